Source: an optimization exercise on an open RTL-to-GDS flow (aim: small area and a short achievable clock period). Production flows keep margins and buffers that such runs may drop. Where RTL was checked, it was by simulation tests only, not by an equivalence proof against the original. Runs are listed by start time; runs that overlapped did not see each other's results, and the first one shown may already differ from the original design. The series may have gaps, and a smaller design here may also do less where the tests do not look. The RTL of runs 1 to 7, 13 to 16, 20 to 23, 26 and 27 was laid out without a check of its function.

### flow/design.v
module convolution (
    input clk,
    input rst,
    input signed [15:0] x_in,
    output reg signed [31:0] y_out,
    output reg signed [31:0] y_out_t
);
    parameter FILTER_LENGTH = 39;
    reg [16*FILTER_LENGTH-1:0] x_buffer;
    reg signed [31:0] accumulator;
    integer i;
    localparam [16*FILTER_LENGTH-1:0] H_LUT = {
        16'h01B, 16'h023, 16'h033, 16'h04C, 16'h072, 16'h0A4,
        16'h0E5, 16'h135, 16'h191, 16'h1FA, 16'h26B, 16'h2E1,
        16'h359, 16'h3CD, 16'h439, 16'h499, 16'h4E9, 16'h524,
        16'h549, 16'h555, 16'h549, 16'h524, 16'h4E9, 16'h499,
        16'h439, 16'h3CD, 16'h359, 16'h2E1, 16'h26B, 16'h1FA,
        16'h191, 16'h135, 16'h0E5, 16'h0A4, 16'h072, 16'h04C,
        16'h033, 16'h023, 16'h01B
    };
    always @(*) begin
        accumulator = 0;
        for (i = 0; i < FILTER_LENGTH; i = i + 1) begin
            accumulator = accumulator + ($signed(x_buffer[16*i +: 16]) * $signed(H_LUT[16*i +: 16]));
        end
    end
    always @(posedge clk, posedge rst) begin
        if (rst == 1) begin
            y_out <= 0;
            y_out_t <= 0;
            x_buffer <= 0;
        end else begin
            if (x_in != 16'hFFFF) begin
                x_buffer <= {x_buffer[16*(FILTER_LENGTH-1)-1:0], x_in};
                y_out_t <= $signed(x_buffer[15:0]);
            end else begin
                x_buffer <= {x_buffer[16*(FILTER_LENGTH-1)-1:0], 16'h0000};
            end
            y_out <= accumulator;
        end
    end
endmodule
### flow/run.sh
#!/bin/bash
# synth_recipe.tcl (not shown) runs the flow's synth.tcl, then flattens the netlist and writes it again
# the make line also repeats each setting of config.mk as NAME=value (left out here)
make -C /OpenROAD-flow-scripts/flow DESIGN_CONFIG=/design/flow/config.mk WORK_HOME=/design/flow/orfs CLKGATE_MAP_FILE= SYNTH_SCRIPT=/design/flow/synth_recipe.tcl finish
### flow/config.mk
export PLATFORM = sky130hd
export DESIGN_NAME = convolution
export DESIGN_NICKNAME = convolution
export VERILOG_FILES = /design/flow/design.v
export SDC_FILE = /design/flow/constraint.sdc
export NUM_CORES = 4
export LEC_CHECK = 0
export CAP_MARGIN = 20
export CORE_MARGIN = 2
export CORE_UTILIZATION = 40
export SLEW_MARGIN = 20
### flow/constraint.sdc
create_clock -name core_clock -period 15.0 [get_ports {clk}]
set_input_delay 3.0000 -clock core_clock [delete_from_list [all_inputs] [get_ports {clk}]]
set_output_delay 3.0000 -clock core_clock [all_outputs]
set_load 0.01 [all_outputs]
==> results.ini, run 1 <==
[run_status]
status=finished clean

[timing]
relSlewSlack_pct=18.8
min_period_ps=14160
finalHoldViolations=0
finClkSkew_ps=56.0
fin_tns_setup_ps=0
slew_violations=0
tightest_slew_ps=1210
rsz0062_at_grt=false
timing.fmax_ghz=0.0706
setup_viol=0
post-route-period-util_pct=94.4

[clocking]
cts_tree=done
cts-resized-gates=0
clk_pin_slew_ps=60
clk_path_buf_depth=3
cts_sinks=672
numCtsBuffers=94
cts-hold-fix-buffers=0
post_cts_buffers=0
htreeDepth=3
root_buffer=clkbuf_16
clk_latency_ps=780

[floorplan]
dieArea_um2=353000
start_util_pct=40.2
die_width_um=594
rows=216
die_h_um=594
coreArea_um2=346000
ios=82

[synthesis]
async_flop_share_pct=100
synth_warnings=1
syn_avg_cell_area_um2=11.2
syn_nets=18200
seq_area_frac_synth_pct=12.1
syn_inst=12400
ys_top_cells_by_area=fa_1, ha_1, inv_1
syn_area_um2=139000
yosysUniqueCellTypes=72
synth_top_area_cell=fa_1
netlist.area_leader.share_pct=47.0
synth_edf_count=0
ys_ff_latch=672
ys.flop_type=dfrtp_1

[global_routing]
grt_max_degree=128
grt_pass1_vias=91100
overflow=0
grt_usage_pct=23.7
grt_pass1_wl_mm=607
antenna_found_initial=28

[min_path]
hold_class=flip-flop to flip-flop

[worst_setup_path]
arrival_ps=14820
cpMostUsedCell=fa_1
slowest_delay_ps=700
path_max_fanout=8
critPathLaunchType=flip-flop
critical_path_class=flip-flop to flip-flop
required_ps=15660
crit_path_end_kind=flip-flop
slowest_stage=o311ai_0

[drt]
antenna_left=0
drc_errors=0
wl_mm=400
viasPerCell=4.73
num_vias=81700
firstDrtPassIters=7
avgRoutedWirePerCell_um=23.1
detail_route.iter0.violations=4972

[final_layout]
final_common_cell=inv_1
layout_common_cells=inv_1, fa_1, ha_1, dfrtp_1, xnor2_1
final_nets=18400
drive_above_1_share_pct=2.08
area_growth_pct=7.23

[job]
drv_cap=0

[placement]
portBuffers=81
dp.final_hpwl_mm=360
gp_congestion=0.957

## per-layer routing
| metal | share of wire [%] | vias up | GRT usage, % |
|---|---|---|---|
| li1 | - | 36400 | - |
| met1 | 44 | 43200 | 32.8 |
| met2 | 47 | 1665 | 38.4 |
| met3 | 5.2 | 446 | 3.39 |
| met4 | 4.1 | 14 | 7.69 |
| met5 | 0.024 | - | 0 |
## synthesized netlist by cell type, types with 7 or more instances
cell	instances
inv_1	4679
fa_1	3273
ha_1	2458
dfrtp_1	672
xnor2_1	212
a21oi_1	144
nor2_1	133
nand2_1	102
xor2_1	101
o21ai_0	99
a21o_1	60
nand3_1	46
nor2b_1	45
nor3_1	45
o21a_1	33
or2_2	31
nand2b_1	24
o21bai_1	23
a211oi_1	20
and3_1	18
buf_4	16
mux2_2	16
a31oi_1	15
nand4_1	11
o21ai_1	11
mux2i_1	10
or3_1	10
clkbuf_1	8
o31ai_1	8
a211o_1	7
and2_1	7
o211ai_1	7
## final cells by class
type,instances,area [um2]
Sequential cell,672,16800
Clock inverter,60,795
Inverter,4679,17600
Multi-Input combinational cell,7056,105000
Clock buffer,114,2600
Antenna cell,11,27.5
Tap cell,4578,5730
Timing Repair Buffer,111,1060
Fill cell,32900,197000
## stage by stage
stage / utilization, % / hold WS [ps] / instances / setup slack [ps] / area (um2)
final: 43.2 / 440 / 17300 / 839 / 150000
after global routing: 43.1 / 457 / 17300 / 24.8 / 149000
after CTS: 43.1 / 439 / 17300 / 999 / 149000
after detailed placement: 42.2 / 426 / 17100 / 1030 / 146000
after global placement: 42.2 / 421 / 17100 / 1010 / 146000
after floorplan: - / 384 / 12400 / 2160 / 139000
## kinds of logic after synthesis
| logic type | count (synthesis) | share of synthesized area [%] |
|---|---|---|
| fa+ha+maj | 5731 | 69.0 |
| buf+inv | 4704 | 12.7 |
| flops | 672 | 12.1 |
| compound gates | 495 | 2.30 |
| simple gates | 490 | 1.71 |
| xor+xnor | 314 | 1.98 |
| mux | 26 | 0.201 |
## worst paths after layout
path	startpoint	to	slack (ps)	depth (start not counted)
worst max register to register	x_buffer[147]	y_out[30]	840	45
worst min-delay path	x_buffer[551]	x_buffer[567]	440	0
min in group asynchronous	rst	x_buffer[617]	2680	2
max in group asynchronous	rst	x_buffer[318]	9390	5
worst min register to register	x_buffer[551]	x_buffer[567]	440	0
worst max-delay path	x_buffer[147]	y_out[30]	840	45
## sequential cells by signal, summed over array words and instances (netlist names)
name and cells:
x_buffer 624, y_out 32, y_out_t 16
## worst max-delay path, delay by kind of cell, from the launching register on
kind                     cells  cell delay, ps
adder cells (fa/ha/maj)     19            9230
buffers and inverters       10             520
AO/OA/AOI/OAI                7            2080
flip-flops                   1             520
AND/OR/NAND/NOR              7            1250
XOR/XNOR                     2             450
Power of run 1 is not shown: default switching activity piles up to over one toggle a cycle in this logic, so the estimate is an artifact.
## Run 2: large edit since run 1, in outline
flow/design.v: 42 -> 2851 lines; modules unchanged: 0
  convolution: edited, 42 -> 2847 lines, shown in part
  fa: new, 4 lines
==> module convolution, changes in run 2, first 54 of 2882 lines <==
@@ -2,41 +2,2846 @@
     input clk,
     input rst,
     input signed [15:0] x_in,
-    output reg signed [31:0] y_out,
-    output reg signed [31:0] y_out_t
+    output signed [31:0] y_out,
+    output signed [31:0] y_out_t
 );
-    parameter FILTER_LENGTH = 39;
-    reg [16*FILTER_LENGTH-1:0] x_buffer;
-    reg signed [31:0] accumulator;
-    integer i;
-    localparam [16*FILTER_LENGTH-1:0] H_LUT = {
-        16'h01B, 16'h023, 16'h033, 16'h04C, 16'h072, 16'h0A4,
-        16'h0E5, 16'h135, 16'h191, 16'h1FA, 16'h26B, 16'h2E1,
-        16'h359, 16'h3CD, 16'h439, 16'h499, 16'h4E9, 16'h524,
-        16'h549, 16'h555, 16'h549, 16'h524, 16'h4E9, 16'h499,
-        16'h439, 16'h3CD, 16'h359, 16'h2E1, 16'h26B, 16'h1FA,
-        16'h191, 16'h135, 16'h0E5, 16'h0A4, 16'h072, 16'h04C,
-        16'h033, 16'h023, 16'h01B
-    };
-    always @(*) begin
-        accumulator = 0;
-        for (i = 0; i < FILTER_LENGTH; i = i + 1) begin
-            accumulator = accumulator + ($signed(x_buffer[16*i +: 16]) * $signed(H_LUT[16*i +: 16]));
-        end
-    end
-    always @(posedge clk, posedge rst) begin
-        if (rst == 1) begin
-            y_out <= 0;
-            y_out_t <= 0;
-            x_buffer <= 0;
-        end else begin
-            if (x_in != 16'hFFFF) begin
-                x_buffer <= {x_buffer[16*(FILTER_LENGTH-1)-1:0], x_in};
-                y_out_t <= $signed(x_buffer[15:0]);
-            end else begin
-                x_buffer <= {x_buffer[16*(FILTER_LENGTH-1)-1:0], 16'h0000};
-            end
-            y_out <= accumulator;
-        end
+  reg [15:0] s0;
+  reg [15:0] s1;
+  reg [15:0] s2;
+  reg [15:0] s3;
+  reg [15:0] s4;
+  reg [15:0] s5;
+  reg [15:0] s6;
+  reg [15:0] s7;
+  reg [15:0] s8;
+  reg [15:0] s9;
+  reg [15:0] s10;
+  reg [15:0] s11;
==> module fa as of run 2 <==
module fa (input a, input b, input c, output s, output co);
  assign s = a ^ b ^ c;
  assign co = (a & b) | (a & c) | (b & c);
endmodule
--- a/flow/config.mk
+++ b/flow/config.mk
@@ -9,3 +9,4 @@
 export CORE_MARGIN = 2
 export CORE_UTILIZATION = 40
 export SLEW_MARGIN = 20
+export SYNTH_HIERARCHICAL = 1
==> run 2 against run 1 <==
Core utilization rose by 2.0 points; worst setup slack gained 8700 ps; non-clock buffer count is 22 lower; still clean; final area fell by 64%; first-iteration DRC count fell by 73%; synthesized area shrank 65%; flip-flop and latch count increased by 151; synthesized cell count shrank 78%; hold slack got worse by 98 ps; critical path depth down 40.
==> results.ini, run 2 <==
[placement]
portBuffers=81  ; unchanged
dp_slack_ps=8340  ; +7310 ps
place_area_um2=51200  ; -65%
dp.final_hpwl_mm=86.3  ; -76%
gp_congestion=0.867  ; -9.5%

[min_path]
min-delay-start=s6[8]
hold_class=flip-flop to flip-flop
hold_end=s7[8]
holdPathStages=0  ; unchanged

[timing]
post-route-period-util_pct=36.5  ; -58 points
relSlewSlack_pct=33.5  ; +15 points
setup_viol=0  ; unchanged
tightest_slew_ps=997  ; -212 ps
timing.fmax_ghz=0.183  ; +160%
finClkSkew_ps=22.3  ; -33.7 ps
finalHoldViolations=0  ; unchanged
whs_ps=341  ; -98.1 ps
rsz0062_at_grt=false
slew_violations=0  ; unchanged
fin_tns_setup_ps=0  ; unchanged
min_period_ps=5470  ; -8690 ps
fin_ws_ps=9530  ; +8690 ps

[final_layout]
final_common_cell=fa_1
final_nets=4150  ; -77%
layout_common_cells=fa_1, dfrtp_1, inv_1, ha_1, clkbuf_16
largestRegisters=vc: 31 flops, vs: 31 flops, y: 31 flops
nFillCells=10300  ; -69%
final_area_um2=54200  ; -64%
antenna-diode-count=0  ; -11
area_growth_pct=11.9
drive_above_1_share_pct=6.44  ; +4.4 points

[clocking]
cts-resized-gates=0  ; unchanged
post_cts_buffers=0  ; unchanged
root_buffer=clkbuf_16
numCtsBuffers=88  ; -6.4%
clk_pin_slew_ps=60  ; about the same
cts-hold-fix-buffers=0  ; unchanged
clk_latency_ps=660  ; -120 ps
clk_path_buf_depth=3  ; unchanged
cts_tree=done
cts_sinks=823  ; +22%
htreeDepth=3  ; unchanged

[worst_setup_path]
slowest_stage=buf_4
path_max_fanout=180  ; +172
critical_path_class=input port to async pin
r2r_start=s0[14]
worstPathCellList=clkdlybuf4s50_1 -> clkinvlp_4 -> buf_6 -> buf_12 -> buf_4
slowest_delay_ps=800  ; +100 ps
cp_num_buf_inv=5  ; -5
regToRegSetupSlack_ps=9560  ; +8720 ps
reg2reg_to=y[29]
rr_worst_depth=14  ; -69%
arrival_ps=6150  ; -8670 ps
required_ps=15680  ; +20 ps
crit_family=buffers and inverters
critPathLaunchType=input port
crit_path_end_kind=async pin

[global_routing]
grt_max_degree=185  ; +45%
antenna_found_initial=1  ; -96%
overflow=0  ; unchanged
grt_pass1_vias=27300  ; -70%
grt_usage_pct=18.1  ; -5.6 points
grt_pass1_wl_mm=169  ; -72%

[drt]
antenna_left=0  ; unchanged
num_vias=21700  ; -73%
firstDrtPassIters=5  ; -2
wl_mm=104  ; -74%
detail_route.iter0.violations=1356  ; -73%
avgRoutedWirePerCell_um=22.9  ; -1.2%
drc_errors=0  ; unchanged
viasPerCell=4.78  ; +1.0%

[floorplan]
die_width_um=352  ; -41%
dieArea_um2=124000  ; -65%
start_util_pct=40.4  ; +0.12 points
rows=127  ; -41%
coreArea_um2=120000  ; -65%
die_h_um=352  ; -41%
ios=82  ; unchanged

[synthesis]
yosysUniqueCellTypes=58  ; -19%
netlist.area_leader.share_pct=47.1  ; +0.15 points
synthTopCellsByCount=fa_1, dfrtp_1, inv_1
syn_inst=2720  ; -78%
syn_avg_cell_area_um2=17.8  ; +59%
synth_edf_count=0  ; unchanged
syn_nets=4007  ; -78%
ys.flop_type=dfrtp_1
synth_warnings=7  ; +6
seq_area_frac_synth_pct=42.5  ; +30 points
synth.most_common_cell=fa_1
ys_ff_latch=823  ; +22%
synth_top_area_cell=fa_1
syn_area_um2=48500  ; -65%
async_flop_share_pct=100  ; unchanged
ys_top_cells_by_area=fa_1, dfrtp_1, ha_1

[job]
drv_cap=0  ; unchanged

[run_status]
status=finished clean

run 2: changes by cell type after synthesis, moves of 101 or more:
| cell | before | now |
|---|---|---|
| inv_1 | 4679 | 207 |
| ha_1 | 2458 | 127 |
| fa_1 | 3273 | 1142 |
| xnor2_1 | 212 | 39 |
| dfrtp_1 | 672 | 800 |
| nor2_1 | 133 | 22 |
| a21oi_1 | 144 | 43 |
run 2: Yosys stat by module, one instance, submodules excluded:
module / area [um2] / flops+latches / copies in the design / cells inside
convolution: 25700 / 823 / 1 / 1580
fa: 20.0 / 0 / 1140 / 1
run 2: stage by stage:
stage	utilization [%]	std cells
5_1_grt	45.2	4547
6_report	45.2	4547
3_5_place_dp	42.6	4385
3_3_place_gp	42.6	4385
4_1_cts	45.2	4547
2_1_floorplan	-	2720
run 2: worst max-delay path by stage:
| stage | to | startpoint | depth (start not counted) |
|---|---|---|---|
| after floorplan | s0[0] | rst | 1 |
| after global placement | s8[4] | rst | 5 |
| after detailed placement | s11[4] | rst | 5 |
| after CTS | s11[4] | rst | 5 |
| after global routing | s15[4] | rst | 5 |
| final | s10[4] | rst | 5 |
run 2: final cells by class:
type,count,area [um2],area share (%)
inverters,207,781,1.44
flip-flops and latches,823,20600,38.0
repair buffers,89,912,1.68
well taps,1612,2020,3.72
clock inverters,35,440,0.812
clock buffers,127,2570,4.74
multi-input cells,1654,26900,49.6
run 2: worst register-to-register path: cells and delay by family, from the launching register on:
family | cells | cell delay, ps
and+or+nand+nor | 3 | 860
DFF | 1 | 630
buffers and inverters | 1 | 210
adders and majority gates | 6 | 2740
AOI/OAI and AO/OA | 4 | 900
run 2: routing by layer:
metal	GRT usage [%]	vias up	wire (um)
li1	-	8838	-
met1	25.3	12400	43900
met2	30.1	402	53800
met3	2.97	135	3860
met4	4.33	0	2430
met5	0	-	0
run 2: kinds of logic (layout without fill, tap and decap cells):
kind of cell    Yosys count  in the layout  synth area share (%)
compound gates          181            181                  2.47
xor+xnor                 55             55                 0.993
fa+ha+maj              1269           1269                  50.4
buf+inv                 243            458                  2.02
flops                   823            823                  42.5
mux                       2              2                0.0413
simple gates            147            147                  1.53
Power of run 2 is left out for the same reason.
==> run 3: too many edits to list; what changed since run 2 <==
flow/design.v: 2851 -> 2328 lines; modules unchanged: 1
  convolution: edited, 2847 -> 2324 lines, shown in part
==> module convolution as of run 3, first 89 of 2324 lines <==
module convolution (
    input clk,
    input rst,
    input signed [15:0] x_in,
    output signed [31:0] y_out,
    output signed [31:0] y_out_t
);
  reg [15:0] s0;
  reg [15:0] s1;
  reg [15:0] s2;
  reg [15:0] s3;
  reg [15:0] s4;
  reg [15:0] s5;
  reg [15:0] s6;
  reg [15:0] s7;
  reg [15:0] s8;
  reg [15:0] s9;
  reg [15:0] s10;
  reg [15:0] s11;
  reg [15:0] s12;
  reg [15:0] s13;
  reg [15:0] s14;
  reg [15:0] s15;
  reg [15:0] s16;
  reg [15:0] s17;
  reg [15:0] s18;
  reg [15:0] s19;
  reg [15:0] s20;
  reg [15:0] s21;
  reg [15:0] s22;
  reg [15:0] s23;
  reg [15:0] s24;
  reg [15:0] s25;
  reg [15:0] s26;
  reg [15:0] s27;
  reg [15:0] s28;
  reg [15:0] s29;
  reg [15:0] s30;
  reg [15:0] s31;
  reg [15:0] s32;
  reg [15:0] s33;
  reg [15:0] s34;
  reg [15:0] s35;
  reg [15:0] s36;
  reg [15:0] s37;
  reg [15:0] s38;
  reg [15:0] s39;
  reg [15:0] yt;
  reg [30:0] y;
  reg [30:0] vs, vc, us, uc;
  wire valid = ~&x_in;
  assign y_out = {y[30], y};
  assign y_out_t = {{16{yt[15]}}, yt};
  wire n0 = ~s0[0];
  wire n1 = ~s0[1];
  wire n2 = ~s0[2];
  wire n3 = ~s0[0];
  wire n4 = ~s0[3];
  wire n5 = ~s0[1];
  wire n6 = ~s0[4];
  wire n7 = ~s0[2];
  wire n8 = ~s0[5];
  wire n9 = ~s0[3];
  wire n10 = ~s0[6];
  wire n11 = ~s0[4];
  wire n12 = ~s0[7];
  wire n13 = ~s0[5];
  wire n14 = ~s0[8];
  wire n15 = ~s0[6];
  wire n16 = ~s0[9];
  wire n17 = ~s0[7];
  wire n18 = ~s0[10];
  wire n19 = ~s0[8];
  wire n20 = ~s0[11];
  wire n21 = ~s0[9];
  wire n22 = ~s0[12];
  wire n23 = ~s0[10];
  wire n24 = ~s0[13];
  wire n25 = ~s0[11];
  wire n26 = ~s0[14];
  wire n27 = ~s0[12];
  wire n28 = ~s0[13];
  wire n29 = ~s0[14];
  wire n30 = ~s0[15];
  wire n31 = ~(us[0] ^ uc[0]);
  wire n32 = us[0] | uc[0];
  wire n33, n34;
  fa un33 (vs[0], vc[0], n0, n33, n34);
  wire n35, n36;
==> run 3 against run 2 <==
Still clean; sequential share of layout area grew 3.7 points; synthesized area fell by 11%; global-route usage grew 2.4 points.
==> results.ini, run 3 <==
[drt]
viasPerCell=4.80  ; +0.52%
antenna_left=0  ; unchanged
wl_mm=106  ; +1.5%
avgRoutedWirePerCell_um=26.3  ; +15%
num_vias=19300  ; -11%
detail_route.iter0.violations=1349  ; -0.52%
firstDrtPassIters=5  ; unchanged
drc_errors=0  ; unchanged

[synthesis]
netlist.area_leader.share_pct=47.1  ; -0.084 points
ys.flop_type=dfrtp_1
yosysUniqueCellTypes=50  ; -14%
syn_inst=2392  ; -12%
synth.most_common_cell=fa_1
ys_ff_latch=811  ; -1.5%
syn_avg_cell_area_um2=18.0  ; +1.1%
async_flop_share_pct=100  ; unchanged
syn_area_um2=43100  ; -11%
synth_warnings=7  ; unchanged
synth_edf_count=0  ; unchanged
syn_nets=3463  ; -14%
synth_top_area_cell=dfrtp_1
ys_top_cells_by_area=dfrtp_1, fa_1, ha_1
seq_area_frac_synth_pct=47.1  ; +4.5 points
synthTopCellsByCount=fa_1, dfrtp_1, inv_1

[final_layout]
final_nets=3612  ; -13%
area_growth_pct=12.8
layout_common_cells=fa_1, dfrtp_1, inv_1, ha_1, clkbuf_16
final_common_cell=fa_1
final_area_um2=48600  ; -10%
final_cells=4010  ; -12%
antenna-diode-count=0  ; unchanged
drive_above_1_share_pct=6.25  ; -0.19 points
nFillCells=9124  ; -12%

[global_routing]
overflow=0  ; unchanged
grt_usage_pct=20.6  ; +2.4 points
grt_pass1_wl_mm=162  ; -4.1%
grt_pass1_vias=23600  ; -14%
grt_util_met3_pct=3.13  ; +0.15 points
grt_max_degree=181  ; -2.2%
use_met2_pct=34.3  ; +4.2 points
grt_most_used_layer=met2
grt.met1_usage_pct=28.2  ; +3.0 points
antenna_found_initial=2  ; +1

[clocking]
clk_latency_ps=670  ; about the same
post_cts_buffers=0  ; unchanged
numCtsBuffers=84  ; -4.5%
cts_sinks=811  ; -1.5%
root_buffer=clkbuf_16
clk_path_buf_depth=3  ; unchanged
cts_tree=done
cts-hold-fix-buffers=0  ; unchanged
clk_pin_slew_ps=60  ; about the same
htreeDepth=3  ; unchanged
cts-resized-gates=0  ; unchanged

[timing]
finClkSkew_ps=31.3  ; +9.06 ps
timing.fmax_ghz=0.193  ; +5.6%
post-route-period-util_pct=34.5  ; -1.9 points
slew_violations=0  ; unchanged
whs_ps=343  ; +1.83 ps
min_period_ps=5180  ; -290 ps
tightest_slew_ps=940  ; -57.4 ps
relSlewSlack_pct=37.3  ; +3.8 points
setup_viol=0  ; unchanged
rsz0062_at_grt=false
fin_tns_setup_ps=0  ; unchanged
finalHoldViolations=0  ; unchanged

[floorplan]
coreArea_um2=107000  ; -11%
rows=120  ; -5.5%
ios=82  ; unchanged
die_h_um=332  ; -5.6%
start_util_pct=40.3  ; -0.084 points
die_width_um=332  ; -5.6%
dieArea_um2=110000  ; -11%

[worst_setup_path]
arrival_ps=5710  ; -440 ps
required_ps=15530  ; -150 ps
rr_worst_depth=13  ; -1
r2r_start=s0[14]
reg2reg_to=y[30]
cp-endpoint=y[30]
crit_path_end_kind=flip-flop
critical_path_class=flip-flop to flip-flop
startpoint=s0[14]
regToRegSetupSlack_ps=9820  ; +260 ps
critPathLaunchType=flip-flop
path_max_fanout=8  ; -96%

[placement]
portBuffers=81  ; unchanged
place_area_um2=45600  ; -11%
placed_cells=3856  ; -12%
dp.final_hpwl_mm=87.4  ; +1.2%
gp_congestion=0.928  ; +7.0%

[job]
drv_cap=0  ; unchanged

[run_status]
status=finished clean

[min_path]
hold_class=flip-flop to flip-flop
holdPathStages=0  ; unchanged

[run 3: cell types whose count changed in the layout (fill, tap and decap cells not counted), moves of 8 or more]
cell	before	now
a21o_1	26	10
nand3_1	16	8
fa_1	1142	933
xnor2_1	39	27
o21ai_0	46	32
a21oi_1	43	32
dfstp_2	23	0
xor2_1	16	6
a211oi_1	12	1
inv_1	206	239
dfrtp_1	800	811
[run 3: area by class of cell]
cell class	instances	area (um2)	share of cell area, %
Multi-Input combinational cell	1311	21800	44.7
Tap cell	1403	1760	3.61
Clock buffer	119	2470	5.08
Inverter	240	905	1.86
Sequential cell	811	20300	41.7
Clock inverter	33	487	1.00
Timing Repair Buffer	93	962	1.98
[run 3: cell families after synthesis]
group                      synth area share [%]
adders and majority gates                  46.8
muxes                                    0.0464
buffers and inverters                      2.50
and+or+nand+nor                            1.36
AOI/OAI and AO/OA                          1.56
xor gates and xnor gates                  0.670
DFF                                        47.1
[run 3: metrics by stage]
stage / utilization [%] / worst slack (ps)
6_report: 45.4 / 9820
5_1_grt: 45.4 / 9430
4_1_cts: 45.4 / 9570
3_5_place_dp: 42.6 / 8880
3_3_place_gp: 42.6 / 8950
2_1_floorplan: - / 865
[run 3: worst max-delay path, cell delays in order, from the launching register on]
cell and delay [ps]:
dfrtp_1 750, inv_1 250, fa_1 440, fa_1 400, fa_1 420, fa_1 580
fa_1 440, ha_1 400, a21oi_1 270, o21ai_0 190, a221oi_1 390, o41a_4 280
o32ai_2 100, xnor2_1 140
[run 3: routing by layer]
layer	wire, um	vias to the layer above	part of all wire [%]
met3	3680	153	3.5
met2	54700	363	52
met4	3100	0	2.9
li1	-	7666	-
met5	0	-	0
met1	44100	11100	42
[run 3: worst min-delay path by stage]
| stage | from | to |
|---|---|---|
| CTS | s33[5] | s34[5] |
| detailed placement | s14[3] | s15[3] |
| floorplan | s14[0] | s15[0] |
| finish | s20[11] | s21[11] |
| global route | s33[5] | s34[5] |
| global placement | s14[5] | s15[5] |
[run 3: Yosys stat by module, one instance, submodules excluded]
module / area [um2] / flip-flops and latches / cells inside
convolution: 24500 / 811 / 1460
fa: 20.0 / 0 / 1
Power of run 3 is left out for the same reason.
==> run 4, diff against run 3 <==
==> flow/flow/run.sh (new file) <==
#!/bin/bash
# Standard ORFS layout, with repair_timing asked to keep a larger setup margin
# than the clock period needs, so that it works on the paths that set the
# achieved period.  Constraints (constraint.sdc) are unchanged.
set -euo pipefail
export SETUP_SLACK_MARGIN=10.5
bash standard.sh finish > standard_finish.log 2>&1
==> flow/standard.sh (new file) <==
#!/bin/bash
# synth_recipe.tcl (not shown) runs the flow's synth.tcl, then flattens the netlist and writes it again
# the make line also repeats each setting of config.mk as NAME=value (left out here)
make -C /OpenROAD-flow-scripts/flow DESIGN_CONFIG=/design/flow/config.mk WORK_HOME=/design/flow/orfs CLKGATE_MAP_FILE= SYNTH_SCRIPT=/design/flow/synth_recipe.tcl "${@:-finish}"
removed: flow/run.sh
==> run 4 against run 3 <==
Still clean; synthesized area did not move; clock-buffer cell count rose by 11; hold slack got worse by 6.8 ps; register-to-register slack improved by 520 ps.
==> results.ini, run 4 <==
[run_status]
status=finished clean

[synthesis]
ys_ff_latch=811  ; unchanged
seq_area_frac_synth_pct=47.1  ; unchanged
synth_edf_count=0  ; unchanged
synth_top_area_cell=dfrtp_1
yosysUniqueCellTypes=50  ; unchanged
syn_area_um2=43100  ; unchanged
ys_top_cells_by_area=dfrtp_1, fa_1, ha_1
ys.flop_type=dfrtp_1
synthTopCellsByCount=fa_1, dfrtp_1, inv_1
syn_inst=2392  ; unchanged
async_flop_share_pct=100  ; unchanged
syn_avg_cell_area_um2=18.0  ; unchanged
netlist.area_leader.share_pct=47.1  ; unchanged
syn_nets=3463  ; unchanged
synth_warnings=7  ; unchanged
synth.most_common_cell=fa_1

[placement]
gp_congestion=0.898  ; -3.2%
placed_cells=3854  ; -0.052%
dp.final_hpwl_mm=86.8  ; -0.65%
place_area_um2=45600  ; about the same
portBuffers=81  ; unchanged

[final_layout]
area_growth_pct=18.2
final_nets=3743  ; +3.6%
final_cells=4139  ; +3.2%
final_common_cell=fa_1
layout_common_cells=fa_1, dfrtp_1, inv_1, fa_2, buf_4
drive_above_1_share_pct=24.9  ; +19 points
final_area_um2=51000  ; +4.8%
fin_util_pct=47.6  ; +2.2 points
antenna-diode-count=0  ; unchanged
nFillCells=8926  ; -2.2%

[floorplan]
rows=120  ; unchanged
start_util_pct=40.3  ; unchanged
dieArea_um2=110000  ; unchanged
die_width_um=332  ; unchanged
ios=82  ; unchanged
die_h_um=332  ; unchanged
coreArea_um2=107000  ; unchanged

[drt]
wl_mm=110  ; +4.2%
detail_route.iter0.violations=1209  ; -10%
avgRoutedWirePerCell_um=26.6  ; +0.92%
viasPerCell=4.83  ; +0.56%
num_vias=20000  ; +3.8%
antenna_left=0  ; unchanged
firstDrtPassIters=6  ; +1
drc_errors=0  ; unchanged

[job]
drv_cap=0  ; unchanged

[global_routing]
grt_pass1_vias=24300  ; +2.8%
grt_usage_pct=21.1  ; +0.55 points
antenna_found_initial=2  ; unchanged
grt_pass1_wl_mm=166  ; +2.0%
overflow=0  ; unchanged
grt_max_degree=101  ; -44%

[clocking]
clk_pin_slew_ps=60  ; about the same
cts_tree=done
cts-hold-fix-buffers=0  ; unchanged
root_buffer=clkbuf_16
numCtsBuffers=85  ; +1.2%
cts_sinks=811  ; unchanged
clk_path_buf_depth=3  ; unchanged
htreeDepth=3  ; unchanged
clk_latency_ps=650  ; -20 ps

[worst_setup_path]
path_max_fanout=4  ; -4
critical_path_class=flip-flop to flip-flop
required_ps=15580  ; +50 ps
crit_path_end_kind=flip-flop
rr_worst_depth=9  ; -4
critPathLaunchType=flip-flop
arrival_ps=5250  ; -460 ps

[timing]
finClkSkew_ps=21.6  ; -9.70 ps
post-route-period-util_pct=31.1  ; -3.4 points
min_period_ps=4670  ; -515 ps
fin_tns_setup_ps=0  ; unchanged
rsz0062_at_grt=true
finalHoldViolations=0  ; unchanged
tightest_slew_ps=888  ; -51.8 ps
timing.fmax_ghz=0.214  ; +11%
relSlewSlack_pct=40.8  ; +3.5 points
setup_viol=0  ; unchanged
slew_violations=0  ; unchanged

[min_path]
holdPathStages=0  ; unchanged
hold_class=flip-flop to flip-flop

[run 4: cell counts after synthesis]
No cell type changed its count.
[run 4: per-stage QoR]
| stage | hold slack (ps) | setup slack [ps] |
|---|---|---|
| 2_1_floorplan | 331 | 865 |
| 3_3_place_gp | 331 | 9160 |
| 3_5_place_dp | 335 | 9040 |
| 4_1_cts | 342 | 10310 |
| 5_1_grt | 352 | 10280 |
| 6_report | 336 | 10330 |
[run 4: cells by family after synthesis]
kind of cell               Yosys count  synth area share, %
DFF                                811                 47.1
muxes                                2               0.0464
buffers and inverters              270                 2.50
xor gates and xnor gates            33                0.670
AOI/OAI and AO/OA                  102                 1.56
adders and majority gates         1053                 46.8
and+or+nand+nor                    121                 1.36
[run 4: modules after synthesis, one instance, submodules excluded]
module / times used / area, um2
fa: 932 / 20.0
convolution: 1 / 24500
[run 4: layer usage]
layer  routed length, um  global-route usage [%]  part of all wire [%]
met3                5370                    4.13                   4.9
met1               44700                    28.4                    41
met4                4410                    7.45                   4.0
met5                   0                       0                     0
met2               55600                    34.6                    51
[run 4: final cells by class]
class	instances	area [um2]	area share [%]
Multi-Input combinational cell	1311	22900	44.8
Sequential cell	811	20400	40.1
Clock buffer	130	2570	5.04
Timing Repair Buffer	222	2150	4.22
Tap cell	1403	1760	3.44
Inverter	240	923	1.81
Clock inverter	21	282	0.552
Timing Repair inverter	1	5.00	0.00982
[run 4: worst max-delay path, cell delays in order (launching register included)]
cell     delay (ps)
dfrtp_4         530
fa_2            370
fa_1            460
fa_1            540
ha_4            220
fa_1            550
fa_1            430
fa_1            510
fa_1            450
fa_2            550
[run 4: what timing repair did]
action                     CTS  global route
buffers inserted            92            37
setup endpoints to repair  676           340
cloned                       5             0
pin swaps                   80            90
gates resized for setup    417           163
[run 4: path summary, 6_finish.rpt]
check	to	start	slack [ps]
worst max-delay path	uc[18]	s0[15]	10330
worst min-delay path	s32[9]	s31[9]	340
worst max register to register	uc[18]	s0[15]	10330
worst min register to register	s32[9]	s31[9]	340
max in group asynchronous	s0[5]	rst	10680
min in group asynchronous	yt[3]	rst	2890
Power of run 4 is left out for the same reason.
==> run 5, diff against run 4 <==
==> flow/flow/run.sh (replaced) <==
#!/bin/bash
# Standard ORFS layout, with repair_timing asked to keep a larger setup margin
# than the clock period needs, so that it works on the paths that set the
# achieved period.  Constraints (constraint.sdc) are unchanged.
set -euo pipefail
export SETUP_SLACK_MARGIN=11.0
bash standard.sh finish > standard_finish.log 2>&1
==> run 5 against run 4 <==
Critical path depth is 1 higher; first-iteration DRC count grew 8.4%; final cell count grew 1.8%; critical endpoint unchanged; highest routed layer unchanged.
==> results.ini, run 5 <==
[drt]
wl_mm=113  ; +2.4%
num_vias=20400  ; +2.0%
antenna_left=0  ; unchanged
firstDrtPassIters=5  ; -1
detail_route.iter0.violations=1311  ; +8.4%
viasPerCell=4.84  ; +0.18%
drc_errors=0  ; unchanged
avgRoutedWirePerCell_um=26.7  ; +0.62%

[global_routing]
grt_pass1_wl_mm=171  ; +3.3%
grt_max_degree=96  ; -5.0%
overflow=0  ; unchanged
antenna_found_initial=0  ; -2
grt_usage_pct=21.6  ; +0.47 points
grt_pass1_vias=25000  ; +2.8%

[timing]
slew_violations=0  ; unchanged
finalHoldViolations=0  ; unchanged
finClkSkew_ps=34.4  ; +12.8 ps
relSlewSlack_pct=54.3  ; +13 points
fin_ws_ps=10310  ; -24.8 ps
timing.fmax_ghz=0.213  ; -0.53%
rsz0062_at_grt=true
whs_ps=332  ; -4.12 ps
fin_tns_setup_ps=0  ; unchanged
min_period_ps=4690  ; +24.8 ps
setup_viol=0  ; unchanged
post-route-period-util_pct=31.3  ; +0.17 points
tightest_slew_ps=686  ; -202 ps

[worst_setup_path]
critPathLaunchType=flip-flop
arrival_ps=5270  ; +20 ps
required_ps=15580  ; about the same
critical_path_class=flip-flop to flip-flop
crit_path_end_kind=flip-flop
path_max_fanout=4  ; unchanged

[floorplan]
dieArea_um2=110000  ; unchanged
rows=120  ; unchanged
die_h_um=332  ; unchanged
die_width_um=332  ; unchanged
start_util_pct=40.3  ; unchanged
ios=82  ; unchanged
coreArea_um2=107000  ; unchanged

[placement]
dp.final_hpwl_mm=87.4  ; +0.67%
gp_congestion=0.900  ; +0.19%
dp_slack_ps=9070  ; +30.6 ps
portBuffers=81  ; unchanged

[synthesis]
synthAdderAreaFrac_pct=46.8  ; unchanged
netlist.area_leader.share_pct=47.1  ; unchanged
yosysUniqueCellTypes=50  ; unchanged
seq_area_frac_synth_pct=47.1  ; unchanged
synthTopCellsByCount=fa_1, dfrtp_1, inv_1
synth_top_family_by_area=adder cells
synth-simple-area-share_pct=1.36  ; unchanged
synth.most_common_cell=fa_1
synthXorXnorAreaFrac_pct=0.670  ; unchanged
syn_area_um2=43100  ; unchanged
async_flop_share_pct=100  ; unchanged
syn_inst=2392  ; unchanged
synth_warnings=7  ; unchanged
synth_compound_area_share_pct=1.56  ; unchanged
synth_edf_count=0  ; unchanged
synth_top_area_cell=dfrtp_1
synthMuxAreaShare_pct=0.0464  ; unchanged
syn_nets=3463  ; unchanged
ys_top_cells_by_area=dfrtp_1, fa_1, ha_1
ys_ff_latch=811  ; unchanged
ys.flop_type=dfrtp_1
syn_avg_cell_area_um2=18.0  ; unchanged

[job]
drv_cap=0  ; unchanged

[clocking]
clk_latency_ps=670  ; +20 ps
clk_path_buf_depth=3  ; unchanged
cts_tree=done
htreeDepth=3  ; unchanged
numCtsBuffers=85  ; unchanged
cts_sinks=811  ; unchanged
clk_pin_slew_ps=60  ; about the same
root_buffer=clkbuf_16

[final_layout]
drive_above_1_share_pct=35.4  ; +10 points
nFillCells=8737  ; -2.1%
layout_common_cells=dfrtp_1, fa_1, fa_2, inv_1, buf_4
area_growth_pct=21.8
final_nets=3812  ; +1.8%
final_common_cell=dfrtp_1
antenna-diode-count=0  ; unchanged

[run_status]
status=finished clean

[min_path]
hold_class=flip-flop to flip-flop

[run 5: cell types whose count changed in the layout (fill, tap and decap cells not counted), moves of 13 or more]
cell             previous run  this run
buf_6                      29        82
fa_2                      202       320
dlygate4sd2_1              47         8
inv_1                     227       213
fa_1                      731       613
buf_4                     110       131
inv_2                       7        20
clkdlybuf4s50_1            17         1
buf_2                       0        29
dfrtp_1                   718       702
[run 5: repair_timing]
item,in CTS,in global routing
pin swaps,146,135
buffers inserted,145,43
gates cloned,6,6
hold buffers,0,0
endpoints found under the setup margin,929,665
gates resized for setup,824,218
[run 5: final timing paths]
| path | slack [ps] | from | depth (start not counted) | endpoint |
|---|---|---|---|---|
| min in group asynchronous | 2890 | rst | 2 | y[9] |
| worst min register to register | 330 | s31[12] | 0 | s32[12] |
| worst min-delay path | 330 | s31[12] | 0 | s32[12] |
| worst max register to register | 10310 | s0[15] | 10 | uc[18] |
| worst max-delay path | 10310 | s0[15] | 10 | uc[18] |
| max in group asynchronous | 11080 | rst | 6 | s9[4] |
[run 5: worst max-delay path, cell delays in order, from the launching register on]
cell	delay, ps
dfrtp_4	530
buf_4	160
fa_1	520
fa_2	460
fa_1	590
ha_4	230
fa_2	360
fa_2	360
fa_1	490
fa_1	390
fa_2	530
[run 5: layout make-up]
cell class                 count  area (um2)  share of cell area (%)
sequential                   811       20500                    39.0
multi-input combinational   1311       23400                    44.6
timing repair buffer         291        2910                    5.54
inverter                     240         927                    1.76
tap                         1403        1760                    3.34
timing repair inverter         1        5.00                 0.00952
clock inverter                35         531                    1.01
clock buffer                 121        2520                    4.81
[run 5: metrics by stage]
stage	utilization [%]	cell area (um2)	instances
6_report	49.1	52500	4213
5_1_grt	49.1	52500	4213
4_1_cts	48.0	51400	4164
3_5_place_dp	42.6	45600	3857
3_3_place_gp	42.6	45600	3857
2_1_floorplan	-	43200	2392
[run 5: per-module statistics from Yosys, one instance, submodules excluded]
module,cell area [um2],cells
fa,20.0,1
convolution,24500,1460
[run 5: logic make-up (layout without fill, tap and decap cells)]
family          Yosys count  in the layout
compound gates          102            102
xor+xnor                 33             33
fa+ha+maj              1053           1053
buf+inv                 270            688
flops                   811            811
mux                       2              2
simple gates            121            121
[run 5: metal layers]
| layer | up-vias | part of all wire [%] | GRT usage [%] |
|---|---|---|---|
| met4 | 0 | 4.4 | 8.00 |
| li1 | 8073 | - | - |
| met2 | 476 | 51 | 35.5 |
| met3 | 199 | 3.8 | 2.74 |
| met1 | 11600 | 41 | 29.7 |
| met5 | - | 0 | 0 |
Power of run 5 is left out for the same reason.
==> run 6, diff against run 5 <==
==> flow/flow/run.sh (replaced) <==
#!/bin/bash
# Standard ORFS layout, with repair_timing asked to keep a larger setup margin
# than the clock period needs, so that it works on the paths that set the
# achieved period.  Constraints (constraint.sdc) are unchanged.
set -euo pipefail
export SETUP_SLACK_MARGIN=11.5
bash standard.sh finish > standard_finish.log 2>&1
==> run 6 against run 5 <==
Fmax about the same; clock skew decreased by 1.4 ps; via count increased by 0.77%; critical path depth unchanged; largest cell class unchanged; hold slack got worse by 5.2 ps; global-route usage increased by 0.40 points.
==> results.ini, run 6 <==
[run_status]
status=finished clean

[synthesis]
ys_top_cells_by_area=dfrtp_1, fa_1, ha_1
syn_nets=3463  ; unchanged
synthAdderAreaFrac_pct=46.8  ; unchanged
async_flop_share_pct=100  ; unchanged
syn_area_um2=43100  ; unchanged
synthMuxAreaShare_pct=0.0464  ; unchanged
ys_ff_latch=811  ; unchanged
yosysUniqueCellTypes=50  ; unchanged
syn_avg_cell_area_um2=18.0  ; unchanged
synth_warnings=7  ; unchanged
syn_inst=2392  ; unchanged
synth_compound_area_share_pct=1.56  ; unchanged
synth_edf_count=0  ; unchanged
synth.most_common_cell=fa_1
ys.flop_type=dfrtp_1
synth-simple-area-share_pct=1.36  ; unchanged
synth_top_area_cell=dfrtp_1
synthXorXnorAreaFrac_pct=0.670  ; unchanged
synthTopCellsByCount=fa_1, dfrtp_1, inv_1
netlist.area_leader.share_pct=47.1  ; unchanged
synth_top_family_by_area=adder cells
seq_area_frac_synth_pct=47.1  ; unchanged

[final_layout]
final_nets=3850  ; +1.0%
area_growth_pct=23.9
nFillCells=8648  ; -1.0%
final_common_cell=dfrtp_1
layout_common_cells=dfrtp_1, fa_1, fa_2, inv_1, buf_4
drive_above_1_share_pct=39.1  ; +3.7 points
antenna-diode-count=0  ; unchanged

[clocking]
clk_path_buf_depth=3  ; unchanged
cts_sinks=811  ; unchanged
clk_pin_slew_ps=70  ; about the same
root_buffer=clkbuf_16
clk_latency_ps=670  ; about the same
cts-hold-fix-buffers=0  ; unchanged
cts_tree=done
numCtsBuffers=85  ; unchanged
htreeDepth=3  ; unchanged

[timing]
relSlewSlack_pct=59.3  ; +5.0 points
timing.fmax_ghz=0.213  ; about the same
fin_tns_setup_ps=0  ; unchanged
rsz0062_at_grt=true
finClkSkew_ps=33.0  ; -1.39 ps
finalHoldViolations=0  ; unchanged
setup_viol=0  ; unchanged
tightest_slew_ps=602  ; -83.5 ps
slew_violations=0  ; unchanged
post-route-period-util_pct=31.3  ; about the same
min_period_ps=4690  ; -0.700 ps

[placement]
gp_congestion=0.900  ; unchanged
dp.final_hpwl_mm=87.4  ; unchanged
portBuffers=81  ; unchanged

[floorplan]
dieArea_um2=110000  ; unchanged
die_width_um=332  ; unchanged
die_h_um=332  ; unchanged
start_util_pct=40.3  ; unchanged
ios=82  ; unchanged
coreArea_um2=107000  ; unchanged
rows=120  ; unchanged

[global_routing]
grt_pass1_wl_mm=173  ; +0.95%
grt_usage_pct=22.0  ; +0.40 points
overflow=0  ; unchanged
antenna_found_initial=0  ; unchanged
grt_max_degree=87  ; -9.4%
grt_pass1_vias=25100  ; +0.41%

[min_path]
hold_class=flip-flop to flip-flop
min-delay-start=s31[12]

[worst_setup_path]
critical_path_class=flip-flop to flip-flop
arrival_ps=5280  ; about the same
critPathLaunchType=flip-flop
slowest_stage=fa_1
r2r_start=s0[15]
slowest_delay_ps=590  ; about the same
crit_family=adder cells
path_max_fanout=4  ; unchanged
cp_num_buf_inv=1  ; unchanged
crit_path_end_kind=flip-flop
required_ps=15590  ; about the same
startpoint=s0[15]
worstPathCellList=buf_4 -> fa_1 -> fa_2 -> fa_1 -> ha_4 -> fa_2 -> fa_2 -> fa_1 -> fa_1 -> fa_2

[job]
drv_cap=0  ; unchanged

[drt]
drc_errors=0  ; unchanged
num_vias=20500  ; +0.77%
avgRoutedWirePerCell_um=26.9  ; +0.79%
antenna_left=0  ; unchanged
firstDrtPassIters=5  ; unchanged
viasPerCell=4.83  ; -0.13%
detail_route.iter0.violations=1228  ; -6.3%
wl_mm=115  ; +1.7%

run 6: layout make-up:
type,instances,area (um2),share of cell area (%)
Timing Repair Buffer,329,3470,6.50
Sequential cell,811,20500,38.3
Multi-Input combinational cell,1311,23700,44.4
Inverter,240,931,1.74
Clock inverter,35,531,0.993
Timing Repair inverter,1,5.00,0.00937
Tap cell,1403,1760,3.29
Clock buffer,121,2520,4.73
run 6: layer usage:
layer	vias to the layer above	share of wire, %	global-route usage, %
li1	8148	-	-
met1	11600	40	29.3
met2	546	51	35.8
met3	199	4.8	4.26
met4	0	4.1	8.87
met5	-	0	0
run 6: cell families (layout without fill, tap and decap cells):
logic type | Yosys count | after routing
multiplexers | 2 | 2
adder cells (fa/ha/maj) | 1053 | 1053
AO/OA/AOI/OAI | 102 | 102
XOR/XNOR | 33 | 33
AND/OR/NAND/NOR | 121 | 121
flip-flops | 811 | 811
buffers and inverters | 270 | 726
run 6: per-module statistics from Yosys (local to each module, per instance):
| module | cells | copies in the design |
|---|---|---|
| convolution | 1460 | 1 |
| fa | 1 | 932 |
run 6: metrics by stage:
stage          util, %  hold WS [ps]  setup slack, ps  area [um2]  cells
2_1_floorplan        -           331              865       43200   2392
3_3_place_gp      42.6           331             9150       45600   3857
3_5_place_dp      42.6           335             9070       45600   3857
4_1_cts           48.7           341            10280       52100   4187
5_1_grt           49.9           347            10220       53400   4251
6_report          49.9           327            10310       53400   4251
run 6: timing repair:
item	in CTS	in global routing
resized for setup	958	239
buffers inserted	158	62
setup endpoints to repair	993	620
pin swaps	181	160
gates cloned	16	2
run 6: worst paths after layout:
check                               end  slack [ps]  cells past startpoint
worst max-delay path             uc[18]       10310                     10
worst min-delay path            s32[12]         330                      0
worst max register to register   uc[18]       10310                     10
worst min register to register  s32[12]         330                      0
max in group asynchronous         vs[7]       11510                      5
min in group asynchronous          y[9]        2630                      2
Power of run 6 is left out for the same reason.
--- run 7: outline of the changes from run 6 ---
flow/design.v: 2328 -> 2583 lines; modules unchanged: 1
  convolution: edited, 2324 -> 2579 lines, shown in part
==> module convolution, changes in run 7, first 84 of 3917 lines <==
@@ -47,10 +47,55 @@
   reg [15:0] s39;
   reg [15:0] yt;
   reg [30:0] y;
-  reg [30:0] vs, vc, us, uc;
+  reg [30:0] vs, vc, rs, rc;
+  reg [3:0] ytsx;    
+  reg zr0_0;
+  reg zr0_1;
+  reg zr1_0;
+  reg zr1_1;
+  reg zr2_0;
+  reg zr2_1;
+  reg zr3_0;
+  reg zr3_1;
+  reg zr4_0;
+  reg zr4_1;
+  reg zr5_0;
+  reg zr5_1;
+  reg zr6_0;
+  reg zr6_1;
+  reg zr7_0;
+  reg zr7_1;
+  reg zr8_0;
+  reg zr8_1;
+  reg zr9_0;
+  reg zr9_1;
+  reg zr10_0;
+  reg zr10_1;
+  reg zr11_0;
+  reg zr11_1;
+  reg zr12_0;
+  reg zr12_1;
+  reg zr13_0;
+  reg zr13_1;
+  reg zr14_0;
+  reg zr14_1;
+  reg zr15_0;
+  reg zr15_1;
+  reg zr16_0;
+  reg zr16_1;
+  reg zr17_0;
+  reg zr17_1;
+  reg zr18_0;
+  reg zr18_1;
+  reg zr19_0;
+  reg zr19_1;
+  reg zr20_0;
+  reg zr20_1;
+  reg zr21_0;
+  reg zr21_1;
   wire valid = ~&x_in;
   assign y_out = {y[30], y};
-  assign y_out_t = {{16{yt[15]}}, yt};
+  assign y_out_t = {{4{ytsx[0]}}, {4{ytsx[1]}}, {4{ytsx[2]}}, {4{ytsx[3]}}, yt};
   wire n0 = ~s0[0];
   wire n1 = ~s0[1];
   wire n2 = ~s0[2];
@@ -82,2148 +127,2268 @@
   wire n28 = ~s0[13];
   wire n29 = ~s0[14];
   wire n30 = ~s0[15];
-  wire n31 = ~(us[0] ^ uc[0]);
-  wire n32 = us[0] | uc[0];
-  wire n33, n34;
-  fa un33 (vs[0], vc[0], n0, n33, n34);
+  wire n31 = ~(rs[0] ^ rc[0]);
+  wire n32 = rs[0] | rc[0];
+  wire n33 = y[0] ^ n0;
+  wire n34 = y[0] & n0;
   wire n35, n36;
-  fa un35 (us[1], uc[1], vs[1], n35, n36);
+  fa un35 (rs[1], rc[1], y[1], n35, n36);
   wire n37, n38;
-  fa un37 (vc[1], n1, n32, n37, n38);
-  wire n39 = n35 ^ n34;
-  wire n40 = n35 & n34;
-  wire n41 = ~(us[2] ^ uc[2]);
-  wire n42 = us[2] | uc[2];
+  fa un37 (n1, n32, n34, n37, n38);
+  wire n39 = ~(rs[2] ^ rc[2]);
+  wire n40 = rs[2] | rc[2];
+  wire n41, n42;
+  fa un41 (y[2], n2, n3, n41, n42);
==> flow/flow/run.sh (replaced) <==
#!/bin/bash
# Standard ORFS layout, with repair_timing asked to keep a larger setup margin
# than the clock period needs, so that it works on the paths that set the
# achieved period.  Constraints (constraint.sdc) are unchanged.
set -euo pipefail
export SETUP_SLACK_MARGIN=11.0
bash standard.sh finish > standard_finish.log 2>&1
==> run 7 against run 6 <==
First-iteration DRC count down 23%; via count decreased by 2.9%; register-to-register slack better by 480 ps; non-clock buffer count down 81; hold slack gained 14 ps; routed wire length is 13% lower; clock-buffer cell count grew 3; clock skew down 15 ps; synthesized cell count is 3.1% higher; still clean on timing, DRC and antenna; core utilization decreased by 2.2 points; fmax grew 4.8%; largest cell class unchanged; critical path depth shrank 8.
==> results.ini, run 7 <==
[synthesis]
seq_area_frac_synth_pct=47.7  ; +0.68 points
ys.flop_type=dfrtp_1
syn_avg_cell_area_um2=18.2  ; +0.90%
syn_inst=2467  ; +3.1%
syn_nets=3572  ; +3.1%
synthTopCellsByCount=fa_1, dfrtp_1, inv_1
ys_top_cells_by_area=dfrtp_1, fa_1, ha_1
syn_area_um2=44900  ; +4.1%
ys_ff_latch=855  ; +5.4%
synth_warnings=7  ; unchanged
async_flop_share_pct=100  ; unchanged
netlist.area_leader.share_pct=46.4  ; -0.66 points
synth_top_area_cell=dfrtp_1
synth_edf_count=0  ; unchanged
yosysUniqueCellTypes=42  ; -16%
synth.most_common_cell=fa_1

[drt]
firstDrtPassIters=4  ; -1
drc_errors=0  ; unchanged
detail_route.iter0.violations=949  ; -23%
avgRoutedWirePerCell_um=23.0  ; -15%
num_vias=19900  ; -2.9%
viasPerCell=4.60  ; -4.8%
wl_mm=99.8  ; -13%
antenna_left=0  ; unchanged

[final_layout]
antenna-diode-count=0  ; unchanged
area_growth_pct=18.1
layout_common_cells=dfrtp_1, fa_1, inv_1, fa_2, ha_1
nFillCells=9254  ; +7.0%
fin_util_pct=47.8  ; -2.2 points
drive_above_1_share_pct=23.4  ; -16 points
final_nets=3879  ; +0.75%
final_common_cell=dfrtp_1

[worst_setup_path]
worstPathCellList=buf_12 -> buf_2
slowest_stage=dfrtp_4
arrival_ps=1470  ; -3810 ps
crit_path_end_kind=output pin
critical_path_class=flip-flop to output pin
slowest_delay_ps=540  ; -50 ps
path_max_fanout=9  ; +5
required_ps=12000  ; -3590 ps
critPathLaunchType=flip-flop

[timing]
post-route-period-util_pct=29.8  ; -1.4 points
fin_tns_setup_ps=0  ; unchanged
finalHoldViolations=0  ; unchanged
relSlewSlack_pct=54.7  ; -4.6 points
min_period_ps=4470  ; -215 ps
timing.fmax_ghz=0.223  ; +4.8%
slew_violations=0  ; unchanged
setup_viol=0  ; unchanged
finClkSkew_ps=18.1  ; -14.9 ps
tightest_slew_ps=676  ; +73.4 ps
rsz0062_at_grt=true

[floorplan]
rows=122  ; +1.7%
die_width_um=339  ; +2.0%
ios=82  ; unchanged
die_h_um=339  ; +2.0%
dieArea_um2=115000  ; +4.0%
start_util_pct=40.4  ; +0.15 points
coreArea_um2=111000  ; +3.7%

[global_routing]
overflow=0  ; unchanged
grt_max_degree=84  ; -3.4%
grt_pass1_wl_mm=159  ; -8.0%
grt_usage_pct=18.8  ; -3.2 points
antenna_found_initial=0  ; unchanged
grt_pass1_vias=24900  ; -0.61%

[run_status]
status=finished clean

[clocking]
clk_pin_slew_ps=60  ; about the same
htreeDepth=3  ; unchanged
cts_sinks=855  ; +5.4%
root_buffer=clkbuf_16
clk_path_buf_depth=3  ; unchanged
clk_latency_ps=630  ; -40 ps
numCtsBuffers=86  ; +1.2%
cts_tree=done

[placement]
dp.final_hpwl_mm=76.8  ; -12%
gp_congestion=0.840  ; -6.6%
portBuffers=81  ; unchanged

[min_path]
hold_class=flip-flop to flip-flop

[job]
drv_cap=0  ; unchanged

run 7: changes by cell type after synthesis, sizes merged, moves of 5 or more:
cell,delta
a31oi,-6
inv,+19
fa,+32
nand2,-8
dfstp,+23
nor3,-6
dfrtp,+21
nor2,-8
xor2,+5
run 7: layer usage:
layer,global-route usage (%),share of wire (%)
met1,25.0,40
met2,31.7,53
met3,2.85,3.2
met4,6.39,3.6
met5,0,0
run 7: cell families (layout without fill, tap and decap cells):
family                   Yosys count  count (layout)  synth area share [%]
adder cells (fa/ha/maj)         1087            1087                  46.5
XOR/XNOR                          34              34                 0.664
buffers and inverters            289             666                  2.56
flip-flops                       855             855                  47.7
AND/OR/NAND/NOR                   98              98                  1.09
AO/OA/AOI/OAI                    104             104                  1.49
run 7: cell type report:
type / count / area [um2] / area share [%]
Sequential cell: 855 / 21500 / 40.5
Tap cell: 1488 / 1860 / 3.51
Multi-Input combinational cell: 1323 / 23100 / 43.6
Timing Repair inverter: 1 / 5.00 / 0.00944
Timing Repair Buffer: 248 / 2530 / 4.77
Clock inverter: 34 / 500 / 0.944
Clock buffer: 124 / 2540 / 4.79
Inverter: 259 / 993 / 1.87
run 7: timing repair:
| action | in CTS | in global routing |
|---|---|---|
| hold endpoints to repair | 0 | 0 |
| pin swaps | 70 | 89 |
| hold buffers | 0 | 0 |
| resized for setup | 530 | 136 |
| cloned | 7 | 2 |
| buffers inserted | 99 | 35 |
| setup endpoints to repair | 994 | 374 |
run 7: worst paths after layout:
kind                              from     endpoint  slack, ps  depth (start not counted)
worst max register to register   s0[6]        rc[7]      10790                         10
worst max-delay path            yt[15]  y_out_t[21]      10530                          2
max in group asynchronous          rst      s22[11]      11040                          5
worst min-delay path            s24[9]       s25[9]        340                          0
min in group asynchronous          rst         y[7]       2870                          2
worst min register to register  s24[9]       s25[9]        340                          0
run 7: critical path, delay by kind of cell, from the launching register on:
kind	cells	cell delay, ps
flip-flops	1	540
buffers and inverters	2	300
run 7: metrics by stage:
step / hold WS [ps] / instances / setup slack (ps) / area [um2]
after detailed placement: 335 / 4031 / 7950 / 47600
after global placement: 331 / 4031 / 8110 / 47600
after CTS: 343 / 4295 / 10430 / 52300
after floorplan: 331 / 2467 / 269 / 44900
after global routing: 350 / 4332 / 10480 / 53000
final: 341 / 4332 / 10530 / 53000
run 7: per-module statistics from Yosys, one instance, submodules excluded:
module / flops+latches / area [um2] / cells inside
convolution: 855 / 25600 / 1503
fa: 0 / 20.0 / 1
Power of run 7 is left out for the same reason.
==> run 8, diff against run 7 <==
--- a/flow/design.v
+++ b/flow/design.v
@@ -44,7 +44,6 @@
   reg [15:0] s36;
   reg [15:0] s37;
   reg [15:0] s38;
-  reg [15:0] s39;
   reg [15:0] yt;
   reg [30:0] y;
   reg [30:0] vs, vc, rs, rc;
@@ -93,6 +92,48 @@
   reg zr20_1;
   reg zr21_0;
   reg zr21_1;
+  reg zv0_0;
+  reg zv0_1;
+  reg zv1_0;
+  reg zv1_1;
+  reg zv2_0;
+  reg zv2_1;
+  reg zv3_0;
+  reg zv3_1;
+  reg zv4_0;
+  reg zv4_1;
+  reg zv5_0;
+  reg zv5_1;
+  reg zv6_0;
+  reg zv6_1;
+  reg zv7_0;
+  reg zv7_1;
+  reg zv8_0;
+  reg zv8_1;
+  reg zv9_0;
+  reg zv9_1;
+  reg zv10_0;
+  reg zv10_1;
+  reg zv11_0;
+  reg zv11_1;
+  reg zv12_0;
+  reg zv12_1;
+  reg zv13_0;
+  reg zv13_1;
+  reg zv14_0;
+  reg zv14_1;
+  reg zv15_0;
+  reg zv15_1;
+  reg zv16_0;
+  reg zv16_1;
+  reg zv17_0;
+  reg zv17_1;
+  reg zv18_0;
+  reg zv18_1;
+  reg zv19_0;
+  reg zv19_1;
+  reg zv20_0;
+  reg zv20_1;
   wire valid = ~&x_in;
   assign y_out = {y[30], y};
   assign y_out_t = {{4{ytsx[0]}}, {4{ytsx[1]}}, {4{ytsx[2]}}, {4{ytsx[3]}}, yt};
@@ -1614,780 +1655,822 @@
   fa un1514 (n1510, n1505, n1512, n1514, n1515);
   wire n1516 = n1507 ^ n1514;
   wire n1517 = n1507 & n1514;
-  wire n1518 = s8[0] ^ s15[0];
-  wire n1519 = s8[0] & s15[0];
+  wire n1518, n1519;
+  fa un1518 (s14[2], s16[0], s34[0], n1518, n1519);
   wire n1520, n1521;
-  fa un1520 (s8[1], s15[1], s39[1], n1520, n1521);
+  fa un1520 (s14[3], s16[1], s34[1], n1520, n1521);
   wire n1522, n1523;
-  fa un1522 (s8[2], s15[2], s17[0], n1522, n1523);
+  fa un1522 (s38[3], s38[0], n1519, n1522, n1523);
   wire n1524, n1525;
-  fa un1524 (s35[0], s39[2], n1521, n1524, n1525);
+  fa un1524 (s14[4], s16[2], s34[2], n1524, n1525);
   wire n1526, n1527;
-  fa un1526 (s8[3], s9[0], s11[0], n1526, n1527);
-  wire n1528, n1529;
-  fa un1528 (s12[0], s14[0], s15[3], n1528, n1529);
+  fa un1526 (s38[4], s38[1], n1521, n1526, n1527);
+  wire n1528 = n1524 ^ n1523;
+  wire n1529 = n1524 & n1523;
   wire n1530, n1531;
-  fa un1530 (s17[1], s35[1], s39[3], n1530, n1531);
+  fa un1530 (s14[5], s16[3], s34[3], n1530, n1531);
   wire n1532, n1533;
-  fa un1532 (s39[0], n1523, n1526, n1532, n1533);
+  fa un1532 (s38[5], s38[2], n1525, n1532, n1533);
   wire n1534, n1535;
-  fa un1534 (n1528, n1530, n1525, n1534, n1535);
+  fa un1534 (n1530, n1527, n1532, n1534, n1535);
   wire n1536, n1537;
-  fa un1536 (s8[4], s9[1], s11[1], n1536, n1537);
+  fa un1536 (s14[6], s16[4], s34[4], n1536, n1537);
   wire n1538, n1539;
-  fa un1538 (s12[1], s14[1], s15[4], n1538, n1539);
+  fa un1538 (s38[6], s38[3], n1531, n1538, n1539);
   wire n1540, n1541;
-  fa un1540 (s17[2], s35[2], s39[4], n1540, n1541);
+  fa un1540 (n1536, n1533, n1538, n1540, n1541);
   wire n1542, n1543;
-  fa un1542 (s39[1], n1527, n1529, n1542, n1543);
+  fa un1542 (s14[7], s16[5], s34[5], n1542, n1543);
   wire n1544, n1545;
-  fa un1544 (n1531, n1536, n1538, n1544, n1545);
+  fa un1544 (s38[7], s38[4], n1537, n1544, n1545);
   wire n1546, n1547;
-  fa un1546 (n1540, n1533, n1542, n1546, n1547);
-  wire n1548 = n1544 ^ n1535;
-  wire n1549 = n1544 & n1535;
+  fa un1546 (n1542, n1539, n1544, n1546, n1547);
+  wire n1548, n1549;
+  fa un1548 (s14[8], s16[6], s34[6], n1548, n1549);
   wire n1550, n1551;
-  fa un1550 (s8[5], s9[2], s11[2], n1550, n1551);
+  fa un1550 (s38[8], s38[5], n1543, n1550, n1551);
   wire n1552, n1553;
-  fa un1552 (s12[2], s14[2], s15[5], n1552, n1553);
+  fa un1552 (n1548, n1545, n1550, n1552, n1553);
   wire n1554, n1555;
-  fa un1554 (s17[3], s35[3], s39[5], n1554, n1555);
+  fa un1554 (s14[9], s16[7], s34[7], n1554, n1555);
   wire n1556, n1557;
-  fa un1556 (s39[2], n1537, n1539, n1556, n1557);
+  fa un1556 (s38[9], s38[6], n1549, n1556, n1557);
   wire n1558, n1559;
-  fa un1558 (n1541, n1550, n1552, n1558, n1559);
+  fa un1558 (n1554, n1551, n1556, n1558, n1559);
   wire n1560, n1561;
-  fa un1560 (n1554, n1543, n1545, n1560, n1561);
+  fa un1560 (s14[10], s16[8], s34[8], n1560, n1561);
   wire n1562, n1563;
-  fa un1562 (n1556, n1558, n1547, n1562, n1563);
-  wire n1564 = n1560 ^ n1549;
-  wire n1565 = n1560 & n1549;
+  fa un1562 (s38[10], s38[7], n1555, n1562, n1563);
+  wire n1564, n1565;
+  fa un1564 (n1560, n1557, n1562, n1564, n1565);
   wire n1566, n1567;
-  fa un1566 (s8[6], s9[3], s11[3], n1566, n1567);
+  fa un1566 (s14[11], s16[9], s34[9], n1566, n1567);
   wire n1568, n1569;
-  fa un1568 (s12[3], s14[3], s15[6], n1568, n1569);
+  fa un1568 (s38[11], s38[8], n1561, n1568, n1569);
   wire n1570, n1571;
-  fa un1570 (s17[4], s35[4], s39[6], n1570, n1571);
+  fa un1570 (n1566, n1563, n1568, n1570, n1571);
   wire n1572, n1573;
-  fa un1572 (s39[3], n1551, n1553, n1572, n1573);
+  fa un1572 (s14[12], s16[10], s34[10], n1572, n1573);
   wire n1574, n1575;
-  fa un1574 (n1555, n1566, n1568, n1574, n1575);
+  fa un1574 (s38[12], s38[9], n1567, n1574, n1575);
   wire n1576, n1577;
-  fa un1576 (n1570, n1557, n1559, n1576, n1577);
+  fa un1576 (n1572, n1569, n1574, n1576, n1577);
   wire n1578, n1579;
-  fa un1578 (n1572, n1574, n1561, n1578, n1579);
+  fa un1578 (s14[13], s16[11], s34[11], n1578, n1579);
   wire n1580, n1581;
-  fa un1580 (n1576, n1565, n1563, n1580, n1581);
+  fa un1580 (s38[13], s38[10], n1573, n1580, n1581);
   wire n1582, n1583;
-  fa un1582 (s8[7], s9[4], s11[4], n1582, n1583);
+  fa un1582 (n1578, n1575, n1580, n1582, n1583);
   wire n1584, n1585;
-  fa un1584 (s12[4], s14[4], s15[7], n1584, n1585);
+  fa un1584 (s14[14], s16[12], s34[12], n1584, n1585);
   wire n1586, n1587;
-  fa un1586 (s17[5], s35[5], s39[7], n1586, n1587);
+  fa un1586 (s38[14], s38[11], n1579, n1586, n1587);
   wire n1588, n1589;
-  fa un1588 (s39[4], n1567, n1569, n1588, n1589);
+  fa un1588 (n1584, n1581, n1586, n1588, n1589);
   wire n1590, n1591;
-  fa un1590 (n1571, n1582, n1584, n1590, n1591);
+  fa un1590 (s16[13], s21[15], s26[15], n1590, n1591);
   wire n1592, n1593;
-  fa un1592 (n1586, n1573, n1575, n1592, n1593);
+  fa un1592 (s34[13], s38[12], n1585, n1592, n1593);
   wire n1594, n1595;
-  fa un1594 (n1588, n1590, n1577, n1594, n1595);
+  fa un1594 (n1590, n1587, n1592, n1594, n1595);
   wire n1596, n1597;
-  fa un1596 (n1592, n1579, n1594, n1596, n1597);
+  fa un1596 (s16[14], s34[14], s38[13], n1596, n1597);
   wire n1598, n1599;
-  fa un1598 (s8[8], s9[5], s11[5], n1598, n1599);
+  fa un1598 (n1591, n1596, n1593, n1598, n1599);
   wire n1600, n1601;
-  fa un1600 (s12[5], s14[5], s15[8], n1600, n1601);
+  fa un1600 (s19[15], s21[15], s24[15], n1600, n1601);
   wire n1602, n1603;
-  fa un1602 (s17[6], s35[6], s39[8], n1602, n1603);
+  fa un1602 (s38[14], n1597, n1600, n1602, n1603);
   wire n1604, n1605;
-  fa un1604 (s39[5], n1583, n1585, n1604, n1605);
-  wire n1606, n1607;
-  fa un1606 (n1587, n1598, n1600, n1606, n1607);
-  wire n1608, n1609;
-  fa un1608 (n1602, n1589, n1591, n1608, n1609);
-  wire n1610, n1611;
-  fa un1610 (n1604, n1606, n1593, n1610, n1611);
-  wire n1612, n1613;
-  fa un1612 (n1608, n1595, n1610, n1612, n1613);
-  wire n1614, n1615;
-  fa un1614 (s8[9], s9[6], s11[6], n1614, n1615);
-  wire n1616, n1617;
-  fa un1616 (s12[6], s14[6], s15[9], n1616, n1617);
-  wire n1618, n1619;
-  fa un1618 (s17[7], s35[7], s39[9], n1618, n1619);
-  wire n1620, n1621;
-  fa un1620 (s39[6], n1599, n1601, n1620, n1621);
-  wire n1622, n1623;
-  fa un1622 (n1603, n1614, n1616, n1622, n1623);
-  wire n1624, n1625;
-  fa un1624 (n1618, n1605, n1607, n1624, n1625);
-  wire n1626, n1627;
-  fa un1626 (n1620, n1622, n1609, n1626, n1627);
-  wire n1628, n1629;
-  fa un1628 (n1624, n1611, n1626, n1628, n1629);
-  wire n1630, n1631;
-  fa un1630 (s8[10], s9[7], s11[7], n1630, n1631);
-  wire n1632, n1633;
-  fa un1632 (s12[7], s14[7], s15[10], n1632, n1633);
-  wire n1634, n1635;
-  fa un1634 (s17[8], s35[8], s39[10], n1634, n1635);
-  wire n1636, n1637;
-  fa un1636 (s39[7], n1615, n1617, n1636, n1637);
-  wire n1638, n1639;
-  fa un1638 (n1619, n1630, n1632, n1638, n1639);
-  wire n1640, n1641;
-  fa un1640 (n1634, n1621, n1623, n1640, n1641);
-  wire n1642, n1643;
-  fa un1642 (n1636, n1638, n1625, n1642, n1643);
-  wire n1644, n1645;
-  fa un1644 (n1640, n1627, n1642, n1644, n1645);
-  wire n1646, n1647;
-  fa un1646 (s8[11], s9[8], s11[8], n1646, n1647);
+  fa un1604 (s22[15], s25[15], s27[15], n1604, n1605);
+  wire n1606 = n1601 ^ n1604;
+  wire n1607 = n1601 & n1604;
+  wire n1608 = ~s14[0];
+  wire n1609 = ~s38[0];
+  wire n1610 = ~s14[1];
+  wire n1611 = ~s38[1];
+  wire n1612 = ~s38[2];
+  wire n1613 = ~n1518;
+  wire n1614 = ~n1520;
+  wire n1615 = ~n1522;
+  wire n1616 = ~n1526;
+  wire n1617 = ~n1528;
+  wire n1618 = ~n1529;
+  wire n1619 = ~n1534;
+  wire n1620 = ~n1535;
+  wire n1621 = ~n1540;
+  wire n1622 = ~n1541;
+  wire n1623 = ~n1546;
+  wire n1624 = ~n1547;
+  wire n1625 = ~n1552;
+  wire n1626 = ~n1553;
+  wire n1627 = ~n1558;
+  wire n1628 = ~n1559;
+  wire n1629 = ~n1564;
+  wire n1630 = ~n1565;
+  wire n1631 = ~n1570;
+  wire n1632 = ~n1571;
+  wire n1633 = ~n1576;
+  wire n1634 = ~n1577;
+  wire n1635 = ~n1582;
+  wire n1636 = ~n1583;
+  wire n1637 = ~n1588;
+  wire n1638 = ~n1589;
+  wire n1639 = ~n1594;
+  wire n1640 = ~n1598;
+  wire n1641 = ~n1595;
+  wire n1642 = ~n1602;
+  wire n1643 = ~n1599;
+  wire n1644 = ~n1606;
+  wire n1645 = ~n1603;
+  wire n1646 = ~n1605;
+  wire n1647 = ~n1607;
   wire n1648, n1649;
-  fa un1648 (s12[8], s14[8], s15[11], n1648, n1649);
-  wire n1650, n1651;
-  fa un1650 (s17[9], s35[9], s39[11], n1650, n1651);
+  fa un1648 (s21[0], s26[0], n1608, n1648, n1649);
+  wire n1650 = ~(s21[1] ^ s26[1]);
+  wire n1651 = s21[1] | s26[1];
   wire n1652, n1653;
-  fa un1652 (s39[8], n1631, n1633, n1652, n1653);
+  fa un1652 (n1610, n1611, n1650, n1652, n1653);
   wire n1654, n1655;
-  fa un1654 (n1635, n1646, n1648, n1654, n1655);
+  fa un1654 (s19[0], s21[2], s21[0], n1654, n1655);
   wire n1656, n1657;
-  fa un1656 (n1650, n1637, n1639, n1656, n1657);
+  fa un1656 (s24[0], s26[2], n1612, n1656, n1657);
   wire n1658, n1659;
-  fa un1658 (n1652, n1654, n1641, n1658, n1659);
-  wire n1660, n1661;
-  fa un1660 (n1656, n1643, n1658, n1660, n1661);
+  fa un1658 (n1651, n1654, n1613, n1658, n1659);
+  wire n1660 = n1656 ^ n1653;
+  wire n1661 = n1656 & n1653;
   wire n1662, n1663;
-  fa un1662 (s8[12], s9[9], s11[9], n1662, n1663);
+  fa un1662 (s19[1], s21[3], s21[1], n1662, n1663);
   wire n1664, n1665;
-  fa un1664 (s12[9], s14[9], s15[12], n1664, n1665);
+  fa un1664 (s22[0], s24[1], s25[0], n1664, n1665);
   wire n1666, n1667;
-  fa un1666 (s17[10], s35[10], s39[12], n1666, n1667);
+  fa un1666 (s26[3], s27[0], n1655, n1666, n1667);
   wire n1668, n1669;
-  fa un1668 (s39[9], n1647, n1649, n1668, n1669);
+  fa un1668 (n1662, n1664, n1657, n1668, n1669);
   wire n1670, n1671;
-  fa un1670 (n1651, n1662, n1664, n1670, n1671);
+  fa un1670 (n1614, n1661, n1666, n1670, n1671);
   wire n1672, n1673;
-  fa un1672 (n1666, n1653, n1655, n1672, n1673);
+  fa un1672 (n1615, n1659, n1668, n1672, n1673);
   wire n1674, n1675;
-  fa un1674 (n1668, n1670, n1657, n1674, n1675);
+  fa un1674 (s19[2], s21[4], s21[2], n1674, n1675);
   wire n1676, n1677;
-  fa un1676 (n1672, n1659, n1674, n1676, n1677);
+  fa un1676 (s22[1], s24[2], s25[1], n1676, n1677);
   wire n1678, n1679;
-  fa un1678 (s8[13], s9[10], s11[10], n1678, n1679);
+  fa un1678 (s26[4], s27[1], n1663, n1678, n1679);
   wire n1680, n1681;
-  fa un1680 (s12[10], s14[10], s15[13], n1680, n1681);
+  fa un1680 (n1665, n1674, n1676, n1680, n1681);
   wire n1682, n1683;
-  fa un1682 (s17[11], s35[11], s39[13], n1682, n1683);
+  fa un1682 (n1667, n1678, n1669, n1682, n1683);
   wire n1684, n1685;
-  fa un1684 (s39[10], n1663, n1665, n1684, n1685);
+  fa un1684 (n1680, n1616, n1617, n1684, n1685);
   wire n1686, n1687;
-  fa un1686 (n1667, n1678, n1680, n1686, n1687);
+  fa un1686 (n1671, n1682, n1673, n1686, n1687);
   wire n1688, n1689;
-  fa un1688 (n1682, n1669, n1671, n1688, n1689);
+  fa un1688 (s19[3], s21[5], s21[3], n1688, n1689);
   wire n1690, n1691;
-  fa un1690 (n1684, n1686, n1673, n1690, n1691);
+  fa un1690 (s22[2], s24[3], s25[2], n1690, n1691);
   wire n1692, n1693;
-  fa un1692 (n1688, n1675, n1690, n1692, n1693);
+  fa un1692 (s26[5], s27[2], n1675, n1692, n1693);
   wire n1694, n1695;
-  fa un1694 (s8[14], s9[11], s11[11], n1694, n1695);
+  fa un1694 (n1677, n1688, n1690, n1694, n1695);
   wire n1696, n1697;
-  fa un1696 (s12[11], s14[11], s15[14], n1696, n1697);
+  fa un1696 (n1679, n1681, n1692, n1696, n1697);
   wire n1698, n1699;
-  fa un1698 (s17[12], s35[12], s39[14], n1698, n1699);
+  fa un1698 (n1694, n1618, n1683, n1698, n1699);
   wire n1700, n1701;
-  fa un1700 (s39[11], n1679, n1681, n1700, n1701);
-  wire n1702, n1703;
-  fa un1702 (n1683, n1694, n1696, n1702, n1703);
+  fa un1700 (n1696, n1619, n1685, n1700, n1701);
+  wire n1702 = n1698 ^ n1687;
+  wire n1703 = n1698 & n1687;
   wire n1704, n1705;
-  fa un1704 (n1698, n1685, n1687, n1704, n1705);
+  fa un1704 (s19[4], s21[6], s21[4], n1704, n1705);
   wire n1706, n1707;
-  fa un1706 (n1700, n1702, n1689, n1706, n1707);
+  fa un1706 (s22[3], s24[4], s25[3], n1706, n1707);
   wire n1708, n1709;
-  fa un1708 (n1704, n1691, n1706, n1708, n1709);
+  fa un1708 (s26[6], s27[3], n1689, n1708, n1709);
   wire n1710, n1711;
-  fa un1710 (s1[15], s9[12], s11[12], n1710, n1711);
+  fa un1710 (n1691, n1704, n1706, n1710, n1711);
   wire n1712, n1713;
-  fa un1712 (s12[12], s14[12], s17[13], n1712, n1713);
+  fa un1712 (n1693, n1695, n1708, n1712, n1713);
   wire n1714, n1715;
-  fa un1714 (s22[15], s27[15], s35[13], n1714, n1715);
+  fa un1714 (n1710, n1697, n1712, n1714, n1715);
   wire n1716, n1717;
-  fa un1716 (s39[12], n1695, n1697, n1716, n1717);
+  fa un1716 (n1620, n1621, n1699, n1716, n1717);
   wire n1718, n1719;
-  fa un1718 (n1699, n1710, n1712, n1718, n1719);
+  fa un1718 (n1714, n1701, n1703, n1718, n1719);
   wire n1720, n1721;
-  fa un1720 (n1714, n1701, n1703, n1720, n1721);
+  fa un1720 (s19[5], s21[7], s21[5], n1720, n1721);
   wire n1722, n1723;
-  fa un1722 (n1716, n1718, n1705, n1722, n1723);
+  fa un1722 (s22[4], s24[5], s25[4], n1722, n1723);
   wire n1724, n1725;
-  fa un1724 (n1720, n1707, n1722, n1724, n1725);
+  fa un1724 (s26[7], s27[4], n1705, n1724, n1725);
   wire n1726, n1727;
-  fa un1726 (s9[13], s11[13], s12[13], n1726, n1727);
+  fa un1726 (n1707, n1720, n1722, n1726, n1727);
   wire n1728, n1729;
-  fa un1728 (s14[13], s17[14], s35[14], n1728, n1729);
+  fa un1728 (n1709, n1711, n1724, n1728, n1729);
   wire n1730, n1731;
-  fa un1730 (s39[13], n1711, n1713, n1730, n1731);
+  fa un1730 (n1726, n1713, n1728, n1730, n1731);
   wire n1732, n1733;
-  fa un1732 (n1715, n1726, n1728, n1732, n1733);
+  fa un1732 (n1622, n1623, n1715, n1732, n1733);
   wire n1734, n1735;
-  fa un1734 (n1717, n1719, n1730, n1734, n1735);
+  fa un1734 (n1730, n1717, n1732, n1734, n1735);
   wire n1736, n1737;
-  fa un1736 (n1732, n1721, n1734, n1736, n1737);
-  wire n1738 = n1723 ^ n1736;
-  wire n1739 = n1723 & n1736;
+  fa un1736 (s19[6], s21[8], s21[6], n1736, n1737);
+  wire n1738, n1739;
+  fa un1738 (s22[5], s24[6], s25[5], n1738, n1739);
   wire n1740, n1741;
-  fa un1740 (s2[15], s9[14], s11[14], n1740, n1741);
+  fa un1740 (s26[8], s27[5], n1721, n1740, n1741);
   wire n1742, n1743;
-  fa un1742 (s12[14], s14[14], s20[15], n1742, n1743);
+  fa un1742 (n1723, n1736, n1738, n1742, n1743);
   wire n1744, n1745;
-  fa un1744 (s22[15], s25[15], s39[14], n1744, n1745);
+  fa un1744 (n1725, n1727, n1740, n1744, n1745);
   wire n1746, n1747;
-  fa un1746 (n1727, n1729, n1740, n1746, n1747);
+  fa un1746 (n1742, n1729, n1744, n1746, n1747);
   wire n1748, n1749;
-  fa un1748 (n1742, n1744, n1731, n1748, n1749);
+  fa un1748 (n1624, n1625, n1731, n1748, n1749);
   wire n1750, n1751;
-  fa un1750 (n1733, n1746, n1748, n1750, n1751);
+  fa un1750 (n1746, n1733, n1748, n1750, n1751);
   wire n1752, n1753;
-  fa un1752 (n1735, n1750, n1737, n1752, n1753);
+  fa un1752 (s19[7], s21[9], s21[7], n1752, n1753);
   wire n1754, n1755;
-  fa un1754 (s0[15], s23[15], s26[15], n1754, n1755);
+  fa un1754 (s22[6], s24[7], s25[6], n1754, n1755);
   wire n1756, n1757;
-  fa un1756 (s28[15], n1741, n1743, n1756, n1757);
+  fa un1756 (s26[9], s27[6], n1737, n1756, n1757);
   wire n1758, n1759;
-  fa un1758 (n1745, n1754, n1747, n1758, n1759);
+  fa un1758 (n1739, n1752, n1754, n1758, n1759);
   wire n1760, n1761;
-  fa un1760 (n1756, n1749, n1758, n1760, n1761);
-  wire n1762 = n1751 ^ n1760;
-  wire n1763 = n1751 & n1760;
+  fa un1760 (n1741, n1743, n1756, n1760, n1761);
+  wire n1762, n1763;
+  fa un1762 (n1758, n1745, n1760, n1762, n1763);
   wire n1764, n1765;
-  fa un1764 (n1755, n1757, n1759, n1764, n1765);
-  wire n1766 = n1761 ^ n1764;
-  wire n1767 = n1761 & n1764;
-  wire n1768 = ~s39[0];
-  wire n1769 = ~n1518;
-  wire n1770 = ~n1519;
-  wire n1771 = ~n1520;
-  wire n1772 = ~n1522;
-  wire n1773 = ~n1524;
-  wire n1774 = ~n1532;
-  wire n1775 = ~n1534;
-  wire n1776 = ~n1546;
-  wire n1777 = ~n1548;
-  wire n1778 = ~n1564;
-  wire n1779 = ~n1562;
-  wire n1780 = ~n1578;
-  wire n1781 = ~n1580;
-  wire n1782 = ~n1581;
-  wire n1783 = ~n1596;
-  wire n1784 = ~n1597;
-  wire n1785 = ~n1612;
-  wire n1786 = ~n1613;
-  wire n1787 = ~n1628;
-  wire n1788 = ~n1629;
-  wire n1789 = ~n1644;
-  wire n1790 = ~n1645;
-  wire n1791 = ~n1660;
-  wire n1792 = ~n1661;
-  wire n1793 = ~n1676;
-  wire n1794 = ~n1677;
-  wire n1795 = ~n1692;
-  wire n1796 = ~n1693;
-  wire n1797 = ~n1708;
-  wire n1798 = ~n1709;
-  wire n1799 = ~n1724;
-  wire n1800 = ~n1738;
-  wire n1801 = ~n1725;
-  wire n1802 = ~n1739;
-  wire n1803 = ~n1752;
-  wire n1804 = ~n1762;
-  wire n1805 = ~n1753;
-  wire n1806 = ~n1763;
-  wire n1807 = ~n1766;
-  wire n1808 = ~n1765;
-  wire n1809 = ~n1767;
+  fa un1764 (n1626, n1627, n1747, n1764, n1765);
+  wire n1766, n1767;
+  fa un1766 (n1762, n1749, n1764, n1766, n1767);
+  wire n1768, n1769;
+  fa un1768 (s19[8], s21[10], s21[8], n1768, n1769);
+  wire n1770, n1771;
+  fa un1770 (s22[7], s24[8], s25[7], n1770, n1771);
+  wire n1772, n1773;
+  fa un1772 (s26[10], s27[7], n1753, n1772, n1773);
+  wire n1774, n1775;
+  fa un1774 (n1755, n1768, n1770, n1774, n1775);
+  wire n1776, n1777;
+  fa un1776 (n1757, n1759, n1772, n1776, n1777);
+  wire n1778, n1779;
+  fa un1778 (n1774, n1761, n1776, n1778, n1779);
+  wire n1780, n1781;
+  fa un1780 (n1628, n1629, n1763, n1780, n1781);
+  wire n1782, n1783;
+  fa un1782 (n1778, n1765, n1780, n1782, n1783);
+  wire n1784, n1785;
+  fa un1784 (s19[9], s21[11], s21[9], n1784, n1785);
+  wire n1786, n1787;
+  fa un1786 (s22[8], s24[9], s25[8], n1786, n1787);
+  wire n1788, n1789;
+  fa un1788 (s26[11], s27[8], n1769, n1788, n1789);
+  wire n1790, n1791;
+  fa un1790 (n1771, n1784, n1786, n1790, n1791);
+  wire n1792, n1793;
+  fa un1792 (n1773, n1775, n1788, n1792, n1793);
+  wire n1794, n1795;
+  fa un1794 (n1790, n1777, n1792, n1794, n1795);
+  wire n1796, n1797;
+  fa un1796 (n1630, n1631, n1779, n1796, n1797);
+  wire n1798, n1799;
+  fa un1798 (n1794, n1781, n1796, n1798, n1799);
+  wire n1800, n1801;
+  fa un1800 (s19[10], s21[12], s21[10], n1800, n1801);
+  wire n1802, n1803;
+  fa un1802 (s22[9], s24[10], s25[9], n1802, n1803);
+  wire n1804, n1805;
+  fa un1804 (s26[12], s27[9], n1785, n1804, n1805);
+  wire n1806, n1807;
+  fa un1806 (n1787, n1800, n1802, n1806, n1807);
+  wire n1808, n1809;
+  fa un1808 (n1789, n1791, n1804, n1808, n1809);
   wire n1810, n1811;
-  fa un1810 (vs[0], vc[0], s1[0], n1810, n1811);
+  fa un1810 (n1806, n1793, n1808, n1810, n1811);
   wire n1812, n1813;
-  fa un1812 (s22[0], s27[0], n1768, n1812, n1813);
-  wire n1814 = n1769 ^ n1810;
-  wire n1815 = n1769 & n1810;
-  wire n1816 = ~(vs[1] ^ vc[1]);
-  wire n1817 = vs[1] | vc[1];
+  fa un1812 (n1632, n1633, n1795, n1812, n1813);
+  wire n1814, n1815;
+  fa un1814 (n1810, n1797, n1812, n1814, n1815);
+  wire n1816, n1817;
+  fa un1816 (s19[11], s21[13], s21[11], n1816, n1817);
   wire n1818, n1819;
-  fa un1818 (s1[1], s22[1], s27[1], n1818, n1819);
+  fa un1818 (s22[10], s24[11], s25[10], n1818, n1819);
   wire n1820, n1821;
-  fa un1820 (n1816, n1770, n1811, n1820, n1821);
+  fa un1820 (s26[13], s27[10], n1801, n1820, n1821);
   wire n1822, n1823;
-  fa un1822 (n1818, n1813, n1771, n1822, n1823);
-  wire n1824 = n1815 ^ n1820;
-  wire n1825 = n1815 & n1820;
+  fa un1822 (n1803, n1816, n1818, n1822, n1823);
+  wire n1824, n1825;
+  fa un1824 (n1805, n1807, n1820, n1824, n1825);
   wire n1826, n1827;
-  fa un1826 (vs[2], vc[2], s1[2], n1826, n1827);
+  fa un1826 (n1822, n1809, n1824, n1826, n1827);
   wire n1828, n1829;
-  fa un1828 (s2[0], s20[0], s22[2], n1828, n1829);
+  fa un1828 (n1634, n1635, n1811, n1828, n1829);
   wire n1830, n1831;
-  fa un1830 (s22[0], s25[0], s27[2], n1830, n1831);
+  fa un1830 (n1826, n1813, n1828, n1830, n1831);
   wire n1832, n1833;
-  fa un1832 (n1817, n1819, n1826, n1832, n1833);
+  fa un1832 (s19[12], s21[14], s21[12], n1832, n1833);
   wire n1834, n1835;
-  fa un1834 (n1828, n1830, n1772, n1834, n1835);
+  fa un1834 (s22[11], s24[12], s25[11], n1834, n1835);
   wire n1836, n1837;
-  fa un1836 (n1821, n1832, n1773, n1836, n1837);
+  fa un1836 (s26[14], s27[11], n1817, n1836, n1837);
   wire n1838, n1839;
-  fa un1838 (n1823, n1834, n1825, n1838, n1839);
+  fa un1838 (n1819, n1832, n1834, n1838, n1839);
   wire n1840, n1841;
-  fa un1840 (vs[3], vc[3], s0[0], n1840, n1841);
+  fa un1840 (n1821, n1823, n1836, n1840, n1841);
   wire n1842, n1843;
-  fa un1842 (s1[3], s2[1], s20[1], n1842, n1843);
+  fa un1842 (n1838, n1825, n1840, n1842, n1843);
   wire n1844, n1845;
-  fa un1844 (s22[3], s22[1], s23[0], n1844, n1845);
+  fa un1844 (n1636, n1637, n1827, n1844, n1845);
   wire n1846, n1847;
-  fa un1846 (s25[1], s26[0], s27[3], n1846, n1847);
+  fa un1846 (n1842, n1829, n1844, n1846, n1847);
   wire n1848, n1849;
-  fa un1848 (s28[0], n1827, n1829, n1848, n1849);
+  fa un1848 (s14[15], s19[13], s21[13], n1848, n1849);
   wire n1850, n1851;
-  fa un1850 (n1831, n1840, n1842, n1850, n1851);
+  fa un1850 (s22[12], s24[13], s25[12], n1850, n1851);
   wire n1852, n1853;
-  fa un1852 (n1844, n1846, n1833, n1852, n1853);
+  fa un1852 (s27[12], s38[15], n1833, n1852, n1853);
   wire n1854, n1855;
-  fa un1854 (n1848, n1850, n1835, n1854, n1855);
+  fa un1854 (n1835, n1848, n1850, n1854, n1855);
   wire n1856, n1857;
-  fa un1856 (n1774, n1852, n1775, n1856, n1857);
+  fa un1856 (n1837, n1839, n1852, n1856, n1857);
   wire n1858, n1859;
-  fa un1858 (n1837, n1854, n1839, n1858, n1859);
+  fa un1858 (n1854, n1841, n1856, n1858, n1859);
   wire n1860, n1861;
-  fa un1860 (vs[4], vc[4], s0[1], n1860, n1861);
+  fa un1860 (n1638, n1639, n1843, n1860, n1861);
   wire n1862, n1863;
-  fa un1862 (s1[4], s2[2], s20[2], n1862, n1863);
+  fa un1862 (n1858, n1845, n1860, n1862, n1863);
   wire n1864, n1865;
-  fa un1864 (s22[4], s22[2], s23[1], n1864, n1865);
+  fa un1864 (s19[14], s21[14], s22[13], n1864, n1865);
   wire n1866, n1867;
-  fa un1866 (s25[2], s26[1], s27[4], n1866, n1867);
+  fa un1866 (s24[14], s25[13], s27[13], n1866, n1867);
   wire n1868, n1869;
-  fa un1868 (s28[1], n1841, n1843, n1868, n1869);
+  fa un1868 (n1849, n1851, n1864, n1868, n1869);
   wire n1870, n1871;
-  fa un1870 (n1845, n1847, n1860, n1870, n1871);
+  fa un1870 (n1866, n1853, n1855, n1870, n1871);
   wire n1872, n1873;
-  fa un1872 (n1862, n1864, n1866, n1872, n1873);
+  fa un1872 (n1868, n1857, n1870, n1872, n1873);
   wire n1874, n1875;
-  fa un1874 (n1849, n1851, n1868, n1874, n1875);
+  fa un1874 (n1640, n1641, n1859, n1874, n1875);
   wire n1876, n1877;
-  fa un1876 (n1870, n1872, n1853, n1876, n1877);
+  fa un1876 (n1872, n1861, n1874, n1876, n1877);
   wire n1878, n1879;
-  fa un1878 (n1874, n1855, n1776, n1878, n1879);
+  fa un1878 (s16[15], s22[14], s25[14], n1878, n1879);
   wire n1880, n1881;
-  fa un1880 (n1777, n1876, n1857, n1880, n1881);
-  wire n1882 = n1878 ^ n1859;
-  wire n1883 = n1878 & n1859;
+  fa un1880 (s27[14], s34[15], n1865, n1880, n1881);
+  wire n1882, n1883;
+  fa un1882 (n1867, n1878, n1869, n1882, n1883);
   wire n1884, n1885;
-  fa un1884 (vs[5], vc[5], s0[2], n1884, n1885);
+  fa un1884 (n1880, n1642, n1871, n1884, n1885);
   wire n1886, n1887;
-  fa un1886 (s1[5], s2[3], s20[3], n1886, n1887);
+  fa un1886 (n1643, n1882, n1873, n1886, n1887);
   wire n1888, n1889;
-  fa un1888 (s22[5], s22[3], s23[2], n1888, n1889);
+  fa un1888 (n1884, n1875, n1886, n1888, n1889);
   wire n1890, n1891;
-  fa un1890 (s25[3], s26[2], s27[5], n1890, n1891);
+  fa un1890 (s38[15], n1879, n1881, n1890, n1891);
   wire n1892, n1893;
-  fa un1892 (s28[2], n1861, n1863, n1892, n1893);
+  fa un1892 (n1644, n1645, n1890, n1892, n1893);
   wire n1894, n1895;
-  fa un1894 (n1865, n1867, n1884, n1894, n1895);
-  wire n1896, n1897;
-  fa un1896 (n1886, n1888, n1890, n1896, n1897);
+  fa un1894 (n1883, n1885, n1892, n1894, n1895);
+  wire n1896 = n1887 ^ n1894;
+  wire n1897 = n1887 & n1894;
   wire n1898, n1899;
-  fa un1898 (n1869, n1871, n1873, n1898, n1899);
+  fa un1898 (n1646, n1647, n1891, n1898, n1899);
   wire n1900, n1901;
-  fa un1900 (n1892, n1894, n1896, n1900, n1901);
+  fa un1900 (n1893, n1898, n1895, n1900, n1901);
   wire n1902, n1903;
-  fa un1902 (n1875, n1898, n1900, n1902, n1903);
-  wire n1904, n1905;
-  fa un1904 (n1877, n1778, n1779, n1904, n1905);
+  fa un1902 (s8[3], s9[0], s11[0], n1902, n1903);
+  wire n1904 = s12[0] ^ s14[0];
+  wire n1905 = s12[0] & s14[0];
   wire n1906, n1907;
-  fa un1906 (n1879, n1902, n1883, n1906, n1907);
-  wire n1908 = n1881 ^ n1904;
-  wire n1909 = n1881 & n1904;
-  wire n1910, n1911;
-  fa un1910 (vs[6], vc[6], s0[3], n1910, n1911);
+  fa un1906 (s8[4], s9[1], s11[1], n1906, n1907);
+  wire n1908, n1909;
+  fa un1908 (s12[1], s14[1], n1905, n1908, n1909);
+  wire n1910 = n1903 ^ n1906;
+  wire n1911 = n1903 & n1906;
   wire n1912, n1913;
-  fa un1912 (s1[6], s2[4], s20[4], n1912, n1913);
+  fa un1912 (s8[5], s9[2], s11[2], n1912, n1913);
   wire n1914, n1915;
-  fa un1914 (s22[6], s22[4], s23[3], n1914, n1915);
+  fa un1914 (s12[2], s14[2], n1907, n1914, n1915);
   wire n1916, n1917;
-  fa un1916 (s25[4], s26[3], s27[6], n1916, n1917);
+  fa un1916 (n1912, n1909, n1911, n1916, n1917);
   wire n1918, n1919;
-  fa un1918 (s28[3], n1885, n1887, n1918, n1919);
+  fa un1918 (s8[6], s9[3], s11[3], n1918, n1919);
   wire n1920, n1921;
-  fa un1920 (n1889, n1891, n1910, n1920, n1921);
+  fa un1920 (s12[3], s14[3], n1913, n1920, n1921);
   wire n1922, n1923;
-  fa un1922 (n1912, n1914, n1916, n1922, n1923);
+  fa un1922 (n1918, n1915, n1920, n1922, n1923);
   wire n1924, n1925;
-  fa un1924 (n1893, n1895, n1897, n1924, n1925);
+  fa un1924 (s8[7], s9[4], s11[4], n1924, n1925);
   wire n1926, n1927;
-  fa un1926 (n1918, n1920, n1922, n1926, n1927);
+  fa un1926 (s12[4], s14[4], n1919, n1926, n1927);
   wire n1928, n1929;
-  fa un1928 (n1899, n1901, n1924, n1928, n1929);
+  fa un1928 (n1924, n1921, n1926, n1928, n1929);
   wire n1930, n1931;
-  fa un1930 (n1926, n1903, n1928, n1930, n1931);
+  fa un1930 (s8[8], s9[5], s11[5], n1930, n1931);
   wire n1932, n1933;
-  fa un1932 (n1780, n1781, n1905, n1932, n1933);
+  fa un1932 (s12[5], s14[5], n1925, n1932, n1933);
   wire n1934, n1935;
-  fa un1934 (n1930, n1909, n1907, n1934, n1935);
+  fa un1934 (n1930, n1927, n1932, n1934, n1935);
   wire n1936, n1937;
-  fa un1936 (vs[7], vc[7], s0[4], n1936, n1937);
+  fa un1936 (s8[9], s9[6], s11[6], n1936, n1937);
   wire n1938, n1939;
-  fa un1938 (s1[7], s2[5], s20[5], n1938, n1939);
+  fa un1938 (s12[6], s14[6], n1931, n1938, n1939);
   wire n1940, n1941;
-  fa un1940 (s22[7], s22[5], s23[4], n1940, n1941);
+  fa un1940 (n1936, n1933, n1938, n1940, n1941);
   wire n1942, n1943;
-  fa un1942 (s25[5], s26[4], s27[7], n1942, n1943);
+  fa un1942 (s8[10], s9[7], s11[7], n1942, n1943);
   wire n1944, n1945;
-  fa un1944 (s28[4], n1911, n1913, n1944, n1945);
+  fa un1944 (s12[7], s14[7], n1937, n1944, n1945);
   wire n1946, n1947;
-  fa un1946 (n1915, n1917, n1936, n1946, n1947);
+  fa un1946 (n1942, n1939, n1944, n1946, n1947);
   wire n1948, n1949;
-  fa un1948 (n1938, n1940, n1942, n1948, n1949);
+  fa un1948 (s8[11], s9[8], s11[8], n1948, n1949);
   wire n1950, n1951;
-  fa un1950 (n1919, n1921, n1923, n1950, n1951);
+  fa un1950 (s12[8], s14[8], n1943, n1950, n1951);
   wire n1952, n1953;
-  fa un1952 (n1944, n1946, n1948, n1952, n1953);
+  fa un1952 (n1948, n1945, n1950, n1952, n1953);
   wire n1954, n1955;
-  fa un1954 (n1925, n1927, n1950, n1954, n1955);
+  fa un1954 (s8[12], s9[9], s11[9], n1954, n1955);
   wire n1956, n1957;
-  fa un1956 (n1952, n1929, n1954, n1956, n1957);
+  fa un1956 (s12[9], s14[9], n1949, n1956, n1957);
   wire n1958, n1959;
-  fa un1958 (n1782, n1931, n1956, n1958, n1959);
+  fa un1958 (n1954, n1951, n1956, n1958, n1959);
   wire n1960, n1961;
-  fa un1960 (n1783, n1933, n1958, n1960, n1961);
+  fa un1960 (s8[13], s9[10], s11[10], n1960, n1961);
   wire n1962, n1963;
-  fa un1962 (vs[8], vc[8], s0[5], n1962, n1963);
+  fa un1962 (s12[10], s14[10], n1955, n1962, n1963);
   wire n1964, n1965;
-  fa un1964 (s1[8], s2[6], s20[6], n1964, n1965);
+  fa un1964 (n1960, n1957, n1962, n1964, n1965);
   wire n1966, n1967;
-  fa un1966 (s22[8], s22[6], s23[5], n1966, n1967);
+  fa un1966 (s8[14], s9[11], s11[11], n1966, n1967);
   wire n1968, n1969;
-  fa un1968 (s25[6], s26[5], s27[8], n1968, n1969);
+  fa un1968 (s12[11], s14[11], n1961, n1968, n1969);
   wire n1970, n1971;
-  fa un1970 (s28[5], n1937, n1939, n1970, n1971);
+  fa un1970 (n1966, n1963, n1968, n1970, n1971);
   wire n1972, n1973;
-  fa un1972 (n1941, n1943, n1962, n1972, n1973);
+  fa un1972 (s1[15], s9[12], s11[12], n1972, n1973);
   wire n1974, n1975;
-  fa un1974 (n1964, n1966, n1968, n1974, n1975);
+  fa un1974 (s12[12], s14[12], n1967, n1974, n1975);
   wire n1976, n1977;
-  fa un1976 (n1945, n1947, n1949, n1976, n1977);
+  fa un1976 (n1972, n1969, n1974, n1976, n1977);
   wire n1978, n1979;
-  fa un1978 (n1970, n1972, n1974, n1978, n1979);
+  fa un1978 (s9[13], s11[13], s12[13], n1978, n1979);
   wire n1980, n1981;
-  fa un1980 (n1951, n1953, n1976, n1980, n1981);
-  wire n1982, n1983;
-  fa un1982 (n1978, n1955, n1980, n1982, n1983);
+  fa un1980 (s14[13], n1973, n1978, n1980, n1981);
+  wire n1982 = n1975 ^ n1980;
+  wire n1983 = n1975 & n1980;
   wire n1984, n1985;
-  fa un1984 (n1957, n1784, n1982, n1984, n1985);
+  fa un1984 (s2[15], s9[14], s11[14], n1984, n1985);
   wire n1986, n1987;
-  fa un1986 (n1785, n1959, n1984, n1986, n1987);
+  fa un1986 (s12[14], s14[14], n1979, n1986, n1987);
   wire n1988, n1989;
-  fa un1988 (vs[9], vc[9], s0[6], n1988, n1989);
+  fa un1988 (n1984, n1981, n1986, n1988, n1989);
   wire n1990, n1991;
-  fa un1990 (s1[9], s2[7], s20[7], n1990, n1991);
-  wire n1992, n1993;
-  fa un1992 (s22[9], s22[7], s23[6], n1992, n1993);
-  wire n1994, n1995;
-  fa un1994 (s25[7], s26[6], s27[9], n1994, n1995);
-  wire n1996, n1997;
-  fa un1996 (s28[6], n1963, n1965, n1996, n1997);
-  wire n1998, n1999;
-  fa un1998 (n1967, n1969, n1988, n1998, n1999);
-  wire n2000, n2001;
-  fa un2000 (n1990, n1992, n1994, n2000, n2001);
-  wire n2002, n2003;
-  fa un2002 (n1971, n1973, n1975, n2002, n2003);
-  wire n2004, n2005;
-  fa un2004 (n1996, n1998, n2000, n2004, n2005);
-  wire n2006, n2007;
-  fa un2006 (n1977, n1979, n2002, n2006, n2007);
-  wire n2008, n2009;
-  fa un2008 (n2004, n1981, n2006, n2008, n2009);
-  wire n2010, n2011;
-  fa un2010 (n1983, n1786, n2008, n2010, n2011);
-  wire n2012, n2013;
-  fa un2012 (n1787, n1985, n2010, n2012, n2013);
-  wire n2014, n2015;
-  fa un2014 (vs[10], vc[10], s0[7], n2014, n2015);
-  wire n2016, n2017;
-  fa un2016 (s1[10], s2[8], s20[8], n2016, n2017);
-  wire n2018, n2019;
-  fa un2018 (s22[10], s22[8], s23[7], n2018, n2019);
-  wire n2020, n2021;
-  fa un2020 (s25[8], s26[7], s27[10], n2020, n2021);
-  wire n2022, n2023;
-  fa un2022 (s28[7], n1989, n1991, n2022, n2023);
-  wire n2024, n2025;
-  fa un2024 (n1993, n1995, n2014, n2024, n2025);
-  wire n2026, n2027;
-  fa un2026 (n2016, n2018, n2020, n2026, n2027);
-  wire n2028, n2029;
-  fa un2028 (n1997, n1999, n2001, n2028, n2029);
+  fa un1990 (s0[15], n1985, n1987, n1990, n1991);
+  wire n1992 = ~s8[0];
+  wire n1993 = ~s8[1];
+  wire n1994 = ~s8[2];
+  wire n1995 = ~n1904;
+  wire n1996 = ~n1902;
+  wire n1997 = ~n1908;
+  wire n1998 = ~n1910;
+  wire n1999 = ~n1914;
+  wire n2000 = ~n1916;
+  wire n2001 = ~n1917;
+  wire n2002 = ~n1922;
+  wire n2003 = ~n1923;
+  wire n2004 = ~n1928;
+  wire n2005 = ~n1929;
+  wire n2006 = ~n1934;
+  wire n2007 = ~n1935;
+  wire n2008 = ~n1940;
+  wire n2009 = ~n1941;
+  wire n2010 = ~n1946;
+  wire n2011 = ~n1947;
+  wire n2012 = ~n1952;
+  wire n2013 = ~n1953;
+  wire n2014 = ~n1958;
+  wire n2015 = ~n1959;
+  wire n2016 = ~n1964;
+  wire n2017 = ~n1965;
+  wire n2018 = ~n1970;
+  wire n2019 = ~n1971;
+  wire n2020 = ~n1976;
+  wire n2021 = ~n1982;
+  wire n2022 = ~n1977;
+  wire n2023 = ~n1983;
+  wire n2024 = ~n1988;
+  wire n2025 = ~n1990;
+  wire n2026 = ~n1989;
+  wire n2027 = ~n1991;
+  wire n2028 = ~(vs[0] ^ vc[0]);
+  wire n2029 = vs[0] | vc[0];
   wire n2030, n2031;
-  fa un2030 (n2022, n2024, n2026, n2030, n2031);
-  wire n2032, n2033;
-  fa un2032 (n2003, n2005, n2028, n2032, n2033);
+  fa un2030 (s1[0], zv0_0, zv0_1, n2030, n2031);
+  wire n2032 = n1992 ^ n2028;
+  wire n2033 = n1992 & n2028;
   wire n2034, n2035;
-  fa un2034 (n2030, n2007, n2032, n2034, n2035);
+  fa un2034 (vs[1], vc[1], s1[1], n2034, n2035);
   wire n2036, n2037;
-  fa un2036 (n2009, n1788, n2034, n2036, n2037);
+  fa un2036 (zv1_0, zv1_1, n1993, n2036, n2037);
   wire n2038, n2039;
-  fa un2038 (n1789, n2011, n2036, n2038, n2039);
-  wire n2040, n2041;
-  fa un2040 (vs[11], vc[11], s0[8], n2040, n2041);
+  fa un2038 (n2029, n2031, n2033, n2038, n2039);
+  wire n2040 = n2034 ^ n2036;
+  wire n2041 = n2034 & n2036;
   wire n2042, n2043;
-  fa un2042 (s1[11], s2[9], s20[9], n2042, n2043);
+  fa un2042 (vs[2], vc[2], s1[2], n2042, n2043);
   wire n2044, n2045;
-  fa un2044 (s22[11], s22[9], s23[8], n2044, n2045);
+  fa un2044 (s2[0], zv2_0, zv2_1, n2044, n2045);
   wire n2046, n2047;
-  fa un2046 (s25[9], s26[8], s27[11], n2046, n2047);
+  fa un2046 (n1994, n2035, n2042, n2046, n2047);
   wire n2048, n2049;
-  fa un2048 (s28[8], n2015, n2017, n2048, n2049);
-  wire n2050, n2051;
-  fa un2050 (n2019, n2021, n2040, n2050, n2051);
-  wire n2052, n2053;
-  fa un2052 (n2042, n2044, n2046, n2052, n2053);
+  fa un2048 (n2044, n2037, n2041, n2048, n2049);
+  wire n2050 = n2039 ^ n2046;
+  wire n2051 = n2039 & n2046;
+  wire n2052 = ~(vs[3] ^ vc[3]);
+  wire n2053 = vs[3] | vc[3];
   wire n2054, n2055;
-  fa un2054 (n2023, n2025, n2027, n2054, n2055);
+  fa un2054 (s0[0], s1[3], s2[1], n2054, n2055);
   wire n2056, n2057;
-  fa un2056 (n2048, n2050, n2052, n2056, n2057);
+  fa un2056 (zv3_0, zv3_1, n2052, n2056, n2057);
   wire n2058, n2059;
-  fa un2058 (n2029, n2031, n2054, n2058, n2059);
+  fa un2058 (n1995, n2043, n2045, n2058, n2059);
   wire n2060, n2061;
-  fa un2060 (n2056, n2033, n2058, n2060, n2061);
+  fa un2060 (n2054, n1996, n2056, n2060, n2061);
   wire n2062, n2063;
-  fa un2062 (n2035, n1790, n2060, n2062, n2063);
-  wire n2064, n2065;
-  fa un2064 (n1791, n2037, n2062, n2064, n2065);
+  fa un2062 (n2047, n2058, n2051, n2062, n2063);
+  wire n2064 = n2060 ^ n2049;
+  wire n2065 = n2060 & n2049;
   wire n2066, n2067;
-  fa un2066 (vs[12], vc[12], s0[9], n2066, n2067);
+  fa un2066 (vs[4], vc[4], s0[1], n2066, n2067);
   wire n2068, n2069;
-  fa un2068 (s1[12], s2[10], s20[10], n2068, n2069);
+  fa un2068 (s1[4], s2[2], zv4_0, n2068, n2069);
   wire n2070, n2071;
-  fa un2070 (s22[12], s22[10], s23[9], n2070, n2071);
+  fa un2070 (zv4_1, n2053, n2055, n2070, n2071);
   wire n2072, n2073;
-  fa un2072 (s25[10], s26[9], s27[12], n2072, n2073);
+  fa un2072 (n2066, n2068, n2057, n2072, n2073);
   wire n2074, n2075;
-  fa un2074 (s28[9], n2041, n2043, n2074, n2075);
+  fa un2074 (n1997, n2059, n1998, n2074, n2075);
   wire n2076, n2077;
-  fa un2076 (n2045, n2047, n2066, n2076, n2077);
+  fa un2076 (n2070, n2061, n2072, n2076, n2077);
   wire n2078, n2079;
-  fa un2078 (n2068, n2070, n2072, n2078, n2079);
+  fa un2078 (n2074, n2065, n2063, n2078, n2079);
   wire n2080, n2081;
-  fa un2080 (n2049, n2051, n2053, n2080, n2081);
+  fa un2080 (vs[5], vc[5], s0[2], n2080, n2081);
   wire n2082, n2083;
-  fa un2082 (n2074, n2076, n2078, n2082, n2083);
+  fa un2082 (s1[5], s2[3], zv5_0, n2082, n2083);
   wire n2084, n2085;
-  fa un2084 (n2055, n2057, n2080, n2084, n2085);
+  fa un2084 (zv5_1, n2067, n2069, n2084, n2085);
   wire n2086, n2087;
-  fa un2086 (n2082, n2059, n2084, n2086, n2087);
+  fa un2086 (n2080, n2082, n2071, n2086, n2087);
   wire n2088, n2089;
-  fa un2088 (n2061, n1792, n2086, n2088, n2089);
+  fa un2088 (n2084, n1999, n2073, n2088, n2089);
   wire n2090, n2091;
-  fa un2090 (n1793, n2063, n2088, n2090, n2091);
+  fa un2090 (n2000, n2075, n2086, n2090, n2091);
   wire n2092, n2093;
-  fa un2092 (vs[13], vc[13], s0[10], n2092, n2093);
+  fa un2092 (n2077, n2088, n2090, n2092, n2093);
   wire n2094, n2095;
-  fa un2094 (s1[13], s2[11], s20[11], n2094, n2095);
+  fa un2094 (vs[6], vc[6], s0[3], n2094, n2095);
   wire n2096, n2097;
-  fa un2096 (s22[13], s22[11], s23[10], n2096, n2097);
+  fa un2096 (s1[6], s2[4], zv6_0, n2096, n2097);
   wire n2098, n2099;
-  fa un2098 (s25[11], s26[10], s27[13], n2098, n2099);
+  fa un2098 (zv6_1, n2081, n2083, n2098, n2099);
   wire n2100, n2101;
-  fa un2100 (s28[10], n2067, n2069, n2100, n2101);
+  fa un2100 (n2094, n2096, n2085, n2100, n2101);
   wire n2102, n2103;
-  fa un2102 (n2071, n2073, n2092, n2102, n2103);
+  fa un2102 (n2098, n2001, n2087, n2102, n2103);
   wire n2104, n2105;
-  fa un2104 (n2094, n2096, n2098, n2104, n2105);
+  fa un2104 (n2100, n2002, n2089, n2104, n2105);
   wire n2106, n2107;
-  fa un2106 (n2075, n2077, n2079, n2106, n2107);
+  fa un2106 (n2091, n2102, n2104, n2106, n2107);
   wire n2108, n2109;
-  fa un2108 (n2100, n2102, n2104, n2108, n2109);
+  fa un2108 (vs[7], vc[7], s0[4], n2108, n2109);
   wire n2110, n2111;
-  fa un2110 (n2081, n2083, n2106, n2110, n2111);
+  fa un2110 (s1[7], s2[5], zv7_0, n2110, n2111);
   wire n2112, n2113;
-  fa un2112 (n2108, n2085, n2110, n2112, n2113);
+  fa un2112 (zv7_1, n2095, n2097, n2112, n2113);
   wire n2114, n2115;
-  fa un2114 (n2087, n1794, n2112, n2114, n2115);
+  fa un2114 (n2108, n2110, n2099, n2114, n2115);
   wire n2116, n2117;
-  fa un2116 (n1795, n2089, n2114, n2116, n2117);
+  fa un2116 (n2112, n2101, n2114, n2116, n2117);
   wire n2118, n2119;
-  fa un2118 (vs[14], vc[14], s0[11], n2118, n2119);
+  fa un2118 (n2003, n2004, n2103, n2118, n2119);
   wire n2120, n2121;
-  fa un2120 (s1[14], s2[12], s20[12], n2120, n2121);
+  fa un2120 (n2116, n2105, n2118, n2120, n2121);
   wire n2122, n2123;
-  fa un2122 (s22[14], s22[12], s23[11], n2122, n2123);
+  fa un2122 (vs[8], vc[8], s0[5], n2122, n2123);
   wire n2124, n2125;
-  fa un2124 (s25[12], s26[11], s27[14], n2124, n2125);
+  fa un2124 (s1[8], s2[6], zv8_0, n2124, n2125);
   wire n2126, n2127;
-  fa un2126 (s28[11], n2093, n2095, n2126, n2127);
+  fa un2126 (zv8_1, n2109, n2111, n2126, n2127);
   wire n2128, n2129;
-  fa un2128 (n2097, n2099, n2118, n2128, n2129);
+  fa un2128 (n2122, n2124, n2113, n2128, n2129);
   wire n2130, n2131;
-  fa un2130 (n2120, n2122, n2124, n2130, n2131);
+  fa un2130 (n2126, n2115, n2128, n2130, n2131);
   wire n2132, n2133;
-  fa un2132 (n2101, n2103, n2105, n2132, n2133);
+  fa un2132 (n2005, n2006, n2117, n2132, n2133);
   wire n2134, n2135;
-  fa un2134 (n2126, n2128, n2130, n2134, n2135);
+  fa un2134 (n2130, n2119, n2132, n2134, n2135);
   wire n2136, n2137;
-  fa un2136 (n2107, n2109, n2132, n2136, n2137);
+  fa un2136 (vs[9], vc[9], s0[6], n2136, n2137);
   wire n2138, n2139;
-  fa un2138 (n2134, n2111, n2136, n2138, n2139);
+  fa un2138 (s1[9], s2[7], zv9_0, n2138, n2139);
   wire n2140, n2141;
-  fa un2140 (n2113, n1796, n2138, n2140, n2141);
+  fa un2140 (zv9_1, n2123, n2125, n2140, n2141);
   wire n2142, n2143;
-  fa un2142 (n1797, n2115, n2140, n2142, n2143);
+  fa un2142 (n2136, n2138, n2127, n2142, n2143);
   wire n2144, n2145;
-  fa un2144 (vs[15], vc[15], s0[12], n2144, n2145);
+  fa un2144 (n2140, n2129, n2142, n2144, n2145);
   wire n2146, n2147;
-  fa un2146 (s2[13], s8[15], s15[15], n2146, n2147);
+  fa un2146 (n2007, n2008, n2131, n2146, n2147);
   wire n2148, n2149;
-  fa un2148 (s20[13], s22[13], s23[12], n2148, n2149);
+  fa un2148 (n2144, n2133, n2146, n2148, n2149);
   wire n2150, n2151;
-  fa un2150 (s25[13], s26[12], s28[12], n2150, n2151);
+  fa un2150 (vs[10], vc[10], s0[7], n2150, n2151);
   wire n2152, n2153;
-  fa un2152 (s39[15], n2119, n2121, n2152, n2153);
+  fa un2152 (s1[10], s2[8], zv10_0, n2152, n2153);
   wire n2154, n2155;
-  fa un2154 (n2123, n2125, n2144, n2154, n2155);
+  fa un2154 (zv10_1, n2137, n2139, n2154, n2155);
   wire n2156, n2157;
-  fa un2156 (n2146, n2148, n2150, n2156, n2157);
+  fa un2156 (n2150, n2152, n2141, n2156, n2157);
   wire n2158, n2159;
-  fa un2158 (n2127, n2129, n2131, n2158, n2159);
+  fa un2158 (n2154, n2143, n2156, n2158, n2159);
   wire n2160, n2161;
-  fa un2160 (n2152, n2154, n2156, n2160, n2161);
+  fa un2160 (n2009, n2010, n2145, n2160, n2161);
   wire n2162, n2163;
-  fa un2162 (n2133, n2135, n2158, n2162, n2163);
+  fa un2162 (n2158, n2147, n2160, n2162, n2163);
   wire n2164, n2165;
-  fa un2164 (n2160, n2137, n2162, n2164, n2165);
+  fa un2164 (vs[11], vc[11], s0[8], n2164, n2165);
   wire n2166, n2167;
-  fa un2166 (n2139, n1798, n2164, n2166, n2167);
+  fa un2166 (s1[11], s2[9], zv11_0, n2166, n2167);
   wire n2168, n2169;
-  fa un2168 (n1799, n2141, n2166, n2168, n2169);
+  fa un2168 (zv11_1, n2151, n2153, n2168, n2169);
   wire n2170, n2171;
-  fa un2170 (vs[16], vc[16], s0[13], n2170, n2171);
+  fa un2170 (n2164, n2166, n2155, n2170, n2171);
   wire n2172, n2173;
-  fa un2172 (s2[14], s20[14], s22[14], n2172, n2173);
+  fa un2172 (n2168, n2157, n2170, n2172, n2173);
   wire n2174, n2175;
-  fa un2174 (s23[13], s25[14], s26[13], n2174, n2175);
+  fa un2174 (n2011, n2012, n2159, n2174, n2175);
   wire n2176, n2177;
-  fa un2176 (s28[13], n2145, n2147, n2176, n2177);
+  fa un2176 (n2172, n2161, n2174, n2176, n2177);
   wire n2178, n2179;
-  fa un2178 (n2149, n2151, n2170, n2178, n2179);
+  fa un2178 (vs[12], vc[12], s0[9], n2178, n2179);
   wire n2180, n2181;
-  fa un2180 (n2172, n2174, n2153, n2180, n2181);
+  fa un2180 (s1[12], s2[10], zv12_0, n2180, n2181);
   wire n2182, n2183;
-  fa un2182 (n2155, n2157, n2176, n2182, n2183);
+  fa un2182 (zv12_1, n2165, n2167, n2182, n2183);
   wire n2184, n2185;
-  fa un2184 (n2178, n2180, n2159, n2184, n2185);
+  fa un2184 (n2178, n2180, n2169, n2184, n2185);
   wire n2186, n2187;
-  fa un2186 (n2161, n2182, n2163, n2186, n2187);
+  fa un2186 (n2182, n2171, n2184, n2186, n2187);
   wire n2188, n2189;
-  fa un2188 (n2184, n1800, n2165, n2188, n2189);
+  fa un2188 (n2013, n2014, n2173, n2188, n2189);
   wire n2190, n2191;
-  fa un2190 (n2186, n1801, n2167, n2190, n2191);
-  wire n2192 = n2188 ^ n2169;
-  wire n2193 = n2188 & n2169;
+  fa un2190 (n2186, n2175, n2188, n2190, n2191);
+  wire n2192, n2193;
+  fa un2192 (vs[13], vc[13], s0[10], n2192, n2193);
   wire n2194, n2195;
-  fa un2194 (vs[17], vc[17], s0[14], n2194, n2195);
+  fa un2194 (s1[13], s2[11], zv13_0, n2194, n2195);
   wire n2196, n2197;
-  fa un2196 (s17[15], s23[14], s26[14], n2196, n2197);
+  fa un2196 (zv13_1, n2179, n2181, n2196, n2197);
   wire n2198, n2199;
-  fa un2198 (s28[14], s35[15], n2171, n2198, n2199);
+  fa un2198 (n2192, n2194, n2183, n2198, n2199);
   wire n2200, n2201;
-  fa un2200 (n2173, n2175, n2194, n2200, n2201);
+  fa un2200 (n2196, n2185, n2198, n2200, n2201);
   wire n2202, n2203;
-  fa un2202 (n2196, n2177, n2179, n2202, n2203);
+  fa un2202 (n2015, n2016, n2187, n2202, n2203);
   wire n2204, n2205;
-  fa un2204 (n2198, n2200, n2181, n2204, n2205);
+  fa un2204 (n2200, n2189, n2202, n2204, n2205);
   wire n2206, n2207;
-  fa un2206 (n2183, n2202, n2204, n2206, n2207);
+  fa un2206 (vs[14], vc[14], s0[11], n2206, n2207);
   wire n2208, n2209;
-  fa un2208 (n2185, n1802, n2206, n2208, n2209);
+  fa un2208 (s1[14], s2[12], zv14_0, n2208, n2209);
   wire n2210, n2211;
-  fa un2210 (n2187, n1803, n2208, n2210, n2211);
+  fa un2210 (zv14_1, n2193, n2195, n2210, n2211);
   wire n2212, n2213;
-  fa un2212 (n2189, n2210, n2191, n2212, n2213);
+  fa un2212 (n2206, n2208, n2197, n2212, n2213);
   wire n2214, n2215;
-  fa un2214 (vs[18], vc[18], s9[15], n2214, n2215);
+  fa un2214 (n2210, n2199, n2212, n2214, n2215);
   wire n2216, n2217;
-  fa un2216 (s11[15], s12[15], s14[15], n2216, n2217);
+  fa un2216 (n2017, n2018, n2201, n2216, n2217);
   wire n2218, n2219;
-  fa un2218 (s39[15], n2195, n2197, n2218, n2219);
+  fa un2218 (n2214, n2203, n2216, n2218, n2219);
   wire n2220, n2221;
-  fa un2220 (n2214, n2216, n2199, n2220, n2221);
+  fa un2220 (vs[15], vc[15], s0[12], n2220, n2221);
   wire n2222, n2223;
-  fa un2222 (n2201, n2218, n2220, n2222, n2223);
+  fa un2222 (s2[13], s8[15], zv15_0, n2222, n2223);
   wire n2224, n2225;
-  fa un2224 (n2203, n2205, n2222, n2224, n2225);
+  fa un2224 (zv15_1, n2207, n2209, n2224, n2225);
   wire n2226, n2227;
-  fa un2226 (n2207, n1804, n2224, n2226, n2227);
+  fa un2226 (n2220, n2222, n2211, n2226, n2227);
   wire n2228, n2229;
-  fa un2228 (n1805, n2209, n2226, n2228, n2229);
-  wire n2230 = n2211 ^ n2228;
-  wire n2231 = n2211 & n2228;
+  fa un2228 (n2224, n2213, n2226, n2228, n2229);
+  wire n2230, n2231;
+  fa un2230 (n2019, n2020, n2215, n2230, n2231);
   wire n2232, n2233;
-  fa un2232 (vs[19], vc[19], n2215, n2232, n2233);
+  fa un2232 (n2228, n2217, n2230, n2232, n2233);
   wire n2234, n2235;
-  fa un2234 (n2217, n2219, n2232, n2234, n2235);
+  fa un2234 (vs[16], vc[16], s0[13], n2234, n2235);
   wire n2236, n2237;
-  fa un2236 (n2221, n2234, n2223, n2236, n2237);
+  fa un2236 (s2[14], zv16_0, zv16_1, n2236, n2237);
   wire n2238, n2239;
-  fa un2238 (n1806, n1807, n2225, n2238, n2239);
+  fa un2238 (n2221, n2223, n2234, n2238, n2239);
   wire n2240, n2241;
-  fa un2240 (n2236, n2227, n2238, n2240, n2241);
-  wire n2242 = n2229 ^ n2240;
-  wire n2243 = n2229 & n2240;
+  fa un2240 (n2236, n2225, n2238, n2240, n2241);
+  wire n2242, n2243;
+  fa un2242 (n2227, n2021, n2022, n2242, n2243);
   wire n2244, n2245;
-  fa un2244 (vs[20], vc[20], n2233, n2244, n2245);
-  wire n2246, n2247;
-  fa un2246 (n2244, n2235, n1808, n2246, n2247);
+  fa un2244 (n2240, n2229, n2242, n2244, n2245);
+  wire n2246 = n2231 ^ n2244;
+  wire n2247 = n2231 & n2244;
   wire n2248, n2249;
-  fa un2248 (n1809, n2237, n2246, n2248, n2249);
+  fa un2248 (vs[17], vc[17], s0[14], n2248, n2249);
   wire n2250, n2251;
-  fa un2250 (n2239, n2248, n2241, n2250, n2251);
+  fa un2250 (zv17_0, zv17_1, n2235, n2250, n2251);
   wire n2252, n2253;
-  fa un2252 (vs[21], vc[21], n2245, n2252, n2253);
+  fa un2252 (n2237, n2248, n2239, n2252, n2253);
   wire n2254, n2255;
-  fa un2254 (n2252, n2247, n2249, n2254, n2255);
-  wire n2256 = ~(vs[22] ^ vc[22]);
-  wire n2257 = vs[22] | vc[22];
-  wire n2258 = n2256 ^ n2253;
-  wire n2259 = n2256 & n2253;
-  wire n2260 = ~(vs[23] ^ vc[23]);
-  wire n2261 = vs[23] | vc[23];
-  wire n2262 = n2257 ^ n2260;
-  wire n2263 = n2257 & n2260;
-  wire n2264 = ~(vs[24] ^ vc[24]);
-  wire n2265 = vs[24] | vc[24];
-  wire n2266 = n2261 ^ n2264;
-  wire n2267 = n2261 & n2264;
-  wire n2268 = ~(vs[25] ^ vc[25]);
-  wire n2269 = vs[25] | vc[25];
-  wire n2270 = n2265 ^ n2268;
-  wire n2271 = n2265 & n2268;
-  wire n2272 = ~(vs[26] ^ vc[26]);
-  wire n2273 = vs[26] | vc[26];
-  wire n2274 = n2269 ^ n2272;
-  wire n2275 = n2269 & n2272;
-  wire n2276 = ~(vs[27] ^ vc[27]);
-  wire n2277 = vs[27] | vc[27];
-  wire n2278 = n2273 ^ n2276;
-  wire n2279 = n2273 & n2276;
-  wire n2280 = ~(vs[28] ^ vc[28]);
-  wire n2281 = vs[28] | vc[28];
-  wire n2282 = n2277 ^ n2280;
-  wire n2283 = n2277 & n2280;
-  wire n2284 = ~(vs[29] ^ vc[29]);
-  wire n2285 = vs[29] | vc[29];
-  wire n2286 = n2281 ^ n2284;
-  wire n2287 = n2281 & n2284;
-  wire n2288 = ~(vs[30] ^ vc[30]);
-  wire n2289 = vs[30] | vc[30];
-  wire n2290 = n2285 ^ n2288;
-  wire n2291 = n2285 & n2288;
+  fa un2254 (n2250, n2023, n2241, n2254, n2255);
+  wire n2256, n2257;
+  fa un2256 (n2252, n2024, n2243, n2256, n2257);
+  wire n2258, n2259;
+  fa un2258 (n2254, n2245, n2256, n2258, n2259);
+  wire n2260, n2261;
+  fa un2260 (vs[18], vc[18], s9[15], n2260, n2261);
+  wire n2262, n2263;
+  fa un2262 (s11[15], s12[15], s14[15], n2262, n2263);
+  wire n2264, n2265;
+  fa un2264 (zv18_0, zv18_1, n2249, n2264, n2265);
+  wire n2266, n2267;
+  fa un2266 (n2260, n2262, n2251, n2266, n2267);
+  wire n2268, n2269;
+  fa un2268 (n2264, n2266, n2253, n2268, n2269);
+  wire n2270, n2271;
+  fa un2270 (n2025, n2026, n2255, n2270, n2271);
+  wire n2272, n2273;
+  fa un2272 (n2268, n2257, n2270, n2272, n2273);
+  wire n2274 = ~(vs[19] ^ vc[19]);
+  wire n2275 = vs[19] | vc[19];
+  wire n2276, n2277;
+  fa un2276 (zv19_0, zv19_1, n2274, n2276, n2277);
+  wire n2278, n2279;
+  fa un2278 (n2261, n2263, n2276, n2278, n2279);
+  wire n2280, n2281;
+  fa un2280 (n2265, n2278, n2267, n2280, n2281);
+  wire n2282, n2283;
+  fa un2282 (n2027, n2280, n2269, n2282, n2283);
+  wire n2284 = n2271 ^ n2282;
+  wire n2285 = n2271 & n2282;
+  wire n2286, n2287;
+  fa un2286 (vs[20], vc[20], zv20_0, n2286, n2287);
+  wire n2288, n2289;
+  fa un2288 (zv20_1, n2275, n2286, n2288, n2289);
+  wire n2290, n2291;
+  fa un2290 (n2277, n2288, n2279, n2290, n2291);
+  wire n2292, n2293;
+  fa un2292 (n2290, n2281, n2283, n2292, n2293);
+  wire n2294, n2295;
+  fa un2294 (vs[21], vc[21], n2287, n2294, n2295);
+  wire n2296, n2297;
+  fa un2296 (n2289, n2294, n2291, n2296, n2297);
+  wire n2298 = ~(vs[22] ^ vc[22]);
+  wire n2299 = vs[22] | vc[22];
+  wire n2300 = n2298 ^ n2295;
+  wire n2301 = n2298 & n2295;
+  wire n2302 = ~(vs[23] ^ vc[23]);
+  wire n2303 = vs[23] | vc[23];
+  wire n2304 = n2299 ^ n2302;
+  wire n2305 = n2299 & n2302;
+  wire n2306 = ~(vs[24] ^ vc[24]);
+  wire n2307 = vs[24] | vc[24];
+  wire n2308 = n2303 ^ n2306;
+  wire n2309 = n2303 & n2306;
+  wire n2310 = ~(vs[25] ^ vc[25]);
+  wire n2311 = vs[25] | vc[25];
+  wire n2312 = n2307 ^ n2310;
+  wire n2313 = n2307 & n2310;
+  wire n2314 = ~(vs[26] ^ vc[26]);
+  wire n2315 = vs[26] | vc[26];
+  wire n2316 = n2311 ^ n2314;
+  wire n2317 = n2311 & n2314;
+  wire n2318 = ~(vs[27] ^ vc[27]);
+  wire n2319 = vs[27] | vc[27];
+  wire n2320 = n2315 ^ n2318;
+  wire n2321 = n2315 & n2318;
+  wire n2322 = ~(vs[28] ^ vc[28]);
+  wire n2323 = vs[28] | vc[28];
+  wire n2324 = n2319 ^ n2322;
+  wire n2325 = n2319 & n2322;
+  wire n2326 = ~(vs[29] ^ vc[29]);
+  wire n2327 = vs[29] | vc[29];
+  wire n2328 = n2323 ^ n2326;
+  wire n2329 = n2323 & n2326;
+  wire n2330 = ~(vs[30] ^ vc[30]);
+  wire n2331 = vs[30] | vc[30];
+  wire n2332 = n2327 ^ n2330;
+  wire n2333 = n2327 & n2330;
   wire [30:0] y_next = {n240, n234, n228, n222, n216, n210, n204, n203, n197, n191, n180, n172, n171, n156, n146, n136, n128, n120, n112, n104, n96, n88, n80, n72, n64, n56, n50, n44, n38, n35, n31} + {n245, n239, n233, n227, n221, n215, n209, n198, n192, n186, n185, n179, n164, n163, n155, n145, n135, n127, n119, n111, n103, n95, n87, n79, n71, n63, n55, n49, n43, n37, n33};
   always @(posedge clk, posedge rst) begin
     if (rst) begin
@@ -2430,7 +2513,6 @@
       s36 <= 16'd0;
       s37 <= 16'd0;
       s38 <= 16'd0;
-      s39 <= 16'd0;
       yt <= 16'd0;
       ytsx <= 4'd0;
       y <= 31'd0;
@@ -2482,6 +2564,48 @@
       zr20_1 <= 1'b1;
       zr21_0 <= 1'b1;
       zr21_1 <= 1'b0;
+      zv0_0 <= 1'b1;
+      zv0_1 <= 1'b1;
+      zv1_0 <= 1'b0;
+      zv1_1 <= 1'b1;
+      zv2_0 <= 1'b0;
+      zv2_1 <= 1'b1;
+      zv3_0 <= 1'b0;
+      zv3_1 <= 1'b1;
+      zv4_0 <= 1'b0;
+      zv4_1 <= 1'b1;
+      zv5_0 <= 1'b0;
+      zv5_1 <= 1'b1;
+      zv6_0 <= 1'b0;
+      zv6_1 <= 1'b1;
+      zv7_0 <= 1'b0;
+      zv7_1 <= 1'b1;
+      zv8_0 <= 1'b0;
+      zv8_1 <= 1'b1;
+      zv9_0 <= 1'b0;
+      zv9_1 <= 1'b1;
+      zv10_0 <= 1'b0;
+      zv10_1 <= 1'b1;
+      zv11_0 <= 1'b0;
+      zv11_1 <= 1'b1;
+      zv12_0 <= 1'b0;
+      zv12_1 <= 1'b1;
+      zv13_0 <= 1'b0;
+      zv13_1 <= 1'b1;
+      zv14_0 <= 1'b0;
+      zv14_1 <= 1'b1;
+      zv15_0 <= 1'b0;
+      zv15_1 <= 1'b1;
+      zv16_0 <= 1'b0;
+      zv16_1 <= 1'b1;
+      zv17_0 <= 1'b0;
+      zv17_1 <= 1'b1;
+      zv18_0 <= 1'b0;
+      zv18_1 <= 1'b1;
+      zv19_0 <= 1'b0;
+      zv19_1 <= 1'b1;
+      zv20_0 <= 1'b1;
+      zv20_1 <= 1'b0;
     end else begin
       s0 <= valid ? x_in : 16'd0;
       s1 <= s0;
@@ -2522,12 +2646,11 @@
       s36 <= s35;
       s37 <= s36;
       s38 <= s37;
-      s39 <= s38;
       if (valid) yt <= s0;
       if (valid) ytsx <= {4{s0[15]}};
       y <= y_next;
-      vs <= {n2287, n2283, n2279, n2275, n2271, n2267, n2263, n2262, n2258, n2254, n2243, n2231, n2230, n2193, n2190, n2143, n2117, n2091, n2065, n2039, n2013, n1987, n1961, n1935, n1932, n1908, n1882, n1856, n1836, n1822, n1812};
-      vc <= {n2290, n2286, n2282, n2278, n2274, n2270, n2266, n2259, n2255, n2251, n2250, n2242, n2213, n2212, n2192, n2168, n2142, n2116, n2090, n2064, n2038, n2012, n1986, n1960, n1934, n1906, n1880, n1858, n1838, n1824, n1814};
+      vs <= {n2329, n2325, n2321, n2317, n2313, n2309, n2305, n2304, n2300, n2296, n2285, n2284, n2259, n2247, n2233, n2219, n2205, n2191, n2177, n2163, n2149, n2135, n2121, n2107, n2093, n2079, n2076, n2064, n2050, n2040, n2030};
+      vc <= {n2332, n2328, n2324, n2320, n2316, n2312, n2308, n2301, n2297, n2293, n2292, n2273, n2272, n2258, n2246, n2232, n2218, n2204, n2190, n2176, n2162, n2148, n2134, n2120, n2106, n2092, n2078, n2062, n2048, n2038, n2032};
       rs <= {n1509, n1501, n1493, n1485, n1477, n1476, n1468, n1460, n1452, n1433, n1417, n1416, n1381, n1359, n1335, n1307, n1281, n1255, n1229, n1203, n1177, n1151, n1125, n1099, n1073, n1070, n1044, n1020, n998, n980, n962};
       rc <= {n1516, n1508, n1500, n1492, n1484, n1469, n1461, n1453, n1445, n1444, n1432, n1399, n1398, n1380, n1358, n1334, n1306, n1280, n1254, n1228, n1202, n1176, n1150, n1124, n1098, n1072, n1046, n1022, n1000, n978, n964};
       zr0_0 <= n462;
@@ -2574,6 +2697,48 @@
       zr20_1 <= n710;
       zr21_0 <= n709;
       zr21_1 <= n711;
+      zv0_0 <= n1609;
+      zv0_1 <= n1648;
+      zv1_0 <= n1649;
+      zv1_1 <= n1652;
+      zv2_0 <= n1660;
+      zv2_1 <= n1658;
+      zv3_0 <= n1670;
+      zv3_1 <= n1672;
+      zv4_0 <= n1684;
+      zv4_1 <= n1686;
+      zv5_0 <= n1700;
+      zv5_1 <= n1702;
+      zv6_0 <= n1716;
+      zv6_1 <= n1718;
+      zv7_0 <= n1719;
+      zv7_1 <= n1734;
+      zv8_0 <= n1735;
+      zv8_1 <= n1750;
+      zv9_0 <= n1751;
+      zv9_1 <= n1766;
+      zv10_0 <= n1767;
+      zv10_1 <= n1782;
+      zv11_0 <= n1783;
+      zv11_1 <= n1798;
+      zv12_0 <= n1799;
+      zv12_1 <= n1814;
+      zv13_0 <= n1815;
+      zv13_1 <= n1830;
+      zv14_0 <= n1831;
+      zv14_1 <= n1846;
+      zv15_0 <= n1847;
+      zv15_1 <= n1862;
+      zv16_0 <= n1863;
+      zv16_1 <= n1876;
+      zv17_0 <= n1877;
+      zv17_1 <= n1888;
+      zv18_0 <= n1896;
+      zv18_1 <= n1889;
+      zv19_0 <= n1897;
+      zv19_1 <= n1900;
+      zv20_0 <= n1899;
+      zv20_1 <= n1901;
     end
   end
 endmodule
==> run 8 against run 7 <==
Sequential share of layout area increased by 1.3 points; non-clock buffer count fell by 55; via count grew 2.8%; core utilization down 1.3 points; final area is essentially flat; flip-flop and latch count up 26; synthesized area increased by 2.6%; register-to-register slack better by 220 ps; largest cell class unchanged; highest routed layer unchanged.
==> results.ini, run 8 <==
[run_status]
status=finished clean

[timing]
slew_violations=0  ; unchanged
rsz0062_at_grt=true
tightest_slew_ps=711  ; +35.3 ps
relSlewSlack_pct=52.6  ; -2.1 points
timing.fmax_ghz=0.230  ; +2.8%
finalHoldViolations=0  ; unchanged
post-route-period-util_pct=29.0  ; -0.80 points
min_period_ps=4350  ; -120 ps
finClkSkew_ps=24.7  ; +6.58 ps
setup_viol=0  ; unchanged

[synthesis]
syn_area_um2=46000  ; +2.6%
ys_top_cells_by_area=dfrtp_1, fa_1, ha_1
syn_nets=3692  ; +3.4%
async_flop_share_pct=100  ; unchanged
yosysUniqueCellTypes=63  ; +50%
syn_inst=2583  ; +4.7%
seq_area_frac_synth_pct=48.0  ; +0.26 points
synth_top_area_cell=dfrtp_1
netlist.area_leader.share_pct=45.4  ; -0.96 points
synth_edf_count=0  ; unchanged
synth.most_common_cell=fa_1
syn_avg_cell_area_um2=17.8  ; -2.0%
ys.flop_type=dfrtp_1
synthTopCellsByCount=fa_1, dfrtp_1, inv_1
synth_warnings=7  ; unchanged
ys_ff_latch=881  ; +3.0%

[floorplan]
ios=82  ; unchanged
rows=124  ; +1.6%
start_util_pct=40.3  ; -0.12 points
coreArea_um2=114000  ; +2.9%
die_h_um=343  ; +1.3%
dieArea_um2=118000  ; +2.6%
die_width_um=343  ; +1.3%

[drt]
antenna_left=0  ; unchanged
num_vias=20500  ; +2.8%
firstDrtPassIters=4  ; unchanged
drc_errors=0  ; unchanged
wl_mm=98.5  ; -1.3%
avgRoutedWirePerCell_um=22.3  ; -3.4%
detail_route.iter0.violations=1240  ; +31%
viasPerCell=4.63  ; +0.69%

[worst_setup_path]
crit_path_end_kind=output pin
critical_path_class=flip-flop to output pin
arrival_ps=1350  ; -120 ps
required_ps=12000  ; about the same
critPathLaunchType=flip-flop
regToRegSetupSlack_ps=11010  ; +220 ps
path_max_fanout=9  ; unchanged

[global_routing]
grt_pass1_wl_mm=158  ; -0.72%
grt_max_degree=80  ; -4.8%
grt_pass1_vias=25600  ; +2.7%
overflow=0  ; unchanged
antenna_found_initial=0  ; unchanged
grt_usage_pct=18.1  ; -0.65 points

[clocking]
cts_tree=done
root_buffer=clkbuf_16
cts-hold-fix-buffers=0  ; unchanged
numCtsBuffers=90  ; +4.7%
cts_sinks=881  ; +3.0%
htreeDepth=3  ; unchanged
clk_pin_slew_ps=60  ; about the same
clk_path_buf_depth=3  ; unchanged
clk_latency_ps=660  ; +30 ps

[final_layout]
nFillCells=9793  ; +5.8%
drive_above_1_share_pct=16.3  ; -7.1 points
fin_util_pct=46.5  ; -1.3 points
layout_common_cells=fa_1, dfrtp_1, inv_1, ha_1, clkbuf_16
final_area_um2=53100  ; about the same
final_common_cell=fa_1
area_growth_pct=15.2
final_nets=3945  ; +1.7%

[placement]
portBuffers=81  ; unchanged
gp_congestion=0.870  ; +3.5%
dp.final_hpwl_mm=76.7  ; -0.23%
place_area_um2=48700  ; +2.3%

[job]
drv_cap=0  ; unchanged

[min_path]
hold_class=flip-flop to flip-flop

==> run 8: through the flow <==
stage	hold slack [ps]	setup WS [ps]	cells	setup TNS, ps
floorplan	331	-77.0	2583	-64360
global placement	332	8380	4158	0
detailed placement	336	8240	4158	0
CTS	329	10610	4395	0
global route	336	10590	4422	0
finish	334	10650	4423	0
==> run 8: logic make-up (layout without fill, tap and decap cells) <==
kind of cell	Yosys count	count (layout)	synth area share (%)
AOI/OAI and AO/OA	117	117	1.67
xor gates and xnor gates	31	31	0.590
adders and majority gates	1091	1091	45.4
buffers and inverters	335	662	2.91
DFF	881	881	48.0
muxes	1	1	0.0217
other	0	1	0
and+or+nand+nor	127	127	1.42
==> run 8: Yosys stat by module, one instance, submodules excluded <==
| module | cells inside | flops+latches |
|---|---|---|
| fa | 1 | 0 |
| convolution | 1619 | 881 |
==> run 8: timing repair <==
item                       4_1_cts  5_1_grt
pin swaps                        9       26
buffers inserted                63       25
setup endpoints to repair      889      378
gates cloned                     8        2
resized for setup              367       86
==> run 8: cell type report <==
| type | instances | area, um2 | share of cell area (%) |
|---|---|---|---|
| inverters | 302 | 1140 | 2.14 |
| clock buffers | 129 | 2560 | 4.83 |
| repair inverters | 1 | 5.00 | 0.00943 |
| flip-flops and latches | 881 | 22200 | 41.8 |
| multi-input cells | 1367 | 23000 | 43.3 |
| repair buffers | 193 | 1890 | 3.56 |
| diodes | 1 | 2.50 | 0.00472 |
| clock inverters | 37 | 425 | 0.802 |
| well taps | 1512 | 1890 | 3.57 |
==> run 8: worst paths after layout <==
kind | from | end | depth (start not counted)
min in group asynchronous | rst | s6[2] | 2
worst min-delay path | s3[14] | s4[14] | 0
max in group asynchronous | rst | zv16_1 | 5
worst min register to register | s3[14] | s4[14] | 0
worst max register to register | y[15] | y[25] | 12
worst max-delay path | ytsx[0] | y_out_t[30] | 2
==> run 8: layer usage <==
layer	GRT usage, %	wire, um	part of all wire (%)
met5	0	0	0
met4	5.05	2890	2.9
met3	2.86	3090	3.1
met2	30.4	51800	53
met1	24.7	40700	41
==> run 8: worst max-delay path: stages, from the launching register on <==
cell and delay (ps):
dfrtp_2 410, buf_6 140, buf_2 140
Power of run 8 is left out for the same reason.
==> run 9, diff against run 8 <==
--- a/flow/config.mk
+++ b/flow/config.mk
@@ -8,5 +8,7 @@
 export CAP_MARGIN = 20
 export CORE_MARGIN = 2
 export CORE_UTILIZATION = 40
+export CTS_CLUSTER_DIAMETER = 100
+export CTS_CLUSTER_SIZE = 30
 export SLEW_MARGIN = 20
 export SYNTH_HIERARCHICAL = 1
==> run 9 against run 8 <==
Die area unchanged; core utilization down 1.5 points; clock skew up 7.8 ps; worst setup slack better by 31 ps; final area down 3.3%; first-iteration DRC count down 12%; flip-flop and latch count unchanged; synthesized area unchanged; critical path depth unchanged; global-route usage down 0.35 points; non-clock buffer count down 2; synthesized cell count unchanged; critical path type unchanged; critical endpoint unchanged.
==> results.ini, run 9 <==
[synthesis]
seq_area_frac_synth_pct=48.0  ; unchanged
synthTopCellsByCount=fa_1, dfrtp_1, inv_1
yosysUniqueCellTypes=63  ; unchanged
ys_top_cells_by_area=dfrtp_1, fa_1, ha_1
syn_inst=2583  ; unchanged
synth.most_common_cell=fa_1
synth_edf_count=0  ; unchanged
syn_avg_cell_area_um2=17.8  ; unchanged
synth_top_area_cell=dfrtp_1
ys.flop_type=dfrtp_1
syn_nets=3692  ; unchanged
netlist.area_leader.share_pct=45.4  ; unchanged
async_flop_share_pct=100  ; unchanged
synth_warnings=7  ; unchanged
ys_ff_latch=881  ; unchanged
syn_area_um2=46000  ; unchanged

[final_layout]
final_nets=3891  ; -1.4%
area_growth_pct=11.4
layout_common_cells=fa_1, dfrtp_1, inv_1, ha_1, buf_4
fin_util_pct=44.9  ; -1.5 points
final_cells=4318  ; -2.4%
regArea_um2=22200  ; unchanged
final_common_cell=fa_1
nFillCells=9957  ; +1.7%
antenna-diode-count=0  ; -1
drive_above_1_share_pct=13.9  ; -2.4 points
multi_input_area_um2=23000  ; +0.16%

[floorplan]
coreArea_um2=114000  ; unchanged
ios=82  ; unchanged
start_util_pct=40.3  ; unchanged
rows=124  ; unchanged
die_width_um=343  ; unchanged
die_h_um=343  ; unchanged
dieArea_um2=118000  ; unchanged

[worst_setup_path]
crit_path_end_kind=output pin
arrival_ps=1320  ; -30 ps
required_ps=12000  ; about the same
cp_num_buf_inv=2  ; unchanged
path_max_fanout=9  ; unchanged
worstPathCellList=buf_6 -> buf_2
critical_path_class=flip-flop to output pin
slowest_delay_ps=430  ; +20 ps
slowest_stage=dfrtp_2
crit_family=flip-flops
critPathLaunchType=flip-flop

[timing]
fin_ws_ps=10680  ; +30.6 ps
fin_tns_setup_ps=0  ; unchanged
slew_violations=0  ; unchanged
post-route-period-util_pct=28.8  ; -0.20 points
relSlewSlack_pct=52.6  ; about the same
timing.fmax_ghz=0.231  ; +0.71%
rsz0062_at_grt=true
finClkSkew_ps=32.5  ; +7.80 ps
tightest_slew_ps=710  ; -0.765 ps
finalHoldViolations=0  ; unchanged
min_period_ps=4320  ; -30.6 ps
setup_viol=0  ; unchanged

[drt]
wl_mm=96.9  ; -1.5%
antenna_left=0  ; unchanged
viasPerCell=4.66  ; +0.58%
avgRoutedWirePerCell_um=22.5  ; +0.86%
num_vias=20100  ; -1.8%
detail_route.iter0.violations=1093  ; -12%
drc_errors=0  ; unchanged
firstDrtPassIters=4  ; unchanged

[clocking]
root_buffer=clkbuf_16
cts_sinks=881  ; unchanged
cts_tree=done
htreeDepth=2  ; -1
clk_path_buf_depth=3  ; unchanged
clk_pin_slew_ps=110  ; +50 ps
numCtsBuffers=38  ; -58%
clk_latency_ps=630  ; -30 ps

[placement]
placed_cells=4158  ; unchanged
dp_slack_ps=8240  ; unchanged
portBuffers=81  ; unchanged
dp.final_hpwl_mm=76.7  ; unchanged
gp_congestion=0.870  ; unchanged

[global_routing]
grt_max_degree=80  ; unchanged
overflow=0  ; unchanged
grt_usage_pct=17.8  ; -0.35 points
grt_pass1_vias=25000  ; -2.2%
antenna_found_initial=0  ; unchanged
grt_pass1_wl_mm=155  ; -1.6%

[job]
drv_cap=0  ; unchanged

[run_status]
status=finished clean

[min_path]
hold_class=flip-flop to flip-flop

-- run 9: modules after synthesis (local to each module, per instance) --
| module | flops+latches | times used | area [um2] |
|---|---|---|---|
| convolution | 881 | 1 | 26700 |
| fa | 0 | 964 | 20.0 |
-- run 9: final timing paths --
check	to	start	cells past startpoint	slack, ps
min	s30[9]	s29[9]	0	340
min in group asynchronous	s3[2]	rst	2	2850
min reg2reg	s30[9]	s29[9]	0	340
max reg2reg	rc[13]	s0[6]	8	10980
max in group asynchronous	zv18_1	rst	5	11100
max	y_out_t[30]	ytsx[0]	2	10680
-- run 9: cell type report --
class	count	share of cell area, %
inverters	302	2.22
flip-flops and latches	881	43.2
well taps	1512	3.69
repair inverters	1	0.00976
clock inverters	9	0.261
multi-input cells	1367	44.9
repair buffers	191	3.63
clock buffers	55	2.12
-- run 9: metal layers --
layer  vias to the layer above  track usage [%]  part of all wire (%)
met5                         -                0                     0
met4                         0             4.32                   2.6
met3                       103             2.11                   2.7
met2                       265             30.2                    53
met1                     11500             24.7                    42
li1                       8281                -                     -
-- run 9: through the flow --
step / cell area [um2] / hold WS (ps)
after floorplan: 46100 / 331
after global placement: 48700 / 332
after detailed placement: 48700 / 336
after global routing: 51300 / 347
after CTS: 50800 / 347
final: 51300 / 344
-- run 9: what timing repair did --
| action | in CTS | in global routing |
|---|---|---|
| gates cloned | 8 | 2 |
| buffers inserted | 69 | 17 |
| setup endpoints to repair | 901 | 432 |
| gates resized for setup | 389 | 75 |
| pin swaps | 10 | 28 |
| hold buffers | 0 | 0 |
-- run 9: kinds of logic (layout without fill, tap and decap cells) --
family | after synthesis | count (layout) | synth area share (%)
fa+ha+maj | 1091 | 1091 | 45.4
buf+inv | 335 | 558 | 2.91
simple gates | 127 | 127 | 1.42
flops | 881 | 881 | 48.0
compound gates | 117 | 117 | 1.67
mux | 1 | 1 | 0.0217
xor+xnor | 31 | 31 | 0.590
Power of run 9 is left out for the same reason.
==> run 10, diff against run 9 <==
--- a/flow/config.mk
+++ b/flow/config.mk
@@ -7,8 +7,8 @@
 export LEC_CHECK = 0
 export CAP_MARGIN = 20
 export CORE_MARGIN = 2
-export CORE_UTILIZATION = 40
-export CTS_CLUSTER_DIAMETER = 100
-export CTS_CLUSTER_SIZE = 30
+export CORE_UTILIZATION = 60
+export CTS_CLUSTER_DIAMETER = 80
+export CTS_CLUSTER_SIZE = 24
 export SLEW_MARGIN = 20
 export SYNTH_HIERARCHICAL = 1
==> run 10 against run 9 <==
Still clean on timing, DRC and antenna; via count is 0.24% higher; die area is 33% lower; routed wire length is 0.19% lower; core utilization is 23 points higher; critical path type unchanged.
==> results.ini, run 10 <==
[drt]
viasPerCell=5.19  ; +11%
detail_route.iter0.violations=960  ; -12%
antenna_left=0  ; unchanged
wl_mm=96.8  ; -0.19%
avgRoutedWirePerCell_um=24.9  ; +11%
drc_errors=0  ; unchanged
firstDrtPassIters=4  ; unchanged
num_vias=20200  ; +0.24%

[placement]
dp_slack_ps=8320  ; +84.3 ps
dp.final_hpwl_mm=75.8  ; -1.1%
portBuffers=81  ; unchanged
placed_cells=3672  ; -12%
gp_congestion=0.846  ; -2.7%

[final_layout]
layout_common_cells=fa_1, dfrtp_1, inv_1, ha_1, buf_4
area_growth_pct=11.6
antenna-diode-count=0  ; unchanged
final_cells=3887  ; -10%
final_common_cell=fa_1
drive_above_1_share_pct=15.9  ; +2.0 points
fin_util_pct=67.6  ; +23 points
final_nets=3930  ; +1.0%

[worst_setup_path]
crit_path_end_kind=output pin
startpoint=ytsx[0]
r2r_start=y[3]
cp-endpoint=y_out_t[24]
path_max_fanout=9  ; unchanged
cp_num_buf_inv=2  ; unchanged
arrival_ps=1340  ; +20 ps
slowest_delay_ps=440  ; about the same
regToRegSetupSlack_ps=10880  ; -100 ps
reg2reg_to=y[30]
required_ps=12000  ; about the same
rr_worst_depth=12  ; +4
critical_path_class=flip-flop to output pin
worstPathCellList=buf_12 -> buf_2
slowest_stage=dfrtp_2
path_depth=2  ; unchanged
crit_family=flip-flops
critPathLaunchType=flip-flop

[global_routing]
antenna_found_initial=1  ; +1
grt_usage_pct=27.2  ; +9.4 points
grt_pass1_wl_mm=154  ; -0.93%
grt_pass1_vias=24700  ; -1.2%
grt_max_degree=105  ; +31%
overflow=0  ; unchanged

[timing]
relSlewSlack_pct=50.1  ; -2.5 points
setup_viol=0  ; unchanged
post-route-period-util_pct=28.9  ; +0.096 points
timing.fmax_ghz=0.231  ; -0.33%
min_period_ps=4340  ; +14.4 ps
tightest_slew_ps=748  ; +37.8 ps
rsz0062_at_grt=true
finalHoldViolations=0  ; unchanged
fin_ws_ps=10660  ; -14.4 ps
slew_violations=0  ; unchanged
finClkSkew_ps=23.1  ; -9.35 ps
fin_tns_setup_ps=0  ; unchanged

[synthesis]
yosysUniqueCellTypes=63  ; unchanged
synth.most_common_cell=fa_1
netlist.area_leader.share_pct=45.4  ; unchanged
ys_top_cells_by_area=dfrtp_1, fa_1, ha_1
seq_area_frac_synth_pct=48.0  ; unchanged
synth_edf_count=0  ; unchanged
syn_avg_cell_area_um2=17.8  ; unchanged
syn_area_um2=46000  ; unchanged
async_flop_share_pct=100  ; unchanged
syn_inst=2583  ; unchanged
syn_nets=3692  ; unchanged
ys_ff_latch=881  ; unchanged
synth_warnings=7  ; unchanged
synthTopCellsByCount=fa_1, dfrtp_1, inv_1
ys.flop_type=dfrtp_1
synth_top_area_cell=dfrtp_1

[clocking]
htreeDepth=2  ; unchanged
clk_pin_slew_ps=100  ; about the same
clk_latency_ps=630  ; about the same
cts_tree=done
root_buffer=clkbuf_16
numCtsBuffers=47  ; +24%
cts-hold-fix-buffers=0  ; unchanged
clk_path_buf_depth=3  ; unchanged
cts_sinks=881  ; unchanged

[min_path]
hold_class=flip-flop to flip-flop
holdPathStages=0  ; unchanged

[run_status]
status=finished clean

[floorplan]
dieArea_um2=79000  ; -33%
die_width_um=281  ; -18%
coreArea_um2=75900  ; -33%
start_util_pct=60.6  ; +20 points
rows=101  ; -19%
ios=82  ; unchanged
die_h_um=281  ; -18%

[job]
drv_cap=0  ; unchanged

run 10: cell counts after synthesis:
No cell type changed its count.
run 10: worst register-to-register path, delay by kind of cell, from the launching register on:
family / cells / cell delay (ps)
adder cells (fa/ha/maj): 4 / 1670
AO/OA/AOI/OAI: 6 / 1620
flip-flops: 1 / 400
buffers and inverters: 2 / 320
run 10: worst min path at each step:
| stage | start | to | slack, ps |
|---|---|---|---|
| after floorplan | s29[0] | s30[0] | 330 |
| after CTS | s29[0] | s30[0] | 350 |
| final | s29[11] | s30[11] | 350 |
| after detailed placement | s29[0] | s30[0] | 330 |
| after global routing | s35[15] | s36[15] | 360 |
| after global placement | s29[12] | s30[12] | 330 |
run 10: layer usage:
metal / GRT usage [%] / share of wire (%) / up-vias
li1: - / - / 8383
met1: 37.2 / 39 / 11400
met2: 47.5 / 55 / 253
met3: 2.53 / 2.2 / 121
met4: 7.84 / 3.2 / 0
met5: 0 / 0 / -
run 10: modules after synthesis (local to each module, per instance):
module	flip-flops and latches	cell area, um2	copies in the design
fa	0	20.0	964
convolution	881	26700	1
run 10: layout make-up:
class	count	area (um2)
repair buffers	222	2180
well taps	1030	1290
inverters	302	1140
clock buffers	68	1270
multi-input cells	1367	23100
clock inverters	17	225
fillers	5238	24600
flip-flops and latches	881	22200
run 10: cells by family (layout without fill, tap and decap cells):
logic type	Yosys count	count (layout)	share of synthesized area (%)
xor gates and xnor gates	31	31	0.590
and+or+nand+nor	127	127	1.42
buffers and inverters	335	609	2.91
muxes	1	1	0.0217
adders and majority gates	1091	1091	45.4
AOI/OAI and AO/OA	117	117	1.67
DFF	881	881	48.0
run 10: repair_timing:
item                                    CTS  global route
pin swaps                                10            33
endpoints found under the setup margin  815           465
gates resized for setup                 368           107
buffers inserted                         81            38
gates cloned                              9             2
run 10: through the flow:
step | cell area, um2 | hold slack (ps)
final | 51400 | 353
after global placement | 48100 | 332
after global routing | 51400 | 363
after floorplan | 46100 | 331
after CTS | 50600 | 354
after detailed placement | 48100 | 335
Power of run 10 is left out for the same reason.
==> run 11, diff against run 10 <==
==> flow/flow/run.sh (replaced) <==
#!/bin/bash
# Standard ORFS layout, with repair_timing asked to keep a larger setup margin
# than the clock period needs, so that it works on the paths that set the
# achieved period.  Constraints (constraint.sdc) are unchanged.
set -euo pipefail
export SETUP_SLACK_MARGIN=10.8
bash standard.sh finish > standard_finish.log 2>&1
--- a/flow/config.mk
+++ b/flow/config.mk
@@ -7,8 +7,8 @@
 export LEC_CHECK = 0
 export CAP_MARGIN = 20
 export CORE_MARGIN = 2
-export CORE_UTILIZATION = 60
+export CORE_UTILIZATION = 40
 export CTS_CLUSTER_DIAMETER = 80
-export CTS_CLUSTER_SIZE = 24
+export CTS_CLUSTER_SIZE = 28
 export SLEW_MARGIN = 20
 export SYNTH_HIERARCHICAL = 1
==> run 11 against run 10 <==
Still clean on timing, DRC and antenna; worst setup slack improved by 6.5 ps; global-route usage shrank 9.6 points; clock skew is 5.8 ps higher; fmax up 0.15%; sequential share of layout area grew 0.46 points; non-clock buffer count fell by 61; first-iteration DRC count up 15%.
==> results.ini, run 11 <==
[run_status]
status=finished clean

[global_routing]
antenna_found_initial=0  ; -1
overflow=0  ; unchanged
grt_usage_pct=17.6  ; -9.6 points
grt_pass1_vias=24500  ; -0.93%
grt_max_degree=96  ; -8.6%
grt_pass1_wl_mm=153  ; -0.37%

[placement]
portBuffers=81  ; unchanged
place_area_um2=48700  ; +1.3%
gp_congestion=0.891  ; +5.3%
dp_slack_ps=9000  ; +674 ps
dp.final_hpwl_mm=75.9  ; +0.15%
placed_cells=4155  ; +13%

[worst_setup_path]
cp-endpoint=y_out_t[18]
startpoint=ytsx[0]
regToRegSetupSlack_ps=10890  ; about the same
reg2reg_to=y[23]
arrival_ps=1330  ; about the same
rr_worst_depth=10  ; -2
critPathLaunchType=flip-flop
r2r_start=s0[3]
crit_path_end_kind=output pin
required_ps=12000  ; about the same
critical_path_class=flip-flop to output pin
path_max_fanout=9  ; unchanged

[synthesis]
synth_edf_count=0  ; unchanged
async_flop_share_pct=100  ; unchanged
synth_top_area_cell=dfrtp_1
syn_inst=2583  ; unchanged
yosysUniqueCellTypes=63  ; unchanged
synth_warnings=7  ; unchanged
netlist.area_leader.share_pct=45.4  ; unchanged
ys_top_cells_by_area=dfrtp_1, fa_1, ha_1
synth.most_common_cell=fa_1
syn_avg_cell_area_um2=17.8  ; unchanged
syn_area_um2=46000  ; unchanged
seq_area_frac_synth_pct=48.0  ; unchanged
synthTopCellsByCount=fa_1, dfrtp_1, inv_1
ys.flop_type=dfrtp_1
ys_ff_latch=881  ; unchanged
syn_nets=3692  ; unchanged

[timing]
post-route-period-util_pct=28.9  ; -0.043 points
finClkSkew_ps=28.9  ; +5.76 ps
fin_ws_ps=10670  ; +6.50 ps
relSlewSlack_pct=40.5  ; -9.6 points
finalHoldViolations=0  ; unchanged
slew_violations=0  ; unchanged
rsz0062_at_grt=true
tightest_slew_ps=887  ; +139 ps
setup_viol=0  ; unchanged
timing.fmax_ghz=0.231  ; +0.15%
min_period_ps=4330  ; -6.50 ps

[final_layout]
final_cells=4302  ; +11%
area_growth_pct=10.3
final_area_um2=50800  ; -1.1%
drive_above_1_share_pct=10.6  ; -5.2 points
layout_common_cells=fa_1, dfrtp_1, inv_1, ha_1, buf_4
final_nets=3865  ; -1.7%
final_common_cell=fa_1

[drt]
antenna_left=0  ; unchanged
avgRoutedWirePerCell_um=22.1  ; -11%
detail_route.iter0.violations=1104  ; +15%
num_vias=19900  ; -1.1%
firstDrtPassIters=5  ; +1
drc_errors=0  ; unchanged
viasPerCell=4.64  ; -11%
wl_mm=95.1  ; -1.7%

[clocking]
clk_pin_slew_ps=100  ; about the same
clk_latency_ps=630  ; about the same
cts_tree=done
root_buffer=clkbuf_16
htreeDepth=2  ; unchanged
cts_sinks=881  ; unchanged
clk_path_buf_depth=3  ; unchanged
numCtsBuffers=42  ; -11%

[floorplan]
coreArea_um2=114000  ; +50%
ios=82  ; unchanged
die_width_um=343  ; +22%
start_util_pct=40.3  ; -20 points
rows=124  ; +23%
dieArea_um2=118000  ; +49%
die_h_um=343  ; +22%

[job]
drv_cap=0  ; unchanged

[min_path]
hold_class=flip-flop to flip-flop

-- run 11: critical path: stages (launching register included) --
cell and delay (ps):
dfrtp_2 420, buf_6 150, buf_2 140
-- run 11: stage by stage --
stage	setup TNS (ps)	utilization (%)	hold slack, ps
after floorplan	-64360	-	331
after global placement	0	42.6	332
after detailed placement	0	42.6	335
after CTS	0	44.2	355
after global routing	0	44.5	362
final	0	44.5	351
-- run 11: cell families (layout without fill, tap and decap cells) --
family | count (synthesis) | in the layout | synth area share, %
compound gates | 117 | 117 | 1.67
xor+xnor | 31 | 31 | 0.590
fa+ha+maj | 1091 | 1091 | 45.4
buf+inv | 335 | 541 | 2.91
flops | 881 | 881 | 48.0
mux | 1 | 1 | 0.0217
other cells | 0 | 1 | 0
simple gates | 127 | 127 | 1.42
-- run 11: worst min path at each step --
stage / from / cells after the start / to / slack (ps)
final: s29[12] / 0 / s30[12] / 350
after global routing: s35[3] / 0 / s36[3] / 360
after floorplan: s29[0] / 0 / s30[0] / 330
after global placement: s29[12] / 0 / s30[12] / 330
after CTS: s29[12] / 0 / s30[12] / 360
after detailed placement: s29[4] / 0 / s30[4] / 330
-- run 11: area by class of cell --
cell class / instances / area, um2
diodes: 1 / 2.50
fillers: 9995 / 63400
well taps: 1512 / 1890
clock inverters: 13 / 229
multi-input cells: 1367 / 22700
inverters: 302 / 1140
flip-flops and latches: 881 / 22200
repair buffers: 161 / 1440
repair inverters: 1 / 5.00
clock buffers: 64 / 1210
-- run 11: Yosys stat by module, one instance, submodules excluded --
module	cells	times used
convolution	1619	1
fa	1	964
-- run 11: routing by layer --
layer	routed length [um]	GRT usage, %	vias up
met5	0	0	-
met4	1680	3.30	0
met3	2790	2.11	84
met2	50300	29.8	270
met1	40300	24.8	11400
li1	-	-	8236
-- run 11: timing repair --
item	4_1_cts	5_1_grt
cloned	4	0
setup buffers	43	22
setup endpoints to repair	939	77
pin swaps	0	7
gates resized for setup	327	29
hold buffers	0	0
Power of run 11 is left out for the same reason.
==> run 12, diff against run 11 <==
--- a/flow/config.mk
+++ b/flow/config.mk
@@ -7,8 +7,8 @@
 export LEC_CHECK = 0
 export CAP_MARGIN = 20
 export CORE_MARGIN = 2
-export CORE_UTILIZATION = 40
-export CTS_CLUSTER_DIAMETER = 80
-export CTS_CLUSTER_SIZE = 28
+export CORE_UTILIZATION = 55
+export CTS_CLUSTER_DIAMETER = 60
+export CTS_CLUSTER_SIZE = 30
 export SLEW_MARGIN = 20
 export SYNTH_HIERARCHICAL = 1
==> run 12 against run 11 <==
Still clean on timing, DRC and antenna; final cell count decreased by 8.9%; non-clock buffer count decreased by 3; sequential share of layout area decreased by 0.51 points; final area increased by 1.2%; register-to-register slack got worse by 30 ps; worst setup slack improved by 14 ps; flip-flop and latch count unchanged; die area decreased by 27%; clock-buffer cell count increased by 22.
==> results.ini, run 12 <==
[global_routing]
overflow=0  ; unchanged
grt.met1_usage_pct=34.5  ; +9.7 points
grt_usage_pct=25.3  ; +7.7 points
grt_util_met3_pct=2.84  ; +0.74 points
antenna_found_initial=0  ; unchanged
grt_max_degree=94  ; -2.1%
grt_pass1_vias=24800  ; +1.3%
use_met2_pct=43.4  ; +14 points
grt_pass1_wl_mm=157  ; +2.2%
grt_most_used_layer=met2

[synthesis]
synth_warnings=7  ; unchanged
syn_inst=2583  ; unchanged
seq_area_frac_synth_pct=48.0  ; unchanged
ys_top_cells_by_area=dfrtp_1, fa_1, ha_1
synth_edf_count=0  ; unchanged
syn_area_um2=46000  ; unchanged
synthTopCellsByCount=fa_1, dfrtp_1, inv_1
async_flop_share_pct=100  ; unchanged
synth_top_area_cell=dfrtp_1
synth.most_common_cell=fa_1
syn_nets=3692  ; unchanged
ys.flop_type=dfrtp_1
syn_avg_cell_area_um2=17.8  ; unchanged
ys_ff_latch=881  ; unchanged
yosysUniqueCellTypes=63  ; unchanged
netlist.area_leader.share_pct=45.4  ; unchanged

[timing]
finalHoldViolations=0  ; unchanged
fin_ws_ps=10680  ; +13.7 ps
rsz0062_at_grt=true
finClkSkew_ps=40.2  ; +11.3 ps
post-route-period-util_pct=28.8  ; -0.091 points
timing.fmax_ghz=0.232  ; +0.32%
tightest_slew_ps=889  ; +2.30 ps
setup_viol=0  ; unchanged
slew_violations=0  ; unchanged
whs_ps=345  ; -5.19 ps
min_period_ps=4320  ; -13.7 ps
relSlewSlack_pct=40.7  ; +0.17 points

[worst_setup_path]
required_ps=12000  ; about the same
r2r_start=s0[9]
crit_path_end_kind=output pin
path_max_fanout=9  ; unchanged
worstPathCellList=buf_6 -> buf_2
critPathLaunchType=flip-flop
reg2reg_to=y[18]
slowest_stage=dfrtp_2
rr_worst_depth=12  ; +2
slowest_delay_ps=410  ; about the same
critical_path_class=flip-flop to output pin
arrival_ps=1320  ; about the same
regToRegSetupSlack_ps=10860  ; -30 ps

[floorplan]
start_util_pct=55.3  ; +15 points
rows=106  ; -15%
die_h_um=293  ; -15%
ios=82  ; unchanged
dieArea_um2=86000  ; -27%
coreArea_um2=83300  ; -27%
die_width_um=293  ; -15%

[final_layout]
layout_common_cells=fa_1, dfrtp_1, inv_1, ha_1, clkbuf_16
final_common_cell=fa_1
drive_above_1_share_pct=12.9  ; +2.2 points
fin_util_pct=61.7  ; +17 points
antenna-diode-count=0  ; -1
final_nets=3892  ; +0.70%
area_growth_pct=11.6

[placement]
dp_slack_ps=8620  ; -380 ps
portBuffers=81  ; unchanged
dp.final_hpwl_mm=77.7  ; +2.3%
gp_congestion=0.821  ; -7.8%

[min_path]
hold_end=s36[10]
hold_class=flip-flop to flip-flop
holdPathStages=0  ; unchanged
min-delay-start=s35[10]

[drt]
detail_route.iter0.violations=1035  ; -6.3%
viasPerCell=5.12  ; +10%
drc_errors=0  ; unchanged
antenna_left=0  ; unchanged
num_vias=20100  ; +0.71%
firstDrtPassIters=5  ; unchanged
wl_mm=98.4  ; +3.5%
avgRoutedWirePerCell_um=25.1  ; +14%

[clocking]
cts_sinks=881  ; unchanged
root_buffer=clkbuf_16
clk_latency_ps=640  ; about the same
clk_path_buf_depth=3  ; unchanged
cts_tree=done
numCtsBuffers=72  ; +71%
htreeDepth=3  ; +1
clk_pin_slew_ps=70  ; -30 ps

[job]
drv_cap=0  ; unchanged

[run_status]
status=finished clean

==> run 12: how the worst max path moves through the flow <==
| stage | endpoint | cells after the start | slack (ps) | from |
|---|---|---|---|---|
| floorplan | rc[0] | 1 | -80 | rst |
| global placement | s4[9] | 5 | 8690 | rst |
| detailed placement | s8[9] | 5 | 8620 | rst |
| CTS | y_out_t[16] | 2 | 10640 | ytsx[0] |
| global route | y_out_t[20] | 2 | 10630 | ytsx[0] |
| finish | y_out_t[16] | 2 | 10680 | ytsx[0] |
==> run 12: cells by family (layout without fill, tap and decap cells) <==
group | Yosys count | after routing | synth area share (%)
flip-flops | 881 | 881 | 48.0
buffers and inverters | 335 | 593 | 2.91
adder cells (fa/ha/maj) | 1091 | 1091 | 45.4
XOR/XNOR | 31 | 31 | 0.590
AO/OA/AOI/OAI | 117 | 117 | 1.67
AND/OR/NAND/NOR | 127 | 127 | 1.42
multiplexers | 1 | 1 | 0.0217
==> run 12: through the flow <==
step	instance area (um2)	cells	setup TNS, ps
after floorplan	46000	2583	-64360
after global placement	48100	3723	0
after detailed placement	48100	3723	0
after CTS	51100	3902	0
after global routing	51400	3921	0
final	51400	3921	0
==> run 12: area by class of cell <==
class,count,area [um2]
Timing Repair inverter,1,5.00
Multi-Input combinational cell,1367,22800
Clock inverter,46,534
Timing Repair Buffer,158,1480
Clock buffer,86,1980
Inverter,302,1140
Tap cell,1080,1350
Sequential cell,881,22200
Fill cell,6161,31900
==> run 12: modules after synthesis (local to each module, per instance) <==
module / cell area (um2) / copies in the design / flops+latches
fa: 20.0 / 964 / 0
convolution: 26700 / 1 / 881
==> run 12: timing repair <==
action / 4_1_cts / 5_1_grt
setup buffers: 40 / 16
hold buffers: 0 / 0
cloned: 7 / 3
resized for setup: 321 / 25
endpoints found under the setup margin: 853 / 158
pin swaps: 2 / 13
==> run 12: worst max-delay path: cells and delay by family, from the launching register on <==
kind,cells,cell delay (ps)
buf+inv,2,280
flops,1,410
==> run 12: routing by layer <==
metal	vias to the layer above	routed length [um]
met5	-	0
met4	0	3350
met3	131	2290
met2	245	53800
met1	11400	39000
li1	8347	-
Power of run 12 is left out for the same reason.
--- run 13: outline of the changes from run 12 ---
flow/design.v: 2748 -> 2608 lines; modules unchanged: 1
  convolution: edited, 2744 -> 2604 lines, shown in part
==> module convolution, changes in run 13, first 64 of 2710 lines <==
@@ -46,8 +46,9 @@
   reg [15:0] s38;
   reg [15:0] yt;
   reg [30:0] y;
-  reg [30:0] vs, vc, rs, rc;
-  reg [3:0] ytsx;    
+  reg [24:0] v;
+  reg [30:0] rs, rc;
+  reg ytn;    
   reg zr0_0;
   reg zr0_1;
   reg zr1_0;
@@ -134,9 +135,11 @@
   reg zv19_1;
   reg zv20_0;
   reg zv20_1;
+  reg zv21_0;
+  reg zv21_1;
   wire valid = ~&x_in;
   assign y_out = {y[30], y};
-  assign y_out_t = {{4{ytsx[0]}}, {4{ytsx[1]}}, {4{ytsx[2]}}, {4{ytsx[3]}}, yt};
+  assign y_out_t = {{8{~ytn}}, {8{yt[15]}}, yt};
   wire n0 = ~s0[0];
   wire n1 = ~s0[1];
   wire n2 = ~s0[2];
@@ -1095,1382 +1098,1237 @@
   wire n955 = ~n915;
   wire n956 = ~n917;
   wire n957 = ~s0[15];
-  wire n958, n959;
-  fa un958 (rs[0], rc[0], vs[0], n958, n959);
-  wire n960, n961;
-  fa un960 (vc[0], s0[0], s10[0], n960, n961);
-  wire n962, n963;
-  fa un962 (zr0_0, zr0_1, n918, n962, n963);
-  wire n964, n965;
-  fa un964 (n958, n960, n919, n964, n965);
-  wire n966 = ~(rs[1] ^ rc[1]);
-  wire n967 = rs[1] | rc[1];
-  wire n968, n969;
-  fa un968 (vs[1], vc[1], s0[1], n968, n969);
-  wire n970, n971;
-  fa un970 (s5[0], s6[0], s10[1], n970, n971);
-  wire n972, n973;
-  fa un972 (zr1_0, zr1_1, n966, n972, n973);
-  wire n974, n975;
-  fa un974 (n959, n961, n968, n974, n975);
-  wire n976, n977;
-  fa un976 (n970, n963, n920, n976, n977);
-  wire n978, n979;
-  fa un978 (n972, n974, n921, n978, n979);
-  wire n980 = n965 ^ n976;
-  wire n981 = n965 & n976;
-  wire n982, n983;
-  fa un982 (rs[2], rc[2], vs[2], n982, n983);
-  wire n984, n985;
-  fa un984 (vc[2], s0[2], s5[1], n984, n985);
-  wire n986, n987;
-  fa un986 (s6[1], s10[2], s13[0], n986, n987);
-  wire n988, n989;
-  fa un988 (s15[0], zr2_0, zr2_1, n988, n989);
-  wire n990, n991;
-  fa un990 (n967, n969, n971, n990, n991);
-  wire n992, n993;
--- a/flow/config.mk
+++ b/flow/config.mk
@@ -7,8 +7,8 @@
 export LEC_CHECK = 0
 export CAP_MARGIN = 20
 export CORE_MARGIN = 2
-export CORE_UTILIZATION = 55
-export CTS_CLUSTER_DIAMETER = 60
-export CTS_CLUSTER_SIZE = 30
+export CORE_UTILIZATION = 40
+export CTS_CLUSTER_DIAMETER = 80
+export CTS_CLUSTER_SIZE = 28
 export SLEW_MARGIN = 20
 export SYNTH_HIERARCHICAL = 1
==> run 13 against run 12 <==
Clock-buffer cell count down 26; core utilization down 17 points; non-clock buffer count up 27; critical endpoint is now y_out_t[26]; critical path type unchanged; highest routed layer unchanged; synthesized cell count up 1.0%; clock skew down 1.1 ps; hold slack better by 3.1 ps; flip-flop and latch count down 34; critical path depth unchanged; largest cell class unchanged.
==> results.ini, run 13 <==
[drt]
num_vias=20300  ; +1.2%
avgRoutedWirePerCell_um=22.5  ; -10%
detail_route.iter0.violations=1238  ; +20%
firstDrtPassIters=5  ; unchanged
wl_mm=97.2  ; -1.3%
drc_errors=0  ; unchanged
antenna_left=0  ; unchanged
viasPerCell=4.71  ; -8.2%

[clocking]
cts_sinks=847  ; -3.9%
clk_path_buf_depth=3  ; unchanged
cts_tree=done
cts-hold-fix-buffers=0  ; unchanged
clk_pin_slew_ps=100  ; +30 ps
numCtsBuffers=40  ; -44%
clk_latency_ps=640  ; about the same
root_buffer=clkbuf_16
htreeDepth=2  ; -1

[synthesis]
synth-simple-area-share_pct=1.59  ; +0.17 points
synthMuxAreaShare_pct=0.0446  ; +0.023 points
synthXorXnorAreaFrac_pct=1.05  ; +0.46 points
ys_top_cells_by_area=dfrtp_1, fa_1, ha_1
async_flop_share_pct=100  ; unchanged
yosysUniqueCellTypes=64  ; +1.6%
syn_inst=2609  ; +1.0%
synthAdderAreaFrac_pct=44.3  ; -1.1 points
ys.flop_type=dfrtp_1
seq_area_frac_synth_pct=47.3  ; -0.68 points
synth_compound_area_share_pct=2.74  ; +1.1 points
syn_area_um2=44900  ; -2.5%
synth_top_family_by_area=adder cells
synth.most_common_cell=fa_1
synth_top_area_cell=dfrtp_1
ys_ff_latch=847  ; -3.9%
synth_edf_count=0  ; unchanged
syn_avg_cell_area_um2=17.2  ; -3.4%
synth_warnings=7  ; unchanged
syn_nets=3672  ; -0.54%
synthTopCellsByCount=fa_1, dfrtp_1, inv_1
netlist.area_leader.share_pct=44.6  ; -0.86 points

[timing]
fin_tns_setup_ps=0  ; unchanged
rsz0062_at_grt=true
post-route-period-util_pct=29.0  ; +0.20 points
tightest_slew_ps=593  ; -297 ps
relSlewSlack_pct=60.2  ; +20 points
finalHoldViolations=0  ; unchanged
min_period_ps=4350  ; +30.2 ps
finClkSkew_ps=39.1  ; -1.09 ps
setup_viol=0  ; unchanged
timing.fmax_ghz=0.230  ; -0.69%
slew_violations=0  ; unchanged

[global_routing]
grt_pass1_wl_mm=156  ; -0.60%
antenna_found_initial=1  ; +1
overflow=0  ; unchanged
grt_pass1_vias=24500  ; -1.3%
grt_max_degree=89  ; -5.3%
grt_usage_pct=18.1  ; -7.3 points

[final_layout]
final_common_cell=fa_1
antenna-diode-count=0  ; unchanged
drive_above_1_share_pct=13.1  ; +0.21 points
largestRegisters=rc: 31 flops, rs: 31 flops, y: 31 flops
layout_common_cells=fa_1, dfrtp_1, inv_1, ha_1, buf_4
final_nets=3864  ; -0.72%
area_growth_pct=11.6  ; about the same
final_area_um2=50100  ; -2.5%

[floorplan]
die_width_um=339  ; +16%
rows=122  ; +15%
die_h_um=339  ; +16%
ios=82  ; unchanged
start_util_pct=40.5  ; -15 points
dieArea_um2=115000  ; +34%
coreArea_um2=111000  ; +33%

[worst_setup_path]
crit_family=flip-flops
arrival_ps=1350  ; +30 ps
crit_path_end_kind=output pin
slowest_stage=dfstp_2
slowest_delay_ps=550  ; +140 ps
required_ps=12000  ; about the same
critPathLaunchType=flip-flop
cp_num_buf_inv=2  ; unchanged
path_max_fanout=9  ; unchanged
worstPathCellList=inv_4 -> buf_2
critical_path_class=flip-flop to output pin

[min_path]
hold_class=flip-flop to flip-flop

[placement]
place_area_um2=47500  ; -1.3%
gp_congestion=0.846  ; +3.0%
dp.final_hpwl_mm=77.2  ; -0.68%
portBuffers=81  ; unchanged

[run_status]
status=finished clean

[job]
drv_cap=0  ; unchanged

==> run 13: cell count changes in the layout (fill, tap and decap cells not counted), moves of 10 or more <==
cell and change:
fa_2 +15, buf_4 +19, clkbuf_1 +10, a21o_1 +14
a21oi_1 +17, inv_1 -10, clkbuf_16 -35, dfrtp_1 -28
nor2_1 +11, nand2_1 +15, xnor2_1 +19, fa_1 -71
==> run 13: timing repair <==
| action | 4_1_cts | 5_1_grt |
|---|---|---|
| resized for setup | 374 | 72 |
| setup buffers | 53 | 29 |
| pin swaps | 5 | 39 |
| cloned | 4 | 1 |
| setup endpoints to repair | 804 | 345 |
==> run 13: worst register-to-register path, delay by kind of cell, from the launching register on <==
family          cells  cell delay [ps]
compound gates      5              960
xor+xnor            1              150
fa+ha+maj           5             2190
buf+inv             2              320
flops               1              410
==> run 13: final timing paths <==
| check | from | to | slack, ps | depth (start not counted) |
|---|---|---|---|---|
| max | ytn | y_out_t[26] | 10650 | 2 |
| min | s3[11] | s4[11] | 350 | 0 |
| max reg2reg | s0[2] | v[21] | 10840 | 13 |
| min reg2reg | s3[11] | s4[11] | 350 | 0 |
| max in group asynchronous | rst | zr18_1 | 10950 | 5 |
| min in group asynchronous | rst | s0[1] | 2900 | 3 |
==> run 13: cells by family after synthesis <==
family	count (synthesis)
muxes	2
AOI/OAI and AO/OA	185
adders and majority gates	1045
buffers and inverters	329
DFF	847
and+or+nand+nor	147
xor gates and xnor gates	54
==> run 13: per-module statistics from Yosys (local to each module, per instance) <==
module	area, um2	flops+latches	cells inside
convolution	26700	847	1702
fa	20.0	0	1
==> run 13: stage by stage <==
step	hold WS [ps]	instances	utilization (%)	setup slack, ps
floorplan	331	2609	-	400
global placement	331	4160	42.8	8800
detailed placement	335	4160	42.8	8670
CTS	351	4291	44.7	10600
global route	356	4321	45.2	10600
finish	349	4321	45.2	10650
==> run 13: cell type report <==
class / count / area [um2]
inverter: 294 / 1110
clock buffer: 60 / 1150
tap: 1488 / 1860
multi-input combinational: 1433 / 22800
fill: 9589 / 60800
clock inverter: 14 / 160
sequential: 847 / 21300
timing repair buffer: 185 / 1730
==> run 13: metal layers <==
metal  vias up  share of wire (%)  global-route usage (%)
met5         -                  0                       0
met4         0                2.4                    4.20
met3       111                3.3                    2.21
met2       321                 51                    29.4
met1     11400                 44                    26.1
li1       8452                  -                       -
Power of run 13 is left out for the same reason.
==> run 14, diff against run 13 <==
--- a/flow/config.mk
+++ b/flow/config.mk
@@ -7,7 +7,7 @@
 export LEC_CHECK = 0
 export CAP_MARGIN = 20
 export CORE_MARGIN = 2
-export CORE_UTILIZATION = 40
+export CORE_UTILIZATION = 30
 export CTS_CLUSTER_DIAMETER = 80
 export CTS_CLUSTER_SIZE = 28
 export SLEW_MARGIN = 20
==> run 14 against run 13 <==
Final area increased by 1.8%; worst setup slack lost 7.9 ps; synthesized cell count is the same.
==> results.ini, run 14 <==
[synthesis]
synth_top_area_cell=dfrtp_1
synth_warnings=7  ; unchanged
netlist.area_leader.share_pct=44.6  ; unchanged
syn_nets=3672  ; unchanged
yosysUniqueCellTypes=64  ; unchanged
syn_inst=2609  ; unchanged
syn_avg_cell_area_um2=17.2  ; unchanged
ys.flop_type=dfrtp_1
syn_area_um2=44900  ; unchanged
ys_top_cells_by_area=dfrtp_1, fa_1, ha_1
async_flop_share_pct=100  ; unchanged
seq_area_frac_synth_pct=47.3  ; unchanged
ys_ff_latch=847  ; unchanged
synthTopCellsByCount=fa_1, dfrtp_1, inv_1
synth.most_common_cell=fa_1
synth_edf_count=0  ; unchanged

[timing]
post-route-period-util_pct=29.0  ; +0.053 points
setup_viol=0  ; unchanged
relSlewSlack_pct=43.9  ; -16 points
tightest_slew_ps=837  ; +244 ps
rsz0062_at_grt=true
timing.fmax_ghz=0.230  ; -0.18%
min_period_ps=4360  ; +7.90 ps
fin_tns_setup_ps=0  ; unchanged
finalHoldViolations=0  ; unchanged
fin_ws_ps=10640  ; -7.90 ps
finClkSkew_ps=42.1  ; +2.96 ps
slew_violations=0  ; unchanged

[drt]
drt-met1-wl_mm=42.8  ; +1.1%
top_layer_used=met4
wl_met3_mm=2.68  ; -17%
drc_errors=0  ; unchanged
wl_met2_mm=49.7  ; +0.79%
firstDrtPassIters=5  ; unchanged
avgRoutedWirePerCell_um=20.2  ; -10%
num_vias=20300  ; -0.22%
wl_mm=96.8  ; -0.34%
viasPerCell=4.24  ; -9.9%
detail_route.iter0.violations=1302  ; +5.2%
antenna_left=0  ; unchanged

[clocking]
clk_pin_slew_ps=110  ; about the same
numCtsBuffers=41  ; +2.5%
cts_tree=done
clk_latency_ps=650  ; about the same
clk_path_buf_depth=3  ; unchanged
htreeDepth=2  ; unchanged
cts-hold-fix-buffers=0  ; unchanged
cts_sinks=847  ; unchanged
root_buffer=clkbuf_16

[final_layout]
layout_common_cells=fa_1, dfrtp_1, inv_1, ha_1, buf_4
area_growth_pct=13.6
final_common_cell=fa_1
final_area_um2=51000  ; +1.8%
antenna-diode-count=0  ; unchanged
final_nets=3885  ; +0.54%
largestRegisters=rc: 31 flops, rs: 31 flops, y: 31 flops
drive_above_1_share_pct=14.4  ; +1.3 points

[min_path]
hold_end=s36[8]
holdPathStages=0  ; unchanged
min-delay-start=s35[8]
hold_class=flip-flop to flip-flop

[worst_setup_path]
required_ps=12000  ; about the same
critPathLaunchType=flip-flop
path_max_fanout=9  ; unchanged
regToRegSetupSlack_ps=10840  ; about the same
critical_path_class=flip-flop to output pin
reg2reg_to=rc[13]
r2r_start=s0[6]
rr_worst_depth=9  ; -4
arrival_ps=1360  ; about the same
crit_path_end_kind=output pin

[floorplan]
start_util_pct=30.3  ; -10 points
ios=82  ; unchanged
die_width_um=391  ; +15%
coreArea_um2=148000  ; +34%
dieArea_um2=153000  ; +33%
die_h_um=391  ; +15%
rows=141  ; +16%

[job]
drv_cap=0  ; unchanged

[placement]
portBuffers=81  ; unchanged
gp_congestion=0.827  ; -2.3%
place_area_um2=48100  ; +1.2%
dp.final_hpwl_mm=76.1  ; -1.4%
dp_slack_ps=8510  ; -157 ps

[global_routing]
antenna_found_initial=0  ; -1
grt_max_degree=168  ; +89%
grt_pass1_wl_mm=152  ; -2.3%
grt_usage_pct=13.4  ; -4.7 points
overflow=0  ; unchanged
grt_pass1_vias=23700  ; -3.2%

[run_status]
status=finished clean

-- run 14: changes by cell type in the layout (fill, tap and decap cells not counted), sizes merged --
cell	previous run	this run
bufinv	0	1
clkinv	8	6
clkinvlp	2	9
clkbuf	61	58
bufbuf	4	2
buf	163	182
-- run 14: layout make-up --
class,instances,area [um2]
fill,14100,97200
multi-input combinational,1433,22900
sequential,847,21300
tap,1930,2410
timing repair buffer,204,1920
inverter,294,1130
clock buffer,55,1100
clock inverter,19,241
timing repair inverter,1,5.00
-- run 14: critical path, cell delays in order (launching register included) --
cell	delay, ps
dfstp_2	550
inv_4	50
buf_2	130
-- run 14: worst max-delay path by stage --
stage / from / endpoint / slack (ps) / depth (start not counted)
global route: ytn / y_out_t[28] / 10590 / 2
detailed placement: rst / s32[10] / 8510 / 5
global placement: rst / s32[10] / 8560 / 5
finish: ytn / y_out_t[29] / 10640 / 2
floorplan: rst / rc[0] / 400 / 1
CTS: ytn / y_out_t[29] / 10600 / 2
-- run 14: per-layer routing --
layer	track usage, %	up-vias
met5	0	-
met1	18.9	11400
met2	22.4	274
met3	1.48	78
met4	2.50	0
li1	-	8503
-- run 14: cell families (layout without fill, tap and decap cells) --
family	Yosys count	after routing	synth area share, %
multiplexers	2	2	0.0446
flip-flops	847	847	47.3
adder cells (fa/ha/maj)	1045	1045	44.3
AO/OA/AOI/OAI	185	185	2.74
XOR/XNOR	54	54	1.05
buffers and inverters	329	573	2.93
AND/OR/NAND/NOR	147	147	1.59
-- run 14: repair_timing --
action / 4_1_cts / 5_1_grt
endpoints found under the hold margin: 0 / 0
setup endpoints to repair: 842 / 355
resized for setup: 382 / 99
cloned: 4 / 2
setup buffers: 66 / 37
pin swaps: 9 / 31
-- run 14: modules after synthesis (local to each module, per instance) --
module | flops+latches | copies in the design | area [um2] | cells
convolution | 847 | 1 | 26700 | 1702
fa | 0 | 907 | 20.0 | 1
-- run 14: through the flow --
stage | cells | hold WS (ps) | util [%]
after detailed placement | 4600 | 335 | 32.5
after floorplan | 2609 | 331 | -
final | 4783 | 322 | 34.4
after CTS | 4744 | 329 | 33.9
after global placement | 4600 | 332 | 32.5
after global routing | 4783 | 335 | 34.4
Power of run 14 is left out for the same reason.
==> run 15, diff against run 14 <==
==> flow/flow/run.sh (replaced) <==
#!/bin/bash
# Standard ORFS layout, with repair_timing asked to keep a larger setup margin
# than the clock period needs, so that it works on the paths that set the
# achieved period.  Constraints (constraint.sdc) are unchanged.
set -euo pipefail
export SETUP_SLACK_MARGIN=10.6
bash standard.sh finish > standard_finish.log 2>&1
--- a/flow/config.mk
+++ b/flow/config.mk
@@ -7,7 +7,7 @@
 export LEC_CHECK = 0
 export CAP_MARGIN = 20
 export CORE_MARGIN = 2
-export CORE_UTILIZATION = 30
+export CORE_UTILIZATION = 40
 export CTS_CLUSTER_DIAMETER = 80
 export CTS_CLUSTER_SIZE = 28
 export SLEW_MARGIN = 20
==> run 15 against run 14 <==
First-iteration DRC count fell by 0.69%; synthesized cell count stayed put; final cell count shrank 10%; largest cell class unchanged; worst setup slack lost 17 ps; critical endpoint unchanged; clock skew is 13 ps lower; synthesized area is the same; critical path type unchanged; final area is 2.4% lower; non-clock buffer count is 54 lower; clock-buffer cell count up 1; routed wire length hardly changed.
==> results.ini, run 15 <==
[run_status]
status=finished clean

[synthesis]
synth_edf_count=0  ; unchanged
synth.most_common_cell=fa_1
seq_area_frac_synth_pct=47.3  ; unchanged
synthTopCellsByCount=fa_1, dfrtp_1, inv_1
syn_nets=3672  ; unchanged
syn_inst=2609  ; unchanged
netlist.area_leader.share_pct=44.6  ; unchanged
synthMuxAreaShare_pct=0.0446  ; unchanged
syn_avg_cell_area_um2=17.2  ; unchanged
synth_top_family_by_area=adder cells
ys.flop_type=dfrtp_1
synthXorXnorAreaFrac_pct=1.05  ; unchanged
yosysUniqueCellTypes=64  ; unchanged
synth-simple-area-share_pct=1.59  ; unchanged
synth_top_area_cell=dfrtp_1
synthAdderAreaFrac_pct=44.3  ; unchanged
async_flop_share_pct=100  ; unchanged
ys_top_cells_by_area=dfrtp_1, fa_1, ha_1
syn_area_um2=44900  ; unchanged
synth_compound_area_share_pct=2.74  ; unchanged
synth_warnings=7  ; unchanged
ys_ff_latch=847  ; unchanged

[placement]
portBuffers=81  ; unchanged
gp_congestion=0.864  ; +4.5%
place_area_um2=47500  ; -1.2%
placed_cells=4159  ; -9.6%
dp.final_hpwl_mm=77.0  ; +1.2%

[global_routing]
grt_max_degree=92  ; -45%
grt_pass1_vias=24200  ; +2.0%
overflow=0  ; unchanged
antenna_found_initial=0  ; unchanged
grt_usage_pct=18.0  ; +4.7 points
grt_pass1_wl_mm=156  ; +2.2%

[timing]
rsz0062_at_grt=true
finClkSkew_ps=29.0  ; -13.1 ps
timing.fmax_ghz=0.229  ; -0.38%
relSlewSlack_pct=54.2  ; +10 points
slew_violations=0  ; unchanged
post-route-period-util_pct=29.2  ; +0.11 points
min_period_ps=4370  ; +16.6 ps
fin_tns_setup_ps=0  ; unchanged
tightest_slew_ps=687  ; -150 ps
setup_viol=0  ; unchanged
finalHoldViolations=0  ; unchanged

[clocking]
cts_sinks=847  ; unchanged
clk_latency_ps=640  ; about the same
htreeDepth=2  ; unchanged
root_buffer=clkbuf_16
clk_path_buf_depth=3  ; unchanged
clk_pin_slew_ps=110  ; about the same
cts_tree=done
numCtsBuffers=41  ; unchanged

[final_layout]
drive_above_1_share_pct=9.24  ; -5.2 points
final_area_um2=49800  ; -2.4%
largestRegisters=rc: 31 flops, rs: 31 flops, y: 31 flops
final_common_cell=fa_1
final_cells=4291  ; -10%
area_growth_pct=10.9
layout_common_cells=fa_1, dfrtp_1, inv_1, ha_1, nand2_1
final_nets=3832  ; -1.4%

[floorplan]
die_h_um=339  ; -13%
rows=122  ; -13%
die_width_um=339  ; -13%
dieArea_um2=115000  ; -25%
coreArea_um2=111000  ; -25%
start_util_pct=40.5  ; +10 points
ios=82  ; unchanged

[worst_setup_path]
critical_path_class=flip-flop to output pin
slowest_stage=dfstp_2
slowest_delay_ps=570  ; +20 ps
path_max_fanout=9  ; unchanged
critPathLaunchType=flip-flop
required_ps=12000  ; about the same
arrival_ps=1370  ; about the same
worstPathCellList=inv_6 -> buf_6
crit_path_end_kind=output pin

[min_path]
hold_class=flip-flop to flip-flop

[drt]
antenna_left=0  ; unchanged
avgRoutedWirePerCell_um=22.6  ; +12%
num_vias=20100  ; -0.93%
drc_errors=0  ; unchanged
viasPerCell=4.68  ; +10%
firstDrtPassIters=5  ; unchanged
detail_route.iter0.violations=1293  ; -0.69%
wl_mm=96.9  ; about the same

[job]
drv_cap=0  ; unchanged

[run 15: cell counts after synthesis]
Identical to the previous run, type by type.
[run 15: logic make-up (layout without fill, tap and decap cells)]
| logic type | Yosys count | in the layout |
|---|---|---|
| fa+ha+maj | 1045 | 1045 |
| other cells | 0 | 1 |
| flops | 847 | 847 |
| buf+inv | 329 | 522 |
| compound gates | 185 | 185 |
| xor+xnor | 54 | 54 |
| mux | 2 | 2 |
| simple gates | 147 | 147 |
[run 15: Yosys stat by module (local to each module, per instance)]
module	area (um2)	cells
convolution	26700	1702
fa	20.0	1
[run 15: metrics by stage]
| step | util [%] | hold WS, ps | setup WS [ps] |
|---|---|---|---|
| floorplan | - | 331 | 400 |
| global placement | 42.8 | 332 | 8340 |
| detailed placement | 42.8 | 335 | 8170 |
| CTS | 44.6 | 354 | 10580 |
| global route | 44.9 | 357 | 10530 |
| finish | 44.9 | 352 | 10630 |
[run 15: repair_timing]
item	CTS	global route
pin swaps	1	6
endpoints found under the setup margin	793	474
buffers inserted	36	13
gates cloned	4	2
resized for setup	191	40
hold buffers	0	0
[run 15: layer usage]
metal / vias to the layer above / track usage, % / wire length, um
met2: 299 / 29.8 / 50100
met1: 11300 / 26.2 / 42400
met5: - / 0 / 0
li1: 8387 / - / -
met3: 71 / 2.06 / 2830
met4: 0 / 3.42 / 1620
[run 15: path summary, 6_finish.rpt]
| path | start | endpoint | slack, ps | cells past startpoint |
|---|---|---|---|---|
| max in group asynchronous | rst | s26[13] | 10660 | 5 |
| min in group asynchronous | rst | rc[2] | 2960 | 2 |
| worst max register to register | s0[3] | y[29] | 10710 | 14 |
| worst max-delay path | ytn | y_out_t[29] | 10630 | 2 |
| worst min register to register | s12[13] | s13[13] | 350 | 0 |
| worst min-delay path | s12[13] | s13[13] | 350 | 0 |
[run 15: cell type report]
| cell class | instances | area, um2 |
|---|---|---|
| fill | 9592 | 61200 |
| multi-input combinational | 1433 | 22600 |
| sequential | 847 | 21300 |
| tap | 1488 | 1860 |
| timing repair buffer | 150 | 1510 |
| inverter | 294 | 1120 |
| clock buffer | 56 | 1100 |
| clock inverter | 20 | 357 |
| timing repair inverter | 2 | 12.5 |
| antenna | 1 | 2.50 |
[run 15: critical path, delay by kind of cell, from the launching register on]
| family | cells | cell delay [ps] |
|---|---|---|
| buffers and inverters | 2 | 180 |
| DFF | 1 | 570 |
Power of run 15 is left out for the same reason.
==> run 16, diff against run 15 <==
==> flow/run.sh (new file) <==
#!/bin/bash
# synth_recipe.tcl (not shown) runs the flow's synth.tcl, then flattens the netlist and writes it again
# the make line also repeats each setting of config.mk as NAME=value (left out here)
make -C /OpenROAD-flow-scripts/flow DESIGN_CONFIG=/design/flow/config.mk WORK_HOME=/design/flow/orfs CLKGATE_MAP_FILE= SYNTH_SCRIPT=/design/flow/synth_recipe.tcl finish
removed: flow/flow/run.sh
removed: flow/standard.sh
==> run 16 against run 15 <==
Flip-flop and latch count is the same; highest routed layer unchanged; still clean on timing, DRC and antenna; first-iteration DRC count rose by 4.7%; critical path type is now input port to async pin; critical path depth grew 3; synthesized cell count is the same; register-to-register slack got worse by 920 ps; routed wire length shrank 2.4%.
==> results.ini, run 16 <==
[final_layout]
final_common_cell=fa_1
largestRegisters=rc: 31 flops, rs: 31 flops, y: 31 flops
antenna-diode-count=0  ; -1
final_nets=3777  ; -1.4%
area_growth_pct=9.08
layout_common_cells=fa_1, dfrtp_1, inv_1, ha_1, clkdlybuf4s50_1
drive_above_1_share_pct=5.13  ; -4.1 points
nFillCells=9642  ; +0.52%

[global_routing]
overflow=0  ; unchanged
grt_pass1_wl_mm=153  ; -1.5%
antenna_found_initial=0  ; unchanged
grt_usage_pct=17.7  ; -0.30 points
grt_max_degree=183  ; +99%
grt_pass1_vias=23800  ; -1.4%

[clocking]
cts-hold-fix-buffers=0  ; unchanged
cts-resized-gates=0  ; -100%
cts_sinks=847  ; unchanged
htreeDepth=2  ; unchanged
clk_pin_slew_ps=110  ; about the same
root_buffer=clkbuf_16
numCtsBuffers=41  ; unchanged
post_cts_buffers=0  ; -100%
cts_tree=done
clk_path_buf_depth=3  ; unchanged
clk_latency_ps=650  ; about the same

[drt]
antenna_left=0  ; unchanged
detail_route.iter0.violations=1354  ; +4.7%
wl_mm=94.6  ; -2.4%
drc_errors=0  ; unchanged
num_vias=19900  ; -1.1%
firstDrtPassIters=5  ; unchanged
avgRoutedWirePerCell_um=22.3  ; -1.1%
viasPerCell=4.69  ; +0.17%

[timing]
tightest_slew_ps=984  ; +297 ps
relSlewSlack_pct=34.4  ; -20 points
rsz0062_at_grt=false
fin_tns_setup_ps=0  ; unchanged
post-route-period-util_pct=39.7  ; +11 points
finalHoldViolations=0  ; unchanged
min_period_ps=5960  ; +1580 ps
finClkSkew_ps=27.8  ; -1.22 ps
fin_ws_ps=9040  ; -1580 ps
setup_viol=0  ; unchanged
slew_violations=0  ; unchanged
timing.fmax_ghz=0.168  ; -27%

[synthesis]
seq_area_frac_synth_pct=47.3  ; unchanged
ys.flop_type=dfrtp_1
syn_inst=2609  ; unchanged
async_flop_share_pct=100  ; unchanged
synthTopCellsByCount=fa_1, dfrtp_1, inv_1
syn_area_um2=44900  ; unchanged
synth_top_area_cell=dfrtp_1
syn_avg_cell_area_um2=17.2  ; unchanged
netlist.area_leader.share_pct=44.6  ; unchanged
ys_top_cells_by_area=dfrtp_1, fa_1, ha_1
synth.most_common_cell=fa_1
synth_warnings=7  ; unchanged
synth_edf_count=0  ; unchanged
ys_ff_latch=847  ; unchanged
syn_nets=3672  ; unchanged
yosysUniqueCellTypes=64  ; unchanged

[run_status]
status=finished clean

[floorplan]
ios=82  ; unchanged
die_width_um=339  ; unchanged
start_util_pct=40.5  ; unchanged
die_h_um=339  ; unchanged
rows=122  ; unchanged
coreArea_um2=111000  ; unchanged
dieArea_um2=115000  ; unchanged

[placement]
gp_congestion=0.864  ; unchanged
dp_slack_ps=8170  ; unchanged
portBuffers=81  ; unchanged
dp.final_hpwl_mm=77.0  ; unchanged

[worst_setup_path]
path_max_fanout=72  ; +63
crit_path_end_kind=async pin
critical_path_class=input port to async pin
required_ps=15670  ; +3670 ps
arrival_ps=6630  ; +5260 ps
regToRegSetupSlack_ps=9790  ; -920 ps
critPathLaunchType=input port

[min_path]
hold_class=flip-flop to flip-flop

[job]
drv_cap=0  ; unchanged

-- run 16: Yosys stat by module, one instance, submodules excluded --
module,flops+latches,times used,cell area (um2)
fa,0,907,20.0
convolution,847,1,26700
-- run 16: worst paths after layout --
check                             start       to  cells past startpoint
worst max-delay path                rst   s30[6]                      5
worst min-delay path            s12[13]  s13[13]                      0
worst max register to register    s0[2]    v[23]                     11
worst min register to register  s12[13]  s13[13]                      0
max in group core_clock           s0[2]    v[23]                     11
min in group asynchronous           rst    rc[4]                      2
-- run 16: cells by family after synthesis --
group | count (synthesis) | synth area share, %
DFF | 847 | 47.3
and+or+nand+nor | 147 | 1.59
muxes | 2 | 0.0446
buffers and inverters | 329 | 2.93
xor gates and xnor gates | 54 | 1.05
AOI/OAI and AO/OA | 185 | 2.74
adders and majority gates | 1045 | 44.3
-- run 16: cell type report --
type	count	area, um2	area share, %
clock buffers	56	1100	2.25
well taps	1488	1860	3.80
flip-flops and latches	847	21300	43.4
clock inverters	20	357	0.728
multi-input cells	1433	22300	45.6
repair buffers	97	960	1.96
inverters	294	1110	2.26
-- run 16: critical path, cell delays in order --
cell,delay (ps)
clkdlybuf4s50_1,450
clkinvlp_4,660
buf_4,810
buf_4,770
buf_4,820
-- run 16: per-stage QoR --
stage                     instances  instance area [um2]  hold slack (ps)  utilization (%)
final                          4235                49000              351             44.1
after global routing           4235                49000              358             44.1
after CTS                      4235                49000              354             44.1
after detailed placement       4159                47500              335             42.8
after global placement         4159                47500              332             42.8
after floorplan                2609                44900              331                -
-- run 16: layer usage --
metal  track usage (%)  wire, um
met4              3.26      1570
met3              2.02      3160
met5                 0         0
met1              25.8     41100
met2              29.3     48800
Power of run 16 is left out for the same reason.
==> run 17, diff against run 16 <==
--- a/flow/design.v
+++ b/flow/design.v
@@ -48,7 +48,7 @@
   reg [30:0] y;
   reg [24:0] v;
   reg [30:0] rs, rc;
-  reg ytn;    
+  reg ytc1, ytc2;    
   reg zr0_0;
   reg zr0_1;
   reg zr1_0;
@@ -139,7 +139,7 @@
   reg zv21_1;
   wire valid = ~&x_in;
   assign y_out = {y[30], y};
-  assign y_out_t = {{8{~ytn}}, {8{yt[15]}}, yt};
+  assign y_out_t = {{5{ytc2}}, {6{ytc1}}, {5{yt[15]}}, yt};
   wire n0 = ~s0[0];
   wire n1 = ~s0[1];
   wire n2 = ~s0[2];
@@ -2372,7 +2372,8 @@
       s37 <= 16'd0;
       s38 <= 16'd0;
       yt <= 16'd0;
-      ytn <= 1'b1;
+      ytc1 <= 1'b0;
+      ytc2 <= 1'b0;
       y <= 31'd0;
       rs <= 31'd0;
       rc <= 31'd0;
@@ -2506,7 +2507,8 @@
       s37 <= s36;
       s38 <= s37;
       if (valid) yt <= s0;
-      if (valid) ytn <= ~s0[15];
+      ytc1 <= valid ? s0[15] : yt[15];
+      ytc2 <= valid ? s0[15] : ytc1;
       y <= y_next;
       v <= {v[23], n2187, n2184, n2183, n2177, n2166, n2165, n2146, n2134, n2122, n2110, n2098, n2086, n2074, n2062, n2050, n2038, n2026, n2014, n2002, n1999, n1989, n1975, n1967, n1961} + {n2188, n2186, n2185, n2178, n2172, n2171, n2156, n2155, n2145, n2133, n2121, n2109, n2097, n2085, n2073, n2061, n2049, n2037, n2025, n2013, n2001, n1987, n1977, n1969, n1963};
       rs <= {n1440, n1436, n1432, n1428, n1427, n1423, n1416, n1415, n1409, n1403, n1380, n1379, n1348, n1328, n1306, n1280, n1256, n1232, n1208, n1184, n1160, n1136, n1112, n1088, n1064, n1061, n1037, n1015, n995, n977, n965};
==> flow/flow/run.sh (new file) <==
#!/bin/bash
# Standard ORFS layout, with repair_timing asked to keep a larger setup margin
# than the clock period needs, so that it works on the paths that set the
# achieved period.  Constraints (constraint.sdc) are unchanged.
set -euo pipefail
export SETUP_SLACK_MARGIN=11.0
bash standard.sh finish > standard_finish.log 2>&1
==> flow/standard.sh (new file) <==
#!/bin/bash
# synth_recipe.tcl (not shown) runs the flow's synth.tcl, then flattens the netlist and writes it again
# the make line also repeats each setting of config.mk as NAME=value (left out here)
make -C /OpenROAD-flow-scripts/flow DESIGN_CONFIG=/design/flow/config.mk WORK_HOME=/design/flow/orfs CLKGATE_MAP_FILE= SYNTH_SCRIPT=/design/flow/synth_recipe.tcl "${@:-finish}"
removed: flow/run.sh
==> run 17 against run 16 <==
Synthesized area hardly changed; global-route usage is 0.65 points higher; core utilization up 2.3 points; synthesized cell count hardly changed; die area about the same; clock-buffer cell count up 2; hold slack better by 1.4 ps; worst setup slack better by 1600 ps; non-clock buffer count grew 155; critical path depth down 3; routed wire length up 5.1%; final cell count increased by 3.6%; critical endpoint is now y_out_t[17]; highest routed layer unchanged.
==> results.ini, run 17 <==
[job]
drv_cap=0  ; unchanged

[synthesis]
ys_ff_latch=848  ; +0.12%
synth-simple-area-share_pct=1.60  ; +0.0074 points
ys.flop_type=dfrtp_1
synth_top_family_by_area=adder cells
synthXorXnorAreaFrac_pct=1.05  ; about the same
syn_area_um2=44900  ; about the same
synth_edf_count=0  ; unchanged
synth_compound_area_share_pct=2.75  ; +0.0095 points
synthMuxAreaShare_pct=0.0223  ; -0.022 points
yosysUniqueCellTypes=64  ; unchanged
async_flop_share_pct=100  ; unchanged
synthAdderAreaFrac_pct=44.3  ; about the same
seq_area_frac_synth_pct=47.4  ; about the same
ys_top_cells_by_area=dfrtp_1, fa_1, ha_1
syn_avg_cell_area_um2=17.2  ; about the same
syn_nets=3674  ; +0.054%
syn_inst=2611  ; +0.077%
netlist.area_leader.share_pct=44.7  ; +0.085 points
synthTopCellsByCount=fa_1, dfrtp_1, inv_1
synth_top_area_cell=dfrtp_1
synth.most_common_cell=fa_1
synth_warnings=7  ; unchanged

[drt]
antenna_left=0  ; unchanged
avgRoutedWirePerCell_um=22.7  ; +1.5%
firstDrtPassIters=5  ; unchanged
wl_mm=99.5  ; +5.1%
num_vias=20700  ; +4.2%
detail_route.iter0.violations=1062  ; -22%
drc_errors=0  ; unchanged
viasPerCell=4.72  ; +0.53%

[timing]
min_period_ps=4350  ; -1600 ps
whs_ps=352  ; +1.41 ps
relSlewSlack_pct=63.7  ; +29 points
timing.fmax_ghz=0.230  ; +37%
fin_tns_setup_ps=0  ; unchanged
post-route-period-util_pct=29.0  ; -11 points
tightest_slew_ps=544  ; -440 ps
setup_viol=0  ; unchanged
rsz0062_at_grt=true
finClkSkew_ps=40.3  ; +12.5 ps
finalHoldViolations=0  ; unchanged
slew_violations=0  ; unchanged

[global_routing]
grt_pass1_vias=25100  ; +5.3%
antenna_found_initial=1  ; +1
overflow=0  ; unchanged
grt_pass1_wl_mm=159  ; +3.8%
grt_max_degree=92  ; -50%
grt_usage_pct=18.4  ; +0.65 points

[worst_setup_path]
worstPathCellList=buf_6 -> buf_6
regToRegSetupSlack_ps=10780  ; +990 ps
critical_path_class=flip-flop to output pin
crit_family=flip-flops
critPathLaunchType=flip-flop
rr_worst_depth=9  ; -2
r2r_start=s0[1]
slowest_stage=dfrtp_2
required_ps=12000  ; -3670 ps
crit_path_end_kind=output pin
slowest_delay_ps=460  ; -360 ps
arrival_ps=1350  ; -5280 ps
cpMostUsedCell=buf_6
path_max_fanout=5  ; -93%
reg2reg_to=rc[7]
cp_num_buf_inv=2  ; -3
path_depth=2  ; -3

[placement]
dp.final_hpwl_mm=76.6  ; -0.56%
gp_congestion=0.839  ; -2.9%
portBuffers=81  ; unchanged

[final_layout]
final_common_cell=fa_1
final_nets=3932  ; +4.1%
area_growth_pct=14.6
layout_common_cells=fa_1, dfrtp_1, inv_1, buf_4, ha_1
nFillCells=9534  ; -1.1%
multi_input_area_um2=23400  ; +4.8%
drive_above_1_share_pct=19.8  ; +15 points
regArea_um2=21300  ; +0.39%
antenna-diode-count=0  ; unchanged
largestRegisters=rc: 31 flops, rs: 31 flops, y: 31 flops

[floorplan]
rows=122  ; unchanged
coreArea_um2=111000  ; unchanged
start_util_pct=40.5  ; about the same
ios=82  ; unchanged
dieArea_um2=115000  ; about the same
die_h_um=339  ; about the same
die_width_um=339  ; about the same

[min_path]
hold_class=flip-flop to flip-flop
holdPathStages=0  ; unchanged
min-delay-start=s29[10]
hold_end=s30[10]

[clocking]
clk_latency_ps=640  ; about the same
cts-hold-fix-buffers=0  ; unchanged
cts_sinks=848  ; +0.12%
root_buffer=clkbuf_16
cts_tree=done
clk_pin_slew_ps=100  ; about the same
numCtsBuffers=40  ; -2.4%
htreeDepth=2  ; unchanged
clk_path_buf_depth=3  ; unchanged

[run_status]
status=finished clean

-- run 17: changes by cell type in the layout (fill, tap and decap cells not counted), moves of 11 or more --
| cell | previous run | this run |
|---|---|---|
| ha_1 | 136 | 106 |
| buf_4 | 13 | 114 |
| dfrtp_1 | 800 | 783 |
| fa_2 | 0 | 103 |
| fa_1 | 909 | 806 |
| a21oi_2 | 1 | 12 |
| clkdlybuf4s50_1 | 81 | 17 |
| dfrtp_4 | 0 | 14 |
| a21oi_1 | 51 | 35 |
| buf_6 | 1 | 59 |
| ha_4 | 0 | 23 |
| buf_2 | 0 | 39 |
-- run 17: kinds of logic after synthesis --
family	Yosys count
compound gates	186
mux	1
fa+ha+maj	1045
flops	848
buf+inv	329
simple gates	148
xor+xnor	54
-- run 17: worst max path at each step --
| stage | from | slack, ps | to |
|---|---|---|---|
| floorplan | rst | 390 | rc[0] |
| global placement | rst | 8650 | s35[13] |
| detailed placement | rst | 8550 | s36[13] |
| CTS | yt[15] | 10610 | y_out_t[17] |
| global route | yt[15] | 10610 | y_out_t[17] |
| finish | yt[15] | 10650 | y_out_t[17] |
-- run 17: metal layers --
layer	GRT usage (%)	part of all wire, %	vias up
li1	-	-	8568
met1	26.2	43	11700
met2	30.6	52	293
met3	2.18	2.7	116
met4	4.19	2.3	0
met5	0	0	-
-- run 17: area by class of cell --
class | instances | area share, %
multi-input cells | 1434 | 45.5
flip-flops and latches | 848 | 41.4
repair buffers | 252 | 4.76
well taps | 1488 | 3.62
clock buffers | 58 | 2.20
inverters | 293 | 2.19
clock inverters | 15 | 0.352
-- run 17: stage by stage --
| stage | worst slack [ps] | utilization, % | instances | area, um2 |
|---|---|---|---|---|
| floorplan | 385 | - | 2611 | 44900 |
| global placement | 8650 | 42.8 | 4153 | 47500 |
| detailed placement | 8550 | 42.8 | 4153 | 47500 |
| CTS | 10610 | 45.6 | 4332 | 50600 |
| global route | 10610 | 46.4 | 4388 | 51500 |
| finish | 10650 | 46.4 | 4388 | 51500 |
-- run 17: per-module statistics from Yosys, one instance, submodules excluded --
module / flip-flops and latches / cell area [um2] / cells
convolution: 848 / 26800 / 1704
fa: 0 / 20.0 / 1
-- run 17: repair_timing --
| item | CTS | global route |
|---|---|---|
| setup buffers | 99 | 56 |
| pin swaps | 74 | 88 |
| gates cloned | 7 | 0 |
| gates resized for setup | 529 | 106 |
| setup endpoints to repair | 802 | 203 |
Power of run 17 is left out for the same reason.
==> run 18, diff against run 17 <==
==> flow/flow/run.sh (replaced) <==
#!/bin/bash
# Standard ORFS layout, with repair_timing asked to keep a larger setup margin
# than the clock period needs, so that it works on the paths that set the
# achieved period.  Constraints (constraint.sdc) are unchanged.
set -euo pipefail
export SETUP_SLACK_MARGIN=10.8
bash standard.sh finish > standard_finish.log 2>&1
==> run 18 against run 17 <==
Routed wire length is 1.9% lower; critical endpoint is now y_out_t[15]; synthesized cell count stayed put; die area unchanged; final area decreased by 2.1%; final cell count fell by 1.3%; sequential share of layout area up 0.89 points; via count decreased by 1.8%; clock skew fell by 9.7 ps; flip-flop and latch count stayed put; still clean on timing, DRC and antenna.
==> results.ini, run 18 <==
[global_routing]
grt_pass1_wl_mm=156  ; -1.7%
grt_pass1_vias=24700  ; -1.7%
overflow=0  ; unchanged
grt_max_degree=96  ; +4.3%
antenna_found_initial=1  ; unchanged
grt_usage_pct=18.1  ; -0.26 points

[synthesis]
synthMuxAreaShare_pct=0.0223  ; unchanged
synth-simple-area-share_pct=1.60  ; unchanged
ys_ff_latch=848  ; unchanged
netlist.area_leader.share_pct=44.7  ; unchanged
synth_top_area_cell=dfrtp_1
ys.flop_type=dfrtp_1
synth_compound_area_share_pct=2.75  ; unchanged
synth_top_family_by_area=adder cells
syn_area_um2=44900  ; unchanged
ys_top_cells_by_area=dfrtp_1, fa_1, ha_1
async_flop_share_pct=100  ; unchanged
synthAdderAreaFrac_pct=44.3  ; unchanged
synthXorXnorAreaFrac_pct=1.05  ; unchanged
synth_warnings=7  ; unchanged
syn_nets=3674  ; unchanged
synthTopCellsByCount=fa_1, dfrtp_1, inv_1
syn_inst=2611  ; unchanged
yosysUniqueCellTypes=64  ; unchanged
synth.most_common_cell=fa_1
syn_avg_cell_area_um2=17.2  ; unchanged
seq_area_frac_synth_pct=47.4  ; unchanged
synth_edf_count=0  ; unchanged

[timing]
timing.fmax_ghz=0.232  ; +0.88%
fin_tns_setup_ps=0  ; unchanged
setup_viol=0  ; unchanged
finClkSkew_ps=30.6  ; -9.70 ps
post-route-period-util_pct=28.8  ; -0.25 points
relSlewSlack_pct=54.3  ; -9.4 points
rsz0062_at_grt=true
finalHoldViolations=0  ; unchanged
tightest_slew_ps=681  ; +137 ps
slew_violations=0  ; unchanged
min_period_ps=4310  ; -37.9 ps

[final_layout]
area_growth_pct=12.2
final_cells=4331  ; -1.3%
final_common_cell=fa_1
antenna-diode-count=0  ; unchanged
final_nets=3873  ; -1.5%
largestRegisters=rc: 31 flops, rs: 31 flops, y: 31 flops
layout_common_cells=fa_1, dfrtp_1, inv_1, ha_1, buf_4
drive_above_1_share_pct=14.1  ; -5.7 points

[min_path]
hold_class=flip-flop to flip-flop

[clocking]
cts_sinks=848  ; unchanged
clk_pin_slew_ps=110  ; about the same
cts_tree=done
htreeDepth=2  ; unchanged
cts-hold-fix-buffers=0  ; unchanged
numCtsBuffers=42  ; +5.0%
root_buffer=clkbuf_16
clk_path_buf_depth=3  ; unchanged
clk_latency_ps=640  ; about the same

[worst_setup_path]
crit_path_end_kind=output pin
worstPathCellList=buf_6 -> buf_6
critPathLaunchType=flip-flop
critical_path_class=flip-flop to output pin
cpMostUsedCell=buf_6
arrival_ps=1310  ; -40 ps
slowest_stage=dfrtp_2
cp_num_buf_inv=2  ; unchanged
crit_family=flip-flops
path_max_fanout=3  ; -2
required_ps=12000  ; about the same
slowest_delay_ps=440  ; -20 ps

[drt]
drc_errors=0  ; unchanged
avgRoutedWirePerCell_um=22.5  ; -0.65%
viasPerCell=4.69  ; -0.50%
antenna_left=0  ; unchanged
num_vias=20300  ; -1.8%
firstDrtPassIters=6  ; +1
wl_mm=97.5  ; -1.9%
detail_route.iter0.violations=1038  ; -2.3%

[placement]
placed_cells=4156  ; +0.072%
gp_congestion=0.850  ; +1.3%
dp.final_hpwl_mm=77.5  ; +1.1%
portBuffers=81  ; unchanged

[job]
drv_cap=0  ; unchanged

[floorplan]
rows=122  ; unchanged
die_width_um=339  ; unchanged
coreArea_um2=111000  ; unchanged
dieArea_um2=115000  ; unchanged
start_util_pct=40.5  ; unchanged
die_h_um=339  ; unchanged
ios=82  ; unchanged

[run_status]
status=finished clean

-- run 18: changes by cell type in the layout (fill, tap and decap cells not counted), sizes merged --
cell / before / now
inv: 293 / 301
buf: 230 / 171
bufinv: 0 / 1
bufbuf: 5 / 3
clkbuf: 58 / 57
clkinv: 6 / 5
clkinvlp: 9 / 6
-- run 18: modules after synthesis (local to each module, per instance) --
module	flip-flops and latches	area, um2	copies in the design
convolution	848	26800	1
fa	0	20.0	907
-- run 18: worst paths after layout --
path | start | endpoint | slack, ps | cells after the start
min in group asynchronous | rst | yt[0] | 2840 | 3
min reg2reg | s12[4] | s13[4] | 340 | 0
min | s12[4] | s13[4] | 340 | 0
max in group asynchronous | rst | zv17_0 | 11000 | 5
max reg2reg | s0[1] | rc[7] | 10780 | 9
max | yt[15] | y_out_t[15] | 10690 | 2
-- run 18: layout make-up --
cell class,count,area (um2)
Clock buffer,57,1140
Clock inverter,20,274
Fill cell,9618,60600
Inverter,293,1110
Multi-Input combinational cell,1434,22900
Sequential cell,848,21300
Tap cell,1488,1860
Timing Repair Buffer,191,1820
-- run 18: kinds of logic after synthesis --
kind of cell             after synthesis
buffers and inverters                329
XOR/XNOR                              54
AO/OA/AOI/OAI                        186
multiplexers                           1
AND/OR/NAND/NOR                      148
adder cells (fa/ha/maj)             1045
flip-flops                           848
-- run 18: worst reg2reg max path: stages (launching register included) --
cell and delay, ps:
dfrtp_4 510, buf_6 150, buf_6 150, fa_1 520, fa_1 440, fa_2 550
fa_2 450, fa_2 390, fa_2 540, fa_1 410
-- run 18: stage by stage --
stage          hold slack [ps]  area (um2)  util [%]  worst slack (ps)
2_1_floorplan              331       44900         -               385
3_3_place_gp               331       47500      42.8              8680
3_5_place_dp               335       47500      42.8              8540
4_1_cts                    332       49800      44.9             10660
5_1_grt                    351       50400      45.4             10630
6_report                   340       50400      45.4             10690
-- run 18: metal layers --
metal	wire, um	vias to the layer above	track usage, %
li1	-	8469	-
met5	0	-	0
met4	1760	0	3.44
met2	50100	287	30.0
met3	3480	90	2.67
met1	42200	11500	25.9
-- run 18: timing repair --
action | 4_1_cts | 5_1_grt
cloned | 4 | 0
setup buffers | 67 | 26
gates resized for setup | 389 | 82
pin swaps | 7 | 38
endpoints found under the setup margin | 823 | 97
Power of run 18 is left out for the same reason.
==> run 19, diff against run 18 <==
--- a/flow/config.mk
+++ b/flow/config.mk
@@ -8,7 +8,7 @@
 export CAP_MARGIN = 20
 export CORE_MARGIN = 2
 export CORE_UTILIZATION = 40
-export CTS_CLUSTER_DIAMETER = 80
-export CTS_CLUSTER_SIZE = 28
+export CTS_CLUSTER_DIAMETER = 60
+export CTS_CLUSTER_SIZE = 40
 export SLEW_MARGIN = 20
 export SYNTH_HIERARCHICAL = 1
==> run 19 against run 18 <==
First-iteration DRC count grew 10%; global-route usage grew 0.12 points; synthesized cell count is the same; synthesized area is the same; routed wire length grew 0.80%; largest cell class unchanged; final area grew 1.5%; clock skew grew 7.5 ps; register-to-register slack lost 40 ps.
==> results.ini, run 19 <==
[run_status]
status=finished clean

[synthesis]
synth_top_family_by_area=adder cells
synthAdderAreaFrac_pct=44.3  ; unchanged
synthMuxAreaShare_pct=0.0223  ; unchanged
ys.flop_type=dfrtp_1
ys_top_cells_by_area=dfrtp_1, fa_1, ha_1
syn_inst=2611  ; unchanged
ys_ff_latch=848  ; unchanged
synthXorXnorAreaFrac_pct=1.05  ; unchanged
synth-simple-area-share_pct=1.60  ; unchanged
netlist.area_leader.share_pct=44.7  ; unchanged
syn_area_um2=44900  ; unchanged
synth_edf_count=0  ; unchanged
yosysUniqueCellTypes=64  ; unchanged
syn_nets=3674  ; unchanged
synthTopCellsByCount=fa_1, dfrtp_1, inv_1
async_flop_share_pct=100  ; unchanged
syn_avg_cell_area_um2=17.2  ; unchanged
seq_area_frac_synth_pct=47.4  ; unchanged
synth_top_area_cell=dfrtp_1
synth_compound_area_share_pct=2.75  ; unchanged
synth.most_common_cell=fa_1
synth_warnings=7  ; unchanged

[timing]
rsz0062_at_grt=true
tightest_slew_ps=697  ; +15.2 ps
relSlewSlack_pct=53.3  ; -1.0 points
min_period_ps=4310  ; -0.100 ps
setup_viol=0  ; unchanged
fin_tns_setup_ps=0  ; unchanged
finClkSkew_ps=38.1  ; +7.46 ps
timing.fmax_ghz=0.232  ; about the same
post-route-period-util_pct=28.8  ; about the same
finalHoldViolations=0  ; unchanged
slew_violations=0  ; unchanged

[global_routing]
overflow=0  ; unchanged
grt_pass1_wl_mm=157  ; +0.61%
grt_max_degree=96  ; unchanged
antenna_found_initial=1  ; unchanged
grt_usage_pct=18.3  ; +0.12 points
grt_pass1_vias=25000  ; +1.1%

[clocking]
clk_path_buf_depth=3  ; unchanged
cts_sinks=848  ; unchanged
cts-hold-fix-buffers=0  ; unchanged
htreeDepth=2  ; unchanged
numCtsBuffers=54  ; +29%
root_buffer=clkbuf_16
cts_tree=done
clk_latency_ps=670  ; +30 ps
clk_pin_slew_ps=110  ; about the same

[drt]
num_vias=20500  ; +0.68%
firstDrtPassIters=4  ; -2
wl_mm=98.3  ; +0.80%
drc_errors=0  ; unchanged
antenna_left=0  ; unchanged
avgRoutedWirePerCell_um=22.5  ; about the same
detail_route.iter0.violations=1144  ; +10%
viasPerCell=4.69  ; -0.13%

[worst_setup_path]
critPathLaunchType=flip-flop
slowest_delay_ps=430  ; about the same
critical_path_class=flip-flop to output pin
required_ps=12000  ; about the same
arrival_ps=1310  ; about the same
cpMostUsedCell=buf_6
slowest_stage=dfrtp_2
crit_path_end_kind=output pin
path_max_fanout=4  ; +1
worstPathCellList=buf_6 -> buf_6

[final_layout]
antenna-diode-count=0  ; unchanged
nFillCells=9526  ; -0.96%
largestRegisters=rc: 31 flops, rs: 31 flops, y: 31 flops
layout_common_cells=fa_1, dfrtp_1, inv_1, ha_1, buf_4
area_growth_pct=13.9
drive_above_1_share_pct=15.5  ; +1.4 points
final_area_um2=51200  ; +1.5%
final_common_cell=fa_1
fin_util_pct=46.1  ; +0.70 points
final_nets=3896  ; +0.59%

[min_path]
hold_class=flip-flop to flip-flop

[floorplan]
die_h_um=339  ; unchanged
dieArea_um2=115000  ; unchanged
die_width_um=339  ; unchanged
start_util_pct=40.5  ; unchanged
ios=82  ; unchanged
rows=122  ; unchanged
coreArea_um2=111000  ; unchanged

[placement]
portBuffers=81  ; unchanged
place_area_um2=47500  ; unchanged
dp.final_hpwl_mm=77.5  ; unchanged
gp_congestion=0.850  ; unchanged

[job]
drv_cap=0  ; unchanged

==> run 19: critical path: cells and delay by family (launching register included) <==
kind                   cells  cell delay, ps
DFF                        1             430
buffers and inverters      2             250
==> run 19: per-module statistics from Yosys (local to each module, per instance) <==
module | times used | cell area (um2) | flip-flops and latches
convolution | 1 | 26800 | 848
fa | 907 | 20.0 | 0
==> run 19: final cells by class <==
class | count | area (um2) | share of cell area [%]
Clock buffer | 55 | 1380 | 2.69
Clock inverter | 46 | 676 | 1.32
Inverter | 293 | 1110 | 2.17
Multi-Input combinational cell | 1434 | 22900 | 44.8
Sequential cell | 848 | 21300 | 41.7
Tap cell | 1488 | 1860 | 3.64
Timing Repair Buffer | 202 | 1920 | 3.74
==> run 19: metal layers <==
layer | vias to the layer above | GRT usage [%] | part of all wire [%]
met1 | 11500 | 25.7 | 43
met2 | 294 | 30.1 | 51
met5 | - | 0 | 0
li1 | 8542 | - | -
met3 | 113 | 2.86 | 3.5
met4 | 0 | 4.30 | 2.4
==> run 19: path summary, 6_finish.rpt <==
kind	from	endpoint	slack, ps	depth (start not counted)
max	yt[15]	y_out_t[17]	10690	2
min	s35[15]	s36[15]	340	0
max reg2reg	s0[1]	rc[7]	10740	9
min reg2reg	s35[15]	s36[15]	340	0
max in group asynchronous	rst	s25[14]	11030	5
min in group asynchronous	rst	yt[4]	2590	2
==> run 19: stage by stage <==
| stage | setup WS, ps | std cells | hold WS [ps] |
|---|---|---|---|
| CTS | 10650 | 4327 | 349 |
| global route | 10620 | 4366 | 350 |
| floorplan | 385 | 2611 | 331 |
| finish | 10690 | 4366 | 343 |
| detailed placement | 8540 | 4156 | 335 |
| global placement | 8680 | 4156 | 331 |
==> run 19: what timing repair did <==
item	CTS	global route
setup endpoints to repair	823	407
pin swaps	8	39
gates resized for setup	386	88
buffers inserted	65	38
hold endpoints to repair	0	0
gates cloned	5	0
==> run 19: logic make-up after synthesis <==
group                      after synthesis
adders and majority gates             1045
DFF                                    848
buffers and inverters                  329
AOI/OAI and AO/OA                      186
and+or+nand+nor                        148
xor gates and xnor gates                54
muxes                                    1
Power of run 19 is left out for the same reason.
==> run 20: too many edits to list; what changed since run 19 <==
flow/design.v: 2610 -> 2590 lines; modules unchanged: 1
  convolution: edited, 2606 -> 2586 lines, shown in part
==> module convolution, changes in run 20, first 50 of 3396 lines <==
@@ -387,1948 +387,1928 @@
   fa un243 (y[30], n236, n241, n243, n244);
   wire n245 = n238 ^ n243;
   wire n246 = n238 & n243;
-  wire n247, n248;
-  fa un247 (s20[0], s28[0], s30[0], n247, n248);
-  wire n249 = s33[0] ^ s36[0];
-  wire n250 = s33[0] & s36[0];
-  wire n251, n252;
-  fa un251 (s20[1], s26[0], s28[1], n251, n252);
+  wire n247 = s20[0] ^ s33[0];
+  wire n248 = s20[0] & s33[0];
+  wire n249, n250;
+  fa un249 (s20[1], s26[0], s33[1], n249, n250);
+  wire n251 = s36[1] ^ n248;
+  wire n252 = s36[1] & n248;
   wire n253, n254;
-  fa un253 (s30[1], s33[1], s36[1], n253, n254);
+  fa un253 (s20[2], s22[0], s26[1], n253, n254);
   wire n255, n256;
-  fa un255 (n250, n248, n251, n255, n256);
+  fa un255 (s28[0], s33[2], s36[2], n255, n256);
   wire n257, n258;
-  fa un257 (s20[2], s23[0], s26[1], n257, n258);
+  fa un257 (n250, n252, n253, n257, n258);
   wire n259, n260;
-  fa un259 (s28[2], s28[0], s30[2], n259, n260);
+  fa un259 (s20[3], s22[1], s26[2], n259, n260);
   wire n261, n262;
-  fa un261 (s33[2], s36[2], n252, n261, n262);
+  fa un261 (s28[1], s33[3], s36[3], n261, n262);
   wire n263, n264;
-  fa un263 (n254, n257, n259, n263, n264);
-  wire n265 = n256 ^ n261;
-  wire n266 = n256 & n261;
+  fa un263 (n254, n256, n259, n263, n264);
+  wire n265 = n261 ^ n258;
+  wire n266 = n261 & n258;
   wire n267, n268;
-  fa un267 (s20[3], s23[1], s26[2], n267, n268);
+  fa un267 (s20[4], s22[2], s26[3], n267, n268);
   wire n269, n270;
-  fa un269 (s28[3], s28[1], s30[3], n269, n270);
+  fa un269 (s28[2], s33[4], s36[4], n269, n270);
   wire n271, n272;
-  fa un271 (s33[3], s36[3], n258, n271, n272);
+  fa un271 (n260, n262, n267, n271, n272);
   wire n273, n274;
-  fa un273 (n260, n267, n269, n273, n274);
+  fa un273 (n269, n264, n271, n273, n274);
--- a/flow/config.mk
+++ b/flow/config.mk
@@ -8,7 +8,7 @@
 export CAP_MARGIN = 20
 export CORE_MARGIN = 2
 export CORE_UTILIZATION = 40
-export CTS_CLUSTER_DIAMETER = 60
-export CTS_CLUSTER_SIZE = 40
+export CTS_CLUSTER_DIAMETER = 80
+export CTS_CLUSTER_SIZE = 28
 export SLEW_MARGIN = 20
 export SYNTH_HIERARCHICAL = 1
==> run 20 against run 19 <==
Fmax rose by 0.27%; die area is 0.64% lower; still clean on timing, DRC and antenna; critical path type unchanged; critical endpoint is now y_out_t[15]; synthesized cell count is 1.0% lower.
==> results.ini, run 20 <==
[global_routing]
overflow=0  ; unchanged
grt_pass1_wl_mm=152  ; -3.0%
grt_pass1_vias=24400  ; -2.1%
antenna_found_initial=2  ; +1
grt_max_degree=93  ; -3.1%
grt_usage_pct=18.2  ; -0.076 points

[synthesis]
syn_inst=2585  ; -1.0%
synth-simple-area-share_pct=1.64  ; +0.047 points
seq_area_frac_synth_pct=47.6  ; +0.29 points
syn_area_um2=44600  ; -0.64%
syn_nets=3638  ; -0.98%
synth_top_area_cell=dfrtp_1
synth_edf_count=0  ; unchanged
synthTopCellsByCount=fa_1, dfrtp_1, inv_1
ys.flop_type=dfrtp_1
ys_ff_latch=848  ; unchanged
netlist.area_leader.share_pct=45.2  ; +0.57 points
ys_top_cells_by_area=dfrtp_1, fa_1, ha_1
synthXorXnorAreaFrac_pct=1.06  ; +0.0068 points
syn_avg_cell_area_um2=17.3  ; +0.36%
synth_warnings=7  ; unchanged
yosysUniqueCellTypes=62  ; -3.1%
synthAdderAreaFrac_pct=44.0  ; -0.26 points
async_flop_share_pct=100  ; unchanged
synthMuxAreaShare_pct=0.0224  ; +0.00014 points
synth_top_family_by_area=adder cells
synth_compound_area_share_pct=2.80  ; +0.046 points
synth.most_common_cell=fa_1

[final_layout]
largestRegisters=rc: 31 flops, rs: 31 flops, y: 31 flops
area_growth_pct=12.5
layout_common_cells=fa_1, dfrtp_1, inv_1, ha_1, buf_4
drive_above_1_share_pct=15.4  ; -0.091 points
final_common_cell=fa_1
nFillCells=9537  ; +0.12%
final_nets=3850  ; -1.2%
antenna-diode-count=0  ; unchanged
fin_util_pct=45.4  ; -0.72 points

[timing]
slew_violations=0  ; unchanged
tightest_slew_ps=684  ; -12.7 ps
min_period_ps=4300  ; -11.8 ps
rsz0062_at_grt=true
finClkSkew_ps=36.1  ; -1.95 ps
finalHoldViolations=0  ; unchanged
post-route-period-util_pct=28.7  ; -0.079 points
fin_tns_setup_ps=0  ; unchanged
setup_viol=0  ; unchanged
timing.fmax_ghz=0.232  ; +0.27%
relSlewSlack_pct=54.4  ; +1.1 points

[clocking]
numCtsBuffers=42  ; -22%
clk_pin_slew_ps=100  ; about the same
clk_latency_ps=640  ; -30 ps
cts_sinks=848  ; unchanged
htreeDepth=2  ; unchanged
clk_path_buf_depth=3  ; unchanged
root_buffer=clkbuf_16
cts_tree=done
cts-hold-fix-buffers=0  ; unchanged

[floorplan]
dieArea_um2=114000  ; -0.64%
die_h_um=338  ; -0.32%
start_util_pct=40.3  ; -0.15 points
die_width_um=338  ; -0.32%
ios=82  ; unchanged
coreArea_um2=111000  ; -0.27%
rows=122  ; unchanged

[min_path]
holdPathStages=0  ; unchanged
min-delay-start=s3[0]
hold_class=flip-flop to flip-flop
hold_end=s4[0]

[placement]
dp.final_hpwl_mm=77.5  ; about the same
portBuffers=81  ; unchanged
gp_congestion=0.855  ; +0.49%

[drt]
avgRoutedWirePerCell_um=22.5  ; about the same
wl_mm=97.2  ; -1.2%
detail_route.iter0.violations=1272  ; +11%
firstDrtPassIters=5  ; +1
drc_errors=0  ; unchanged
viasPerCell=4.70  ; +0.29%
antenna_left=0  ; unchanged
num_vias=20300  ; -0.81%

[worst_setup_path]
arrival_ps=1300  ; about the same
rr_worst_depth=14  ; +5
critPathLaunchType=flip-flop
required_ps=12000  ; about the same
regToRegSetupSlack_ps=10730  ; about the same
reg2reg_to=v[23]
critical_path_class=flip-flop to output pin
r2r_start=s0[5]
crit_path_end_kind=output pin
path_max_fanout=4  ; unchanged

[job]
drv_cap=0  ; unchanged

[run_status]
status=finished clean

## run 20: cell types whose count changed after synthesis, moves of 5 or more
cell | previous run | this run
o21ai_0 | 42 | 48
dfstp_2 | 46 | 41
o21ai_1 | 8 | 1
ha_1 | 136 | 142
inv_1 | 293 | 275
fa_1 | 909 | 893
dfrtp_1 | 802 | 807
## run 20: through the flow
| step | cell area (um2) | hold WS (ps) | setup slack (ps) | cells |
|---|---|---|---|---|
| 3_3_place_gp | 47200 | 332 | 8790 | 4128 |
| 5_1_grt | 50200 | 361 | 10630 | 4318 |
| 2_1_floorplan | 44600 | 331 | 381 | 2585 |
| 6_report | 50200 | 357 | 10700 | 4318 |
| 3_5_place_dp | 47200 | 335 | 8710 | 4128 |
| 4_1_cts | 49600 | 358 | 10670 | 4287 |
## run 20: layer usage
metal  global-route usage, %  wire length [um]  vias up
met5                       0                 0        -
met3                    2.33              2890       72
met2                    31.0             50900      284
met4                    3.04              1340        0
li1                        -                 -     8450
met1                    25.5             42000    11500
## run 20: Yosys stat by module, one instance, submodules excluded
module | times used | flip-flops and latches
fa | 891 | 0
convolution | 1 | 848
## run 20: kinds of logic (layout without fill, tap and decap cells)
kind of cell,count (synthesis),count (layout)
compound gates,184,184
xor+xnor,54,54
mux,1,1
flops,848,848
simple gates,152,152
buf+inv,311,556
fa+ha+maj,1035,1035
## run 20: worst max-delay path by stage
stage | end | slack, ps | cells past startpoint | start
2_1_floorplan | rc[0] | 380 | 1 | rst
3_3_place_gp | s25[11] | 8790 | 5 | rst
3_5_place_dp | s31[12] | 8710 | 5 | rst
4_1_cts | y_out_t[16] | 10670 | 2 | yt[15]
5_1_grt | v[19] | 10630 | 14 | s0[6]
6_report | y_out_t[15] | 10700 | 2 | yt[15]
## run 20: timing repair
item	CTS	global route
pin swaps	22	40
endpoints found under the setup margin	822	346
endpoints found under the hold margin	0	0
setup buffers	80	29
resized for setup	413	96
gates cloned	2	2
## run 20: area by class of cell
class / count / area [um2] / share of cell area [%]
inverter: 275 / 1050 / 2.09
multi-input combinational: 1426 / 22800 / 45.3
sequential: 848 / 21300 / 42.5
timing repair buffer: 204 / 1830 / 3.64
tap: 1488 / 1860 / 3.71
clock inverter: 17 / 259 / 0.516
clock buffer: 60 / 1150 / 2.29
## run 20: critical path, cell delays in order (launching register included)
cell,delay [ps]
dfrtp_2,430
buf_6,140
buf_6,110
Power of run 20 is left out for the same reason.
==> run 21, diff against run 20 <==
--- a/flow/config.mk
+++ b/flow/config.mk
@@ -5,6 +5,7 @@
 export SDC_FILE = /design/flow/constraint.sdc
 export NUM_CORES = 4
 export LEC_CHECK = 0
+export ABC_AREA = 1
 export CAP_MARGIN = 20
 export CORE_MARGIN = 2
 export CORE_UTILIZATION = 40
==> run 21 against run 20 <==
Still clean on timing, DRC and antenna; via count is 6.7% higher; core utilization is 0.51 points lower; critical path depth stayed put; die area is 1.7% higher; clock-buffer cell count is 1 lower; worst setup slack worse by 19 ps; clock skew is 8.0 ps lower; first-iteration DRC count is 18% higher; global-route usage is 0.49 points higher; synthesized cell count is 14% higher; routed wire length is 4.8% higher; final area is 0.66% higher; critical endpoint is now y_out_t[21].
==> results.ini, run 21 <==
[drt]
avgRoutedWirePerCell_um=21.7  ; -3.7%
antenna_left=0  ; unchanged
num_vias=21700  ; +6.7%
firstDrtPassIters=5  ; unchanged
viasPerCell=4.61  ; -1.9%
drc_errors=0  ; unchanged
wl_mm=102  ; +4.8%
detail_route.iter0.violations=1501  ; +18%

[clocking]
cts-hold-fix-buffers=0  ; unchanged
clk_latency_ps=640  ; about the same
htreeDepth=2  ; unchanged
root_buffer=clkbuf_16
cts_sinks=848  ; unchanged
clk_path_buf_depth=3  ; unchanged
cts_tree=done
clk_pin_slew_ps=110  ; about the same
numCtsBuffers=43  ; +2.4%

[global_routing]
grt_usage_pct=18.7  ; +0.49 points
overflow=0  ; unchanged
grt_pass1_wl_mm=160  ; +5.1%
grt_max_degree=85  ; -8.6%
grt_pass1_vias=25100  ; +2.8%
antenna_found_initial=0  ; -2

[timing]
timing.fmax_ghz=0.231  ; -0.44%
fin_tns_setup_ps=0  ; unchanged
relSlewSlack_pct=36.3  ; -18 points
min_period_ps=4320  ; +19.2 ps
finalHoldViolations=0  ; unchanged
slew_violations=0  ; unchanged
post-route-period-util_pct=28.8  ; +0.13 points
rsz0062_at_grt=true
fin_ws_ps=10680  ; -19.2 ps
setup_viol=0  ; unchanged
tightest_slew_ps=950  ; +267 ps
finClkSkew_ps=28.1  ; -7.96 ps

[floorplan]
die_h_um=341  ; +0.87%
ios=82  ; unchanged
rows=123  ; +0.82%
die_width_um=341  ; +0.87%
dieArea_um2=116000  ; +1.7%
start_util_pct=40.3  ; about the same
coreArea_um2=113000  ; +1.8%

[placement]
gp_congestion=0.898  ; +5.1%
dp_slack_ps=8140  ; -571 ps
dp.final_hpwl_mm=82.2  ; +6.0%
portBuffers=81  ; unchanged

[worst_setup_path]
slowest_delay_ps=440  ; about the same
path_max_fanout=4  ; unchanged
arrival_ps=1320  ; +20 ps
slowest_stage=dfrtp_1
cp_num_buf_inv=2  ; unchanged
required_ps=12000  ; about the same
critical_path_class=flip-flop to output pin
rr_worst_depth=8  ; -6
worstPathCellList=buf_6 -> buf_6
critPathLaunchType=flip-flop
crit_family=flip-flops
crit_path_end_kind=output pin
cpMostUsedCell=buf_6
path_depth=2  ; unchanged

[run_status]
status=finished clean

[synthesis]
async_flop_share_pct=100  ; unchanged
synthTopCellsByCount=fa_1, dfrtp_1, inv_1
netlist.area_leader.share_pct=44.4  ; -0.79 points
synth.most_common_cell=fa_1
ys_ff_latch=848  ; unchanged
ys.flop_type=dfrtp_1
ys_top_cells_by_area=dfrtp_1, fa_1, ha_1
synth_top_area_cell=dfrtp_1
yosysUniqueCellTypes=24  ; -61%
syn_inst=2955  ; +14%
syn_nets=4008  ; +10%
synth_edf_count=0  ; unchanged
syn_avg_cell_area_um2=15.4  ; -11%
seq_area_frac_synth_pct=46.8  ; -0.83 points
syn_area_um2=45400  ; +1.8%
synth_warnings=7  ; unchanged

[final_layout]
final_common_cell=fa_1
nFillCells=10100  ; +5.6%
final_nets=4216  ; +9.5%
area_growth_pct=11.3
antenna-diode-count=0  ; unchanged
layout_common_cells=fa_1, dfrtp_1, inv_1, nand2_1, ha_1
drive_above_1_share_pct=9.88  ; -5.5 points
largestRegisters=rc: 31 flops, rs: 31 flops, y: 31 flops

[job]
drv_cap=0  ; unchanged

[min_path]
holdPathStages=0  ; unchanged
hold_class=flip-flop to flip-flop

[run 21: cell count changes after synthesis, sizes merged, moves of 12 or more]
| cell | previous run | this run |
|---|---|---|
| nand2 | 60 | 355 |
| inv | 275 | 429 |
| nor2 | 28 | 80 |
| nand3 | 4 | 48 |
| xnor2 | 39 | 5 |
| a21o | 28 | 1 |
| o21ai | 49 | 24 |
| nor2b | 22 | 0 |
| xor2 | 15 | 28 |
| a31oi | 12 | 0 |
| clkbuf | 12 | 0 |
[run 21: repair_timing]
action                                 4_1_cts  5_1_grt
resized for setup                          320       56
pin swaps                                    0        3
gates cloned                                 5        4
setup endpoints to repair                  880      528
buffers inserted                            41       42
endpoints found under the hold margin        0        0
[run 21: logic make-up (layout without fill, tap and decap cells)]
| group | Yosys count | in the layout | synth area share [%] |
|---|---|---|---|
| and+or+nand+nor | 516 | 516 | 4.57 |
| buffers and inverters | 451 | 693 | 3.88 |
| AOI/OAI and AO/OA | 72 | 72 | 0.832 |
| DFF | 848 | 848 | 46.8 |
| adders and majority gates | 1035 | 1035 | 43.3 |
| xor gates and xnor gates | 33 | 33 | 0.636 |
[run 21: final timing paths]
kind,startpoint,endpoint,slack [ps]
max reg2reg,s0[5],rc[13],10890
min,s35[5],s36[5],350
max in group asynchronous,rst,s33[14],10830
max,ytc1,y_out_t[21],10680
min reg2reg,s35[5],s36[5],350
min in group asynchronous,rst,s30[0],3060
[run 21: modules after synthesis, one instance, submodules excluded]
module       area (um2)  copies in the design
convolution       27600                     1
fa                 20.0                   891
[run 21: through the flow]
step | utilization, % | instances | hold slack [ps] | instance area (um2)
global route | 44.9 | 4697 | 362 | 50600
detailed placement | 42.7 | 4526 | 335 | 48100
finish | 44.9 | 4697 | 350 | 50600
CTS | 44.3 | 4651 | 350 | 49900
global placement | 42.7 | 4526 | 332 | 48100
floorplan | - | 2955 | 331 | 45400
[run 21: layer usage]
metal / track usage, % / vias up / wire [um]
met2: 29.3 / 296 / 49400
met5: 0 / - / 0
met1: 28.6 / 12000 / 47600
met3: 2.14 / 73 / 3310
li1: - / 9291 / -
met4: 3.27 / 0 / 1450
[run 21: area by class of cell]
cell class	instances	area, um2	area share [%]
clock inverter	20	294	0.581
timing repair inverter	2	10.0	0.0198
clock buffer	59	1180	2.33
multi-input combinational	1656	22500	44.5
inverter	429	1620	3.21
timing repair buffer	183	1780	3.52
sequential	848	21300	42.2
tap	1500	1880	3.71
[run 21: worst reg2reg max path, stage by stage, from the launching register on]
cell and delay, ps:
dfrtp_4 550, buf_4 200, fa_1 510, fa_1 500
fa_1 400, fa_1 460, fa_1 440, fa_1 520
fa_1 410
Power of run 21 is left out for the same reason.
==> run 22, diff against run 21 <==
--- a/flow/config.mk
+++ b/flow/config.mk
@@ -5,11 +5,11 @@
 export SDC_FILE = /design/flow/constraint.sdc
 export NUM_CORES = 4
 export LEC_CHECK = 0
-export ABC_AREA = 1
 export CAP_MARGIN = 20
 export CORE_MARGIN = 2
 export CORE_UTILIZATION = 40
 export CTS_CLUSTER_DIAMETER = 80
 export CTS_CLUSTER_SIZE = 28
+export PLACE_DENSITY = 0.75
 export SLEW_MARGIN = 20
 export SYNTH_HIERARCHICAL = 1
==> run 22 against run 21 <==
Via count decreased by 4.7%; synthesized area decreased by 1.7%; sequential share of layout area is 0.33 points higher; non-clock buffer count grew 28; routed wire length shrank 6.9%; critical endpoint is now y_out_t[18]; largest cell class unchanged; highest routed layer unchanged.
==> results.ini, run 22 <==
[run_status]
status=finished clean

[timing]
slew_violations=0  ; unchanged
finalHoldViolations=0  ; unchanged
timing.fmax_ghz=0.232  ; +0.30%
post-route-period-util_pct=28.7  ; -0.087 points
finClkSkew_ps=30.5  ; +2.36 ps
tightest_slew_ps=893  ; -57.6 ps
fin_ws_ps=10690  ; +13.0 ps
fin_tns_setup_ps=0  ; unchanged
relSlewSlack_pct=40.5  ; +4.2 points
rsz0062_at_grt=true
setup_viol=0  ; unchanged
min_period_ps=4310  ; -13.0 ps

[placement]
dp_slack_ps=8790  ; +650 ps
dp.final_hpwl_mm=73.9  ; -10%
gp_congestion=0.865  ; -3.7%
placed_cells=4130  ; -8.7%
portBuffers=81  ; unchanged

[synthesis]
ys.flop_type=dfrtp_1
syn_area_um2=44600  ; -1.7%
synth_top_area_cell=dfrtp_1
syn_nets=3638  ; -9.2%
seq_area_frac_synth_pct=47.6  ; +0.83 points
syn_inst=2585  ; -13%
synthTopCellsByCount=fa_1, dfrtp_1, inv_1
async_flop_share_pct=100  ; unchanged
synth.most_common_cell=fa_1
ys_ff_latch=848  ; unchanged
ys_top_cells_by_area=dfrtp_1, fa_1, ha_1
yosysUniqueCellTypes=62  ; +160%
synth_warnings=7  ; unchanged
netlist.area_leader.share_pct=45.2  ; +0.79 points
syn_avg_cell_area_um2=17.3  ; +12%
synth_edf_count=0  ; unchanged

[global_routing]
antenna_found_initial=1  ; +1
grt_pass1_wl_mm=148  ; -7.5%
overflow=0  ; unchanged
grt_max_degree=81  ; -4.7%
grt_pass1_vias=24400  ; -3.0%
grt_usage_pct=17.5  ; -1.2 points

[min_path]
hold_end=s24[8]
min-delay-start=s23[8]
hold_class=flip-flop to flip-flop
holdPathStages=0  ; unchanged

[clocking]
htreeDepth=2  ; unchanged
clk_latency_ps=630  ; about the same
cts_tree=done
root_buffer=clkbuf_16
clk_pin_slew_ps=100  ; about the same
numCtsBuffers=39  ; -9.3%
cts-hold-fix-buffers=0  ; unchanged
cts_sinks=848  ; unchanged
clk_path_buf_depth=3  ; unchanged

[worst_setup_path]
required_ps=12000  ; about the same
rr_worst_depth=13  ; +5
regToRegSetupSlack_ps=10730  ; -160 ps
crit_path_end_kind=output pin
critPathLaunchType=flip-flop
critical_path_class=flip-flop to output pin
startpoint=yt[15]
arrival_ps=1310  ; about the same
r2r_start=s0[8]
reg2reg_to=v[23]
path_max_fanout=5  ; +1

[final_layout]
multi_input_area_um2=22800  ; +1.4%
drive_above_1_share_pct=15.4  ; +5.5 points
largestRegisters=rc: 31 flops, rs: 31 flops, y: 31 flops
layout_common_cells=fa_1, dfrtp_1, inv_1, ha_1, buf_4
area_growth_pct=12.4
antenna-diode-count=0  ; unchanged
final_nets=3854  ; -8.6%
final_common_cell=fa_1
final_cells=4318  ; -8.1%
regArea_um2=21300  ; about the same
nFillCells=9217  ; -8.5%

[drt]
drc_errors=0  ; unchanged
firstDrtPassIters=5  ; unchanged
viasPerCell=4.78  ; +3.7%
wl_mm=94.7  ; -6.9%
antenna_left=0  ; unchanged
avgRoutedWirePerCell_um=21.9  ; +1.2%
num_vias=20600  ; -4.7%
detail_route.iter0.violations=1556  ; +3.7%

[floorplan]
start_util_pct=40.3  ; about the same
dieArea_um2=114000  ; -1.7%
die_h_um=338  ; -0.86%
die_width_um=338  ; -0.86%
rows=122  ; -0.81%
coreArea_um2=111000  ; -1.8%
ios=82  ; unchanged

[job]
drv_cap=0  ; unchanged

-- run 22: cell count changes in the layout (fill, tap and decap cells not counted), sizes merged, moves of 22 or more --
cell and change:
nor2b +22, inv -162, xnor2 +34, buf +29
a21o +27, nand2 -295, nand3 -44, nor2 -52
o21ai +25
-- run 22: final cells by class --
type	instances	share of cell area [%]
Multi-Input combinational cell	1426	45.4
Sequential cell	848	42.5
Timing Repair Buffer	211	3.75
Tap cell	1488	3.71
Clock buffer	60	2.21
Inverter	275	2.09
Clock inverter	10	0.294
-- run 22: Yosys stat by module (local to each module, per instance) --
| module | times used | cells | flip-flops and latches |
|---|---|---|---|
| fa | 891 | 1 | 0 |
| convolution | 1 | 1694 | 848 |
-- run 22: timing repair --
| item | CTS | global route |
|---|---|---|
| setup endpoints to repair | 749 | 421 |
| pin swaps | 19 | 45 |
| resized for setup | 403 | 110 |
| cloned | 1 | 4 |
| hold endpoints to repair | 0 | 0 |
| buffers inserted | 82 | 31 |
-- run 22: cell families after synthesis --
logic type      after synthesis  synth area share (%)
fa+ha+maj                  1035                  44.0
flops                       848                  47.6
buf+inv                     311                  2.81
compound gates              184                  2.80
simple gates                152                  1.64
xor+xnor                     54                  1.06
mux                           1                0.0224
-- run 22: worst max-delay path by stage --
stage	endpoint	slack, ps
after global placement	s21[11]	8870
after floorplan	rc[0]	380
after CTS	y_out_t[18]	10640
final	y_out_t[18]	10690
after global routing	v[23]	10570
after detailed placement	s21[11]	8790
-- run 22: metal layers --
layer	vias to the layer above	track usage, %	wire length (um)
li1	8462	-	-
met1	11600	24.0	39100
met2	416	29.3	49000
met3	130	2.76	4090
met4	0	4.37	2530
met5	-	0	0
-- run 22: metrics by stage --
step | utilization, % | hold WS, ps | instance area, um2
after global routing | 45.3 | 354 | 50200
after floorplan | - | 331 | 44600
after global placement | 42.7 | 332 | 47200
final | 45.3 | 345 | 50200
after detailed placement | 42.7 | 335 | 47200
after CTS | 44.6 | 353 | 49400
-- run 22: worst max-delay path, stage by stage (launching register included) --
cell and delay (ps):
dfrtp_2 450, buf_6 130, buf_6 110
Power of run 22 is left out for the same reason.
==> run 23, diff against run 22 <==
--- a/flow/design.v
+++ b/flow/design.v
@@ -2309,7 +2309,216 @@
   fa un2165 (v[22], n2160, n2162, n2165, n2166);
   wire n2167 = ~v[23];
   wire n2168 = ~v[24];
-  wire [30:0] y_next = {n240, n234, n228, n222, n216, n210, n204, n203, n197, n191, n180, n172, n171, n156, n146, n136, n128, n120, n112, n104, n96, n88, n80, n72, n64, n56, n50, n44, n38, n35, n31} + {n245, n239, n233, n227, n221, n215, n209, n198, n192, n186, n185, n179, n164, n163, n155, n145, n135, n127, n119, n111, n103, n95, n87, n79, n71, n63, n55, n49, n43, n37, n33};
+  wire [30:0] y_next_a = {n240, n234, n228, n222, n216, n210, n204, n203, n197, n191, n180, n172, n171, n156, n146, n136, n128, n120, n112, n104, n96, n88, n80, n72, n64, n56, n50, n44, n38, n35, n31}, y_next_b = {n245, n239, n233, n227, n221, n215, n209, n198, n192, n186, n185, n179, n164, n163, n155, n145, n135, n127, n119, n111, n103, n95, n87, n79, n71, n63, n55, n49, n43, n37, n33};
+  wire [30:0] y_next_g = y_next_a & y_next_b, y_next_p = y_next_a ^ y_next_b;
+  wire y_next_G1_1 = y_next_g[1] | (y_next_p[1] & y_next_g[0]);
+  wire y_next_G1_3 = y_next_g[3] | (y_next_p[3] & y_next_g[2]);
+  wire y_next_P1_3 = y_next_p[3] & y_next_p[2];
+  wire y_next_G1_5 = y_next_g[5] | (y_next_p[5] & y_next_g[4]);
+  wire y_next_P1_5 = y_next_p[5] & y_next_p[4];
+  wire y_next_G1_7 = y_next_g[7] | (y_next_p[7] & y_next_g[6]);
+  wire y_next_P1_7 = y_next_p[7] & y_next_p[6];
+  wire y_next_G1_9 = y_next_g[9] | (y_next_p[9] & y_next_g[8]);
+  wire y_next_P1_9 = y_next_p[9] & y_next_p[8];
+  wire y_next_G1_11 = y_next_g[11] | (y_next_p[11] & y_next_g[10]);
+  wire y_next_P1_11 = y_next_p[11] & y_next_p[10];
+  wire y_next_G1_13 = y_next_g[13] | (y_next_p[13] & y_next_g[12]);
+  wire y_next_P1_13 = y_next_p[13] & y_next_p[12];
+  wire y_next_G1_15 = y_next_g[15] | (y_next_p[15] & y_next_g[14]);
+  wire y_next_P1_15 = y_next_p[15] & y_next_p[14];
+  wire y_next_G1_17 = y_next_g[17] | (y_next_p[17] & y_next_g[16]);
+  wire y_next_P1_17 = y_next_p[17] & y_next_p[16];
+  wire y_next_G1_19 = y_next_g[19] | (y_next_p[19] & y_next_g[18]);
+  wire y_next_P1_19 = y_next_p[19] & y_next_p[18];
+  wire y_next_G1_21 = y_next_g[21] | (y_next_p[21] & y_next_g[20]);
+  wire y_next_P1_21 = y_next_p[21] & y_next_p[20];
+  wire y_next_G1_23 = y_next_g[23] | (y_next_p[23] & y_next_g[22]);
+  wire y_next_P1_23 = y_next_p[23] & y_next_p[22];
+  wire y_next_G1_25 = y_next_g[25] | (y_next_p[25] & y_next_g[24]);
+  wire y_next_P1_25 = y_next_p[25] & y_next_p[24];
+  wire y_next_G1_27 = y_next_g[27] | (y_next_p[27] & y_next_g[26]);
+  wire y_next_P1_27 = y_next_p[27] & y_next_p[26];
+  wire y_next_G1_29 = y_next_g[29] | (y_next_p[29] & y_next_g[28]);
+  wire y_next_P1_29 = y_next_p[29] & y_next_p[28];
+  wire y_next_G2_2 = y_next_g[2] | (y_next_p[2] & y_next_G1_1);
+  wire y_next_G2_3 = y_next_G1_3 | (y_next_P1_3 & y_next_G1_1);
+  wire y_next_G2_6 = y_next_g[6] | (y_next_p[6] & y_next_G1_5);
+  wire y_next_P2_6 = y_next_p[6] & y_next_P1_5;
+  wire y_next_G2_7 = y_next_G1_7 | (y_next_P1_7 & y_next_G1_5);
+  wire y_next_P2_7 = y_next_P1_7 & y_next_P1_5;
+  wire y_next_G2_10 = y_next_g[10] | (y_next_p[10] & y_next_G1_9);
+  wire y_next_P2_10 = y_next_p[10] & y_next_P1_9;
+  wire y_next_G2_11 = y_next_G1_11 | (y_next_P1_11 & y_next_G1_9);
+  wire y_next_P2_11 = y_next_P1_11 & y_next_P1_9;
+  wire y_next_G2_14 = y_next_g[14] | (y_next_p[14] & y_next_G1_13);
+  wire y_next_P2_14 = y_next_p[14] & y_next_P1_13;
+  wire y_next_G2_15 = y_next_G1_15 | (y_next_P1_15 & y_next_G1_13);
+  wire y_next_P2_15 = y_next_P1_15 & y_next_P1_13;
+  wire y_next_G2_18 = y_next_g[18] | (y_next_p[18] & y_next_G1_17);
+  wire y_next_P2_18 = y_next_p[18] & y_next_P1_17;
+  wire y_next_G2_19 = y_next_G1_19 | (y_next_P1_19 & y_next_G1_17);
+  wire y_next_P2_19 = y_next_P1_19 & y_next_P1_17;
+  wire y_next_G2_22 = y_next_g[22] | (y_next_p[22] & y_next_G1_21);
+  wire y_next_P2_22 = y_next_p[22] & y_next_P1_21;
+  wire y_next_G2_23 = y_next_G1_23 | (y_next_P1_23 & y_next_G1_21);
+  wire y_next_P2_23 = y_next_P1_23 & y_next_P1_21;
+  wire y_next_G2_26 = y_next_g[26] | (y_next_p[26] & y_next_G1_25);
+  wire y_next_P2_26 = y_next_p[26] & y_next_P1_25;
+  wire y_next_G2_27 = y_next_G1_27 | (y_next_P1_27 & y_next_G1_25);
+  wire y_next_P2_27 = y_next_P1_27 & y_next_P1_25;
+  wire y_next_G2_30 = y_next_g[30] | (y_next_p[30] & y_next_G1_29);
+  wire y_next_P2_30 = y_next_p[30] & y_next_P1_29;
+  wire y_next_G4_4 = y_next_g[4] | (y_next_p[4] & y_next_G2_3);
+  wire y_next_G4_5 = y_next_G1_5 | (y_next_P1_5 & y_next_G2_3);
+  wire y_next_G4_6 = y_next_G2_6 | (y_next_P2_6 & y_next_G2_3);
+  wire y_next_G4_7 = y_next_G2_7 | (y_next_P2_7 & y_next_G2_3);
+  wire y_next_G4_12 = y_next_g[12] | (y_next_p[12] & y_next_G2_11);
+  wire y_next_P4_12 = y_next_p[12] & y_next_P2_11;
+  wire y_next_G4_13 = y_next_G1_13 | (y_next_P1_13 & y_next_G2_11);
+  wire y_next_P4_13 = y_next_P1_13 & y_next_P2_11;
+  wire y_next_G4_14 = y_next_G2_14 | (y_next_P2_14 & y_next_G2_11);
+  wire y_next_P4_14 = y_next_P2_14 & y_next_P2_11;
+  wire y_next_G4_15 = y_next_G2_15 | (y_next_P2_15 & y_next_G2_11);
+  wire y_next_P4_15 = y_next_P2_15 & y_next_P2_11;
+  wire y_next_G4_20 = y_next_g[20] | (y_next_p[20] & y_next_G2_19);
+  wire y_next_P4_20 = y_next_p[20] & y_next_P2_19;
+  wire y_next_G4_21 = y_next_G1_21 | (y_next_P1_21 & y_next_G2_19);
+  wire y_next_P4_21 = y_next_P1_21 & y_next_P2_19;
+  wire y_next_G4_22 = y_next_G2_22 | (y_next_P2_22 & y_next_G2_19);
+  wire y_next_P4_22 = y_next_P2_22 & y_next_P2_19;
+  wire y_next_G4_23 = y_next_G2_23 | (y_next_P2_23 & y_next_G2_19);
+  wire y_next_P4_23 = y_next_P2_23 & y_next_P2_19;
+  wire y_next_G4_28 = y_next_g[28] | (y_next_p[28] & y_next_G2_27);
+  wire y_next_P4_28 = y_next_p[28] & y_next_P2_27;
+  wire y_next_G4_29 = y_next_G1_29 | (y_next_P1_29 & y_next_G2_27);
+  wire y_next_P4_29 = y_next_P1_29 & y_next_P2_27;
+  wire y_next_G4_30 = y_next_G2_30 | (y_next_P2_30 & y_next_G2_27);
+  wire y_next_P4_30 = y_next_P2_30 & y_next_P2_27;
+  wire y_next_G8_8 = y_next_g[8] | (y_next_p[8] & y_next_G4_7);
+  wire y_next_G8_9 = y_next_G1_9 | (y_next_P1_9 & y_next_G4_7);
+  wire y_next_G8_10 = y_next_G2_10 | (y_next_P2_10 & y_next_G4_7);
+  wire y_next_G8_11 = y_next_G2_11 | (y_next_P2_11 & y_next_G4_7);
+  wire y_next_G8_12 = y_next_G4_12 | (y_next_P4_12 & y_next_G4_7);
+  wire y_next_G8_13 = y_next_G4_13 | (y_next_P4_13 & y_next_G4_7);
+  wire y_next_G8_14 = y_next_G4_14 | (y_next_P4_14 & y_next_G4_7);
+  wire y_next_G8_15 = y_next_G4_15 | (y_next_P4_15 & y_next_G4_7);
+  wire y_next_G8_24 = y_next_g[24] | (y_next_p[24] & y_next_G4_23);
+  wire y_next_P8_24 = y_next_p[24] & y_next_P4_23;
+  wire y_next_G8_25 = y_next_G1_25 | (y_next_P1_25 & y_next_G4_23);
+  wire y_next_P8_25 = y_next_P1_25 & y_next_P4_23;
+  wire y_next_G8_26 = y_next_G2_26 | (y_next_P2_26 & y_next_G4_23);
+  wire y_next_P8_26 = y_next_P2_26 & y_next_P4_23;
+  wire y_next_G8_27 = y_next_G2_27 | (y_next_P2_27 & y_next_G4_23);
+  wire y_next_P8_27 = y_next_P2_27 & y_next_P4_23;
+  wire y_next_G8_28 = y_next_G4_28 | (y_next_P4_28 & y_next_G4_23);
+  wire y_next_P8_28 = y_next_P4_28 & y_next_P4_23;
+  wire y_next_G8_29 = y_next_G4_29 | (y_next_P4_29 & y_next_G4_23);
+  wire y_next_P8_29 = y_next_P4_29 & y_next_P4_23;
+  wire y_next_G8_30 = y_next_G4_30 | (y_next_P4_30 & y_next_G4_23);
+  wire y_next_P8_30 = y_next_P4_30 & y_next_P4_23;
+  wire y_next_G16_16 = y_next_g[16] | (y_next_p[16] & y_next_G8_15);
+  wire y_next_G16_17 = y_next_G1_17 | (y_next_P1_17 & y_next_G8_15);
+  wire y_next_G16_18 = y_next_G2_18 | (y_next_P2_18 & y_next_G8_15);
+  wire y_next_G16_19 = y_next_G2_19 | (y_next_P2_19 & y_next_G8_15);
+  wire y_next_G16_20 = y_next_G4_20 | (y_next_P4_20 & y_next_G8_15);
+  wire y_next_G16_21 = y_next_G4_21 | (y_next_P4_21 & y_next_G8_15);
+  wire y_next_G16_22 = y_next_G4_22 | (y_next_P4_22 & y_next_G8_15);
+  wire y_next_G16_23 = y_next_G4_23 | (y_next_P4_23 & y_next_G8_15);
+  wire y_next_G16_24 = y_next_G8_24 | (y_next_P8_24 & y_next_G8_15);
+  wire y_next_G16_25 = y_next_G8_25 | (y_next_P8_25 & y_next_G8_15);
+  wire y_next_G16_26 = y_next_G8_26 | (y_next_P8_26 & y_next_G8_15);
+  wire y_next_G16_27 = y_next_G8_27 | (y_next_P8_27 & y_next_G8_15);
+  wire y_next_G16_28 = y_next_G8_28 | (y_next_P8_28 & y_next_G8_15);
+  wire y_next_G16_29 = y_next_G8_29 | (y_next_P8_29 & y_next_G8_15);
+  wire y_next_G16_30 = y_next_G8_30 | (y_next_P8_30 & y_next_G8_15);
+  wire [30:0] y_next = {y_next_p[30] ^ y_next_G16_29, y_next_p[29] ^ y_next_G16_28, y_next_p[28] ^ y_next_G16_27, y_next_p[27] ^ y_next_G16_26, y_next_p[26] ^ y_next_G16_25, y_next_p[25] ^ y_next_G16_24, y_next_p[24] ^ y_next_G16_23, y_next_p[23] ^ y_next_G16_22, y_next_p[22] ^ y_next_G16_21, y_next_p[21] ^ y_next_G16_20, y_next_p[20] ^ y_next_G16_19, y_next_p[19] ^ y_next_G16_18, y_next_p[18] ^ y_next_G16_17, y_next_p[17] ^ y_next_G16_16, y_next_p[16] ^ y_next_G8_15, y_next_p[15] ^ y_next_G8_14, y_next_p[14] ^ y_next_G8_13, y_next_p[13] ^ y_next_G8_12, y_next_p[12] ^ y_next_G8_11, y_next_p[11] ^ y_next_G8_10, y_next_p[10] ^ y_next_G8_9, y_next_p[9] ^ y_next_G8_8, y_next_p[8] ^ y_next_G4_7, y_next_p[7] ^ y_next_G4_6, y_next_p[6] ^ y_next_G4_5, y_next_p[5] ^ y_next_G4_4, y_next_p[4] ^ y_next_G2_3, y_next_p[3] ^ y_next_G2_2, y_next_p[2] ^ y_next_G1_1, y_next_p[1] ^ y_next_g[0], y_next_p[0]};
+  wire [24:0] v_next_a = {v[23], n2167, n2164, n2163, n2157, n2146, n2145, n2126, n2112, n2098, n2084, n2070, n2056, n2042, n2028, n2014, n2000, n1986, n1972, n1958, n1955, n1943, n1927, n1917, n1911}, v_next_b = {n2168, n2166, n2165, n2158, n2152, n2151, n2136, n2135, n2125, n2111, n2097, n2083, n2069, n2055, n2041, n2027, n2013, n1999, n1985, n1971, n1957, n1941, n1929, n1919, n1913};
+  wire [24:0] v_next_g = v_next_a & v_next_b, v_next_p = v_next_a ^ v_next_b;
+  wire v_next_G1_1 = v_next_g[1] | (v_next_p[1] & v_next_g[0]);
+  wire v_next_G1_3 = v_next_g[3] | (v_next_p[3] & v_next_g[2]);
+  wire v_next_P1_3 = v_next_p[3] & v_next_p[2];
+  wire v_next_G1_5 = v_next_g[5] | (v_next_p[5] & v_next_g[4]);
+  wire v_next_P1_5 = v_next_p[5] & v_next_p[4];
+  wire v_next_G1_7 = v_next_g[7] | (v_next_p[7] & v_next_g[6]);
+  wire v_next_P1_7 = v_next_p[7] & v_next_p[6];
+  wire v_next_G1_9 = v_next_g[9] | (v_next_p[9] & v_next_g[8]);
+  wire v_next_P1_9 = v_next_p[9] & v_next_p[8];
+  wire v_next_G1_11 = v_next_g[11] | (v_next_p[11] & v_next_g[10]);
+  wire v_next_P1_11 = v_next_p[11] & v_next_p[10];
+  wire v_next_G1_13 = v_next_g[13] | (v_next_p[13] & v_next_g[12]);
+  wire v_next_P1_13 = v_next_p[13] & v_next_p[12];
+  wire v_next_G1_15 = v_next_g[15] | (v_next_p[15] & v_next_g[14]);
+  wire v_next_P1_15 = v_next_p[15] & v_next_p[14];
+  wire v_next_G1_17 = v_next_g[17] | (v_next_p[17] & v_next_g[16]);
+  wire v_next_P1_17 = v_next_p[17] & v_next_p[16];
+  wire v_next_G1_19 = v_next_g[19] | (v_next_p[19] & v_next_g[18]);
+  wire v_next_P1_19 = v_next_p[19] & v_next_p[18];
+  wire v_next_G1_21 = v_next_g[21] | (v_next_p[21] & v_next_g[20]);
+  wire v_next_P1_21 = v_next_p[21] & v_next_p[20];
+  wire v_next_G1_23 = v_next_g[23] | (v_next_p[23] & v_next_g[22]);
+  wire v_next_P1_23 = v_next_p[23] & v_next_p[22];
+  wire v_next_G2_2 = v_next_g[2] | (v_next_p[2] & v_next_G1_1);
+  wire v_next_G2_3 = v_next_G1_3 | (v_next_P1_3 & v_next_G1_1);
+  wire v_next_G2_6 = v_next_g[6] | (v_next_p[6] & v_next_G1_5);
+  wire v_next_P2_6 = v_next_p[6] & v_next_P1_5;
+  wire v_next_G2_7 = v_next_G1_7 | (v_next_P1_7 & v_next_G1_5);
+  wire v_next_P2_7 = v_next_P1_7 & v_next_P1_5;
+  wire v_next_G2_10 = v_next_g[10] | (v_next_p[10] & v_next_G1_9);
+  wire v_next_P2_10 = v_next_p[10] & v_next_P1_9;
+  wire v_next_G2_11 = v_next_G1_11 | (v_next_P1_11 & v_next_G1_9);
+  wire v_next_P2_11 = v_next_P1_11 & v_next_P1_9;
+  wire v_next_G2_14 = v_next_g[14] | (v_next_p[14] & v_next_G1_13);
+  wire v_next_P2_14 = v_next_p[14] & v_next_P1_13;
+  wire v_next_G2_15 = v_next_G1_15 | (v_next_P1_15 & v_next_G1_13);
+  wire v_next_P2_15 = v_next_P1_15 & v_next_P1_13;
+  wire v_next_G2_18 = v_next_g[18] | (v_next_p[18] & v_next_G1_17);
+  wire v_next_P2_18 = v_next_p[18] & v_next_P1_17;
+  wire v_next_G2_19 = v_next_G1_19 | (v_next_P1_19 & v_next_G1_17);
+  wire v_next_P2_19 = v_next_P1_19 & v_next_P1_17;
+  wire v_next_G2_22 = v_next_g[22] | (v_next_p[22] & v_next_G1_21);
+  wire v_next_P2_22 = v_next_p[22] & v_next_P1_21;
+  wire v_next_G2_23 = v_next_G1_23 | (v_next_P1_23 & v_next_G1_21);
+  wire v_next_P2_23 = v_next_P1_23 & v_next_P1_21;
+  wire v_next_G4_4 = v_next_g[4] | (v_next_p[4] & v_next_G2_3);
+  wire v_next_G4_5 = v_next_G1_5 | (v_next_P1_5 & v_next_G2_3);
+  wire v_next_G4_6 = v_next_G2_6 | (v_next_P2_6 & v_next_G2_3);
+  wire v_next_G4_7 = v_next_G2_7 | (v_next_P2_7 & v_next_G2_3);
+  wire v_next_G4_12 = v_next_g[12] | (v_next_p[12] & v_next_G2_11);
+  wire v_next_P4_12 = v_next_p[12] & v_next_P2_11;
+  wire v_next_G4_13 = v_next_G1_13 | (v_next_P1_13 & v_next_G2_11);
+  wire v_next_P4_13 = v_next_P1_13 & v_next_P2_11;
+  wire v_next_G4_14 = v_next_G2_14 | (v_next_P2_14 & v_next_G2_11);
+  wire v_next_P4_14 = v_next_P2_14 & v_next_P2_11;
+  wire v_next_G4_15 = v_next_G2_15 | (v_next_P2_15 & v_next_G2_11);
+  wire v_next_P4_15 = v_next_P2_15 & v_next_P2_11;
+  wire v_next_G4_20 = v_next_g[20] | (v_next_p[20] & v_next_G2_19);
+  wire v_next_P4_20 = v_next_p[20] & v_next_P2_19;
+  wire v_next_G4_21 = v_next_G1_21 | (v_next_P1_21 & v_next_G2_19);
+  wire v_next_P4_21 = v_next_P1_21 & v_next_P2_19;
+  wire v_next_G4_22 = v_next_G2_22 | (v_next_P2_22 & v_next_G2_19);
+  wire v_next_P4_22 = v_next_P2_22 & v_next_P2_19;
+  wire v_next_G4_23 = v_next_G2_23 | (v_next_P2_23 & v_next_G2_19);
+  wire v_next_P4_23 = v_next_P2_23 & v_next_P2_19;
+  wire v_next_G8_8 = v_next_g[8] | (v_next_p[8] & v_next_G4_7);
+  wire v_next_G8_9 = v_next_G1_9 | (v_next_P1_9 & v_next_G4_7);
+  wire v_next_G8_10 = v_next_G2_10 | (v_next_P2_10 & v_next_G4_7);
+  wire v_next_G8_11 = v_next_G2_11 | (v_next_P2_11 & v_next_G4_7);
+  wire v_next_G8_12 = v_next_G4_12 | (v_next_P4_12 & v_next_G4_7);
+  wire v_next_G8_13 = v_next_G4_13 | (v_next_P4_13 & v_next_G4_7);
+  wire v_next_G8_14 = v_next_G4_14 | (v_next_P4_14 & v_next_G4_7);
+  wire v_next_G8_15 = v_next_G4_15 | (v_next_P4_15 & v_next_G4_7);
+  wire v_next_G8_24 = v_next_g[24] | (v_next_p[24] & v_next_G4_23);
+  wire v_next_P8_24 = v_next_p[24] & v_next_P4_23;
+  wire v_next_G16_16 = v_next_g[16] | (v_next_p[16] & v_next_G8_15);
+  wire v_next_G16_17 = v_next_G1_17 | (v_next_P1_17 & v_next_G8_15);
+  wire v_next_G16_18 = v_next_G2_18 | (v_next_P2_18 & v_next_G8_15);
+  wire v_next_G16_19 = v_next_G2_19 | (v_next_P2_19 & v_next_G8_15);
+  wire v_next_G16_20 = v_next_G4_20 | (v_next_P4_20 & v_next_G8_15);
+  wire v_next_G16_21 = v_next_G4_21 | (v_next_P4_21 & v_next_G8_15);
+  wire v_next_G16_22 = v_next_G4_22 | (v_next_P4_22 & v_next_G8_15);
+  wire v_next_G16_23 = v_next_G4_23 | (v_next_P4_23 & v_next_G8_15);
+  wire v_next_G16_24 = v_next_G8_24 | (v_next_P8_24 & v_next_G8_15);
+  wire [24:0] v_next = {v_next_p[24] ^ v_next_G16_23, v_next_p[23] ^ v_next_G16_22, v_next_p[22] ^ v_next_G16_21, v_next_p[21] ^ v_next_G16_20, v_next_p[20] ^ v_next_G16_19, v_next_p[19] ^ v_next_G16_18, v_next_p[18] ^ v_next_G16_17, v_next_p[17] ^ v_next_G16_16, v_next_p[16] ^ v_next_G8_15, v_next_p[15] ^ v_next_G8_14, v_next_p[14] ^ v_next_G8_13, v_next_p[13] ^ v_next_G8_12, v_next_p[12] ^ v_next_G8_11, v_next_p[11] ^ v_next_G8_10, v_next_p[10] ^ v_next_G8_9, v_next_p[9] ^ v_next_G8_8, v_next_p[8] ^ v_next_G4_7, v_next_p[7] ^ v_next_G4_6, v_next_p[6] ^ v_next_G4_5, v_next_p[5] ^ v_next_G4_4, v_next_p[4] ^ v_next_G2_3, v_next_p[3] ^ v_next_G2_2, v_next_p[2] ^ v_next_G1_1, v_next_p[1] ^ v_next_g[0], v_next_p[0]};
   always @(posedge clk, posedge rst) begin
     if (rst) begin
       s0 <= 16'd0;
@@ -2490,7 +2699,7 @@
       ytc1 <= valid ? s0[15] : yt[15];
       ytc2 <= valid ? s0[15] : ytc1;
       y <= y_next;
-      v <= {v[23], n2167, n2164, n2163, n2157, n2146, n2145, n2126, n2112, n2098, n2084, n2070, n2056, n2042, n2028, n2014, n2000, n1986, n1972, n1958, n1955, n1943, n1927, n1917, n1911} + {n2168, n2166, n2165, n2158, n2152, n2151, n2136, n2135, n2125, n2111, n2097, n2083, n2069, n2055, n2041, n2027, n2013, n1999, n1985, n1971, n1957, n1941, n1929, n1919, n1913};
+      v <= v_next;
       rs <= {n1452, n1448, n1444, n1440, n1439, n1435, n1431, n1427, n1421, n1415, n1392, n1376, n1375, n1338, n1312, n1311, n1256, n1230, n1204, n1178, n1152, n1126, n1100, n1074, n1071, n1045, n1021, n995, n973, n955, n899};
       rc <= {n1455, n1451, n1447, n1443, n1436, n1432, n1428, n1422, n1416, n1406, n1405, n1391, n1358, n1357, n1337, n1282, n1281, n1255, n1229, n1203, n1177, n1151, n1125, n1099, n1073, n1047, n1019, n997, n975, n957, n945};
       zr0_0 <= n446;
--- a/flow/config.mk
+++ b/flow/config.mk
@@ -10,6 +10,5 @@
 export CORE_UTILIZATION = 40
 export CTS_CLUSTER_DIAMETER = 80
 export CTS_CLUSTER_SIZE = 28
-export PLACE_DENSITY = 0.75
 export SLEW_MARGIN = 20
 export SYNTH_HIERARCHICAL = 1
==> run 23 against run 22 <==
Highest routed layer unchanged; final cell count fell by 4.2%; synthesized cell count fell by 5.8%; routed wire length fell by 1.1%; flip-flop and latch count did not move.
==> results.ini, run 23 <==
[timing]
fin_ws_ps=10570  ; -125 ps
post-route-period-util_pct=29.6  ; +0.83 points
relSlewSlack_pct=44.8  ; +4.3 points
finalHoldViolations=0  ; unchanged
setup_viol=0  ; unchanged
finClkSkew_ps=30.0  ; -0.453 ps
tightest_slew_ps=828  ; -64.7 ps
min_period_ps=4430  ; +125 ps
fin_tns_setup_ps=0  ; unchanged
timing.fmax_ghz=0.226  ; -2.8%
rsz0062_at_grt=true
slew_violations=0  ; unchanged

[synthesis]
ys_top_cells_by_area=dfrtp_1, fa_1, ha_1
synth_top_area_cell=dfrtp_1
seq_area_frac_synth_pct=48.5  ; +0.85 points
synthTopCellsByCount=fa_1, dfrtp_1, inv_1
ys.flop_type=dfrtp_1
netlist.area_leader.share_pct=46.0  ; +0.80 points
syn_area_um2=43900  ; -1.7%
synth.most_common_cell=fa_1
syn_inst=2435  ; -5.8%
ys_ff_latch=848  ; unchanged
synth_edf_count=0  ; unchanged
synth_warnings=7  ; unchanged
syn_avg_cell_area_um2=18.0  ; +4.3%
yosysUniqueCellTypes=50  ; -19%
async_flop_share_pct=100  ; unchanged
syn_nets=3494  ; -4.0%

[worst_setup_path]
critical_path_class=flip-flop to flip-flop
worstPathCellList=buf_12 -> fa_1 -> fa_1 -> fa_1 -> fa_1 -> ha_4 -> o211ai_1 -> o21ai_4 -> buf_6 -> o21ai_4 -> a21oi_2 -> o21a_2 -> o21a_1 -> nor2_2 -> xnor2_2
cpMostUsedCell=fa_1
crit_path_end_kind=flip-flop
slowest_stage=fa_1
cp_num_buf_inv=2  ; unchanged
critPathLaunchType=flip-flop
crit_family=adder cells
path_max_fanout=4  ; -1
slowest_delay_ps=540  ; +90 ps
arrival_ps=4950  ; +3640 ps
required_ps=15510  ; +3510 ps

[placement]
dp_slack_ps=8570  ; -224 ps
portBuffers=81  ; unchanged
gp_congestion=0.825  ; -4.6%
place_area_um2=46400  ; -1.7%
dp.final_hpwl_mm=73.1  ; -1.1%

[drt]
wl_mm=93.7  ; -1.1%
detail_route.iter0.violations=985  ; -37%
viasPerCell=4.62  ; -3.3%
firstDrtPassIters=5  ; unchanged
drc_errors=0  ; unchanged
num_vias=19100  ; -7.3%
antenna_left=0  ; unchanged
avgRoutedWirePerCell_um=22.7  ; +3.3%

[floorplan]
start_util_pct=40.3  ; -0.042 points
die_width_um=335  ; -0.87%
die_h_um=335  ; -0.87%
dieArea_um2=112000  ; -1.7%
ios=82  ; unchanged
coreArea_um2=109000  ; -1.6%
rows=121  ; -0.82%

[global_routing]
antenna_found_initial=0  ; -1
grt_pass1_vias=23800  ; -2.4%
grt_usage_pct=18.0  ; +0.54 points
grt_max_degree=176  ; +120%
overflow=0  ; unchanged
grt_pass1_wl_mm=149  ; +0.64%

[final_layout]
largestRegisters=rc: 31 flops, rs: 31 flops, y: 31 flops
final_area_um2=49800  ; -0.68%
layout_common_cells=fa_1, dfrtp_1, inv_1, buf_4, ha_1
nFillCells=9221  ; +0.043%
final_common_cell=fa_1
antenna-diode-count=0  ; unchanged
area_growth_pct=13.6
drive_above_1_share_pct=18.4  ; +3.0 points
final_nets=3749  ; -2.7%

[clocking]
cts_sinks=848  ; unchanged
clk_latency_ps=630  ; about the same
clk_path_buf_depth=3  ; unchanged
htreeDepth=2  ; unchanged
root_buffer=clkbuf_16
cts_tree=done
numCtsBuffers=41  ; +5.1%
cts-hold-fix-buffers=0  ; unchanged
clk_pin_slew_ps=110  ; about the same

[run_status]
status=finished clean

[min_path]
hold_class=flip-flop to flip-flop

[job]
drv_cap=0  ; unchanged

-- run 23: final timing paths --
path,depth (start not counted),end,from,slack (ps)
worst max register to register,15,v[14],s0[3],10570
worst max-delay path,15,v[14],s0[3],10570
worst min register to register,0,s4[9],s3[9],340
worst min-delay path,0,s4[9],s3[9],340
min in group asynchronous,3,s17[6],rst,2870
max in group asynchronous,5,zv16_0,rst,10970
-- run 23: area by class of cell --
class                           instances  area (um2)  area share, %
Clock inverter                         16         211          0.424
Multi-Input combinational cell       1287       22200           44.5
Clock buffer                           60        1150           2.31
Timing Repair Buffer                  234        2140           4.29
Inverter                              278        1060           2.13
Sequential cell                       848       21300           42.8
Tap cell                             1414        1770           3.55
-- run 23: per-layer routing --
metal / GRT usage (%) / vias to the layer above / part of all wire (%)
met2: 31.1 / 204 / 54
met5: 0 / - / 0
met1: 24.7 / 10900 / 42
li1: - / 7933 / -
met4: 3.60 / 0 / 1.9
met3: 2.25 / 83 / 2.8
-- run 23: timing repair --
action / in CTS / in global routing
gates cloned: 4 / 1
pin swaps: 66 / 64
buffers inserted: 105 / 36
endpoints found under the setup margin: 716 / 158
gates resized for setup: 445 / 77
-- run 23: logic make-up (layout without fill, tap and decap cells) --
kind of cell | count (synthesis) | in the layout | synth area share [%]
xor gates and xnor gates | 45 | 45 | 0.898
adders and majority gates | 1041 | 1041 | 45.1
buffers and inverters | 300 | 588 | 2.71
DFF | 848 | 848 | 48.5
AOI/OAI and AO/OA | 99 | 99 | 1.62
and+or+nand+nor | 102 | 102 | 1.17
-- run 23: per-stage QoR --
stage | std cells | utilization [%] | hold WS (ps)
4_1_cts | 4100 | 45.2 | 343
3_5_place_dp | 3915 | 42.6 | 335
6_report | 4137 | 45.8 | 343
5_1_grt | 4137 | 45.8 | 362
2_1_floorplan | 2435 | - | 331
3_3_place_gp | 3915 | 42.6 | 335
-- run 23: modules after synthesis (local to each module, per instance) --
| module | cell area [um2] | copies in the design | cells | flip-flops and latches |
|---|---|---|---|---|
| fa | 20.0 | 891 | 1 | 0 |
| convolution | 26000 | 1 | 1544 | 848 |
Power of run 23 is left out for the same reason.
==> run 24, diff against run 23 <==
--- a/flow/design.v
+++ b/flow/design.v
@@ -48,7 +48,7 @@
   reg [30:0] y;
   reg [24:0] v;
   reg [30:0] rs, rc;
-  reg ytc1, ytc2;    
+  reg ytc1, ytc2, ytc3;    
   reg zr0_0;
   reg zr0_1;
   reg zr1_0;
@@ -138,8 +138,9 @@
   reg zv21_0;
   reg zv21_1;
   wire valid = ~&x_in;
+  wire [15:0] xg = valid ? x_in : 16'd0;    
   assign y_out = {y[30], y};
-  assign y_out_t = {{5{ytc2}}, {6{ytc1}}, {5{yt[15]}}, yt};
+  assign y_out_t = {{5{ytc3}}, {5{ytc2}}, {4{ytc1}}, {2{yt[15]}}, yt};
   wire n0 = ~s0[0];
   wire n1 = ~s0[1];
   wire n2 = ~s0[2];
@@ -2309,216 +2310,7 @@
   fa un2165 (v[22], n2160, n2162, n2165, n2166);
   wire n2167 = ~v[23];
   wire n2168 = ~v[24];
-  wire [30:0] y_next_a = {n240, n234, n228, n222, n216, n210, n204, n203, n197, n191, n180, n172, n171, n156, n146, n136, n128, n120, n112, n104, n96, n88, n80, n72, n64, n56, n50, n44, n38, n35, n31}, y_next_b = {n245, n239, n233, n227, n221, n215, n209, n198, n192, n186, n185, n179, n164, n163, n155, n145, n135, n127, n119, n111, n103, n95, n87, n79, n71, n63, n55, n49, n43, n37, n33};
-  wire [30:0] y_next_g = y_next_a & y_next_b, y_next_p = y_next_a ^ y_next_b;
-  wire y_next_G1_1 = y_next_g[1] | (y_next_p[1] & y_next_g[0]);
-  wire y_next_G1_3 = y_next_g[3] | (y_next_p[3] & y_next_g[2]);
-  wire y_next_P1_3 = y_next_p[3] & y_next_p[2];
-  wire y_next_G1_5 = y_next_g[5] | (y_next_p[5] & y_next_g[4]);
-  wire y_next_P1_5 = y_next_p[5] & y_next_p[4];
-  wire y_next_G1_7 = y_next_g[7] | (y_next_p[7] & y_next_g[6]);
-  wire y_next_P1_7 = y_next_p[7] & y_next_p[6];
-  wire y_next_G1_9 = y_next_g[9] | (y_next_p[9] & y_next_g[8]);
-  wire y_next_P1_9 = y_next_p[9] & y_next_p[8];
-  wire y_next_G1_11 = y_next_g[11] | (y_next_p[11] & y_next_g[10]);
-  wire y_next_P1_11 = y_next_p[11] & y_next_p[10];
-  wire y_next_G1_13 = y_next_g[13] | (y_next_p[13] & y_next_g[12]);
-  wire y_next_P1_13 = y_next_p[13] & y_next_p[12];
-  wire y_next_G1_15 = y_next_g[15] | (y_next_p[15] & y_next_g[14]);
-  wire y_next_P1_15 = y_next_p[15] & y_next_p[14];
-  wire y_next_G1_17 = y_next_g[17] | (y_next_p[17] & y_next_g[16]);
-  wire y_next_P1_17 = y_next_p[17] & y_next_p[16];
-  wire y_next_G1_19 = y_next_g[19] | (y_next_p[19] & y_next_g[18]);
-  wire y_next_P1_19 = y_next_p[19] & y_next_p[18];
-  wire y_next_G1_21 = y_next_g[21] | (y_next_p[21] & y_next_g[20]);
-  wire y_next_P1_21 = y_next_p[21] & y_next_p[20];
-  wire y_next_G1_23 = y_next_g[23] | (y_next_p[23] & y_next_g[22]);
-  wire y_next_P1_23 = y_next_p[23] & y_next_p[22];
-  wire y_next_G1_25 = y_next_g[25] | (y_next_p[25] & y_next_g[24]);
-  wire y_next_P1_25 = y_next_p[25] & y_next_p[24];
-  wire y_next_G1_27 = y_next_g[27] | (y_next_p[27] & y_next_g[26]);
-  wire y_next_P1_27 = y_next_p[27] & y_next_p[26];
-  wire y_next_G1_29 = y_next_g[29] | (y_next_p[29] & y_next_g[28]);
-  wire y_next_P1_29 = y_next_p[29] & y_next_p[28];
-  wire y_next_G2_2 = y_next_g[2] | (y_next_p[2] & y_next_G1_1);
-  wire y_next_G2_3 = y_next_G1_3 | (y_next_P1_3 & y_next_G1_1);
-  wire y_next_G2_6 = y_next_g[6] | (y_next_p[6] & y_next_G1_5);
-  wire y_next_P2_6 = y_next_p[6] & y_next_P1_5;
-  wire y_next_G2_7 = y_next_G1_7 | (y_next_P1_7 & y_next_G1_5);
-  wire y_next_P2_7 = y_next_P1_7 & y_next_P1_5;
-  wire y_next_G2_10 = y_next_g[10] | (y_next_p[10] & y_next_G1_9);
-  wire y_next_P2_10 = y_next_p[10] & y_next_P1_9;
-  wire y_next_G2_11 = y_next_G1_11 | (y_next_P1_11 & y_next_G1_9);
-  wire y_next_P2_11 = y_next_P1_11 & y_next_P1_9;
-  wire y_next_G2_14 = y_next_g[14] | (y_next_p[14] & y_next_G1_13);
-  wire y_next_P2_14 = y_next_p[14] & y_next_P1_13;
-  wire y_next_G2_15 = y_next_G1_15 | (y_next_P1_15 & y_next_G1_13);
-  wire y_next_P2_15 = y_next_P1_15 & y_next_P1_13;
-  wire y_next_G2_18 = y_next_g[18] | (y_next_p[18] & y_next_G1_17);
-  wire y_next_P2_18 = y_next_p[18] & y_next_P1_17;
-  wire y_next_G2_19 = y_next_G1_19 | (y_next_P1_19 & y_next_G1_17);
-  wire y_next_P2_19 = y_next_P1_19 & y_next_P1_17;
-  wire y_next_G2_22 = y_next_g[22] | (y_next_p[22] & y_next_G1_21);
-  wire y_next_P2_22 = y_next_p[22] & y_next_P1_21;
-  wire y_next_G2_23 = y_next_G1_23 | (y_next_P1_23 & y_next_G1_21);
-  wire y_next_P2_23 = y_next_P1_23 & y_next_P1_21;
-  wire y_next_G2_26 = y_next_g[26] | (y_next_p[26] & y_next_G1_25);
-  wire y_next_P2_26 = y_next_p[26] & y_next_P1_25;
-  wire y_next_G2_27 = y_next_G1_27 | (y_next_P1_27 & y_next_G1_25);
-  wire y_next_P2_27 = y_next_P1_27 & y_next_P1_25;
-  wire y_next_G2_30 = y_next_g[30] | (y_next_p[30] & y_next_G1_29);
-  wire y_next_P2_30 = y_next_p[30] & y_next_P1_29;
-  wire y_next_G4_4 = y_next_g[4] | (y_next_p[4] & y_next_G2_3);
-  wire y_next_G4_5 = y_next_G1_5 | (y_next_P1_5 & y_next_G2_3);
-  wire y_next_G4_6 = y_next_G2_6 | (y_next_P2_6 & y_next_G2_3);
-  wire y_next_G4_7 = y_next_G2_7 | (y_next_P2_7 & y_next_G2_3);
-  wire y_next_G4_12 = y_next_g[12] | (y_next_p[12] & y_next_G2_11);
-  wire y_next_P4_12 = y_next_p[12] & y_next_P2_11;
-  wire y_next_G4_13 = y_next_G1_13 | (y_next_P1_13 & y_next_G2_11);
-  wire y_next_P4_13 = y_next_P1_13 & y_next_P2_11;
-  wire y_next_G4_14 = y_next_G2_14 | (y_next_P2_14 & y_next_G2_11);
-  wire y_next_P4_14 = y_next_P2_14 & y_next_P2_11;
-  wire y_next_G4_15 = y_next_G2_15 | (y_next_P2_15 & y_next_G2_11);
-  wire y_next_P4_15 = y_next_P2_15 & y_next_P2_11;
-  wire y_next_G4_20 = y_next_g[20] | (y_next_p[20] & y_next_G2_19);
-  wire y_next_P4_20 = y_next_p[20] & y_next_P2_19;
-  wire y_next_G4_21 = y_next_G1_21 | (y_next_P1_21 & y_next_G2_19);
-  wire y_next_P4_21 = y_next_P1_21 & y_next_P2_19;
-  wire y_next_G4_22 = y_next_G2_22 | (y_next_P2_22 & y_next_G2_19);
-  wire y_next_P4_22 = y_next_P2_22 & y_next_P2_19;
-  wire y_next_G4_23 = y_next_G2_23 | (y_next_P2_23 & y_next_G2_19);
-  wire y_next_P4_23 = y_next_P2_23 & y_next_P2_19;
-  wire y_next_G4_28 = y_next_g[28] | (y_next_p[28] & y_next_G2_27);
-  wire y_next_P4_28 = y_next_p[28] & y_next_P2_27;
-  wire y_next_G4_29 = y_next_G1_29 | (y_next_P1_29 & y_next_G2_27);
-  wire y_next_P4_29 = y_next_P1_29 & y_next_P2_27;
-  wire y_next_G4_30 = y_next_G2_30 | (y_next_P2_30 & y_next_G2_27);
-  wire y_next_P4_30 = y_next_P2_30 & y_next_P2_27;
-  wire y_next_G8_8 = y_next_g[8] | (y_next_p[8] & y_next_G4_7);
-  wire y_next_G8_9 = y_next_G1_9 | (y_next_P1_9 & y_next_G4_7);
-  wire y_next_G8_10 = y_next_G2_10 | (y_next_P2_10 & y_next_G4_7);
-  wire y_next_G8_11 = y_next_G2_11 | (y_next_P2_11 & y_next_G4_7);
-  wire y_next_G8_12 = y_next_G4_12 | (y_next_P4_12 & y_next_G4_7);
-  wire y_next_G8_13 = y_next_G4_13 | (y_next_P4_13 & y_next_G4_7);
-  wire y_next_G8_14 = y_next_G4_14 | (y_next_P4_14 & y_next_G4_7);
-  wire y_next_G8_15 = y_next_G4_15 | (y_next_P4_15 & y_next_G4_7);
-  wire y_next_G8_24 = y_next_g[24] | (y_next_p[24] & y_next_G4_23);
-  wire y_next_P8_24 = y_next_p[24] & y_next_P4_23;
-  wire y_next_G8_25 = y_next_G1_25 | (y_next_P1_25 & y_next_G4_23);
-  wire y_next_P8_25 = y_next_P1_25 & y_next_P4_23;
-  wire y_next_G8_26 = y_next_G2_26 | (y_next_P2_26 & y_next_G4_23);
-  wire y_next_P8_26 = y_next_P2_26 & y_next_P4_23;
-  wire y_next_G8_27 = y_next_G2_27 | (y_next_P2_27 & y_next_G4_23);
-  wire y_next_P8_27 = y_next_P2_27 & y_next_P4_23;
-  wire y_next_G8_28 = y_next_G4_28 | (y_next_P4_28 & y_next_G4_23);
-  wire y_next_P8_28 = y_next_P4_28 & y_next_P4_23;
-  wire y_next_G8_29 = y_next_G4_29 | (y_next_P4_29 & y_next_G4_23);
-  wire y_next_P8_29 = y_next_P4_29 & y_next_P4_23;
-  wire y_next_G8_30 = y_next_G4_30 | (y_next_P4_30 & y_next_G4_23);
-  wire y_next_P8_30 = y_next_P4_30 & y_next_P4_23;
-  wire y_next_G16_16 = y_next_g[16] | (y_next_p[16] & y_next_G8_15);
-  wire y_next_G16_17 = y_next_G1_17 | (y_next_P1_17 & y_next_G8_15);
-  wire y_next_G16_18 = y_next_G2_18 | (y_next_P2_18 & y_next_G8_15);
-  wire y_next_G16_19 = y_next_G2_19 | (y_next_P2_19 & y_next_G8_15);
-  wire y_next_G16_20 = y_next_G4_20 | (y_next_P4_20 & y_next_G8_15);
-  wire y_next_G16_21 = y_next_G4_21 | (y_next_P4_21 & y_next_G8_15);
-  wire y_next_G16_22 = y_next_G4_22 | (y_next_P4_22 & y_next_G8_15);
-  wire y_next_G16_23 = y_next_G4_23 | (y_next_P4_23 & y_next_G8_15);
-  wire y_next_G16_24 = y_next_G8_24 | (y_next_P8_24 & y_next_G8_15);
-  wire y_next_G16_25 = y_next_G8_25 | (y_next_P8_25 & y_next_G8_15);
-  wire y_next_G16_26 = y_next_G8_26 | (y_next_P8_26 & y_next_G8_15);
-  wire y_next_G16_27 = y_next_G8_27 | (y_next_P8_27 & y_next_G8_15);
-  wire y_next_G16_28 = y_next_G8_28 | (y_next_P8_28 & y_next_G8_15);
-  wire y_next_G16_29 = y_next_G8_29 | (y_next_P8_29 & y_next_G8_15);
-  wire y_next_G16_30 = y_next_G8_30 | (y_next_P8_30 & y_next_G8_15);
-  wire [30:0] y_next = {y_next_p[30] ^ y_next_G16_29, y_next_p[29] ^ y_next_G16_28, y_next_p[28] ^ y_next_G16_27, y_next_p[27] ^ y_next_G16_26, y_next_p[26] ^ y_next_G16_25, y_next_p[25] ^ y_next_G16_24, y_next_p[24] ^ y_next_G16_23, y_next_p[23] ^ y_next_G16_22, y_next_p[22] ^ y_next_G16_21, y_next_p[21] ^ y_next_G16_20, y_next_p[20] ^ y_next_G16_19, y_next_p[19] ^ y_next_G16_18, y_next_p[18] ^ y_next_G16_17, y_next_p[17] ^ y_next_G16_16, y_next_p[16] ^ y_next_G8_15, y_next_p[15] ^ y_next_G8_14, y_next_p[14] ^ y_next_G8_13, y_next_p[13] ^ y_next_G8_12, y_next_p[12] ^ y_next_G8_11, y_next_p[11] ^ y_next_G8_10, y_next_p[10] ^ y_next_G8_9, y_next_p[9] ^ y_next_G8_8, y_next_p[8] ^ y_next_G4_7, y_next_p[7] ^ y_next_G4_6, y_next_p[6] ^ y_next_G4_5, y_next_p[5] ^ y_next_G4_4, y_next_p[4] ^ y_next_G2_3, y_next_p[3] ^ y_next_G2_2, y_next_p[2] ^ y_next_G1_1, y_next_p[1] ^ y_next_g[0], y_next_p[0]};
-  wire [24:0] v_next_a = {v[23], n2167, n2164, n2163, n2157, n2146, n2145, n2126, n2112, n2098, n2084, n2070, n2056, n2042, n2028, n2014, n2000, n1986, n1972, n1958, n1955, n1943, n1927, n1917, n1911}, v_next_b = {n2168, n2166, n2165, n2158, n2152, n2151, n2136, n2135, n2125, n2111, n2097, n2083, n2069, n2055, n2041, n2027, n2013, n1999, n1985, n1971, n1957, n1941, n1929, n1919, n1913};
-  wire [24:0] v_next_g = v_next_a & v_next_b, v_next_p = v_next_a ^ v_next_b;
-  wire v_next_G1_1 = v_next_g[1] | (v_next_p[1] & v_next_g[0]);
-  wire v_next_G1_3 = v_next_g[3] | (v_next_p[3] & v_next_g[2]);
-  wire v_next_P1_3 = v_next_p[3] & v_next_p[2];
-  wire v_next_G1_5 = v_next_g[5] | (v_next_p[5] & v_next_g[4]);
-  wire v_next_P1_5 = v_next_p[5] & v_next_p[4];
-  wire v_next_G1_7 = v_next_g[7] | (v_next_p[7] & v_next_g[6]);
-  wire v_next_P1_7 = v_next_p[7] & v_next_p[6];
-  wire v_next_G1_9 = v_next_g[9] | (v_next_p[9] & v_next_g[8]);
-  wire v_next_P1_9 = v_next_p[9] & v_next_p[8];
-  wire v_next_G1_11 = v_next_g[11] | (v_next_p[11] & v_next_g[10]);
-  wire v_next_P1_11 = v_next_p[11] & v_next_p[10];
-  wire v_next_G1_13 = v_next_g[13] | (v_next_p[13] & v_next_g[12]);
-  wire v_next_P1_13 = v_next_p[13] & v_next_p[12];
-  wire v_next_G1_15 = v_next_g[15] | (v_next_p[15] & v_next_g[14]);
-  wire v_next_P1_15 = v_next_p[15] & v_next_p[14];
-  wire v_next_G1_17 = v_next_g[17] | (v_next_p[17] & v_next_g[16]);
-  wire v_next_P1_17 = v_next_p[17] & v_next_p[16];
-  wire v_next_G1_19 = v_next_g[19] | (v_next_p[19] & v_next_g[18]);
-  wire v_next_P1_19 = v_next_p[19] & v_next_p[18];
-  wire v_next_G1_21 = v_next_g[21] | (v_next_p[21] & v_next_g[20]);
-  wire v_next_P1_21 = v_next_p[21] & v_next_p[20];
-  wire v_next_G1_23 = v_next_g[23] | (v_next_p[23] & v_next_g[22]);
-  wire v_next_P1_23 = v_next_p[23] & v_next_p[22];
-  wire v_next_G2_2 = v_next_g[2] | (v_next_p[2] & v_next_G1_1);
-  wire v_next_G2_3 = v_next_G1_3 | (v_next_P1_3 & v_next_G1_1);
-  wire v_next_G2_6 = v_next_g[6] | (v_next_p[6] & v_next_G1_5);
-  wire v_next_P2_6 = v_next_p[6] & v_next_P1_5;
-  wire v_next_G2_7 = v_next_G1_7 | (v_next_P1_7 & v_next_G1_5);
-  wire v_next_P2_7 = v_next_P1_7 & v_next_P1_5;
-  wire v_next_G2_10 = v_next_g[10] | (v_next_p[10] & v_next_G1_9);
-  wire v_next_P2_10 = v_next_p[10] & v_next_P1_9;
-  wire v_next_G2_11 = v_next_G1_11 | (v_next_P1_11 & v_next_G1_9);
-  wire v_next_P2_11 = v_next_P1_11 & v_next_P1_9;
-  wire v_next_G2_14 = v_next_g[14] | (v_next_p[14] & v_next_G1_13);
-  wire v_next_P2_14 = v_next_p[14] & v_next_P1_13;
-  wire v_next_G2_15 = v_next_G1_15 | (v_next_P1_15 & v_next_G1_13);
-  wire v_next_P2_15 = v_next_P1_15 & v_next_P1_13;
-  wire v_next_G2_18 = v_next_g[18] | (v_next_p[18] & v_next_G1_17);
-  wire v_next_P2_18 = v_next_p[18] & v_next_P1_17;
-  wire v_next_G2_19 = v_next_G1_19 | (v_next_P1_19 & v_next_G1_17);
-  wire v_next_P2_19 = v_next_P1_19 & v_next_P1_17;
-  wire v_next_G2_22 = v_next_g[22] | (v_next_p[22] & v_next_G1_21);
-  wire v_next_P2_22 = v_next_p[22] & v_next_P1_21;
-  wire v_next_G2_23 = v_next_G1_23 | (v_next_P1_23 & v_next_G1_21);
-  wire v_next_P2_23 = v_next_P1_23 & v_next_P1_21;
-  wire v_next_G4_4 = v_next_g[4] | (v_next_p[4] & v_next_G2_3);
-  wire v_next_G4_5 = v_next_G1_5 | (v_next_P1_5 & v_next_G2_3);
-  wire v_next_G4_6 = v_next_G2_6 | (v_next_P2_6 & v_next_G2_3);
-  wire v_next_G4_7 = v_next_G2_7 | (v_next_P2_7 & v_next_G2_3);
-  wire v_next_G4_12 = v_next_g[12] | (v_next_p[12] & v_next_G2_11);
-  wire v_next_P4_12 = v_next_p[12] & v_next_P2_11;
-  wire v_next_G4_13 = v_next_G1_13 | (v_next_P1_13 & v_next_G2_11);
-  wire v_next_P4_13 = v_next_P1_13 & v_next_P2_11;
-  wire v_next_G4_14 = v_next_G2_14 | (v_next_P2_14 & v_next_G2_11);
-  wire v_next_P4_14 = v_next_P2_14 & v_next_P2_11;
-  wire v_next_G4_15 = v_next_G2_15 | (v_next_P2_15 & v_next_G2_11);
-  wire v_next_P4_15 = v_next_P2_15 & v_next_P2_11;
-  wire v_next_G4_20 = v_next_g[20] | (v_next_p[20] & v_next_G2_19);
-  wire v_next_P4_20 = v_next_p[20] & v_next_P2_19;
-  wire v_next_G4_21 = v_next_G1_21 | (v_next_P1_21 & v_next_G2_19);
-  wire v_next_P4_21 = v_next_P1_21 & v_next_P2_19;
-  wire v_next_G4_22 = v_next_G2_22 | (v_next_P2_22 & v_next_G2_19);
-  wire v_next_P4_22 = v_next_P2_22 & v_next_P2_19;
-  wire v_next_G4_23 = v_next_G2_23 | (v_next_P2_23 & v_next_G2_19);
-  wire v_next_P4_23 = v_next_P2_23 & v_next_P2_19;
-  wire v_next_G8_8 = v_next_g[8] | (v_next_p[8] & v_next_G4_7);
-  wire v_next_G8_9 = v_next_G1_9 | (v_next_P1_9 & v_next_G4_7);
-  wire v_next_G8_10 = v_next_G2_10 | (v_next_P2_10 & v_next_G4_7);
-  wire v_next_G8_11 = v_next_G2_11 | (v_next_P2_11 & v_next_G4_7);
-  wire v_next_G8_12 = v_next_G4_12 | (v_next_P4_12 & v_next_G4_7);
-  wire v_next_G8_13 = v_next_G4_13 | (v_next_P4_13 & v_next_G4_7);
-  wire v_next_G8_14 = v_next_G4_14 | (v_next_P4_14 & v_next_G4_7);
-  wire v_next_G8_15 = v_next_G4_15 | (v_next_P4_15 & v_next_G4_7);
-  wire v_next_G8_24 = v_next_g[24] | (v_next_p[24] & v_next_G4_23);
-  wire v_next_P8_24 = v_next_p[24] & v_next_P4_23;
-  wire v_next_G16_16 = v_next_g[16] | (v_next_p[16] & v_next_G8_15);
-  wire v_next_G16_17 = v_next_G1_17 | (v_next_P1_17 & v_next_G8_15);
-  wire v_next_G16_18 = v_next_G2_18 | (v_next_P2_18 & v_next_G8_15);
-  wire v_next_G16_19 = v_next_G2_19 | (v_next_P2_19 & v_next_G8_15);
-  wire v_next_G16_20 = v_next_G4_20 | (v_next_P4_20 & v_next_G8_15);
-  wire v_next_G16_21 = v_next_G4_21 | (v_next_P4_21 & v_next_G8_15);
-  wire v_next_G16_22 = v_next_G4_22 | (v_next_P4_22 & v_next_G8_15);
-  wire v_next_G16_23 = v_next_G4_23 | (v_next_P4_23 & v_next_G8_15);
-  wire v_next_G16_24 = v_next_G8_24 | (v_next_P8_24 & v_next_G8_15);
-  wire [24:0] v_next = {v_next_p[24] ^ v_next_G16_23, v_next_p[23] ^ v_next_G16_22, v_next_p[22] ^ v_next_G16_21, v_next_p[21] ^ v_next_G16_20, v_next_p[20] ^ v_next_G16_19, v_next_p[19] ^ v_next_G16_18, v_next_p[18] ^ v_next_G16_17, v_next_p[17] ^ v_next_G16_16, v_next_p[16] ^ v_next_G8_15, v_next_p[15] ^ v_next_G8_14, v_next_p[14] ^ v_next_G8_13, v_next_p[13] ^ v_next_G8_12, v_next_p[12] ^ v_next_G8_11, v_next_p[11] ^ v_next_G8_10, v_next_p[10] ^ v_next_G8_9, v_next_p[9] ^ v_next_G8_8, v_next_p[8] ^ v_next_G4_7, v_next_p[7] ^ v_next_G4_6, v_next_p[6] ^ v_next_G4_5, v_next_p[5] ^ v_next_G4_4, v_next_p[4] ^ v_next_G2_3, v_next_p[3] ^ v_next_G2_2, v_next_p[2] ^ v_next_G1_1, v_next_p[1] ^ v_next_g[0], v_next_p[0]};
+  wire [30:0] y_next = {n240, n234, n228, n222, n216, n210, n204, n203, n197, n191, n180, n172, n171, n156, n146, n136, n128, n120, n112, n104, n96, n88, n80, n72, n64, n56, n50, n44, n38, n35, n31} + {n245, n239, n233, n227, n221, n215, n209, n198, n192, n186, n185, n179, n164, n163, n155, n145, n135, n127, n119, n111, n103, n95, n87, n79, n71, n63, n55, n49, n43, n37, n33};
   always @(posedge clk, posedge rst) begin
     if (rst) begin
       s0 <= 16'd0;
@@ -2563,6 +2355,7 @@
       yt <= 16'd0;
       ytc1 <= 1'b0;
       ytc2 <= 1'b0;
+      ytc3 <= 1'b0;
       y <= 31'd0;
       rs <= 31'd0;
       rc <= 31'd0;
@@ -2656,7 +2449,7 @@
       zv21_0 <= 1'b1;
       zv21_1 <= 1'b0;
     end else begin
-      s0 <= valid ? x_in : 16'd0;
+      s0 <= xg;
       s1 <= s0;
       s2 <= s1;
       s3 <= s2;
@@ -2698,8 +2491,9 @@
       if (valid) yt <= s0;
       ytc1 <= valid ? s0[15] : yt[15];
       ytc2 <= valid ? s0[15] : ytc1;
+      ytc3 <= valid ? s0[15] : ytc2;
       y <= y_next;
-      v <= v_next;
+      v <= {v[23], n2167, n2164, n2163, n2157, n2146, n2145, n2126, n2112, n2098, n2084, n2070, n2056, n2042, n2028, n2014, n2000, n1986, n1972, n1958, n1955, n1943, n1927, n1917, n1911} + {n2168, n2166, n2165, n2158, n2152, n2151, n2136, n2135, n2125, n2111, n2097, n2083, n2069, n2055, n2041, n2027, n2013, n1999, n1985, n1971, n1957, n1941, n1929, n1919, n1913};
       rs <= {n1452, n1448, n1444, n1440, n1439, n1435, n1431, n1427, n1421, n1415, n1392, n1376, n1375, n1338, n1312, n1311, n1256, n1230, n1204, n1178, n1152, n1126, n1100, n1074, n1071, n1045, n1021, n995, n973, n955, n899};
       rc <= {n1455, n1451, n1447, n1443, n1436, n1432, n1428, n1422, n1416, n1406, n1405, n1391, n1358, n1357, n1337, n1282, n1281, n1255, n1229, n1203, n1177, n1151, n1125, n1099, n1073, n1047, n1019, n997, n975, n957, n945};
       zr0_0 <= n446;
==> run 24 against run 23 <==
Final area rose by 0.88%; flip-flop and latch count rose by 1; fmax rose by 3.3%; critical path depth fell by 13; still clean; final cell count rose by 4.5%; global-route usage fell by 0.14 points; sequential share of layout area fell by 0.32 points; first-iteration DRC count rose by 20%; register-to-register slack improved by 210 ps; synthesized area rose by 1.9%; core utilization fell by 0.36 points.
==> results.ini, run 24 <==
[drt]
wl_mm=97.1  ; +3.6%
firstDrtPassIters=7  ; +2
detail_route.iter0.violations=1185  ; +20%
num_vias=20300  ; +6.2%
drc_errors=0  ; unchanged
avgRoutedWirePerCell_um=22.5  ; -0.87%
antenna_left=0  ; unchanged
viasPerCell=4.70  ; +1.6%

[synthesis]
syn_area_um2=44700  ; +1.9%
ys_top_cells_by_area=dfrtp_1, fa_1, ha_1
synth_warnings=7  ; unchanged
yosysUniqueCellTypes=62  ; +24%
ys.flop_type=dfrtp_1
syn_avg_cell_area_um2=17.3  ; -4.2%
synth.most_common_cell=fa_1
syn_nets=3642  ; +4.2%
syn_inst=2589  ; +6.3%
seq_area_frac_synth_pct=47.7  ; -0.83 points
synth_edf_count=0  ; unchanged
synth_top_area_cell=dfrtp_1
async_flop_share_pct=100  ; unchanged
netlist.area_leader.share_pct=45.3  ; -0.78 points
synthTopCellsByCount=fa_1, dfrtp_1, inv_1
ys_ff_latch=849  ; +0.12%

[worst_setup_path]
regToRegSetupSlack_ps=10780  ; +210 ps
required_ps=12000  ; -3510 ps
path_max_fanout=2  ; -2
reg2reg_to=v[24]
critical_path_class=flip-flop to output pin
crit_path_end_kind=output pin
r2r_start=s0[10]
rr_worst_depth=11  ; -4
arrival_ps=1290  ; -3660 ps
critPathLaunchType=flip-flop

[floorplan]
dieArea_um2=114000  ; +1.8%
coreArea_um2=111000  ; +1.7%
die_width_um=338  ; +0.91%
start_util_pct=40.4  ; +0.075 points
rows=122  ; +0.83%
die_h_um=338  ; +0.91%
ios=82  ; unchanged

[final_layout]
layout_common_cells=fa_1, dfrtp_1, inv_1, ha_1, buf_4
area_growth_pct=12.5
drive_above_1_share_pct=15.7  ; -2.7 points
largestRegisters=rc: 31 flops, rs: 31 flops, y: 31 flops
final_nets=3859  ; +2.9%
antenna-diode-count=0  ; unchanged
final_common_cell=fa_1
nFillCells=9511  ; +3.1%

[global_routing]
grt_usage_pct=17.9  ; -0.14 points
overflow=0  ; unchanged
grt_max_degree=184  ; +4.5%
grt_pass1_vias=24600  ; +3.6%
grt_pass1_wl_mm=153  ; +2.8%
antenna_found_initial=0  ; unchanged

[timing]
finalHoldViolations=0  ; unchanged
relSlewSlack_pct=46.0  ; +1.2 points
min_period_ps=4290  ; -144 ps
finClkSkew_ps=32.4  ; +2.32 ps
setup_viol=0  ; unchanged
timing.fmax_ghz=0.233  ; +3.3%
post-route-period-util_pct=28.6  ; -0.96 points
fin_tns_setup_ps=0  ; unchanged
tightest_slew_ps=810  ; -18.2 ps
slew_violations=0  ; unchanged
rsz0062_at_grt=true

[min_path]
min-delay-start=s35[8]
hold_class=flip-flop to flip-flop
holdPathStages=0  ; unchanged
hold_end=s36[8]

[placement]
portBuffers=81  ; unchanged
dp.final_hpwl_mm=78.0  ; +6.8%
gp_congestion=0.837  ; +1.4%

[clocking]
clk_path_buf_depth=3  ; unchanged
clk_latency_ps=640  ; about the same
clk_pin_slew_ps=110  ; about the same
cts_sinks=849  ; +0.12%
root_buffer=clkbuf_16
cts_tree=done
cts-hold-fix-buffers=0  ; unchanged
htreeDepth=2  ; unchanged
numCtsBuffers=40  ; -2.4%

[job]
drv_cap=0  ; unchanged

[run_status]
status=finished clean

run 24: cell count changes in the layout (fill, tap and decap cells not counted), moves of 7 or more:
| cell | delta |
|---|---|
| buf_4 | -12 |
| o21ai_0 | +17 |
| buf_6 | -14 |
| a21oi_1 | +21 |
| nand4_1 | +9 |
| a21o_1 | +15 |
| nand2_1 | +34 |
| ha_4 | -7 |
| fa_2 | -23 |
| fa_1 | +15 |
| xnor2_1 | +13 |
| nor2_1 | +16 |
run 24: critical path, stage by stage, from the launching register on:
cell and delay, ps:
dfrtp_2 430, buf_6 130, buf_6 110
run 24: metal layers:
layer	wire [um]	vias up	track usage, %
li1	-	8468	-
met1	42400	11500	25.3
met2	49900	256	29.9
met3	2660	100	2.17
met4	2130	0	3.84
met5	0	-	0
run 24: logic make-up after synthesis:
family	count (synthesis)	share of synthesized area, %
AO/OA/AOI/OAI	182	2.77
XOR/XNOR	54	1.06
adder cells (fa/ha/maj)	1035	44.0
buffers and inverters	311	2.81
flip-flops	849	47.7
multiplexers	1	0.0224
AND/OR/NAND/NOR	157	1.69
run 24: layout make-up:
class	instances	area [um2]	area share (%)
clock inverters	18	314	0.625
flip-flops and latches	849	21400	42.5
clock buffers	54	1050	2.10
repair buffers	211	1830	3.64
well taps	1488	1860	3.70
multi-input cells	1429	22800	45.4
inverters	275	1050	2.08
run 24: modules after synthesis (local to each module, per instance):
| module | flops+latches | cell area [um2] | cells |
|---|---|---|---|
| convolution | 849 | 26800 | 1698 |
| fa | 0 | 20.0 | 1 |
run 24: timing repair:
item | CTS | global route
pin swaps | 26 | 65
cloned | 0 | 2
resized for setup | 407 | 100
endpoints found under the setup margin | 517 | 458
buffers inserted | 83 | 35
run 24: worst max path at each step:
stage          cells after the start  slack [ps]   from        end
3_3_place_gp                       4        9370    rst     s12[1]
6_report                           2       10710  y[30]  y_out[31]
2_1_floorplan                      1         370    rst      rc[0]
5_1_grt                           13       10650  s0[1]      v[21]
3_5_place_dp                       4        9280    rst     s36[0]
4_1_cts                            4       10560    rst     s33[0]
run 24: stage by stage:
| step | hold slack, ps | utilization, % | area (um2) | worst slack (ps) | std cells |
|---|---|---|---|---|---|
| final | 345 | 45.4 | 50300 | 10710 | 4324 |
| after global routing | 360 | 45.4 | 50300 | 10650 | 4324 |
| after CTS | 345 | 44.8 | 49500 | 10560 | 4287 |
| after detailed placement | 335 | 42.7 | 47300 | 9280 | 4132 |
| after global placement | 332 | 42.7 | 47300 | 9370 | 4132 |
| after floorplan | 331 | - | 44700 | 367 | 2589 |
Power of run 24 is left out for the same reason.
==> run 25, diff against run 24 <==
--- a/flow/config.mk
+++ b/flow/config.mk
@@ -5,10 +5,10 @@
 export SDC_FILE = /design/flow/constraint.sdc
 export NUM_CORES = 4
 export LEC_CHECK = 0
-export CAP_MARGIN = 20
+export CAP_MARGIN = 5
 export CORE_MARGIN = 2
 export CORE_UTILIZATION = 40
 export CTS_CLUSTER_DIAMETER = 80
 export CTS_CLUSTER_SIZE = 28
-export SLEW_MARGIN = 20
+export SLEW_MARGIN = 5
 export SYNTH_HIERARCHICAL = 1
==> run 25 against run 24 <==
Still clean; clock-buffer cell count stayed put; fmax unchanged; core utilization stayed put; largest cell class unchanged; highest routed layer unchanged.
==> results.ini, run 25 <==
[clocking]
cts-hold-fix-buffers=0  ; unchanged
numCtsBuffers=40  ; unchanged
cts_tree=done
clk_pin_slew_ps=110  ; about the same
cts_sinks=849  ; unchanged
htreeDepth=2  ; unchanged
root_buffer=clkbuf_16
clk_path_buf_depth=3  ; unchanged
clk_latency_ps=640  ; about the same

[min_path]
hold_end=s36[8]
min-delay-start=s35[8]
hold_class=flip-flop to flip-flop
holdPathStages=0  ; unchanged

[timing]
min_period_ps=4290  ; unchanged
tightest_slew_ps=810  ; unchanged
rsz0062_at_grt=true
post-route-period-util_pct=28.6  ; unchanged
setup_viol=0  ; unchanged
fin_tns_setup_ps=0  ; unchanged
finClkSkew_ps=32.4  ; unchanged
slew_violations=0  ; unchanged
timing.fmax_ghz=0.233  ; unchanged
relSlewSlack_pct=46.0  ; unchanged
finalHoldViolations=0  ; unchanged

[worst_setup_path]
slowest_stage=dfrtp_2
cp_num_buf_inv=2  ; unchanged
critical_path_class=flip-flop to output pin
path_max_fanout=2  ; unchanged
arrival_ps=1290  ; about the same
critPathLaunchType=flip-flop
regToRegSetupSlack_ps=10780  ; about the same
slowest_delay_ps=430  ; about the same
reg2reg_to=v[24]
crit_family=flip-flops
required_ps=12000  ; about the same
r2r_start=s0[10]
rr_worst_depth=11  ; unchanged
cpMostUsedCell=buf_6
worstPathCellList=buf_6 -> buf_6
crit_path_end_kind=output pin

[final_layout]
fin_util_pct=45.4  ; unchanged
final_cells=4324  ; unchanged
final_nets=3859  ; unchanged
final_area_um2=50300  ; unchanged
nFillCells=9511  ; unchanged
area_growth_pct=12.5  ; unchanged
drive_above_1_share_pct=15.7  ; unchanged
regArea_um2=21400  ; unchanged
antenna-diode-count=0  ; unchanged
final_common_cell=fa_1
multi_input_area_um2=22800  ; unchanged
largestRegisters=rc: 31 flops, rs: 31 flops, y: 31 flops
layout_common_cells=fa_1, dfrtp_1, inv_1, ha_1, buf_4

[floorplan]
dieArea_um2=114000  ; unchanged
die_h_um=338  ; unchanged
start_util_pct=40.4  ; unchanged
ios=82  ; unchanged
die_width_um=338  ; unchanged
coreArea_um2=111000  ; unchanged
rows=122  ; unchanged

[synthesis]
ys.flop_type=dfrtp_1
netlist.area_leader.share_pct=45.3  ; unchanged
syn_area_um2=44700  ; unchanged
syn_inst=2589  ; unchanged
seq_area_frac_synth_pct=47.7  ; unchanged
ys_ff_latch=849  ; unchanged
syn_nets=3642  ; unchanged
synth.most_common_cell=fa_1
synth_top_area_cell=dfrtp_1
synth_edf_count=0  ; unchanged
async_flop_share_pct=100  ; unchanged
synth_warnings=7  ; unchanged
yosysUniqueCellTypes=62  ; unchanged
synthTopCellsByCount=fa_1, dfrtp_1, inv_1
ys_top_cells_by_area=dfrtp_1, fa_1, ha_1
syn_avg_cell_area_um2=17.3  ; unchanged

[placement]
place_area_um2=47300  ; unchanged
placed_cells=4132  ; unchanged
dp.final_hpwl_mm=78.0  ; unchanged
portBuffers=81  ; unchanged
gp_congestion=0.837  ; unchanged

[global_routing]
grt_usage_pct=17.9  ; unchanged
grt_pass1_wl_mm=153  ; unchanged
grt_pass1_vias=24600  ; unchanged
overflow=0  ; unchanged
antenna_found_initial=0  ; unchanged
grt_max_degree=184  ; unchanged

[drt]
viasPerCell=4.70  ; unchanged
avgRoutedWirePerCell_um=22.5  ; unchanged
num_vias=20300  ; unchanged
antenna_left=0  ; unchanged
firstDrtPassIters=7  ; unchanged
detail_route.iter0.violations=1185  ; unchanged
wl_mm=97.1  ; unchanged
drc_errors=0  ; unchanged

[run_status]
status=finished clean

[job]
drv_cap=0  ; unchanged

## run 25: Yosys stat by module, one instance, submodules excluded
module,cells inside,flip-flops and latches
convolution,1698,849
fa,1,0
## run 25: cell type report
type,count,share of cell area (%)
Multi-Input combinational cell,1429,45.4
Sequential cell,849,42.5
Tap cell,1488,3.70
Timing Repair Buffer,211,3.64
Clock buffer,54,2.10
Inverter,275,2.08
Clock inverter,18,0.625
## run 25: worst reg2reg max path: stages, from the launching register on
cell and delay (ps):
dfrtp_4 570, fa_2 500, fa_1 460, fa_1 480, fa_1 500, ha_2 320, a21o_4 240, a21o_1 180
a21o_1 190, a21oi_2 180, a31oi_4 90, o311a_1 390
## run 25: how the worst max path moves through the flow
stage / slack, ps / end / cells past startpoint / startpoint
2_1_floorplan: 370 / rc[0] / 1 / rst
3_3_place_gp: 9370 / s12[1] / 4 / rst
3_5_place_dp: 9280 / s36[0] / 4 / rst
4_1_cts: 10560 / s33[0] / 4 / rst
5_1_grt: 10650 / v[21] / 13 / s0[1]
6_report: 10710 / y_out[31] / 2 / y[30]
## run 25: kinds of logic (layout without fill, tap and decap cells)
family | Yosys count | after routing | synth area share (%)
simple gates | 157 | 157 | 1.69
buf+inv | 311 | 558 | 2.81
xor+xnor | 54 | 54 | 1.06
compound gates | 182 | 182 | 2.77
flops | 849 | 849 | 47.7
fa+ha+maj | 1035 | 1035 | 44.0
mux | 1 | 1 | 0.0224
## run 25: metal layers
metal | GRT usage, % | vias to the layer above | share of wire, %
li1 | - | 8468 | -
met1 | 25.3 | 11500 | 44
met2 | 29.9 | 256 | 51
met3 | 2.17 | 100 | 2.7
met4 | 3.84 | 0 | 2.2
met5 | 0 | - | 0
## run 25: what timing repair did
| action | in CTS | in global routing |
|---|---|---|
| gates resized for setup | 407 | 100 |
| endpoints found under the hold margin | 0 | 0 |
| endpoints found under the setup margin | 517 | 458 |
| gates cloned | 0 | 2 |
| setup buffers | 83 | 35 |
| pin swaps | 26 | 65 |
## run 25: through the flow
step / hold slack (ps) / setup slack (ps)
after detailed placement: 335 / 9280
after global placement: 332 / 9370
after floorplan: 331 / 367
final: 345 / 10710
after global routing: 360 / 10650
after CTS: 345 / 10560
Power of run 25 is left out for the same reason.
--- run 26: outline of the changes from run 25 ---
flow/design.v: 2593 -> 2443 lines; modules unchanged: 1
  convolution: edited, 2589 -> 2439 lines, shown in part
==> module convolution as of run 26, first 115 of 2439 lines <==
module convolution (
    input clk,
    input rst,
    input signed [15:0] x_in,
    output signed [31:0] y_out,
    output signed [31:0] y_out_t
);
  reg [15:0] s0;
  reg [15:0] s1;
  reg [15:0] s2;
  reg [15:0] s3;
  reg [15:0] s4;
  reg [15:0] s5;
  reg [15:0] s6;
  reg [15:0] s7;
  reg [15:0] s8;
  reg [15:0] s9;
  reg [15:0] s10;
  reg [15:0] s11;
  reg [15:0] s12;
  reg [15:0] s13;
  reg [15:0] s14;
  reg [15:0] s15;
  reg [15:0] s16;
  reg [15:0] s17;
  reg [15:0] s18;
  reg [15:0] s19;
  reg [15:0] s20;
  reg [15:0] s21;
  reg [15:0] s22;
  reg [15:0] s23;
  reg [15:0] s24;
  reg [15:0] s25;
  reg [15:0] s26;
  reg [15:0] s27;
  reg [15:0] s28;
  reg [15:0] s29;
  reg [15:0] s30;
  reg [15:0] s31;
  reg [15:0] s32;
  reg [15:0] s33;
  reg [15:0] s34;
  reg [15:0] s35;
  reg [15:0] s36;
  reg [15:0] s37;
  reg [15:0] s38;
  reg [15:0] yt;
  reg [30:0] y;
  reg [24:0] v;
  reg [27:0] r;
  reg ytc1, ytc2, ytc3;    
  reg zr0_0;
  reg zr0_1;
  reg zr1_0;
  reg zr1_1;
  reg zr2_0;
  reg zr2_1;
  reg zr3_0;
  reg zr3_1;
  reg zr4_0;
  reg zr4_1;
  reg zr5_0;
  reg zr5_1;
  reg zr6_0;
  reg zr6_1;
  reg zr7_0;
  reg zr7_1;
  reg zr8_0;
  reg zr8_1;
  reg zr9_0;
  reg zr9_1;
  reg zr10_0;
  reg zr10_1;
  reg zr11_0;
  reg zr11_1;
  reg zr12_0;
  reg zr12_1;
  reg zr13_0;
  reg zr13_1;
  reg zr14_0;
  reg zr14_1;
  reg zr15_0;
  reg zr15_1;
  reg zr16_0;
  reg zr16_1;
  reg zr17_0;
  reg zr17_1;
  reg zr18_0;
  reg zr18_1;
  reg zr19_0;
  reg zr19_1;
  reg zr20_0;
  reg zr20_1;
  reg zr21_0;
  reg zr21_1;
  reg zv0_0;
  reg zv0_1;
  reg zv1_0;
  reg zv1_1;
  reg zv2_0;
  reg zv2_1;
  reg zv3_0;
  reg zv3_1;
  reg zv4_0;
  reg zv4_1;
  reg zv5_0;
  reg zv5_1;
  reg zv6_0;
  reg zv6_1;
  reg zv7_0;
  reg zv7_1;
  reg zv8_0;
  reg zv8_1;
  reg zv9_0;
  reg zv9_1;
==> run 26 against run 25 <==
Global-route usage rose by 0.85 points; routed wire length increased by 2.9%; fmax is 14% lower; worst setup slack worse by 700 ps; synthesized cell count up 2.1%; clock skew shrank 1.7 ps; core utilization grew 1.3 points; flip-flop and latch count is 34 lower; sequential share of layout area decreased by 2.0 points; final area increased by 0.95%; clock-buffer cell count fell by 5; still clean; synthesized area is 2.1% lower.
==> results.ini, run 26 <==
[synthesis]
ys_ff_latch=815  ; -4.0%
synth.most_common_cell=fa_1
yosysUniqueCellTypes=58  ; -6.5%
syn_area_um2=43700  ; -2.1%
syn_nets=3657  ; +0.41%
synth_top_area_cell=dfrtp_1
ys.flop_type=dfrtp_1
async_flop_share_pct=100  ; unchanged
syn_avg_cell_area_um2=16.5  ; -4.1%
syn_inst=2643  ; +2.1%
netlist.area_leader.share_pct=44.0  ; -1.3 points
synthTopCellsByCount=fa_1, dfrtp_1, inv_1
ys_top_cells_by_area=dfrtp_1, fa_1, ha_1
synth_edf_count=0  ; unchanged
seq_area_frac_synth_pct=46.8  ; -0.90 points
synth_warnings=7  ; unchanged

[worst_setup_path]
critical_path_class=flip-flop to flip-flop
arrival_ps=5480  ; +4190 ps
worstPathCellList=fa_1 -> fa_1 -> fa_2 -> fa_1 -> fa_1 -> ha_4 -> o21a_1 -> o211ai_1 -> buf_4 -> a31oi_4 -> o21ai_4 -> or4_1 -> o311a_1 -> a31o_2 -> xnor2_1
r2r_start=s0[4]
reg2reg_to=r[26]
regToRegSetupSlack_ps=10010  ; -770 ps
cp_num_buf_inv=1  ; -1
slowest_delay_ps=540  ; +110 ps
slowest_stage=dfrtp_4
crit_family=adder cells
cpMostUsedCell=fa_1
critPathLaunchType=flip-flop
crit_path_end_kind=flip-flop
rr_worst_depth=15  ; +4
required_ps=15500  ; +3500 ps
path_max_fanout=5  ; +3

[timing]
finalHoldViolations=0  ; unchanged
fin_ws_ps=10010  ; -698 ps
slew_violations=0  ; unchanged
post-route-period-util_pct=33.2  ; +4.7 points
fin_tns_setup_ps=0  ; unchanged
relSlewSlack_pct=50.5  ; +4.5 points
timing.fmax_ghz=0.201  ; -14%
setup_viol=0  ; unchanged
min_period_ps=4990  ; +698 ps
rsz0062_at_grt=true
finClkSkew_ps=30.7  ; -1.67 ps
tightest_slew_ps=738  ; -71.5 ps

[final_layout]
final_area_um2=50800  ; +0.95%
final_cells=4390  ; +1.5%
top_register=y
layout_common_cells=fa_1, dfrtp_1, inv_1, buf_4, ha_1
nFillCells=9241  ; -2.8%
drive_above_1_share_pct=21.8  ; +6.1 points
multi_input_area_um2=23400  ; +2.5%
regArea_um2=20500  ; -3.9%
final_common_cell=fa_1
final_nets=3965  ; +2.7%
largest_reg_flops=31
largestRegisters=y: 31 flops, r: 28 flops, v: 25 flops
antenna-diode-count=0  ; unchanged
area_growth_pct=16.1

[drt]
drc_errors=0  ; unchanged
avgRoutedWirePerCell_um=22.8  ; +1.4%
antenna_left=0  ; unchanged
wl_mm=99.9  ; +2.9%
firstDrtPassIters=5  ; -2
viasPerCell=4.85  ; +3.2%
num_vias=21300  ; +4.7%
detail_route.iter0.violations=1331  ; +12%

[min_path]
min-delay-start=s3[3]
hold_end=s4[3]
hold_class=flip-flop to flip-flop
holdPathStages=0  ; unchanged

[floorplan]
die_h_um=335  ; -1.0%
dieArea_um2=112000  ; -2.1%
die_width_um=335  ; -1.0%
start_util_pct=40.2  ; -0.14 points
coreArea_um2=109000  ; -1.8%
ios=82  ; unchanged
rows=121  ; -0.82%

[placement]
gp_congestion=0.938  ; +12%
dp.final_hpwl_mm=77.8  ; -0.33%
placed_cells=4118  ; -0.34%
portBuffers=81  ; unchanged
place_area_um2=46200  ; -2.1%
dp_slack_ps=8350  ; -928 ps

[global_routing]
grt_pass1_vias=25100  ; +2.0%
grt_usage_pct=18.7  ; +0.85 points
antenna_found_initial=1  ; +1
grt_pass1_wl_mm=156  ; +1.6%
overflow=0  ; unchanged
grt_max_degree=80  ; -57%

[clocking]
numCtsBuffers=40  ; unchanged
clk_latency_ps=610  ; -30 ps
cts_tree=done
htreeDepth=2  ; unchanged
cts-hold-fix-buffers=0  ; unchanged
clk_pin_slew_ps=100  ; about the same
cts_sinks=815  ; -4.0%
clk_path_buf_depth=3  ; unchanged
root_buffer=clkbuf_16

[run_status]
status=finished clean

[job]
drv_cap=0  ; unchanged

-- run 26: cell types whose count changed after synthesis, sizes merged, moves of 6 or more --
cell   before  now
dfrtp     808  769
fa        893  841
xnor2      39   48
and2        2   10
nor2b      22   28
and3        1   18
a21oi      51   71
xor2       15   23
a21o       28   45
buf        24   18
ha        142  155
o21ai      47   56
nand3       4   16
-- run 26: modules after synthesis, one instance, submodules excluded --
module       cells inside  flops+latches  cell area (um2)  times used
fa                      1              0             20.0         838
convolution          1805            815            27000           1
-- run 26: cell type report --
type | instances | share of cell area [%]
Timing Repair inverter | 1 | 0.00986
Clock inverter | 18 | 0.397
Multi-Input combinational cell | 1523 | 46.1
Tap cell | 1414 | 3.49
Inverter | 271 | 2.05
Clock buffer | 49 | 2.08
Timing Repair Buffer | 299 | 5.47
Sequential cell | 815 | 40.5
-- run 26: logic make-up after synthesis --
| kind of cell | synth area share [%] |
|---|---|
| adder cells (fa/ha/maj) | 42.9 |
| flip-flops | 46.8 |
| buffers and inverters | 2.78 |
| AO/OA/AOI/OAI | 3.81 |
| AND/OR/NAND/NOR | 2.30 |
| XOR/XNOR | 1.42 |
-- run 26: routing by layer --
metal | global-route usage [%] | wire length [um] | vias to the layer above
li1 | - | - | 8937
met1 | 26.3 | 42900 | 11900
met2 | 31.2 | 51300 | 374
met3 | 2.54 | 3400 | 111
met4 | 4.51 | 2380 | 0
met5 | 0 | 0 | -
-- run 26: worst max path at each step --
stage,from,end,slack [ps],cells past startpoint
floorplan,rst,r[0],850,1
global placement,rst,s22[11],8470,5
detailed placement,rst,s22[11],8350,5
CTS,s0[5],r[26],10030,15
global route,s0[4],r[26],9910,15
finish,s0[4],r[26],10010,15
-- run 26: stage by stage --
stage / util [%] / hold WS, ps
floorplan: - / 331
global placement: 42.5 / 331
detailed placement: 42.5 / 335
CTS: 45.8 / 345
global route: 46.7 / 358
finish: 46.7 / 343
-- run 26: what timing repair did --
item	4_1_cts	5_1_grt
resized for setup	559	143
cloned	4	1
setup endpoints to repair	705	459
pin swaps	90	74
buffers inserted	153	47
endpoints found under the hold margin	0	0
Power of run 26 is left out for the same reason.
--- run 27: outline of the changes from run 26 ---
flow/design.v: 2443 -> 2454 lines; modules unchanged: 1
  convolution: edited, 2439 -> 2450 lines, shown in part
==> module convolution, changes in run 27, first 51 of 3636 lines <==
@@ -317,1851 +317,1862 @@
   wire n173 = ~y[29];
   wire n174 = ~y[30];
   wire n175, n176;
-  fa un175 (s6[0], s16[0], s20[0], n175, n176);
-  wire n177 = s33[0] ^ s36[0];
-  wire n178 = s33[0] & s36[0];
+  fa un175 (s16[0], s20[0], s33[0], n175, n176);
+  wire n177, n178;
+  fa un177 (s10[0], s16[1], s20[1], n177, n178);
   wire n179, n180;
-  fa un179 (s6[1], s10[0], s16[1], n179, n180);
-  wire n181, n182;
-  fa un181 (s20[1], s26[0], s33[1], n181, n182);
+  fa un179 (s26[0], s33[1], s36[1], n179, n180);
+  wire n181 = n176 ^ n177;
+  wire n182 = n176 & n177;
   wire n183, n184;
-  fa un183 (s36[1], n178, n176, n183, n184);
-  wire n185 = n179 ^ n181;
-  wire n186 = n179 & n181;
+  fa un183 (s10[1], s16[2], s20[2], n183, n184);
+  wire n185, n186;
+  fa un185 (s22[0], s26[1], s28[0], n185, n186);
   wire n187, n188;
-  fa un187 (s6[2], s10[1], s16[2], n187, n188);
+  fa un187 (s33[2], s36[2], n178, n187, n188);
   wire n189, n190;
-  fa un189 (s20[2], s22[0], s26[1], n189, n190);
-  wire n191, n192;
-  fa un191 (s28[0], s33[2], s36[2], n191, n192);
+  fa un189 (n180, n183, n185, n189, n190);
+  wire n191 = n182 ^ n187;
+  wire n192 = n182 & n187;
   wire n193, n194;
-  fa un193 (n180, n182, n187, n193, n194);
+  fa un193 (s10[2], s11[0], s16[3], n193, n194);
   wire n195, n196;
-  fa un195 (n189, n191, n186, n195, n196);
-  wire n197 = n184 ^ n193;
-  wire n198 = n184 & n193;
+  fa un195 (s20[3], s22[1], s26[2], n195, n196);
+  wire n197, n198;
+  fa un197 (s28[1], s33[3], s36[3], n197, n198);
   wire n199, n200;
-  fa un199 (s6[3], s10[2], s11[0], n199, n200);
+  fa un199 (n184, n186, n193, n199, n200);
   wire n201, n202;
-  fa un201 (s16[3], s20[3], s22[1], n201, n202);
+  fa un201 (n195, n197, n188, n201, n202);
   wire n203, n204;
==> run 27 against run 26 <==
Worst setup slack worse by 73 ps; still clean on timing, DRC and antenna; clock skew down 9.0 ps; clock-buffer cell count up 4; critical path type unchanged; critical endpoint is now r[22].
==> results.ini, run 27 <==
[drt]
num_vias=21100  ; -0.90%
antenna_left=0  ; unchanged
drc_errors=0  ; unchanged
top_layer_used=met4
avgRoutedWirePerCell_um=23.0  ; +0.96%
viasPerCell=4.84  ; -0.13%
drt-met1-wl_mm=42.9  ; +0.19%
firstDrtPassIters=5  ; unchanged
wl_met3_mm=3.68  ; +8.2%
detail_route.iter0.violations=1446  ; +8.6%
wl_mm=100  ; +0.18%
wl_met2_mm=51.0  ; -0.61%

[worst_setup_path]
slowest_stage=dfrtp_4
reg2reg_to=r[22]
worstPathCellList=fa_1 -> fa_1 -> fa_2 -> fa_1 -> fa_2 -> fa_1 -> ha_4 -> a21oi_4 -> o21ai_1 -> a221o_1 -> a21oi_2 -> o31ai_4 -> buf_6 -> a31o_2 -> xor2_1
slowest_delay_ps=540  ; about the same
path_max_fanout=4  ; -1
critical_path_class=flip-flop to flip-flop
arrival_ps=5580  ; +100 ps
startpoint=s0[5]
crit_path_end_kind=flip-flop
cpMostUsedCell=fa_1
rr_worst_depth=15  ; unchanged
required_ps=15520  ; +20 ps
critPathLaunchType=flip-flop
cp-endpoint=r[22]
r2r_start=s0[5]
regToRegSetupSlack_ps=9940  ; -70 ps

[clocking]
htreeDepth=2  ; unchanged
cts_tree=done
cts-hold-fix-buffers=0  ; unchanged
root_buffer=clkbuf_16
clk_pin_slew_ps=110  ; about the same
clk_latency_ps=630  ; +20 ps
clk_path_buf_depth=3  ; unchanged
cts_sinks=815  ; unchanged
numCtsBuffers=40  ; unchanged

[synthesis]
synthTopCellsByCount=fa_1, dfrtp_1, inv_1
async_flop_share_pct=100  ; unchanged
netlist.area_leader.share_pct=43.9  ; -0.092 points
seq_area_frac_synth_pct=46.7  ; -0.097 points
syn_nets=3657  ; unchanged
syn_avg_cell_area_um2=16.6  ; +0.40%
synth_warnings=7  ; unchanged
ys_ff_latch=815  ; unchanged
syn_inst=2638  ; -0.19%
yosysUniqueCellTypes=68  ; +17%
synth.most_common_cell=fa_1
ys.flop_type=dfrtp_1
synth_top_area_cell=dfrtp_1
ys_top_cells_by_area=dfrtp_1, fa_1, ha_1
synth_edf_count=0  ; unchanged
syn_area_um2=43800  ; +0.21%

[timing]
slew_violations=0  ; unchanged
timing.fmax_ghz=0.198  ; -1.4%
finClkSkew_ps=21.7  ; -8.96 ps
tightest_slew_ps=602  ; -137 ps
fin_tns_setup_ps=0  ; unchanged
post-route-period-util_pct=33.7  ; +0.49 points
setup_viol=0  ; unchanged
finalHoldViolations=0  ; unchanged
min_period_ps=5060  ; +73.3 ps
rsz0062_at_grt=true
fin_ws_ps=9940  ; -73.3 ps
relSlewSlack_pct=59.9  ; +9.4 points

[floorplan]
rows=121  ; unchanged
ios=82  ; unchanged
die_h_um=335  ; +0.10%
coreArea_um2=109000  ; unchanged
dieArea_um2=112000  ; +0.21%
start_util_pct=40.3  ; +0.084 points
die_width_um=335  ; +0.10%

[final_layout]
largest_reg_flops=31  ; unchanged
antenna-diode-count=0  ; unchanged
nFillCells=9221  ; -0.22%
top_register=y
layout_common_cells=fa_1, dfrtp_1, inv_1, ha_1, buf_4
area_growth_pct=15.4
drive_above_1_share_pct=20.3  ; -1.5 points
final_common_cell=fa_1
largestRegisters=y: 31 flops, r: 28 flops, v: 25 flops
final_nets=3929  ; -0.91%

[global_routing]
grt_usage_pct=18.7  ; -0.058 points
overflow=0  ; unchanged
grt_max_degree=85  ; +6.3%
grt_pass1_vias=25000  ; -0.62%
antenna_found_initial=2  ; +1
grt_pass1_wl_mm=156  ; +0.29%

[placement]
portBuffers=81  ; unchanged
gp_congestion=0.908  ; -3.3%
dp_slack_ps=8820  ; +469 ps
dp.final_hpwl_mm=76.5  ; -1.7%

[min_path]
hold_class=flip-flop to flip-flop

[job]
drv_cap=0  ; unchanged

[run_status]
status=finished clean

run 27: final cells by class:
cell class	instances	area [um2]	share of cell area [%]
Timing Repair Buffer	266	2510	4.96
Clock inverter	21	322	0.636
Multi-Input combinational cell	1518	23400	46.2
Clock buffer	53	1070	2.12
Sequential cell	815	20500	40.6
Inverter	269	1030	2.03
Tap cell	1414	1770	3.50
run 27: kinds of logic after synthesis:
kind of cell,share of synthesized area [%]
and+or+nand+nor,2.16
xor gates and xnor gates,1.44
AOI/OAI and AO/OA,3.97
adders and majority gates,43.0
muxes,0.0228
DFF,46.7
buffers and inverters,2.76
run 27: worst max-delay path, delay by kind of cell (launching register included):
family          cells  cell delay [ps]
compound gates      6             1210
buf+inv             1              150
fa+ha+maj           7             2910
flops               1              540
xor+xnor            1              140
run 27: through the flow:
stage,instances,instance area (um2),utilization (%),hold slack [ps]
floorplan,2638,43800,-,331
global placement,4108,46300,42.6,331
detailed placement,4108,46300,42.6,335
CTS,4320,49700,45.7,346
global route,4356,50600,46.5,361
finish,4356,50600,46.5,353
run 27: worst min-delay path by stage:
stage | from | slack (ps) | end | depth (start not counted)
floorplan | s15[0] | 330 | s16[0] | 0
global placement | s15[8] | 330 | s16[8] | 0
detailed placement | s15[1] | 330 | s16[1] | 0
CTS | s35[7] | 350 | s36[7] | 0
global route | s35[0] | 360 | s36[0] | 0
finish | s17[9] | 350 | s18[9] | 0
run 27: routing by layer:
layer | global-route usage [%] | vias up
met4 | 4.38 | 0
met2 | 31.0 | 406
met5 | 0 | -
li1 | - | 8858
met1 | 26.3 | 11700
met3 | 2.49 | 121
run 27: repair_timing:
action | in CTS | in global routing
hold endpoints to repair | 0 | 0
setup buffers | 134 | 31
gates resized for setup | 526 | 106
pin swaps | 96 | 67
endpoints found under the setup margin | 772 | 419
cloned | 4 | 5
run 27: Yosys stat by module (local to each module, per instance):
module       cells  copies in the design
fa               1                   838
convolution   1800                     1
Power of run 27 is left out for the same reason.
==> run 28, diff against run 27 <==
==> flow/design.v: back to that of run 24 <==
==> flow/config.mk (replaced) <==
export PLATFORM = sky130hd
export DESIGN_NAME = convolution
export DESIGN_NICKNAME = convolution
export VERILOG_FILES = /design/flow/design.v
export SDC_FILE = /design/flow/constraint.sdc
export NUM_CORES = 4
export LEC_CHECK = 0
export CAP_MARGIN = 20
export CORE_MARGIN = 2
export CORE_UTILIZATION = 40
export CTS_CLUSTER_DIAMETER = 60
export CTS_CLUSTER_SIZE = 20
export SLEW_MARGIN = 20
export SYNTH_HIERARCHICAL = 1
==> run 28 against run 27 <==
Still clean; clock skew grew 9.7 ps; worst setup slack gained 780 ps; first-iteration DRC count shrank 21%; fmax grew 18%; global-route usage shrank 0.65 points; synthesized cell count shrank 1.9%; final area grew 0.15%; critical path depth shrank 14; critical endpoint is now y_out_t[25]; highest routed layer unchanged.
==> results.ini, run 28 <==
[synthesis]
seq_area_frac_synth_pct=47.7  ; +1.0 points
syn_nets=3642  ; -0.41%
yosysUniqueCellTypes=62  ; -8.8%
async_flop_share_pct=100  ; unchanged
syn_inst=2589  ; -1.9%
netlist.area_leader.share_pct=45.3  ; +1.3 points
synth_edf_count=0  ; unchanged
synth_top_area_cell=dfrtp_1
ys.flop_type=dfrtp_1
synth_warnings=7  ; unchanged
synthTopCellsByCount=fa_1, dfrtp_1, inv_1
syn_avg_cell_area_um2=17.3  ; +3.9%
synth.most_common_cell=fa_1
syn_area_um2=44700  ; +1.9%
ys_top_cells_by_area=dfrtp_1, fa_1, ha_1
ys_ff_latch=849  ; +4.2%

[floorplan]
coreArea_um2=111000  ; +1.8%
die_h_um=338  ; +0.96%
dieArea_um2=114000  ; +1.9%
die_width_um=338  ; +0.96%
ios=82  ; unchanged
start_util_pct=40.4  ; +0.053 points
rows=122  ; +0.83%

[job]
drv_cap=0  ; unchanged

[final_layout]
final_nets=3872  ; -1.5%
final_common_cell=fa_1
largestRegisters=rc: 31 flops, rs: 31 flops, y: 31 flops
drive_above_1_share_pct=15.9  ; -4.4 points
area_growth_pct=13.4
nFillCells=9470  ; +2.7%
antenna-diode-count=0  ; unchanged
layout_common_cells=fa_1, dfrtp_1, inv_1, ha_1, buf_4

[timing]
relSlewSlack_pct=45.7  ; -14 points
finalHoldViolations=0  ; unchanged
post-route-period-util_pct=28.5  ; -5.2 points
finClkSkew_ps=31.5  ; +9.71 ps
min_period_ps=4280  ; -778 ps
tightest_slew_ps=814  ; +212 ps
slew_violations=0  ; unchanged
rsz0062_at_grt=true
setup_viol=0  ; unchanged
timing.fmax_ghz=0.234  ; +18%
fin_tns_setup_ps=0  ; unchanged

[worst_setup_path]
reg2reg_to=v[21]
slowest_delay_ps=470  ; -70 ps
slowest_stage=dfrtp_2
crit_path_end_kind=output pin
worstPathCellList=buf_6
regToRegSetupSlack_ps=10720  ; +780 ps
required_ps=12000  ; -3520 ps
cp_num_buf_inv=1  ; unchanged
crit_family=flip-flops
critical_path_class=flip-flop to output pin
r2r_start=s0[3]
arrival_ps=1280  ; -4300 ps
path_max_fanout=6  ; +2
rr_worst_depth=11  ; -4
critPathLaunchType=flip-flop

[clocking]
numCtsBuffers=57  ; +43%
clk_pin_slew_ps=90  ; -20 ps
clk_latency_ps=670  ; +40 ps
cts_sinks=849  ; +4.2%
clk_path_buf_depth=3  ; unchanged
root_buffer=clkbuf_16
cts-hold-fix-buffers=0  ; unchanged
htreeDepth=2  ; unchanged
cts_tree=done

[placement]
gp_congestion=0.837  ; -7.8%
dp.final_hpwl_mm=78.0  ; +2.0%
portBuffers=81  ; unchanged

[global_routing]
antenna_found_initial=1  ; -1
grt_pass1_vias=24700  ; -0.84%
grt_max_degree=184  ; +120%
overflow=0  ; unchanged
grt_pass1_wl_mm=154  ; -1.1%
grt_usage_pct=18.0  ; -0.65 points

[min_path]
min-delay-start=s3[15]
hold_class=flip-flop to flip-flop
hold_end=s4[15]
holdPathStages=0  ; unchanged

[drt]
firstDrtPassIters=5  ; unchanged
viasPerCell=4.71  ; -2.6%
num_vias=20500  ; -2.6%
wl_mm=97.9  ; -2.2%
avgRoutedWirePerCell_um=22.5  ; -2.2%
detail_route.iter0.violations=1148  ; -21%
antenna_left=0  ; unchanged
drc_errors=0  ; unchanged

[run_status]
status=finished clean

-- run 28: cell count changes in the layout (fill, tap and decap cells not counted), moves of 11 or more --
cell,change
fa_1,+77
dfrtp_1,+43
buf_6,-39
fa_2,-25
ha_4,-16
clkbuf_16,+13
buf_4,-11
-- run 28: logic make-up after synthesis --
| kind of cell | Yosys count | synth area share (%) |
|---|---|---|
| xor+xnor | 54 | 1.06 |
| compound gates | 182 | 2.77 |
| flops | 849 | 47.7 |
| fa+ha+maj | 1035 | 44.0 |
| buf+inv | 311 | 2.81 |
| simple gates | 157 | 1.69 |
| mux | 1 | 0.0224 |
-- run 28: worst max path at each step --
stage	start	end	slack [ps]	cells after the start
floorplan	rst	rc[0]	370	1
finish	ytc2	y_out_t[25]	10720	1
detailed placement	rst	s36[0]	9280	4
global placement	rst	s12[1]	9370	4
CTS	rst	s36[0]	10600	4
global route	s0[3]	v[21]	10620	11
-- run 28: per-module statistics from Yosys, one instance, submodules excluded --
module / flops+latches / cells / times used / cell area, um2
convolution: 849 / 1698 / 1 / 26800
fa: 0 / 1 / 891 / 20.0
-- run 28: what timing repair did --
| action | 4_1_cts | 5_1_grt |
|---|---|---|
| gates resized for setup | 398 | 93 |
| endpoints found under the setup margin | 518 | 470 |
| pin swaps | 25 | 53 |
| gates cloned | 0 | 2 |
| setup buffers | 80 | 34 |
-- run 28: cell type report --
| type | count | area [um2] | area share, % |
|---|---|---|---|
| multi-input combinational | 1429 | 22800 | 44.9 |
| sequential | 849 | 21400 | 42.2 |
| tap | 1488 | 1860 | 3.68 |
| timing repair buffer | 207 | 1770 | 3.50 |
| clock buffer | 80 | 1530 | 3.03 |
| inverter | 275 | 1050 | 2.07 |
| clock inverter | 27 | 315 | 0.622 |
-- run 28: routing by layer --
metal | track usage, % | part of all wire [%] | vias to the layer above
met1 | 25.7 | 43 | 11600
met4 | 3.84 | 2.0 | 0
li1 | - | - | 8532
met5 | 0 | 0 | -
met2 | 30.0 | 52 | 289
met3 | 2.13 | 2.9 | 99
-- run 28: metrics by stage --
step	cell area [um2]	hold slack [ps]	utilization (%)	setup slack (ps)	cells
after floorplan	44700	331	-	367	2589
after global placement	47300	332	42.7	9370	4132
after detailed placement	47300	335	42.7	9280	4132
after CTS	49900	346	45.1	10600	4319
after global routing	50700	351	45.8	10620	4355
final	50700	340	45.8	10720	4355
Power of run 28 is left out for the same reason.
==> run 29, diff against run 28 <==
--- a/flow/config.mk
+++ b/flow/config.mk
@@ -7,8 +7,8 @@
 export LEC_CHECK = 0
 export CAP_MARGIN = 20
 export CORE_MARGIN = 2
-export CORE_UTILIZATION = 40
-export CTS_CLUSTER_DIAMETER = 60
-export CTS_CLUSTER_SIZE = 20
+export CORE_UTILIZATION = 45
+export CTS_CLUSTER_DIAMETER = 70
+export CTS_CLUSTER_SIZE = 32
 export SLEW_MARGIN = 20
 export SYNTH_HIERARCHICAL = 1
==> run 29 against run 28 <==
Critical endpoint is now y_out_t[26]; critical path type unchanged; global-route usage is 2.4 points higher; routed wire length shrank 0.54%; still clean on timing, DRC and antenna; fmax shrank 0.62%; first-iteration DRC count fell by 1.3%.
==> results.ini, run 29 <==
[run_status]
status=finished clean

[synthesis]
synth_warnings=7  ; unchanged
synthTopCellsByCount=fa_1, dfrtp_1, inv_1
async_flop_share_pct=100  ; unchanged
synth.most_common_cell=fa_1
netlist.area_leader.share_pct=45.3  ; unchanged
syn_avg_cell_area_um2=17.3  ; unchanged
syn_nets=3642  ; unchanged
synth_edf_count=0  ; unchanged
yosysUniqueCellTypes=62  ; unchanged
syn_area_um2=44700  ; unchanged
ys_top_cells_by_area=dfrtp_1, fa_1, ha_1
synth_top_area_cell=dfrtp_1
ys.flop_type=dfrtp_1
seq_area_frac_synth_pct=47.7  ; unchanged
ys_ff_latch=849  ; unchanged
syn_inst=2589  ; unchanged

[final_layout]
final_common_cell=fa_1
largestRegisters=rc: 31 flops, rs: 31 flops, y: 31 flops
nFillCells=8100  ; -14%
final_nets=3865  ; -0.18%
drive_above_1_share_pct=15.9  ; -0.045 points
layout_common_cells=fa_1, dfrtp_1, inv_1, ha_1, buf_4
area_growth_pct=12.8

[floorplan]
ios=82  ; unchanged
rows=115  ; -5.7%
die_h_um=319  ; -5.7%
dieArea_um2=102000  ; -11%
die_width_um=319  ; -5.7%
coreArea_um2=98400  ; -11%
start_util_pct=45.4  ; +5.0 points

[drt]
num_vias=20300  ; -1.1%
wl_mm=97.3  ; -0.54%
drc_errors=0  ; unchanged
detail_route.iter0.violations=1133  ; -1.3%
antenna_left=0  ; unchanged
firstDrtPassIters=7  ; +2
avgRoutedWirePerCell_um=23.5  ; +4.7%
viasPerCell=4.91  ; +4.1%

[worst_setup_path]
critical_path_class=flip-flop to output pin
arrival_ps=1310  ; +30 ps
critPathLaunchType=flip-flop
regToRegSetupSlack_ps=10760  ; +40 ps
path_max_fanout=5  ; -1
required_ps=12000  ; about the same
crit_path_end_kind=output pin

[placement]
portBuffers=81  ; unchanged
gp_congestion=0.858  ; +2.6%
dp.final_hpwl_mm=77.5  ; -0.62%

[clocking]
cts_tree=done
clk_latency_ps=650  ; -20 ps
htreeDepth=2  ; unchanged
root_buffer=clkbuf_16
cts_sinks=849  ; unchanged
clk_pin_slew_ps=120  ; +30 ps
numCtsBuffers=47  ; -18%
clk_path_buf_depth=3  ; unchanged

[timing]
timing.fmax_ghz=0.232  ; -0.62%
tightest_slew_ps=642  ; -172 ps
rsz0062_at_grt=true
fin_tns_setup_ps=0  ; unchanged
slew_violations=0  ; unchanged
finClkSkew_ps=29.0  ; -2.48 ps
finalHoldViolations=0  ; unchanged
min_period_ps=4310  ; +26.7 ps
post-route-period-util_pct=28.7  ; +0.18 points
relSlewSlack_pct=57.2  ; +11 points
setup_viol=0  ; unchanged

[min_path]
hold_class=flip-flop to flip-flop

[global_routing]
grt_pass1_wl_mm=154  ; -0.36%
grt_max_degree=92  ; -50%
antenna_found_initial=2  ; +1
overflow=0  ; unchanged
grt_usage_pct=20.5  ; +2.4 points
grt_pass1_vias=24500  ; -0.85%

[job]
drv_cap=0  ; unchanged

[run 29: routing by layer]
layer,up-vias,part of all wire (%),track usage [%],wire [um]
met2,328,52,34.1,50600
met4,0,2.0,4.32,1960
li1,8480,-,-,-
met5,-,0,0,0
met1,11400,43,29.3,41600
met3,99,3.3,2.48,3180
[run 29: worst paths after layout]
path | end | from | cells after the start
max in group asynchronous | zr18_0 | rst | 5
min | s24[12] | s23[12] | 0
min reg2reg | s24[12] | s23[12] | 0
max | y_out_t[26] | ytc2 | 2
max reg2reg | v[23] | s0[10] | 12
min in group asynchronous | s9[0] | rst | 2
[run 29: what timing repair did]
item,4_1_cts,5_1_grt
gates resized for setup,401,81
buffers inserted,81,27
endpoints found under the setup margin,923,388
cloned,8,2
pin swaps,15,30
hold buffers,0,0
[run 29: cell families (layout without fill, tap and decap cells)]
| group | count (synthesis) | count (layout) | share of synthesized area [%] |
|---|---|---|---|
| other | 0 | 1 | 0 |
| DFF | 849 | 849 | 47.7 |
| xor gates and xnor gates | 54 | 54 | 1.06 |
| and+or+nand+nor | 157 | 157 | 1.69 |
| muxes | 1 | 1 | 0.0224 |
| AOI/OAI and AO/OA | 182 | 182 | 2.77 |
| buffers and inverters | 311 | 572 | 2.81 |
| adders and majority gates | 1035 | 1035 | 44.0 |
[run 29: cell type report]
class | instances | area (um2) | share of cell area (%)
multi-input combinational | 1429 | 22700 | 45.0
sequential | 849 | 21400 | 42.4
timing repair buffer | 208 | 1900 | 3.77
tap | 1287 | 1610 | 3.19
clock buffer | 53 | 1240 | 2.46
inverter | 275 | 1050 | 2.08
clock inverter | 34 | 543 | 1.08
timing repair inverter | 2 | 12.5 | 0.0248
antenna | 1 | 2.50 | 0.00496
[run 29: critical path, cell delays in order, from the launching register on]
cell and delay, ps:
dfrtp_2 430, buf_6 140, buf_6 110
[run 29: modules after synthesis, one instance, submodules excluded]
module / flops+latches / cell area, um2 / copies in the design
convolution: 849 / 26800 / 1
fa: 0 / 20.0 / 891
[run 29: metrics by stage]
stage          setup slack, ps  instance area [um2]  cells  utilization (%)  hold WS, ps
4_1_cts                  10650                49900   4108             50.7          339
3_3_place_gp              8200                47000   3932             47.8          333
3_5_place_dp              8090                47000   3932             47.8          335
5_1_grt                  10620                50400   4137             51.2          340
2_1_floorplan              367                44700   2589                -          331
6_report                 10690                50400   4138             51.2          339
Power of run 29 is left out for the same reason.
==> run 30, diff against run 29 <==
==> flow/flow/run.sh (replaced) <==
#!/bin/bash
# Standard ORFS layout, with repair_timing asked to keep a larger setup margin
# than the clock period needs, so that it works on the paths that set the
# achieved period.  Constraints (constraint.sdc) are unchanged.
set -euo pipefail
export SETUP_SLACK_MARGIN=10.7
bash standard.sh finish > standard_finish.log 2>&1
==> flow/config.mk (replaced) <==
export PLATFORM = sky130hd
export DESIGN_NAME = convolution
export DESIGN_NICKNAME = convolution
export VERILOG_FILES = /design/flow/design.v
export SDC_FILE = /design/flow/constraint.sdc
export NUM_CORES = 4
export LEC_CHECK = 0
export CAP_MARGIN = 5
export CORE_MARGIN = 2
export CORE_UTILIZATION = 40
export CTS_CLUSTER_DIAMETER = 80
export CTS_CLUSTER_SIZE = 28
export SLEW_MARGIN = 5
export SYNTH_HIERARCHICAL = 1
==> run 30 against run 29 <==
Still clean; hold slack worse by 8.7 ps; final cell count is 4.5% higher; routed wire length is 0.34% lower; critical path depth is 1 higher; sequential share of layout area rose by 0.14 points; via count rose by 0.30%; core utilization shrank 5.8 points; clock skew increased by 12 ps; die area up 12%; global-route usage is 2.4 points lower; flip-flop and latch count unchanged; highest routed layer unchanged.
==> results.ini, run 30 <==
[synthesis]
async_flop_share_pct=100  ; unchanged
syn_inst=2589  ; unchanged
syn_avg_cell_area_um2=17.3  ; unchanged
seq_area_frac_synth_pct=47.7  ; unchanged
ys_top_cells_by_area=dfrtp_1, fa_1, ha_1
syn_area_um2=44700  ; unchanged
synthTopCellsByCount=fa_1, dfrtp_1, inv_1
synth.most_common_cell=fa_1
synth_top_area_cell=dfrtp_1
ys_ff_latch=849  ; unchanged
netlist.area_leader.share_pct=45.3  ; unchanged
synth_edf_count=0  ; unchanged
syn_nets=3642  ; unchanged
ys.flop_type=dfrtp_1
yosysUniqueCellTypes=62  ; unchanged
synth_warnings=7  ; unchanged

[final_layout]
area_growth_pct=12.5
nFillCells=9576  ; +18%
final_common_cell=fa_1
layout_common_cells=fa_1, dfrtp_1, inv_1, ha_1, buf_4
multi_input_area_um2=22700  ; about the same
largestRegisters=rc: 31 flops, rs: 31 flops, y: 31 flops
drive_above_1_share_pct=14.3  ; -1.6 points
final_nets=3857  ; -0.21%
fin_util_pct=45.4  ; -5.8 points
regArea_um2=21400  ; about the same
final_area_um2=50200  ; -0.34%
antenna-diode-count=0  ; -1

[floorplan]
coreArea_um2=111000  ; +12%
rows=122  ; +6.1%
ios=82  ; unchanged
die_h_um=338  ; +6.0%
start_util_pct=40.4  ; -5.0 points
dieArea_um2=114000  ; +12%
die_width_um=338  ; +6.0%

[drt]
num_vias=20400  ; +0.30%
avgRoutedWirePerCell_um=22.4  ; -4.6%
firstDrtPassIters=5  ; -2
drc_errors=0  ; unchanged
detail_route.iter0.violations=1139  ; +0.53%
wl_mm=97.0  ; -0.34%
viasPerCell=4.71  ; -4.0%
antenna_left=0  ; unchanged

[worst_setup_path]
path_max_fanout=2  ; -3
slowest_stage=dfrtp_1
critPathLaunchType=flip-flop
arrival_ps=1400  ; +90 ps
required_ps=12000  ; about the same
worstPathCellList=buf_4 -> buf_6 -> buf_6
regToRegSetupSlack_ps=10690  ; -70 ps
cpMostUsedCell=buf_6
slowest_delay_ps=420  ; about the same
rr_worst_depth=12  ; unchanged
crit_path_end_kind=output pin
critical_path_class=flip-flop to output pin

[timing]
finalHoldViolations=0  ; unchanged
fin_ws_ps=10600  ; -90.8 ps
relSlewSlack_pct=41.2  ; -16 points
tightest_slew_ps=882  ; +240 ps
fin_tns_setup_ps=0  ; unchanged
timing.fmax_ghz=0.227  ; -2.1%
min_period_ps=4400  ; +90.8 ps
setup_viol=0  ; unchanged
finClkSkew_ps=41.1  ; +12.1 ps
slew_violations=0  ; unchanged
rsz0062_at_grt=true
post-route-period-util_pct=29.3  ; +0.61 points

[global_routing]
grt_pass1_wl_mm=154  ; +0.28%
grt_usage_pct=18.0  ; -2.4 points
antenna_found_initial=1  ; -1
overflow=0  ; unchanged
grt_pass1_vias=24500  ; -0.10%
grt_max_degree=93  ; +1.1%

[clocking]
cts_tree=done
clk_path_buf_depth=3  ; unchanged
cts_sinks=849  ; unchanged
numCtsBuffers=42  ; -11%
root_buffer=clkbuf_16
htreeDepth=2  ; unchanged
clk_pin_slew_ps=110  ; about the same
clk_latency_ps=650  ; about the same

[min_path]
holdPathStages=0  ; unchanged
hold_class=flip-flop to flip-flop

[placement]
place_area_um2=47200  ; +0.50%
portBuffers=81  ; unchanged
gp_congestion=0.873  ; +1.7%
dp.final_hpwl_mm=77.7  ; +0.26%
dp_slack_ps=8510  ; +424 ps

[run_status]
status=finished clean

[job]
drv_cap=0  ; unchanged

==> run 30: what timing repair did <==
action / 4_1_cts / 5_1_grt
pin swaps: 5 / 41
setup endpoints to repair: 573 / 265
hold buffers: 0 / 0
gates cloned: 3 / 0
setup buffers: 83 / 30
resized for setup: 317 / 121
==> run 30: modules after synthesis (local to each module, per instance) <==
module       cell area [um2]  cells inside  flops+latches  copies in the design
convolution            26800          1698            849                     1
fa                      20.0             1              0                   891
==> run 30: logic make-up (layout without fill, tap and decap cells) <==
logic type,after synthesis,count (layout),share of synthesized area (%)
AOI/OAI and AO/OA,182,182,2.77
xor gates and xnor gates,54,54,1.06
adders and majority gates,1035,1035,44.0
buffers and inverters,311,558,2.81
DFF,849,849,47.7
muxes,1,1,0.0224
and+or+nand+nor,157,157,1.69
==> run 30: path summary, 6_finish.rpt <==
| path | to | start |
|---|---|---|
| max | y_out_t[20] | ytc1 |
| max reg2reg | v[22] | s0[5] |
| min in group asynchronous | s0[2] | rst |
| max in group asynchronous | s20[7] | rst |
| min | s24[13] | s23[13] |
| min reg2reg | s24[13] | s23[13] |
==> run 30: layer usage <==
layer	share of wire, %	GRT usage, %
met1	43	25.7
met2	52	29.8
met3	3.1	2.36
met4	2.1	3.94
met5	0	0
==> run 30: layout make-up <==
type,instances,share of cell area (%)
clock buffers,58,2.27
clock inverters,18,0.498
inverters,275,2.08
multi-input cells,1429,45.2
flip-flops and latches,849,42.5
well taps,1488,3.71
repair buffers,206,3.75
repair inverters,1,0.00996
==> run 30: stage by stage <==
step / instances / hold WS [ps]
after floorplan: 2589 / 331
after global placement: 4132 / 333
after detailed placement: 4132 / 336
after CTS: 4294 / 333
after global routing: 4324 / 329
final: 4324 / 330
==> run 30: worst max-delay path, delay by kind of cell (launching register included) <==
kind / cells / cell delay, ps
buf+inv: 3 / 360
flops: 1 / 420
Power of run 30 is left out for the same reason.
==> run 31, diff against run 30 <==
==> flow/flow/run.sh (replaced) <==
#!/bin/bash
# Standard ORFS layout, with repair_timing asked to keep a larger setup margin
# than the clock period needs, so that it works on the paths that set the
# achieved period.  Constraints (constraint.sdc) are unchanged.
set -euo pipefail
export SETUP_SLACK_MARGIN=10.9
bash standard.sh finish > standard_finish.log 2>&1
==> run 31 against run 30 <==
Non-clock buffer count grew 54; clock skew fell by 14 ps; die area unchanged; via count is 0.55% higher.
==> results.ini, run 31 <==
[global_routing]
overflow=0  ; unchanged
antenna_found_initial=0  ; -1
grt_max_degree=88  ; -5.4%
grt_pass1_wl_mm=156  ; +1.3%
grt_pass1_vias=24700  ; +0.86%
grt_usage_pct=18.2  ; +0.21 points

[placement]
dp.final_hpwl_mm=78.0  ; +0.29%
portBuffers=81  ; unchanged
gp_congestion=0.881  ; +0.93%

[worst_setup_path]
slowest_stage=dfrtp_1
worstPathCellList=buf_6 -> buf_6
critical_path_class=flip-flop to output pin
crit_family=flip-flops
critPathLaunchType=flip-flop
path_max_fanout=3  ; +1
cpMostUsedCell=buf_6
required_ps=12000  ; about the same
slowest_delay_ps=430  ; about the same
cp_num_buf_inv=2  ; -1
crit_path_end_kind=output pin
arrival_ps=1320  ; -80 ps

[drt]
firstDrtPassIters=5  ; unchanged
antenna_left=0  ; unchanged
viasPerCell=4.68  ; -0.62%
wl_mm=99.1  ; +2.1%
avgRoutedWirePerCell_um=22.6  ; +0.93%
drc_errors=0  ; unchanged
detail_route.iter0.violations=1137  ; -0.18%
num_vias=20500  ; +0.55%

[clocking]
clk_pin_slew_ps=110  ; about the same
clk_path_buf_depth=3  ; unchanged
cts_tree=done
cts-hold-fix-buffers=0  ; unchanged
numCtsBuffers=41  ; -2.4%
clk_latency_ps=630  ; -20 ps
cts_sinks=849  ; unchanged
htreeDepth=2  ; unchanged
root_buffer=clkbuf_16

[timing]
tightest_slew_ps=528  ; -354 ps
rsz0062_at_grt=true
min_period_ps=4320  ; -78.9 ps
post-route-period-util_pct=28.8  ; -0.53 points
finalHoldViolations=0  ; unchanged
finClkSkew_ps=27.2  ; -13.9 ps
relSlewSlack_pct=64.8  ; +24 points
setup_viol=0  ; unchanged
timing.fmax_ghz=0.231  ; +1.8%
fin_tns_setup_ps=0  ; unchanged
slew_violations=0  ; unchanged

[floorplan]
die_h_um=338  ; unchanged
start_util_pct=40.4  ; unchanged
rows=122  ; unchanged
dieArea_um2=114000  ; unchanged
die_width_um=338  ; unchanged
ios=82  ; unchanged
coreArea_um2=111000  ; unchanged

[synthesis]
yosysUniqueCellTypes=62  ; unchanged
async_flop_share_pct=100  ; unchanged
synth_top_area_cell=dfrtp_1
synth.most_common_cell=fa_1
synthTopCellsByCount=fa_1, dfrtp_1, inv_1
syn_inst=2589  ; unchanged
ys_ff_latch=849  ; unchanged
ys_top_cells_by_area=dfrtp_1, fa_1, ha_1
netlist.area_leader.share_pct=45.3  ; unchanged
synth_warnings=7  ; unchanged
syn_avg_cell_area_um2=17.3  ; unchanged
syn_nets=3642  ; unchanged
synth_edf_count=0  ; unchanged
syn_area_um2=44700  ; unchanged
ys.flop_type=dfrtp_1
seq_area_frac_synth_pct=47.7  ; unchanged

[final_layout]
largestRegisters=rc: 31 flops, rs: 31 flops, y: 31 flops
drive_above_1_share_pct=19.2  ; +4.9 points
final_nets=3909  ; +1.3%
layout_common_cells=fa_1, dfrtp_1, inv_1, buf_4, ha_1
area_growth_pct=14.5
antenna-diode-count=0  ; unchanged
final_common_cell=fa_1

[job]
drv_cap=0  ; unchanged

[min_path]
hold_class=flip-flop to flip-flop

[run_status]
status=finished clean

-- run 31: per-stage QoR --
step / area, um2 / hold slack [ps] / worst slack, ps / instances / util, %
global route: 51200 / 353 / 10630 / 4375 / 46.2
CTS: 50200 / 345 / 10650 / 4320 / 45.4
finish: 51200 / 344 / 10680 / 4375 / 46.2
global placement: 47200 / 334 / 8600 / 4133 / 42.7
floorplan: 44700 / 331 / 367 / 2589 / -
detailed placement: 47200 / 335 / 8470 / 4133 / 42.7
-- run 31: worst paths after layout --
check / start / end / slack, ps / cells past startpoint
max: ytc2 / y_out_t[26] / 10680 / 2
min: s35[14] / s36[14] / 340 / 0
max reg2reg: s0[13] / v[24] / 10750 / 12
min reg2reg: s35[14] / s36[14] / 340 / 0
max in group asynchronous: rst / s14[15] / 11080 / 6
min in group asynchronous: rst / v[10] / 2810 / 3
-- run 31: logic make-up (layout without fill, tap and decap cells) --
logic type	Yosys count	after routing	share of synthesized area (%)
AO/OA/AOI/OAI	182	182	2.77
buffers and inverters	311	609	2.81
XOR/XNOR	54	54	1.06
AND/OR/NAND/NOR	157	157	1.69
multiplexers	1	1	0.0224
adder cells (fa/ha/maj)	1035	1035	44.0
flip-flops	849	849	47.7
-- run 31: layout make-up --
type	instances	area, um2
tap	1488	1860
timing repair buffer	260	2470
clock buffer	60	1130
fill	9475	59500
inverter	275	1050
clock inverter	14	199
sequential	849	21400
multi-input combinational	1429	23100
-- run 31: timing repair --
item | 4_1_cts | 5_1_grt
endpoints found under the setup margin | 764 | 472
pin swaps | 72 | 100
gates cloned | 4 | 4
buffers inserted | 109 | 51
resized for setup | 507 | 112
-- run 31: per-layer routing --
metal	vias to the layer above	wire length (um)	track usage, %
met2	270	51100	30.3
li1	8577	-	-
met1	11500	43500	26.4
met5	-	0	0
met4	0	1950	3.81
met3	99	2590	1.84
-- run 31: Yosys stat by module (local to each module, per instance) --
module | flops+latches | cells inside | area, um2
convolution | 849 | 1698 | 26800
fa | 0 | 1 | 20.0
Power of run 31 is left out for the same reason.
==> run 32, diff against run 31 <==
==> flow/flow/run.sh (replaced) <==
#!/bin/bash
# Standard ORFS layout, with repair_timing asked to keep a larger setup margin
# than the clock period needs, so that it works on the paths that set the
# achieved period.  Constraints (constraint.sdc) are unchanged.
set -euo pipefail
export SETUP_SLACK_MARGIN=10.8
bash standard.sh finish > standard_finish.log 2>&1
--- a/flow/config.mk
+++ b/flow/config.mk
@@ -5,10 +5,11 @@
 export SDC_FILE = /design/flow/constraint.sdc
 export NUM_CORES = 4
 export LEC_CHECK = 0
-export CAP_MARGIN = 5
+export CAP_MARGIN = 20
 export CORE_MARGIN = 2
 export CORE_UTILIZATION = 40
 export CTS_CLUSTER_DIAMETER = 80
 export CTS_CLUSTER_SIZE = 28
-export SLEW_MARGIN = 5
+export GPL_ROUTABILITY_DRIVEN = 0
+export SLEW_MARGIN = 20
 export SYNTH_HIERARCHICAL = 1
==> run 32 against run 31 <==
Routed wire length decreased by 2.0%; core utilization decreased by 0.79 points; synthesized area unchanged; still clean on timing, DRC and antenna; final area decreased by 1.7%; via count decreased by 0.78%; register-to-register slack improved by 30 ps; first-iteration DRC count increased by 4.2%; fmax increased by 0.74%.
==> results.ini, run 32 <==
[clocking]
clk_latency_ps=640  ; about the same
root_buffer=clkbuf_16
clk_pin_slew_ps=110  ; about the same
clk_path_buf_depth=3  ; unchanged
htreeDepth=2  ; unchanged
cts_sinks=849  ; unchanged
numCtsBuffers=40  ; -2.4%
cts_tree=done
cts-hold-fix-buffers=0  ; unchanged

[timing]
finalHoldViolations=0  ; unchanged
relSlewSlack_pct=46.0  ; -19 points
tightest_slew_ps=810  ; +282 ps
finClkSkew_ps=32.4  ; +5.13 ps
timing.fmax_ghz=0.233  ; +0.74%
fin_tns_setup_ps=0  ; unchanged
setup_viol=0  ; unchanged
rsz0062_at_grt=true
min_period_ps=4290  ; -31.8 ps
slew_violations=0  ; unchanged
post-route-period-util_pct=28.6  ; -0.21 points

[run_status]
status=finished clean

[worst_setup_path]
arrival_ps=1290  ; -30 ps
rr_worst_depth=11  ; -1
critical_path_class=flip-flop to output pin
crit_path_end_kind=output pin
critPathLaunchType=flip-flop
path_max_fanout=2  ; -1
required_ps=12000  ; about the same

[min_path]
hold_class=flip-flop to flip-flop
holdPathStages=0  ; unchanged

[synthesis]
synth-simple-area-share_pct=1.69  ; unchanged
synthMuxAreaShare_pct=0.0224  ; unchanged
synth.most_common_cell=fa_1
yosysUniqueCellTypes=62  ; unchanged
syn_area_um2=44700  ; unchanged
synthXorXnorAreaFrac_pct=1.06  ; unchanged
syn_inst=2589  ; unchanged
async_flop_share_pct=100  ; unchanged
synth_compound_area_share_pct=2.77  ; unchanged
synth_top_family_by_area=adder cells
synth_top_area_cell=dfrtp_1
syn_nets=3642  ; unchanged
ys_ff_latch=849  ; unchanged
syn_avg_cell_area_um2=17.3  ; unchanged
ys.flop_type=dfrtp_1
synthAdderAreaFrac_pct=44.0  ; unchanged
ys_top_cells_by_area=dfrtp_1, fa_1, ha_1
synth_edf_count=0  ; unchanged
synth_warnings=7  ; unchanged
seq_area_frac_synth_pct=47.7  ; unchanged
netlist.area_leader.share_pct=45.3  ; unchanged
synthTopCellsByCount=fa_1, dfrtp_1, inv_1

[drt]
firstDrtPassIters=7  ; +2
detail_route.iter0.violations=1185  ; +4.2%
wl_mm=97.1  ; -2.0%
drc_errors=0  ; unchanged
antenna_left=0  ; unchanged
viasPerCell=4.70  ; +0.39%
avgRoutedWirePerCell_um=22.5  ; -0.84%
num_vias=20300  ; -0.78%

[placement]
dp.final_hpwl_mm=78.0  ; about the same
portBuffers=81  ; unchanged
placed_cells=4132  ; -0.024%

[floorplan]
die_h_um=338  ; unchanged
start_util_pct=40.4  ; unchanged
die_width_um=338  ; unchanged
rows=122  ; unchanged
dieArea_um2=114000  ; unchanged
coreArea_um2=111000  ; unchanged
ios=82  ; unchanged

[final_layout]
antenna-diode-count=0  ; unchanged
final_cells=4324  ; -1.2%
layout_common_cells=fa_1, dfrtp_1, inv_1, ha_1, buf_4
final_nets=3859  ; -1.3%
final_common_cell=fa_1
drive_above_1_share_pct=15.7  ; -3.5 points
largestRegisters=rc: 31 flops, rs: 31 flops, y: 31 flops
area_growth_pct=12.5

[global_routing]
use_met2_pct=29.9  ; -0.36 points
grt_pass1_vias=24600  ; -0.38%
grt_util_met3_pct=2.17  ; +0.33 points
grt_most_used_layer=met2
grt_pass1_wl_mm=153  ; -1.9%
overflow=0  ; unchanged
grt.met1_usage_pct=25.3  ; -1.0 points
grt_max_degree=184  ; +110%
antenna_found_initial=0  ; unchanged
grt_usage_pct=17.9  ; -0.36 points

[job]
drv_cap=0  ; unchanged

[run 32: cell counts after synthesis]
No cell type changed its count.
[run 32: layout make-up]
| class | count | area, um2 |
|---|---|---|
| Clock buffer | 54 | 1050 |
| Clock inverter | 18 | 314 |
| Fill cell | 9511 | 60400 |
| Inverter | 275 | 1050 |
| Multi-Input combinational cell | 1429 | 22800 |
| Sequential cell | 849 | 21400 |
| Tap cell | 1488 | 1860 |
| Timing Repair Buffer | 211 | 1830 |
[run 32: per-module statistics from Yosys (local to each module, per instance)]
module       cells inside  flip-flops and latches  cell area (um2)  times used
convolution          1698                     849            26800           1
fa                      1                       0             20.0         891
[run 32: repair_timing]
action | in CTS | in global routing
setup buffers | 83 | 35
endpoints found under the setup margin | 517 | 458
resized for setup | 407 | 100
pin swaps | 26 | 65
cloned | 0 | 2
hold endpoints to repair | 0 | 0
[run 32: final timing paths]
kind	startpoint	slack [ps]	to
max	y[30]	10710	y_out[31]
min	s35[8]	350	s36[8]
max reg2reg	s0[10]	10780	v[24]
min reg2reg	s35[8]	350	s36[8]
max in group asynchronous	rst	11040	zr16_1
min in group asynchronous	rst	2920	y[7]
[run 32: cell families after synthesis]
group	Yosys count
flip-flops	849
adder cells (fa/ha/maj)	1035
multiplexers	1
AO/OA/AOI/OAI	182
AND/OR/NAND/NOR	157
XOR/XNOR	54
buffers and inverters	311
[run 32: per-stage QoR]
stage / cell area (um2) / hold WS, ps / util, % / setup WS (ps)
final: 50300 / 345 / 45.4 / 10710
after global routing: 50300 / 360 / 45.4 / 10650
after CTS: 49500 / 345 / 44.8 / 10560
after detailed placement: 47300 / 335 / 42.7 / 9280
after global placement: 47300 / 332 / 42.7 / 9370
after floorplan: 44700 / 331 / - / 367
[run 32: metal layers]
layer	vias up	part of all wire [%]
li1	8468	-
met1	11500	44
met2	256	51
met3	100	2.7
met4	0	2.2
met5	-	0
[run 32: worst max-delay path, cell delays in order, from the launching register on]
cell     delay, ps
dfrtp_2        430
buf_6          130
buf_6          110
Power of run 32 is left out for the same reason.
==> run 33, diff against run 32 <==
--- a/flow/config.mk
+++ b/flow/config.mk
@@ -10,6 +10,6 @@
 export CORE_UTILIZATION = 40
 export CTS_CLUSTER_DIAMETER = 80
 export CTS_CLUSTER_SIZE = 28
-export GPL_ROUTABILITY_DRIVEN = 0
+export PLACE_DENSITY = 0.5
 export SLEW_MARGIN = 20
 export SYNTH_HIERARCHICAL = 1
==> run 33 against run 32 <==
Final cell count grew 0.62%; critical path depth is the same; core utilization grew 0.56 points; largest cell class unchanged.
==> results.ini, run 33 <==
[floorplan]
ios=82  ; unchanged
dieArea_um2=114000  ; unchanged
rows=122  ; unchanged
die_width_um=338  ; unchanged
start_util_pct=40.4  ; unchanged
die_h_um=338  ; unchanged
coreArea_um2=111000  ; unchanged

[synthesis]
synth_edf_count=0  ; unchanged
ys_ff_latch=849  ; unchanged
seq_area_frac_synth_pct=47.7  ; unchanged
synthTopCellsByCount=fa_1, dfrtp_1, inv_1
ys.flop_type=dfrtp_1
syn_avg_cell_area_um2=17.3  ; unchanged
synth_warnings=7  ; unchanged
synth.most_common_cell=fa_1
async_flop_share_pct=100  ; unchanged
syn_inst=2589  ; unchanged
synth_top_area_cell=dfrtp_1
ys_top_cells_by_area=dfrtp_1, fa_1, ha_1
syn_area_um2=44700  ; unchanged
yosysUniqueCellTypes=62  ; unchanged
netlist.area_leader.share_pct=45.3  ; unchanged
syn_nets=3642  ; unchanged

[timing]
slew_violations=0  ; unchanged
relSlewSlack_pct=38.2  ; -7.8 points
min_period_ps=4310  ; +19.6 ps
rsz0062_at_grt=true
timing.fmax_ghz=0.232  ; -0.45%
finClkSkew_ps=34.1  ; +1.75 ps
fin_tns_setup_ps=0  ; unchanged
tightest_slew_ps=923  ; +113 ps
setup_viol=0  ; unchanged
post-route-period-util_pct=28.7  ; +0.13 points
finalHoldViolations=0  ; unchanged

[worst_setup_path]
critPathLaunchType=flip-flop
cpMostUsedCell=buf_6
slowest_delay_ps=420  ; about the same
crit_path_end_kind=output pin
cp_num_buf_inv=2  ; unchanged
arrival_ps=1310  ; +20 ps
critical_path_class=flip-flop to output pin
worstPathCellList=buf_6 -> buf_6
crit_family=flip-flops
regToRegSetupSlack_ps=10770  ; about the same
slowest_stage=dfrtp_2
path_max_fanout=2  ; unchanged
required_ps=12000  ; about the same

[final_layout]
drive_above_1_share_pct=16.7  ; +0.97 points
fin_util_pct=46.0  ; +0.56 points
area_growth_pct=13.9
nFillCells=9631  ; +1.3%
layout_common_cells=fa_1, dfrtp_1, inv_1, ha_1, buf_4
final_nets=3878  ; +0.49%
largestRegisters=rc: 31 flops, rs: 31 flops, y: 31 flops
regArea_um2=21400  ; about the same
antenna-diode-count=0  ; unchanged
multi_input_area_um2=22900  ; +0.27%
final_common_cell=fa_1

[placement]
gp_congestion=0.836
portBuffers=81  ; unchanged
dp.final_hpwl_mm=83.3  ; +6.8%

[drt]
avgRoutedWirePerCell_um=23.8  ; +5.8%
antenna_left=0  ; unchanged
wl_mm=103  ; +6.5%
drc_errors=0  ; unchanged
viasPerCell=4.61  ; -1.8%
detail_route.iter0.violations=1015  ; -14%
num_vias=20100  ; -1.2%
firstDrtPassIters=5  ; -2

[clocking]
cts_sinks=849  ; unchanged
clk_path_buf_depth=3  ; unchanged
clk_pin_slew_ps=90  ; -20 ps
cts_tree=done
clk_latency_ps=650  ; about the same
root_buffer=clkbuf_16
numCtsBuffers=46  ; +15%
cts-hold-fix-buffers=0  ; unchanged
htreeDepth=2  ; unchanged

[global_routing]
grt_pass1_wl_mm=161  ; +5.2%
overflow=0  ; unchanged
grt_max_degree=93  ; -49%
grt_usage_pct=19.2  ; +1.3 points
grt_pass1_vias=24500  ; -0.54%
antenna_found_initial=2  ; +2

[min_path]
hold_class=flip-flop to flip-flop

[run_status]
status=finished clean

[job]
drv_cap=0  ; unchanged

[run 33: cell types whose count changed in the layout (fill, tap and decap cells not counted), moves of 3 or more]
| cell | previous run | this run |
|---|---|---|
| clkbuf_16 | 42 | 51 |
| buf_6 | 33 | 39 |
| ha_1 | 121 | 116 |
| ha_4 | 14 | 19 |
| buf_16 | 3 | 7 |
| bufbuf_16 | 0 | 4 |
| a21oi_2 | 13 | 10 |
| buf_2 | 42 | 39 |
| bufinv_16 | 4 | 1 |
| clkbuf_1 | 14 | 11 |
| clkinv_2 | 0 | 3 |
| dfrtp_1 | 787 | 790 |
| inv_16 | 1 | 4 |
[run 33: layout make-up]
type,count,share of cell area [%]
repair buffers,223,4.17
repair inverters,1,0.00983
clock buffers,62,2.54
multi-input cells,1429,44.9
flip-flops and latches,849,42.0
well taps,1488,3.66
inverters,275,2.07
clock inverters,24,0.654
[run 33: through the flow]
step | cells | worst slack [ps] | area [um2] | hold WS, ps
finish | 4351 | 10690 | 50900 | 347
global route | 4351 | 10630 | 50900 | 355
CTS | 4302 | 10630 | 50000 | 345
detailed placement | 4136 | 8290 | 47300 | 335
global placement | 4136 | 8400 | 47300 | 335
floorplan | 2589 | 367 | 44700 | 331
[run 33: timing repair]
action | in CTS | in global routing
gates resized for setup | 423 | 113
pin swaps | 16 | 65
cloned | 5 | 2
setup buffers | 75 | 47
hold endpoints to repair | 0 | 0
setup endpoints to repair | 734 | 187
[run 33: metal layers]
layer | share of wire, % | up-vias | global-route usage, %
met5 | 0 | - | 0
met2 | 53 | 195 | 32.9
met1 | 43 | 11300 | 26.7
met4 | 1.8 | 0 | 3.82
met3 | 2.0 | 83 | 1.87
li1 | - | 8510 | -
[run 33: cell families after synthesis]
family / count (synthesis) / synth area share [%]
buffers and inverters: 311 / 2.81
XOR/XNOR: 54 / 1.06
AO/OA/AOI/OAI: 182 / 2.77
adder cells (fa/ha/maj): 1035 / 44.0
multiplexers: 1 / 0.0224
flip-flops: 849 / 47.7
AND/OR/NAND/NOR: 157 / 1.69
[run 33: Yosys stat by module (local to each module, per instance)]
module       cells  copies in the design  flip-flops and latches
convolution   1698                     1                     849
fa               1                   891                       0
[run 33: final timing paths]
path	endpoint	start	cells past startpoint
max in group asynchronous	zv15_0	rst	4
min in group asynchronous	v[0]	rst	2
min reg2reg	s4[6]	s3[6]	0
min	s4[6]	s3[6]	0
max	y_out[30]	y[30]	2
max reg2reg	v[18]	s0[4]	12
Power of run 33 is left out for the same reason.
==> run 34, diff against run 33 <==
--- a/flow/config.mk
+++ b/flow/config.mk
@@ -5,11 +5,11 @@
 export SDC_FILE = /design/flow/constraint.sdc
 export NUM_CORES = 4
 export LEC_CHECK = 0
+export ABC_CLOCK_PERIOD_IN_PS = 3000
 export CAP_MARGIN = 20
 export CORE_MARGIN = 2
 export CORE_UTILIZATION = 40
 export CTS_CLUSTER_DIAMETER = 80
 export CTS_CLUSTER_SIZE = 28
-export PLACE_DENSITY = 0.5
 export SLEW_MARGIN = 20
 export SYNTH_HIERARCHICAL = 1
==> run 34 against run 33 <==
Critical path type unchanged; final cell count is 0.62% lower; flip-flop and latch count stayed put; global-route usage is 1.3 points lower; clock-buffer cell count is 8 lower; largest cell class unchanged.
==> results.ini, run 34 <==
[clocking]
htreeDepth=2  ; unchanged
cts_tree=done
root_buffer=clkbuf_16
numCtsBuffers=40  ; -13%
clk_latency_ps=640  ; about the same
cts_sinks=849  ; unchanged
cts-hold-fix-buffers=0  ; unchanged
clk_pin_slew_ps=110  ; +20 ps
clk_path_buf_depth=3  ; unchanged

[placement]
dp.final_hpwl_mm=78.0  ; -6.3%
gp_congestion=0.837  ; about the same
portBuffers=81  ; unchanged
dp_slack_ps=9280  ; +986 ps

[global_routing]
grt_pass1_vias=24600  ; +0.54%
overflow=0  ; unchanged
antenna_found_initial=0  ; -2
grt_usage_pct=17.9  ; -1.3 points
grt_pass1_wl_mm=153  ; -4.9%
grt_max_degree=184  ; +98%

[drt]
viasPerCell=4.70  ; +1.8%
wl_mm=97.1  ; -6.1%
antenna_left=0  ; unchanged
detail_route.iter0.violations=1185  ; +17%
wl_met2_mm=49.9  ; -9.4%
top_layer_used=met4
num_vias=20300  ; +1.2%
wl_met3_mm=2.66  ; +31%
drc_errors=0  ; unchanged
avgRoutedWirePerCell_um=22.5  ; -5.5%
firstDrtPassIters=7  ; +2
drt-met1-wl_mm=42.4  ; -4.4%

[floorplan]
rows=122  ; unchanged
dieArea_um2=114000  ; unchanged
die_width_um=338  ; unchanged
coreArea_um2=111000  ; unchanged
ios=82  ; unchanged
die_h_um=338  ; unchanged
start_util_pct=40.4  ; unchanged

[synthesis]
synthXorXnorAreaFrac_pct=1.06  ; unchanged
synth_compound_area_share_pct=2.77  ; unchanged
syn_inst=2589  ; unchanged
ys_top_cells_by_area=dfrtp_1, fa_1, ha_1
syn_area_um2=44700  ; unchanged
netlist.area_leader.share_pct=45.3  ; unchanged
synth.most_common_cell=fa_1
yosysUniqueCellTypes=62  ; unchanged
synth_top_family_by_area=adder cells
synthMuxAreaShare_pct=0.0224  ; unchanged
synthTopCellsByCount=fa_1, dfrtp_1, inv_1
synthAdderAreaFrac_pct=44.0  ; unchanged
synth_warnings=7  ; unchanged
syn_nets=3642  ; unchanged
seq_area_frac_synth_pct=47.7  ; unchanged
async_flop_share_pct=100  ; unchanged
synth_top_area_cell=dfrtp_1
syn_avg_cell_area_um2=17.3  ; unchanged
ys.flop_type=dfrtp_1
synth-simple-area-share_pct=1.69  ; unchanged
ys_ff_latch=849  ; unchanged
synth_edf_count=0  ; unchanged

[timing]
finalHoldViolations=0  ; unchanged
post-route-period-util_pct=28.6  ; -0.13 points
relSlewSlack_pct=46.0  ; +7.8 points
rsz0062_at_grt=true
fin_tns_setup_ps=0  ; unchanged
slew_violations=0  ; unchanged
timing.fmax_ghz=0.233  ; +0.46%
tightest_slew_ps=810  ; -113 ps
fin_ws_ps=10710  ; +19.6 ps
setup_viol=0  ; unchanged
min_period_ps=4290  ; -19.6 ps
finClkSkew_ps=32.4  ; -1.75 ps

[final_layout]
area_growth_pct=12.5
largestRegisters=rc: 31 flops, rs: 31 flops, y: 31 flops
layout_common_cells=fa_1, dfrtp_1, inv_1, ha_1, buf_4
final_common_cell=fa_1
final_nets=3859  ; -0.49%
drive_above_1_share_pct=15.7  ; -0.97 points
antenna-diode-count=0  ; unchanged

[min_path]
hold_class=flip-flop to flip-flop
hold_end=s36[8]
min-delay-start=s35[8]
holdPathStages=0  ; unchanged

[worst_setup_path]
r2r_start=s0[10]
arrival_ps=1290  ; -20 ps
critical_path_class=flip-flop to output pin
reg2reg_to=v[24]
crit_path_end_kind=output pin
path_max_fanout=2  ; unchanged
critPathLaunchType=flip-flop
rr_worst_depth=11  ; -1
regToRegSetupSlack_ps=10780  ; about the same
required_ps=12000  ; about the same

[run_status]
status=finished clean

[job]
drv_cap=0  ; unchanged

[run 34: cell types whose count changed in the layout (fill, tap and decap cells not counted), moves of 4 or more]
cell / change
bufbuf_16: -4
buf_6: -6
ha_4: -5
buf_16: -4
ha_1: +5
clkbuf_16: -9
[run 34: modules after synthesis, one instance, submodules excluded]
| module | flip-flops and latches | cells |
|---|---|---|
| convolution | 849 | 1698 |
| fa | 0 | 1 |
[run 34: layout make-up]
class                           count  area [um2]
Clock buffer                       54        1050
Clock inverter                     18         314
Fill cell                        9511       60400
Inverter                          275        1050
Multi-Input combinational cell   1429       22800
Sequential cell                   849       21400
Tap cell                         1488        1860
Timing Repair Buffer              211        1830
[run 34: timing repair]
item,4_1_cts,5_1_grt
gates resized for setup,407,100
buffers inserted,83,35
pin swaps,26,65
endpoints found under the setup margin,517,458
cloned,0,2
[run 34: cell families after synthesis]
kind of cell / Yosys count
simple gates: 157
compound gates: 182
flops: 849
fa+ha+maj: 1035
buf+inv: 311
mux: 1
xor+xnor: 54
[run 34: layer usage]
layer / vias to the layer above / track usage, %
met2: 256 / 29.9
met4: 0 / 3.84
met5: - / 0
li1: 8468 / -
met3: 100 / 2.17
met1: 11500 / 25.3
[run 34: how the worst max path moves through the flow]
stage | from | to | slack, ps
after floorplan | rst | rc[0] | 370
final | y[30] | y_out[31] | 10710
after global placement | rst | s12[1] | 9370
after detailed placement | rst | s36[0] | 9280
after global routing | s0[1] | v[21] | 10650
after CTS | rst | s33[0] | 10560
[run 34: metrics by stage]
stage                     hold slack [ps]  util [%]  area, um2  cells
after floorplan                       331         -      44700   2589
after global routing                  360      45.4      50300   4324
after CTS                             345      44.8      49500   4287
after detailed placement              335      42.7      47300   4132
after global placement                332      42.7      47300   4132
final                                 345      45.4      50300   4324
[run 34: critical path, cell delays in order, from the launching register on]
cell	delay [ps]
dfrtp_2	430
buf_6	130
buf_6	110
Power of run 34 is left out for the same reason.
==> run 35, diff against run 34 <==
--- a/flow/config.mk
+++ b/flow/config.mk
@@ -5,7 +5,7 @@
 export SDC_FILE = /design/flow/constraint.sdc
 export NUM_CORES = 4
 export LEC_CHECK = 0
-export ABC_CLOCK_PERIOD_IN_PS = 3000
+export ABC_CLOCK_PERIOD_IN_PS = 1000
 export CAP_MARGIN = 20
 export CORE_MARGIN = 2
 export CORE_UTILIZATION = 40
==> run 35 against run 34 <==
Synthesized cell count did not move; fmax did not move; final area did not move; die area did not move; sequential share of layout area did not move; routed wire length did not move; critical endpoint unchanged.
==> results.ini, run 35 <==
[worst_setup_path]
critical_path_class=flip-flop to output pin
worstPathCellList=buf_6 -> buf_6
slowest_stage=dfrtp_2
slowest_delay_ps=430  ; about the same
critPathLaunchType=flip-flop
crit_path_end_kind=output pin
required_ps=12000  ; about the same
cp_num_buf_inv=2  ; unchanged
crit_family=flip-flops
cpMostUsedCell=buf_6
path_max_fanout=2  ; unchanged
arrival_ps=1290  ; about the same

[clocking]
htreeDepth=2  ; unchanged
clk_pin_slew_ps=110  ; about the same
clk_path_buf_depth=3  ; unchanged
root_buffer=clkbuf_16
numCtsBuffers=40  ; unchanged
cts_sinks=849  ; unchanged
clk_latency_ps=640  ; about the same
cts-hold-fix-buffers=0  ; unchanged
cts_tree=done

[floorplan]
die_width_um=338  ; unchanged
start_util_pct=40.4  ; unchanged
ios=82  ; unchanged
rows=122  ; unchanged
dieArea_um2=114000  ; unchanged
die_h_um=338  ; unchanged
coreArea_um2=111000  ; unchanged

[drt]
avgRoutedWirePerCell_um=22.5  ; unchanged
viasPerCell=4.70  ; unchanged
wl_mm=97.1  ; unchanged
drc_errors=0  ; unchanged
num_vias=20300  ; unchanged
detail_route.iter0.violations=1185  ; unchanged
antenna_left=0  ; unchanged
firstDrtPassIters=7  ; unchanged

[global_routing]
grt_pass1_vias=24600  ; unchanged
use_met2_pct=29.9  ; unchanged
grt_util_met3_pct=2.17  ; unchanged
grt_most_used_layer=met2
overflow=0  ; unchanged
grt_usage_pct=17.9  ; unchanged
grt_max_degree=184  ; unchanged
antenna_found_initial=0  ; unchanged
grt.met1_usage_pct=25.3  ; unchanged
grt_pass1_wl_mm=153  ; unchanged

[final_layout]
regArea_um2=21400  ; unchanged
area_growth_pct=12.5  ; unchanged
layout_common_cells=fa_1, dfrtp_1, inv_1, ha_1, buf_4
final_common_cell=fa_1
drive_above_1_share_pct=15.7  ; unchanged
final_nets=3859  ; unchanged
largestRegisters=rc: 31 flops, rs: 31 flops, y: 31 flops
multi_input_area_um2=22800  ; unchanged
final_area_um2=50300  ; unchanged
nFillCells=9511  ; unchanged
antenna-diode-count=0  ; unchanged

[placement]
gp_congestion=0.837  ; unchanged
place_area_um2=47300  ; unchanged
dp.final_hpwl_mm=78.0  ; unchanged
portBuffers=81  ; unchanged

[timing]
finalHoldViolations=0  ; unchanged
fin_tns_setup_ps=0  ; unchanged
post-route-period-util_pct=28.6  ; unchanged
min_period_ps=4290  ; unchanged
tightest_slew_ps=810  ; unchanged
rsz0062_at_grt=true
timing.fmax_ghz=0.233  ; unchanged
setup_viol=0  ; unchanged
slew_violations=0  ; unchanged
relSlewSlack_pct=46.0  ; unchanged
finClkSkew_ps=32.4  ; unchanged

[synthesis]
synth_warnings=7  ; unchanged
synthTopCellsByCount=fa_1, dfrtp_1, inv_1
ys_top_cells_by_area=dfrtp_1, fa_1, ha_1
netlist.area_leader.share_pct=45.3  ; unchanged
synth_top_area_cell=dfrtp_1
ys_ff_latch=849  ; unchanged
syn_nets=3642  ; unchanged
syn_inst=2589  ; unchanged
synth.most_common_cell=fa_1
syn_area_um2=44700  ; unchanged
synth_edf_count=0  ; unchanged
seq_area_frac_synth_pct=47.7  ; unchanged
ys.flop_type=dfrtp_1
async_flop_share_pct=100  ; unchanged
yosysUniqueCellTypes=62  ; unchanged
syn_avg_cell_area_um2=17.3  ; unchanged

[job]
drv_cap=0  ; unchanged

[run_status]
status=finished clean

[min_path]
hold_class=flip-flop to flip-flop

-- run 35: timing repair --
| action | 4_1_cts | 5_1_grt |
|---|---|---|
| endpoints found under the setup margin | 517 | 458 |
| hold endpoints to repair | 0 | 0 |
| pin swaps | 26 | 65 |
| buffers inserted | 83 | 35 |
| resized for setup | 407 | 100 |
| cloned | 0 | 2 |
-- run 35: worst paths after layout --
kind | slack [ps] | from | depth (start not counted) | to
setup / recovery | 10710 | y[30] | 2 | y_out[31]
hold / removal | 350 | s35[8] | 0 | s36[8]
setup reg to reg | 10780 | s0[10] | 11 | v[24]
hold reg to reg | 350 | s35[8] | 0 | s36[8]
max in group asynchronous | 11040 | rst | 4 | zr16_1
min in group asynchronous | 2920 | rst | 3 | y[7]
-- run 35: cell type report --
type,instances,share of cell area (%)
multi-input combinational,1429,45.4
clock buffer,54,2.10
sequential,849,42.5
inverter,275,2.08
clock inverter,18,0.625
timing repair buffer,211,3.64
tap,1488,3.70
-- run 35: stage by stage --
stage,utilization (%),setup WS [ps],instances,hold WS (ps)
2_1_floorplan,-,367,2589,331
5_1_grt,45.4,10650,4324,360
3_3_place_gp,42.7,9370,4132,332
4_1_cts,44.8,10560,4287,345
6_report,45.4,10710,4324,345
3_5_place_dp,42.7,9280,4132,335
-- run 35: cells by family (layout without fill, tap and decap cells) --
| logic type | Yosys count | count (layout) | share of synthesized area (%) |
|---|---|---|---|
| muxes | 1 | 1 | 0.0224 |
| and+or+nand+nor | 157 | 157 | 1.69 |
| DFF | 849 | 849 | 47.7 |
| AOI/OAI and AO/OA | 182 | 182 | 2.77 |
| xor gates and xnor gates | 54 | 54 | 1.06 |
| buffers and inverters | 311 | 558 | 2.81 |
| adders and majority gates | 1035 | 1035 | 44.0 |
-- run 35: routing by layer --
metal | vias up | wire [um]
met4 | 0 | 2130
met1 | 11500 | 42400
met2 | 256 | 49900
met5 | - | 0
li1 | 8468 | -
met3 | 100 | 2660
-- run 35: Yosys stat by module (local to each module, per instance) --
module / flops+latches / area, um2
convolution: 849 / 26800
fa: 0 / 20.0
Power of run 35 is left out for the same reason.

-- port drivers added, routing unchanged --
The results above use ideal ports. As a check the final layouts listed here were re-extracted and re-timed, cells and wires unchanged. Step 1 sets driving cells, clkbuf_16 on the clock port and buf_2 on the other inputs (assumed; they add their load-dependent delay and slew). Step 2, shift: input delay + t, output delay - t, t = (earliest + latest rising clock arrival at the registers) / 2. This alone moves slack from input paths to output paths. Three values: ideal, step 1, step 2; two values: the first two.
run | t, ns | setup slack, ns | worst hold slack (ns) | latest minus earliest clock arrival (ns)
run 1 | 0.851 | 0.839 / 0.839 / 0.839 | 0.440 / 0.440 / 0.440 | 0.056 / 0.056
run 2 | 0.714 | 9.529 / 9.560 / 8.856 | 0.341 / 0.341 / 0.341 | 0.025 / 0.025
run 3 | 0.717 | 9.820 / 9.820 / 9.209 | 0.343 / 0.343 / 0.343 | 0.034 / 0.034
run 4 | 0.705 | 10.335 / 10.335 / 10.013 | 0.336 / 0.336 / 0.336 | 0.024 / 0.024
run 5 | 0.720 | 10.310 / 10.303 / 10.310 | 0.332 / 0.332 / 0.332 | 0.037 / 0.036
run 6 | 0.718 | 10.311 / 10.293 / 10.311 | 0.327 / 0.327 / 0.327 | 0.035 / 0.035
run 7 | 0.694 | 10.525 / 10.458 / 10.380 | 0.341 / 0.341 / 0.341 | 0.024 / 0.024
run 8 | 0.720 | 10.645 / 10.579 / 10.420 | 0.334 / 0.334 / 0.334 | 0.031 / 0.031
run 9 | 0.681 | 10.676 / 10.610 / 10.436 | 0.344 / 0.344 / 0.344 | 0.037 / 0.037
run 10 | 0.690 | 10.662 / 10.594 / 10.381 | 0.353 / 0.353 / 0.353 | 0.027 / 0.027
run 11 | 0.682 | 10.668 / 10.603 / 10.244 | 0.351 / 0.351 / 0.351 | 0.028 / 0.029
run 12 | 0.686 | 10.682 / 10.621 / 10.310 | 0.345 / 0.345 / 0.345 | 0.043 / 0.043
run 13 | 0.681 | 10.652 / 10.588 / 10.271 | 0.349 / 0.349 / 0.349 | 0.041 / 0.041
run 14 | 0.689 | 10.644 / 10.580 / 10.227 | 0.322 / 0.322 / 0.322 | 0.045 / 0.045
run 15 | 0.695 | 10.627 / 10.562 / 9.989 | 0.352 / 0.352 / 0.352 | 0.031 / 0.031
run 16 | 0.695 | 9.044 / 9.072 / 8.377 | 0.351 / 0.351 / 0.351 | 0.032 / 0.032
run 17 | 0.682 | 10.649 / 10.584 / 10.438 | 0.352 / 0.352 / 0.352 | 0.044 / 0.044
run 18 | 0.690 | 10.687 / 10.621 / 10.347 | 0.340 / 0.340 / 0.340 | 0.035 / 0.034
run 19 | 0.716 | 10.687 / 10.621 / 10.314 | 0.343 / 0.343 / 0.343 | 0.041 / 0.041
run 20 | 0.687 | 10.698 / 10.633 / 10.294 | 0.357 / 0.357 / 0.357 | 0.041 / 0.040
run 21 | 0.696 | 10.679 / 10.609 / 10.182 | 0.350 / 0.350 / 0.350 | 0.035 / 0.034
run 22 | 0.679 | 10.692 / 10.626 / 10.310 | 0.345 / 0.345 / 0.345 | 0.034 / 0.033
run 23 | 0.686 | 10.567 / 10.554 / 10.310 | 0.343 / 0.343 / 0.343 | 0.039 / 0.039
run 24 | 0.692 | 10.711 / 10.644 / 10.373 | 0.345 / 0.345 / 0.345 | 0.047 / 0.047
run 25 | 0.692 | 10.711 / 10.644 / 10.373 | 0.345 / 0.345 / 0.345 | 0.047 / 0.047
run 26 | 0.669 | 10.013 / 10.013 / 10.013 | 0.343 / 0.343 / 0.343 | 0.043 / 0.043
run 27 | 0.688 | 9.940 / 9.940 / 9.940 | 0.353 / 0.353 / 0.353 | 0.022 / 0.023
run 28 | 0.721 | 10.718 / 10.653 / 10.227 | 0.340 / 0.340 / 0.340 | 0.032 / 0.032
run 29 | 0.697 | 10.691 / 10.626 / 10.253 | 0.339 / 0.339 / 0.339 | 0.031 / 0.031
run 30 | 0.694 | 10.600 / 10.533 / 10.227 | 0.330 / 0.330 / 0.330 | 0.041 / 0.041
run 31 | 0.687 | 10.679 / 10.612 / 10.300 | 0.344 / 0.344 / 0.344 | 0.030 / 0.030
run 32 | 0.692 | 10.711 / 10.644 / 10.373 | 0.345 / 0.345 / 0.345 | 0.047 / 0.047
run 33 | 0.703 | 10.691 / 10.624 / 10.219 | 0.347 / 0.347 / 0.347 | 0.036 / 0.037
run 34 | 0.692 | 10.711 / 10.644 / 10.373 | 0.345 / 0.345 / 0.345 | 0.047 / 0.047
run 35 | 0.692 | 10.711 / 10.644 / 10.373 | 0.345 / 0.345 / 0.345 | 0.047 / 0.047
After both steps every run listed still meets setup and hold. For run 2, which loses most, drivers alone change the setup slack by +0.031 ns; drivers and shift together by -0.673 ns. Setup slack includes reset recovery checks.
